Background: an optimization exercise with open tools, aiming at small area and a short achievable clock period. Do not read the settings as production practice. The RTL was checked by simulation tests, not by an equivalence proof against the original design. Order is by start time. A run may have started before the one above it ended, and the first run may already hold edits. Some runs may be left out. An edit can pass the tests and still lose a function that they never use. Power figures rest on the tool's default switching activity, not on a simulated workload.

File: flow/constraint.sdc
create_clock -name core_clock -period 14.0 [get_ports {clk}]
set_input_delay 2.8000 -clock core_clock [delete_from_list [all_inputs] [get_ports {clk}]]
set_output_delay 2.8000 -clock core_clock [all_outputs]
set_load 0.01 [all_outputs]
File: flow/config.mk
export PLATFORM = sky130hd
export DESIGN_NAME = conv_calc_5ks
export DESIGN_NICKNAME = conv_calc_5ks
export VERILOG_FILES = /design/flow/design.v
export SDC_FILE = /design/flow/constraint.sdc
export NUM_CORES = 4
export LEC_CHECK = 0
export CAP_MARGIN = 20
export CORE_MARGIN = 2
export CORE_UTILIZATION = 40
export SLEW_MARGIN = 20
File: flow/run.sh
#!/bin/bash
# synth_recipe.tcl (not shown) runs the flow's synth.tcl, then flattens the netlist and writes it again
# the make line also repeats each setting of config.mk as NAME=value (left out here)
make -C /OpenROAD-flow-scripts/flow DESIGN_CONFIG=/design/flow/config.mk WORK_HOME=/design/flow/orfs CLKGATE_MAP_FILE= SYNTH_SCRIPT=/design/flow/synth_recipe.tcl finish
File: flow/design.v
`timescale 1ns / 1ps
module bit_shifter_1(
	input         clk,
	input         rst,
	input         i_skip,
	input  [3:0]  i_weight,
	input  [7:0]  i_activation,
	output [14:0] o_bit_shifted 
);
reg [13:0] r_bit_shifted;
reg        r_sign;
always @(posedge clk or posedge rst) begin
	if(rst) begin
		r_bit_shifted <= 14'd0;
		r_sign        <=  1'd0;
	end else begin
		if(i_skip) begin
			r_sign        <= 1'd0;
			r_bit_shifted <= 14'd0;
		end else begin
			case (i_weight [2:0])  
				3'd1    : r_bit_shifted <= {6'd0, i_activation      };
				3'd2    : r_bit_shifted <= {5'd0, i_activation, 1'd0};
				3'd3    : r_bit_shifted <= {4'd0, i_activation, 2'd0};
				3'd4    : r_bit_shifted <= {3'd0, i_activation, 3'd0};
				3'd5    : r_bit_shifted <= {2'd0, i_activation, 4'd0};
				3'd6    : r_bit_shifted <= {1'd0, i_activation, 5'd0};
				3'd7    : r_bit_shifted <= {      i_activation, 6'd0};
				default : r_bit_shifted <= 14'd0;
			endcase
			r_sign <= (i_weight[3]) ? 1'd1 : 1'd0;
		end
	end
end
assign o_bit_shifted = (r_sign) ? {r_sign, ~(r_bit_shifted)} + 1'd1 : {r_sign, r_bit_shifted};
endmodule
`timescale 1ns / 1ps
module pe_1(
    input clk,
    input rst,
    input  [3:0]  i_weight,
    input  [7:0]  i_activation,
    output [14:0] o_calculated
);
wire   w_skip;
assign w_skip    = ((!(i_activation[0]|
                       i_activation[1]|
                       i_activation[2]|
                       i_activation[3]|
                       i_activation[4]|
                       i_activation[5]|
                       i_activation[6]|
                       i_activation[7])) |
                   (!(i_weight[0]|
                      i_weight[1]|
                      i_weight[2]|
                      i_weight[3])));
bit_shifter_1 u_bit_shifter_1(
    .clk           (clk),
    .rst           (rst),
    .i_skip        (w_skip), 
	.i_weight      (i_weight),
	.i_activation  (i_activation),
	.o_bit_shifted (o_calculated)
);
endmodule
module conv_calc_5ks(
	valid_in, clk, rst,
	out_data_0, out_data_1, out_data_2, out_data_3, out_data_4,
	out_data_5, out_data_6, out_data_7, out_data_8, out_data_9,
	out_data_10, out_data_11, out_data_12, out_data_13, out_data_14,
	out_data_15, out_data_16, out_data_17, out_data_18, out_data_19,
	out_data_20, out_data_21, out_data_22, out_data_23, out_data_24,
    out_weight_0, out_weight_1,out_weight_2,out_weight_3,out_weight_4,out_weight_5,out_weight_6,
    out_weight_7,out_weight_8,out_weight_9,out_weight_10,out_weight_11,out_weight_12,out_weight_13,
    out_weight_14,out_weight_15,out_weight_16,out_weight_17,out_weight_18,out_weight_19,out_weight_20,
    out_weight_21,out_weight_22,out_weight_23,out_weight_24,out_weight_25,out_weight_26,out_weight_27,
    out_weight_28,out_weight_29,out_weight_30,out_weight_31,out_weight_32,out_weight_33,out_weight_34,
    out_weight_35,out_weight_36,out_weight_37,out_weight_38,out_weight_39,out_weight_40,out_weight_41,
    out_weight_42,out_weight_43,out_weight_44,out_weight_45,out_weight_46,out_weight_47,out_weight_48,
    out_weight_49,out_weight_50,out_weight_51,out_weight_52,out_weight_53,out_weight_54,out_weight_55,
    out_weight_56,out_weight_57,out_weight_58,out_weight_59,out_weight_60,out_weight_61,out_weight_62,
    out_weight_63,out_weight_64,out_weight_65,out_weight_66,out_weight_67,out_weight_68,out_weight_69,
    out_weight_70,out_weight_71,out_weight_72,out_weight_73,out_weight_74,
    bias_0, bias_1, bias_2,
	conv_out_1, conv_out_2, conv_out_3,
	valid_out
);
input valid_in, clk, rst;
input [7:0] out_data_0, out_data_1, out_data_2, out_data_3, out_data_4,
			out_data_5, out_data_6, out_data_7, out_data_8, out_data_9,
			out_data_10, out_data_11, out_data_12, out_data_13, out_data_14,
			out_data_15, out_data_16, out_data_17, out_data_18, out_data_19,
			out_data_20, out_data_21, out_data_22, out_data_23, out_data_24;
input [3:0] out_weight_0, out_weight_1,out_weight_2,out_weight_3,out_weight_4,out_weight_5,out_weight_6,
           out_weight_7,out_weight_8,out_weight_9,out_weight_10,out_weight_11,out_weight_12,out_weight_13,
           out_weight_14,out_weight_15,out_weight_16,out_weight_17,out_weight_18,out_weight_19,out_weight_20,
           out_weight_21,out_weight_22,out_weight_23,out_weight_24,out_weight_25,out_weight_26,out_weight_27,
           out_weight_28,out_weight_29,out_weight_30,out_weight_31,out_weight_32,out_weight_33,out_weight_34,
           out_weight_35,out_weight_36,out_weight_37,out_weight_38,out_weight_39,out_weight_40,out_weight_41,
           out_weight_42,out_weight_43,out_weight_44,out_weight_45,out_weight_46,out_weight_47,out_weight_48,
           out_weight_49,out_weight_50,out_weight_51,out_weight_52,out_weight_53,out_weight_54,out_weight_55,
           out_weight_56,out_weight_57,out_weight_58,out_weight_59,out_weight_60,out_weight_61,out_weight_62,
           out_weight_63,out_weight_64,out_weight_65,out_weight_66,out_weight_67,out_weight_68,out_weight_69,
           out_weight_70,out_weight_71,out_weight_72,out_weight_73,out_weight_74;
input [7:0] bias_0, bias_1, bias_2;			
output signed [11:0] conv_out_1;
output signed [11:0] conv_out_2;
output signed [11:0] conv_out_3;
output reg valid_out;
reg [7:0] r_bias_0, r_bias_1, r_bias_2;
always @(posedge clk or posedge rst) begin
	if (rst) begin
		r_bias_0  <= 8'd0;
		r_bias_1  <= 8'd0;
		r_bias_2  <= 8'd0;
		valid_out <= 1'b0;
	end else begin
		r_bias_0  <= bias_0;
		r_bias_1  <= bias_1;
		r_bias_2  <= bias_2;
		valid_out <= valid_in;
	end
end
wire signed [19:0] calc_out_1;  
wire signed [19:0] calc_out_2;  
wire signed [19:0] calc_out_3;  
wire signed [11:0] exp_bias [0:2];
reg [3:0] weight_1 [0:24];
reg [3:0] weight_2 [0:24];
reg [3:0] weight_3 [0:24];
wire signed [14:0] mul_out_1 [0:24];  
wire signed [14:0] mul_out_2 [0:24];  
wire signed [14:0] mul_out_3 [0:24];  
wire [7:0] exp_data [0:24];
assign exp_data[0] = out_data_0;
assign exp_data[1] = out_data_1;
assign exp_data[2] = out_data_2;
assign exp_data[3] = out_data_3;
assign exp_data[4] = out_data_4;
assign exp_data[5] = out_data_5;
assign exp_data[6] = out_data_6;
assign exp_data[7] = out_data_7;
assign exp_data[8] = out_data_8;
assign exp_data[9] = out_data_9;
assign exp_data[10] = out_data_10;
assign exp_data[11] = out_data_11;
assign exp_data[12] = out_data_12;
assign exp_data[13] = out_data_13;
assign exp_data[14] = out_data_14;
assign exp_data[15] = out_data_15;
assign exp_data[16] = out_data_16;
assign exp_data[17] = out_data_17;
assign exp_data[18] = out_data_18;
assign exp_data[19] = out_data_19;
assign exp_data[20] = out_data_20;
assign exp_data[21] = out_data_21;
assign exp_data[22] = out_data_22;
assign exp_data[23] = out_data_23;
assign exp_data[24] = out_data_24;
assign exp_bias[0] = (r_bias_0[7] == 1) ? {4'b1111, r_bias_0} : {4'd0, r_bias_0};
assign exp_bias[1] = (r_bias_1[7] == 1) ? {4'b1111, r_bias_1} : {4'd0, r_bias_1};
assign exp_bias[2] = (r_bias_2[7] == 1) ? {4'b1111, r_bias_2} : {4'd0, r_bias_2};
pe_1 pe_1_0(clk, rst, out_weight_0, exp_data[0],  mul_out_1[0]);
pe_1 pe_1_1(clk, rst, out_weight_1, exp_data[1],  mul_out_1[1]);
pe_1 pe_1_2(clk, rst, out_weight_2, exp_data[2],  mul_out_1[2]);
pe_1 pe_1_3(clk, rst, out_weight_3, exp_data[3],  mul_out_1[3]);
pe_1 pe_1_4(clk, rst, out_weight_4, exp_data[4],  mul_out_1[4]);
pe_1 pe_1_5(clk, rst, out_weight_5, exp_data[5],  mul_out_1[5]);
pe_1 pe_1_6(clk, rst, out_weight_6, exp_data[6],  mul_out_1[6]);
pe_1 pe_1_7(clk, rst, out_weight_7, exp_data[7],  mul_out_1[7]);
pe_1 pe_1_8(clk, rst, out_weight_8, exp_data[8],  mul_out_1[8]);
pe_1 pe_1_9(clk, rst, out_weight_9, exp_data[9],  mul_out_1[9]);
pe_1 pe_1_10(clk, rst, out_weight_10, exp_data[10],  mul_out_1[10]);
pe_1 pe_1_11(clk, rst, out_weight_11, exp_data[11],  mul_out_1[11]);
pe_1 pe_1_12(clk, rst, out_weight_12, exp_data[12],  mul_out_1[12]);
pe_1 pe_1_13(clk, rst, out_weight_13, exp_data[13],  mul_out_1[13]);
pe_1 pe_1_14(clk, rst, out_weight_14, exp_data[14],  mul_out_1[14]);
pe_1 pe_1_15(clk, rst, out_weight_15, exp_data[15],  mul_out_1[15]);
pe_1 pe_1_16(clk, rst, out_weight_16, exp_data[16],  mul_out_1[16]);
pe_1 pe_1_17(clk, rst, out_weight_17, exp_data[17],  mul_out_1[17]);
pe_1 pe_1_18(clk, rst, out_weight_18, exp_data[18],  mul_out_1[18]);
pe_1 pe_1_19(clk, rst, out_weight_19, exp_data[19],  mul_out_1[19]);
pe_1 pe_1_20(clk, rst, out_weight_20, exp_data[20],  mul_out_1[20]);
pe_1 pe_1_21(clk, rst, out_weight_21, exp_data[21],  mul_out_1[21]);
pe_1 pe_1_22(clk, rst, out_weight_22, exp_data[22],  mul_out_1[22]);
pe_1 pe_1_23(clk, rst, out_weight_23, exp_data[23],  mul_out_1[23]);
pe_1 pe_1_24(clk, rst, out_weight_24, exp_data[24],  mul_out_1[24]);
pe_1 pe_2_0(clk, rst, out_weight_25, exp_data[0],  mul_out_2[0]);
pe_1 pe_2_1(clk, rst, out_weight_26, exp_data[1],  mul_out_2[1]);
pe_1 pe_2_2(clk, rst, out_weight_27, exp_data[2],  mul_out_2[2]);
pe_1 pe_2_3(clk, rst, out_weight_28, exp_data[3],  mul_out_2[3]);
pe_1 pe_2_4(clk, rst, out_weight_29, exp_data[4],  mul_out_2[4]);
pe_1 pe_2_5(clk, rst, out_weight_30, exp_data[5],  mul_out_2[5]);
pe_1 pe_2_6(clk, rst, out_weight_31, exp_data[6],  mul_out_2[6]);
pe_1 pe_2_7(clk, rst, out_weight_32, exp_data[7],  mul_out_2[7]);
pe_1 pe_2_8(clk, rst, out_weight_33, exp_data[8],  mul_out_2[8]);
pe_1 pe_2_9(clk, rst, out_weight_34, exp_data[9],  mul_out_2[9]);
pe_1 pe_2_10(clk, rst, out_weight_35, exp_data[10],  mul_out_2[10]);
pe_1 pe_2_11(clk, rst, out_weight_36, exp_data[11],  mul_out_2[11]);
pe_1 pe_2_12(clk, rst, out_weight_37, exp_data[12],  mul_out_2[12]);
pe_1 pe_2_13(clk, rst, out_weight_38, exp_data[13],  mul_out_2[13]);
pe_1 pe_2_14(clk, rst, out_weight_39, exp_data[14],  mul_out_2[14]);
pe_1 pe_2_15(clk, rst, out_weight_40, exp_data[15],  mul_out_2[15]);
pe_1 pe_2_16(clk, rst, out_weight_41, exp_data[16],  mul_out_2[16]);
pe_1 pe_2_17(clk, rst, out_weight_42, exp_data[17],  mul_out_2[17]);
pe_1 pe_2_18(clk, rst, out_weight_43, exp_data[18],  mul_out_2[18]);
pe_1 pe_2_19(clk, rst, out_weight_44, exp_data[19],  mul_out_2[19]);
pe_1 pe_2_20(clk, rst, out_weight_45, exp_data[20],  mul_out_2[20]);
pe_1 pe_2_21(clk, rst, out_weight_46, exp_data[21],  mul_out_2[21]);
pe_1 pe_2_22(clk, rst, out_weight_47, exp_data[22],  mul_out_2[22]);
pe_1 pe_2_23(clk, rst, out_weight_48, exp_data[23],  mul_out_2[23]);
pe_1 pe_2_24(clk, rst, out_weight_49, exp_data[24],  mul_out_2[24]);
pe_1 pe_3_0(clk, rst, out_weight_50, exp_data[0],  mul_out_3[0]);
pe_1 pe_3_1(clk, rst, out_weight_51, exp_data[1],  mul_out_3[1]);
pe_1 pe_3_2(clk, rst, out_weight_52, exp_data[2],  mul_out_3[2]);
pe_1 pe_3_3(clk, rst, out_weight_53, exp_data[3],  mul_out_3[3]);
pe_1 pe_3_4(clk, rst, out_weight_54, exp_data[4],  mul_out_3[4]);
pe_1 pe_3_5(clk, rst, out_weight_55, exp_data[5],  mul_out_3[5]);
pe_1 pe_3_6(clk, rst, out_weight_56, exp_data[6],  mul_out_3[6]);
pe_1 pe_3_7(clk, rst, out_weight_57, exp_data[7],  mul_out_3[7]);
pe_1 pe_3_8(clk, rst, out_weight_58, exp_data[8],  mul_out_3[8]);
pe_1 pe_3_9(clk, rst, out_weight_59, exp_data[9],  mul_out_3[9]);
pe_1 pe_3_10(clk, rst, out_weight_60, exp_data[10],  mul_out_3[10]);
pe_1 pe_3_11(clk, rst, out_weight_61, exp_data[11],  mul_out_3[11]);
pe_1 pe_3_12(clk, rst, out_weight_62, exp_data[12],  mul_out_3[12]);
pe_1 pe_3_13(clk, rst, out_weight_63, exp_data[13],  mul_out_3[13]);
pe_1 pe_3_14(clk, rst, out_weight_64, exp_data[14],  mul_out_3[14]);
pe_1 pe_3_15(clk, rst, out_weight_65, exp_data[15],  mul_out_3[15]);
pe_1 pe_3_16(clk, rst, out_weight_66, exp_data[16],  mul_out_3[16]);
pe_1 pe_3_17(clk, rst, out_weight_67, exp_data[17],  mul_out_3[17]);
pe_1 pe_3_18(clk, rst, out_weight_68, exp_data[18],  mul_out_3[18]);
pe_1 pe_3_19(clk, rst, out_weight_69, exp_data[19],  mul_out_3[19]);
pe_1 pe_3_20(clk, rst, out_weight_70, exp_data[20],  mul_out_3[20]);
pe_1 pe_3_21(clk, rst, out_weight_71, exp_data[21],  mul_out_3[21]);
pe_1 pe_3_22(clk, rst, out_weight_72, exp_data[22],  mul_out_3[22]);
pe_1 pe_3_23(clk, rst, out_weight_73, exp_data[23],  mul_out_3[23]);
pe_1 pe_3_24(clk, rst, out_weight_74, exp_data[24],  mul_out_3[24]);
assign calc_out_1 =   mul_out_1[0] + mul_out_1[1] + mul_out_1[2] + mul_out_1[3] + mul_out_1[4] 
                    + mul_out_1[5] + mul_out_1[6] + mul_out_1[7] + mul_out_1[8] + mul_out_1[9]
                    + mul_out_1[10] + mul_out_1[11] + mul_out_1[12] + mul_out_1[13] + mul_out_1[14]
                    + mul_out_1[15] + mul_out_1[16] + mul_out_1[17] + mul_out_1[18] + mul_out_1[19] 
                    + mul_out_1[20] + mul_out_1[21] + mul_out_1[22] + mul_out_1[23] + mul_out_1[24];
assign calc_out_2 =   mul_out_2[0] + mul_out_2[1] + mul_out_2[2] + mul_out_2[3] + mul_out_2[4] 
                    + mul_out_2[5] + mul_out_2[6] + mul_out_2[7] + mul_out_2[8] + mul_out_2[9] 
                    + mul_out_2[10] + mul_out_2[11] + mul_out_2[12] + mul_out_2[13] + mul_out_2[14] 
                    + mul_out_2[15] + mul_out_2[16] + mul_out_2[17] + mul_out_2[18] + mul_out_2[19] 
                    + mul_out_2[20] + mul_out_2[21] + mul_out_2[22] + mul_out_2[23] + mul_out_2[24];
assign calc_out_3 =   mul_out_3[0] + mul_out_3[1] + mul_out_3[2] + mul_out_3[3] + mul_out_3[4] 
                    + mul_out_3[5] + mul_out_3[6] + mul_out_3[7] + mul_out_3[8] + mul_out_3[9] 
                    + mul_out_3[10] + mul_out_3[11] + mul_out_3[12] + mul_out_3[13] + mul_out_3[14] 
                    + mul_out_3[15] + mul_out_3[16] + mul_out_3[17] + mul_out_3[18] + mul_out_3[19] 
                    + mul_out_3[20] + mul_out_3[21] + mul_out_3[22] + mul_out_3[23] + mul_out_3[24];	
assign conv_out_1 = calc_out_1[19:8] + exp_bias[0];  
assign conv_out_2 = calc_out_2[19:8] + exp_bias[1];
assign conv_out_3 = calc_out_3[19:8] + exp_bias[2];
endmodule
==> results by group, run 1 <==
Floorplanning
  – Die W: about 520 um
  – Die height: 524 um
  – # rows: 190
  – Initial cell density of the core: 40.3%
  – Ports: about 560
  – Core ar.: between 200000 and 300000 um^2
  – Full die area: around 270000 um^2

Yosys
  – Most used DFF post-synth: dfrtp_1
  – Mux cell area share after synthesis: ~7.7%
  – Post-synth ARST share: 100%
  – Synth unique cells: between 70 and 80
  – Cell area after synthesis: between 100000 and 150000 um^2
  – Simple-gate area share of the yosys netlist: roughly 15%
  – Complex-gate fraction of the synthesized area: roughly 14%
  – Cell count after synthesis: 11895
  – Yosys Warn Count: 2
  – Largest family of logic cells by synthesized area: adder cells
  – Syn nets: between 10000 and 15000
  – Adder-cell share of the synthesized area: 22.3%
  – Sequential share of the synthesized area: a little over a quarter
  – Mean post-synth cell area: around 9 um^2
  – Post-synth EDFFs: 0
  – Yosys reg bits: around 1200
  – Post-Synth XOR/XNOR Area: between 7 and 8%

Cells and area
  – Number of fill cells: 25636
  – Layout cells sized above 1: roughly 5%
  – Commonest non-fill, non-tap cells in the layout: 1508 x nand2_1, 1296 x inv_1, 1150 x dfrtp_1
  – Area Overhead vs Synth: 11.8%
  – Fin util: between 40 and 50%
  – Final #Nets: between 10000 and 15000
  – Commonest non-fill, non-tap cell in the layout: nand2_1
  – Final instance count without filler cells: between 15000 and 20000

Clock tree
  – Number of setup buffers added after CTS: 0
  – Clk slew on worst S/H paths: 60 ps
  – H-tree depth: 4
  – CTS max path bufs: 3
  – Number of sinks on the clock net: ~1200
  – CTS tree: done
  – Cts bufs inserted: about 140
  – Root Driver: clkbuf_16

Global route
  – Grt total ovfl: 0
  – Largest net degree at the start of global routing: between 150 and 200
  – Global-route wire length before repair: ~620000 um
  – Vias in the first global route: 86632
  – All-Layer GR Usage: a little under a third
  – Initial antenna violation count: 57

Route
  – Routed wire length: between 400000 and 500000 um
  – Post-route ant nets: 0
  – Via count: about 90000
  – Initial DRC count: 9081
  – Via-to-Cell Ratio: 5.64
  – Routed WL per cell: approximately 28 um
  – DR pass1 iterations: 7
  – Final routed DRC violation total: 0

Critical path
  – Setup crit end kind: primary output
  – Max incr delay on CP: slightly above 800 ps
  – Type of origin of the critical path: register
  – CP arrival: 10760 ps
  – Most common cell on crit path: fa_1
  – CP max-delay cell: fa_1
  – Worst Path Max Fanout: 5
  – Crit path kind: register to primary output
  – CP Data Required Time: 11200 ps

Place
  – Final Wtd Congestion: roughly 1.0
  – Placed cell count: ~15000
  – Port buffer count: between 500 and 600
  – HPWL Detailed: approximately 360000 um

Run
  – Max cap viols: 0

STA
  – Max transition margin: between 20% and 30%
  – Period Utilization, post-route: 96.9%
  – Fin. max-slew vios: 0
  – # setup viols final: 0
  – Final period demand of the worst path: between 10000 and 15000 ps
  – Final Hold Viols: 0
  – Fmax: ~74 MHz
  – Least-Margin Pin Slew: between 1000 and 1500 ps

Outcome
  – Outcome: complete, no violations

Worst hold path
  – Hold Path Class: primary input to async pin
synthesized netlist by cell type (45+ instances only):
cell	number	share of area, %
nand2_1	1508	5.2
inv_1	1297	4.5
dfrtp_1	1150	27
fa_1	1080	20
o21ai_0	892	4.1
clkbuf_1	632	2.2
xnor2_1	579	4.7
nor2_1	555	1.9
mux2i_1	496	4.6
xor2_1	398	3.2
a21oi_1	384	1.8
nand2b_1	247	1.4
mux2_2	235	2.5
nor2b_1	221	1.3
o31ai_1	196	1.4
ha_1	192	2.2
nand3_1	154	0.71
a22oi_1	153	1.1
or3_1	146	0.85
and2_1	124	0.72
nor4_1	104	0.60
o41ai_1	101	0.82
buf_1	80	0.28
a21o_1	77	0.54
o22ai_1	77	0.45
o211ai_1	74	0.51
a211oi_1	63	0.44
or4_1	63	0.44
nor3_1	59	0.27
and3_1	45	0.26
worst max-delay path, delay by kind of cell, from the launching register on:
| kind | cells | cell delay, ps |
|---|---|---|
| flops | 1 | 410 |
| compound gates | 11 | 2540 |
| xor+xnor | 4 | 920 |
| buf+inv | 4 | 830 |
| simple gates | 3 | 720 |
| fa+ha+maj | 9 | 4550 |
final timing paths:
| kind | start | to | slack, ps | cells after the start |
|---|---|---|---|---|
| max in group asynchronous | rst | pe_1_12.u_bit_shifter_1.r_bit_shifted[0] | 8880 | 5 |
| worst min-delay path | rst | r_bias_2[6] | 2390 | 2 |
| min in group core_clock | bias_0[1] | r_bias_0[1] | 2420 | 1 |
| worst max-delay path | pe_3_13.u_bit_shifter_1.r_bit_shifted[2] | conv_out_3[11] | 440 | 31 |
cells by family (layout without fill, tap and decap cells):
| logic type | after synthesis | after routing |
|---|---|---|
| AO/OA/AOI/OAI | 2367 | 2367 |
| XOR/XNOR | 977 | 977 |
| adder cells (fa/ha/maj) | 1272 | 1272 |
| buffers and inverters | 2018 | 2153 |
| flip-flops | 1150 | 1150 |
| multiplexers | 761 | 761 |
| other | 0 | 27 |
| AND/OR/NAND/NOR | 3350 | 3350 |
layer usage:
metal | vias to the layer above | wire length [um] | global-route usage [%]
met3 | 677 | 30500 | 5.59
met2 | 3626 | 191000 | 47.5
met1 | 44111 | 185000 | 42.5
li1 | 39613 | - | -
met5 | - | 156 | 0
met4 | 24 | 25500 | 16.1
per-stage QoR:
step / setup WS [ps] / cell area, um^2 / hold slack [ps] / TNS [ps]
after global routing: -9.39 / 121000 / 2380 / -9.39
after floorplan: -4680 / 108000 / 2830 / -5377820
after detailed placement: 937 / 116000 / 3250 / 0
after CTS: 43.6 / 121000 / 2360 / 0
after global placement: 919 / 116000 / 3250 / 0
final: 441 / 121000 / 2390 / 0
timing repair:
item / 4_1_cts / 5_1_grt
hold buffers: 0 / 0
setup endpoints to repair: 0 / 2
gates resized for setup: 0 / 16
cell type report:
type                       count  area (um^2)  share of cell area, %
antenna                       27         67.6                 0.0560
timing repair buffer         588         5900                   4.89
clock buffer                 189         4050                   3.35
tap                         3552         4440                   3.68
clock inverter                70          862                  0.714
sequential                  1150        28800                   23.8
inverter                    1306         4910                   4.06
multi-input combinational   8727        71700                   59.4
Power of run 1 is left out: the tool's default activity adds up to more than one toggle a clock period on the data nets, which glitch-free logic cannot reach.
## Run 2: large edit since run 1, in outline
flow/design.v: 257 -> 4874 lines; modules unchanged: 0
  bit_shifter_1: edited, 35 -> 18 lines
  pe_1: edited, 29 -> 17 lines
  conv_calc_5ks: edited, 191 -> 4839 lines, shown in part
  code outside the modules changed too, not shown
==> module bit_shifter_1 as of run 2 <==
module bit_shifter_1(
    input  [2:0]  i_weight,
    input  [7:0]  i_activation,
    output reg [13:0] o_bit_shifted
);
always @(*) begin
    case (i_weight)
        3'd1    : o_bit_shifted = {6'd0, i_activation      };
        3'd2    : o_bit_shifted = {5'd0, i_activation, 1'd0};
        3'd3    : o_bit_shifted = {4'd0, i_activation, 2'd0};
        3'd4    : o_bit_shifted = {3'd0, i_activation, 3'd0};
        3'd5    : o_bit_shifted = {2'd0, i_activation, 4'd0};
        3'd6    : o_bit_shifted = {1'd0, i_activation, 5'd0};
        3'd7    : o_bit_shifted = {      i_activation, 6'd0};
        default : o_bit_shifted = 14'd0;
    endcase
end
endmodule
==> module pe_1 as of run 2 <==
module pe_1(
    input  [3:0]  i_weight,
    input  [7:0]  i_activation,
    output [15:0] o_pp
);
wire [13:0] t;
wire        s = i_weight[3];
bit_shifter_1 u_bit_shifter_1(
    .i_weight     (i_weight[2:0]),
    .i_activation (i_activation),
    .o_bit_shifted(t)
);
assign o_pp[0]    = t[0];
assign o_pp[13:1] = t[13:1] ^ {13{s}};
assign o_pp[14]   = s & ~t[0];
assign o_pp[15]   = ~s;
endmodule
==> module conv_calc_5ks as of run 2, first 9 of 4839 lines <==
module conv_calc_5ks(
    valid_in, clk, rst,
    out_data_0, out_data_1, out_data_2, out_data_3, out_data_4, out_data_5, out_data_6, out_data_7, out_data_8, out_data_9, out_data_10, out_data_11, out_data_12, out_data_13, out_data_14, out_data_15, out_data_16, out_data_17, out_data_18, out_data_19, out_data_20, out_data_21, out_data_22, out_data_23, out_data_24,
    out_weight_0, out_weight_1, out_weight_2, out_weight_3, out_weight_4, out_weight_5, out_weight_6, out_weight_7, out_weight_8, out_weight_9, out_weight_10, out_weight_11, out_weight_12, out_weight_13, out_weight_14, out_weight_15, out_weight_16, out_weight_17, out_weight_18, out_weight_19, out_weight_20, out_weight_21, out_weight_22, out_weight_23, out_weight_24, out_weight_25, out_weight_26, out_weight_27, out_weight_28, out_weight_29, out_weight_30, out_weight_31, out_weight_32, out_weight_33, out_weight_34, out_weight_35, out_weight_36, out_weight_37, out_weight_38, out_weight_39, out_weight_40, out_weight_41, out_weight_42, out_weight_43, out_weight_44, out_weight_45, out_weight_46, out_weight_47, out_weight_48, out_weight_49, out_weight_50, out_weight_51, out_weight_52, out_weight_53, out_weight_54, out_weight_55, out_weight_56, out_weight_57, out_weight_58, out_weight_59, out_weight_60, out_weight_61, out_weight_62, out_weight_63, out_weight_64, out_weight_65, out_weight_66, out_weight_67, out_weight_68, out_weight_69, out_weight_70, out_weight_71, out_weight_72, out_weight_73, out_weight_74,
    bias_0, bias_1, bias_2,
    conv_out_1, conv_out_2, conv_out_3,
    valid_out
);
input valid_in, clk, rst;
==> run 2 against run 1 <==
Against the previous run:
- sequential share of layout area down 23 points
- critical path depth shrank 10
- worst hold slack improved by 180 ps
- synthesized cell count is 29% lower
- area after synthesis down 37%
- global-route usage up 7.2 points
- via count is 29% lower
- routed wire length shrank 22%
- cell count fell by 33%
==> results by group, run 2 <==
Critical path
  – Worst Path Max Fanout: 23 (+18)
  – Setup crit end kind: register
  – Type of origin of the critical path: primary input
  – Crit path kind: primary input to register
  – CP arrival: 12190 ps (+1430 ps)
  – Crit path launch: out_weight_11[0]
  – CP Data Required Time: 14250 ps (+3050 ps)

STA
  – Max transition margin: 27.1% (+0.91 points)
  – Least-Margin Pin Slew: 1090 ps (-13.6 ps)
  – Fmax: 83.7 MHz (+14%)
  – Setup_tns: 0 ps (unchanged)
  – Period Utilization, post-route: 85.3% (-12 points)
  – RSZ-0062 raised after global routing: no
  – Fin. max-slew vios: 0 (unchanged)
  – # setup viols final: 0 (unchanged)
  – Final Hold Viols: 0 (unchanged)
  – Final period demand of the worst path: 11940 ps (-1620 ps)

Clock tree
  – Cts bufs inserted: 5 (-97%)
  – Resize count post-CTS: 0 (unchanged)
  – Root Driver: clkbuf_16
  – Hold_buf cts: 0 (unchanged)
  – H-tree depth: 2 (-2)
  – CTS max path bufs: 2 (-1)
  – Number of sinks on the clock net: 37 (-97%)
  – Clk slew on worst S/H paths: 90 ps (+30 ps)
  – Number of setup buffers added after CTS: 0 (unchanged)
  – CTS tree: done

Floorplanning
  – Die W: 415 um (-21%)
  – Full die area: 172000 um^2 (-37%)
  – Core ar.: 167000 um^2 (-38%)
  – Ports: 564 (unchanged)
  – Die height: 415 um (-21%)
  – Initial cell density of the core: 40.3% (+0.075 points)
  – # rows: 150 (-21%)

Route
  – Via count: 62622 (-29%)
  – Routed wire length: 338000 um (-22%)
  – Final routed DRC violation total: 0 (unchanged)
  – DR pass1 iterations: 8 (+1)
  – Post-route ant nets: 0 (unchanged)
  – Via-to-Cell Ratio: 5.94 (+5.4%)
  – Initial DRC count: 7887 (-13%)
  – Routed WL per cell: 32.1 um (+16%)

Cells and area
  – Layout cells sized above 1: 4.60% (-0.40 points)
  – Final instance count without filler cells: 10534 (-33%)
  – Sequential cell area: 746 um^2 (-97%)
  – Final instance area: 73400 um^2 (-39%)
  – Multi-input combinational cell area: 59400 um^2 (-17%)
  – Commonest non-fill, non-tap cells in the layout: 1139 x inv_1, 1123 x fa_1, 757 x nand2_1
  – Commonest non-fill, non-tap cell in the layout: inv_1
  – Area Overhead vs Synth: 8.71%
  – Number of fill cells: 17194 (-33%)
  – Largest regs: r_out_1 (12), r_out_2 (12), r_out_3 (12)
  – Final #Nets: 10019 (-27%)

Yosys
  – Most frequent cells after synthesis: 1139 x inv_1, 1123 x fa_1, 757 x nand2_1
  – Cell count after synthesis: 8491 (-29%)
  – Synth unique cells: 80 (+9.6%)
  – Largest cells by area after synthesis: fa_1 33%, xnor2_1 8.3%, inv_1 6.3%
  – Syn nets: 10185 (-26%)
  – Post-Synth XOR/XNOR Area: 13.1% (+5.2 points)
  – Post-synth top area share: 33.3% (+6.6 points)
  – Mean post-synth cell area: 7.95 um^2 (-12%)
  – Yosys reg bits: 37 (-97%)
  – Adder-cell share of the synthesized area: 34.1% (+12 points)
  – Area leader, netlist: fa_1
  – Cell area after synthesis: 67500 um^2 (-37%)
  – Most used DFF post-synth: dfxtp_1
  – Complex-gate fraction of the synthesized area: 15.6% (+1.8 points)
  – Top-count cell post-synth: inv_1
  – Sequential share of the synthesized area: 1.10% (-26 points)
  – Post-synth ARST share: 2.70% (-97 points)
  – Mux cell area share after synthesis: 11.2% (+3.6 points)
  – Simple-gate area share of the yosys netlist: 13.8% (-0.77 points)
  – Largest family of logic cells by synthesized area: adder cells
  – Yosys Warn Count: 2 (unchanged)
  – Post-synth EDFFs: 0 (unchanged)

Global route
  – Largest net degree at the start of global routing: 27 (-84%)
  – Initial antenna violation count: 15 (-74%)
  – All-Layer GR Usage: 38.4% (+7.2 points)
  – Vias in the first global route: 60092 (-31%)
  – Grt total ovfl: 0 (unchanged)
  – Global-route wire length before repair: 467000 um (-24%)

Run
  – Max cap viols: 0 (unchanged)

Place
  – Port buffer count: 563 (unchanged)
  – Post-DP Area: 73300 um^2 (-37%)
  – Final Wtd Congestion: 1.09 (+5.6%)
  – Placed cell count: 10522 (-31%)
  – HPWL Detailed: 292000 um (-18%)

Outcome
  – Outcome: complete, no violations

Worst hold path
  – Hold Path Class: primary input to async pin
-- run 2: cell types whose count changed after synthesis, moves of 102 or more --
cell,change
nor4_1,-102
nand2_1,-751
and2_1,-103
o31ai_1,-190
inv_1,-158
ha_1,-148
o21ai_0,-377
nand2b_1,-175
nor2_1,-136
or3_1,-143
dfrtp_1,-1149
-- run 2: final timing paths --
kind	endpoint	cells after the start
setup / recovery	r_out_1[9]	21
hold / removal	valid_out	2
max in group asynchronous	valid_out	2
min in group core_clock	valid_out	1
-- run 2: worst max-delay path, cell delays in order --
cell,delay [ps]
clkdlybuf4s50_1,1040
nor2b_1,470
nor3b_1,880
nor2b_1,160
fa_1,490
fa_1,520
fa_1,510
fa_1,450
fa_1,500
fa_1,530
fa_1,470
fa_1,490
fa_1,450
inv_1,90
fa_1,380
nand3b_1,220
a211oi_1,800
a31oi_1,340
o21ai_0,350
nand2_1,120
xnor2_1,130
-- run 2: cells by family (layout without fill, tap and decap cells) --
group | Yosys count | in the layout
simple gates | 1959 | 1959
buf+inv | 1950 | 1785
compound gates | 1665 | 1665
fa+ha+maj | 1167 | 1167
xor+xnor | 1009 | 1009
mux | 704 | 704
flops | 37 | 37
other cells | 0 | 4
-- run 2: through the flow --
stage               utilization (%)  hold slack, ps  setup WS, ps
global route                   43.8            2570          1790
detailed placement             43.8            2960          1820
finish                         43.8            2570          2060
CTS                            43.8            2550          2190
global placement               43.8            2940          1860
floorplan                         -            2530          4200
-- run 2: final cells by class --
cell class	instances	share of cell area (%)
inverter	1163	5.95
timing repair buffer	614	8.20
sequential	37	1.02
clock inverter	2	0.0136
multi-input combinational	6504	80.9
antenna	4	0.0136
tap	2204	3.76
clock buffer	6	0.176
-- run 2: routing by layer --
| metal | GRT usage (%) | up-vias | part of all wire, % |
|---|---|---|---|
| met2 | 58.1 | 3255 | 44 |
| li1 | - | 27231 | - |
| met4 | 22.2 | 16 | 7.0 |
| met5 | 0 | - | 0.028 |
| met1 | 50.6 | 31561 | 40 |
| met3 | 7.89 | 559 | 9.1 |
Power of run 2 is left out for the same reason.
--- run 3: outline of the changes from run 2 ---
flow/design.v: 4874 -> 4207 lines; modules unchanged: 0
  bit_shifter_1: edited, 18 -> 15 lines
  pe_1: edited, 17 -> 15 lines
  conv_calc_5ks: edited, 4839 -> 4177 lines, shown in part
==> module bit_shifter_1 as of run 3 <==
module bit_shifter_1(
    input  [3:0]  i_weight,
    input  [7:0]  i_activation,
    input  [8:0]  i_neg,
    output [14:0] o_bit_shifted
);
wire [2:0]  m  = i_weight[2:0];
wire        s  = i_weight[3];
wire [8:0]  v  = s ? i_neg : {1'b0, i_activation};
wire        g  = ~m[0] & (m[1] | m[2]);
wire [9:0]  y1 = ({v, 1'b0} & {10{m[0]}}) | ({v[8], v} & {10{g}});
wire [11:0] y2 = m[1] ? {y1, 2'b00} : {{2{y1[9]}}, y1};
wire [15:0] y3 = m[2] ? {y2, 4'b0000} : {{4{y2[11]}}, y2};
assign o_bit_shifted = y3[15:1];
endmodule
==> module pe_1 as of run 3 <==
module pe_1(
    input  [3:0]  i_weight,
    input  [7:0]  i_activation,
    input  [8:0]  i_neg,         
    output [14:0] o_pp
);
wire [14:0] p;
bit_shifter_1 u_bit_shifter_1(
    .i_weight     (i_weight),
    .i_activation (i_activation),
    .i_neg        (i_neg),
    .o_bit_shifted(p)
);
assign o_pp = {~p[14], p[13:0]};
endmodule
==> module conv_calc_5ks, changes in run 3, first 47 of 8780 lines <==
@@ -39,4 +39,30 @@
 assign a[23] = out_data_23;
 assign a[24] = out_data_24;
+wire [8:0] na [0:24];
+assign na[0] = 9'd0 - {1'b0, a[0]};
+assign na[1] = 9'd0 - {1'b0, a[1]};
+assign na[2] = 9'd0 - {1'b0, a[2]};
+assign na[3] = 9'd0 - {1'b0, a[3]};
+assign na[4] = 9'd0 - {1'b0, a[4]};
+assign na[5] = 9'd0 - {1'b0, a[5]};
+assign na[6] = 9'd0 - {1'b0, a[6]};
+assign na[7] = 9'd0 - {1'b0, a[7]};
+assign na[8] = 9'd0 - {1'b0, a[8]};
+assign na[9] = 9'd0 - {1'b0, a[9]};
+assign na[10] = 9'd0 - {1'b0, a[10]};
+assign na[11] = 9'd0 - {1'b0, a[11]};
+assign na[12] = 9'd0 - {1'b0, a[12]};
+assign na[13] = 9'd0 - {1'b0, a[13]};
+assign na[14] = 9'd0 - {1'b0, a[14]};
+assign na[15] = 9'd0 - {1'b0, a[15]};
+assign na[16] = 9'd0 - {1'b0, a[16]};
+assign na[17] = 9'd0 - {1'b0, a[17]};
+assign na[18] = 9'd0 - {1'b0, a[18]};
+assign na[19] = 9'd0 - {1'b0, a[19]};
+assign na[20] = 9'd0 - {1'b0, a[20]};
+assign na[21] = 9'd0 - {1'b0, a[21]};
+assign na[22] = 9'd0 - {1'b0, a[22]};
+assign na[23] = 9'd0 - {1'b0, a[23]};
+assign na[24] = 9'd0 - {1'b0, a[24]};
 wire [3:0] w [0:74];
 assign w[0] = out_weight_0;
@@ -115,4725 +141,4037 @@
 assign w[73] = out_weight_73;
 assign w[74] = out_weight_74;
-wire [15:0] pp0_0;
-pe_1 u_pe_0_0 (.i_weight(w[0]), .i_activation(a[0]), .o_pp(pp0_0));
-wire [15:0] pp0_1;
-pe_1 u_pe_0_1 (.i_weight(w[1]), .i_activation(a[1]), .o_pp(pp0_1));
-wire [15:0] pp0_2;
-pe_1 u_pe_0_2 (.i_weight(w[2]), .i_activation(a[2]), .o_pp(pp0_2));
-wire [15:0] pp0_3;
-pe_1 u_pe_0_3 (.i_weight(w[3]), .i_activation(a[3]), .o_pp(pp0_3));
-wire [15:0] pp0_4;
-pe_1 u_pe_0_4 (.i_weight(w[4]), .i_activation(a[4]), .o_pp(pp0_4));
-wire [15:0] pp0_5;
-pe_1 u_pe_0_5 (.i_weight(w[5]), .i_activation(a[5]), .o_pp(pp0_5));
-wire [15:0] pp0_6;
==> run 3 against run 2 <==
Against the previous run:
- design area rose by 8.9%
- cell count rose by 11%
- critical path depth fell by 5
- non-clock buffer count rose by 1
- highest routed layer unchanged
- first-iteration DRC count rose by 27%
- sequential share of layout area rose by 6.8 points
- critical endpoint is now conv_out_2[11]
- area after synthesis rose by 6.4%
==> results by group, run 3 <==
Yosys
  – Syn nets: 10926 (+7.3%)
  – Post-synth EDFFs: 0 (unchanged)
  – Sequential share of the synthesized area: 8.73% (+7.6 points)
  – Most used DFF post-synth: dfxtp_1
  – Largest cells by area after synthesis: fa_1 29%, dfxtp_1 8.7%, inv_1 6.9%
  – Cell area after synthesis: 71900 um^2 (+6.4%)
  – Yosys Warn Count: 1 (-1)
  – Post-synth ARST share: 0.319% (-2.4 points)
  – Mean post-synth cell area: 7.78 um^2 (-2.2%)
  – Cell count after synthesis: 9243 (+8.9%)
  – Area leader, netlist: fa_1
  – Yosys reg bits: 313 (+750%)
  – Post-synth top area share: 28.7% (-4.6 points)
  – Most frequent cells after synthesis: 1329 x inv_1, 1032 x fa_1, 863 x nand2_1, 863 x o21ai_0, 720 x nor2_1
  – Top-count cell post-synth: inv_1
  – Synth unique cells: 85 (+6.3%)

Floorplanning
  – Core ar.: 178000 um^2 (+6.6%)
  – Die W: 428 um (+3.1%)
  – Initial cell density of the core: 40.3% (-0.049 points)
  – Die height: 428 um (+3.1%)
  – Full die area: 183000 um^2 (+6.4%)
  – Ports: 564 (unchanged)
  – # rows: 155 (+3.3%)

Route
  – WL met1: 147000 um (+8.4%)
  – Routed WL per cell: 33.0 um (+2.9%)
  – Post-route ant nets: 0 (unchanged)
  – Routed wire length: 385000 um (+14%)
  – Met2 wire length: 169000 um (+14%)
  – Via count: 70367 (+12%)
  – Final routed DRC violation total: 0 (unchanged)
  – Uppermost routed layer: met5
  – Via-to-Cell Ratio: 6.03 (+1.4%)
  – Initial DRC count: 10012 (+27%)
  – DR pass1 iterations: 7 (-1)
  – WL met3: 35400 um (+15%)

Critical path
  – Crit path kind: register to primary output
  – Worst Path Buf+Inv: 5 (+3)
  – CP Cell Sequence: inv_1, fa_1, inv_1, fa_1, inv_1, fa_1, inv_1, ha_1, a21oi_1, o221ai_1, o21a_1, a2111oi_0, o31a_1, o21bai_1, a21oi_1, clkdlybuf4s50_1
  – CP Data Required Time: 11200 ps (-3050 ps)
  – Setup crit end kind: primary output
  – Type of origin of the critical path: register
  – CP arrival: 5850 ps (-6340 ps)
  – CP max-delay cell: a2111oi_0
  – Worst Path Max Fanout: 5 (-78%)
  – Max incr delay on CP: 800 ps (-240 ps)
  – Delay-heaviest family, CP: compound AO/OA/AOI/OAI gates
  – Most common cell on crit path: inv_1

STA
  – Max transition margin: 10.7% (-16 points)
  – Least-Margin Pin Slew: 1330 ps (+243 ps)
  – Fin. max-slew vios: 0 (unchanged)
  – Hold_ws: 2320 ps (-246 ps)
  – RSZ-0062 raised after global routing: no
  – Final period demand of the worst path: 8650 ps (-3290 ps)
  – # setup viols final: 0 (unchanged)
  – Period Utilization, post-route: 61.8% (-24 points)
  – Setup_tns: 0 ps (unchanged)
  – Fmax: 116 MHz (+38%)
  – Final Hold Viols: 0 (unchanged)

Pwr
  – Pwr Total: between 20 and 25 mW
  – P_int: around 11 mW
  – Power share of the sequential group: under 10%
  – Switch share: roughly 53%
  – Comb pwr share: between 80 and 90%
  – Worst VDD drop: roughly 0.0013 V
  – Leakage: about 35 nW
  – Power Density: 299 nW/um^2
  – Sw Pwr: roughly 13 mW
  – Clock power frac: under 10%

Clock tree
  – Cts bufs inserted: 43 (+38)
  – Hold_buf cts: 0 (unchanged)
  – CTS tree: done
  – Number of sinks on the clock net: 313 (+750%)
  – Resize count post-CTS: 0 (unchanged)
  – Clk slew on worst S/H paths: 60 ps (-30 ps)
  – H-tree depth: 2 (unchanged)
  – Number of setup buffers added after CTS: 0 (unchanged)
  – CTS max path bufs: 3 (+1)
  – Root Driver: clkbuf_16

Place
  – Port buffer count: 563 (unchanged)
  – HPWL Detailed: 342000 um (+17%)
  – Final Wtd Congestion: 1.15 (+5.4%)

Outcome
  – Outcome: complete, no violations

Global route
  – Initial antenna violation count: 65 (+50)
  – Vias in the first global route: 65866 (+9.6%)
  – All-Layer GR Usage: 40.9% (+2.5 points)
  – Largest net degree at the start of global routing: 29 (+7.4%)
  – Global-route wire length before repair: 523000 um (+12%)
  – Grt total ovfl: 0 (unchanged)

Run
  – Max cap viols: 0 (unchanged)

Cells and area
  – Area Overhead vs Synth: 11.2%
  – Final #Nets: 10921 (+9.0%)
  – Layout cells sized above 1: 4.24% (-0.36 points)
  – Commonest non-fill, non-tap cells in the layout: 1329 x inv_1, 1032 x fa_1, 863 x nand2_1, 863 x o21ai_0, 720 x nor2_1
  – Commonest non-fill, non-tap cell in the layout: inv_1
  – Number of fill cells: 18048 (+5.0%)

Worst hold path
  – Hold Path Class: primary input to async pin
[run 3: cell types whose count changed in the layout (fill, tap and decap cells not counted), moves of 171 or more]
cell     delta
o21ai_0   +348
xnor2_1   -335
nor2_1    +301
dfxtp_1   +276
a21oi_1   +206
inv_1     +190
xor2_1    -171
[run 3: logic make-up after synthesis]
family | synth area share [%]
buffers and inverters | 10.7
AO/OA/AOI/OAI | 22.0
adder cells (fa/ha/maj) | 30.9
AND/OR/NAND/NOR | 13.5
multiplexers | 7.97
flip-flops | 8.73
XOR/XNOR | 6.14
[run 3: power groups by stage]
stage                     registers, mW  logic, mW  clock network [mW]
after detailed placement           1.62       20.8                   0
after global routing               1.64       22.8                1.22
after CTS                          1.61       20.9                1.19
after global placement             1.63       20.5                   0
final                              1.61       21.1                1.19
after floorplan                    1.53       11.5                   0
[run 3: through the flow]
stage / utilization (%) / instances / instance area, um^2 / setup slack (ps)
after floorplan: - / 9243 / 71900 / 6600
after global placement: 43.9 / 11548 / 78300 / 5100
after detailed placement: 43.9 / 11548 / 78300 / 5070
after CTS: 44.7 / 11628 / 79800 / 5280
after global routing: 44.8 / 11658 / 79900 / 5120
final: 44.8 / 11669 / 79900 / 5350
[run 3: how the worst max path moves through the flow]
stage	to	slack, ps	startpoint	cells after the start
3_5_place_dp	r1_9_1	5070	out_data_0[0]	15
5_1_grt	conv_out_2[10]	5120	r1_6_1	16
6_report	conv_out_2[11]	5350	r1_6_1	16
2_1_floorplan	r1_7_1	6600	out_data_1[0]	16
4_1_cts	conv_out_2[11]	5280	r1_6_1	16
3_3_place_gp	r2_9_1	5100	out_data_12[0]	14
[run 3: routing by layer]
layer | vias to the layer above | global-route usage, %
li1 | 30820 | -
met1 | 34655 | 51.4
met2 | 4076 | 62.5
met3 | 788 | 8.06
met4 | 28 | 30.1
met5 | - | 0
[run 3: area by class of cell]
class,instances,area (um^2),area share [%]
inverter,1378,5170,6.47
tap,2355,2950,3.69
clock buffer,57,1170,1.46
multi-input combinational,6887,57900,72.5
sequential,313,6270,7.85
antenna,41,103,0.128
timing repair buffer,615,6020,7.53
clock inverter,23,310,0.388
==> run 4, diff against run 3 <==
--- a/flow/design.v
+++ b/flow/design.v
@@ -1404,316 +1404,4 @@
 wire t2_s1079, t2_c1079;
 wire [19:0] sa2, sb2, sum2;
-reg r0_0_0;
-reg r0_0_1;
-reg r0_0_2;
-reg r0_0_3;
-reg r0_0_4;
-reg r0_0_5;
-reg r0_1_0;
-reg r0_1_1;
-reg r0_1_2;
-reg r0_1_3;
-reg r0_1_4;
-reg r0_1_5;
-reg r0_2_0;
-reg r0_2_1;
-reg r0_2_2;
-reg r0_2_3;
-reg r0_2_4;
-reg r0_2_5;
-reg r0_3_0;
-reg r0_3_1;
-reg r0_3_2;
-reg r0_3_3;
-reg r0_3_4;
-reg r0_3_5;
-reg r0_4_0;
-reg r0_4_1;
-reg r0_4_2;
-reg r0_4_3;
-reg r0_4_4;
-reg r0_4_5;
-reg r0_5_0;
-reg r0_5_1;
-reg r0_5_2;
-reg r0_5_3;
-reg r0_5_4;
-reg r0_5_5;
-reg r0_6_0;
-reg r0_6_1;
-reg r0_6_2;
-reg r0_6_3;
-reg r0_6_4;
-reg r0_6_5;
-reg r0_7_0;
-reg r0_7_1;
-reg r0_7_2;
-reg r0_7_3;
-reg r0_7_4;
-reg r0_7_5;
-reg r0_8_0;
-reg r0_8_1;
-reg r0_8_2;
-reg r0_8_3;
-reg r0_8_4;
-reg r0_8_5;
-reg r0_9_0;
-reg r0_9_1;
-reg r0_9_2;
-reg r0_9_3;
-reg r0_9_4;
-reg r0_9_5;
-reg r0_10_0;
-reg r0_10_1;
-reg r0_10_2;
-reg r0_10_3;
-reg r0_10_4;
-reg r0_10_5;
-reg r0_11_0;
-reg r0_11_1;
-reg r0_11_2;
-reg r0_11_3;
-reg r0_11_4;
-reg r0_11_5;
-reg r0_12_0;
-reg r0_12_1;
-reg r0_12_2;
-reg r0_12_3;
-reg r0_12_4;
-reg r0_12_5;
-reg r0_13_0;
-reg r0_13_1;
-reg r0_13_2;
-reg r0_13_3;
-reg r0_13_4;
-reg r0_13_5;
-reg r0_14_0;
-reg r0_14_1;
-reg r0_14_2;
-reg r0_14_3;
-reg r0_14_4;
-reg r0_14_5;
-reg r0_15_0;
-reg r0_15_1;
-reg r0_15_2;
-reg r0_15_3;
-reg r0_15_4;
-reg r0_15_5;
-reg r0_16_0;
-reg r0_16_1;
-reg r0_16_2;
-reg r0_16_3;
-reg r0_16_4;
-reg r0_16_5;
-reg r0_17_0;
-reg r0_17_1;
-reg r1_0_0;
-reg r1_0_1;
-reg r1_0_2;
-reg r1_0_3;
-reg r1_0_4;
-reg r1_0_5;
-reg r1_1_0;
-reg r1_1_1;
-reg r1_1_2;
-reg r1_1_3;
-reg r1_1_4;
-reg r1_1_5;
-reg r1_2_0;
-reg r1_2_1;
-reg r1_2_2;
-reg r1_2_3;
-reg r1_2_4;
-reg r1_2_5;
-reg r1_3_0;
-reg r1_3_1;
-reg r1_3_2;
-reg r1_3_3;
-reg r1_3_4;
-reg r1_3_5;
-reg r1_4_0;
-reg r1_4_1;
-reg r1_4_2;
-reg r1_4_3;
-reg r1_4_4;
-reg r1_4_5;
-reg r1_5_0;
-reg r1_5_1;
-reg r1_5_2;
-reg r1_5_3;
-reg r1_5_4;
-reg r1_5_5;
-reg r1_6_0;
-reg r1_6_1;
-reg r1_6_2;
-reg r1_6_3;
-reg r1_6_4;
-reg r1_6_5;
-reg r1_7_0;
-reg r1_7_1;
-reg r1_7_2;
-reg r1_7_3;
-reg r1_7_4;
-reg r1_7_5;
-reg r1_8_0;
-reg r1_8_1;
-reg r1_8_2;
-reg r1_8_3;
-reg r1_8_4;
-reg r1_8_5;
-reg r1_9_0;
-reg r1_9_1;
-reg r1_9_2;
-reg r1_9_3;
-reg r1_9_4;
-reg r1_9_5;
-reg r1_10_0;
-reg r1_10_1;
-reg r1_10_2;
-reg r1_10_3;
-reg r1_10_4;
-reg r1_10_5;
-reg r1_11_0;
-reg r1_11_1;
-reg r1_11_2;
-reg r1_11_3;
-reg r1_11_4;
-reg r1_11_5;
-reg r1_12_0;
-reg r1_12_1;
-reg r1_12_2;
-reg r1_12_3;
-reg r1_12_4;
-reg r1_12_5;
-reg r1_13_0;
-reg r1_13_1;
-reg r1_13_2;
-reg r1_13_3;
-reg r1_13_4;
-reg r1_13_5;
-reg r1_14_0;
-reg r1_14_1;
-reg r1_14_2;
-reg r1_14_3;
-reg r1_14_4;
-reg r1_14_5;
-reg r1_15_0;
-reg r1_15_1;
-reg r1_15_2;
-reg r1_15_3;
-reg r1_15_4;
-reg r1_15_5;
-reg r1_16_0;
-reg r1_16_1;
-reg r1_16_2;
-reg r1_16_3;
-reg r1_16_4;
-reg r1_16_5;
-reg r1_17_0;
-reg r1_17_1;
-reg r2_0_0;
-reg r2_0_1;
-reg r2_0_2;
-reg r2_0_3;
-reg r2_0_4;
-reg r2_0_5;
-reg r2_1_0;
-reg r2_1_1;
-reg r2_1_2;
-reg r2_1_3;
-reg r2_1_4;
-reg r2_1_5;
-reg r2_2_0;
-reg r2_2_1;
-reg r2_2_2;
-reg r2_2_3;
-reg r2_2_4;
-reg r2_2_5;
-reg r2_3_0;
-reg r2_3_1;
-reg r2_3_2;
-reg r2_3_3;
-reg r2_3_4;
-reg r2_3_5;
-reg r2_4_0;
-reg r2_4_1;
-reg r2_4_2;
-reg r2_4_3;
-reg r2_4_4;
-reg r2_4_5;
-reg r2_5_0;
-reg r2_5_1;
-reg r2_5_2;
-reg r2_5_3;
-reg r2_5_4;
-reg r2_5_5;
-reg r2_6_0;
-reg r2_6_1;
-reg r2_6_2;
-reg r2_6_3;
-reg r2_6_4;
-reg r2_6_5;
-reg r2_7_0;
-reg r2_7_1;
-reg r2_7_2;
-reg r2_7_3;
-reg r2_7_4;
-reg r2_7_5;
-reg r2_8_0;
-reg r2_8_1;
-reg r2_8_2;
-reg r2_8_3;
-reg r2_8_4;
-reg r2_8_5;
-reg r2_9_0;
-reg r2_9_1;
-reg r2_9_2;
-reg r2_9_3;
-reg r2_9_4;
-reg r2_9_5;
-reg r2_10_0;
-reg r2_10_1;
-reg r2_10_2;
-reg r2_10_3;
-reg r2_10_4;
-reg r2_10_5;
-reg r2_11_0;
-reg r2_11_1;
-reg r2_11_2;
-reg r2_11_3;
-reg r2_11_4;
-reg r2_11_5;
-reg r2_12_0;
-reg r2_12_1;
-reg r2_12_2;
-reg r2_12_3;
-reg r2_12_4;
-reg r2_12_5;
-reg r2_13_0;
-reg r2_13_1;
-reg r2_13_2;
-reg r2_13_3;
-reg r2_13_4;
-reg r2_13_5;
-reg r2_14_0;
-reg r2_14_1;
-reg r2_14_2;
-reg r2_14_3;
-reg r2_14_4;
-reg r2_14_5;
-reg r2_15_0;
-reg r2_15_1;
-reg r2_15_2;
-reg r2_15_3;
-reg r2_15_4;
-reg r2_15_5;
-reg r2_16_0;
-reg r2_16_1;
-reg r2_16_2;
-reg r2_16_3;
-reg r2_16_4;
-reg r2_16_5;
-reg r2_17_0;
-reg r2_17_1;
 assign t0_s0 = pp0_0[0] ^ pp0_1[0] ^ pp0_2[0];
 assign t0_c0 = (pp0_0[0] & pp0_1[0]) | (pp0_0[0] & pp0_2[0]) | (pp0_1[0] & pp0_2[0]);
@@ -2298,82 +1986,82 @@
 assign t0_s290 = t0_c239 ^ t0_c240;
 assign t0_c290 = t0_c239 & t0_c240;
-assign t0_s291 = r0_0_0 ^ r0_0_1 ^ r0_0_2;
-assign t0_c291 = (r0_0_0 & r0_0_1) | (r0_0_0 & r0_0_2) | (r0_0_1 & r0_0_2);
-assign t0_s292 = r0_1_0 ^ r0_1_1 ^ r0_1_2;
-assign t0_c292 = (r0_1_0 & r0_1_1) | (r0_1_0 & r0_1_2) | (r0_1_1 & r0_1_2);
-assign t0_s293 = r0_1_3 ^ r0_1_4;
-assign t0_c293 = r0_1_3 & r0_1_4;
-assign t0_s294 = r0_2_0 ^ r0_2_1 ^ r0_2_2;
-assign t0_c294 = (r0_2_0 & r0_2_1) | (r0_2_0 & r0_2_2) | (r0_2_1 & r0_2_2);
-assign t0_s295 = r0_2_3 ^ r0_2_4 ^ r0_2_5;
-assign t0_c295 = (r0_2_3 & r0_2_4) | (r0_2_3 & r0_2_5) | (r0_2_4 & r0_2_5);
-assign t0_s296 = r0_3_0 ^ r0_3_1 ^ r0_3_2;
-assign t0_c296 = (r0_3_0 & r0_3_1) | (r0_3_0 & r0_3_2) | (r0_3_1 & r0_3_2);
-assign t0_s297 = r0_3_3 ^ r0_3_4 ^ r0_3_5;
-assign t0_c297 = (r0_3_3 & r0_3_4) | (r0_3_3 & r0_3_5) | (r0_3_4 & r0_3_5);
-assign t0_s298 = r0_4_0 ^ r0_4_1 ^ r0_4_2;
-assign t0_c298 = (r0_4_0 & r0_4_1) | (r0_4_0 & r0_4_2) | (r0_4_1 & r0_4_2);
-assign t0_s299 = r0_4_3 ^ r0_4_4 ^ r0_4_5;
-assign t0_c299 = (r0_4_3 & r0_4_4) | (r0_4_3 & r0_4_5) | (r0_4_4 & r0_4_5);
-assign t0_s300 = r0_5_0 ^ r0_5_1 ^ r0_5_2;
-assign t0_c300 = (r0_5_0 & r0_5_1) | (r0_5_0 & r0_5_2) | (r0_5_1 & r0_5_2);
-assign t0_s301 = r0_5_3 ^ r0_5_4 ^ r0_5_5;
-assign t0_c301 = (r0_5_3 & r0_5_4) | (r0_5_3 & r0_5_5) | (r0_5_4 & r0_5_5);
-assign t0_s302 = r0_6_0 ^ r0_6_1 ^ r0_6_2;
-assign t0_c302 = (r0_6_0 & r0_6_1) | (r0_6_0 & r0_6_2) | (r0_6_1 & r0_6_2);
-assign t0_s303 = r0_6_3 ^ r0_6_4 ^ r0_6_5;
-assign t0_c303 = (r0_6_3 & r0_6_4) | (r0_6_3 & r0_6_5) | (r0_6_4 & r0_6_5);
-assign t0_s304 = r0_7_0 ^ r0_7_1 ^ r0_7_2;
-assign t0_c304 = (r0_7_0 & r0_7_1) | (r0_7_0 & r0_7_2) | (r0_7_1 & r0_7_2);
-assign t0_s305 = r0_7_3 ^ r0_7_4 ^ r0_7_5;
-assign t0_c305 = (r0_7_3 & r0_7_4) | (r0_7_3 & r0_7_5) | (r0_7_4 & r0_7_5);
-assign t0_s306 = r0_8_0 ^ r0_8_1 ^ r0_8_2;
-assign t0_c306 = (r0_8_0 & r0_8_1) | (r0_8_0 & r0_8_2) | (r0_8_1 & r0_8_2);
-assign t0_s307 = r0_8_3 ^ r0_8_4 ^ r0_8_5;
-assign t0_c307 = (r0_8_3 & r0_8_4) | (r0_8_3 & r0_8_5) | (r0_8_4 & r0_8_5);
-assign t0_s308 = r0_9_0 ^ r0_9_1 ^ r0_9_2;
-assign t0_c308 = (r0_9_0 & r0_9_1) | (r0_9_0 & r0_9_2) | (r0_9_1 & r0_9_2);
-assign t0_s309 = r0_9_3 ^ r0_9_4 ^ r0_9_5;
-assign t0_c309 = (r0_9_3 & r0_9_4) | (r0_9_3 & r0_9_5) | (r0_9_4 & r0_9_5);
-assign t0_s310 = r0_10_0 ^ r0_10_1 ^ r0_10_2;
-assign t0_c310 = (r0_10_0 & r0_10_1) | (r0_10_0 & r0_10_2) | (r0_10_1 & r0_10_2);
-assign t0_s311 = r0_10_3 ^ r0_10_4 ^ r0_10_5;
-assign t0_c311 = (r0_10_3 & r0_10_4) | (r0_10_3 & r0_10_5) | (r0_10_4 & r0_10_5);
-assign t0_s312 = r0_11_0 ^ r0_11_1 ^ r0_11_2;
-assign t0_c312 = (r0_11_0 & r0_11_1) | (r0_11_0 & r0_11_2) | (r0_11_1 & r0_11_2);
-assign t0_s313 = r0_11_3 ^ r0_11_4 ^ r0_11_5;
-assign t0_c313 = (r0_11_3 & r0_11_4) | (r0_11_3 & r0_11_5) | (r0_11_4 & r0_11_5);
-assign t0_s314 = r0_12_0 ^ r0_12_1 ^ r0_12_2;
-assign t0_c314 = (r0_12_0 & r0_12_1) | (r0_12_0 & r0_12_2) | (r0_12_1 & r0_12_2);
-assign t0_s315 = r0_12_3 ^ r0_12_4 ^ r0_12_5;
-assign t0_c315 = (r0_12_3 & r0_12_4) | (r0_12_3 & r0_12_5) | (r0_12_4 & r0_12_5);
-assign t0_s316 = r0_13_0 ^ r0_13_1 ^ r0_13_2;
-assign t0_c316 = (r0_13_0 & r0_13_1) | (r0_13_0 & r0_13_2) | (r0_13_1 & r0_13_2);
-assign t0_s317 = r0_13_3 ^ r0_13_4 ^ r0_13_5;
-assign t0_c317 = (r0_13_3 & r0_13_4) | (r0_13_3 & r0_13_5) | (r0_13_4 & r0_13_5);
-assign t0_s318 = r0_14_0 ^ r0_14_1 ^ r0_14_2;
-assign t0_c318 = (r0_14_0 & r0_14_1) | (r0_14_0 & r0_14_2) | (r0_14_1 & r0_14_2);
-assign t0_s319 = r0_14_3 ^ r0_14_4 ^ r0_14_5;
-assign t0_c319 = (r0_14_3 & r0_14_4) | (r0_14_3 & r0_14_5) | (r0_14_4 & r0_14_5);
-assign t0_s320 = r0_15_0 ^ r0_15_1 ^ r0_15_2;
-assign t0_c320 = (r0_15_0 & r0_15_1) | (r0_15_0 & r0_15_2) | (r0_15_1 & r0_15_2);
-assign t0_s321 = r0_15_3 ^ r0_15_4 ^ r0_15_5;
-assign t0_c321 = (r0_15_3 & r0_15_4) | (r0_15_3 & r0_15_5) | (r0_15_4 & r0_15_5);
-assign t0_s322 = r0_16_0 ^ r0_16_1 ^ r0_16_2;
-assign t0_c322 = (r0_16_0 & r0_16_1) | (r0_16_0 & r0_16_2) | (r0_16_1 & r0_16_2);
-assign t0_s323 = r0_16_3 ^ r0_16_4 ^ r0_16_5;
-assign t0_c323 = (r0_16_3 & r0_16_4) | (r0_16_3 & r0_16_5) | (r0_16_4 & r0_16_5);
-assign t0_s324 = r0_0_3 ^ r0_0_4;
-assign t0_c324 = r0_0_3 & r0_0_4;
-assign t0_s325 = r0_1_5 ^ t0_s293 ^ t0_s292;
-assign t0_c325 = (r0_1_5 & t0_s293) | (r0_1_5 & t0_s292) | (t0_s293 & t0_s292);
-assign t0_s326 = t0_c293 ^ t0_s294 ^ t0_s295;
-assign t0_c326 = (t0_c293 & t0_s294) | (t0_c293 & t0_s295) | (t0_s294 & t0_s295);
-assign t0_s327 = t0_s296 ^ t0_s297 ^ t0_c294;
-assign t0_c327 = (t0_s296 & t0_s297) | (t0_s296 & t0_c294) | (t0_s297 & t0_c294);
-assign t0_s328 = t0_s298 ^ t0_s299 ^ t0_c296;
-assign t0_c328 = (t0_s298 & t0_s299) | (t0_s298 & t0_c296) | (t0_s299 & t0_c296);
-assign t0_s329 = t0_s300 ^ t0_s301 ^ t0_c298;
-assign t0_c329 = (t0_s300 & t0_s301) | (t0_s300 & t0_c298) | (t0_s301 & t0_c298);
+assign t0_s291 = t0_s95 ^ t0_s96 ^ t0_s181;
+assign t0_c291 = (t0_s95 & t0_s96) | (t0_s95 & t0_s181) | (t0_s96 & t0_s181);
+assign t0_s292 = t0_c243 ^ t0_s185 ^ t0_s244;
+assign t0_c292 = (t0_c243 & t0_s185) | (t0_c243 & t0_s244) | (t0_s185 & t0_s244);
+assign t0_s293 = t0_c242 ^ t0_s245;
+assign t0_c293 = t0_c242 & t0_s245;
+assign t0_s294 = t0_c244 ^ t0_c245 ^ t0_c246;
+assign t0_c294 = (t0_c244 & t0_c245) | (t0_c244 & t0_c246) | (t0_c245 & t0_c246);
+assign t0_s295 = t0_s247 ^ t0_s248 ^ t0_s249;
+assign t0_c295 = (t0_s247 & t0_s248) | (t0_s247 & t0_s249) | (t0_s248 & t0_s249);
+assign t0_s296 = t0_s250 ^ t0_c247 ^ t0_c248;
+assign t0_c296 = (t0_s250 & t0_c247) | (t0_s250 & t0_c248) | (t0_c247 & t0_c248);
+assign t0_s297 = t0_s251 ^ t0_c249 ^ t0_s252;
+assign t0_c297 = (t0_s251 & t0_c249) | (t0_s251 & t0_s252) | (t0_c249 & t0_s252);
+assign t0_s298 = t0_s253 ^ t0_c250 ^ t0_c251;
+assign t0_c298 = (t0_s253 & t0_c250) | (t0_s253 & t0_c251) | (t0_c250 & t0_c251);
+assign t0_s299 = t0_s254 ^ t0_s255 ^ t0_c252;
+assign t0_c299 = (t0_s254 & t0_s255) | (t0_s254 & t0_c252) | (t0_s255 & t0_c252);
+assign t0_s300 = t0_s256 ^ t0_c253 ^ t0_s257;
+assign t0_c300 = (t0_s256 & t0_c253) | (t0_s256 & t0_s257) | (t0_c253 & t0_s257);
+assign t0_s301 = t0_s258 ^ t0_c254 ^ t0_c255;
+assign t0_c301 = (t0_s258 & t0_c254) | (t0_s258 & t0_c255) | (t0_c254 & t0_c255);
+assign t0_s302 = t0_s259 ^ t0_c256 ^ t0_s260;
+assign t0_c302 = (t0_s259 & t0_c256) | (t0_s259 & t0_s260) | (t0_c256 & t0_s260);
+assign t0_s303 = t0_s261 ^ t0_c257 ^ t0_c258;
+assign t0_c303 = (t0_s261 & t0_c257) | (t0_s261 & t0_c258) | (t0_c257 & t0_c258);
+assign t0_s304 = t0_s262 ^ t0_c259 ^ t0_s263;
+assign t0_c304 = (t0_s262 & t0_c259) | (t0_s262 & t0_s263) | (t0_c259 & t0_s263);
+assign t0_s305 = t0_s264 ^ t0_c260 ^ t0_c261;
+assign t0_c305 = (t0_s264 & t0_c260) | (t0_s264 & t0_c261) | (t0_c260 & t0_c261);
+assign t0_s306 = t0_s265 ^ t0_c262 ^ t0_s266;
+assign t0_c306 = (t0_s265 & t0_c262) | (t0_s265 & t0_s266) | (t0_c262 & t0_s266);
+assign t0_s307 = t0_s267 ^ t0_c263 ^ t0_c264;
+assign t0_c307 = (t0_s267 & t0_c263) | (t0_s267 & t0_c264) | (t0_c263 & t0_c264);
+assign t0_s308 = t0_s268 ^ t0_c265 ^ t0_s269;
+assign t0_c308 = (t0_s268 & t0_c265) | (t0_s268 & t0_s269) | (t0_c265 & t0_s269);
+assign t0_s309 = t0_s270 ^ t0_c266 ^ t0_c267;
+assign t0_c309 = (t0_s270 & t0_c266) | (t0_s270 & t0_c267) | (t0_c266 & t0_c267);
+assign t0_s310 = t0_s271 ^ t0_c268 ^ t0_s272;
+assign t0_c310 = (t0_s271 & t0_c268) | (t0_s271 & t0_s272) | (t0_c268 & t0_s272);
+assign t0_s311 = t0_s273 ^ t0_c269 ^ t0_c270;
+assign t0_c311 = (t0_s273 & t0_c269) | (t0_s273 & t0_c270) | (t0_c269 & t0_c270);
+assign t0_s312 = t0_s274 ^ t0_c271 ^ t0_s275;
+assign t0_c312 = (t0_s274 & t0_c271) | (t0_s274 & t0_s275) | (t0_c271 & t0_s275);
+assign t0_s313 = t0_s276 ^ t0_c272 ^ t0_c273;
+assign t0_c313 = (t0_s276 & t0_c272) | (t0_s276 & t0_c273) | (t0_c272 & t0_c273);
+assign t0_s314 = t0_s277 ^ t0_c274 ^ t0_s278;
+assign t0_c314 = (t0_s277 & t0_c274) | (t0_s277 & t0_s278) | (t0_c274 & t0_s278);
+assign t0_s315 = t0_s279 ^ t0_c275 ^ t0_c276;
+assign t0_c315 = (t0_s279 & t0_c275) | (t0_s279 & t0_c276) | (t0_c275 & t0_c276);
+assign t0_s316 = t0_s280 ^ t0_c277 ^ t0_s281;
+assign t0_c316 = (t0_s280 & t0_c277) | (t0_s280 & t0_s281) | (t0_c277 & t0_s281);
+assign t0_s317 = t0_s282 ^ t0_c278 ^ t0_c279;
+assign t0_c317 = (t0_s282 & t0_c278) | (t0_s282 & t0_c279) | (t0_c278 & t0_c279);
+assign t0_s318 = t0_s283 ^ t0_c280 ^ t0_s284;
+assign t0_c318 = (t0_s283 & t0_c280) | (t0_s283 & t0_s284) | (t0_c280 & t0_s284);
+assign t0_s319 = t0_s285 ^ t0_c281 ^ t0_c282;
+assign t0_c319 = (t0_s285 & t0_c281) | (t0_s285 & t0_c282) | (t0_c281 & t0_c282);
+assign t0_s320 = t0_s286 ^ t0_c283 ^ t0_s287;
+assign t0_c320 = (t0_s286 & t0_c283) | (t0_s286 & t0_s287) | (t0_c283 & t0_s287);
+assign t0_s321 = t0_s288 ^ t0_c284 ^ t0_c285;
+assign t0_c321 = (t0_s288 & t0_c284) | (t0_s288 & t0_c285) | (t0_c284 & t0_c285);
+assign t0_s322 = t0_c241 ^ t0_s289 ^ t0_c286;
+assign t0_c322 = (t0_c241 & t0_s289) | (t0_c241 & t0_c286) | (t0_s289 & t0_c286);
+assign t0_s323 = t0_s290 ^ t0_c287 ^ t0_c288;
+assign t0_c323 = (t0_s290 & t0_c287) | (t0_s290 & t0_c288) | (t0_c287 & t0_c288);
+assign t0_s324 = t0_s182 ^ t0_s243;
+assign t0_c324 = t0_s182 & t0_s243;
+assign t0_s325 = t0_c291 ^ t0_s246 ^ t0_s292;
+assign t0_c325 = (t0_c291 & t0_s246) | (t0_c291 & t0_s292) | (t0_s246 & t0_s292);
+assign t0_s326 = t0_c292 ^ t0_c293 ^ t0_s294;
+assign t0_c326 = (t0_c292 & t0_c293) | (t0_c292 & t0_s294) | (t0_c293 & t0_s294);
+assign t0_s327 = t0_c294 ^ t0_s296 ^ t0_c295;
+assign t0_c327 = (t0_c294 & t0_s296) | (t0_c294 & t0_c295) | (t0_s296 & t0_c295);
+assign t0_s328 = t0_c296 ^ t0_s298 ^ t0_s299;
+assign t0_c328 = (t0_c296 & t0_s298) | (t0_c296 & t0_s299) | (t0_s298 & t0_s299);
+assign t0_s329 = t0_c298 ^ t0_s300 ^ t0_s301;
+assign t0_c329 = (t0_c298 & t0_s300) | (t0_c298 & t0_s301) | (t0_s300 & t0_s301);
 assign t0_s330 = t0_s302 ^ t0_s303 ^ t0_c300;
 assign t0_c330 = (t0_s302 & t0_s303) | (t0_s302 & t0_c300) | (t0_s303 & t0_c300);
@@ -2398,16 +2086,16 @@
 assign t0_s340 = t0_s322 ^ t0_s323 ^ t0_c320;
 assign t0_c340 = (t0_s322 & t0_s323) | (t0_s322 & t0_c320) | (t0_s323 & t0_c320);
-assign t0_s341 = r0_17_0 ^ r0_17_1 ^ t0_c322;
-assign t0_c341 = (r0_17_0 & r0_17_1) | (r0_17_0 & t0_c322) | (r0_17_1 & t0_c322);
-assign t0_s342 = r0_0_5 ^ t0_s324;
-assign t0_c342 = r0_0_5 & t0_s324;
-assign t0_s343 = t0_c324 ^ t0_c291 ^ t0_s325;
-assign t0_c343 = (t0_c324 & t0_c291) | (t0_c324 & t0_s325) | (t0_c291 & t0_s325);
-assign t0_s344 = t0_c292 ^ t0_s326 ^ t0_c325;
-assign t0_c344 = (t0_c292 & t0_s326) | (t0_c292 & t0_c325) | (t0_s326 & t0_c325);
-assign t0_s345 = t0_c295 ^ t0_s327 ^ t0_c326;
-assign t0_c345 = (t0_c295 & t0_s327) | (t0_c295 & t0_c326) | (t0_s327 & t0_c326);
-assign t0_s346 = t0_c297 ^ t0_s328 ^ t0_c327;
-assign t0_c346 = (t0_c297 & t0_s328) | (t0_c297 & t0_c327) | (t0_s328 & t0_c327);
+assign t0_s341 = t0_c289 ^ t0_c290 ^ t0_c322;
+assign t0_c341 = (t0_c289 & t0_c290) | (t0_c289 & t0_c322) | (t0_c290 & t0_c322);
+assign t0_s342 = t0_s242 ^ t0_s291;
+assign t0_c342 = t0_s242 & t0_s291;
+assign t0_s343 = t0_c324 ^ t0_s293 ^ t0_s325;
+assign t0_c343 = (t0_c324 & t0_s293) | (t0_c324 & t0_s325) | (t0_s293 & t0_s325);
+assign t0_s344 = t0_c325 ^ t0_s295 ^ t0_s326;
+assign t0_c344 = (t0_c325 & t0_s295) | (t0_c325 & t0_s326) | (t0_s295 & t0_s326);
+assign t0_s345 = t0_c326 ^ t0_s297 ^ t0_s327;
+assign t0_c345 = (t0_c326 & t0_s297) | (t0_c326 & t0_s327) | (t0_s297 & t0_s327);
+assign t0_s346 = t0_c297 ^ t0_c327 ^ t0_s328;
+assign t0_c346 = (t0_c297 & t0_c327) | (t0_c297 & t0_s328) | (t0_c327 & t0_s328);
 assign t0_s347 = t0_c299 ^ t0_s329 ^ t0_c328;
 assign t0_c347 = (t0_c299 & t0_s329) | (t0_c299 & t0_c328) | (t0_s329 & t0_c328);
@@ -2436,5 +2124,5 @@
 assign t0_s359 = t0_c323 ^ t0_s341 ^ t0_c340;
 assign t0_c359 = (t0_c323 & t0_s341) | (t0_c323 & t0_c340) | (t0_s341 & t0_c340);
-assign sa0 = {1'b1, t0_c341, t0_s359, t0_s358, t0_s357, t0_s356, t0_s355, t0_s354, t0_s353, t0_s352, t0_s351, t0_s350, t0_s349, t0_s348, t0_s347, t0_s346, t0_s345, t0_s344, t0_s343, t0_s291};
+assign sa0 = {1'b1, t0_c341, t0_s359, t0_s358, t0_s357, t0_s356, t0_s355, t0_s354, t0_s353, t0_s352, t0_s351, t0_s350, t0_s349, t0_s348, t0_s347, t0_s346, t0_s345, t0_s344, t0_s343, t0_s324};
 assign sb0 = {1'b0, t0_c359, t0_c358, t0_c357, t0_c356, t0_c355, t0_c354, t0_c353, t0_c352, t0_c351, t0_c350, t0_c349, t0_c348, t0_c347, t0_c346, t0_c345, t0_c344, t0_c343, t0_c342, t0_s342};
 assign sum0 = sa0 + sb0;
@@ -3021,82 +2709,82 @@
 assign t1_s650 = t1_c599 ^ t1_c600;
 assign t1_c650 = t1_c599 & t1_c600;
-assign t1_s651 = r1_0_0 ^ r1_0_1 ^ r1_0_2;
-assign t1_c651 = (r1_0_0 & r1_0_1) | (r1_0_0 & r1_0_2) | (r1_0_1 & r1_0_2);
-assign t1_s652 = r1_1_0 ^ r1_1_1 ^ r1_1_2;
-assign t1_c652 = (r1_1_0 & r1_1_1) | (r1_1_0 & r1_1_2) | (r1_1_1 & r1_1_2);
-assign t1_s653 = r1_1_3 ^ r1_1_4;
-assign t1_c653 = r1_1_3 & r1_1_4;
-assign t1_s654 = r1_2_0 ^ r1_2_1 ^ r1_2_2;
-assign t1_c654 = (r1_2_0 & r1_2_1) | (r1_2_0 & r1_2_2) | (r1_2_1 & r1_2_2);
-assign t1_s655 = r1_2_3 ^ r1_2_4 ^ r1_2_5;
-assign t1_c655 = (r1_2_3 & r1_2_4) | (r1_2_3 & r1_2_5) | (r1_2_4 & r1_2_5);
-assign t1_s656 = r1_3_0 ^ r1_3_1 ^ r1_3_2;
-assign t1_c656 = (r1_3_0 & r1_3_1) | (r1_3_0 & r1_3_2) | (r1_3_1 & r1_3_2);
-assign t1_s657 = r1_3_3 ^ r1_3_4 ^ r1_3_5;
-assign t1_c657 = (r1_3_3 & r1_3_4) | (r1_3_3 & r1_3_5) | (r1_3_4 & r1_3_5);
-assign t1_s658 = r1_4_0 ^ r1_4_1 ^ r1_4_2;
-assign t1_c658 = (r1_4_0 & r1_4_1) | (r1_4_0 & r1_4_2) | (r1_4_1 & r1_4_2);
-assign t1_s659 = r1_4_3 ^ r1_4_4 ^ r1_4_5;
-assign t1_c659 = (r1_4_3 & r1_4_4) | (r1_4_3 & r1_4_5) | (r1_4_4 & r1_4_5);
-assign t1_s660 = r1_5_0 ^ r1_5_1 ^ r1_5_2;
-assign t1_c660 = (r1_5_0 & r1_5_1) | (r1_5_0 & r1_5_2) | (r1_5_1 & r1_5_2);
-assign t1_s661 = r1_5_3 ^ r1_5_4 ^ r1_5_5;
-assign t1_c661 = (r1_5_3 & r1_5_4) | (r1_5_3 & r1_5_5) | (r1_5_4 & r1_5_5);
-assign t1_s662 = r1_6_0 ^ r1_6_1 ^ r1_6_2;
-assign t1_c662 = (r1_6_0 & r1_6_1) | (r1_6_0 & r1_6_2) | (r1_6_1 & r1_6_2);
-assign t1_s663 = r1_6_3 ^ r1_6_4 ^ r1_6_5;
-assign t1_c663 = (r1_6_3 & r1_6_4) | (r1_6_3 & r1_6_5) | (r1_6_4 & r1_6_5);
-assign t1_s664 = r1_7_0 ^ r1_7_1 ^ r1_7_2;
-assign t1_c664 = (r1_7_0 & r1_7_1) | (r1_7_0 & r1_7_2) | (r1_7_1 & r1_7_2);
-assign t1_s665 = r1_7_3 ^ r1_7_4 ^ r1_7_5;
-assign t1_c665 = (r1_7_3 & r1_7_4) | (r1_7_3 & r1_7_5) | (r1_7_4 & r1_7_5);
-assign t1_s666 = r1_8_0 ^ r1_8_1 ^ r1_8_2;
-assign t1_c666 = (r1_8_0 & r1_8_1) | (r1_8_0 & r1_8_2) | (r1_8_1 & r1_8_2);
-assign t1_s667 = r1_8_3 ^ r1_8_4 ^ r1_8_5;
-assign t1_c667 = (r1_8_3 & r1_8_4) | (r1_8_3 & r1_8_5) | (r1_8_4 & r1_8_5);
-assign t1_s668 = r1_9_0 ^ r1_9_1 ^ r1_9_2;
-assign t1_c668 = (r1_9_0 & r1_9_1) | (r1_9_0 & r1_9_2) | (r1_9_1 & r1_9_2);
-assign t1_s669 = r1_9_3 ^ r1_9_4 ^ r1_9_5;
-assign t1_c669 = (r1_9_3 & r1_9_4) | (r1_9_3 & r1_9_5) | (r1_9_4 & r1_9_5);
-assign t1_s670 = r1_10_0 ^ r1_10_1 ^ r1_10_2;
-assign t1_c670 = (r1_10_0 & r1_10_1) | (r1_10_0 & r1_10_2) | (r1_10_1 & r1_10_2);
-assign t1_s671 = r1_10_3 ^ r1_10_4 ^ r1_10_5;
-assign t1_c671 = (r1_10_3 & r1_10_4) | (r1_10_3 & r1_10_5) | (r1_10_4 & r1_10_5);
-assign t1_s672 = r1_11_0 ^ r1_11_1 ^ r1_11_2;
-assign t1_c672 = (r1_11_0 & r1_11_1) | (r1_11_0 & r1_11_2) | (r1_11_1 & r1_11_2);
-assign t1_s673 = r1_11_3 ^ r1_11_4 ^ r1_11_5;
-assign t1_c673 = (r1_11_3 & r1_11_4) | (r1_11_3 & r1_11_5) | (r1_11_4 & r1_11_5);
-assign t1_s674 = r1_12_0 ^ r1_12_1 ^ r1_12_2;
-assign t1_c674 = (r1_12_0 & r1_12_1) | (r1_12_0 & r1_12_2) | (r1_12_1 & r1_12_2);
-assign t1_s675 = r1_12_3 ^ r1_12_4 ^ r1_12_5;
-assign t1_c675 = (r1_12_3 & r1_12_4) | (r1_12_3 & r1_12_5) | (r1_12_4 & r1_12_5);
-assign t1_s676 = r1_13_0 ^ r1_13_1 ^ r1_13_2;
-assign t1_c676 = (r1_13_0 & r1_13_1) | (r1_13_0 & r1_13_2) | (r1_13_1 & r1_13_2);
-assign t1_s677 = r1_13_3 ^ r1_13_4 ^ r1_13_5;
-assign t1_c677 = (r1_13_3 & r1_13_4) | (r1_13_3 & r1_13_5) | (r1_13_4 & r1_13_5);
-assign t1_s678 = r1_14_0 ^ r1_14_1 ^ r1_14_2;
-assign t1_c678 = (r1_14_0 & r1_14_1) | (r1_14_0 & r1_14_2) | (r1_14_1 & r1_14_2);
-assign t1_s679 = r1_14_3 ^ r1_14_4 ^ r1_14_5;
-assign t1_c679 = (r1_14_3 & r1_14_4) | (r1_14_3 & r1_14_5) | (r1_14_4 & r1_14_5);
-assign t1_s680 = r1_15_0 ^ r1_15_1 ^ r1_15_2;
-assign t1_c680 = (r1_15_0 & r1_15_1) | (r1_15_0 & r1_15_2) | (r1_15_1 & r1_15_2);
-assign t1_s681 = r1_15_3 ^ r1_15_4 ^ r1_15_5;
-assign t1_c681 = (r1_15_3 & r1_15_4) | (r1_15_3 & r1_15_5) | (r1_15_4 & r1_15_5);
-assign t1_s682 = r1_16_0 ^ r1_16_1 ^ r1_16_2;
-assign t1_c682 = (r1_16_0 & r1_16_1) | (r1_16_0 & r1_16_2) | (r1_16_1 & r1_16_2);
-assign t1_s683 = r1_16_3 ^ r1_16_4 ^ r1_16_5;
-assign t1_c683 = (r1_16_3 & r1_16_4) | (r1_16_3 & r1_16_5) | (r1_16_4 & r1_16_5);
-assign t1_s684 = r1_0_3 ^ r1_0_4;
-assign t1_c684 = r1_0_3 & r1_0_4;
-assign t1_s685 = r1_1_5 ^ t1_s653 ^ t1_s652;
-assign t1_c685 = (r1_1_5 & t1_s653) | (r1_1_5 & t1_s652) | (t1_s653 & t1_s652);
-assign t1_s686 = t1_c653 ^ t1_s654 ^ t1_s655;
-assign t1_c686 = (t1_c653 & t1_s654) | (t1_c653 & t1_s655) | (t1_s654 & t1_s655);
-assign t1_s687 = t1_s656 ^ t1_s657 ^ t1_c654;
-assign t1_c687 = (t1_s656 & t1_s657) | (t1_s656 & t1_c654) | (t1_s657 & t1_c654);
-assign t1_s688 = t1_s658 ^ t1_s659 ^ t1_c656;
-assign t1_c688 = (t1_s658 & t1_s659) | (t1_s658 & t1_c656) | (t1_s659 & t1_c656);
-assign t1_s689 = t1_s660 ^ t1_s661 ^ t1_c658;
-assign t1_c689 = (t1_s660 & t1_s661) | (t1_s660 & t1_c658) | (t1_s661 & t1_c658);
+assign t1_s651 = t1_s455 ^ t1_s456 ^ t1_s541;
+assign t1_c651 = (t1_s455 & t1_s456) | (t1_s455 & t1_s541) | (t1_s456 & t1_s541);
+assign t1_s652 = t1_c603 ^ t1_s545 ^ t1_s604;
+assign t1_c652 = (t1_c603 & t1_s545) | (t1_c603 & t1_s604) | (t1_s545 & t1_s604);
+assign t1_s653 = t1_c602 ^ t1_s605;
+assign t1_c653 = t1_c602 & t1_s605;
+assign t1_s654 = t1_c604 ^ t1_c605 ^ t1_c606;
+assign t1_c654 = (t1_c604 & t1_c605) | (t1_c604 & t1_c606) | (t1_c605 & t1_c606);
+assign t1_s655 = t1_s607 ^ t1_s608 ^ t1_s609;
+assign t1_c655 = (t1_s607 & t1_s608) | (t1_s607 & t1_s609) | (t1_s608 & t1_s609);
+assign t1_s656 = t1_s610 ^ t1_c607 ^ t1_c608;
+assign t1_c656 = (t1_s610 & t1_c607) | (t1_s610 & t1_c608) | (t1_c607 & t1_c608);
+assign t1_s657 = t1_s611 ^ t1_c609 ^ t1_s612;
+assign t1_c657 = (t1_s611 & t1_c609) | (t1_s611 & t1_s612) | (t1_c609 & t1_s612);
+assign t1_s658 = t1_s613 ^ t1_c610 ^ t1_c611;
+assign t1_c658 = (t1_s613 & t1_c610) | (t1_s613 & t1_c611) | (t1_c610 & t1_c611);
+assign t1_s659 = t1_s614 ^ t1_s615 ^ t1_c612;
+assign t1_c659 = (t1_s614 & t1_s615) | (t1_s614 & t1_c612) | (t1_s615 & t1_c612);
+assign t1_s660 = t1_s616 ^ t1_c613 ^ t1_s617;
+assign t1_c660 = (t1_s616 & t1_c613) | (t1_s616 & t1_s617) | (t1_c613 & t1_s617);
+assign t1_s661 = t1_s618 ^ t1_c614 ^ t1_c615;
+assign t1_c661 = (t1_s618 & t1_c614) | (t1_s618 & t1_c615) | (t1_c614 & t1_c615);
+assign t1_s662 = t1_s619 ^ t1_c616 ^ t1_s620;
+assign t1_c662 = (t1_s619 & t1_c616) | (t1_s619 & t1_s620) | (t1_c616 & t1_s620);
+assign t1_s663 = t1_s621 ^ t1_c617 ^ t1_c618;
+assign t1_c663 = (t1_s621 & t1_c617) | (t1_s621 & t1_c618) | (t1_c617 & t1_c618);
+assign t1_s664 = t1_s622 ^ t1_c619 ^ t1_s623;
+assign t1_c664 = (t1_s622 & t1_c619) | (t1_s622 & t1_s623) | (t1_c619 & t1_s623);
+assign t1_s665 = t1_s624 ^ t1_c620 ^ t1_c621;
+assign t1_c665 = (t1_s624 & t1_c620) | (t1_s624 & t1_c621) | (t1_c620 & t1_c621);
+assign t1_s666 = t1_s625 ^ t1_c622 ^ t1_s626;
+assign t1_c666 = (t1_s625 & t1_c622) | (t1_s625 & t1_s626) | (t1_c622 & t1_s626);
+assign t1_s667 = t1_s627 ^ t1_c623 ^ t1_c624;
+assign t1_c667 = (t1_s627 & t1_c623) | (t1_s627 & t1_c624) | (t1_c623 & t1_c624);
+assign t1_s668 = t1_s628 ^ t1_c625 ^ t1_s629;
+assign t1_c668 = (t1_s628 & t1_c625) | (t1_s628 & t1_s629) | (t1_c625 & t1_s629);
+assign t1_s669 = t1_s630 ^ t1_c626 ^ t1_c627;
+assign t1_c669 = (t1_s630 & t1_c626) | (t1_s630 & t1_c627) | (t1_c626 & t1_c627);
+assign t1_s670 = t1_s631 ^ t1_c628 ^ t1_s632;
+assign t1_c670 = (t1_s631 & t1_c628) | (t1_s631 & t1_s632) | (t1_c628 & t1_s632);
+assign t1_s671 = t1_s633 ^ t1_c629 ^ t1_c630;
+assign t1_c671 = (t1_s633 & t1_c629) | (t1_s633 & t1_c630) | (t1_c629 & t1_c630);
+assign t1_s672 = t1_s634 ^ t1_c631 ^ t1_s635;
+assign t1_c672 = (t1_s634 & t1_c631) | (t1_s634 & t1_s635) | (t1_c631 & t1_s635);
+assign t1_s673 = t1_s636 ^ t1_c632 ^ t1_c633;
+assign t1_c673 = (t1_s636 & t1_c632) | (t1_s636 & t1_c633) | (t1_c632 & t1_c633);
+assign t1_s674 = t1_s637 ^ t1_c634 ^ t1_s638;
+assign t1_c674 = (t1_s637 & t1_c634) | (t1_s637 & t1_s638) | (t1_c634 & t1_s638);
+assign t1_s675 = t1_s639 ^ t1_c635 ^ t1_c636;
+assign t1_c675 = (t1_s639 & t1_c635) | (t1_s639 & t1_c636) | (t1_c635 & t1_c636);
+assign t1_s676 = t1_s640 ^ t1_c637 ^ t1_s641;
+assign t1_c676 = (t1_s640 & t1_c637) | (t1_s640 & t1_s641) | (t1_c637 & t1_s641);
+assign t1_s677 = t1_s642 ^ t1_c638 ^ t1_c639;
+assign t1_c677 = (t1_s642 & t1_c638) | (t1_s642 & t1_c639) | (t1_c638 & t1_c639);
+assign t1_s678 = t1_s643 ^ t1_c640 ^ t1_s644;
+assign t1_c678 = (t1_s643 & t1_c640) | (t1_s643 & t1_s644) | (t1_c640 & t1_s644);
+assign t1_s679 = t1_s645 ^ t1_c641 ^ t1_c642;
+assign t1_c679 = (t1_s645 & t1_c641) | (t1_s645 & t1_c642) | (t1_c641 & t1_c642);
+assign t1_s680 = t1_s646 ^ t1_c643 ^ t1_s647;
+assign t1_c680 = (t1_s646 & t1_c643) | (t1_s646 & t1_s647) | (t1_c643 & t1_s647);
+assign t1_s681 = t1_s648 ^ t1_c644 ^ t1_c645;
+assign t1_c681 = (t1_s648 & t1_c644) | (t1_s648 & t1_c645) | (t1_c644 & t1_c645);
+assign t1_s682 = t1_c601 ^ t1_s649 ^ t1_c646;
+assign t1_c682 = (t1_c601 & t1_s649) | (t1_c601 & t1_c646) | (t1_s649 & t1_c646);
+assign t1_s683 = t1_s650 ^ t1_c647 ^ t1_c648;
+assign t1_c683 = (t1_s650 & t1_c647) | (t1_s650 & t1_c648) | (t1_c647 & t1_c648);
+assign t1_s684 = t1_s542 ^ t1_s603;
+assign t1_c684 = t1_s542 & t1_s603;
+assign t1_s685 = t1_c651 ^ t1_s606 ^ t1_s652;
+assign t1_c685 = (t1_c651 & t1_s606) | (t1_c651 & t1_s652) | (t1_s606 & t1_s652);
+assign t1_s686 = t1_c652 ^ t1_c653 ^ t1_s654;
+assign t1_c686 = (t1_c652 & t1_c653) | (t1_c652 & t1_s654) | (t1_c653 & t1_s654);
+assign t1_s687 = t1_c654 ^ t1_s656 ^ t1_c655;
+assign t1_c687 = (t1_c654 & t1_s656) | (t1_c654 & t1_c655) | (t1_s656 & t1_c655);
+assign t1_s688 = t1_c656 ^ t1_s658 ^ t1_s659;
+assign t1_c688 = (t1_c656 & t1_s658) | (t1_c656 & t1_s659) | (t1_s658 & t1_s659);
+assign t1_s689 = t1_c658 ^ t1_s660 ^ t1_s661;
+assign t1_c689 = (t1_c658 & t1_s660) | (t1_c658 & t1_s661) | (t1_s660 & t1_s661);
 assign t1_s690 = t1_s662 ^ t1_s663 ^ t1_c660;
 assign t1_c690 = (t1_s662 & t1_s663) | (t1_s662 & t1_c660) | (t1_s663 & t1_c660);
@@ -3121,16 +2809,16 @@
 assign t1_s700 = t1_s682 ^ t1_s683 ^ t1_c680;
 assign t1_c700 = (t1_s682 & t1_s683) | (t1_s682 & t1_c680) | (t1_s683 & t1_c680);
-assign t1_s701 = r1_17_0 ^ r1_17_1 ^ t1_c682;
-assign t1_c701 = (r1_17_0 & r1_17_1) | (r1_17_0 & t1_c682) | (r1_17_1 & t1_c682);
-assign t1_s702 = r1_0_5 ^ t1_s684;
-assign t1_c702 = r1_0_5 & t1_s684;
-assign t1_s703 = t1_c684 ^ t1_c651 ^ t1_s685;
-assign t1_c703 = (t1_c684 & t1_c651) | (t1_c684 & t1_s685) | (t1_c651 & t1_s685);
-assign t1_s704 = t1_c652 ^ t1_s686 ^ t1_c685;
-assign t1_c704 = (t1_c652 & t1_s686) | (t1_c652 & t1_c685) | (t1_s686 & t1_c685);
-assign t1_s705 = t1_c655 ^ t1_s687 ^ t1_c686;
-assign t1_c705 = (t1_c655 & t1_s687) | (t1_c655 & t1_c686) | (t1_s687 & t1_c686);
-assign t1_s706 = t1_c657 ^ t1_s688 ^ t1_c687;
-assign t1_c706 = (t1_c657 & t1_s688) | (t1_c657 & t1_c687) | (t1_s688 & t1_c687);
+assign t1_s701 = t1_c649 ^ t1_c650 ^ t1_c682;
+assign t1_c701 = (t1_c649 & t1_c650) | (t1_c649 & t1_c682) | (t1_c650 & t1_c682);
+assign t1_s702 = t1_s602 ^ t1_s651;
+assign t1_c702 = t1_s602 & t1_s651;
+assign t1_s703 = t1_c684 ^ t1_s653 ^ t1_s685;
+assign t1_c703 = (t1_c684 & t1_s653) | (t1_c684 & t1_s685) | (t1_s653 & t1_s685);
+assign t1_s704 = t1_c685 ^ t1_s655 ^ t1_s686;
+assign t1_c704 = (t1_c685 & t1_s655) | (t1_c685 & t1_s686) | (t1_s655 & t1_s686);
+assign t1_s705 = t1_c686 ^ t1_s657 ^ t1_s687;
+assign t1_c705 = (t1_c686 & t1_s657) | (t1_c686 & t1_s687) | (t1_s657 & t1_s687);
+assign t1_s706 = t1_c657 ^ t1_c687 ^ t1_s688;
+assign t1_c706 = (t1_c657 & t1_c687) | (t1_c657 & t1_s688) | (t1_c687 & t1_s688);
 assign t1_s707 = t1_c659 ^ t1_s689 ^ t1_c688;
 assign t1_c707 = (t1_c659 & t1_s689) | (t1_c659 & t1_c688) | (t1_s689 & t1_c688);
@@ -3159,5 +2847,5 @@
 assign t1_s719 = t1_c683 ^ t1_s701 ^ t1_c700;
 assign t1_c719 = (t1_c683 & t1_s701) | (t1_c683 & t1_c700) | (t1_s701 & t1_c700);
-assign sa1 = {1'b1, t1_c701, t1_s719, t1_s718, t1_s717, t1_s716, t1_s715, t1_s714, t1_s713, t1_s712, t1_s711, t1_s710, t1_s709, t1_s708, t1_s707, t1_s706, t1_s705, t1_s704, t1_s703, t1_s651};
+assign sa1 = {1'b1, t1_c701, t1_s719, t1_s718, t1_s717, t1_s716, t1_s715, t1_s714, t1_s713, t1_s712, t1_s711, t1_s710, t1_s709, t1_s708, t1_s707, t1_s706, t1_s705, t1_s704, t1_s703, t1_s684};
 assign sb1 = {1'b0, t1_c719, t1_c718, t1_c717, t1_c716, t1_c715, t1_c714, t1_c713, t1_c712, t1_c711, t1_c710, t1_c709, t1_c708, t1_c707, t1_c706, t1_c705, t1_c704, t1_c703, t1_c702, t1_s702};
 assign sum1 = sa1 + sb1;
@@ -3744,82 +3432,82 @@
 assign t2_s1010 = t2_c959 ^ t2_c960;
 assign t2_c1010 = t2_c959 & t2_c960;
-assign t2_s1011 = r2_0_0 ^ r2_0_1 ^ r2_0_2;
-assign t2_c1011 = (r2_0_0 & r2_0_1) | (r2_0_0 & r2_0_2) | (r2_0_1 & r2_0_2);
-assign t2_s1012 = r2_1_0 ^ r2_1_1 ^ r2_1_2;
-assign t2_c1012 = (r2_1_0 & r2_1_1) | (r2_1_0 & r2_1_2) | (r2_1_1 & r2_1_2);
-assign t2_s1013 = r2_1_3 ^ r2_1_4;
-assign t2_c1013 = r2_1_3 & r2_1_4;
-assign t2_s1014 = r2_2_0 ^ r2_2_1 ^ r2_2_2;
-assign t2_c1014 = (r2_2_0 & r2_2_1) | (r2_2_0 & r2_2_2) | (r2_2_1 & r2_2_2);
-assign t2_s1015 = r2_2_3 ^ r2_2_4 ^ r2_2_5;
-assign t2_c1015 = (r2_2_3 & r2_2_4) | (r2_2_3 & r2_2_5) | (r2_2_4 & r2_2_5);
-assign t2_s1016 = r2_3_0 ^ r2_3_1 ^ r2_3_2;
-assign t2_c1016 = (r2_3_0 & r2_3_1) | (r2_3_0 & r2_3_2) | (r2_3_1 & r2_3_2);
-assign t2_s1017 = r2_3_3 ^ r2_3_4 ^ r2_3_5;
-assign t2_c1017 = (r2_3_3 & r2_3_4) | (r2_3_3 & r2_3_5) | (r2_3_4 & r2_3_5);
-assign t2_s1018 = r2_4_0 ^ r2_4_1 ^ r2_4_2;
-assign t2_c1018 = (r2_4_0 & r2_4_1) | (r2_4_0 & r2_4_2) | (r2_4_1 & r2_4_2);
-assign t2_s1019 = r2_4_3 ^ r2_4_4 ^ r2_4_5;
-assign t2_c1019 = (r2_4_3 & r2_4_4) | (r2_4_3 & r2_4_5) | (r2_4_4 & r2_4_5);
-assign t2_s1020 = r2_5_0 ^ r2_5_1 ^ r2_5_2;
-assign t2_c1020 = (r2_5_0 & r2_5_1) | (r2_5_0 & r2_5_2) | (r2_5_1 & r2_5_2);
-assign t2_s1021 = r2_5_3 ^ r2_5_4 ^ r2_5_5;
-assign t2_c1021 = (r2_5_3 & r2_5_4) | (r2_5_3 & r2_5_5) | (r2_5_4 & r2_5_5);
-assign t2_s1022 = r2_6_0 ^ r2_6_1 ^ r2_6_2;
-assign t2_c1022 = (r2_6_0 & r2_6_1) | (r2_6_0 & r2_6_2) | (r2_6_1 & r2_6_2);
-assign t2_s1023 = r2_6_3 ^ r2_6_4 ^ r2_6_5;
-assign t2_c1023 = (r2_6_3 & r2_6_4) | (r2_6_3 & r2_6_5) | (r2_6_4 & r2_6_5);
-assign t2_s1024 = r2_7_0 ^ r2_7_1 ^ r2_7_2;
-assign t2_c1024 = (r2_7_0 & r2_7_1) | (r2_7_0 & r2_7_2) | (r2_7_1 & r2_7_2);
-assign t2_s1025 = r2_7_3 ^ r2_7_4 ^ r2_7_5;
-assign t2_c1025 = (r2_7_3 & r2_7_4) | (r2_7_3 & r2_7_5) | (r2_7_4 & r2_7_5);
-assign t2_s1026 = r2_8_0 ^ r2_8_1 ^ r2_8_2;
-assign t2_c1026 = (r2_8_0 & r2_8_1) | (r2_8_0 & r2_8_2) | (r2_8_1 & r2_8_2);
-assign t2_s1027 = r2_8_3 ^ r2_8_4 ^ r2_8_5;
-assign t2_c1027 = (r2_8_3 & r2_8_4) | (r2_8_3 & r2_8_5) | (r2_8_4 & r2_8_5);
-assign t2_s1028 = r2_9_0 ^ r2_9_1 ^ r2_9_2;
-assign t2_c1028 = (r2_9_0 & r2_9_1) | (r2_9_0 & r2_9_2) | (r2_9_1 & r2_9_2);
-assign t2_s1029 = r2_9_3 ^ r2_9_4 ^ r2_9_5;
-assign t2_c1029 = (r2_9_3 & r2_9_4) | (r2_9_3 & r2_9_5) | (r2_9_4 & r2_9_5);
-assign t2_s1030 = r2_10_0 ^ r2_10_1 ^ r2_10_2;
-assign t2_c1030 = (r2_10_0 & r2_10_1) | (r2_10_0 & r2_10_2) | (r2_10_1 & r2_10_2);
-assign t2_s1031 = r2_10_3 ^ r2_10_4 ^ r2_10_5;
-assign t2_c1031 = (r2_10_3 & r2_10_4) | (r2_10_3 & r2_10_5) | (r2_10_4 & r2_10_5);
-assign t2_s1032 = r2_11_0 ^ r2_11_1 ^ r2_11_2;
-assign t2_c1032 = (r2_11_0 & r2_11_1) | (r2_11_0 & r2_11_2) | (r2_11_1 & r2_11_2);
-assign t2_s1033 = r2_11_3 ^ r2_11_4 ^ r2_11_5;
-assign t2_c1033 = (r2_11_3 & r2_11_4) | (r2_11_3 & r2_11_5) | (r2_11_4 & r2_11_5);
-assign t2_s1034 = r2_12_0 ^ r2_12_1 ^ r2_12_2;
-assign t2_c1034 = (r2_12_0 & r2_12_1) | (r2_12_0 & r2_12_2) | (r2_12_1 & r2_12_2);
-assign t2_s1035 = r2_12_3 ^ r2_12_4 ^ r2_12_5;
-assign t2_c1035 = (r2_12_3 & r2_12_4) | (r2_12_3 & r2_12_5) | (r2_12_4 & r2_12_5);
-assign t2_s1036 = r2_13_0 ^ r2_13_1 ^ r2_13_2;
-assign t2_c1036 = (r2_13_0 & r2_13_1) | (r2_13_0 & r2_13_2) | (r2_13_1 & r2_13_2);
-assign t2_s1037 = r2_13_3 ^ r2_13_4 ^ r2_13_5;
-assign t2_c1037 = (r2_13_3 & r2_13_4) | (r2_13_3 & r2_13_5) | (r2_13_4 & r2_13_5);
-assign t2_s1038 = r2_14_0 ^ r2_14_1 ^ r2_14_2;
-assign t2_c1038 = (r2_14_0 & r2_14_1) | (r2_14_0 & r2_14_2) | (r2_14_1 & r2_14_2);
-assign t2_s1039 = r2_14_3 ^ r2_14_4 ^ r2_14_5;
-assign t2_c1039 = (r2_14_3 & r2_14_4) | (r2_14_3 & r2_14_5) | (r2_14_4 & r2_14_5);
-assign t2_s1040 = r2_15_0 ^ r2_15_1 ^ r2_15_2;
-assign t2_c1040 = (r2_15_0 & r2_15_1) | (r2_15_0 & r2_15_2) | (r2_15_1 & r2_15_2);
-assign t2_s1041 = r2_15_3 ^ r2_15_4 ^ r2_15_5;
-assign t2_c1041 = (r2_15_3 & r2_15_4) | (r2_15_3 & r2_15_5) | (r2_15_4 & r2_15_5);
-assign t2_s1042 = r2_16_0 ^ r2_16_1 ^ r2_16_2;
-assign t2_c1042 = (r2_16_0 & r2_16_1) | (r2_16_0 & r2_16_2) | (r2_16_1 & r2_16_2);
-assign t2_s1043 = r2_16_3 ^ r2_16_4 ^ r2_16_5;
-assign t2_c1043 = (r2_16_3 & r2_16_4) | (r2_16_3 & r2_16_5) | (r2_16_4 & r2_16_5);
-assign t2_s1044 = r2_0_3 ^ r2_0_4;
-assign t2_c1044 = r2_0_3 & r2_0_4;
-assign t2_s1045 = r2_1_5 ^ t2_s1013 ^ t2_s1012;
-assign t2_c1045 = (r2_1_5 & t2_s1013) | (r2_1_5 & t2_s1012) | (t2_s1013 & t2_s1012);
-assign t2_s1046 = t2_c1013 ^ t2_s1014 ^ t2_s1015;
-assign t2_c1046 = (t2_c1013 & t2_s1014) | (t2_c1013 & t2_s1015) | (t2_s1014 & t2_s1015);
-assign t2_s1047 = t2_s1016 ^ t2_s1017 ^ t2_c1014;
-assign t2_c1047 = (t2_s1016 & t2_s1017) | (t2_s1016 & t2_c1014) | (t2_s1017 & t2_c1014);
-assign t2_s1048 = t2_s1018 ^ t2_s1019 ^ t2_c1016;
-assign t2_c1048 = (t2_s1018 & t2_s1019) | (t2_s1018 & t2_c1016) | (t2_s1019 & t2_c1016);
-assign t2_s1049 = t2_s1020 ^ t2_s1021 ^ t2_c1018;
-assign t2_c1049 = (t2_s1020 & t2_s1021) | (t2_s1020 & t2_c1018) | (t2_s1021 & t2_c1018);
+assign t2_s1011 = t2_s815 ^ t2_s816 ^ t2_s901;
+assign t2_c1011 = (t2_s815 & t2_s816) | (t2_s815 & t2_s901) | (t2_s816 & t2_s901);
+assign t2_s1012 = t2_c963 ^ t2_s905 ^ t2_s964;
+assign t2_c1012 = (t2_c963 & t2_s905) | (t2_c963 & t2_s964) | (t2_s905 & t2_s964);
+assign t2_s1013 = t2_c962 ^ t2_s965;
+assign t2_c1013 = t2_c962 & t2_s965;
+assign t2_s1014 = t2_c964 ^ t2_c965 ^ t2_c966;
+assign t2_c1014 = (t2_c964 & t2_c965) | (t2_c964 & t2_c966) | (t2_c965 & t2_c966);
+assign t2_s1015 = t2_s967 ^ t2_s968 ^ t2_s969;
+assign t2_c1015 = (t2_s967 & t2_s968) | (t2_s967 & t2_s969) | (t2_s968 & t2_s969);
+assign t2_s1016 = t2_s970 ^ t2_c967 ^ t2_c968;
+assign t2_c1016 = (t2_s970 & t2_c967) | (t2_s970 & t2_c968) | (t2_c967 & t2_c968);
+assign t2_s1017 = t2_s971 ^ t2_c969 ^ t2_s972;
+assign t2_c1017 = (t2_s971 & t2_c969) | (t2_s971 & t2_s972) | (t2_c969 & t2_s972);
+assign t2_s1018 = t2_s973 ^ t2_c970 ^ t2_c971;
+assign t2_c1018 = (t2_s973 & t2_c970) | (t2_s973 & t2_c971) | (t2_c970 & t2_c971);
+assign t2_s1019 = t2_s974 ^ t2_s975 ^ t2_c972;
+assign t2_c1019 = (t2_s974 & t2_s975) | (t2_s974 & t2_c972) | (t2_s975 & t2_c972);
+assign t2_s1020 = t2_s976 ^ t2_c973 ^ t2_s977;
+assign t2_c1020 = (t2_s976 & t2_c973) | (t2_s976 & t2_s977) | (t2_c973 & t2_s977);
+assign t2_s1021 = t2_s978 ^ t2_c974 ^ t2_c975;
+assign t2_c1021 = (t2_s978 & t2_c974) | (t2_s978 & t2_c975) | (t2_c974 & t2_c975);
+assign t2_s1022 = t2_s979 ^ t2_c976 ^ t2_s980;
+assign t2_c1022 = (t2_s979 & t2_c976) | (t2_s979 & t2_s980) | (t2_c976 & t2_s980);
+assign t2_s1023 = t2_s981 ^ t2_c977 ^ t2_c978;
+assign t2_c1023 = (t2_s981 & t2_c977) | (t2_s981 & t2_c978) | (t2_c977 & t2_c978);
+assign t2_s1024 = t2_s982 ^ t2_c979 ^ t2_s983;
+assign t2_c1024 = (t2_s982 & t2_c979) | (t2_s982 & t2_s983) | (t2_c979 & t2_s983);
+assign t2_s1025 = t2_s984 ^ t2_c980 ^ t2_c981;
+assign t2_c1025 = (t2_s984 & t2_c980) | (t2_s984 & t2_c981) | (t2_c980 & t2_c981);
+assign t2_s1026 = t2_s985 ^ t2_c982 ^ t2_s986;
+assign t2_c1026 = (t2_s985 & t2_c982) | (t2_s985 & t2_s986) | (t2_c982 & t2_s986);
+assign t2_s1027 = t2_s987 ^ t2_c983 ^ t2_c984;
+assign t2_c1027 = (t2_s987 & t2_c983) | (t2_s987 & t2_c984) | (t2_c983 & t2_c984);
+assign t2_s1028 = t2_s988 ^ t2_c985 ^ t2_s989;
+assign t2_c1028 = (t2_s988 & t2_c985) | (t2_s988 & t2_s989) | (t2_c985 & t2_s989);
+assign t2_s1029 = t2_s990 ^ t2_c986 ^ t2_c987;
+assign t2_c1029 = (t2_s990 & t2_c986) | (t2_s990 & t2_c987) | (t2_c986 & t2_c987);
+assign t2_s1030 = t2_s991 ^ t2_c988 ^ t2_s992;
+assign t2_c1030 = (t2_s991 & t2_c988) | (t2_s991 & t2_s992) | (t2_c988 & t2_s992);
+assign t2_s1031 = t2_s993 ^ t2_c989 ^ t2_c990;
+assign t2_c1031 = (t2_s993 & t2_c989) | (t2_s993 & t2_c990) | (t2_c989 & t2_c990);
+assign t2_s1032 = t2_s994 ^ t2_c991 ^ t2_s995;
+assign t2_c1032 = (t2_s994 & t2_c991) | (t2_s994 & t2_s995) | (t2_c991 & t2_s995);
+assign t2_s1033 = t2_s996 ^ t2_c992 ^ t2_c993;
+assign t2_c1033 = (t2_s996 & t2_c992) | (t2_s996 & t2_c993) | (t2_c992 & t2_c993);
+assign t2_s1034 = t2_s997 ^ t2_c994 ^ t2_s998;
+assign t2_c1034 = (t2_s997 & t2_c994) | (t2_s997 & t2_s998) | (t2_c994 & t2_s998);
+assign t2_s1035 = t2_s999 ^ t2_c995 ^ t2_c996;
+assign t2_c1035 = (t2_s999 & t2_c995) | (t2_s999 & t2_c996) | (t2_c995 & t2_c996);
+assign t2_s1036 = t2_s1000 ^ t2_c997 ^ t2_s1001;
+assign t2_c1036 = (t2_s1000 & t2_c997) | (t2_s1000 & t2_s1001) | (t2_c997 & t2_s1001);
+assign t2_s1037 = t2_s1002 ^ t2_c998 ^ t2_c999;
+assign t2_c1037 = (t2_s1002 & t2_c998) | (t2_s1002 & t2_c999) | (t2_c998 & t2_c999);
+assign t2_s1038 = t2_s1003 ^ t2_c1000 ^ t2_s1004;
+assign t2_c1038 = (t2_s1003 & t2_c1000) | (t2_s1003 & t2_s1004) | (t2_c1000 & t2_s1004);
+assign t2_s1039 = t2_s1005 ^ t2_c1001 ^ t2_c1002;
+assign t2_c1039 = (t2_s1005 & t2_c1001) | (t2_s1005 & t2_c1002) | (t2_c1001 & t2_c1002);
+assign t2_s1040 = t2_s1006 ^ t2_c1003 ^ t2_s1007;
+assign t2_c1040 = (t2_s1006 & t2_c1003) | (t2_s1006 & t2_s1007) | (t2_c1003 & t2_s1007);
+assign t2_s1041 = t2_s1008 ^ t2_c1004 ^ t2_c1005;
+assign t2_c1041 = (t2_s1008 & t2_c1004) | (t2_s1008 & t2_c1005) | (t2_c1004 & t2_c1005);
+assign t2_s1042 = t2_c961 ^ t2_s1009 ^ t2_c1006;
+assign t2_c1042 = (t2_c961 & t2_s1009) | (t2_c961 & t2_c1006) | (t2_s1009 & t2_c1006);
+assign t2_s1043 = t2_s1010 ^ t2_c1007 ^ t2_c1008;
+assign t2_c1043 = (t2_s1010 & t2_c1007) | (t2_s1010 & t2_c1008) | (t2_c1007 & t2_c1008);
+assign t2_s1044 = t2_s902 ^ t2_s963;
+assign t2_c1044 = t2_s902 & t2_s963;
+assign t2_s1045 = t2_c1011 ^ t2_s966 ^ t2_s1012;
+assign t2_c1045 = (t2_c1011 & t2_s966) | (t2_c1011 & t2_s1012) | (t2_s966 & t2_s1012);
+assign t2_s1046 = t2_c1012 ^ t2_c1013 ^ t2_s1014;
+assign t2_c1046 = (t2_c1012 & t2_c1013) | (t2_c1012 & t2_s1014) | (t2_c1013 & t2_s1014);
+assign t2_s1047 = t2_c1014 ^ t2_s1016 ^ t2_c1015;
+assign t2_c1047 = (t2_c1014 & t2_s1016) | (t2_c1014 & t2_c1015) | (t2_s1016 & t2_c1015);
+assign t2_s1048 = t2_c1016 ^ t2_s1018 ^ t2_s1019;
+assign t2_c1048 = (t2_c1016 & t2_s1018) | (t2_c1016 & t2_s1019) | (t2_s1018 & t2_s1019);
+assign t2_s1049 = t2_c1018 ^ t2_s1020 ^ t2_s1021;
+assign t2_c1049 = (t2_c1018 & t2_s1020) | (t2_c1018 & t2_s1021) | (t2_s1020 & t2_s1021);
 assign t2_s1050 = t2_s1022 ^ t2_s1023 ^ t2_c1020;
 assign t2_c1050 = (t2_s1022 & t2_s1023) | (t2_s1022 & t2_c1020) | (t2_s1023 & t2_c1020);
@@ -3844,16 +3532,16 @@
 assign t2_s1060 = t2_s1042 ^ t2_s1043 ^ t2_c1040;
 assign t2_c1060 = (t2_s1042 & t2_s1043) | (t2_s1042 & t2_c1040) | (t2_s1043 & t2_c1040);
-assign t2_s1061 = r2_17_0 ^ r2_17_1 ^ t2_c1042;
-assign t2_c1061 = (r2_17_0 & r2_17_1) | (r2_17_0 & t2_c1042) | (r2_17_1 & t2_c1042);
-assign t2_s1062 = r2_0_5 ^ t2_s1044;
-assign t2_c1062 = r2_0_5 & t2_s1044;
-assign t2_s1063 = t2_c1044 ^ t2_c1011 ^ t2_s1045;
-assign t2_c1063 = (t2_c1044 & t2_c1011) | (t2_c1044 & t2_s1045) | (t2_c1011 & t2_s1045);
-assign t2_s1064 = t2_c1012 ^ t2_s1046 ^ t2_c1045;
-assign t2_c1064 = (t2_c1012 & t2_s1046) | (t2_c1012 & t2_c1045) | (t2_s1046 & t2_c1045);
-assign t2_s1065 = t2_c1015 ^ t2_s1047 ^ t2_c1046;
-assign t2_c1065 = (t2_c1015 & t2_s1047) | (t2_c1015 & t2_c1046) | (t2_s1047 & t2_c1046);
-assign t2_s1066 = t2_c1017 ^ t2_s1048 ^ t2_c1047;
-assign t2_c1066 = (t2_c1017 & t2_s1048) | (t2_c1017 & t2_c1047) | (t2_s1048 & t2_c1047);
+assign t2_s1061 = t2_c1009 ^ t2_c1010 ^ t2_c1042;
+assign t2_c1061 = (t2_c1009 & t2_c1010) | (t2_c1009 & t2_c1042) | (t2_c1010 & t2_c1042);
+assign t2_s1062 = t2_s962 ^ t2_s1011;
+assign t2_c1062 = t2_s962 & t2_s1011;
+assign t2_s1063 = t2_c1044 ^ t2_s1013 ^ t2_s1045;
+assign t2_c1063 = (t2_c1044 & t2_s1013) | (t2_c1044 & t2_s1045) | (t2_s1013 & t2_s1045);
+assign t2_s1064 = t2_c1045 ^ t2_s1015 ^ t2_s1046;
+assign t2_c1064 = (t2_c1045 & t2_s1015) | (t2_c1045 & t2_s1046) | (t2_s1015 & t2_s1046);
+assign t2_s1065 = t2_c1046 ^ t2_s1017 ^ t2_s1047;
+assign t2_c1065 = (t2_c1046 & t2_s1017) | (t2_c1046 & t2_s1047) | (t2_s1017 & t2_s1047);
+assign t2_s1066 = t2_c1017 ^ t2_c1047 ^ t2_s1048;
+assign t2_c1066 = (t2_c1017 & t2_c1047) | (t2_c1017 & t2_s1048) | (t2_c1047 & t2_s1048);
 assign t2_s1067 = t2_c1019 ^ t2_s1049 ^ t2_c1048;
 assign t2_c1067 = (t2_c1019 & t2_s1049) | (t2_c1019 & t2_c1048) | (t2_s1049 & t2_c1048);
@@ -3882,5 +3570,5 @@
 assign t2_s1079 = t2_c1043 ^ t2_s1061 ^ t2_c1060;
 assign t2_c1079 = (t2_c1043 & t2_s1061) | (t2_c1043 & t2_c1060) | (t2_s1061 & t2_c1060);
-assign sa2 = {1'b1, t2_c1061, t2_s1079, t2_s1078, t2_s1077, t2_s1076, t2_s1075, t2_s1074, t2_s1073, t2_s1072, t2_s1071, t2_s1070, t2_s1069, t2_s1068, t2_s1067, t2_s1066, t2_s1065, t2_s1064, t2_s1063, t2_s1011};
+assign sa2 = {1'b1, t2_c1061, t2_s1079, t2_s1078, t2_s1077, t2_s1076, t2_s1075, t2_s1074, t2_s1073, t2_s1072, t2_s1071, t2_s1070, t2_s1069, t2_s1068, t2_s1067, t2_s1066, t2_s1065, t2_s1064, t2_s1063, t2_s1044};
 assign sb2 = {1'b0, t2_c1079, t2_c1078, t2_c1077, t2_c1076, t2_c1075, t2_c1074, t2_c1073, t2_c1072, t2_c1071, t2_c1070, t2_c1069, t2_c1068, t2_c1067, t2_c1066, t2_c1065, t2_c1064, t2_c1063, t2_c1062, t2_s1062};
 assign sum2 = sa2 + sb2;
@@ -3888,320 +3576,12 @@
     if (rst) valid_out <= 1'b0;
     else valid_out <= valid_in;
+reg [11:0] r_out_1, r_out_2, r_out_3;
 always @(posedge clk) begin
-    r0_0_0 <= t0_s95;
-    r0_0_1 <= t0_s96;
-    r0_0_2 <= t0_s181;
-    r0_0_3 <= t0_s182;
-    r0_0_4 <= t0_s242;
-    r0_0_5 <= t0_s243;
-    r0_1_0 <= t0_s185;
-    r0_1_1 <= t0_s244;
-    r0_1_2 <= t0_s245;
-    r0_1_3 <= t0_s246;
-    r0_1_4 <= t0_c242;
-    r0_1_5 <= t0_c243;
-    r0_2_0 <= t0_s247;
-    r0_2_1 <= t0_s248;
-    r0_2_2 <= t0_s249;
-    r0_2_3 <= t0_c244;
-    r0_2_4 <= t0_c245;
-    r0_2_5 <= t0_c246;
-    r0_3_0 <= t0_s250;
-    r0_3_1 <= t0_s251;
-    r0_3_2 <= t0_s252;
-    r0_3_3 <= t0_c247;
-    r0_3_4 <= t0_c248;
-    r0_3_5 <= t0_c249;
-    r0_4_0 <= t0_s253;
-    r0_4_1 <= t0_s254;
-    r0_4_2 <= t0_s255;
-    r0_4_3 <= t0_c250;
-    r0_4_4 <= t0_c251;
-    r0_4_5 <= t0_c252;
-    r0_5_0 <= t0_s256;
-    r0_5_1 <= t0_s257;
-    r0_5_2 <= t0_s258;
-    r0_5_3 <= t0_c253;
-    r0_5_4 <= t0_c254;
-    r0_5_5 <= t0_c255;
-    r0_6_0 <= t0_s259;
-    r0_6_1 <= t0_s260;
-    r0_6_2 <= t0_s261;
-    r0_6_3 <= t0_c256;
-    r0_6_4 <= t0_c257;
-    r0_6_5 <= t0_c258;
-    r0_7_0 <= t0_s262;
-    r0_7_1 <= t0_s263;
-    r0_7_2 <= t0_s264;
-    r0_7_3 <= t0_c259;
-    r0_7_4 <= t0_c260;
-    r0_7_5 <= t0_c261;
-    r0_8_0 <= t0_s265;
-    r0_8_1 <= t0_s266;
-    r0_8_2 <= t0_s267;
-    r0_8_3 <= t0_c262;
-    r0_8_4 <= t0_c263;
-    r0_8_5 <= t0_c264;
-    r0_9_0 <= t0_s268;
-    r0_9_1 <= t0_s269;
-    r0_9_2 <= t0_s270;
-    r0_9_3 <= t0_c265;
-    r0_9_4 <= t0_c266;
-    r0_9_5 <= t0_c267;
-    r0_10_0 <= t0_s271;
-    r0_10_1 <= t0_s272;
-    r0_10_2 <= t0_s273;
-    r0_10_3 <= t0_c268;
-    r0_10_4 <= t0_c269;
-    r0_10_5 <= t0_c270;
-    r0_11_0 <= t0_s274;
-    r0_11_1 <= t0_s275;
-    r0_11_2 <= t0_s276;
-    r0_11_3 <= t0_c271;
-    r0_11_4 <= t0_c272;
-    r0_11_5 <= t0_c273;
-    r0_12_0 <= t0_s277;
-    r0_12_1 <= t0_s278;
-    r0_12_2 <= t0_s279;
-    r0_12_3 <= t0_c274;
-    r0_12_4 <= t0_c275;
-    r0_12_5 <= t0_c276;
-    r0_13_0 <= t0_s280;
-    r0_13_1 <= t0_s281;
-    r0_13_2 <= t0_s282;
-    r0_13_3 <= t0_c277;
-    r0_13_4 <= t0_c278;
-    r0_13_5 <= t0_c279;
-    r0_14_0 <= t0_s283;
-    r0_14_1 <= t0_s284;
-    r0_14_2 <= t0_s285;
-    r0_14_3 <= t0_c280;
-    r0_14_4 <= t0_c281;
-    r0_14_5 <= t0_c282;
-    r0_15_0 <= t0_s286;
-    r0_15_1 <= t0_s287;
-    r0_15_2 <= t0_s288;
-    r0_15_3 <= t0_c283;
-    r0_15_4 <= t0_c284;
-    r0_15_5 <= t0_c285;
-    r0_16_0 <= t0_c241;
-    r0_16_1 <= t0_s289;
-    r0_16_2 <= t0_s290;
-    r0_16_3 <= t0_c286;
-    r0_16_4 <= t0_c287;
-    r0_16_5 <= t0_c288;
-    r0_17_0 <= t0_c289;
-    r0_17_1 <= t0_c290;
-    r1_0_0 <= t1_s455;
-    r1_0_1 <= t1_s456;
-    r1_0_2 <= t1_s541;
-    r1_0_3 <= t1_s542;
-    r1_0_4 <= t1_s602;
-    r1_0_5 <= t1_s603;
-    r1_1_0 <= t1_s545;
-    r1_1_1 <= t1_s604;
-    r1_1_2 <= t1_s605;
-    r1_1_3 <= t1_s606;
-    r1_1_4 <= t1_c602;
-    r1_1_5 <= t1_c603;
-    r1_2_0 <= t1_s607;
-    r1_2_1 <= t1_s608;
-    r1_2_2 <= t1_s609;
-    r1_2_3 <= t1_c604;
-    r1_2_4 <= t1_c605;
-    r1_2_5 <= t1_c606;
-    r1_3_0 <= t1_s610;
-    r1_3_1 <= t1_s611;
-    r1_3_2 <= t1_s612;
-    r1_3_3 <= t1_c607;
-    r1_3_4 <= t1_c608;
-    r1_3_5 <= t1_c609;
-    r1_4_0 <= t1_s613;
-    r1_4_1 <= t1_s614;
-    r1_4_2 <= t1_s615;
-    r1_4_3 <= t1_c610;
-    r1_4_4 <= t1_c611;
-    r1_4_5 <= t1_c612;
-    r1_5_0 <= t1_s616;
-    r1_5_1 <= t1_s617;
-    r1_5_2 <= t1_s618;
-    r1_5_3 <= t1_c613;
-    r1_5_4 <= t1_c614;
-    r1_5_5 <= t1_c615;
-    r1_6_0 <= t1_s619;
-    r1_6_1 <= t1_s620;
-    r1_6_2 <= t1_s621;
-    r1_6_3 <= t1_c616;
-    r1_6_4 <= t1_c617;
-    r1_6_5 <= t1_c618;
-    r1_7_0 <= t1_s622;
-    r1_7_1 <= t1_s623;
-    r1_7_2 <= t1_s624;
-    r1_7_3 <= t1_c619;
-    r1_7_4 <= t1_c620;
-    r1_7_5 <= t1_c621;
-    r1_8_0 <= t1_s625;
-    r1_8_1 <= t1_s626;
-    r1_8_2 <= t1_s627;
-    r1_8_3 <= t1_c622;
-    r1_8_4 <= t1_c623;
-    r1_8_5 <= t1_c624;
-    r1_9_0 <= t1_s628;
-    r1_9_1 <= t1_s629;
-    r1_9_2 <= t1_s630;
-    r1_9_3 <= t1_c625;
-    r1_9_4 <= t1_c626;
-    r1_9_5 <= t1_c627;
-    r1_10_0 <= t1_s631;
-    r1_10_1 <= t1_s632;
-    r1_10_2 <= t1_s633;
-    r1_10_3 <= t1_c628;
-    r1_10_4 <= t1_c629;
-    r1_10_5 <= t1_c630;
-    r1_11_0 <= t1_s634;
-    r1_11_1 <= t1_s635;
-    r1_11_2 <= t1_s636;
-    r1_11_3 <= t1_c631;
-    r1_11_4 <= t1_c632;
-    r1_11_5 <= t1_c633;
-    r1_12_0 <= t1_s637;
-    r1_12_1 <= t1_s638;
-    r1_12_2 <= t1_s639;
-    r1_12_3 <= t1_c634;
-    r1_12_4 <= t1_c635;
-    r1_12_5 <= t1_c636;
-    r1_13_0 <= t1_s640;
-    r1_13_1 <= t1_s641;
-    r1_13_2 <= t1_s642;
-    r1_13_3 <= t1_c637;
-    r1_13_4 <= t1_c638;
-    r1_13_5 <= t1_c639;
-    r1_14_0 <= t1_s643;
-    r1_14_1 <= t1_s644;
-    r1_14_2 <= t1_s645;
-    r1_14_3 <= t1_c640;
-    r1_14_4 <= t1_c641;
-    r1_14_5 <= t1_c642;
-    r1_15_0 <= t1_s646;
-    r1_15_1 <= t1_s647;
-    r1_15_2 <= t1_s648;
-    r1_15_3 <= t1_c643;
-    r1_15_4 <= t1_c644;
-    r1_15_5 <= t1_c645;
-    r1_16_0 <= t1_c601;
-    r1_16_1 <= t1_s649;
-    r1_16_2 <= t1_s650;
-    r1_16_3 <= t1_c646;
-    r1_16_4 <= t1_c647;
-    r1_16_5 <= t1_c648;
-    r1_17_0 <= t1_c649;
-    r1_17_1 <= t1_c650;
-    r2_0_0 <= t2_s815;
-    r2_0_1 <= t2_s816;
-    r2_0_2 <= t2_s901;
-    r2_0_3 <= t2_s902;
-    r2_0_4 <= t2_s962;
-    r2_0_5 <= t2_s963;
-    r2_1_0 <= t2_s905;
-    r2_1_1 <= t2_s964;
-    r2_1_2 <= t2_s965;
-    r2_1_3 <= t2_s966;
-    r2_1_4 <= t2_c962;
-    r2_1_5 <= t2_c963;
-    r2_2_0 <= t2_s967;
-    r2_2_1 <= t2_s968;
-    r2_2_2 <= t2_s969;
-    r2_2_3 <= t2_c964;
-    r2_2_4 <= t2_c965;
-    r2_2_5 <= t2_c966;
-    r2_3_0 <= t2_s970;
-    r2_3_1 <= t2_s971;
-    r2_3_2 <= t2_s972;
-    r2_3_3 <= t2_c967;
-    r2_3_4 <= t2_c968;
-    r2_3_5 <= t2_c969;
-    r2_4_0 <= t2_s973;
-    r2_4_1 <= t2_s974;
-    r2_4_2 <= t2_s975;
-    r2_4_3 <= t2_c970;
-    r2_4_4 <= t2_c971;
-    r2_4_5 <= t2_c972;
-    r2_5_0 <= t2_s976;
-    r2_5_1 <= t2_s977;
-    r2_5_2 <= t2_s978;
-    r2_5_3 <= t2_c973;
-    r2_5_4 <= t2_c974;
-    r2_5_5 <= t2_c975;
-    r2_6_0 <= t2_s979;
-    r2_6_1 <= t2_s980;
-    r2_6_2 <= t2_s981;
-    r2_6_3 <= t2_c976;
-    r2_6_4 <= t2_c977;
-    r2_6_5 <= t2_c978;
-    r2_7_0 <= t2_s982;
-    r2_7_1 <= t2_s983;
-    r2_7_2 <= t2_s984;
-    r2_7_3 <= t2_c979;
-    r2_7_4 <= t2_c980;
-    r2_7_5 <= t2_c981;
-    r2_8_0 <= t2_s985;
-    r2_8_1 <= t2_s986;
-    r2_8_2 <= t2_s987;
-    r2_8_3 <= t2_c982;
-    r2_8_4 <= t2_c983;
-    r2_8_5 <= t2_c984;
-    r2_9_0 <= t2_s988;
-    r2_9_1 <= t2_s989;
-    r2_9_2 <= t2_s990;
-    r2_9_3 <= t2_c985;
-    r2_9_4 <= t2_c986;
-    r2_9_5 <= t2_c987;
-    r2_10_0 <= t2_s991;
-    r2_10_1 <= t2_s992;
-    r2_10_2 <= t2_s993;
-    r2_10_3 <= t2_c988;
-    r2_10_4 <= t2_c989;
-    r2_10_5 <= t2_c990;
-    r2_11_0 <= t2_s994;
-    r2_11_1 <= t2_s995;
-    r2_11_2 <= t2_s996;
-    r2_11_3 <= t2_c991;
-    r2_11_4 <= t2_c992;
-    r2_11_5 <= t2_c993;
-    r2_12_0 <= t2_s997;
-    r2_12_1 <= t2_s998;
-    r2_12_2 <= t2_s999;
-    r2_12_3 <= t2_c994;
-    r2_12_4 <= t2_c995;
-    r2_12_5 <= t2_c996;
-    r2_13_0 <= t2_s1000;
-    r2_13_1 <= t2_s1001;
-    r2_13_2 <= t2_s1002;
-    r2_13_3 <= t2_c997;
-    r2_13_4 <= t2_c998;
-    r2_13_5 <= t2_c999;
-    r2_14_0 <= t2_s1003;
-    r2_14_1 <= t2_s1004;
-    r2_14_2 <= t2_s1005;
-    r2_14_3 <= t2_c1000;
-    r2_14_4 <= t2_c1001;
-    r2_14_5 <= t2_c1002;
-    r2_15_0 <= t2_s1006;
-    r2_15_1 <= t2_s1007;
-    r2_15_2 <= t2_s1008;
-    r2_15_3 <= t2_c1003;
-    r2_15_4 <= t2_c1004;
-    r2_15_5 <= t2_c1005;
-    r2_16_0 <= t2_c961;
-    r2_16_1 <= t2_s1009;
-    r2_16_2 <= t2_s1010;
-    r2_16_3 <= t2_c1006;
-    r2_16_4 <= t2_c1007;
-    r2_16_5 <= t2_c1008;
-    r2_17_0 <= t2_c1009;
-    r2_17_1 <= t2_c1010;
+    r_out_1 <= sum0[19:8];
+    r_out_2 <= sum1[19:8];
+    r_out_3 <= sum2[19:8];
 end
-assign conv_out_1 = sum0[19:8];
-assign conv_out_2 = sum1[19:8];
-assign conv_out_3 = sum2[19:8];
+assign conv_out_1 = r_out_1;
+assign conv_out_2 = r_out_2;
+assign conv_out_3 = r_out_3;
 endmodule
--- a/flow/config.mk
+++ b/flow/config.mk
@@ -9,3 +9,4 @@
 export CORE_MARGIN = 2
 export CORE_UTILIZATION = 40
+export SETUP_SLACK_MARGIN = 5
 export SLEW_MARGIN = 20
==> run 4 against run 3 <==
Against the previous run:
- still clean
- flip-flop and latch count down 276
- worst hold slack better by 270 ps
- global-route usage is 1.9 points higher
- via count shrank 0.12%
- design area grew 1.7%
==> results by group, run 4 <==
Global route
  – Global-route wire length before repair: 518000 um (-0.92%)
  – Grt total ovfl: 0 (unchanged)
  – Vias in the first global route: 65920 (+0.082%)
  – Largest net degree at the start of global routing: 28 (-3.4%)
  – Initial antenna violation count: 30 (-54%)
  – All-Layer GR Usage: 42.8% (+1.9 points)

STA
  – # setup viols final: 0 (unchanged)
  – Final period demand of the worst path: 10100 ps (+1450 ps)
  – RSZ-0062 raised after global routing: yes
  – Max transition margin: 31.0% (+20 points)
  – Fin. max-slew vios: 0 (unchanged)
  – Period Utilization, post-route: 72.1% (+10 points)
  – Setup_tns: 0 ps (unchanged)
  – Fmax: 99.0 MHz (-14%)
  – Least-Margin Pin Slew: 1030 ps (-304 ps)
  – Final Hold Viols: 0 (unchanged)

Cells and area
  – Commonest non-fill, non-tap cell in the layout: inv_1
  – Layout cells sized above 1: 20.2% (+16 points)
  – Final #Nets: 10726 (-1.8%)
  – Commonest non-fill, non-tap cells in the layout: 1251 x inv_1, 869 x fa_1, 690 x nand2_1
  – Largest regs: r_out_1 (12), r_out_2 (12), r_out_3 (12)
  – Area Overhead vs Synth: 20.7%

Critical path
  – WP depth: 23 (+7)
  – Type of origin of the critical path: primary input
  – Worst Path Buf+Inv: 4 (-1)
  – Worst Path Max Fanout: 10 (+5)
  – CP max-delay cell: clkdlybuf4s50_1
  – Max incr delay on CP: 690 ps (-110 ps)
  – Crit path kind: primary input to register
  – CP Data Required Time: 14290 ps (+3090 ps)
  – CP Cell Sequence: clkdlybuf4s50_1, o21ai_0, xor2_1, o22ai_1, mux2i_2, o22ai_4, fa_1, inv_1, fa_1, fa_1, fa_1, fa_1, inv_1, fa_1, fa_1, ha_1, a21oi_1, o211ai_1, buf_4, o2111ai_4, a21boi_2, o41ai_2, xnor2_1
  – Crit path launch: out_weight_0[3]
  – Delay-heaviest family, CP: adder cells
  – Setup crit end kind: register
  – Most common cell on crit path: fa_1
  – CP arrival: 10390 ps (+4540 ps)

Yosys
  – Most used DFF post-synth: dfxtp_1
  – Yosys Warn Count: 1 (unchanged)
  – Syn nets: 10465 (-4.2%)
  – Synth unique cells: 82 (-3.5%)
  – Post-synth top area share: 30.8% (+2.0 points)
  – Cell area after synthesis: 67300 um^2 (-6.3%)
  – Post-synth EDFFs: 0 (unchanged)
  – Largest cells by area after synthesis: fa_1 31%, inv_1 7.7%, mux2i_1 5.5%
  – Post-synth ARST share: 2.70% (+2.4 points)
  – Area leader, netlist: fa_1
  – Sequential share of the synthesized area: 1.11% (-7.6 points)
  – Top-count cell post-synth: inv_1
  – Most frequent cells after synthesis: 1381 x inv_1, 1035 x fa_1, 722 x o21ai_0
  – Cell count after synthesis: 8779 (-5.0%)
  – Mean post-synth cell area: 7.67 um^2 (-1.4%)
  – Yosys reg bits: 37 (-88%)

Route
  – Via-to-Cell Ratio: 6.24 (+3.5%)
  – Final routed DRC violation total: 0 (unchanged)
  – DR pass1 iterations: 7 (unchanged)
  – Post-route ant nets: 0 (unchanged)
  – Via count: 70283 (-0.12%)
  – Routed wire length: 379000 um (-1.7%)
  – Initial DRC count: 9148 (-8.6%)
  – Routed WL per cell: 33.6 um (+1.8%)

Clock tree
  – CTS tree: done
  – Clk slew on worst S/H paths: 90 ps (+30 ps)
  – Root Driver: clkbuf_16
  – Hold_buf cts: 0 (unchanged)
  – Cts bufs inserted: 5 (-88%)
  – Number of sinks on the clock net: 37 (-88%)
  – CTS max path bufs: 2 (-1)
  – H-tree depth: 2 (unchanged)

Floorplanning
  – Full die area: 172000 um^2 (-6.2%)
  – Initial cell density of the core: 40.3% (about the same)
  – # rows: 150 (-3.2%)
  – Die height: 414 um (-3.2%)
  – Core ar.: 167000 um^2 (-6.3%)
  – Ports: 564 (unchanged)
  – Die W: 414 um (-3.2%)

Place
  – Port buffer count: 563 (unchanged)
  – HPWL Detailed: 332000 um (-3.0%)
  – Final Wtd Congestion: 1.10 (-4.6%)

Outcome
  – Outcome: complete, no violations

Worst hold path
  – Hold Path Class: primary input to async pin

Run
  – Max cap viols: 0 (unchanged)
run 4: cell types whose count changed after synthesis, moves of 92 or more:
cell,before,now
o21ai_0,863,722
a21oi_1,582,347
mux2_2,97,189
nor2_1,720,555
nand2_1,863,699
dfxtp_1,312,36
run 4: final cells by class:
type / instances / area (um^2)
clock buffer: 5 / 125
multi-input combinational: 6685 / 63800
inverter: 1417 / 5560
fill: 16697 / 85900
clock inverter: 3 / 43.8
sequential: 37 / 746
timing repair buffer: 894 / 8190
antenna: 15 / 37.5
tap: 2204 / 2760
run 4: repair_timing:
action,in CTS,in global routing
buffers inserted,245,49
endpoints found under the setup margin,36,36
pin swaps,344,139
resized for setup,1690,410
run 4: final timing paths:
kind	to	slack [ps]
min in group core_clock	valid_out	2880
hold / removal	valid_out	2590
max in group asynchronous	valid_out	11330
setup / recovery	r_out_1[6]	3900
run 4: kinds of logic (layout without fill, tap and decap cells):
| family | after synthesis | after routing | synth area share [%] |
|---|---|---|---|
| xor gates and xnor gates | 477 | 477 | 6.20 |
| and+or+nand+nor | 1969 | 1969 | 13.4 |
| DFF | 37 | 37 | 1.11 |
| muxes | 612 | 612 | 10.4 |
| AOI/OAI and AO/OA | 2468 | 2468 | 24.2 |
| adders and majority gates | 1159 | 1159 | 33.1 |
| buffers and inverters | 2057 | 2319 | 11.6 |
| other | 0 | 15 | 0 |
run 4: stage by stage:
step | worst slack (ps) | std cells | util [%] | instance area [um^2] | hold WS [ps]
after CTS | 3930 | 11196 | 47.8 | 79900 | 2580
after global routing | 3770 | 11248 | 48.6 | 81300 | 2600
after floorplan | 4030 | 8779 | - | 68600 | 2530
after detailed placement | 2050 | 10943 | 44.6 | 74600 | 2950
after global placement | 1930 | 10939 | 44.5 | 74500 | 2940
final | 3900 | 11260 | 48.6 | 81300 | 2590
run 4: routing by layer:
metal  global-route usage, %  routed length, um  vias up
met5                       0                126        -
met4                    23.9              26800       20
met3                    8.37              35000      651
met2                    63.1             160000     3885
met1                    58.5             157000    35403
li1                        -                  -    30324
Power of run 4 is not shown: default switching activity piles up to over one toggle a cycle in this logic, so the estimate is an artifact.
--- run 5: outline of the changes from run 4 ---
flow/design.v: 3587 -> 3801 lines; modules unchanged: 0
  bit_shifter_1: edited, 15 -> 12 lines
  pe_1: edited, 15 -> 13 lines
  conv_calc_5ks: edited, 3557 -> 3776 lines, shown in part
==> module bit_shifter_1 as of run 5 <==
module bit_shifter_1(
    input  [2:0]  i_weight,
    input  [7:0]  i_activation,
    output [13:0] o_bit_shifted
);
wire [2:0]  m  = i_weight;
wire        g  = ~m[0] & (m[1] | m[2]);
wire [8:0]  y1 = ({i_activation, 1'b0} & {9{m[0]}}) | ({1'b0, i_activation} & {9{g}});
wire [10:0] y2 = m[1] ? {y1, 2'b00} : {2'b00, y1};
wire [14:0] y3 = m[2] ? {y2, 4'b0000} : {4'b0000, y2};
assign o_bit_shifted = y3[14:1];
endmodule
==> module pe_1 as of run 5 <==
module pe_1(
    input  [3:0]  i_weight,
    input  [7:0]  i_activation,
    output [13:0] o_pp
);
wire [13:0] t;
bit_shifter_1 u_bit_shifter_1(
    .i_weight     (i_weight[2:0]),
    .i_activation (i_activation),
    .o_bit_shifted(t)
);
assign o_pp = t ^ {14{i_weight[3]}};
endmodule
==> module conv_calc_5ks as of run 5, first 9 of 3776 lines <==
module conv_calc_5ks(
    valid_in, clk, rst,
    out_data_0, out_data_1, out_data_2, out_data_3, out_data_4, out_data_5, out_data_6, out_data_7, out_data_8, out_data_9, out_data_10, out_data_11, out_data_12, out_data_13, out_data_14, out_data_15, out_data_16, out_data_17, out_data_18, out_data_19, out_data_20, out_data_21, out_data_22, out_data_23, out_data_24,
    out_weight_0, out_weight_1, out_weight_2, out_weight_3, out_weight_4, out_weight_5, out_weight_6, out_weight_7, out_weight_8, out_weight_9, out_weight_10, out_weight_11, out_weight_12, out_weight_13, out_weight_14, out_weight_15, out_weight_16, out_weight_17, out_weight_18, out_weight_19, out_weight_20, out_weight_21, out_weight_22, out_weight_23, out_weight_24, out_weight_25, out_weight_26, out_weight_27, out_weight_28, out_weight_29, out_weight_30, out_weight_31, out_weight_32, out_weight_33, out_weight_34, out_weight_35, out_weight_36, out_weight_37, out_weight_38, out_weight_39, out_weight_40, out_weight_41, out_weight_42, out_weight_43, out_weight_44, out_weight_45, out_weight_46, out_weight_47, out_weight_48, out_weight_49, out_weight_50, out_weight_51, out_weight_52, out_weight_53, out_weight_54, out_weight_55, out_weight_56, out_weight_57, out_weight_58, out_weight_59, out_weight_60, out_weight_61, out_weight_62, out_weight_63, out_weight_64, out_weight_65, out_weight_66, out_weight_67, out_weight_68, out_weight_69, out_weight_70, out_weight_71, out_weight_72, out_weight_73, out_weight_74,
    bias_0, bias_1, bias_2,
    conv_out_1, conv_out_2, conv_out_3,
    valid_out
);
input valid_in, clk, rst;
--- a/flow/config.mk
+++ b/flow/config.mk
@@ -9,4 +9,3 @@
 export CORE_MARGIN = 2
 export CORE_UTILIZATION = 40
-export SETUP_SLACK_MARGIN = 5
 export SLEW_MARGIN = 20
==> run 5 against run 4 <==
Against the previous run:
- still clean on timing, DRC and antenna
- routed wire length decreased by 18%
- worst hold slack got worse by 190 ps
- design area decreased by 12%
- worst setup slack improved by 460 ps
- clock-buffer cell count increased by 13
- cell count decreased by 11%
- first-iteration DRC count decreased by 12%
- fmax increased by 4.8%
- synthesized cell count decreased by 9.9%
- critical path depth decreased by 7
- highest routed layer unchanged
==> results by group, run 5 <==
Clock tree
  – H-tree depth: 4 (+2)
  – Cts bufs inserted: 17 (+12)
  – Hold_buf cts: 0 (unchanged)
  – Clk slew on worst S/H paths: 90 ps (about the same)
  – CTS tree: done
  – CTS max path bufs: 2 (unchanged)
  – Number of setup buffers added after CTS: 0 (-100%)
  – Root Driver: clkbuf_16
  – Number of sinks on the clock net: 169 (+360%)
  – Resize count post-CTS: 0 (-100%)

Critical path
  – Most common cell on crit path: fa_1
  – Crit path kind: primary input to register
  – Max incr delay on CP: 1080 ps (+390 ps)
  – CP arrival: 10030 ps (-360 ps)
  – Setup crit end kind: register
  – CP Data Required Time: 14390 ps (+100 ps)
  – Worst Path Max Fanout: 15 (+5)
  – CP Cell Sequence: clkdlybuf4s50_1, fa_1, fa_1, fa_1, fa_1, inv_1, fa_1, fa_1, fa_1, xnor2_1, inv_1, fa_1, inv_1, fa_1, fa_1, fa_1
  – CP max-delay cell: clkdlybuf4s50_1
  – Type of origin of the critical path: primary input

Place
  – Port buffer count: 563 (unchanged)
  – HPWL Detailed: 271000 um (-18%)
  – Final Wtd Congestion: 1.06 (-3.6%)

Route
  – Met2 wire length: 132000 um (-18%)
  – WL met3: 36500 um (+4.4%)
  – WL met1: 126000 um (-20%)
  – Initial DRC count: 8050 (-12%)
  – Post-route ant nets: 0 (unchanged)
  – Final routed DRC violation total: 0 (unchanged)
  – Uppermost routed layer: met5
  – DR pass1 iterations: 6 (-1)
  – Routed WL per cell: 30.7 um (-8.7%)
  – Via-to-Cell Ratio: 5.83 (-6.7%)
  – Routed wire length: 309000 um (-18%)
  – Via count: 58585 (-17%)

STA
  – Least-Margin Pin Slew: 1130 ps (+105 ps)
  – Period Utilization, post-route: 68.8% (-3.3 points)
  – Final period demand of the worst path: 9640 ps (-462 ps)
  – Setup_tns: 0 ps (unchanged)
  – # setup viols final: 0 (unchanged)
  – RSZ-0062 raised after global routing: no
  – Final Hold Viols: 0 (unchanged)
  – Fin. max-slew vios: 0 (unchanged)
  – Fmax: 104 MHz (+4.8%)
  – Max transition margin: 24.2% (-6.8 points)

Yosys
  – Yosys Warn Count: 1 (unchanged)
  – Cell area after synthesis: 64800 um^2 (-3.7%)
  – Post-synth EDFFs: 0 (unchanged)
  – Most frequent cells after synthesis: 1041 x fa_1, 1000 x inv_1, 729 x xnor2_1
  – Sequential share of the synthesized area: 5.23% (+4.1 points)
  – Top-count cell post-synth: fa_1
  – Largest cells by area after synthesis: fa_1 32%, xnor2_1 9.9%, mux2i_1 6.3%
  – Syn nets: 9612 (-8.2%)
  – Most used DFF post-synth: dfxtp_1
  – Area leader, netlist: fa_1
  – Post-synth top area share: 32.2% (+1.4 points)
  – Mean post-synth cell area: 8.19 um^2 (+6.8%)
  – Synth unique cells: 69 (-16%)
  – Post-synth ARST share: 0.592% (-2.1 points)
  – Yosys reg bits: 169 (+360%)
  – Cell count after synthesis: 7912 (-9.9%)

Worst hold path
  – Hold Path Class: primary input to async pin

Cells and area
  – Area Overhead vs Synth: 10.3%
  – Commonest non-fill, non-tap cell in the layout: fa_1
  – Commonest non-fill, non-tap cells in the layout: 1041 x fa_1, 1000 x inv_1, 729 x xnor2_1
  – Layout cells sized above 1: 2.14% (-18 points)
  – Number of fill cells: 16237 (-2.8%)
  – Final #Nets: 9538 (-11%)

Floorplanning
  – Ports: 564 (unchanged)
  – Die W: 407 um (-1.9%)
  – Initial cell density of the core: 40.3% (+0.053 points)
  – Die height: 407 um (-1.9%)
  – # rows: 147 (-2.0%)
  – Core ar.: 161000 um^2 (-3.9%)
  – Full die area: 165000 um^2 (-3.7%)

Global route
  – Grt total ovfl: 0 (unchanged)
  – Global-route wire length before repair: 425000 um (-18%)
  – Initial antenna violation count: 86 (+190%)
  – Vias in the first global route: 55372 (-16%)
  – All-Layer GR Usage: 36.9% (-5.9 points)
  – Largest net degree at the start of global routing: 25 (-11%)

Outcome
  – Outcome: complete, no violations

Run
  – Max cap viols: 0 (unchanged)
## run 5: cell types whose count changed after synthesis, moves of 81 or more
cell,before,now
inv_1,1381,1000
xnor2_1,348,729
o21ai_0,722,375
a21oi_1,347,656
nand2_1,699,439
xor2_1,129,354
o22ai_1,151,8
mux2_2,189,52
dfxtp_1,36,168
a221oi_1,57,178
a32oi_1,21,111
o211ai_1,93,3
or2_2,88,1
o21a_1,94,13
## run 5: per-stage QoR
stage | hold WS, ps | std cells | utilization [%] | worst slack [ps] | area, um^2
global placement | 2940 | 9979 | 44.0 | 3960 | 70800
finish | 2400 | 10057 | 44.5 | 4360 | 71500
detailed placement | 2940 | 9979 | 44.0 | 3940 | 70800
floorplan | 2530 | 7912 | - | 4850 | 64800
CTS | 2360 | 10011 | 44.4 | 4490 | 71400
global route | 2390 | 10031 | 44.4 | 4130 | 71400
## run 5: cells by family after synthesis
family                     share of synthesized area (%)
AOI/OAI and AO/OA                                   16.2
xor gates and xnor gates                            14.6
adders and majority gates                           34.7
buffers and inverters                               10.2
DFF                                                 5.23
muxes                                               7.20
and+or+nand+nor                                     11.8
## run 5: layout make-up
cell class                      count  area [um^2]  share of cell area, %
Sequential cell                   169         3390                   4.74
Timing Repair Buffer              596         5880                   8.23
Antenna cell                       46          115                  0.161
Clock buffer                       18          429                  0.600
Clock inverter                     14          206                  0.289
Multi-Input combinational cell   5991        54800                   76.6
Inverter                         1063         3990                   5.58
Tap cell                         2160         2700                   3.78
## run 5: layer usage
layer	vias to the layer above	global-route usage [%]
met3	557	11.1
met2	3196	54.5
met5	-	0
met4	106	14.6
li1	25818	-
met1	28908	50.1
## run 5: path summary, 6_finish.rpt
| kind | cells after the start | to | startpoint |
|---|---|---|---|
| max | 16 | r2_3_1 | out_weight_57[3] |
| min | 2 | valid_out | rst |
| max in group asynchronous | 2 | valid_out | rst |
| min in group core_clock | 1 | valid_out | valid_in |
## run 5: critical path, delay by kind of cell
| family | cells | cell delay, ps |
|---|---|---|
| fa+ha+maj | 11 | 5550 |
| xor+xnor | 1 | 380 |
| buf+inv | 4 | 1290 |
Power of run 5 is not shown: the default activity estimate is doubtful for this run.
==> run 6, diff against run 5 <==
--- a/flow/design.v
+++ b/flow/design.v
@@ -1349,169 +1349,217 @@
 reg r0_0_1;
 reg r0_0_2;
+reg r0_0_3;
 reg r0_1_0;
 reg r0_1_1;
 reg r0_1_2;
+reg r0_1_3;
 reg r0_2_0;
 reg r0_2_1;
 reg r0_2_2;
+reg r0_2_3;
 reg r0_3_0;
 reg r0_3_1;
 reg r0_3_2;
+reg r0_3_3;
 reg r0_4_0;
 reg r0_4_1;
 reg r0_4_2;
+reg r0_4_3;
 reg r0_5_0;
 reg r0_5_1;
 reg r0_5_2;
+reg r0_5_3;
 reg r0_6_0;
 reg r0_6_1;
 reg r0_6_2;
+reg r0_6_3;
 reg r0_7_0;
 reg r0_7_1;
 reg r0_7_2;
+reg r0_7_3;
 reg r0_8_0;
 reg r0_8_1;
 reg r0_8_2;
+reg r0_8_3;
 reg r0_9_0;
 reg r0_9_1;
 reg r0_9_2;
+reg r0_9_3;
 reg r0_10_0;
 reg r0_10_1;
 reg r0_10_2;
+reg r0_10_3;
 reg r0_11_0;
 reg r0_11_1;
 reg r0_11_2;
+reg r0_11_3;
 reg r0_12_0;
 reg r0_12_1;
 reg r0_12_2;
+reg r0_12_3;
 reg r0_13_0;
 reg r0_13_1;
 reg r0_13_2;
+reg r0_13_3;
 reg r0_14_0;
 reg r0_14_1;
 reg r0_14_2;
+reg r0_14_3;
 reg r0_15_0;
 reg r0_15_1;
 reg r0_15_2;
+reg r0_15_3;
 reg r0_16_0;
 reg r0_16_1;
 reg r0_16_2;
-reg r0_17_0;
+reg r0_16_3;
 reg r0_17_1;
 reg r0_17_2;
+reg r0_17_3;
 reg r0_18_1;
-reg r0_18_2;
 reg r1_0_0;
 reg r1_0_1;
 reg r1_0_2;
+reg r1_0_3;
 reg r1_1_0;
 reg r1_1_1;
 reg r1_1_2;
+reg r1_1_3;
 reg r1_2_0;
 reg r1_2_1;
 reg r1_2_2;
+reg r1_2_3;
 reg r1_3_0;
 reg r1_3_1;
 reg r1_3_2;
+reg r1_3_3;
 reg r1_4_0;
 reg r1_4_1;
 reg r1_4_2;
+reg r1_4_3;
 reg r1_5_0;
 reg r1_5_1;
 reg r1_5_2;
+reg r1_5_3;
 reg r1_6_0;
 reg r1_6_1;
 reg r1_6_2;
+reg r1_6_3;
 reg r1_7_0;
 reg r1_7_1;
 reg r1_7_2;
+reg r1_7_3;
 reg r1_8_0;
 reg r1_8_1;
 reg r1_8_2;
+reg r1_8_3;
 reg r1_9_0;
 reg r1_9_1;
 reg r1_9_2;
+reg r1_9_3;
 reg r1_10_0;
 reg r1_10_1;
 reg r1_10_2;
+reg r1_10_3;
 reg r1_11_0;
 reg r1_11_1;
 reg r1_11_2;
+reg r1_11_3;
 reg r1_12_0;
 reg r1_12_1;
 reg r1_12_2;
+reg r1_12_3;
 reg r1_13_0;
 reg r1_13_1;
 reg r1_13_2;
+reg r1_13_3;
 reg r1_14_0;
 reg r1_14_1;
 reg r1_14_2;
+reg r1_14_3;
 reg r1_15_0;
 reg r1_15_1;
 reg r1_15_2;
+reg r1_15_3;
 reg r1_16_0;
 reg r1_16_1;
 reg r1_16_2;
-reg r1_17_0;
+reg r1_16_3;
 reg r1_17_1;
 reg r1_17_2;
+reg r1_17_3;
 reg r1_18_1;
-reg r1_18_2;
 reg r2_0_0;
 reg r2_0_1;
 reg r2_0_2;
+reg r2_0_3;
 reg r2_1_0;
 reg r2_1_1;
 reg r2_1_2;
+reg r2_1_3;
 reg r2_2_0;
 reg r2_2_1;
 reg r2_2_2;
+reg r2_2_3;
 reg r2_3_0;
 reg r2_3_1;
 reg r2_3_2;
+reg r2_3_3;
 reg r2_4_0;
 reg r2_4_1;
 reg r2_4_2;
+reg r2_4_3;
 reg r2_5_0;
 reg r2_5_1;
 reg r2_5_2;
+reg r2_5_3;
 reg r2_6_0;
 reg r2_6_1;
 reg r2_6_2;
+reg r2_6_3;
 reg r2_7_0;
 reg r2_7_1;
 reg r2_7_2;
+reg r2_7_3;
 reg r2_8_0;
 reg r2_8_1;
 reg r2_8_2;
+reg r2_8_3;
 reg r2_9_0;
 reg r2_9_1;
 reg r2_9_2;
+reg r2_9_3;
 reg r2_10_0;
 reg r2_10_1;
 reg r2_10_2;
+reg r2_10_3;
 reg r2_11_0;
 reg r2_11_1;
 reg r2_11_2;
+reg r2_11_3;
 reg r2_12_0;
 reg r2_12_1;
 reg r2_12_2;
+reg r2_12_3;
 reg r2_13_0;
 reg r2_13_1;
 reg r2_13_2;
+reg r2_13_3;
 reg r2_14_0;
 reg r2_14_1;
 reg r2_14_2;
+reg r2_14_3;
 reg r2_15_0;
 reg r2_15_1;
 reg r2_15_2;
+reg r2_15_3;
 reg r2_16_0;
 reg r2_16_1;
 reg r2_16_2;
-reg r2_17_0;
+reg r2_16_3;
 reg r2_17_1;
 reg r2_17_2;
+reg r2_17_3;
 reg r2_18_1;
-reg r2_18_2;
 assign t0_s0 = pp0_0[0] ^ pp0_1[0] ^ pp0_2[0];
 assign t0_c0 = (pp0_0[0] & pp0_1[0]) | (pp0_0[0] & pp0_2[0]) | (pp0_1[0] & pp0_2[0]);
@@ -2140,79 +2188,79 @@
 assign t0_s312 = t0_c278 ^ t0_c279;
 assign t0_c312 = t0_c278 & t0_c279;
-assign t0_s313 = t0_s177 ^ t0_s234;
-assign t0_c313 = t0_s177 & t0_s234;
-assign t0_s314 = t0_c280 ^ t0_s236 ^ t0_s281;
-assign t0_c314 = (t0_c280 & t0_s236) | (t0_c280 & t0_s281) | (t0_s236 & t0_s281);
-assign t0_s315 = t0_c281 ^ t0_c282 ^ t0_s283;
-assign t0_c315 = (t0_c281 & t0_c282) | (t0_c281 & t0_s283) | (t0_c282 & t0_s283);
-assign t0_s316 = t0_c283 ^ t0_s285 ^ t0_c284;
-assign t0_c316 = (t0_c283 & t0_s285) | (t0_c283 & t0_c284) | (t0_s285 & t0_c284);
-assign t0_s317 = t0_c285 ^ t0_s287 ^ t0_s288;
-assign t0_c317 = (t0_c285 & t0_s287) | (t0_c285 & t0_s288) | (t0_s287 & t0_s288);
-assign t0_s318 = t0_c287 ^ t0_s289 ^ t0_s290;
-assign t0_c318 = (t0_c287 & t0_s289) | (t0_c287 & t0_s290) | (t0_s289 & t0_s290);
-assign t0_s319 = t0_s291 ^ t0_s292 ^ t0_c289;
-assign t0_c319 = (t0_s291 & t0_s292) | (t0_s291 & t0_c289) | (t0_s292 & t0_c289);
-assign t0_s320 = t0_s293 ^ t0_s294 ^ t0_c291;
-assign t0_c320 = (t0_s293 & t0_s294) | (t0_s293 & t0_c291) | (t0_s294 & t0_c291);
-assign t0_s321 = t0_s295 ^ t0_s296 ^ t0_c293;
-assign t0_c321 = (t0_s295 & t0_s296) | (t0_s295 & t0_c293) | (t0_s296 & t0_c293);
-assign t0_s322 = t0_s297 ^ t0_s298 ^ t0_c295;
-assign t0_c322 = (t0_s297 & t0_s298) | (t0_s297 & t0_c295) | (t0_s298 & t0_c295);
-assign t0_s323 = t0_s299 ^ t0_s300 ^ t0_c297;
-assign t0_c323 = (t0_s299 & t0_s300) | (t0_s299 & t0_c297) | (t0_s300 & t0_c297);
-assign t0_s324 = t0_s301 ^ t0_s302 ^ t0_c299;
-assign t0_c324 = (t0_s301 & t0_s302) | (t0_s301 & t0_c299) | (t0_s302 & t0_c299);
-assign t0_s325 = t0_s303 ^ t0_s304 ^ t0_c301;
-assign t0_c325 = (t0_s303 & t0_s304) | (t0_s303 & t0_c301) | (t0_s304 & t0_c301);
-assign t0_s326 = t0_s305 ^ t0_s306 ^ t0_c303;
-assign t0_c326 = (t0_s305 & t0_s306) | (t0_s305 & t0_c303) | (t0_s306 & t0_c303);
-assign t0_s327 = t0_s307 ^ t0_s308 ^ t0_c305;
-assign t0_c327 = (t0_s307 & t0_s308) | (t0_s307 & t0_c305) | (t0_s308 & t0_c305);
-assign t0_s328 = t0_s309 ^ t0_s310 ^ t0_c307;
-assign t0_c328 = (t0_s309 & t0_s310) | (t0_s309 & t0_c307) | (t0_s310 & t0_c307);
-assign t0_s329 = t0_s311 ^ t0_c309 ^ t0_s312;
-assign t0_c329 = (t0_s311 & t0_c309) | (t0_s311 & t0_s312) | (t0_c309 & t0_s312);
-assign t0_s330 = 1'b1 ^ ~pc0[3] ^ t0_c311;
-assign t0_c330 = (1'b1 & ~pc0[3]) | (1'b1 & t0_c311) | (~pc0[3] & t0_c311);
-assign t0_s331 = r0_0_0 ^ r0_0_1;
-assign t0_c331 = r0_0_0 & r0_0_1;
-assign t0_s332 = r0_1_0 ^ r0_1_1 ^ r0_1_2;
-assign t0_c332 = (r0_1_0 & r0_1_1) | (r0_1_0 & r0_1_2) | (r0_1_1 & r0_1_2);
-assign t0_s333 = r0_2_0 ^ r0_2_1 ^ r0_2_2;
-assign t0_c333 = (r0_2_0 & r0_2_1) | (r0_2_0 & r0_2_2) | (r0_2_1 & r0_2_2);
-assign t0_s334 = r0_3_0 ^ r0_3_1 ^ r0_3_2;
-assign t0_c334 = (r0_3_0 & r0_3_1) | (r0_3_0 & r0_3_2) | (r0_3_1 & r0_3_2);
-assign t0_s335 = r0_4_0 ^ r0_4_1 ^ r0_4_2;
-assign t0_c335 = (r0_4_0 & r0_4_1) | (r0_4_0 & r0_4_2) | (r0_4_1 & r0_4_2);
-assign t0_s336 = r0_5_0 ^ r0_5_1 ^ r0_5_2;
-assign t0_c336 = (r0_5_0 & r0_5_1) | (r0_5_0 & r0_5_2) | (r0_5_1 & r0_5_2);
-assign t0_s337 = r0_6_0 ^ r0_6_1 ^ r0_6_2;
-assign t0_c337 = (r0_6_0 & r0_6_1) | (r0_6_0 & r0_6_2) | (r0_6_1 & r0_6_2);
-assign t0_s338 = r0_7_0 ^ r0_7_1 ^ r0_7_2;
-assign t0_c338 = (r0_7_0 & r0_7_1) | (r0_7_0 & r0_7_2) | (r0_7_1 & r0_7_2);
-assign t0_s339 = r0_8_0 ^ r0_8_1 ^ r0_8_2;
-assign t0_c339 = (r0_8_0 & r0_8_1) | (r0_8_0 & r0_8_2) | (r0_8_1 & r0_8_2);
-assign t0_s340 = r0_9_0 ^ r0_9_1 ^ r0_9_2;
-assign t0_c340 = (r0_9_0 & r0_9_1) | (r0_9_0 & r0_9_2) | (r0_9_1 & r0_9_2);
-assign t0_s341 = r0_10_0 ^ r0_10_1 ^ r0_10_2;
-assign t0_c341 = (r0_10_0 & r0_10_1) | (r0_10_0 & r0_10_2) | (r0_10_1 & r0_10_2);
-assign t0_s342 = r0_11_0 ^ r0_11_1 ^ r0_11_2;
-assign t0_c342 = (r0_11_0 & r0_11_1) | (r0_11_0 & r0_11_2) | (r0_11_1 & r0_11_2);
-assign t0_s343 = r0_12_0 ^ r0_12_1 ^ r0_12_2;
-assign t0_c343 = (r0_12_0 & r0_12_1) | (r0_12_0 & r0_12_2) | (r0_12_1 & r0_12_2);
-assign t0_s344 = r0_13_0 ^ r0_13_1 ^ r0_13_2;
-assign t0_c344 = (r0_13_0 & r0_13_1) | (r0_13_0 & r0_13_2) | (r0_13_1 & r0_13_2);
-assign t0_s345 = r0_14_0 ^ r0_14_1 ^ r0_14_2;
-assign t0_c345 = (r0_14_0 & r0_14_1) | (r0_14_0 & r0_14_2) | (r0_14_1 & r0_14_2);
-assign t0_s346 = r0_15_0 ^ r0_15_1 ^ r0_15_2;
-assign t0_c346 = (r0_15_0 & r0_15_1) | (r0_15_0 & r0_15_2) | (r0_15_1 & r0_15_2);
-assign t0_s347 = r0_16_0 ^ r0_16_1 ^ r0_16_2;
-assign t0_c347 = (r0_16_0 & r0_16_1) | (r0_16_0 & r0_16_2) | (r0_16_1 & r0_16_2);
-assign t0_s348 = r0_17_0 ^ r0_17_1 ^ r0_17_2;
-assign t0_c348 = (r0_17_0 & r0_17_1) | (r0_17_0 & r0_17_2) | (r0_17_1 & r0_17_2);
-assign t0_s349 = 1'b1 ^ r0_18_1 ^ r0_18_2;
-assign t0_c349 = (1'b1 & r0_18_1) | (1'b1 & r0_18_2) | (r0_18_1 & r0_18_2);
-assign sa0 = {t0_c349, t0_s349, t0_s348, t0_s347, t0_s346, t0_s345, t0_s344, t0_s343, t0_s342, t0_s341, t0_s340, t0_s339, t0_s338, t0_s337, t0_s336, t0_s335, t0_s334, t0_s333, t0_s332, r0_0_2};
+assign t0_s313 = r0_0_0 ^ r0_0_1;
+assign t0_c313 = r0_0_0 & r0_0_1;
+assign t0_s314 = r0_1_0 ^ r0_1_1 ^ r0_1_2;
+assign t0_c314 = (r0_1_0 & r0_1_1) | (r0_1_0 & r0_1_2) | (r0_1_1 & r0_1_2);
+assign t0_s315 = r0_2_0 ^ r0_2_1 ^ r0_2_2;
+assign t0_c315 = (r0_2_0 & r0_2_1) | (r0_2_0 & r0_2_2) | (r0_2_1 & r0_2_2);
+assign t0_s316 = r0_3_0 ^ r0_3_1 ^ r0_3_2;
+assign t0_c316 = (r0_3_0 & r0_3_1) | (r0_3_0 & r0_3_2) | (r0_3_1 & r0_3_2);
+assign t0_s317 = r0_4_0 ^ r0_4_1 ^ r0_4_2;
+assign t0_c317 = (r0_4_0 & r0_4_1) | (r0_4_0 & r0_4_2) | (r0_4_1 & r0_4_2);
+assign t0_s318 = r0_5_0 ^ r0_5_1 ^ r0_5_2;
+assign t0_c318 = (r0_5_0 & r0_5_1) | (r0_5_0 & r0_5_2) | (r0_5_1 & r0_5_2);
+assign t0_s319 = r0_6_0 ^ r0_6_1 ^ r0_6_2;
+assign t0_c319 = (r0_6_0 & r0_6_1) | (r0_6_0 & r0_6_2) | (r0_6_1 & r0_6_2);
+assign t0_s320 = r0_7_0 ^ r0_7_1 ^ r0_7_2;
+assign t0_c320 = (r0_7_0 & r0_7_1) | (r0_7_0 & r0_7_2) | (r0_7_1 & r0_7_2);
+assign t0_s321 = r0_8_0 ^ r0_8_1 ^ r0_8_2;
+assign t0_c321 = (r0_8_0 & r0_8_1) | (r0_8_0 & r0_8_2) | (r0_8_1 & r0_8_2);
+assign t0_s322 = r0_9_0 ^ r0_9_1 ^ r0_9_2;
+assign t0_c322 = (r0_9_0 & r0_9_1) | (r0_9_0 & r0_9_2) | (r0_9_1 & r0_9_2);
+assign t0_s323 = r0_10_0 ^ r0_10_1 ^ r0_10_2;
+assign t0_c323 = (r0_10_0 & r0_10_1) | (r0_10_0 & r0_10_2) | (r0_10_1 & r0_10_2);
+assign t0_s324 = r0_11_0 ^ r0_11_1 ^ r0_11_2;
+assign t0_c324 = (r0_11_0 & r0_11_1) | (r0_11_0 & r0_11_2) | (r0_11_1 & r0_11_2);
+assign t0_s325 = r0_12_0 ^ r0_12_1 ^ r0_12_2;
+assign t0_c325 = (r0_12_0 & r0_12_1) | (r0_12_0 & r0_12_2) | (r0_12_1 & r0_12_2);
+assign t0_s326 = r0_13_0 ^ r0_13_1 ^ r0_13_2;
+assign t0_c326 = (r0_13_0 & r0_13_1) | (r0_13_0 & r0_13_2) | (r0_13_1 & r0_13_2);
+assign t0_s327 = r0_14_0 ^ r0_14_1 ^ r0_14_2;
+assign t0_c327 = (r0_14_0 & r0_14_1) | (r0_14_0 & r0_14_2) | (r0_14_1 & r0_14_2);
+assign t0_s328 = r0_15_0 ^ r0_15_1 ^ r0_15_2;
+assign t0_c328 = (r0_15_0 & r0_15_1) | (r0_15_0 & r0_15_2) | (r0_15_1 & r0_15_2);
+assign t0_s329 = r0_16_0 ^ r0_16_1 ^ r0_16_2;
+assign t0_c329 = (r0_16_0 & r0_16_1) | (r0_16_0 & r0_16_2) | (r0_16_1 & r0_16_2);
+assign t0_s330 = 1'b1 ^ r0_17_1 ^ r0_17_2;
+assign t0_c330 = (1'b1 & r0_17_1) | (1'b1 & r0_17_2) | (r0_17_1 & r0_17_2);
+assign t0_s331 = r0_0_2 ^ r0_0_3;
+assign t0_c331 = r0_0_2 & r0_0_3;
+assign t0_s332 = r0_1_3 ^ t0_c313 ^ t0_s314;
+assign t0_c332 = (r0_1_3 & t0_c313) | (r0_1_3 & t0_s314) | (t0_c313 & t0_s314);
+assign t0_s333 = r0_2_3 ^ t0_s315 ^ t0_c314;
+assign t0_c333 = (r0_2_3 & t0_s315) | (r0_2_3 & t0_c314) | (t0_s315 & t0_c314);
+assign t0_s334 = r0_3_3 ^ t0_s316 ^ t0_c315;
+assign t0_c334 = (r0_3_3 & t0_s316) | (r0_3_3 & t0_c315) | (t0_s316 & t0_c315);
+assign t0_s335 = r0_4_3 ^ t0_s317 ^ t0_c316;
+assign t0_c335 = (r0_4_3 & t0_s317) | (r0_4_3 & t0_c316) | (t0_s317 & t0_c316);
+assign t0_s336 = r0_5_3 ^ t0_s318 ^ t0_c317;
+assign t0_c336 = (r0_5_3 & t0_s318) | (r0_5_3 & t0_c317) | (t0_s318 & t0_c317);
+assign t0_s337 = r0_6_3 ^ t0_s319 ^ t0_c318;
+assign t0_c337 = (r0_6_3 & t0_s319) | (r0_6_3 & t0_c318) | (t0_s319 & t0_c318);
+assign t0_s338 = r0_7_3 ^ t0_s320 ^ t0_c319;
+assign t0_c338 = (r0_7_3 & t0_s320) | (r0_7_3 & t0_c319) | (t0_s320 & t0_c319);
+assign t0_s339 = r0_8_3 ^ t0_s321 ^ t0_c320;
+assign t0_c339 = (r0_8_3 & t0_s321) | (r0_8_3 & t0_c320) | (t0_s321 & t0_c320);
+assign t0_s340 = r0_9_3 ^ t0_s322 ^ t0_c321;
+assign t0_c340 = (r0_9_3 & t0_s322) | (r0_9_3 & t0_c321) | (t0_s322 & t0_c321);
+assign t0_s341 = r0_10_3 ^ t0_s323 ^ t0_c322;
+assign t0_c341 = (r0_10_3 & t0_s323) | (r0_10_3 & t0_c322) | (t0_s323 & t0_c322);
+assign t0_s342 = r0_11_3 ^ t0_s324 ^ t0_c323;
+assign t0_c342 = (r0_11_3 & t0_s324) | (r0_11_3 & t0_c323) | (t0_s324 & t0_c323);
+assign t0_s343 = r0_12_3 ^ t0_s325 ^ t0_c324;
+assign t0_c343 = (r0_12_3 & t0_s325) | (r0_12_3 & t0_c324) | (t0_s325 & t0_c324);
+assign t0_s344 = r0_13_3 ^ t0_s326 ^ t0_c325;
+assign t0_c344 = (r0_13_3 & t0_s326) | (r0_13_3 & t0_c325) | (t0_s326 & t0_c325);
+assign t0_s345 = r0_14_3 ^ t0_s327 ^ t0_c326;
+assign t0_c345 = (r0_14_3 & t0_s327) | (r0_14_3 & t0_c326) | (t0_s327 & t0_c326);
+assign t0_s346 = r0_15_3 ^ t0_s328 ^ t0_c327;
+assign t0_c346 = (r0_15_3 & t0_s328) | (r0_15_3 & t0_c327) | (t0_s328 & t0_c327);
+assign t0_s347 = r0_16_3 ^ t0_s329 ^ t0_c328;
+assign t0_c347 = (r0_16_3 & t0_s329) | (r0_16_3 & t0_c328) | (t0_s329 & t0_c328);
+assign t0_s348 = r0_17_3 ^ t0_s330 ^ t0_c329;
+assign t0_c348 = (r0_17_3 & t0_s330) | (r0_17_3 & t0_c329) | (t0_s330 & t0_c329);
+assign t0_s349 = 1'b1 ^ r0_18_1 ^ t0_c330;
+assign t0_c349 = (1'b1 & r0_18_1) | (1'b1 & t0_c330) | (r0_18_1 & t0_c330);
+assign sa0 = {t0_c349, t0_s349, t0_s348, t0_s347, t0_s346, t0_s345, t0_s344, t0_s343, t0_s342, t0_s341, t0_s340, t0_s339, t0_s338, t0_s337, t0_s336, t0_s335, t0_s334, t0_s333, t0_s332, t0_s313};
 assign sb0 = {1'b0, t0_c348, t0_c347, t0_c346, t0_c345, t0_c344, t0_c343, t0_c342, t0_c341, t0_c340, t0_c339, t0_c338, t0_c337, t0_c336, t0_c335, t0_c334, t0_c333, t0_c332, t0_c331, t0_s331};
 assign sum0 = sa0 + sb0;
@@ -2843,79 +2891,79 @@
 assign t1_s662 = t1_c628 ^ t1_c629;
 assign t1_c662 = t1_c628 & t1_c629;
-assign t1_s663 = t1_s527 ^ t1_s584;
-assign t1_c663 = t1_s527 & t1_s584;
-assign t1_s664 = t1_c630 ^ t1_s586 ^ t1_s631;
-assign t1_c664 = (t1_c630 & t1_s586) | (t1_c630 & t1_s631) | (t1_s586 & t1_s631);
-assign t1_s665 = t1_c631 ^ t1_c632 ^ t1_s633;
-assign t1_c665 = (t1_c631 & t1_c632) | (t1_c631 & t1_s633) | (t1_c632 & t1_s633);
-assign t1_s666 = t1_c633 ^ t1_s635 ^ t1_c634;
-assign t1_c666 = (t1_c633 & t1_s635) | (t1_c633 & t1_c634) | (t1_s635 & t1_c634);
-assign t1_s667 = t1_c635 ^ t1_s637 ^ t1_s638;
-assign t1_c667 = (t1_c635 & t1_s637) | (t1_c635 & t1_s638) | (t1_s637 & t1_s638);
-assign t1_s668 = t1_c637 ^ t1_s639 ^ t1_s640;
-assign t1_c668 = (t1_c637 & t1_s639) | (t1_c637 & t1_s640) | (t1_s639 & t1_s640);
-assign t1_s669 = t1_s641 ^ t1_s642 ^ t1_c639;
-assign t1_c669 = (t1_s641 & t1_s642) | (t1_s641 & t1_c639) | (t1_s642 & t1_c639);
-assign t1_s670 = t1_s643 ^ t1_s644 ^ t1_c641;
-assign t1_c670 = (t1_s643 & t1_s644) | (t1_s643 & t1_c641) | (t1_s644 & t1_c641);
-assign t1_s671 = t1_s645 ^ t1_s646 ^ t1_c643;
-assign t1_c671 = (t1_s645 & t1_s646) | (t1_s645 & t1_c643) | (t1_s646 & t1_c643);
-assign t1_s672 = t1_s647 ^ t1_s648 ^ t1_c645;
-assign t1_c672 = (t1_s647 & t1_s648) | (t1_s647 & t1_c645) | (t1_s648 & t1_c645);
-assign t1_s673 = t1_s649 ^ t1_s650 ^ t1_c647;
-assign t1_c673 = (t1_s649 & t1_s650) | (t1_s649 & t1_c647) | (t1_s650 & t1_c647);
-assign t1_s674 = t1_s651 ^ t1_s652 ^ t1_c649;
-assign t1_c674 = (t1_s651 & t1_s652) | (t1_s651 & t1_c649) | (t1_s652 & t1_c649);
-assign t1_s675 = t1_s653 ^ t1_s654 ^ t1_c651;
-assign t1_c675 = (t1_s653 & t1_s654) | (t1_s653 & t1_c651) | (t1_s654 & t1_c651);
-assign t1_s676 = t1_s655 ^ t1_s656 ^ t1_c653;
-assign t1_c676 = (t1_s655 & t1_s656) | (t1_s655 & t1_c653) | (t1_s656 & t1_c653);
-assign t1_s677 = t1_s657 ^ t1_s658 ^ t1_c655;
-assign t1_c677 = (t1_s657 & t1_s658) | (t1_s657 & t1_c655) | (t1_s658 & t1_c655);
-assign t1_s678 = t1_s659 ^ t1_s660 ^ t1_c657;
-assign t1_c678 = (t1_s659 & t1_s660) | (t1_s659 & t1_c657) | (t1_s660 & t1_c657);
-assign t1_s679 = t1_s661 ^ t1_c659 ^ t1_s662;
-assign t1_c679 = (t1_s661 & t1_c659) | (t1_s661 & t1_s662) | (t1_c659 & t1_s662);
-assign t1_s680 = 1'b1 ^ ~pc1[3] ^ t1_c661;
-assign t1_c680 = (1'b1 & ~pc1[3]) | (1'b1 & t1_c661) | (~pc1[3] & t1_c661);
-assign t1_s681 = r1_0_0 ^ r1_0_1;
-assign t1_c681 = r1_0_0 & r1_0_1;
-assign t1_s682 = r1_1_0 ^ r1_1_1 ^ r1_1_2;
-assign t1_c682 = (r1_1_0 & r1_1_1) | (r1_1_0 & r1_1_2) | (r1_1_1 & r1_1_2);
-assign t1_s683 = r1_2_0 ^ r1_2_1 ^ r1_2_2;
-assign t1_c683 = (r1_2_0 & r1_2_1) | (r1_2_0 & r1_2_2) | (r1_2_1 & r1_2_2);
-assign t1_s684 = r1_3_0 ^ r1_3_1 ^ r1_3_2;
-assign t1_c684 = (r1_3_0 & r1_3_1) | (r1_3_0 & r1_3_2) | (r1_3_1 & r1_3_2);
-assign t1_s685 = r1_4_0 ^ r1_4_1 ^ r1_4_2;
-assign t1_c685 = (r1_4_0 & r1_4_1) | (r1_4_0 & r1_4_2) | (r1_4_1 & r1_4_2);
-assign t1_s686 = r1_5_0 ^ r1_5_1 ^ r1_5_2;
-assign t1_c686 = (r1_5_0 & r1_5_1) | (r1_5_0 & r1_5_2) | (r1_5_1 & r1_5_2);
-assign t1_s687 = r1_6_0 ^ r1_6_1 ^ r1_6_2;
-assign t1_c687 = (r1_6_0 & r1_6_1) | (r1_6_0 & r1_6_2) | (r1_6_1 & r1_6_2);
-assign t1_s688 = r1_7_0 ^ r1_7_1 ^ r1_7_2;
-assign t1_c688 = (r1_7_0 & r1_7_1) | (r1_7_0 & r1_7_2) | (r1_7_1 & r1_7_2);
-assign t1_s689 = r1_8_0 ^ r1_8_1 ^ r1_8_2;
-assign t1_c689 = (r1_8_0 & r1_8_1) | (r1_8_0 & r1_8_2) | (r1_8_1 & r1_8_2);
-assign t1_s690 = r1_9_0 ^ r1_9_1 ^ r1_9_2;
-assign t1_c690 = (r1_9_0 & r1_9_1) | (r1_9_0 & r1_9_2) | (r1_9_1 & r1_9_2);
-assign t1_s691 = r1_10_0 ^ r1_10_1 ^ r1_10_2;
-assign t1_c691 = (r1_10_0 & r1_10_1) | (r1_10_0 & r1_10_2) | (r1_10_1 & r1_10_2);
-assign t1_s692 = r1_11_0 ^ r1_11_1 ^ r1_11_2;
-assign t1_c692 = (r1_11_0 & r1_11_1) | (r1_11_0 & r1_11_2) | (r1_11_1 & r1_11_2);
-assign t1_s693 = r1_12_0 ^ r1_12_1 ^ r1_12_2;
-assign t1_c693 = (r1_12_0 & r1_12_1) | (r1_12_0 & r1_12_2) | (r1_12_1 & r1_12_2);
-assign t1_s694 = r1_13_0 ^ r1_13_1 ^ r1_13_2;
-assign t1_c694 = (r1_13_0 & r1_13_1) | (r1_13_0 & r1_13_2) | (r1_13_1 & r1_13_2);
-assign t1_s695 = r1_14_0 ^ r1_14_1 ^ r1_14_2;
-assign t1_c695 = (r1_14_0 & r1_14_1) | (r1_14_0 & r1_14_2) | (r1_14_1 & r1_14_2);
-assign t1_s696 = r1_15_0 ^ r1_15_1 ^ r1_15_2;
-assign t1_c696 = (r1_15_0 & r1_15_1) | (r1_15_0 & r1_15_2) | (r1_15_1 & r1_15_2);
-assign t1_s697 = r1_16_0 ^ r1_16_1 ^ r1_16_2;
-assign t1_c697 = (r1_16_0 & r1_16_1) | (r1_16_0 & r1_16_2) | (r1_16_1 & r1_16_2);
-assign t1_s698 = r1_17_0 ^ r1_17_1 ^ r1_17_2;
-assign t1_c698 = (r1_17_0 & r1_17_1) | (r1_17_0 & r1_17_2) | (r1_17_1 & r1_17_2);
-assign t1_s699 = 1'b1 ^ r1_18_1 ^ r1_18_2;
-assign t1_c699 = (1'b1 & r1_18_1) | (1'b1 & r1_18_2) | (r1_18_1 & r1_18_2);
-assign sa1 = {t1_c699, t1_s699, t1_s698, t1_s697, t1_s696, t1_s695, t1_s694, t1_s693, t1_s692, t1_s691, t1_s690, t1_s689, t1_s688, t1_s687, t1_s686, t1_s685, t1_s684, t1_s683, t1_s682, r1_0_2};
+assign t1_s663 = r1_0_0 ^ r1_0_1;
+assign t1_c663 = r1_0_0 & r1_0_1;
+assign t1_s664 = r1_1_0 ^ r1_1_1 ^ r1_1_2;
+assign t1_c664 = (r1_1_0 & r1_1_1) | (r1_1_0 & r1_1_2) | (r1_1_1 & r1_1_2);
+assign t1_s665 = r1_2_0 ^ r1_2_1 ^ r1_2_2;
+assign t1_c665 = (r1_2_0 & r1_2_1) | (r1_2_0 & r1_2_2) | (r1_2_1 & r1_2_2);
+assign t1_s666 = r1_3_0 ^ r1_3_1 ^ r1_3_2;
+assign t1_c666 = (r1_3_0 & r1_3_1) | (r1_3_0 & r1_3_2) | (r1_3_1 & r1_3_2);
+assign t1_s667 = r1_4_0 ^ r1_4_1 ^ r1_4_2;
+assign t1_c667 = (r1_4_0 & r1_4_1) | (r1_4_0 & r1_4_2) | (r1_4_1 & r1_4_2);
+assign t1_s668 = r1_5_0 ^ r1_5_1 ^ r1_5_2;
+assign t1_c668 = (r1_5_0 & r1_5_1) | (r1_5_0 & r1_5_2) | (r1_5_1 & r1_5_2);
+assign t1_s669 = r1_6_0 ^ r1_6_1 ^ r1_6_2;
+assign t1_c669 = (r1_6_0 & r1_6_1) | (r1_6_0 & r1_6_2) | (r1_6_1 & r1_6_2);
+assign t1_s670 = r1_7_0 ^ r1_7_1 ^ r1_7_2;
+assign t1_c670 = (r1_7_0 & r1_7_1) | (r1_7_0 & r1_7_2) | (r1_7_1 & r1_7_2);
+assign t1_s671 = r1_8_0 ^ r1_8_1 ^ r1_8_2;
+assign t1_c671 = (r1_8_0 & r1_8_1) | (r1_8_0 & r1_8_2) | (r1_8_1 & r1_8_2);
+assign t1_s672 = r1_9_0 ^ r1_9_1 ^ r1_9_2;
+assign t1_c672 = (r1_9_0 & r1_9_1) | (r1_9_0 & r1_9_2) | (r1_9_1 & r1_9_2);
+assign t1_s673 = r1_10_0 ^ r1_10_1 ^ r1_10_2;
+assign t1_c673 = (r1_10_0 & r1_10_1) | (r1_10_0 & r1_10_2) | (r1_10_1 & r1_10_2);
+assign t1_s674 = r1_11_0 ^ r1_11_1 ^ r1_11_2;
+assign t1_c674 = (r1_11_0 & r1_11_1) | (r1_11_0 & r1_11_2) | (r1_11_1 & r1_11_2);
+assign t1_s675 = r1_12_0 ^ r1_12_1 ^ r1_12_2;
+assign t1_c675 = (r1_12_0 & r1_12_1) | (r1_12_0 & r1_12_2) | (r1_12_1 & r1_12_2);
+assign t1_s676 = r1_13_0 ^ r1_13_1 ^ r1_13_2;
+assign t1_c676 = (r1_13_0 & r1_13_1) | (r1_13_0 & r1_13_2) | (r1_13_1 & r1_13_2);
+assign t1_s677 = r1_14_0 ^ r1_14_1 ^ r1_14_2;
+assign t1_c677 = (r1_14_0 & r1_14_1) | (r1_14_0 & r1_14_2) | (r1_14_1 & r1_14_2);
+assign t1_s678 = r1_15_0 ^ r1_15_1 ^ r1_15_2;
+assign t1_c678 = (r1_15_0 & r1_15_1) | (r1_15_0 & r1_15_2) | (r1_15_1 & r1_15_2);
+assign t1_s679 = r1_16_0 ^ r1_16_1 ^ r1_16_2;
+assign t1_c679 = (r1_16_0 & r1_16_1) | (r1_16_0 & r1_16_2) | (r1_16_1 & r1_16_2);
+assign t1_s680 = 1'b1 ^ r1_17_1 ^ r1_17_2;
+assign t1_c680 = (1'b1 & r1_17_1) | (1'b1 & r1_17_2) | (r1_17_1 & r1_17_2);
+assign t1_s681 = r1_0_2 ^ r1_0_3;
+assign t1_c681 = r1_0_2 & r1_0_3;
+assign t1_s682 = r1_1_3 ^ t1_c663 ^ t1_s664;
+assign t1_c682 = (r1_1_3 & t1_c663) | (r1_1_3 & t1_s664) | (t1_c663 & t1_s664);
+assign t1_s683 = r1_2_3 ^ t1_s665 ^ t1_c664;
+assign t1_c683 = (r1_2_3 & t1_s665) | (r1_2_3 & t1_c664) | (t1_s665 & t1_c664);
+assign t1_s684 = r1_3_3 ^ t1_s666 ^ t1_c665;
+assign t1_c684 = (r1_3_3 & t1_s666) | (r1_3_3 & t1_c665) | (t1_s666 & t1_c665);
+assign t1_s685 = r1_4_3 ^ t1_s667 ^ t1_c666;
+assign t1_c685 = (r1_4_3 & t1_s667) | (r1_4_3 & t1_c666) | (t1_s667 & t1_c666);
+assign t1_s686 = r1_5_3 ^ t1_s668 ^ t1_c667;
+assign t1_c686 = (r1_5_3 & t1_s668) | (r1_5_3 & t1_c667) | (t1_s668 & t1_c667);
+assign t1_s687 = r1_6_3 ^ t1_s669 ^ t1_c668;
+assign t1_c687 = (r1_6_3 & t1_s669) | (r1_6_3 & t1_c668) | (t1_s669 & t1_c668);
+assign t1_s688 = r1_7_3 ^ t1_s670 ^ t1_c669;
+assign t1_c688 = (r1_7_3 & t1_s670) | (r1_7_3 & t1_c669) | (t1_s670 & t1_c669);
+assign t1_s689 = r1_8_3 ^ t1_s671 ^ t1_c670;
+assign t1_c689 = (r1_8_3 & t1_s671) | (r1_8_3 & t1_c670) | (t1_s671 & t1_c670);
+assign t1_s690 = r1_9_3 ^ t1_s672 ^ t1_c671;
+assign t1_c690 = (r1_9_3 & t1_s672) | (r1_9_3 & t1_c671) | (t1_s672 & t1_c671);
+assign t1_s691 = r1_10_3 ^ t1_s673 ^ t1_c672;
+assign t1_c691 = (r1_10_3 & t1_s673) | (r1_10_3 & t1_c672) | (t1_s673 & t1_c672);
+assign t1_s692 = r1_11_3 ^ t1_s674 ^ t1_c673;
+assign t1_c692 = (r1_11_3 & t1_s674) | (r1_11_3 & t1_c673) | (t1_s674 & t1_c673);
+assign t1_s693 = r1_12_3 ^ t1_s675 ^ t1_c674;
+assign t1_c693 = (r1_12_3 & t1_s675) | (r1_12_3 & t1_c674) | (t1_s675 & t1_c674);
+assign t1_s694 = r1_13_3 ^ t1_s676 ^ t1_c675;
+assign t1_c694 = (r1_13_3 & t1_s676) | (r1_13_3 & t1_c675) | (t1_s676 & t1_c675);
+assign t1_s695 = r1_14_3 ^ t1_s677 ^ t1_c676;
+assign t1_c695 = (r1_14_3 & t1_s677) | (r1_14_3 & t1_c676) | (t1_s677 & t1_c676);
+assign t1_s696 = r1_15_3 ^ t1_s678 ^ t1_c677;
+assign t1_c696 = (r1_15_3 & t1_s678) | (r1_15_3 & t1_c677) | (t1_s678 & t1_c677);
+assign t1_s697 = r1_16_3 ^ t1_s679 ^ t1_c678;
+assign t1_c697 = (r1_16_3 & t1_s679) | (r1_16_3 & t1_c678) | (t1_s679 & t1_c678);
+assign t1_s698 = r1_17_3 ^ t1_s680 ^ t1_c679;
+assign t1_c698 = (r1_17_3 & t1_s680) | (r1_17_3 & t1_c679) | (t1_s680 & t1_c679);
+assign t1_s699 = 1'b1 ^ r1_18_1 ^ t1_c680;
+assign t1_c699 = (1'b1 & r1_18_1) | (1'b1 & t1_c680) | (r1_18_1 & t1_c680);
+assign sa1 = {t1_c699, t1_s699, t1_s698, t1_s697, t1_s696, t1_s695, t1_s694, t1_s693, t1_s692, t1_s691, t1_s690, t1_s689, t1_s688, t1_s687, t1_s686, t1_s685, t1_s684, t1_s683, t1_s682, t1_s663};
 assign sb1 = {1'b0, t1_c698, t1_c697, t1_c696, t1_c695, t1_c694, t1_c693, t1_c692, t1_c691, t1_c690, t1_c689, t1_c688, t1_c687, t1_c686, t1_c685, t1_c684, t1_c683, t1_c682, t1_c681, t1_s681};
 assign sum1 = sa1 + sb1;
@@ -3546,79 +3594,79 @@
 assign t2_s1012 = t2_c978 ^ t2_c979;
 assign t2_c1012 = t2_c978 & t2_c979;
-assign t2_s1013 = t2_s877 ^ t2_s934;
-assign t2_c1013 = t2_s877 & t2_s934;
-assign t2_s1014 = t2_c980 ^ t2_s936 ^ t2_s981;
-assign t2_c1014 = (t2_c980 & t2_s936) | (t2_c980 & t2_s981) | (t2_s936 & t2_s981);
-assign t2_s1015 = t2_c981 ^ t2_c982 ^ t2_s983;
-assign t2_c1015 = (t2_c981 & t2_c982) | (t2_c981 & t2_s983) | (t2_c982 & t2_s983);
-assign t2_s1016 = t2_c983 ^ t2_s985 ^ t2_c984;
-assign t2_c1016 = (t2_c983 & t2_s985) | (t2_c983 & t2_c984) | (t2_s985 & t2_c984);
-assign t2_s1017 = t2_c985 ^ t2_s987 ^ t2_s988;
-assign t2_c1017 = (t2_c985 & t2_s987) | (t2_c985 & t2_s988) | (t2_s987 & t2_s988);
-assign t2_s1018 = t2_c987 ^ t2_s989 ^ t2_s990;
-assign t2_c1018 = (t2_c987 & t2_s989) | (t2_c987 & t2_s990) | (t2_s989 & t2_s990);
-assign t2_s1019 = t2_s991 ^ t2_s992 ^ t2_c989;
-assign t2_c1019 = (t2_s991 & t2_s992) | (t2_s991 & t2_c989) | (t2_s992 & t2_c989);
-assign t2_s1020 = t2_s993 ^ t2_s994 ^ t2_c991;
-assign t2_c1020 = (t2_s993 & t2_s994) | (t2_s993 & t2_c991) | (t2_s994 & t2_c991);
-assign t2_s1021 = t2_s995 ^ t2_s996 ^ t2_c993;
-assign t2_c1021 = (t2_s995 & t2_s996) | (t2_s995 & t2_c993) | (t2_s996 & t2_c993);
-assign t2_s1022 = t2_s997 ^ t2_s998 ^ t2_c995;
-assign t2_c1022 = (t2_s997 & t2_s998) | (t2_s997 & t2_c995) | (t2_s998 & t2_c995);
-assign t2_s1023 = t2_s999 ^ t2_s1000 ^ t2_c997;
-assign t2_c1023 = (t2_s999 & t2_s1000) | (t2_s999 & t2_c997) | (t2_s1000 & t2_c997);
-assign t2_s1024 = t2_s1001 ^ t2_s1002 ^ t2_c999;
-assign t2_c1024 = (t2_s1001 & t2_s1002) | (t2_s1001 & t2_c999) | (t2_s1002 & t2_c999);
-assign t2_s1025 = t2_s1003 ^ t2_s1004 ^ t2_c1001;
-assign t2_c1025 = (t2_s1003 & t2_s1004) | (t2_s1003 & t2_c1001) | (t2_s1004 & t2_c1001);
-assign t2_s1026 = t2_s1005 ^ t2_s1006 ^ t2_c1003;
-assign t2_c1026 = (t2_s1005 & t2_s1006) | (t2_s1005 & t2_c1003) | (t2_s1006 & t2_c1003);
-assign t2_s1027 = t2_s1007 ^ t2_s1008 ^ t2_c1005;
-assign t2_c1027 = (t2_s1007 & t2_s1008) | (t2_s1007 & t2_c1005) | (t2_s1008 & t2_c1005);
-assign t2_s1028 = t2_s1009 ^ t2_s1010 ^ t2_c1007;
-assign t2_c1028 = (t2_s1009 & t2_s1010) | (t2_s1009 & t2_c1007) | (t2_s1010 & t2_c1007);
-assign t2_s1029 = t2_s1011 ^ t2_c1009 ^ t2_s1012;
-assign t2_c1029 = (t2_s1011 & t2_c1009) | (t2_s1011 & t2_s1012) | (t2_c1009 & t2_s1012);
-assign t2_s1030 = 1'b1 ^ ~pc2[3] ^ t2_c1011;
-assign t2_c1030 = (1'b1 & ~pc2[3]) | (1'b1 & t2_c1011) | (~pc2[3] & t2_c1011);
-assign t2_s1031 = r2_0_0 ^ r2_0_1;
-assign t2_c1031 = r2_0_0 & r2_0_1;
-assign t2_s1032 = r2_1_0 ^ r2_1_1 ^ r2_1_2;
-assign t2_c1032 = (r2_1_0 & r2_1_1) | (r2_1_0 & r2_1_2) | (r2_1_1 & r2_1_2);
-assign t2_s1033 = r2_2_0 ^ r2_2_1 ^ r2_2_2;
-assign t2_c1033 = (r2_2_0 & r2_2_1) | (r2_2_0 & r2_2_2) | (r2_2_1 & r2_2_2);
-assign t2_s1034 = r2_3_0 ^ r2_3_1 ^ r2_3_2;
-assign t2_c1034 = (r2_3_0 & r2_3_1) | (r2_3_0 & r2_3_2) | (r2_3_1 & r2_3_2);
-assign t2_s1035 = r2_4_0 ^ r2_4_1 ^ r2_4_2;
-assign t2_c1035 = (r2_4_0 & r2_4_1) | (r2_4_0 & r2_4_2) | (r2_4_1 & r2_4_2);
-assign t2_s1036 = r2_5_0 ^ r2_5_1 ^ r2_5_2;
-assign t2_c1036 = (r2_5_0 & r2_5_1) | (r2_5_0 & r2_5_2) | (r2_5_1 & r2_5_2);
-assign t2_s1037 = r2_6_0 ^ r2_6_1 ^ r2_6_2;
-assign t2_c1037 = (r2_6_0 & r2_6_1) | (r2_6_0 & r2_6_2) | (r2_6_1 & r2_6_2);
-assign t2_s1038 = r2_7_0 ^ r2_7_1 ^ r2_7_2;
-assign t2_c1038 = (r2_7_0 & r2_7_1) | (r2_7_0 & r2_7_2) | (r2_7_1 & r2_7_2);
-assign t2_s1039 = r2_8_0 ^ r2_8_1 ^ r2_8_2;
-assign t2_c1039 = (r2_8_0 & r2_8_1) | (r2_8_0 & r2_8_2) | (r2_8_1 & r2_8_2);
-assign t2_s1040 = r2_9_0 ^ r2_9_1 ^ r2_9_2;
-assign t2_c1040 = (r2_9_0 & r2_9_1) | (r2_9_0 & r2_9_2) | (r2_9_1 & r2_9_2);
-assign t2_s1041 = r2_10_0 ^ r2_10_1 ^ r2_10_2;
-assign t2_c1041 = (r2_10_0 & r2_10_1) | (r2_10_0 & r2_10_2) | (r2_10_1 & r2_10_2);
-assign t2_s1042 = r2_11_0 ^ r2_11_1 ^ r2_11_2;
-assign t2_c1042 = (r2_11_0 & r2_11_1) | (r2_11_0 & r2_11_2) | (r2_11_1 & r2_11_2);
-assign t2_s1043 = r2_12_0 ^ r2_12_1 ^ r2_12_2;
-assign t2_c1043 = (r2_12_0 & r2_12_1) | (r2_12_0 & r2_12_2) | (r2_12_1 & r2_12_2);
-assign t2_s1044 = r2_13_0 ^ r2_13_1 ^ r2_13_2;
-assign t2_c1044 = (r2_13_0 & r2_13_1) | (r2_13_0 & r2_13_2) | (r2_13_1 & r2_13_2);
-assign t2_s1045 = r2_14_0 ^ r2_14_1 ^ r2_14_2;
-assign t2_c1045 = (r2_14_0 & r2_14_1) | (r2_14_0 & r2_14_2) | (r2_14_1 & r2_14_2);
-assign t2_s1046 = r2_15_0 ^ r2_15_1 ^ r2_15_2;
-assign t2_c1046 = (r2_15_0 & r2_15_1) | (r2_15_0 & r2_15_2) | (r2_15_1 & r2_15_2);
-assign t2_s1047 = r2_16_0 ^ r2_16_1 ^ r2_16_2;
-assign t2_c1047 = (r2_16_0 & r2_16_1) | (r2_16_0 & r2_16_2) | (r2_16_1 & r2_16_2);
-assign t2_s1048 = r2_17_0 ^ r2_17_1 ^ r2_17_2;
-assign t2_c1048 = (r2_17_0 & r2_17_1) | (r2_17_0 & r2_17_2) | (r2_17_1 & r2_17_2);
-assign t2_s1049 = 1'b1 ^ r2_18_1 ^ r2_18_2;
-assign t2_c1049 = (1'b1 & r2_18_1) | (1'b1 & r2_18_2) | (r2_18_1 & r2_18_2);
-assign sa2 = {t2_c1049, t2_s1049, t2_s1048, t2_s1047, t2_s1046, t2_s1045, t2_s1044, t2_s1043, t2_s1042, t2_s1041, t2_s1040, t2_s1039, t2_s1038, t2_s1037, t2_s1036, t2_s1035, t2_s1034, t2_s1033, t2_s1032, r2_0_2};
+assign t2_s1013 = r2_0_0 ^ r2_0_1;
+assign t2_c1013 = r2_0_0 & r2_0_1;
+assign t2_s1014 = r2_1_0 ^ r2_1_1 ^ r2_1_2;
+assign t2_c1014 = (r2_1_0 & r2_1_1) | (r2_1_0 & r2_1_2) | (r2_1_1 & r2_1_2);
+assign t2_s1015 = r2_2_0 ^ r2_2_1 ^ r2_2_2;
+assign t2_c1015 = (r2_2_0 & r2_2_1) | (r2_2_0 & r2_2_2) | (r2_2_1 & r2_2_2);
+assign t2_s1016 = r2_3_0 ^ r2_3_1 ^ r2_3_2;
+assign t2_c1016 = (r2_3_0 & r2_3_1) | (r2_3_0 & r2_3_2) | (r2_3_1 & r2_3_2);
+assign t2_s1017 = r2_4_0 ^ r2_4_1 ^ r2_4_2;
+assign t2_c1017 = (r2_4_0 & r2_4_1) | (r2_4_0 & r2_4_2) | (r2_4_1 & r2_4_2);
+assign t2_s1018 = r2_5_0 ^ r2_5_1 ^ r2_5_2;
+assign t2_c1018 = (r2_5_0 & r2_5_1) | (r2_5_0 & r2_5_2) | (r2_5_1 & r2_5_2);
+assign t2_s1019 = r2_6_0 ^ r2_6_1 ^ r2_6_2;
+assign t2_c1019 = (r2_6_0 & r2_6_1) | (r2_6_0 & r2_6_2) | (r2_6_1 & r2_6_2);
+assign t2_s1020 = r2_7_0 ^ r2_7_1 ^ r2_7_2;
+assign t2_c1020 = (r2_7_0 & r2_7_1) | (r2_7_0 & r2_7_2) | (r2_7_1 & r2_7_2);
+assign t2_s1021 = r2_8_0 ^ r2_8_1 ^ r2_8_2;
+assign t2_c1021 = (r2_8_0 & r2_8_1) | (r2_8_0 & r2_8_2) | (r2_8_1 & r2_8_2);
+assign t2_s1022 = r2_9_0 ^ r2_9_1 ^ r2_9_2;
+assign t2_c1022 = (r2_9_0 & r2_9_1) | (r2_9_0 & r2_9_2) | (r2_9_1 & r2_9_2);
+assign t2_s1023 = r2_10_0 ^ r2_10_1 ^ r2_10_2;
+assign t2_c1023 = (r2_10_0 & r2_10_1) | (r2_10_0 & r2_10_2) | (r2_10_1 & r2_10_2);
+assign t2_s1024 = r2_11_0 ^ r2_11_1 ^ r2_11_2;
+assign t2_c1024 = (r2_11_0 & r2_11_1) | (r2_11_0 & r2_11_2) | (r2_11_1 & r2_11_2);
+assign t2_s1025 = r2_12_0 ^ r2_12_1 ^ r2_12_2;
+assign t2_c1025 = (r2_12_0 & r2_12_1) | (r2_12_0 & r2_12_2) | (r2_12_1 & r2_12_2);
+assign t2_s1026 = r2_13_0 ^ r2_13_1 ^ r2_13_2;
+assign t2_c1026 = (r2_13_0 & r2_13_1) | (r2_13_0 & r2_13_2) | (r2_13_1 & r2_13_2);
+assign t2_s1027 = r2_14_0 ^ r2_14_1 ^ r2_14_2;
+assign t2_c1027 = (r2_14_0 & r2_14_1) | (r2_14_0 & r2_14_2) | (r2_14_1 & r2_14_2);
+assign t2_s1028 = r2_15_0 ^ r2_15_1 ^ r2_15_2;
+assign t2_c1028 = (r2_15_0 & r2_15_1) | (r2_15_0 & r2_15_2) | (r2_15_1 & r2_15_2);
+assign t2_s1029 = r2_16_0 ^ r2_16_1 ^ r2_16_2;
+assign t2_c1029 = (r2_16_0 & r2_16_1) | (r2_16_0 & r2_16_2) | (r2_16_1 & r2_16_2);
+assign t2_s1030 = 1'b1 ^ r2_17_1 ^ r2_17_2;
+assign t2_c1030 = (1'b1 & r2_17_1) | (1'b1 & r2_17_2) | (r2_17_1 & r2_17_2);
+assign t2_s1031 = r2_0_2 ^ r2_0_3;
+assign t2_c1031 = r2_0_2 & r2_0_3;
+assign t2_s1032 = r2_1_3 ^ t2_c1013 ^ t2_s1014;
+assign t2_c1032 = (r2_1_3 & t2_c1013) | (r2_1_3 & t2_s1014) | (t2_c1013 & t2_s1014);
+assign t2_s1033 = r2_2_3 ^ t2_s1015 ^ t2_c1014;
+assign t2_c1033 = (r2_2_3 & t2_s1015) | (r2_2_3 & t2_c1014) | (t2_s1015 & t2_c1014);
+assign t2_s1034 = r2_3_3 ^ t2_s1016 ^ t2_c1015;
+assign t2_c1034 = (r2_3_3 & t2_s1016) | (r2_3_3 & t2_c1015) | (t2_s1016 & t2_c1015);
+assign t2_s1035 = r2_4_3 ^ t2_s1017 ^ t2_c1016;
+assign t2_c1035 = (r2_4_3 & t2_s1017) | (r2_4_3 & t2_c1016) | (t2_s1017 & t2_c1016);
+assign t2_s1036 = r2_5_3 ^ t2_s1018 ^ t2_c1017;
+assign t2_c1036 = (r2_5_3 & t2_s1018) | (r2_5_3 & t2_c1017) | (t2_s1018 & t2_c1017);
+assign t2_s1037 = r2_6_3 ^ t2_s1019 ^ t2_c1018;
+assign t2_c1037 = (r2_6_3 & t2_s1019) | (r2_6_3 & t2_c1018) | (t2_s1019 & t2_c1018);
+assign t2_s1038 = r2_7_3 ^ t2_s1020 ^ t2_c1019;
+assign t2_c1038 = (r2_7_3 & t2_s1020) | (r2_7_3 & t2_c1019) | (t2_s1020 & t2_c1019);
+assign t2_s1039 = r2_8_3 ^ t2_s1021 ^ t2_c1020;
+assign t2_c1039 = (r2_8_3 & t2_s1021) | (r2_8_3 & t2_c1020) | (t2_s1021 & t2_c1020);
+assign t2_s1040 = r2_9_3 ^ t2_s1022 ^ t2_c1021;
+assign t2_c1040 = (r2_9_3 & t2_s1022) | (r2_9_3 & t2_c1021) | (t2_s1022 & t2_c1021);
+assign t2_s1041 = r2_10_3 ^ t2_s1023 ^ t2_c1022;
+assign t2_c1041 = (r2_10_3 & t2_s1023) | (r2_10_3 & t2_c1022) | (t2_s1023 & t2_c1022);
+assign t2_s1042 = r2_11_3 ^ t2_s1024 ^ t2_c1023;
+assign t2_c1042 = (r2_11_3 & t2_s1024) | (r2_11_3 & t2_c1023) | (t2_s1024 & t2_c1023);
+assign t2_s1043 = r2_12_3 ^ t2_s1025 ^ t2_c1024;
+assign t2_c1043 = (r2_12_3 & t2_s1025) | (r2_12_3 & t2_c1024) | (t2_s1025 & t2_c1024);
+assign t2_s1044 = r2_13_3 ^ t2_s1026 ^ t2_c1025;
+assign t2_c1044 = (r2_13_3 & t2_s1026) | (r2_13_3 & t2_c1025) | (t2_s1026 & t2_c1025);
+assign t2_s1045 = r2_14_3 ^ t2_s1027 ^ t2_c1026;
+assign t2_c1045 = (r2_14_3 & t2_s1027) | (r2_14_3 & t2_c1026) | (t2_s1027 & t2_c1026);
+assign t2_s1046 = r2_15_3 ^ t2_s1028 ^ t2_c1027;
+assign t2_c1046 = (r2_15_3 & t2_s1028) | (r2_15_3 & t2_c1027) | (t2_s1028 & t2_c1027);
+assign t2_s1047 = r2_16_3 ^ t2_s1029 ^ t2_c1028;
+assign t2_c1047 = (r2_16_3 & t2_s1029) | (r2_16_3 & t2_c1028) | (t2_s1029 & t2_c1028);
+assign t2_s1048 = r2_17_3 ^ t2_s1030 ^ t2_c1029;
+assign t2_c1048 = (r2_17_3 & t2_s1030) | (r2_17_3 & t2_c1029) | (t2_s1030 & t2_c1029);
+assign t2_s1049 = 1'b1 ^ r2_18_1 ^ t2_c1030;
+assign t2_c1049 = (1'b1 & r2_18_1) | (1'b1 & t2_c1030) | (r2_18_1 & t2_c1030);
+assign sa2 = {t2_c1049, t2_s1049, t2_s1048, t2_s1047, t2_s1046, t2_s1045, t2_s1044, t2_s1043, t2_s1042, t2_s1041, t2_s1040, t2_s1039, t2_s1038, t2_s1037, t2_s1036, t2_s1035, t2_s1034, t2_s1033, t2_s1032, t2_s1013};
 assign sb2 = {1'b0, t2_c1048, t2_c1047, t2_c1046, t2_c1045, t2_c1044, t2_c1043, t2_c1042, t2_c1041, t2_c1040, t2_c1039, t2_c1038, t2_c1037, t2_c1036, t2_c1035, t2_c1034, t2_c1033, t2_c1032, t2_c1031, t2_s1031};
 assign sum2 = sa2 + sb2;
@@ -3627,172 +3675,220 @@
     else valid_out <= valid_in;
 always @(posedge clk) begin
-    r0_0_0 <= t0_s233;
-    r0_0_1 <= t0_s280;
-    r0_0_2 <= t0_s313;
-    r0_1_0 <= t0_s282;
-    r0_1_1 <= t0_s314;
-    r0_1_2 <= t0_c313;
-    r0_2_0 <= t0_s284;
-    r0_2_1 <= t0_s315;
-    r0_2_2 <= t0_c314;
-    r0_3_0 <= t0_s286;
-    r0_3_1 <= t0_s316;
-    r0_3_2 <= t0_c315;
-    r0_4_0 <= t0_c286;
-    r0_4_1 <= t0_s317;
-    r0_4_2 <= t0_c316;
-    r0_5_0 <= t0_c288;
-    r0_5_1 <= t0_s318;
-    r0_5_2 <= t0_c317;
-    r0_6_0 <= t0_c290;
-    r0_6_1 <= t0_s319;
-    r0_6_2 <= t0_c318;
-    r0_7_0 <= t0_c292;
-    r0_7_1 <= t0_s320;
-    r0_7_2 <= t0_c319;
-    r0_8_0 <= t0_c294;
-    r0_8_1 <= t0_s321;
-    r0_8_2 <= t0_c320;
-    r0_9_0 <= t0_c296;
-    r0_9_1 <= t0_s322;
-    r0_9_2 <= t0_c321;
-    r0_10_0 <= t0_c298;
-    r0_10_1 <= t0_s323;
-    r0_10_2 <= t0_c322;
-    r0_11_0 <= t0_c300;
-    r0_11_1 <= t0_s324;
-    r0_11_2 <= t0_c323;
-    r0_12_0 <= t0_c302;
-    r0_12_1 <= t0_s325;
-    r0_12_2 <= t0_c324;
-    r0_13_0 <= t0_c304;
-    r0_13_1 <= t0_s326;
-    r0_13_2 <= t0_c325;
-    r0_14_0 <= t0_c306;
-    r0_14_1 <= t0_s327;
-    r0_14_2 <= t0_c326;
-    r0_15_0 <= t0_c308;
-    r0_15_1 <= t0_s328;
-    r0_15_2 <= t0_c327;
-    r0_16_0 <= t0_c310;
-    r0_16_1 <= t0_s329;
-    r0_16_2 <= t0_c328;
-    r0_17_0 <= t0_c312;
-    r0_17_1 <= t0_s330;
-    r0_17_2 <= t0_c329;
+    r0_0_0 <= t0_s177;
+    r0_0_1 <= t0_s234;
+    r0_0_2 <= t0_s233;
+    r0_0_3 <= t0_s280;
+    r0_1_0 <= t0_s236;
+    r0_1_1 <= t0_s281;
+    r0_1_2 <= t0_s282;
+    r0_1_3 <= t0_c280;
+    r0_2_0 <= t0_s283;
+    r0_2_1 <= t0_s284;
+    r0_2_2 <= t0_c281;
+    r0_2_3 <= t0_c282;
+    r0_3_0 <= t0_s285;
+    r0_3_1 <= t0_s286;
+    r0_3_2 <= t0_c283;
+    r0_3_3 <= t0_c284;
+    r0_4_0 <= t0_s287;
+    r0_4_1 <= t0_s288;
+    r0_4_2 <= t0_c285;
+    r0_4_3 <= t0_c286;
+    r0_5_0 <= t0_s289;
+    r0_5_1 <= t0_s290;
+    r0_5_2 <= t0_c287;
+    r0_5_3 <= t0_c288;
+    r0_6_0 <= t0_s291;
+    r0_6_1 <= t0_s292;
+    r0_6_2 <= t0_c289;
+    r0_6_3 <= t0_c290;
+    r0_7_0 <= t0_s293;
+    r0_7_1 <= t0_s294;
+    r0_7_2 <= t0_c291;
+    r0_7_3 <= t0_c292;
+    r0_8_0 <= t0_s295;
+    r0_8_1 <= t0_s296;
+    r0_8_2 <= t0_c293;
+    r0_8_3 <= t0_c294;
+    r0_9_0 <= t0_s297;
+    r0_9_1 <= t0_s298;
+    r0_9_2 <= t0_c295;
+    r0_9_3 <= t0_c296;
+    r0_10_0 <= t0_s299;
+    r0_10_1 <= t0_s300;
+    r0_10_2 <= t0_c297;
+    r0_10_3 <= t0_c298;
+    r0_11_0 <= t0_s301;
+    r0_11_1 <= t0_s302;
+    r0_11_2 <= t0_c299;
+    r0_11_3 <= t0_c300;
+    r0_12_0 <= t0_s303;
+    r0_12_1 <= t0_s304;
+    r0_12_2 <= t0_c301;
+    r0_12_3 <= t0_c302;
+    r0_13_0 <= t0_s305;
+    r0_13_1 <= t0_s306;
+    r0_13_2 <= t0_c303;
+    r0_13_3 <= t0_c304;
+    r0_14_0 <= t0_s307;
+    r0_14_1 <= t0_s308;
+    r0_14_2 <= t0_c305;
+    r0_14_3 <= t0_c306;
+    r0_15_0 <= t0_s309;
+    r0_15_1 <= t0_s310;
+    r0_15_2 <= t0_c307;
+    r0_15_3 <= t0_c308;
+    r0_16_0 <= t0_s311;
+    r0_16_1 <= t0_s312;
+    r0_16_2 <= t0_c309;
+    r0_16_3 <= t0_c310;
+    r0_17_1 <= ~pc0[3];
+    r0_17_2 <= t0_c311;
+    r0_17_3 <= t0_c312;
     r0_18_1 <= ~pc0[4];
-    r0_18_2 <= t0_c330;
-    r1_0_0 <= t1_s583;
-    r1_0_1 <= t1_s630;
-    r1_0_2 <= t1_s663;
-    r1_1_0 <= t1_s632;
-    r1_1_1 <= t1_s664;
-    r1_1_2 <= t1_c663;
-    r1_2_0 <= t1_s634;
-    r1_2_1 <= t1_s665;
-    r1_2_2 <= t1_c664;
-    r1_3_0 <= t1_s636;
-    r1_3_1 <= t1_s666;
-    r1_3_2 <= t1_c665;
-    r1_4_0 <= t1_c636;
-    r1_4_1 <= t1_s667;
-    r1_4_2 <= t1_c666;
-    r1_5_0 <= t1_c638;
-    r1_5_1 <= t1_s668;
-    r1_5_2 <= t1_c667;
-    r1_6_0 <= t1_c640;
-    r1_6_1 <= t1_s669;
-    r1_6_2 <= t1_c668;
-    r1_7_0 <= t1_c642;
-    r1_7_1 <= t1_s670;
-    r1_7_2 <= t1_c669;
-    r1_8_0 <= t1_c644;
-    r1_8_1 <= t1_s671;
-    r1_8_2 <= t1_c670;
-    r1_9_0 <= t1_c646;
-    r1_9_1 <= t1_s672;
-    r1_9_2 <= t1_c671;
-    r1_10_0 <= t1_c648;
-    r1_10_1 <= t1_s673;
-    r1_10_2 <= t1_c672;
-    r1_11_0 <= t1_c650;
-    r1_11_1 <= t1_s674;
-    r1_11_2 <= t1_c673;
-    r1_12_0 <= t1_c652;
-    r1_12_1 <= t1_s675;
-    r1_12_2 <= t1_c674;
-    r1_13_0 <= t1_c654;
-    r1_13_1 <= t1_s676;
-    r1_13_2 <= t1_c675;
-    r1_14_0 <= t1_c656;
-    r1_14_1 <= t1_s677;
-    r1_14_2 <= t1_c676;
-    r1_15_0 <= t1_c658;
-    r1_15_1 <= t1_s678;
-    r1_15_2 <= t1_c677;
-    r1_16_0 <= t1_c660;
-    r1_16_1 <= t1_s679;
-    r1_16_2 <= t1_c678;
-    r1_17_0 <= t1_c662;
-    r1_17_1 <= t1_s680;
-    r1_17_2 <= t1_c679;
+    r1_0_0 <= t1_s527;
+    r1_0_1 <= t1_s584;
+    r1_0_2 <= t1_s583;
+    r1_0_3 <= t1_s630;
+    r1_1_0 <= t1_s586;
+    r1_1_1 <= t1_s631;
+    r1_1_2 <= t1_s632;
+    r1_1_3 <= t1_c630;
+    r1_2_0 <= t1_s633;
+    r1_2_1 <= t1_s634;
+    r1_2_2 <= t1_c631;
+    r1_2_3 <= t1_c632;
+    r1_3_0 <= t1_s635;
+    r1_3_1 <= t1_s636;
+    r1_3_2 <= t1_c633;
+    r1_3_3 <= t1_c634;
+    r1_4_0 <= t1_s637;
+    r1_4_1 <= t1_s638;
+    r1_4_2 <= t1_c635;
+    r1_4_3 <= t1_c636;
+    r1_5_0 <= t1_s639;
+    r1_5_1 <= t1_s640;
+    r1_5_2 <= t1_c637;
+    r1_5_3 <= t1_c638;
+    r1_6_0 <= t1_s641;
+    r1_6_1 <= t1_s642;
+    r1_6_2 <= t1_c639;
+    r1_6_3 <= t1_c640;
+    r1_7_0 <= t1_s643;
+    r1_7_1 <= t1_s644;
+    r1_7_2 <= t1_c641;
+    r1_7_3 <= t1_c642;
+    r1_8_0 <= t1_s645;
+    r1_8_1 <= t1_s646;
+    r1_8_2 <= t1_c643;
+    r1_8_3 <= t1_c644;
+    r1_9_0 <= t1_s647;
+    r1_9_1 <= t1_s648;
+    r1_9_2 <= t1_c645;
+    r1_9_3 <= t1_c646;
+    r1_10_0 <= t1_s649;
+    r1_10_1 <= t1_s650;
+    r1_10_2 <= t1_c647;
+    r1_10_3 <= t1_c648;
+    r1_11_0 <= t1_s651;
+    r1_11_1 <= t1_s652;
+    r1_11_2 <= t1_c649;
+    r1_11_3 <= t1_c650;
+    r1_12_0 <= t1_s653;
+    r1_12_1 <= t1_s654;
+    r1_12_2 <= t1_c651;
+    r1_12_3 <= t1_c652;
+    r1_13_0 <= t1_s655;
+    r1_13_1 <= t1_s656;
+    r1_13_2 <= t1_c653;
+    r1_13_3 <= t1_c654;
+    r1_14_0 <= t1_s657;
+    r1_14_1 <= t1_s658;
+    r1_14_2 <= t1_c655;
+    r1_14_3 <= t1_c656;
+    r1_15_0 <= t1_s659;
+    r1_15_1 <= t1_s660;
+    r1_15_2 <= t1_c657;
+    r1_15_3 <= t1_c658;
+    r1_16_0 <= t1_s661;
+    r1_16_1 <= t1_s662;
+    r1_16_2 <= t1_c659;
+    r1_16_3 <= t1_c660;
+    r1_17_1 <= ~pc1[3];
+    r1_17_2 <= t1_c661;
+    r1_17_3 <= t1_c662;
     r1_18_1 <= ~pc1[4];
-    r1_18_2 <= t1_c680;
-    r2_0_0 <= t2_s933;
-    r2_0_1 <= t2_s980;
-    r2_0_2 <= t2_s1013;
-    r2_1_0 <= t2_s982;
-    r2_1_1 <= t2_s1014;
-    r2_1_2 <= t2_c1013;
-    r2_2_0 <= t2_s984;
-    r2_2_1 <= t2_s1015;
-    r2_2_2 <= t2_c1014;
-    r2_3_0 <= t2_s986;
-    r2_3_1 <= t2_s1016;
-    r2_3_2 <= t2_c1015;
-    r2_4_0 <= t2_c986;
-    r2_4_1 <= t2_s1017;
-    r2_4_2 <= t2_c1016;
-    r2_5_0 <= t2_c988;
-    r2_5_1 <= t2_s1018;
-    r2_5_2 <= t2_c1017;
-    r2_6_0 <= t2_c990;
-    r2_6_1 <= t2_s1019;
-    r2_6_2 <= t2_c1018;
-    r2_7_0 <= t2_c992;
-    r2_7_1 <= t2_s1020;
-    r2_7_2 <= t2_c1019;
-    r2_8_0 <= t2_c994;
-    r2_8_1 <= t2_s1021;
-    r2_8_2 <= t2_c1020;
-    r2_9_0 <= t2_c996;
-    r2_9_1 <= t2_s1022;
-    r2_9_2 <= t2_c1021;
-    r2_10_0 <= t2_c998;
-    r2_10_1 <= t2_s1023;
-    r2_10_2 <= t2_c1022;
-    r2_11_0 <= t2_c1000;
-    r2_11_1 <= t2_s1024;
-    r2_11_2 <= t2_c1023;
-    r2_12_0 <= t2_c1002;
-    r2_12_1 <= t2_s1025;
-    r2_12_2 <= t2_c1024;
-    r2_13_0 <= t2_c1004;
-    r2_13_1 <= t2_s1026;
-    r2_13_2 <= t2_c1025;
-    r2_14_0 <= t2_c1006;
-    r2_14_1 <= t2_s1027;
-    r2_14_2 <= t2_c1026;
-    r2_15_0 <= t2_c1008;
-    r2_15_1 <= t2_s1028;
-    r2_15_2 <= t2_c1027;
-    r2_16_0 <= t2_c1010;
-    r2_16_1 <= t2_s1029;
-    r2_16_2 <= t2_c1028;
-    r2_17_0 <= t2_c1012;
-    r2_17_1 <= t2_s1030;
-    r2_17_2 <= t2_c1029;
+    r2_0_0 <= t2_s877;
+    r2_0_1 <= t2_s934;
+    r2_0_2 <= t2_s933;
+    r2_0_3 <= t2_s980;
+    r2_1_0 <= t2_s936;
+    r2_1_1 <= t2_s981;
+    r2_1_2 <= t2_s982;
+    r2_1_3 <= t2_c980;
+    r2_2_0 <= t2_s983;
+    r2_2_1 <= t2_s984;
+    r2_2_2 <= t2_c981;
+    r2_2_3 <= t2_c982;
+    r2_3_0 <= t2_s985;
+    r2_3_1 <= t2_s986;
+    r2_3_2 <= t2_c983;
+    r2_3_3 <= t2_c984;
+    r2_4_0 <= t2_s987;
+    r2_4_1 <= t2_s988;
+    r2_4_2 <= t2_c985;
+    r2_4_3 <= t2_c986;
+    r2_5_0 <= t2_s989;
+    r2_5_1 <= t2_s990;
+    r2_5_2 <= t2_c987;
+    r2_5_3 <= t2_c988;
+    r2_6_0 <= t2_s991;
+    r2_6_1 <= t2_s992;
+    r2_6_2 <= t2_c989;
+    r2_6_3 <= t2_c990;
+    r2_7_0 <= t2_s993;
+    r2_7_1 <= t2_s994;
+    r2_7_2 <= t2_c991;
+    r2_7_3 <= t2_c992;
+    r2_8_0 <= t2_s995;
+    r2_8_1 <= t2_s996;
+    r2_8_2 <= t2_c993;
+    r2_8_3 <= t2_c994;
+    r2_9_0 <= t2_s997;
+    r2_9_1 <= t2_s998;
+    r2_9_2 <= t2_c995;
+    r2_9_3 <= t2_c996;
+    r2_10_0 <= t2_s999;
+    r2_10_1 <= t2_s1000;
+    r2_10_2 <= t2_c997;
+    r2_10_3 <= t2_c998;
+    r2_11_0 <= t2_s1001;
+    r2_11_1 <= t2_s1002;
+    r2_11_2 <= t2_c999;
+    r2_11_3 <= t2_c1000;
+    r2_12_0 <= t2_s1003;
+    r2_12_1 <= t2_s1004;
+    r2_12_2 <= t2_c1001;
+    r2_12_3 <= t2_c1002;
+    r2_13_0 <= t2_s1005;
+    r2_13_1 <= t2_s1006;
+    r2_13_2 <= t2_c1003;
+    r2_13_3 <= t2_c1004;
+    r2_14_0 <= t2_s1007;
+    r2_14_1 <= t2_s1008;
+    r2_14_2 <= t2_c1005;
+    r2_14_3 <= t2_c1006;
+    r2_15_0 <= t2_s1009;
+    r2_15_1 <= t2_s1010;
+    r2_15_2 <= t2_c1007;
+    r2_15_3 <= t2_c1008;
+    r2_16_0 <= t2_s1011;
+    r2_16_1 <= t2_s1012;
+    r2_16_2 <= t2_c1009;
+    r2_16_3 <= t2_c1010;
+    r2_17_1 <= ~pc2[3];
+    r2_17_2 <= t2_c1011;
+    r2_17_3 <= t2_c1012;
     r2_18_1 <= ~pc2[4];
-    r2_18_2 <= t2_c1030;
 end
 assign conv_out_1 = sum0[19:8];
==> run 6 against run 5 <==
Against the previous run:
- utilization fell by 0.22 points
- routed wire length up 3.8%
- area after synthesis rose by 2.1%
- worst setup slack better by 380 ps
- via count grew 2.4%
- still clean on timing, DRC and antenna
- critical endpoint is now r2_2_1
==> results by group, run 6 <==
Cells and area
  – Final #Nets: 9599 (+0.64%)
  – Layout cells sized above 1: 2.61% (+0.47 points)
  – Commonest non-fill, non-tap cell in the layout: fa_1
  – Area Overhead vs Synth: 10.1%
  – Commonest non-fill, non-tap cells in the layout: 1041 x fa_1, 963 x inv_1, 697 x xnor2_1

Yosys
  – Most used DFF post-synth: dfxtp_1
  – Yosys Warn Count: 1 (unchanged)
  – Area leader, netlist: fa_1
  – Simple-gate area share of the yosys netlist: 11.1% (-0.74 points)
  – Post-synth ARST share: 0.461% (-0.13 points)
  – Syn nets: 9673 (+0.63%)
  – Post-synth top area share: 31.5% (-0.66 points)
  – Cell count after synthesis: 7973 (+0.77%)
  – Synth unique cells: 75 (+8.7%)
  – Post-synth EDFFs: 0 (unchanged)
  – Complex-gate fraction of the synthesized area: 17.0% (+0.79 points)
  – Mean post-synth cell area: 8.30 um^2 (+1.3%)
  – Top-count cell post-synth: fa_1
  – Largest family of logic cells by synthesized area: adder cells
  – Sequential share of the synthesized area: 6.57% (+1.3 points)
  – Adder-cell share of the synthesized area: 34.0% (-0.71 points)
  – Largest cells by area after synthesis: fa_1 31%, xnor2_1 9.2%, dfxtp_1 6.5%
  – Cell area after synthesis: 66200 um^2 (+2.1%)
  – Mux cell area share after synthesis: 6.72% (-0.49 points)
  – Most frequent cells after synthesis: 1041 x fa_1, 963 x inv_1, 697 x xnor2_1
  – Post-Synth XOR/XNOR Area: 14.4% (-0.25 points)
  – Yosys reg bits: 217 (+28%)

Critical path
  – Crit path kind: primary input to register
  – CP max-delay cell: clkdlybuf4s50_1
  – Most common cell on crit path: fa_1
  – Max incr delay on CP: 980 ps (-100 ps)
  – Worst Path Buf+Inv: 4 (unchanged)
  – Type of origin of the critical path: primary input
  – CP Data Required Time: 14540 ps (+150 ps)
  – Setup crit end kind: register
  – WP depth: 15 (-1)
  – Crit path capture: r2_2_1
  – CP Cell Sequence: clkdlybuf4s50_1, fa_1, inv_1, fa_1, fa_1, fa_1, fa_1, fa_1, fa_1, xnor2_1, fa_1, inv_1, fa_1, inv_1, fa_1
  – Crit path launch: out_weight_51[3]
  – Delay-heaviest family, CP: adder cells
  – CP arrival: 9800 ps (-230 ps)
  – Worst Path Max Fanout: 15 (unchanged)

Clock tree
  – Hold_buf cts: 0 (unchanged)
  – Root Driver: clkbuf_16
  – CTS tree: done
  – H-tree depth: 1 (-3)
  – Cts bufs inserted: 28 (+11)
  – CTS max path bufs: 3 (+1)
  – Number of setup buffers added after CTS: 0 (unchanged)
  – Resize count post-CTS: 0 (unchanged)
  – Number of sinks on the clock net: 217 (+28%)
  – Clk slew on worst S/H paths: 80 ps (about the same)

Global route
  – Grt total ovfl: 0 (unchanged)
  – Global-route wire length before repair: 437000 um (+2.9%)
  – Vias in the first global route: 55886 (+0.93%)
  – Initial antenna violation count: 72 (-16%)
  – Largest net degree at the start of global routing: 24 (-4.0%)
  – All-Layer GR Usage: 37.0% (+0.14 points)

Route
  – Via count: 59989 (+2.4%)
  – Via-to-Cell Ratio: 5.91 (+1.4%)
  – DR pass1 iterations: 6 (unchanged)
  – Final routed DRC violation total: 0 (unchanged)
  – Initial DRC count: 8394 (+4.3%)
  – Routed wire length: 321000 um (+3.8%)
  – Routed WL per cell: 31.6 um (+2.9%)
  – Post-route ant nets: 0 (unchanged)

STA
  – Max transition margin: 20.6% (-3.5 points)
  – Period Utilization, post-route: 66.1% (-2.7 points)
  – # setup viols final: 0 (unchanged)
  – Fmax: 108 MHz (+4.1%)
  – Setup_tns: 0 ps (unchanged)
  – RSZ-0062 raised after global routing: no
  – Final Hold Viols: 0 (unchanged)
  – Least-Margin Pin Slew: 1190 ps (+53.0 ps)
  – Fin. max-slew vios: 0 (unchanged)
  – Final period demand of the worst path: 9260 ps (-381 ps)

Floorplanning
  – Full die area: 169000 um^2 (+2.1%)
  – Initial cell density of the core: 40.2% (-0.13 points)
  – Core ar.: 165000 um^2 (+2.4%)
  – Die height: 411 um (+1.0%)
  – Die W: 411 um (+1.0%)
  – # rows: 149 (+1.4%)
  – Ports: 564 (unchanged)

Place
  – Port buffer count: 563 (unchanged)
  – HPWL Detailed: 280000 um (+3.4%)
  – Final Wtd Congestion: 1.06 (+0.31%)

Outcome
  – Outcome: complete, no violations

Worst hold path
  – Hold Path Class: primary input to async pin

Run
  – Max cap viols: 0 (unchanged)
run 6: layout make-up:
cell class	count	area, um^2
Clock buffer	39	812
Multi-Input combinational cell	6021	55000
Fill cell	16382	91800
Inverter	1047	3930
Antenna cell	44	110
Clock inverter	10	120
Tap cell	2189	2740
Timing Repair Buffer	584	5790
Sequential cell	217	4350
run 6: metal layers:
metal / routed length (um) / GRT usage, % / up-vias
met5: 391 / 0 / -
met4: 13500 / 13.4 / 64
met3: 36200 / 9.47 / 423
met2: 139000 / 55.4 / 3476
met1: 132000 / 51.3 / 29807
li1: - / - / 26219
run 6: worst min path at each step:
stage	end	slack, ps	cells after the start
finish	valid_out	2300	2
global route	valid_out	2310	2
CTS	valid_out	2300	2
detailed placement	valid_out	2950	2
global placement	valid_out	2940	2
floorplan	valid_out	2530	1
run 6: kinds of logic after synthesis:
| logic type | Yosys count |
|---|---|
| AOI/OAI and AO/OA | 1792 |
| buffers and inverters | 1735 |
| and+or+nand+nor | 1541 |
| adders and majority gates | 1173 |
| xor gates and xnor gates | 1087 |
| muxes | 428 |
| DFF | 217 |
run 6: per-stage QoR:
step	cell area, um^2	instances	utilization [%]	setup slack [ps]	hold WS [ps]
after global routing	72800	10124	44.2	4660	2310
after global placement	71800	10058	43.6	4220	2940
after CTS	72800	10107	44.2	4910	2300
final	72900	10151	44.3	4740	2300
after detailed placement	71800	10058	43.6	4250	2950
after floorplan	66200	7973	-	5960	2530
Power of run 6 is not shown: the default activity estimate is doubtful for this run.
--- run 7: outline of the changes from run 6 ---
flow/design.v: 3897 -> 4254 lines; modules unchanged: 2
  conv_calc_5ks: edited, 3872 -> 4229 lines, shown in part
==> module conv_calc_5ks as of run 7, first 9 of 4229 lines <==
module conv_calc_5ks(
    valid_in, clk, rst,
    out_data_0, out_data_1, out_data_2, out_data_3, out_data_4, out_data_5, out_data_6, out_data_7, out_data_8, out_data_9, out_data_10, out_data_11, out_data_12, out_data_13, out_data_14, out_data_15, out_data_16, out_data_17, out_data_18, out_data_19, out_data_20, out_data_21, out_data_22, out_data_23, out_data_24,
    out_weight_0, out_weight_1, out_weight_2, out_weight_3, out_weight_4, out_weight_5, out_weight_6, out_weight_7, out_weight_8, out_weight_9, out_weight_10, out_weight_11, out_weight_12, out_weight_13, out_weight_14, out_weight_15, out_weight_16, out_weight_17, out_weight_18, out_weight_19, out_weight_20, out_weight_21, out_weight_22, out_weight_23, out_weight_24, out_weight_25, out_weight_26, out_weight_27, out_weight_28, out_weight_29, out_weight_30, out_weight_31, out_weight_32, out_weight_33, out_weight_34, out_weight_35, out_weight_36, out_weight_37, out_weight_38, out_weight_39, out_weight_40, out_weight_41, out_weight_42, out_weight_43, out_weight_44, out_weight_45, out_weight_46, out_weight_47, out_weight_48, out_weight_49, out_weight_50, out_weight_51, out_weight_52, out_weight_53, out_weight_54, out_weight_55, out_weight_56, out_weight_57, out_weight_58, out_weight_59, out_weight_60, out_weight_61, out_weight_62, out_weight_63, out_weight_64, out_weight_65, out_weight_66, out_weight_67, out_weight_68, out_weight_69, out_weight_70, out_weight_71, out_weight_72, out_weight_73, out_weight_74,
    bias_0, bias_1, bias_2,
    conv_out_1, conv_out_2, conv_out_3,
    valid_out
);
input valid_in, clk, rst;
==> run 7 against run 6 <==
Against the previous run:
- still clean on timing, DRC and antenna
- utilization up 0.30 points
- design area increased by 1.0%
- flip-flop and latch count did not move
- clock-buffer cell count down 9
- sequential share of layout area fell by 0.060 points
- synthesized cell count grew 0.43%
- largest cell class unchanged
==> results by group, run 7 <==
Route
  – Routed wire length: 311000 um (-3.0%)
  – Via-to-Cell Ratio: 5.83 (-1.3%)
  – DR pass1 iterations: 7 (+1)
  – Via count: 59487 (-0.84%)
  – Post-route ant nets: 0 (unchanged)
  – Final routed DRC violation total: 0 (unchanged)
  – Routed WL per cell: 30.5 um (-3.4%)
  – Initial DRC count: 8408 (+0.17%)

Global route
  – Vias in the first global route: 56308 (+0.76%)
  – Global-route wire length before repair: 430000 um (-1.7%)
  – Largest net degree at the start of global routing: 26 (+8.3%)
  – All-Layer GR Usage: 35.9% (-1.1 points)
  – Initial antenna violation count: 67 (-6.9%)
  – Grt total ovfl: 0 (unchanged)

Worst hold path
  – Hold Path Class: primary input to async pin

STA
  – # setup viols final: 0 (unchanged)
  – Setup_tns: 0 ps (unchanged)
  – RSZ-0062 raised after global routing: no
  – Final Hold Viols: 0 (unchanged)
  – Max transition margin: 20.7% (+0.046 points)
  – Fmax: 129 MHz (+20%)
  – Period Utilization, post-route: 55.2% (-11 points)
  – Final period demand of the worst path: 7730 ps (-1530 ps)
  – Least-Margin Pin Slew: 1190 ps (-0.691 ps)
  – Fin. max-slew vios: 0 (unchanged)

Yosys
  – Yosys reg bits: 217 (unchanged)
  – Area leader, netlist: fa_1
  – Post-Synth XOR/XNOR Area: 14.1% (-0.30 points)
  – Most frequent cells after synthesis: 1107 x fa_1, 939 x inv_1, 681 x xnor2_1
  – Top-count cell post-synth: fa_1
  – Largest cells by area after synthesis: fa_1 33%, xnor2_1 9.0%, dfxtp_1 6.5%
  – Complex-gate fraction of the synthesized area: 15.6% (-1.4 points)
  – Synth unique cells: 68 (-9.3%)
  – Simple-gate area share of the yosys netlist: 11.9% (+0.79 points)
  – Mean post-synth cell area: 8.32 um^2 (+0.22%)
  – Sequential share of the synthesized area: 6.53% (-0.042 points)
  – Mux cell area share after synthesis: 6.94% (+0.22 points)
  – Largest family of logic cells by synthesized area: adder cells
  – Cell area after synthesis: 66600 um^2 (+0.65%)
  – Adder-cell share of the synthesized area: 35.4% (+1.4 points)
  – Post-synth EDFFs: 0 (unchanged)
  – Syn nets: 9755 (+0.85%)
  – Post-synth top area share: 33.3% (+1.8 points)
  – Most used DFF post-synth: dfxtp_1
  – Post-synth ARST share: 0.461% (unchanged)
  – Cell count after synthesis: 8007 (+0.43%)
  – Yosys Warn Count: 1 (unchanged)

Critical path
  – Crit path kind: register to primary output
  – Setup crit end kind: primary output
  – Worst Path Max Fanout: 4 (-11)
  – CP Data Required Time: 11200 ps (-3340 ps)
  – CP arrival: 4930 ps (-4870 ps)
  – Type of origin of the critical path: register

Clock tree
  – Number of setup buffers added after CTS: 0 (unchanged)
  – CTS max path bufs: 3 (unchanged)
  – Cts bufs inserted: 25 (-11%)
  – Number of sinks on the clock net: 217 (unchanged)
  – Root Driver: clkbuf_16
  – Hold_buf cts: 0 (unchanged)
  – Clk slew on worst S/H paths: 60 ps (-20 ps)
  – H-tree depth: 1 (unchanged)
  – Resize count post-CTS: 0 (unchanged)
  – CTS tree: done

Cells and area
  – Commonest non-fill, non-tap cell in the layout: fa_1
  – Area Overhead vs Synth: 10.5%
  – Final #Nets: 9696 (+1.0%)
  – Fin util: 44.6% (+0.30 points)
  – Layout cells sized above 1: 2.66% (+0.047 points)
  – Commonest non-fill, non-tap cells in the layout: 1107 x fa_1, 939 x inv_1, 681 x xnor2_1
  – Number of fill cells: 16551 (+1.0%)

Floorplanning
  – Die W: 412 um (+0.32%)
  – Full die area: 170000 um^2 (+0.65%)
  – Die height: 412 um (+0.32%)
  – Initial cell density of the core: 40.3% (+0.12 points)
  – # rows: 149 (unchanged)
  – Ports: 564 (unchanged)
  – Core ar.: 165000 um^2 (+0.34%)

Pwr
  – Power Density: between 200 and 300 nW/um^2
  – Worst VDD drop: 0.000525 V
  – Leakage: around 30 nW

Run
  – Max cap viols: 0 (unchanged)

Place
  – Port buffer count: 563 (unchanged)
  – Final Wtd Congestion: 1.09 (+2.9%)
  – HPWL Detailed: 272000 um (-3.0%)

Outcome
  – Outcome: complete, no violations
run 7: layout make-up:
| class | count | area [um^2] | share of cell area (%) |
|---|---|---|---|
| Antenna cell | 41 | 103 | 0.139 |
| Clock inverter | 15 | 181 | 0.247 |
| Tap cell | 2189 | 2740 | 3.72 |
| Multi-Input combinational cell | 6103 | 55900 | 75.9 |
| Timing Repair Buffer | 603 | 5930 | 8.06 |
| Clock buffer | 30 | 674 | 0.916 |
| Sequential cell | 217 | 4350 | 5.91 |
| Inverter | 998 | 3750 | 5.09 |
run 7: per-layer routing:
layer  wire length (um)  up-vias  track usage (%)
met5                494        -                0
met4              13400       70             12.7
met3              38800      503             11.0
met2             131000     3367             52.5
met1             127000    29418             49.9
li1                   -    26129                -
run 7: kinds of logic after synthesis:
logic type | Yosys count
xor gates and xnor gates | 1071
adders and majority gates | 1221
DFF | 217
muxes | 452
AOI/OAI and AO/OA | 1696
buffers and inverters | 1687
and+or+nand+nor | 1663
run 7: where the power goes:
part	switching, mW	internal, mW	leakage [nW]
sequential	0.199	1.23	1.83
combinational	9.96	7.39	27.8
clock	0.306	0.403	0.416
run 7: how the worst max path moves through the flow:
| stage | slack (ps) | from | end | cells after the start |
|---|---|---|---|---|
| after CTS | 6270 | r0_1_0 | conv_out_1[7] | 13 |
| after detailed placement | 5800 | out_weight_8[3] | r0_3_1 | 15 |
| after global routing | 6090 | out_weight_41[2] | r1_4_0 | 16 |
| after global placement | 5780 | out_weight_33[3] | r1_3_1 | 15 |
| final | 6270 | r0_1_0 | conv_out_1[7] | 13 |
| after floorplan | 6930 | out_weight_56[3] | r2_3_1 | 15 |
run 7: per-stage QoR:
stage | instances | power (mW) | instance area [um^2] | setup slack (ps) | hold slack, ps
2_1_floorplan | 8007 | 11.5 | 66600 | 6930 | 2530
3_3_place_gp | 10110 | 18.3 | 72600 | 5780 | 2940
3_5_place_dp | 10110 | 18.5 | 72600 | 5800 | 2950
4_1_cts | 10155 | 19.3 | 73500 | 6270 | 2350
5_1_grt | 10172 | 21.4 | 73500 | 6090 | 2360
6_report | 10196 | 19.5 | 73600 | 6270 | 2370
run 7: worst max-delay path: stages, from the launching register on:
cell,delay (ps)
dfxtp_1,340
fa_1,540
inv_1,50
fa_1,500
inv_1,40
ha_1,260
a31o_2,140
a21oi_1,70
o22ai_1,540
a221oi_1,260
o21ai_0,350
a21oi_1,150
o21ai_0,460
clkdlybuf4s50_1,640
==> run 8, diff against run 7 <==
==> flow/flow/run.sh (new file) <==
#!/bin/bash
set -euo pipefail
MARGIN=${MARGIN:-7.0}
bash standard.sh SETUP_SLACK_MARGIN=$MARGIN finish > standard.log 2>&1
==> flow/standard.sh (new file) <==
#!/bin/bash
# synth_recipe.tcl (not shown) runs the flow's synth.tcl, then flattens the netlist and writes it again
# the make line also repeats each setting of config.mk as NAME=value (left out here)
make -C /OpenROAD-flow-scripts/flow DESIGN_CONFIG=/design/flow/config.mk WORK_HOME=/design/flow/orfs CLKGATE_MAP_FILE= SYNTH_SCRIPT=/design/flow/synth_recipe.tcl "${@:-finish}"
removed: flow/run.sh
==> run 8 against run 7 <==
Against the previous run:
- still clean
- synthesized cell count did not move
- worst hold slack got worse by 45 ps
- cell count is 0.25% higher
- routed wire length increased by 0.68%
- clock-buffer cell count rose by 3
- worst setup slack gained 730 ps
- sequential share of layout area about the same
- clock power is 3.8% higher
- highest routed layer unchanged
==> results by group, run 8 <==
Outcome
  – Outcome: complete, no violations

Place
  – Pre-CTS setup slack: 5770 ps (-32.3 ps)
  – Post-DP Area: 72700 um^2 (about the same)
  – Port buffer count: 563 (unchanged)
  – HPWL Detailed: 273000 um (+0.27%)
  – Final Wtd Congestion: 1.07 (-1.9%)

Yosys
  – Yosys reg bits: 217 (unchanged)
  – Sequential share of the synthesized area: 6.53% (unchanged)
  – Synth unique cells: 68 (unchanged)
  – Post-synth EDFFs: 0 (unchanged)
  – Cell count after synthesis: 8007 (unchanged)
  – Largest cells by area after synthesis: fa_1 33%, xnor2_1 9.0%, dfxtp_1 6.5%
  – Mean post-synth cell area: 8.32 um^2 (unchanged)
  – Area leader, netlist: fa_1
  – Post-synth top area share: 33.3% (unchanged)
  – Yosys Warn Count: 1 (unchanged)
  – Top-count cell post-synth: fa_1
  – Syn nets: 9755 (unchanged)
  – Most frequent cells after synthesis: 1107 x fa_1, 939 x inv_1, 681 x xnor2_1
  – Post-synth ARST share: 0.461% (unchanged)
  – Most used DFF post-synth: dfxtp_1
  – Cell area after synthesis: 66600 um^2 (unchanged)

Global route
  – Global-route wire length before repair: 431000 um (+0.28%)
  – Grt total ovfl: 0 (unchanged)
  – All-Layer GR Usage: 36.1% (+0.14 points)
  – Largest net degree at the start of global routing: 26 (unchanged)
  – Initial antenna violation count: 108 (+61%)
  – Vias in the first global route: 56208 (-0.18%)

Pwr
  – Worst VDD drop: 0.000548 V (+4.4%)
  – Sw Pwr: 10.6 mW (+1.2%)
  – Power share of the sequential group: 7.3% (about the same)
  – Switch share: 54.0% (+0.28 points)
  – Clock power frac: 3.8% (+0.2 points)
  – P_int: 9.03 mW (+0.12%)
  – Power Density: 268 nW/um^2 (+1.1%)
  – Comb pwr share: 89.0% (about the same)
  – Leakage: 31.2 nW (+3.9%)

STA
  – Fmax: 143 MHz (+10%)
  – Worst Slack Setup Final: 7000 ps (+729 ps)
  – RSZ-0062 raised after global routing: yes
  – Period Utilization, post-route: 50.0% (-5.2 points)
  – Fin. max-slew vios: 0 (unchanged)
  – Final Hold Viols: 0 (unchanged)
  – Setup_tns: 0 ps (unchanged)
  – Final period demand of the worst path: 7000 ps (-729 ps)
  – # setup viols final: 0 (unchanged)
  – Max transition margin: 24.3% (+3.6 points)
  – Hold_ws: 2320 ps (-44.7 ps)
  – Least-Margin Pin Slew: 1130 ps (-52.6 ps)

Floorplanning
  – Initial cell density of the core: 40.3% (unchanged)
  – Full die area: 170000 um^2 (unchanged)
  – Die height: 412 um (unchanged)
  – Core ar.: 165000 um^2 (unchanged)
  – Die W: 412 um (unchanged)
  – Ports: 564 (unchanged)
  – # rows: 149 (unchanged)

Critical path
  – Type of origin of the critical path: primary input
  – Setup crit end kind: register
  – CP Data Required Time: 14480 ps (+3280 ps)
  – Crit path kind: primary input to register
  – CP arrival: 7480 ps (+2550 ps)
  – Worst Path Max Fanout: 12 (+8)

Cells and area
  – Final instance area: 73300 um^2 (-0.40%)
  – Fin util: 44.4% (-0.18 points)
  – Area Overhead vs Synth: 10.1%
  – Commonest non-fill, non-tap cell in the layout: fa_1
  – Commonest non-fill, non-tap cells in the layout: 1103 x fa_1, 937 x inv_1, 679 x xnor2_1
  – Final #Nets: 9714 (+0.19%)
  – Layout cells sized above 1: 6.01% (+3.4 points)

Route
  – Via-to-Cell Ratio: 5.88 (+0.81%)
  – Via count: 60114 (+1.1%)
  – DR pass1 iterations: 6 (-1)
  – Initial DRC count: 8660 (+3.0%)
  – Post-route ant nets: 0 (unchanged)
  – Final routed DRC violation total: 0 (unchanged)
  – Routed WL per cell: 30.6 um (+0.43%)
  – Routed wire length: 313000 um (+0.68%)

Clock tree
  – CTS tree: done
  – Root Driver: clkbuf_16
  – Clk slew on worst S/H paths: 60 ps (about the same)
  – Number of sinks on the clock net: 217 (unchanged)
  – Cts bufs inserted: 25 (unchanged)
  – CTS max path bufs: 3 (unchanged)
  – H-tree depth: 1 (unchanged)

Run
  – Max cap viols: 0 (unchanged)

Worst hold path
  – Hold Path Class: primary input to async pin
## run 8: power groups by stage
stage	logic (mW)	registers (mW)	clock network, mW
2_1_floorplan	10.1	1.38	0
3_3_place_gp	16.6	1.43	0
3_5_place_dp	17.0	1.44	0
4_1_cts	17.2	1.43	0.743
5_1_grt	19.2	1.46	0.761
6_report	17.5	1.43	0.736
## run 8: stage by stage
| step | std cells | total power, mW |
|---|---|---|
| 2_1_floorplan | 8007 | 11.5 |
| 3_3_place_gp | 10114 | 18.1 |
| 3_5_place_dp | 10114 | 18.4 |
| 4_1_cts | 10163 | 19.4 |
| 5_1_grt | 10191 | 21.4 |
| 6_report | 10221 | 19.6 |
## run 8: final timing paths
kind | endpoint | startpoint | slack, ps
min in group core_clock | valid_out | valid_in | 2630
max in group asynchronous | valid_out | rst | 11590
hold / removal | valid_out | rst | 2320
setup / recovery | r1_6_0 | out_data_0[0] | 7000
## run 8: area by class of cell
cell class                      count  area [um^2]
Fill cell                       16725        91900
Multi-Input combinational cell   6103        56100
Timing Repair Buffer              621         5350
Sequential cell                   217         4350
Inverter                          998         3790
Tap cell                         2189         2740
Clock buffer                       33          686
Clock inverter                     12          171
Antenna cell                       48          120
## run 8: metal layers
| layer | up-vias | track usage [%] | share of wire [%] |
|---|---|---|---|
| met3 | 596 | 11.1 | 12 |
| li1 | 26213 | - | - |
| met5 | - | 0 | 0.21 |
| met2 | 3445 | 53.0 | 42 |
| met1 | 29756 | 50.1 | 41 |
| met4 | 104 | 12.3 | 4.4 |
## run 8: cells by family after synthesis
family,synth area share (%)
and+or+nand+nor,11.9
buffers and inverters,9.58
xor gates and xnor gates,14.1
AOI/OAI and AO/OA,15.6
DFF,6.53
adders and majority gates,35.4
muxes,6.94
## run 8: timing repair
action                     CTS  global route
hold buffers                 0             0
gates resized for setup    399           497
pin swaps                   10             9
buffers inserted             4            10
setup endpoints to repair  157           136
## run 8: worst max-delay path: stages
cell,delay [ps]
clkdlybuf4s50_1,1050
a21oi_1,190
a21oi_1,280
mux2i_1,160
xnor2_1,190
fa_1,580
inv_1,100
fa_1,510
inv_1,50
fa_1,480
fa_1,530
inv_1,70
fa_1,480
## Run 9: large edit since run 8, in outline
flow/design.v: 4254 -> 3084 lines; modules unchanged: 2
  conv_calc_5ks: edited, 4229 -> 3059 lines, shown in part
==> module conv_calc_5ks as of run 9, first 9 of 3059 lines <==
module conv_calc_5ks(
    valid_in, clk, rst,
    out_data_0, out_data_1, out_data_2, out_data_3, out_data_4, out_data_5, out_data_6, out_data_7, out_data_8, out_data_9, out_data_10, out_data_11, out_data_12, out_data_13, out_data_14, out_data_15, out_data_16, out_data_17, out_data_18, out_data_19, out_data_20, out_data_21, out_data_22, out_data_23, out_data_24,
    out_weight_0, out_weight_1, out_weight_2, out_weight_3, out_weight_4, out_weight_5, out_weight_6, out_weight_7, out_weight_8, out_weight_9, out_weight_10, out_weight_11, out_weight_12, out_weight_13, out_weight_14, out_weight_15, out_weight_16, out_weight_17, out_weight_18, out_weight_19, out_weight_20, out_weight_21, out_weight_22, out_weight_23, out_weight_24, out_weight_25, out_weight_26, out_weight_27, out_weight_28, out_weight_29, out_weight_30, out_weight_31, out_weight_32, out_weight_33, out_weight_34, out_weight_35, out_weight_36, out_weight_37, out_weight_38, out_weight_39, out_weight_40, out_weight_41, out_weight_42, out_weight_43, out_weight_44, out_weight_45, out_weight_46, out_weight_47, out_weight_48, out_weight_49, out_weight_50, out_weight_51, out_weight_52, out_weight_53, out_weight_54, out_weight_55, out_weight_56, out_weight_57, out_weight_58, out_weight_59, out_weight_60, out_weight_61, out_weight_62, out_weight_63, out_weight_64, out_weight_65, out_weight_66, out_weight_67, out_weight_68, out_weight_69, out_weight_70, out_weight_71, out_weight_72, out_weight_73, out_weight_74,
    bias_0, bias_1, bias_2,
    conv_out_1, conv_out_2, conv_out_3,
    valid_out
);
input valid_in, clk, rst;
removed: flow/flow/run.sh
removed: flow/standard.sh
==> flow/run.sh (new file) <==
#!/bin/bash
# synth_recipe.tcl (not shown) runs the flow's synth.tcl, then flattens the netlist and writes it again
# the make line also repeats each setting of config.mk as NAME=value (left out here)
make -C /OpenROAD-flow-scripts/flow DESIGN_CONFIG=/design/flow/config.mk WORK_HOME=/design/flow/orfs CLKGATE_MAP_FILE= SYNTH_SCRIPT=/design/flow/synth_recipe.tcl finish
==> run 9 against run 8 <==
Against the previous run:
- sequential power is essentially flat
- utilization is 0.29 points higher
- cell count is 3.5% lower
- non-clock buffer count is 30 lower
- fmax down 11%
- via count decreased by 2.3%
- design area decreased by 0.81%
- still clean on timing, DRC and antenna
- critical path type unchanged
- worst setup slack worse by 860 ps
==> results by group, run 9 <==
Yosys
  – Cell count after synthesis: 7673 (-4.2%)
  – Mean post-synth cell area: 8.55 um^2 (+2.8%)
  – Synth unique cells: 65 (-4.4%)
  – Most frequent cells after synthesis: 1109 x fa_1, 1050 x xnor2_1, 723 x inv_1
  – Post-synth EDFFs: 0 (unchanged)
  – Area leader, netlist: fa_1
  – Syn nets: 9423 (-3.4%)
  – Most used DFF post-synth: dfxtp_1
  – Largest cells by area after synthesis: fa_1 34%, xnor2_1 14%, dfxtp_1 6.6%
  – Sequential share of the synthesized area: 6.63% (+0.097 points)
  – Post-synth top area share: 33.8% (+0.55 points)
  – Yosys Warn Count: 1 (unchanged)
  – Post-synth ARST share: 0.461% (unchanged)
  – Top-count cell post-synth: fa_1
  – Yosys reg bits: 217 (unchanged)
  – Cell area after synthesis: 65600 um^2 (-1.5%)

Cells and area
  – Final instance count without filler cells: 9866 (-3.5%)
  – Commonest non-fill, non-tap cell in the layout: fa_1
  – Final #Nets: 9361 (-3.6%)
  – Fin util: 44.7% (+0.29 points)
  – Area Overhead vs Synth: 10.8%
  – Final instance area: 72700 um^2 (-0.81%)
  – Layout cells sized above 1: 2.35% (-3.7 points)
  – Commonest non-fill, non-tap cells in the layout: 1109 x fa_1, 1050 x xnor2_1, 723 x inv_1

Clock tree
  – Clk slew on worst S/H paths: 60 ps (about the same)
  – CTS tree: done
  – Number of sinks on the clock net: 217 (unchanged)
  – CTS max path bufs: 3 (unchanged)
  – Root Driver: clkbuf_16
  – Cts bufs inserted: 29 (+16%)
  – Resize count post-CTS: 0 (-100%)
  – Number of setup buffers added after CTS: 0 (-4)
  – Hold_buf cts: 0 (unchanged)
  – H-tree depth: 1 (unchanged)

Pwr
  – Pwr Total: 19.8 mW (+0.98%)
  – Worst VDD drop: 0.00107 V (+96%)
  – Sw Pwr: 10.4 mW (-1.4%)
  – P_int: 9.38 mW (+3.8%)
  – Leakage: 28.2 nW (-9.6%)
  – Power Density: 273 nW/um^2 (+1.8%)
  – Clock power frac: 3.9% (about the same)
  – Comb pwr share: 88.9% (about the same)
  – Switch share: 52.7% (-1.3 points)
  – Power share of the sequential group: 7.2% (about the same)

Place
  – Final Wtd Congestion: 1.12 (+4.2%)
  – Post-DP Area: 71600 um^2 (-1.4%)
  – Port buffer count: 563 (unchanged)
  – HPWL Detailed: 278000 um (+1.8%)
  – Placed cell count: 9755 (-3.5%)
  – Pre-CTS setup slack: 5620 ps (-149 ps)

Floorplanning
  – Full die area: 167000 um^2 (-1.4%)
  – Core ar.: 163000 um^2 (-1.5%)
  – Ports: 564 (unchanged)
  – Initial cell density of the core: 40.3% (about the same)
  – Die W: 409 um (-0.73%)
  – Die height: 409 um (-0.73%)
  – # rows: 148 (-0.67%)

STA
  – Setup_tns: 0 ps (unchanged)
  – Hold_ws: 2280 ps (-39.4 ps)
  – Max transition margin: 17.7% (-6.6 points)
  – Final Hold Viols: 0 (unchanged)
  – Fmax: 127 MHz (-11%)
  – Least-Margin Pin Slew: 1230 ps (+97.1 ps)
  – Worst Slack Setup Final: 6140 ps (-863 ps)
  – Final period demand of the worst path: 7860 ps (+863 ps)
  – RSZ-0062 raised after global routing: no
  – Period Utilization, post-route: 56.1% (+6.2 points)
  – Fin. max-slew vios: 0 (unchanged)
  – # setup viols final: 0 (unchanged)

Global route
  – Grt total ovfl: 0 (unchanged)
  – Vias in the first global route: 56243 (+0.062%)
  – Global-route wire length before repair: 440000 um (+2.1%)
  – All-Layer GR Usage: 37.6% (+1.5 points)
  – Largest net degree at the start of global routing: 26 (unchanged)
  – Initial antenna violation count: 95 (-12%)

Critical path
  – Type of origin of the critical path: primary input
  – Setup crit end kind: register
  – Crit path kind: primary input to register
  – Worst Path Max Fanout: 14 (+2)
  – CP Data Required Time: 14530 ps (+50 ps)
  – CP arrival: 8390 ps (+910 ps)

Route
  – Final routed DRC violation total: 0 (unchanged)
  – Initial DRC count: 8054 (-7.0%)
  – Via-to-Cell Ratio: 5.95 (+1.2%)
  – Routed wire length: 321000 um (+2.6%)
  – DR pass1 iterations: 7 (+1)
  – Routed WL per cell: 32.6 um (+6.3%)
  – Via count: 58751 (-2.3%)
  – Post-route ant nets: 0 (unchanged)

Outcome
  – Outcome: complete, no violations

Run
  – Max cap viols: 0 (unchanged)

Worst hold path
  – Hold Path Class: primary input to async pin
[run 9: critical path, stage by stage]
cell             delay [ps]
clkdlybuf4s50_1         650
clkinv_1                660
fa_1                    700
inv_1                   380
ha_1                    240
inv_1                    60
fa_1                    480
fa_1                    440
fa_1                    430
fa_1                    510
fa_1                    520
inv_1                    60
fa_1                    440
[run 9: final timing paths]
path,startpoint,endpoint,slack (ps)
worst max-delay path,out_weight_57[3],r2_3_1,6140
worst min-delay path,rst,valid_out,2280
max in group asynchronous,rst,valid_out,11630
min in group core_clock,valid_in,valid_out,2660
[run 9: power by group through the flow]
stage                     clock network (mW)  registers (mW)  logic (mW)
final                                  0.777            1.43        17.6
after global placement                     0            1.44        17.1
after global routing                   0.806            1.46        19.3
after floorplan                            0            1.39        10.3
after detailed placement                   0            1.44        17.3
after CTS                              0.787            1.43        17.5
[run 9: routing by layer]
metal | track usage (%) | wire, um
met1 | 49.3 | 125000
met2 | 55.8 | 138000
met3 | 9.51 | 34600
met4 | 22.5 | 23300
met5 | 0 | 451
[run 9: cells by family after synthesis]
kind of cell	share of synthesized area [%]
AO/OA/AOI/OAI	15.5
AND/OR/NAND/NOR	11.4
buffers and inverters	8.35
adder cells (fa/ha/maj)	36.0
XOR/XNOR	14.3
multiplexers	7.77
flip-flops	6.63
[run 9: cell type report]
type / instances / area (um^2)
timing repair buffer: 591 / 5850
fill: 16040 / 90100
clock buffer: 35 / 748
clock inverter: 17 / 189
antenna: 59 / 148
tap: 2175 / 2720
sequential: 217 / 4350
multi-input combinational: 5998 / 55800
inverter: 774 / 2910
==> run 10, diff against run 9 <==
==> flow/flow/run.sh (new file) <==
#!/bin/bash
set -euo pipefail
MARGIN=${MARGIN:-7.5}
bash standard.sh SETUP_SLACK_MARGIN=$MARGIN finish > standard.log 2>&1
==> flow/standard.sh (new file) <==
#!/bin/bash
# synth_recipe.tcl (not shown) runs the flow's synth.tcl, then flattens the netlist and writes it again
# the make line also repeats each setting of config.mk as NAME=value (left out here)
make -C /OpenROAD-flow-scripts/flow DESIGN_CONFIG=/design/flow/config.mk WORK_HOME=/design/flow/orfs CLKGATE_MAP_FILE= SYNTH_SCRIPT=/design/flow/synth_recipe.tcl "${@:-finish}"
removed: flow/run.sh
==> run 10 against run 9 <==
Against the previous run:
- critical endpoint is now conv_out_1[2]
- combinational power rose by 6%
- critical path depth increased by 2
- power grew 5.7%
- global-route usage fell by 0.24 points
==> results by group, run 10 <==
Route
  – Via-to-Cell Ratio: 5.98 (+0.37%)
  – Routed WL per cell: 32.1 um (-1.4%)
  – Final routed DRC violation total: 0 (unchanged)
  – WL met3: 35000 um (+1.0%)
  – Uppermost routed layer: met5
  – Post-route ant nets: 0 (unchanged)
  – Met2 wire length: 136000 um (-1.1%)
  – DR pass1 iterations: 9 (+2)
  – Initial DRC count: 7737 (-3.9%)
  – WL met1: 124000 um (-0.69%)
  – Via count: 59959 (+2.1%)
  – Routed wire length: 322000 um (+0.23%)

Yosys
  – Syn nets: 9423 (unchanged)
  – Mean post-synth cell area: 8.55 um^2 (unchanged)
  – Largest family of logic cells by synthesized area: adder cells
  – Complex-gate fraction of the synthesized area: 15.5% (unchanged)
  – Post-synth ARST share: 0.461% (unchanged)
  – Mux cell area share after synthesis: 7.77% (unchanged)
  – Adder-cell share of the synthesized area: 36.0% (unchanged)
  – Largest cells by area after synthesis: fa_1 34%, xnor2_1 14%, dfxtp_1 6.6%
  – Synth unique cells: 65 (unchanged)
  – Cell count after synthesis: 7673 (unchanged)
  – Most used DFF post-synth: dfxtp_1
  – Post-synth top area share: 33.8% (unchanged)
  – Most frequent cells after synthesis: 1109 x fa_1, 1050 x xnor2_1, 723 x inv_1
  – Sequential share of the synthesized area: 6.63% (unchanged)
  – Top-count cell post-synth: fa_1
  – Yosys Warn Count: 1 (unchanged)
  – Yosys reg bits: 217 (unchanged)
  – Simple-gate area share of the yosys netlist: 11.4% (unchanged)
  – Post-Synth XOR/XNOR Area: 14.3% (unchanged)
  – Cell area after synthesis: 65600 um^2 (unchanged)
  – Post-synth EDFFs: 0 (unchanged)
  – Area leader, netlist: fa_1

Floorplanning
  – Ports: 564 (unchanged)
  – Die W: 409 um (unchanged)
  – Full die area: 167000 um^2 (unchanged)
  – Die height: 409 um (unchanged)
  – Core ar.: 163000 um^2 (unchanged)
  – # rows: 148 (unchanged)
  – Initial cell density of the core: 40.3% (unchanged)

Pwr
  – Leakage: 30.1 nW (+6.7%)
  – Worst VDD drop: 0.000841 V (-22%)
  – Power Density: 278 nW/um^2 (+2.1%)

STA
  – Fmax: 148 MHz (+16%)
  – # setup viols final: 0 (unchanged)
  – Worst Slack Setup Final: 7240 ps (+1100 ps)
  – Final period demand of the worst path: 6760 ps (-1100 ps)
  – Final Hold Viols: 0 (unchanged)
  – RSZ-0062 raised after global routing: yes
  – Fin. max-slew vios: 0 (unchanged)
  – Setup_tns: 0 ps (unchanged)
  – Max transition margin: 25.9% (+8.2 points)
  – Period Utilization, post-route: 48.3% (-7.8 points)
  – Least-Margin Pin Slew: 1110 ps (-119 ps)

Run
  – Max cap viols: 0 (unchanged)

Clock tree
  – H-tree depth: 1 (unchanged)
  – Cts bufs inserted: 31 (+6.9%)
  – CTS tree: done
  – Clk slew on worst S/H paths: 70 ps (about the same)
  – Root Driver: clkbuf_16
  – Number of sinks on the clock net: 217 (unchanged)
  – CTS max path bufs: 3 (unchanged)
  – Hold_buf cts: 0 (unchanged)

Global route
  – Initial antenna violation count: 131 (+38%)
  – Largest net degree at the start of global routing: 26 (unchanged)
  – All-Layer GR Usage: 37.4% (-0.24 points)
  – Vias in the first global route: 56279 (+0.064%)
  – Global-route wire length before repair: 438000 um (-0.46%)
  – Grt total ovfl: 0 (unchanged)

Cells and area
  – Commonest non-fill, non-tap cells in the layout: 1009 x fa_1, 962 x xnor2_1, 663 x inv_1
  – Area Overhead vs Synth: 14.7%
  – Number of fill cells: 16046 (+0.037%)
  – Layout cells sized above 1: 16.1% (+14 points)
  – Final #Nets: 9512 (+1.6%)
  – Commonest non-fill, non-tap cell in the layout: fa_1

Place
  – HPWL Detailed: 277000 um (-0.11%)
  – Final Wtd Congestion: 1.13 (+0.88%)
  – Pre-CTS setup slack: 5800 ps (+185 ps)
  – Port buffer count: 563 (unchanged)

Critical path
  – CP Data Required Time: 11200 ps (-3330 ps)
  – CP arrival: 3960 ps (-4430 ps)
  – Type of origin of the critical path: register
  – Worst Path Max Fanout: 3 (-11)
  – Setup crit end kind: primary output
  – Crit path kind: register to primary output

Worst hold path
  – Hold Path Class: primary input to async pin

Outcome
  – Outcome: complete, no violations
run 10: cell count changes in the layout (fill, tap and decap cells not counted), sizes merged:
cell	before	now
inv	754	720
buf	28	347
clkdlybuf4s50	563	63
clkbuf	35	214
dlygate4sd2	0	32
clkdlybuf4s18	0	15
clkdlybuf4s15	0	62
dlymetal6s2s	0	44
clkinvlp	3	44
diode	59	73
clkinv	32	26
run 10: routing by layer:
metal / global-route usage, % / up-vias
li1: - / 25761
met1: 49.2 / 29825
met2: 54.4 / 3532
met3: 8.85 / 773
met4: 24.8 / 68
met5: 0 / -
run 10: logic make-up (layout without fill, tap and decap cells):
group,after synthesis,in the layout
mux,501,501
compound gates,1646,1646
fa+ha+maj,1223,1223
buf+inv,1458,1569
flops,217,217
xor+xnor,1074,1074
other cells,0,73
simple gates,1554,1554
run 10: worst max-delay path: stages (launching register included):
cell and delay (ps):
dfxtp_2 320, fa_1 550, inv_2 40, fa_2 530
inv_2 40, ha_4 140, a211oi_2 170, nand2_1 90
a221o_2 420, buf_4 170, buf_6 110, o21a_1 190
o21a_1 190, nor2_2 90, xnor2_1 120, buf_2 160
run 10: cell type report:
| class | instances | area (um^2) | share of cell area (%) |
|---|---|---|---|
| inverters | 774 | 3160 | 4.20 |
| well taps | 2175 | 2720 | 3.61 |
| flip-flops and latches | 217 | 4360 | 5.79 |
| clock buffers | 37 | 838 | 1.11 |
| repair buffers | 740 | 5780 | 7.68 |
| diodes | 73 | 183 | 0.243 |
| multi-input cells | 5998 | 58100 | 77.1 |
| clock inverters | 18 | 173 | 0.229 |
run 10: worst max-delay path by stage:
stage	slack (ps)	end	cells after the start	start
floorplan	7440	r0_3_1	14	out_weight_7[3]
global placement	5720	r1_5_0	14	out_weight_41[1]
detailed placement	5800	r1_5_0	14	out_weight_41[1]
CTS	7210	conv_out_1[10]	14	r0_1_0
global route	7130	conv_out_1[10]	14	r0_1_0
finish	7240	conv_out_1[2]	15	r0_1_0
run 10: through the flow:
stage | instances | total power, mW | instance area [um^2] | utilization [%] | hold slack [ps]
2_1_floorplan | 7673 | 11.7 | 66100 | - | 2530
3_3_place_gp | 9746 | 18.3 | 71600 | 44.0 | 2950
3_5_place_dp | 9746 | 18.6 | 71600 | 44.0 | 2950
4_1_cts | 9882 | 20.1 | 74500 | 45.7 | 2280
5_1_grt | 10001 | 22.8 | 75200 | 46.2 | 2300
6_report | 10032 | 21.0 | 75300 | 46.3 | 2290
run 10: report_power, final:
group          total (mW)  internal, mW  leakage [nW]  switching, mW
Sequential           1.44          1.23          1.83          0.207
Combinational        18.7          8.09          27.8           10.6
Clock               0.829         0.463         0.493          0.366
run 10: what timing repair did:
action | 4_1_cts | 5_1_grt
gates resized for setup | 1564 | 1043
buffers inserted | 81 | 75
hold endpoints to repair | 0 | 0
setup endpoints to repair | 212 | 175
cloned | 0 | 2
pin swaps | 128 | 115
==> run 11, diff against run 10 <==
==> flow/design.v: back to that of run 7 <==
==> flow/flow/run.sh (replaced) <==
#!/bin/bash
set -euo pipefail
MARGIN=${MARGIN:-7.0}
bash standard.sh SETUP_SLACK_MARGIN=$MARGIN finish > standard.log 2>&1
--- a/flow/config.mk
+++ b/flow/config.mk
@@ -8,4 +8,5 @@
 export CAP_MARGIN = 20
 export CORE_MARGIN = 2
-export CORE_UTILIZATION = 40
+export CORE_UTILIZATION = 55
+export PLACE_DENSITY = 0.75
 export SLEW_MARGIN = 20
==> run 11 against run 10 <==
Against the previous run:
- critical path depth is 1 lower
- cell count shrank 3.7%
- sequential share of layout area up 0.19 points
- power fell by 6.4%
- global-route usage grew 9.7 points
- clock power is 8.0% lower
- worst hold slack gained 49 ps
- routed wire length fell by 7.9%
- largest cell class unchanged
==> results by group, run 11 <==
Outcome
  – Outcome: complete, no violations

Route
  – Via count: 60527 (+0.95%)
  – Initial DRC count: 8709 (+13%)
  – DR pass1 iterations: 8 (-1)
  – Post-route ant nets: 0 (unchanged)
  – Final routed DRC violation total: 0 (unchanged)
  – Routed wire length: 296000 um (-7.9%)
  – Routed WL per cell: 30.7 um (-4.4%)
  – Via-to-Cell Ratio: 6.27 (+4.9%)

Critical path
  – CP arrival: 7470 ps (+3510 ps)
  – CP Cell Sequence: dlygate4sd2_1, mux2_2, nand2_1, o21ai_0, mux2i_1, xnor2_1, fa_1, inv_1, fa_1, inv_1, fa_1, fa_1, inv_1, fa_1
  – Delay-heaviest family, CP: adder cells
  – Worst Path Max Fanout: 11 (+8)
  – Type of origin of the critical path: primary input
  – CP max-delay cell: dlygate4sd2_1
  – Max incr delay on CP: 710 ps (+160 ps)
  – Most common cell on crit path: fa_1
  – Setup crit end kind: register
  – Worst Path Buf+Inv: 4 (-1)
  – CP Data Required Time: 14470 ps (+3270 ps)
  – Crit path kind: primary input to register

Yosys
  – Syn nets: 9755 (+3.5%)
  – Cell area after synthesis: 66600 um^2 (+1.5%)
  – Most used DFF post-synth: dfxtp_1
  – Synth unique cells: 68 (+4.6%)
  – Top-count cell post-synth: fa_1
  – Adder-cell share of the synthesized area: 35.4% (-0.59 points)
  – Area leader, netlist: fa_1
  – Yosys Warn Count: 1 (unchanged)
  – Post-synth ARST share: 0.461% (unchanged)
  – Most frequent cells after synthesis: 1107 x fa_1, 939 x inv_1, 681 x xnor2_1
  – Sequential share of the synthesized area: 6.53% (-0.097 points)
  – Complex-gate fraction of the synthesized area: 15.6% (+0.11 points)
  – Post-Synth XOR/XNOR Area: 14.1% (-0.25 points)
  – Mux cell area share after synthesis: 6.94% (-0.83 points)
  – Post-synth EDFFs: 0 (unchanged)
  – Largest cells by area after synthesis: fa_1 33%, xnor2_1 9.0%, dfxtp_1 6.5%
  – Simple-gate area share of the yosys netlist: 11.9% (+0.43 points)
  – Post-synth top area share: 33.3% (-0.55 points)
  – Largest family of logic cells by synthesized area: adder cells
  – Mean post-synth cell area: 8.32 um^2 (-2.8%)
  – Yosys reg bits: 217 (unchanged)
  – Cell count after synthesis: 8007 (+4.4%)

Clock tree
  – H-tree depth: 1 (unchanged)
  – Root Driver: clkbuf_16
  – CTS max path bufs: 3 (unchanged)
  – Clk slew on worst S/H paths: 70 ps (about the same)
  – CTS tree: done
  – Number of sinks on the clock net: 217 (unchanged)
  – Cts bufs inserted: 27 (-13%)

Global route
  – All-Layer GR Usage: 47.1% (+9.7 points)
  – Met1 Use GR: 62.7% (+13 points)
  – Met2 usage: 66.3% (+12 points)
  – Grt total ovfl: 0 (unchanged)
  – Initial antenna violation count: 80 (-39%)
  – Most used routing layer in global routing: met2
  – Vias in the first global route: 56819 (+0.96%)
  – Largest net degree at the start of global routing: 26 (unchanged)
  – Global Route met3 Usage: 18.0% (+9.1 points)
  – Global-route wire length before repair: 416000 um (-5.0%)

STA
  – Fmax: 143 MHz (-3.4%)
  – RSZ-0062 raised after global routing: yes
  – Worst Slack Setup Final: 7000 ps (-235 ps)
  – Period Utilization, post-route: 50.0% (+1.7 points)
  – Setup_tns: 0 ps (unchanged)
  – Final period demand of the worst path: 7000 ps (+235 ps)
  – Fin. max-slew vios: 0 (unchanged)
  – Least-Margin Pin Slew: 1140 ps (+26.4 ps)
  – Final Hold Viols: 0 (unchanged)
  – # setup viols final: 0 (unchanged)
  – Max transition margin: 24.1% (-1.8 points)

Floorplanning
  – Initial cell density of the core: 55.5% (+15 points)
  – Core ar.: 120000 um^2 (-26%)
  – Die height: 352 um (-14%)
  – Full die area: 124000 um^2 (-26%)
  – # rows: 127 (-14%)
  – Ports: 564 (unchanged)
  – Die W: 352 um (-14%)

Pwr
  – Worst VDD drop: 0.000430 V (-49%)
  – Leakage: 31.4 nW (+4.4%)
  – Power Density: 270 nW/um^2 (-3.1%)

Cells and area
  – Final #Nets: 9725 (+2.2%)
  – Number of fill cells: 10796 (-33%)
  – Area Overhead vs Synth: 9.25%
  – Layout cells sized above 1: 6.38% (-9.7 points)
  – Multi-input combinational cell area: 56100 um^2 (-3.3%)
  – Final instance count without filler cells: 9656 (-3.7%)
  – Sequential cell area: 4350 um^2 (-0.17%)
  – Commonest non-fill, non-tap cell in the layout: fa_1
  – Commonest non-fill, non-tap cells in the layout: 1104 x fa_1, 937 x inv_1, 673 x xnor2_1

Place
  – HPWL Detailed: 256000 um (-7.8%)
  – Placed cell count: 9540 (-2.1%)
  – Final Wtd Congestion: 1.13 (+0.46%)
  – Port buffer count: 563 (unchanged)
  – Pre-CTS setup slack: 5860 ps (+59.0 ps)

Worst hold path
  – Hold Path Class: primary input to async pin

Run
  – Max cap viols: 0 (unchanged)
run 11: cell types whose count changed after synthesis, moves of 37 or more:
cell	before	now
xnor2_1	1050	681
xor2_1	24	390
inv_1	723	939
nand2_1	430	489
mux2i_1	431	373
nor2_1	472	509
run 11: cell type report:
class | count | area share, %
multi-input cells | 6103 | 77.2
flip-flops and latches | 217 | 5.98
clock inverters | 17 | 0.297
diodes | 47 | 0.162
clock buffers | 32 | 0.982
repair buffers | 630 | 7.44
inverters | 998 | 5.21
well taps | 1612 | 2.77
run 11: metrics by stage:
| step | utilization [%] | total power [mW] | instance area (um^2) | hold WS [ps] |
|---|---|---|---|---|
| floorplan | - | 11.5 | 66600 | 2530 |
| global placement | 60.0 | 17.7 | 72000 | 2940 |
| detailed placement | 60.0 | 18.2 | 72000 | 2950 |
| CTS | 60.6 | 19.0 | 72700 | 2330 |
| global route | 60.6 | 21.3 | 72700 | 2360 |
| finish | 60.7 | 19.6 | 72800 | 2340 |
run 11: power by group:
part / total, mW / internal [mW] / switching [mW]
clock: 0.763 / 0.441 / 0.322
combinational: 17.4 / 7.24 / 10.2
sequential: 1.43 / 1.23 / 0.204
total: 19.6 / 8.91 / 10.7
run 11: layer usage:
layer	wire length (um)	up-vias
met3	43600	802
met5	399	-
met2	120000	4225
li1	-	26235
met4	20200	62
met1	112000	29203
run 11: worst paths after layout:
kind                               start         to  slack [ps]  cells after the start
setup / recovery           out_data_3[5]     r0_7_0        7000                     14
hold / removal                       rst  valid_out        2340                      2
min in group core_clock         valid_in  valid_out        2650                      1
max in group asynchronous            rst  valid_out       11580                      2
run 11: logic make-up (layout without fill, tap and decap cells):
kind of cell             count (synthesis)  after routing
multiplexers                           452            452
AND/OR/NAND/NOR                       1663           1663
buffers and inverters                 1687           1677
other                                    0             47
XOR/XNOR                              1071           1071
flip-flops                             217            217
adder cells (fa/ha/maj)               1221           1221
AO/OA/AOI/OAI                         1696           1696
run 11: what timing repair did:
action,in CTS,in global routing
setup buffers,2,18
gates resized for setup,376,576
pin swaps,8,13
hold buffers,0,0
setup endpoints to repair,159,143
==> run 12, diff against run 11 <==
==> flow/design.v: back to that of run 9 <==
==> flow/flow/run.sh (replaced) <==
#!/bin/bash
set -euo pipefail
MARGIN=${MARGIN:-8.0}
bash standard.sh SETUP_SLACK_MARGIN=$MARGIN finish > standard.log 2>&1
--- a/flow/config.mk
+++ b/flow/config.mk
@@ -8,5 +8,4 @@
 export CAP_MARGIN = 20
 export CORE_MARGIN = 2
-export CORE_UTILIZATION = 55
-export PLACE_DENSITY = 0.75
+export CORE_UTILIZATION = 40
 export SLEW_MARGIN = 20
==> run 12 against run 11 <==
Against the previous run:
- via count increased by 0.24%
- power increased by 18%
- cell count increased by 6.4%
- global-route usage decreased by 9.8 points
- combinational power increased by 21%
- clock-buffer cell count increased by 2
- sequential power about the same
- critical endpoint is now conv_out_2[10]
- largest cell class unchanged
==> results by group, run 12 <==
Outcome
  – Outcome: complete, no violations

Clock tree
  – CTS max path bufs: 3 (unchanged)
  – Clk slew on worst S/H paths: 60 ps (about the same)
  – CTS tree: done
  – H-tree depth: 1 (unchanged)
  – Number of sinks on the clock net: 217 (unchanged)
  – Cts bufs inserted: 27 (unchanged)
  – Root Driver: clkbuf_16

Yosys
  – Synth unique cells: 65 (-4.4%)
  – Most frequent cells after synthesis: 1109 x fa_1, 1050 x xnor2_1, 723 x inv_1
  – Syn nets: 9423 (-3.4%)
  – Post-synth ARST share: 0.461% (unchanged)
  – Sequential share of the synthesized area: 6.63% (+0.097 points)
  – Post-synth EDFFs: 0 (unchanged)
  – Top-count cell post-synth: fa_1
  – Post-synth top area share: 33.8% (+0.55 points)
  – Yosys reg bits: 217 (unchanged)
  – Most used DFF post-synth: dfxtp_1
  – Cell area after synthesis: 65600 um^2 (-1.5%)
  – Largest cells by area after synthesis: fa_1 34%, xnor2_1 14%, dfxtp_1 6.6%
  – Mean post-synth cell area: 8.55 um^2 (+2.8%)
  – Cell count after synthesis: 7673 (-4.2%)
  – Area leader, netlist: fa_1
  – Yosys Warn Count: 1 (unchanged)

Pwr
  – Power share of the sequential group: 6.2% (-1.1 points)
  – Switch share: 51.8% (-2.8 points)
  – Worst VDD drop: 0.000770 V (+79%)
  – Power Density: 264 nW/um^2 (-2.2%)
  – P_int: 11.2 mW (+25%)
  – Leakage: 34.6 nW (+10%)
  – Sw Pwr: 12.0 mW (+12%)
  – Clock power frac: 3.2% (-0.7 points)
  – Comb pwr share: 90.6% (+1.8 points)
  – Pwr Total: 23.2 mW (+18%)

STA
  – # setup viols final: 0 (unchanged)
  – Max transition margin: 47.4% (+23 points)
  – RSZ-0062 raised after global routing: yes
  – Worst Slack Setup Final: 7060 ps (+57.8 ps)
  – Fmax: 144 MHz (+0.83%)
  – Least-Margin Pin Slew: 778 ps (-361 ps)
  – Final period demand of the worst path: 6940 ps (-57.8 ps)
  – Period Utilization, post-route: 49.6% (-0.41 points)
  – Fin. max-slew vios: 0 (unchanged)
  – Final Hold Viols: 0 (unchanged)
  – Setup_tns: 0 ps (unchanged)

Cells and area
  – Final #Nets: 9805 (+0.82%)
  – Area Overhead vs Synth: 33.9%
  – Number of fill cells: 14543 (+35%)
  – Commonest non-fill, non-tap cell in the layout: xnor2_1
  – Final instance count without filler cells: 10275 (+6.4%)
  – Layout cells sized above 1: 38.8% (+32 points)
  – Commonest non-fill, non-tap cells in the layout: 721 x xnor2_1, 702 x fa_1, 556 x inv_1

Route
  – Via-to-Cell Ratio: 5.90 (-5.8%)
  – Post-route ant nets: 0 (unchanged)
  – DR pass1 iterations: 8 (unchanged)
  – Routed WL per cell: 31.6 um (+2.9%)
  – Initial DRC count: 6894 (-21%)
  – Final routed DRC violation total: 0 (unchanged)
  – Via count: 60670 (+0.24%)
  – Routed wire length: 324000 um (+9.5%)

Global route
  – Grt total ovfl: 0 (unchanged)
  – Initial antenna violation count: 40 (-50%)
  – Global-route wire length before repair: 439000 um (+5.4%)
  – Largest net degree at the start of global routing: 25 (-3.8%)
  – Global Route met3 Usage: 6.26% (-12 points)
  – Most used routing layer in global routing: met2
  – All-Layer GR Usage: 37.2% (-9.8 points)
  – Met2 usage: 57.0% (-9.3 points)
  – Met1 Use GR: 48.2% (-14 points)
  – Vias in the first global route: 58276 (+2.6%)

Critical path
  – Max incr delay on CP: 580 ps (-130 ps)
  – Worst Path Buf+Inv: 4 (unchanged)
  – Crit path kind: register to primary output
  – CP arrival: 4140 ps (-3330 ps)
  – Setup crit end kind: primary output
  – CP Cell Sequence: fa_1, fa_1, ha_4, nand4_1, a21oi_4, o2111ai_4, buf_6, a211oi_4, buf_4, o41ai_4, buf_4, o311ai_2, buf_2
  – Delay-heaviest family, CP: adder cells
  – Type of origin of the critical path: register
  – CP Data Required Time: 11200 ps (-3270 ps)
  – CP max-delay cell: fa_1
  – Worst Path Max Fanout: 3 (-8)

Floorplanning
  – # rows: 148 (+17%)
  – Core ar.: 163000 um^2 (+36%)
  – Die W: 409 um (+16%)
  – Full die area: 167000 um^2 (+35%)
  – Die height: 409 um (+16%)
  – Initial cell density of the core: 40.3% (-15 points)
  – Ports: 564 (unchanged)

Place
  – HPWL Detailed: 271000 um (+6.1%)
  – Placed cell count: 9754 (+2.2%)
  – Pre-CTS setup slack: 6030 ps (+163 ps)
  – Port buffer count: 563 (unchanged)
  – Final Wtd Congestion: 1.07 (-5.4%)

Run
  – Max cap viols: 0 (unchanged)

Worst hold path
  – Hold Path Class: primary input to async pin
## run 12: cell count changes in the layout (fill, tap and decap cells not counted), sizes merged, moves of 129 or more
cell           before   now
clkdlybuf4s50     164    35
xor2              390    24
inv               977   715
clkbuf            219    87
xnor2             681  1050
buf                70   889
## run 12: what timing repair did
action	4_1_cts	5_1_grt
setup buffers	283	145
pin swaps	640	702
hold buffers	0	0
endpoints found under the hold margin	0	0
setup endpoints to repair	225	175
gates cloned	8	11
resized for setup	4096	1258
## run 12: power groups by stage
stage / clock [mW] / combinational [mW] / sequential [mW]
2_1_floorplan: 0 / 10.8 / 1.39
3_3_place_gp: 0 / 17.5 / 1.44
3_5_place_dp: 0 / 17.7 / 1.44
4_1_cts: 0.755 / 19.3 / 1.43
5_1_grt: 0.775 / 22.7 / 1.46
6_report: 0.746 / 21.0 / 1.43
## run 12: cell families after synthesis
| group | after synthesis | synth area share, % |
|---|---|---|
| XOR/XNOR | 1074 | 14.3 |
| buffers and inverters | 1458 | 8.35 |
| AO/OA/AOI/OAI | 1646 | 15.5 |
| adder cells (fa/ha/maj) | 1223 | 36.0 |
| AND/OR/NAND/NOR | 1554 | 11.4 |
| multiplexers | 501 | 7.77 |
| flip-flops | 217 | 6.63 |
## run 12: metrics by stage
| step | util [%] | cell area [um^2] | hold WS [ps] |
|---|---|---|---|
| after floorplan | - | 71000 | 2530 |
| after CTS | 50.2 | 81600 | 2310 |
| after global routing | 54.0 | 87800 | 2350 |
| final | 54.0 | 87900 | 2330 |
| after detailed placement | 45.1 | 73400 | 2940 |
| after global placement | 45.1 | 73400 | 2940 |
## run 12: cell type report
class	count	area, um^2	area share (%)
diodes	25	62.6	0.0712
clock buffers	34	732	0.833
clock inverters	15	185	0.211
inverters	774	3380	3.85
multi-input cells	5998	65500	74.6
flip-flops and latches	217	4360	4.96
well taps	2175	2720	3.10
repair buffers	1037	10900	12.4
## run 12: worst paths after layout
check | end | from | cells past startpoint | slack, ps
max in group asynchronous | valid_out | rst | 2 | 11580
min in group core_clock | valid_out | valid_in | 1 | 2640
setup / recovery | conv_out_2[10] | r1_6_1 | 13 | 7060
hold / removal | valid_out | rst | 2 | 2330
## run 12: metal layers
layer | part of all wire, % | wire length [um] | vias to the layer above
met5 | 0.017 | 54 | -
met4 | 8.5 | 27700 | 8
met3 | 8.5 | 27600 | 693
met2 | 44 | 144000 | 3036
met1 | 39 | 125000 | 30532
li1 | - | - | 26401
==> run 13, diff against run 12 <==
--- a/flow/design.v
+++ b/flow/design.v
@@ -1808,7 +1808,7 @@
 assign {t0_c127, t0_s127} = {pp0_18[1]} + {pp0_19[1]} + {pp0_20[1]};
 assign {t0_c128, t0_s128} = {pp0_21[1]} + {pp0_22[1]} + {pp0_23[1]};
-assign {t0_c129, t0_s129} = {pp0_24[1]} + {p0_c18} + {t0_s25};
-assign {t0_c130, t0_s130} = {t0_s26} + {t0_s27} + {t0_s28};
-assign {t0_c131, t0_s131} = {t0_s29} + {t0_s30};
+assign {t0_c129, t0_s129} = {pp0_24[1]} + {t0_s25} + {t0_s26};
+assign {t0_c130, t0_s130} = {t0_s27} + {t0_s28} + {t0_s29};
+assign {t0_c131, t0_s131} = {t0_s30} + {t0_c21};
 assign {t0_c132, t0_s132} = {pp0_21[2]} + {pp0_22[2]} + {pp0_23[2]};
 assign {t0_c133, t0_s133} = {pp0_24[2]} + {t0_s31} + {t0_s32};
@@ -1891,8 +1891,8 @@
 assign {t0_c210, t0_s210} = {~bias_0[7]} + {t0_c123} + {t0_c116};
 assign {t0_c211, t0_s211} = {pp0_21[0]} + {pp0_22[0]} + {pp0_23[0]};
-assign {t0_c212, t0_s212} = {pp0_24[0]} + {p0_s15} + {p0_s18};
-assign {t0_c213, t0_s213} = {t0_c21} + {t0_c22} + {t0_c23};
-assign {t0_c214, t0_s214} = {t0_c24} + {t0_s127} + {t0_s128};
-assign {t0_c215, t0_s215} = {t0_c124} + {t0_c125} + {t0_c126};
+assign {t0_c212, t0_s212} = {pp0_24[0]} + {t0_s21} + {t0_s22};
+assign {t0_c213, t0_s213} = {t0_c22} + {t0_c23} + {t0_c24};
+assign {t0_c214, t0_s214} = {t0_s127} + {t0_s128} + {t0_c124};
+assign {t0_c215, t0_s215} = {t0_c125} + {t0_c126} + {t0_s131};
 assign {t0_c216, t0_s216} = {t0_s132} + {t0_c127} + {t0_c128};
 assign {t0_c217, t0_s217} = {t0_s137} + {t0_c131} + {t0_s133};
@@ -1943,6 +1943,6 @@
 assign {t0_c262, t0_s262} = {t0_s202} + {t0_s203} + {t0_c193};
 assign {t0_c263, t0_s263} = {t0_c194} + {t0_c195} + {t0_c196};
-assign {t0_c264, t0_s264} = {t0_s204} + {t0_s205} + {t0_s206};
-assign {t0_c265, t0_s265} = {t0_s207} + {t0_c115} + {t0_c198};
+assign {t0_c264, t0_s264} = {t0_s204} + {t0_c115} + {t0_c198};
+assign {t0_c265, t0_s265} = {t0_s205} + {t0_s206} + {t0_s207};
 assign {t0_c266, t0_s266} = {t0_s208} + {t0_s209} + {t0_c199};
 assign {t0_c267, t0_s267} = {t0_c200} + {t0_c201} + {t0_c202};
@@ -1951,18 +1951,18 @@
 assign {t0_c270, t0_s270} = {t0_c204} + {t0_s210} + {t0_c205};
 assign {t0_c271, t0_s271} = {t0_c206} + {t0_c207} + {t0_c208};
-assign {t0_c272, t0_s272} = {t0_s21} + {t0_s22} + {t0_s23};
-assign {t0_c273, t0_s273} = {t0_s24} + {t0_s124};
-assign {t0_c274, t0_s274} = {t0_c211} + {t0_s131} + {t0_c212};
-assign {t0_c275, t0_s275} = {t0_s129} + {t0_s130} + {t0_s213};
-assign {t0_c276, t0_s276} = {t0_s214} + {t0_s215};
+assign {t0_c272, t0_s272} = {t0_s23} + {t0_s24} + {t0_s124};
+assign {t0_c273, t0_s273} = {t0_s125} + {t0_s126};
+assign {t0_c274, t0_s274} = {t0_c211} + {t0_s129} + {t0_s130};
+assign {t0_c275, t0_s275} = {t0_s213} + {t0_s214} + {t0_c212};
+assign {t0_c276, t0_s276} = {p0_c18} + {t0_s215};
 assign {t0_c277, t0_s277} = {t0_s216} + {t0_c213} + {t0_c214};
-assign {t0_c278, t0_s278} = {t0_c215} + {p0_s20} + {p0_c19};
-assign {t0_c279, t0_s279} = {t0_s219} + {t0_s217} + {t0_s218};
-assign {t0_c280, t0_s280} = {t0_c216} + {t0_s143} + {t0_s220};
-assign {t0_c281, t0_s281} = {t0_c219} + {t0_s221} + {t0_s222};
-assign {t0_c282, t0_s282} = {t0_c217} + {t0_c218} + {t0_s223};
-assign {t0_c283, t0_s283} = {t0_c143} + {t0_s224} + {t0_c220};
-assign {t0_c284, t0_s284} = {t0_s225} + {t0_s226} + {t0_s227};
-assign {t0_c285, t0_s285} = {t0_c221} + {t0_c222} + {t0_c223};
+assign {t0_c278, t0_s278} = {t0_c215} + {t0_s219} + {t0_s217};
+assign {t0_c279, t0_s279} = {t0_s218} + {p0_s20} + {p0_c19};
+assign {t0_c280, t0_s280} = {t0_c216} + {t0_s220} + {t0_c219};
+assign {t0_c281, t0_s281} = {t0_s221} + {t0_s222} + {t0_c217};
+assign {t0_c282, t0_s282} = {t0_c218} + {t0_s143} + {t0_s223};
+assign {t0_c283, t0_s283} = {t0_s224} + {t0_c220} + {t0_s225};
+assign {t0_c284, t0_s284} = {t0_s226} + {t0_s227} + {t0_c221};
+assign {t0_c285, t0_s285} = {t0_c222} + {t0_c143} + {t0_c223};
 assign {t0_c286, t0_s286} = {t0_c149} + {t0_s228} + {t0_c224};
 assign {t0_c287, t0_s287} = {t0_s229} + {t0_s230} + {t0_s231};
@@ -1992,23 +1992,23 @@
 assign {t0_c311, t0_s311} = {t0_s261} + {t0_s262} + {t0_s263};
 assign {t0_c312, t0_s312} = {t0_c257} + {t0_c258} + {t0_c259};
-assign {t0_c313, t0_s313} = {t0_s264} + {t0_c203} + {t0_s265};
-assign {t0_c314, t0_s314} = {t0_c260} + {t0_s266} + {t0_s267};
+assign {t0_c313, t0_s313} = {t0_c203} + {t0_s264} + {t0_c260};
+assign {t0_c314, t0_s314} = {t0_s265} + {t0_s266} + {t0_s267};
 assign {t0_c315, t0_s315} = {t0_c261} + {t0_c262} + {t0_c263};
-assign {t0_c316, t0_s316} = {t0_s268} + {t0_s269} + {t0_s270};
-assign {t0_c317, t0_s317} = {t0_c264} + {t0_c209} + {t0_c265};
+assign {t0_c316, t0_s316} = {t0_s268} + {t0_s269} + {t0_c209};
+assign {t0_c317, t0_s317} = {t0_c264} + {t0_s270} + {t0_c265};
 assign {t0_c318, t0_s318} = {t0_s271} + {t0_c266} + {t0_c267};
 assign {t0_c319, t0_s319} = {1'b1} + {t0_c210} + {t0_c268};
 assign {t0_c320, t0_s320} = {t0_c269} + {t0_c270};
-assign {t0_c321, t0_s321} = {t0_s125} + {t0_s126} + {t0_s211};
-assign {t0_c322, t0_s322} = {t0_c273} + {t0_c272} + {p0_s19};
-assign {t0_c323, t0_s323} = {t0_s274} + {t0_s276};
-assign {t0_c324, t0_s324} = {t0_c274} + {t0_c276} + {t0_s277};
-assign {t0_c325, t0_s325} = {t0_c275} + {t0_s278} + {t0_s279};
-assign {t0_c326, t0_s326} = {t0_c277} + {t0_s280} + {t0_c278};
-assign {t0_c327, t0_s327} = {t0_s281} + {t0_c279} + {t0_s282};
-assign {t0_c328, t0_s328} = {t0_s283} + {t0_c280} + {t0_s284};
+assign {t0_c321, t0_s321} = {t0_s211} + {t0_s273} + {p0_s15};
+assign {t0_c322, t0_s322} = {t0_c273} + {t0_c272} + {t0_s274};
+assign {t0_c323, t0_s323} = {t0_s275} + {t0_s276};
+assign {t0_c324, t0_s324} = {t0_s277} + {t0_c274} + {t0_c275};
+assign {t0_c325, t0_s325} = {t0_c276} + {t0_s278} + {t0_s279};
+assign {t0_c326, t0_s326} = {t0_c277} + {t0_s280} + {t0_s281};
+assign {t0_c327, t0_s327} = {t0_c278} + {t0_c279} + {t0_s282};
+assign {t0_c328, t0_s328} = {t0_c280} + {t0_s283} + {t0_s284};
 assign {t0_c329, t0_s329} = {t0_c281} + {t0_s285} + {t0_c282};
-assign {t0_c330, t0_s330} = {t0_s286} + {t0_c283} + {t0_s287};
-assign {t0_c331, t0_s331} = {t0_s288} + {t0_c284} + {t0_c285};
+assign {t0_c330, t0_s330} = {t0_s286} + {t0_s287} + {t0_s288};
+assign {t0_c331, t0_s331} = {t0_c283} + {t0_c284} + {t0_c285};
 assign {t0_c332, t0_s332} = {t0_s289} + {t0_c286} + {t0_s290};
 assign {t0_c333, t0_s333} = {t0_s291} + {t0_c287} + {t0_c288};
@@ -2029,8 +2029,8 @@
 assign {t0_c348, t0_s348} = {t0_s313} + {t0_c310} + {t0_s314};
 assign {t0_c349, t0_s349} = {t0_s315} + {t0_c311} + {t0_c312};
-assign {t0_c350, t0_s350} = {t0_s316} + {t0_s317} + {t0_c313};
+assign {t0_c350, t0_s350} = {t0_s316} + {t0_c313} + {t0_s317};
 assign {t0_c351, t0_s351} = {t0_s318} + {t0_c314} + {t0_c315};
-assign {t0_c352, t0_s352} = {t0_s319} + {t0_s320} + {t0_c316};
-assign {t0_c353, t0_s353} = {t0_c271} + {t0_c317} + {t0_c318};
+assign {t0_c352, t0_s352} = {t0_s319} + {t0_c271} + {t0_c316};
+assign {t0_c353, t0_s353} = {t0_s320} + {t0_c317} + {t0_c318};
 assign {t0_c354, t0_s354} = {r0_0_0} + {r0_0_1};
 assign {t0_c355, t0_s355} = {r0_1_0} + {r0_1_1} + {r0_1_2};
@@ -2201,7 +2201,7 @@
 assign {t1_c517, t1_s517} = {pp1_18[1]} + {pp1_19[1]} + {pp1_20[1]};
 assign {t1_c518, t1_s518} = {pp1_21[1]} + {pp1_22[1]} + {pp1_23[1]};
-assign {t1_c519, t1_s519} = {pp1_24[1]} + {p1_c408} + {t1_s415};
-assign {t1_c520, t1_s520} = {t1_s416} + {t1_s417} + {t1_s418};
-assign {t1_c521, t1_s521} = {t1_s419} + {t1_s420};
+assign {t1_c519, t1_s519} = {pp1_24[1]} + {t1_s415} + {t1_s416};
+assign {t1_c520, t1_s520} = {t1_s417} + {t1_s418} + {t1_s419};
+assign {t1_c521, t1_s521} = {t1_s420} + {t1_c411};
 assign {t1_c522, t1_s522} = {pp1_21[2]} + {pp1_22[2]} + {pp1_23[2]};
 assign {t1_c523, t1_s523} = {pp1_24[2]} + {t1_s421} + {t1_s422};
@@ -2284,8 +2284,8 @@
 assign {t1_c600, t1_s600} = {~bias_1[7]} + {t1_c513} + {t1_c506};
 assign {t1_c601, t1_s601} = {pp1_21[0]} + {pp1_22[0]} + {pp1_23[0]};
-assign {t1_c602, t1_s602} = {pp1_24[0]} + {p1_s405} + {p1_s408};
-assign {t1_c603, t1_s603} = {t1_c411} + {t1_c412} + {t1_c413};
-assign {t1_c604, t1_s604} = {t1_c414} + {t1_s517} + {t1_s518};
-assign {t1_c605, t1_s605} = {t1_c514} + {t1_c515} + {t1_c516};
+assign {t1_c602, t1_s602} = {pp1_24[0]} + {t1_s411} + {t1_s412};
+assign {t1_c603, t1_s603} = {t1_c412} + {t1_c413} + {t1_c414};
+assign {t1_c604, t1_s604} = {t1_s517} + {t1_s518} + {t1_c514};
+assign {t1_c605, t1_s605} = {t1_c515} + {t1_c516} + {t1_s521};
 assign {t1_c606, t1_s606} = {t1_s522} + {t1_c517} + {t1_c518};
 assign {t1_c607, t1_s607} = {t1_s527} + {t1_c521} + {t1_s523};
@@ -2336,6 +2336,6 @@
 assign {t1_c652, t1_s652} = {t1_s592} + {t1_s593} + {t1_c583};
 assign {t1_c653, t1_s653} = {t1_c584} + {t1_c585} + {t1_c586};
-assign {t1_c654, t1_s654} = {t1_s594} + {t1_s595} + {t1_s596};
-assign {t1_c655, t1_s655} = {t1_s597} + {t1_c505} + {t1_c588};
+assign {t1_c654, t1_s654} = {t1_s594} + {t1_c505} + {t1_c588};
+assign {t1_c655, t1_s655} = {t1_s595} + {t1_s596} + {t1_s597};
 assign {t1_c656, t1_s656} = {t1_s598} + {t1_s599} + {t1_c589};
 assign {t1_c657, t1_s657} = {t1_c590} + {t1_c591} + {t1_c592};
@@ -2344,18 +2344,18 @@
 assign {t1_c660, t1_s660} = {t1_c594} + {t1_s600} + {t1_c595};
 assign {t1_c661, t1_s661} = {t1_c596} + {t1_c597} + {t1_c598};
-assign {t1_c662, t1_s662} = {t1_s411} + {t1_s412} + {t1_s413};
-assign {t1_c663, t1_s663} = {t1_s414} + {t1_s514};
-assign {t1_c664, t1_s664} = {t1_c601} + {t1_s521} + {t1_c602};
-assign {t1_c665, t1_s665} = {t1_s519} + {t1_s520} + {t1_s603};
-assign {t1_c666, t1_s666} = {t1_s604} + {t1_s605};
+assign {t1_c662, t1_s662} = {t1_s413} + {t1_s414} + {t1_s514};
+assign {t1_c663, t1_s663} = {t1_s515} + {t1_s516};
+assign {t1_c664, t1_s664} = {t1_c601} + {t1_s519} + {t1_s520};
+assign {t1_c665, t1_s665} = {t1_s603} + {t1_s604} + {t1_c602};
+assign {t1_c666, t1_s666} = {p1_c408} + {t1_s605};
 assign {t1_c667, t1_s667} = {t1_s606} + {t1_c603} + {t1_c604};
-assign {t1_c668, t1_s668} = {t1_c605} + {p1_s410} + {p1_c409};
-assign {t1_c669, t1_s669} = {t1_s609} + {t1_s607} + {t1_s608};
-assign {t1_c670, t1_s670} = {t1_c606} + {t1_s533} + {t1_s610};
-assign {t1_c671, t1_s671} = {t1_c609} + {t1_s611} + {t1_s612};
-assign {t1_c672, t1_s672} = {t1_c607} + {t1_c608} + {t1_s613};
-assign {t1_c673, t1_s673} = {t1_c533} + {t1_s614} + {t1_c610};
-assign {t1_c674, t1_s674} = {t1_s615} + {t1_s616} + {t1_s617};
-assign {t1_c675, t1_s675} = {t1_c611} + {t1_c612} + {t1_c613};
+assign {t1_c668, t1_s668} = {t1_c605} + {t1_s609} + {t1_s607};
+assign {t1_c669, t1_s669} = {t1_s608} + {p1_s410} + {p1_c409};
+assign {t1_c670, t1_s670} = {t1_c606} + {t1_s610} + {t1_c609};
+assign {t1_c671, t1_s671} = {t1_s611} + {t1_s612} + {t1_c607};
+assign {t1_c672, t1_s672} = {t1_c608} + {t1_s533} + {t1_s613};
+assign {t1_c673, t1_s673} = {t1_s614} + {t1_c610} + {t1_s615};
+assign {t1_c674, t1_s674} = {t1_s616} + {t1_s617} + {t1_c611};
+assign {t1_c675, t1_s675} = {t1_c612} + {t1_c533} + {t1_c613};
 assign {t1_c676, t1_s676} = {t1_c539} + {t1_s618} + {t1_c614};
 assign {t1_c677, t1_s677} = {t1_s619} + {t1_s620} + {t1_s621};
@@ -2385,23 +2385,23 @@
 assign {t1_c701, t1_s701} = {t1_s651} + {t1_s652} + {t1_s653};
 assign {t1_c702, t1_s702} = {t1_c647} + {t1_c648} + {t1_c649};
-assign {t1_c703, t1_s703} = {t1_s654} + {t1_c593} + {t1_s655};
-assign {t1_c704, t1_s704} = {t1_c650} + {t1_s656} + {t1_s657};
+assign {t1_c703, t1_s703} = {t1_c593} + {t1_s654} + {t1_c650};
+assign {t1_c704, t1_s704} = {t1_s655} + {t1_s656} + {t1_s657};
 assign {t1_c705, t1_s705} = {t1_c651} + {t1_c652} + {t1_c653};
-assign {t1_c706, t1_s706} = {t1_s658} + {t1_s659} + {t1_s660};
-assign {t1_c707, t1_s707} = {t1_c654} + {t1_c599} + {t1_c655};
+assign {t1_c706, t1_s706} = {t1_s658} + {t1_s659} + {t1_c599};
+assign {t1_c707, t1_s707} = {t1_c654} + {t1_s660} + {t1_c655};
 assign {t1_c708, t1_s708} = {t1_s661} + {t1_c656} + {t1_c657};
 assign {t1_c709, t1_s709} = {1'b1} + {t1_c600} + {t1_c658};
 assign {t1_c710, t1_s710} = {t1_c659} + {t1_c660};
-assign {t1_c711, t1_s711} = {t1_s515} + {t1_s516} + {t1_s601};
-assign {t1_c712, t1_s712} = {t1_c663} + {t1_c662} + {p1_s409};
-assign {t1_c713, t1_s713} = {t1_s664} + {t1_s666};
-assign {t1_c714, t1_s714} = {t1_c664} + {t1_c666} + {t1_s667};
-assign {t1_c715, t1_s715} = {t1_c665} + {t1_s668} + {t1_s669};
-assign {t1_c716, t1_s716} = {t1_c667} + {t1_s670} + {t1_c668};
-assign {t1_c717, t1_s717} = {t1_s671} + {t1_c669} + {t1_s672};
-assign {t1_c718, t1_s718} = {t1_s673} + {t1_c670} + {t1_s674};
+assign {t1_c711, t1_s711} = {t1_s601} + {t1_s663} + {p1_s405};
+assign {t1_c712, t1_s712} = {t1_c663} + {t1_c662} + {t1_s664};
+assign {t1_c713, t1_s713} = {t1_s665} + {t1_s666};
+assign {t1_c714, t1_s714} = {t1_s667} + {t1_c664} + {t1_c665};
+assign {t1_c715, t1_s715} = {t1_c666} + {t1_s668} + {t1_s669};
+assign {t1_c716, t1_s716} = {t1_c667} + {t1_s670} + {t1_s671};
+assign {t1_c717, t1_s717} = {t1_c668} + {t1_c669} + {t1_s672};
+assign {t1_c718, t1_s718} = {t1_c670} + {t1_s673} + {t1_s674};
 assign {t1_c719, t1_s719} = {t1_c671} + {t1_s675} + {t1_c672};
-assign {t1_c720, t1_s720} = {t1_s676} + {t1_c673} + {t1_s677};
-assign {t1_c721, t1_s721} = {t1_s678} + {t1_c674} + {t1_c675};
+assign {t1_c720, t1_s720} = {t1_s676} + {t1_s677} + {t1_s678};
+assign {t1_c721, t1_s721} = {t1_c673} + {t1_c674} + {t1_c675};
 assign {t1_c722, t1_s722} = {t1_s679} + {t1_c676} + {t1_s680};
 assign {t1_c723, t1_s723} = {t1_s681} + {t1_c677} + {t1_c678};
@@ -2422,8 +2422,8 @@
 assign {t1_c738, t1_s738} = {t1_s703} + {t1_c700} + {t1_s704};
 assign {t1_c739, t1_s739} = {t1_s705} + {t1_c701} + {t1_c702};
-assign {t1_c740, t1_s740} = {t1_s706} + {t1_s707} + {t1_c703};
+assign {t1_c740, t1_s740} = {t1_s706} + {t1_c703} + {t1_s707};
 assign {t1_c741, t1_s741} = {t1_s708} + {t1_c704} + {t1_c705};
-assign {t1_c742, t1_s742} = {t1_s709} + {t1_s710} + {t1_c706};
-assign {t1_c743, t1_s743} = {t1_c661} + {t1_c707} + {t1_c708};
+assign {t1_c742, t1_s742} = {t1_s709} + {t1_c661} + {t1_c706};
+assign {t1_c743, t1_s743} = {t1_s710} + {t1_c707} + {t1_c708};
 assign {t1_c744, t1_s744} = {r1_0_0} + {r1_0_1};
 assign {t1_c745, t1_s745} = {r1_1_0} + {r1_1_1} + {r1_1_2};
@@ -2594,7 +2594,7 @@
 assign {t2_c907, t2_s907} = {pp2_18[1]} + {pp2_19[1]} + {pp2_20[1]};
 assign {t2_c908, t2_s908} = {pp2_21[1]} + {pp2_22[1]} + {pp2_23[1]};
-assign {t2_c909, t2_s909} = {pp2_24[1]} + {p2_c798} + {t2_s805};
-assign {t2_c910, t2_s910} = {t2_s806} + {t2_s807} + {t2_s808};
-assign {t2_c911, t2_s911} = {t2_s809} + {t2_s810};
+assign {t2_c909, t2_s909} = {pp2_24[1]} + {t2_s805} + {t2_s806};
+assign {t2_c910, t2_s910} = {t2_s807} + {t2_s808} + {t2_s809};
+assign {t2_c911, t2_s911} = {t2_s810} + {t2_c801};
 assign {t2_c912, t2_s912} = {pp2_21[2]} + {pp2_22[2]} + {pp2_23[2]};
 assign {t2_c913, t2_s913} = {pp2_24[2]} + {t2_s811} + {t2_s812};
@@ -2677,8 +2677,8 @@
 assign {t2_c990, t2_s990} = {~bias_2[7]} + {t2_c903} + {t2_c896};
 assign {t2_c991, t2_s991} = {pp2_21[0]} + {pp2_22[0]} + {pp2_23[0]};
-assign {t2_c992, t2_s992} = {pp2_24[0]} + {p2_s795} + {p2_s798};
-assign {t2_c993, t2_s993} = {t2_c801} + {t2_c802} + {t2_c803};
-assign {t2_c994, t2_s994} = {t2_c804} + {t2_s907} + {t2_s908};
-assign {t2_c995, t2_s995} = {t2_c904} + {t2_c905} + {t2_c906};
+assign {t2_c992, t2_s992} = {pp2_24[0]} + {t2_s801} + {t2_s802};
+assign {t2_c993, t2_s993} = {t2_c802} + {t2_c803} + {t2_c804};
+assign {t2_c994, t2_s994} = {t2_s907} + {t2_s908} + {t2_c904};
+assign {t2_c995, t2_s995} = {t2_c905} + {t2_c906} + {t2_s911};
 assign {t2_c996, t2_s996} = {t2_s912} + {t2_c907} + {t2_c908};
 assign {t2_c997, t2_s997} = {t2_s917} + {t2_c911} + {t2_s913};
@@ -2729,6 +2729,6 @@
 assign {t2_c1042, t2_s1042} = {t2_s982} + {t2_s983} + {t2_c973};
 assign {t2_c1043, t2_s1043} = {t2_c974} + {t2_c975} + {t2_c976};
-assign {t2_c1044, t2_s1044} = {t2_s984} + {t2_s985} + {t2_s986};
-assign {t2_c1045, t2_s1045} = {t2_s987} + {t2_c895} + {t2_c978};
+assign {t2_c1044, t2_s1044} = {t2_s984} + {t2_c895} + {t2_c978};
+assign {t2_c1045, t2_s1045} = {t2_s985} + {t2_s986} + {t2_s987};
 assign {t2_c1046, t2_s1046} = {t2_s988} + {t2_s989} + {t2_c979};
 assign {t2_c1047, t2_s1047} = {t2_c980} + {t2_c981} + {t2_c982};
@@ -2737,18 +2737,18 @@
 assign {t2_c1050, t2_s1050} = {t2_c984} + {t2_s990} + {t2_c985};
 assign {t2_c1051, t2_s1051} = {t2_c986} + {t2_c987} + {t2_c988};
-assign {t2_c1052, t2_s1052} = {t2_s801} + {t2_s802} + {t2_s803};
-assign {t2_c1053, t2_s1053} = {t2_s804} + {t2_s904};
-assign {t2_c1054, t2_s1054} = {t2_c991} + {t2_s911} + {t2_c992};
-assign {t2_c1055, t2_s1055} = {t2_s909} + {t2_s910} + {t2_s993};
-assign {t2_c1056, t2_s1056} = {t2_s994} + {t2_s995};
+assign {t2_c1052, t2_s1052} = {t2_s803} + {t2_s804} + {t2_s904};
+assign {t2_c1053, t2_s1053} = {t2_s905} + {t2_s906};
+assign {t2_c1054, t2_s1054} = {t2_c991} + {t2_s909} + {t2_s910};
+assign {t2_c1055, t2_s1055} = {t2_s993} + {t2_s994} + {t2_c992};
+assign {t2_c1056, t2_s1056} = {p2_c798} + {t2_s995};
 assign {t2_c1057, t2_s1057} = {t2_s996} + {t2_c993} + {t2_c994};
-assign {t2_c1058, t2_s1058} = {t2_c995} + {p2_s800} + {p2_c799};
-assign {t2_c1059, t2_s1059} = {t2_s999} + {t2_s997} + {t2_s998};
-assign {t2_c1060, t2_s1060} = {t2_c996} + {t2_s923} + {t2_s1000};
-assign {t2_c1061, t2_s1061} = {t2_c999} + {t2_s1001} + {t2_s1002};
-assign {t2_c1062, t2_s1062} = {t2_c997} + {t2_c998} + {t2_s1003};
-assign {t2_c1063, t2_s1063} = {t2_c923} + {t2_s1004} + {t2_c1000};
-assign {t2_c1064, t2_s1064} = {t2_s1005} + {t2_s1006} + {t2_s1007};
-assign {t2_c1065, t2_s1065} = {t2_c1001} + {t2_c1002} + {t2_c1003};
+assign {t2_c1058, t2_s1058} = {t2_c995} + {t2_s999} + {t2_s997};
+assign {t2_c1059, t2_s1059} = {t2_s998} + {p2_s800} + {p2_c799};
+assign {t2_c1060, t2_s1060} = {t2_c996} + {t2_s1000} + {t2_c999};
+assign {t2_c1061, t2_s1061} = {t2_s1001} + {t2_s1002} + {t2_c997};
+assign {t2_c1062, t2_s1062} = {t2_c998} + {t2_s923} + {t2_s1003};
+assign {t2_c1063, t2_s1063} = {t2_s1004} + {t2_c1000} + {t2_s1005};
+assign {t2_c1064, t2_s1064} = {t2_s1006} + {t2_s1007} + {t2_c1001};
+assign {t2_c1065, t2_s1065} = {t2_c1002} + {t2_c923} + {t2_c1003};
 assign {t2_c1066, t2_s1066} = {t2_c929} + {t2_s1008} + {t2_c1004};
 assign {t2_c1067, t2_s1067} = {t2_s1009} + {t2_s1010} + {t2_s1011};
@@ -2778,23 +2778,23 @@
 assign {t2_c1091, t2_s1091} = {t2_s1041} + {t2_s1042} + {t2_s1043};
 assign {t2_c1092, t2_s1092} = {t2_c1037} + {t2_c1038} + {t2_c1039};
-assign {t2_c1093, t2_s1093} = {t2_s1044} + {t2_c983} + {t2_s1045};
-assign {t2_c1094, t2_s1094} = {t2_c1040} + {t2_s1046} + {t2_s1047};
+assign {t2_c1093, t2_s1093} = {t2_c983} + {t2_s1044} + {t2_c1040};
+assign {t2_c1094, t2_s1094} = {t2_s1045} + {t2_s1046} + {t2_s1047};
 assign {t2_c1095, t2_s1095} = {t2_c1041} + {t2_c1042} + {t2_c1043};
-assign {t2_c1096, t2_s1096} = {t2_s1048} + {t2_s1049} + {t2_s1050};
-assign {t2_c1097, t2_s1097} = {t2_c1044} + {t2_c989} + {t2_c1045};
+assign {t2_c1096, t2_s1096} = {t2_s1048} + {t2_s1049} + {t2_c989};
+assign {t2_c1097, t2_s1097} = {t2_c1044} + {t2_s1050} + {t2_c1045};
 assign {t2_c1098, t2_s1098} = {t2_s1051} + {t2_c1046} + {t2_c1047};
 assign {t2_c1099, t2_s1099} = {1'b1} + {t2_c990} + {t2_c1048};
 assign {t2_c1100, t2_s1100} = {t2_c1049} + {t2_c1050};
-assign {t2_c1101, t2_s1101} = {t2_s905} + {t2_s906} + {t2_s991};
-assign {t2_c1102, t2_s1102} = {t2_c1053} + {t2_c1052} + {p2_s799};
-assign {t2_c1103, t2_s1103} = {t2_s1054} + {t2_s1056};
-assign {t2_c1104, t2_s1104} = {t2_c1054} + {t2_c1056} + {t2_s1057};
-assign {t2_c1105, t2_s1105} = {t2_c1055} + {t2_s1058} + {t2_s1059};
-assign {t2_c1106, t2_s1106} = {t2_c1057} + {t2_s1060} + {t2_c1058};
-assign {t2_c1107, t2_s1107} = {t2_s1061} + {t2_c1059} + {t2_s1062};
-assign {t2_c1108, t2_s1108} = {t2_s1063} + {t2_c1060} + {t2_s1064};
+assign {t2_c1101, t2_s1101} = {t2_s991} + {t2_s1053} + {p2_s795};
+assign {t2_c1102, t2_s1102} = {t2_c1053} + {t2_c1052} + {t2_s1054};
+assign {t2_c1103, t2_s1103} = {t2_s1055} + {t2_s1056};
+assign {t2_c1104, t2_s1104} = {t2_s1057} + {t2_c1054} + {t2_c1055};
+assign {t2_c1105, t2_s1105} = {t2_c1056} + {t2_s1058} + {t2_s1059};
+assign {t2_c1106, t2_s1106} = {t2_c1057} + {t2_s1060} + {t2_s1061};
+assign {t2_c1107, t2_s1107} = {t2_c1058} + {t2_c1059} + {t2_s1062};
+assign {t2_c1108, t2_s1108} = {t2_c1060} + {t2_s1063} + {t2_s1064};
 assign {t2_c1109, t2_s1109} = {t2_c1061} + {t2_s1065} + {t2_c1062};
-assign {t2_c1110, t2_s1110} = {t2_s1066} + {t2_c1063} + {t2_s1067};
-assign {t2_c1111, t2_s1111} = {t2_s1068} + {t2_c1064} + {t2_c1065};
+assign {t2_c1110, t2_s1110} = {t2_s1066} + {t2_s1067} + {t2_s1068};
+assign {t2_c1111, t2_s1111} = {t2_c1063} + {t2_c1064} + {t2_c1065};
 assign {t2_c1112, t2_s1112} = {t2_s1069} + {t2_c1066} + {t2_s1070};
 assign {t2_c1113, t2_s1113} = {t2_s1071} + {t2_c1067} + {t2_c1068};
@@ -2815,8 +2815,8 @@
 assign {t2_c1128, t2_s1128} = {t2_s1093} + {t2_c1090} + {t2_s1094};
 assign {t2_c1129, t2_s1129} = {t2_s1095} + {t2_c1091} + {t2_c1092};
-assign {t2_c1130, t2_s1130} = {t2_s1096} + {t2_s1097} + {t2_c1093};
+assign {t2_c1130, t2_s1130} = {t2_s1096} + {t2_c1093} + {t2_s1097};
 assign {t2_c1131, t2_s1131} = {t2_s1098} + {t2_c1094} + {t2_c1095};
-assign {t2_c1132, t2_s1132} = {t2_s1099} + {t2_s1100} + {t2_c1096};
-assign {t2_c1133, t2_s1133} = {t2_c1051} + {t2_c1097} + {t2_c1098};
+assign {t2_c1132, t2_s1132} = {t2_s1099} + {t2_c1051} + {t2_c1096};
+assign {t2_c1133, t2_s1133} = {t2_s1100} + {t2_c1097} + {t2_c1098};
 assign {t2_c1134, t2_s1134} = {r2_0_0} + {r2_0_1};
 assign {t2_c1135, t2_s1135} = {r2_1_0} + {r2_1_1} + {r2_1_2};
@@ -2863,8 +2863,8 @@
 always @(posedge clk) begin
     r0_0_0 <= t0_s212;
-    r0_0_1 <= t0_s273;
-    r0_0_2 <= t0_s272;
+    r0_0_1 <= t0_s272;
+    r0_0_2 <= p0_s18;
     r0_0_3 <= t0_s321;
-    r0_1_0 <= t0_s275;
+    r0_1_0 <= p0_s19;
     r0_1_1 <= t0_s322;
     r0_1_2 <= t0_s323;
@@ -2935,8 +2935,8 @@
     r0_17_3 <= t0_c353;
     r1_0_0 <= t1_s602;
-    r1_0_1 <= t1_s663;
-    r1_0_2 <= t1_s662;
+    r1_0_1 <= t1_s662;
+    r1_0_2 <= p1_s408;
     r1_0_3 <= t1_s711;
-    r1_1_0 <= t1_s665;
+    r1_1_0 <= p1_s409;
     r1_1_1 <= t1_s712;
     r1_1_2 <= t1_s713;
@@ -3007,8 +3007,8 @@
     r1_17_3 <= t1_c743;
     r2_0_0 <= t2_s992;
-    r2_0_1 <= t2_s1053;
-    r2_0_2 <= t2_s1052;
+    r2_0_1 <= t2_s1052;
+    r2_0_2 <= p2_s798;
     r2_0_3 <= t2_s1101;
-    r2_1_0 <= t2_s1055;
+    r2_1_0 <= p2_s799;
     r2_1_1 <= t2_s1102;
     r2_1_2 <= t2_s1103;
==> flow/flow/run.sh (replaced) <==
#!/bin/bash
set -euo pipefail
MARGIN=${MARGIN:-7.5}
bash standard.sh SETUP_SLACK_MARGIN=$MARGIN finish > standard.log 2>&1
==> run 13 against run 12 <==
Against the previous run:
- highest routed layer unchanged
- first-iteration DRC count is 18% higher
- utilization shrank 7.8 points
- routed wire length up 2.6%
- critical path type unchanged
- fmax is 3.4% higher
- worst setup slack improved by 220 ps
- critical path depth did not move
- synthesized cell count up 0.78%
- still clean
- clock-buffer cell count grew 2
- global-route usage rose by 1.3 points
- via count is 0.80% lower
==> results by group, run 13 <==
Floorplanning
  – Core ar.: 164000 um^2 (+1.0%)
  – Die W: 410 um (+0.31%)
  – Initial cell density of the core: 40.2% (-0.16 points)
  – Ports: 564 (unchanged)
  – # rows: 149 (+0.68%)
  – Die height: 410 um (+0.31%)
  – Full die area: 168000 um^2 (+0.61%)

Cells and area
  – Commonest non-fill, non-tap cells in the layout: 977 x fa_1, 930 x xnor2_1, 656 x inv_1
  – Commonest non-fill, non-tap cell in the layout: fa_1
  – Final #Nets: 9567 (-2.4%)
  – Fin util: 46.2% (-7.8 points)
  – Area Overhead vs Synth: 15.0%
  – Final instance count without filler cells: 10070 (-2.0%)
  – Layout cells sized above 1: 17.0% (-22 points)

Critical path
  – CP max-delay cell: fa_1
  – CP arrival: 3910 ps (-230 ps)
  – Max incr delay on CP: 530 ps (-50 ps)
  – Worst Path Max Fanout: 3 (unchanged)
  – CP Cell Sequence: fa_1, inv_1, fa_1, inv_1, ha_1, nand4_1, nand3b_1, a2111oi_4, nor3_4, buf_6, a221o_1, xor2_1, buf_2
  – Crit path launch: r1_1_2
  – Setup crit end kind: primary output
  – Delay-heaviest family, CP: adder cells
  – Crit path kind: register to primary output
  – Worst Path Buf+Inv: 4 (unchanged)
  – CP Data Required Time: 11200 ps (about the same)
  – Type of origin of the critical path: register

Yosys
  – Yosys Warn Count: 1 (unchanged)
  – Top-count cell post-synth: fa_1
  – Syn nets: 9484 (+0.65%)
  – Yosys reg bits: 217 (unchanged)
  – Synth unique cells: 70 (+7.7%)
  – Most frequent cells after synthesis: 1110 x fa_1, 1051 x xnor2_1, 696 x inv_1
  – Cell count after synthesis: 7733 (+0.78%)
  – Most used DFF post-synth: dfxtp_1
  – Area leader, netlist: fa_1
  – Sequential share of the synthesized area: 6.59% (-0.041 points)
  – Post-synth EDFFs: 0 (unchanged)
  – Post-synth top area share: 33.7% (-0.18 points)
  – Largest cells by area after synthesis: fa_1 34%, xnor2_1 14%, dfxtp_1 6.5%
  – Mean post-synth cell area: 8.54 um^2 (-0.16%)
  – Cell area after synthesis: 66000 um^2 (+0.62%)
  – Post-synth ARST share: 0.461% (unchanged)

Worst hold path
  – Hold Path Class: primary input to async pin

Place
  – Placed cell count: 9823 (+0.71%)
  – HPWL Detailed: 288000 um (+6.2%)
  – Final Wtd Congestion: 1.11 (+3.4%)
  – Port buffer count: 563 (unchanged)

Global route
  – Initial antenna violation count: 77 (+93%)
  – Global-route wire length before repair: 450000 um (+2.7%)
  – Grt total ovfl: 0 (unchanged)
  – Vias in the first global route: 56636 (-2.8%)
  – All-Layer GR Usage: 38.5% (+1.3 points)
  – Largest net degree at the start of global routing: 25 (unchanged)

Clock tree
  – Hold_buf cts: 0 (unchanged)
  – Cts bufs inserted: 27 (unchanged)
  – Number of sinks on the clock net: 217 (unchanged)
  – Clk slew on worst S/H paths: 70 ps (about the same)
  – CTS tree: done
  – H-tree depth: 1 (unchanged)
  – CTS max path bufs: 3 (unchanged)
  – Root Driver: clkbuf_16

Outcome
  – Outcome: complete, no violations

Route
  – Via count: 60187 (-0.80%)
  – Routed WL per cell: 33.1 um (+4.7%)
  – Initial DRC count: 8140 (+18%)
  – Post-route ant nets: 0 (unchanged)
  – DR pass1 iterations: 6 (-2)
  – Final routed DRC violation total: 0 (unchanged)
  – Routed wire length: 333000 um (+2.6%)
  – Via-to-Cell Ratio: 5.98 (+1.2%)

STA
  – Final period demand of the worst path: 6710 ps (-225 ps)
  – RSZ-0062 raised after global routing: yes
  – Least-Margin Pin Slew: 933 ps (+155 ps)
  – Setup_tns: 0 ps (unchanged)
  – Period Utilization, post-route: 48.0% (-1.6 points)
  – Fin. max-slew vios: 0 (unchanged)
  – Max transition margin: 37.8% (-9.6 points)
  – Final Hold Viols: 0 (unchanged)
  – Fmax: 149 MHz (+3.4%)
  – # setup viols final: 0 (unchanged)

Run
  – Max cap viols: 0 (unchanged)
## run 13: through the flow
step,area (um^2),setup slack (ps),hold slack (ps)
floorplan,66300,7490,2530
global placement,72000,5810,2940
detailed placement,72000,5940,2940
CTS,75000,7330,2280
global route,75900,7190,2320
finish,76000,7290,2300
## run 13: cells by family (layout without fill, tap and decap cells)
group / after synthesis / in the layout / synth area share [%]
AND/OR/NAND/NOR: 1616 / 1616 / 11.9
multiplexers: 477 / 477 / 7.34
flip-flops: 217 / 217 / 6.59
XOR/XNOR: 1074 / 1074 / 14.2
AO/OA/AOI/OAI: 1688 / 1688 / 15.9
adder cells (fa/ha/maj): 1224 / 1224 / 35.8
other: 0 / 45 / 0
buffers and inverters: 1437 / 1540 / 8.25
## run 13: worst paths after layout
kind,to,slack [ps],depth (start not counted)
worst max-delay path,conv_out_2[6],7290,13
worst min-delay path,valid_out,2300,2
max in group asynchronous,valid_out,11610,2
min in group core_clock,valid_out,2610,1
## run 13: layout make-up
type | count | area (um^2)
Fill cell | 16376 | 88500
Multi-Input combinational cell | 6079 | 59100
Timing Repair Buffer | 729 | 5560
Sequential cell | 217 | 4370
Inverter | 762 | 3130
Tap cell | 2189 | 2740
Clock buffer | 36 | 719
Clock inverter | 13 | 265
Antenna cell | 45 | 113
## run 13: layer usage
| layer | vias to the layer above | GRT usage, % | part of all wire, % |
|---|---|---|---|
| met4 | 62 | 18.1 | 6.4 |
| met1 | 30053 | 52.1 | 40 |
| met3 | 638 | 10.0 | 11 |
| li1 | 25985 | - | - |
| met5 | - | 0 | 0.11 |
| met2 | 3449 | 57.3 | 42 |
## run 13: what timing repair did
item / 4_1_cts / 5_1_grt
endpoints found under the setup margin: 214 / 171
setup buffers: 97 / 55
gates cloned: 0 / 1
endpoints found under the hold margin: 0 / 0
gates resized for setup: 1634 / 1124
pin swaps: 91 / 134
Power of run 13 is not shown: the default activity estimate is doubtful for this run.
==> run 14, diff against run 13 <==
==> flow/design.v: back to that of run 9 <==
==> flow/flow/run.sh (replaced) <==
#!/bin/bash
set -euo pipefail
MARGIN=${MARGIN:-8.0}
bash standard.sh SETUP_SLACK_MARGIN=$MARGIN finish > standard.log 2>&1
--- a/flow/config.mk
+++ b/flow/config.mk
@@ -10,2 +10,3 @@
 export CORE_UTILIZATION = 40
 export SLEW_MARGIN = 20
+export TNS_END_PERCENT = 0
==> run 14 against run 13 <==
Against the previous run:
- still clean on timing, DRC and antenna
- worst hold slack worse by 23 ps
- non-clock buffer count is 116 lower
- first-iteration DRC count is 3.2% lower
- cell count is 2.0% lower
- routed wire length is 2.4% lower
- design area is 3.7% lower
- worst setup slack worse by 310 ps
- area after synthesis is 0.62% lower
- largest cell class unchanged
==> results by group, run 14 <==
Global route
  – Largest net degree at the start of global routing: 26 (+4.0%)
  – All-Layer GR Usage: 38.1% (-0.43 points)
  – Grt total ovfl: 0 (unchanged)
  – Global-route wire length before repair: 444000 um (-1.3%)
  – Vias in the first global route: 55724 (-1.6%)
  – Initial antenna violation count: 71 (-7.8%)

STA
  – Period Utilization, post-route: 50.1% (+2.2 points)
  – Setup_tns: 0 ps (unchanged)
  – Max transition margin: 15.9% (-22 points)
  – Fmax: 142 MHz (-4.4%)
  – Fin. max-slew vios: 0 (unchanged)
  – Least-Margin Pin Slew: 1240 ps (+311 ps)
  – # setup viols final: 0 (unchanged)
  – RSZ-0062 raised after global routing: yes
  – Final period demand of the worst path: 7020 ps (+306 ps)
  – Worst Slack Setup Final: 6980 ps (-306 ps)
  – Final Hold Viols: 0 (unchanged)

Critical path
  – Worst Path Max Fanout: 13 (+10)
  – Type of origin of the critical path: primary input
  – Most common cell on crit path: fa_1
  – Delay-heaviest family, CP: adder cells
  – Worst Path Buf+Inv: 3 (-1)
  – CP max-delay cell: xnor2_1
  – CP Data Required Time: 14550 ps (+3350 ps)
  – CP Cell Sequence: clkdlybuf4s50_1, clkinv_1, xnor2_1, fa_1, fa_1, fa_1, fa_1, inv_1
  – Crit path kind: primary input to register
  – Setup crit end kind: register
  – CP arrival: 7570 ps (+3660 ps)
  – Max incr delay on CP: 1000 ps (+470 ps)

Yosys
  – Cell area after synthesis: 65600 um^2 (-0.62%)
  – Syn nets: 9423 (-0.64%)
  – Yosys reg bits: 217 (unchanged)
  – Cell count after synthesis: 7673 (-0.78%)
  – Sequential share of the synthesized area: 6.63% (+0.041 points)
  – Synth unique cells: 65 (-7.1%)
  – Post-synth top area share: 33.8% (+0.18 points)
  – Post-synth ARST share: 0.461% (unchanged)
  – Area leader, netlist: fa_1
  – Mean post-synth cell area: 8.55 um^2 (+0.16%)
  – Top-count cell post-synth: fa_1
  – Most used DFF post-synth: dfxtp_1
  – Post-synth EDFFs: 0 (unchanged)
  – Most frequent cells after synthesis: 1109 x fa_1, 1050 x xnor2_1, 723 x inv_1
  – Yosys Warn Count: 1 (unchanged)
  – Largest cells by area after synthesis: fa_1 34%, xnor2_1 14%, dfxtp_1 6.6%

Floorplanning
  – # rows: 148 (-0.67%)
  – Initial cell density of the core: 40.3% (+0.16 points)
  – Core ar.: 163000 um^2 (-1.0%)
  – Die W: 409 um (-0.30%)
  – Die height: 409 um (-0.30%)
  – Full die area: 167000 um^2 (-0.61%)
  – Ports: 564 (unchanged)

Cells and area
  – Commonest non-fill, non-tap cells in the layout: 1089 x fa_1, 1025 x xnor2_1, 712 x inv_1
  – Area Overhead vs Synth: 11.4%
  – Commonest non-fill, non-tap cell in the layout: fa_1
  – Fin util: 44.9% (-1.3 points)
  – Final instance count without filler cells: 9870 (-2.0%)
  – Final instance area: 73100 um^2 (-3.7%)
  – Final #Nets: 9384 (-1.9%)
  – Layout cells sized above 1: 5.75% (-11 points)

Route
  – Via count: 58489 (-2.8%)
  – Via-to-Cell Ratio: 5.93 (-0.85%)
  – Final routed DRC violation total: 0 (unchanged)
  – Routed wire length: 325000 um (-2.4%)
  – DR pass1 iterations: 8 (+2)
  – Routed WL per cell: 32.9 um (-0.45%)
  – Initial DRC count: 7881 (-3.2%)
  – Post-route ant nets: 0 (unchanged)

Pwr
  – Clock power frac: roughly 4%
  – Power share of the sequential group: slightly above 7%
  – P_int: approximately 9.3 mW
  – Switch share: about 53%
  – Comb pwr share: 88.7%
  – Sw Pwr: 10.6 mW
  – Worst VDD drop: ~0.00086 V
  – Leakage: a little under 30 nW
  – Power Density: ~270 nW/um^2

Place
  – HPWL Detailed: 284000 um (-1.4%)
  – Pre-CTS setup slack: 5870 ps (-66.7 ps)
  – Post-DP Area: 71700 um^2 (-0.36%)
  – Placed cell count: 9757 (-0.67%)
  – Port buffer count: 563 (unchanged)
  – Final Wtd Congestion: 1.13 (+2.1%)

Worst hold path
  – Hold Path Class: primary input to async pin

Clock tree
  – Clk slew on worst S/H paths: 70 ps (about the same)
  – H-tree depth: 1 (unchanged)
  – Root Driver: clkbuf_16
  – CTS max path bufs: 3 (unchanged)
  – Number of sinks on the clock net: 217 (unchanged)
  – CTS tree: done
  – Cts bufs inserted: 30 (+11%)

Outcome
  – Outcome: complete, no violations

Run
  – Max cap viols: 0 (unchanged)
==> run 14: repair_timing <==
item | in CTS | in global routing
hold buffers | 0 | 0
pin swaps | 17 | 5
endpoints found under the setup margin | 228 | 227
buffers inserted | 19 | 1
hold endpoints to repair | 0 | 0
gates resized for setup | 475 | 248
==> run 14: power by group through the flow <==
stage          registers, mW  clock network (mW)  logic [mW]
2_1_floorplan           1.39                   0        10.3
5_1_grt                 1.47               0.844        19.4
6_report                1.43               0.810        17.7
3_5_place_dp            1.45                   0        17.2
4_1_cts                 1.44               0.822        17.5
3_3_place_gp            1.44                   0        17.0
==> run 14: final cells by class <==
type	instances	area (um^2)
diodes	41	103
clock buffers	35	800
clock inverters	17	190
fillers	16158	89600
inverters	774	2960
multi-input cells	5998	56400
flip-flops and latches	217	4350
well taps	2175	2720
repair buffers	613	5610
==> run 14: worst paths after layout <==
path	startpoint	to	slack, ps	cells past startpoint
worst min-delay path	rst	valid_out	2270	2
min in group core_clock	valid_in	valid_out	2590	1
worst max-delay path	out_weight_73[3]	r2_7_0	6980	8
max in group asynchronous	rst	valid_out	11640	2
==> run 14: stage by stage <==
step,hold slack (ps),power [mW]
global route,2290,21.7
global placement,2940,18.4
floorplan,2530,11.7
finish,2270,19.9
detailed placement,2950,18.6
CTS,2240,19.8
==> run 14: per-layer routing <==
metal  vias to the layer above  wire length, um  share of wire (%)  global-route usage, %
li1                      25438                -                  -                      -
met1                     29098           131000                 40                   51.6
met2                      3344           139000                 43                   57.0
met3                       573            31300                9.6                   7.23
met4                        36            23000                7.1                   21.2
met5                         -              237              0.073                      0
==> run 14: logic make-up after synthesis <==
logic type               share of synthesized area, %
AO/OA/AOI/OAI                                    15.5
AND/OR/NAND/NOR                                  11.4
buffers and inverters                            8.35
adder cells (fa/ha/maj)                          36.0
XOR/XNOR                                         14.3
multiplexers                                     7.77
flip-flops                                       6.63
--- run 15: outline of the changes from run 14 ---
flow/design.v: 3084 -> 2970 lines; modules unchanged: 2
  conv_calc_5ks: edited, 3059 -> 2945 lines, shown in part
==> module conv_calc_5ks, changes in run 15, first 74 of 2777 lines <==
@@ -636,45 +636,45 @@
 wire t0_s369, t0_c369;
 wire t0_s370, t0_c370;
-wire t0_s371, t0_c371;
-wire t0_s372, t0_c372;
-wire t0_s373, t0_c373;
-wire t0_s374, t0_c374;
-wire t0_s375, t0_c375;
-wire t0_s376, t0_c376;
-wire t0_s377, t0_c377;
-wire t0_s378, t0_c378;
-wire t0_s379, t0_c379;
-wire t0_s380, t0_c380;
-wire t0_s381, t0_c381;
-wire t0_s382, t0_c382;
-wire t0_s383, t0_c383;
-wire t0_s384, t0_c384;
-wire t0_s385, t0_c385;
-wire t0_s386, t0_c386;
-wire t0_s387, t0_c387;
-wire t0_s388, t0_c388;
-wire t0_s389, t0_c389;
 wire [19:0] sa0, sb0, sum0;
+wire p1_s371, p1_c371;
+wire p1_s372, p1_c372;
+wire p1_s373, p1_c373;
+wire p1_s374, p1_c374;
+wire p1_s375, p1_c375;
+wire p1_s376, p1_c376;
+wire p1_s377, p1_c377;
+wire p1_s378, p1_c378;
+wire p1_s379, p1_c379;
+wire p1_s380, p1_c380;
+wire p1_s381, p1_c381;
+wire p1_s382, p1_c382;
+wire p1_s383, p1_c383;
+wire p1_s384, p1_c384;
+wire p1_s385, p1_c385;
+wire p1_s386, p1_c386;
+wire p1_s387, p1_c387;
+wire p1_s388, p1_c388;
+wire p1_s389, p1_c389;
 wire p1_s390, p1_c390;
 wire p1_s391, p1_c391;
-wire p1_s392, p1_c392;
-wire p1_s393, p1_c393;
-wire p1_s394, p1_c394;
-wire p1_s395, p1_c395;
-wire p1_s396, p1_c396;
-wire p1_s397, p1_c397;
-wire p1_s398, p1_c398;
-wire p1_s399, p1_c399;
-wire p1_s400, p1_c400;
-wire p1_s401, p1_c401;
-wire p1_s402, p1_c402;
-wire p1_s403, p1_c403;
-wire p1_s404, p1_c404;
-wire p1_s405, p1_c405;
-wire p1_s406, p1_c406;
-wire p1_s407, p1_c407;
-wire p1_s408, p1_c408;
-wire p1_s409, p1_c409;
-wire p1_s410, p1_c410;
+wire t1_s392, t1_c392;
+wire t1_s393, t1_c393;
+wire t1_s394, t1_c394;
+wire t1_s395, t1_c395;
+wire t1_s396, t1_c396;
+wire t1_s397, t1_c397;
+wire t1_s398, t1_c398;
+wire t1_s399, t1_c399;
+wire t1_s400, t1_c400;
+wire t1_s401, t1_c401;
+wire t1_s402, t1_c402;
==> run 15 against run 14 <==
Against the previous run:
- routed wire length fell by 3.2%
- combinational power is 4% higher
- fmax increased by 2.6%
- area after synthesis is 2.0% lower
- flip-flop and latch count unchanged
- global-route usage fell by 0.48 points
- sequential share of layout area up 0.087 points
- cell count is 1.5% lower
- die area down 2.0%
- largest cell class unchanged
- highest routed layer unchanged
==> results by group, run 15 <==
STA
  – Period Utilization, post-route: 48.9% (-1.3 points)
  – Worst Slack Setup Final: 7160 ps (+179 ps)
  – RSZ-0062 raised after global routing: yes
  – Least-Margin Pin Slew: 1090 ps (-154 ps)
  – Max transition margin: 27.3% (+11 points)
  – # setup viols final: 0 (unchanged)
  – Final Hold Viols: 0 (unchanged)
  – Fmax: 146 MHz (+2.6%)
  – Final period demand of the worst path: 6840 ps (-179 ps)
  – Setup_tns: 0 ps (unchanged)
  – Fin. max-slew vios: 0 (unchanged)

Yosys
  – Top-count cell post-synth: fa_1
  – Syn nets: 9249 (-1.8%)
  – Yosys reg bits: 217 (unchanged)
  – Post-Synth XOR/XNOR Area: 14.7% (+0.32 points)
  – Cell count after synthesis: 7555 (-1.5%)
  – Yosys Warn Count: 1 (unchanged)
  – Complex-gate fraction of the synthesized area: 17.1% (+1.6 points)
  – Post-synth EDFFs: 0 (unchanged)
  – Post-synth ARST share: 0.461% (unchanged)
  – Mux cell area share after synthesis: 6.94% (-0.83 points)
  – Most frequent cells after synthesis: 1059 x fa_1, 704 x inv_1, 643 x xor2_1
  – Post-synth top area share: 33.0% (-0.86 points)
  – Area leader, netlist: fa_1
  – Most used DFF post-synth: dfxtp_1
  – Adder-cell share of the synthesized area: 35.1% (-0.94 points)
  – Simple-gate area share of the yosys netlist: 11.0% (-0.40 points)
  – Sequential share of the synthesized area: 6.76% (+0.14 points)
  – Synth unique cells: 66 (+1.5%)
  – Largest cells by area after synthesis: fa_1 33%, xor2_1 8.8%, dfxtp_1 6.7%
  – Cell area after synthesis: 64300 um^2 (-2.0%)
  – Mean post-synth cell area: 8.51 um^2 (-0.48%)
  – Largest family of logic cells by synthesized area: adder cells

Critical path
  – Type of origin of the critical path: primary input
  – CP arrival: 7350 ps (-220 ps)
  – CP Data Required Time: 14500 ps (-50 ps)
  – Worst Path Max Fanout: 12 (-1)
  – Setup crit end kind: register
  – Crit path kind: primary input to register

Cells and area
  – Layout cells sized above 1: 8.19% (+2.4 points)
  – Commonest non-fill, non-tap cell in the layout: fa_1
  – Area Overhead vs Synth: 12.1%
  – Final #Nets: 9182 (-2.2%)
  – Sequential cell area: 4350 um^2 (unchanged)
  – Number of fill cells: 16031 (-0.79%)
  – Commonest non-fill, non-tap cells in the layout: 1001 x fa_1, 694 x inv_1, 611 x xor2_1
  – Multi-input combinational cell area: 55700 um^2 (-1.3%)
  – Final instance count without filler cells: 9724 (-1.5%)

Floorplanning
  – Die height: 405 um (-1.0%)
  – Ports: 564 (unchanged)
  – Die W: 405 um (-1.0%)
  – Core ar.: 160000 um^2 (-1.6%)
  – # rows: 147 (-0.68%)
  – Full die area: 164000 um^2 (-2.0%)
  – Initial cell density of the core: 40.1% (-0.18 points)

Place
  – Pre-CTS setup slack: 6010 ps (+137 ps)
  – Placed cell count: 9600 (-1.6%)
  – Port buffer count: 563 (unchanged)
  – HPWL Detailed: 274000 um (-3.4%)
  – Final Wtd Congestion: 1.06 (-6.2%)

Route
  – Routed WL per cell: 32.3 um (-1.7%)
  – DR pass1 iterations: 8 (unchanged)
  – Via count: 58259 (-0.39%)
  – Final routed DRC violation total: 0 (unchanged)
  – Post-route ant nets: 0 (unchanged)
  – Via-to-Cell Ratio: 5.99 (+1.1%)
  – Initial DRC count: 7585 (-3.8%)
  – Routed wire length: 314000 um (-3.2%)

Worst hold path
  – Hold Path Class: primary input to async pin

Global route
  – Initial antenna violation count: 102 (+44%)
  – Global-route wire length before repair: 431000 um (-3.1%)
  – Grt total ovfl: 0 (unchanged)
  – Largest net degree at the start of global routing: 24 (-7.7%)
  – All-Layer GR Usage: 37.6% (-0.48 points)
  – Vias in the first global route: 54976 (-1.3%)

Clock tree
  – Number of sinks on the clock net: 217 (unchanged)
  – CTS tree: done
  – CTS max path bufs: 3 (unchanged)
  – Root Driver: clkbuf_16
  – H-tree depth: 1 (unchanged)
  – Hold_buf cts: 0 (unchanged)
  – Cts bufs inserted: 24 (-20%)
  – Clk slew on worst S/H paths: 80 ps (about the same)

Pwr
  – Pwr Total: 20.5 mW (+3.1%)
  – Leakage: 29.3 nW (+0.20%)
  – Worst VDD drop: 0.000406 V (-53%)
  – Power Density: 285 nW/um^2 (+4.6%)

Run
  – Max cap viols: 0 (unchanged)

Outcome
  – Outcome: complete, no violations
[run 15: changes by cell type in the layout (fill, tap and decap cells not counted), sizes merged, moves of 42 or more]
| cell | previous run | this run |
|---|---|---|
| nor2 | 472 | 413 |
| nand3 | 118 | 169 |
| xor2 | 24 | 643 |
| clkdlybuf4s15 | 57 | 142 |
| clkdlybuf4s50 | 221 | 118 |
| xnor2 | 1050 | 433 |
| a211o | 1 | 43 |
| mux2 | 70 | 16 |
| fa | 1109 | 1059 |
| a211oi | 48 | 90 |
[run 15: logic make-up (layout without fill, tap and decap cells)]
kind of cell               count (synthesis)  in the layout
and+or+nand+nor                         1469           1469
adders and majority gates               1167           1167
AOI/OAI and AO/OA                       1732           1732
muxes                                    444            444
buffers and inverters                   1450           1401
other                                      0             58
xor gates and xnor gates                1076           1076
DFF                                      217            217
[run 15: final cells by class]
class                   count  share of cell area, %
multi-input cells        5888                   77.2
repair buffers            614                   7.65
flip-flops and latches    217                   6.03
inverters                 743                   3.96
well taps                2160                   3.75
clock buffers              30                  0.934
clock inverters            14                  0.257
diodes                     58                  0.201
[run 15: layer usage]
| metal | vias up | wire length, um | track usage (%) |
|---|---|---|---|
| li1 | 25226 | - | - |
| met5 | - | 486 | 0 |
| met2 | 3284 | 134000 | 55.8 |
| met1 | 29151 | 128000 | 51.4 |
| met4 | 78 | 14900 | 14.4 |
| met3 | 520 | 37600 | 11.0 |
[run 15: per-stage QoR]
| step | instance area, um^2 | utilization (%) | hold slack, ps |
|---|---|---|---|
| after floorplan | 65100 | - | 2530 |
| after global placement | 70400 | 43.9 | 2940 |
| after detailed placement | 70400 | 43.9 | 2950 |
| after CTS | 71800 | 44.8 | 2290 |
| after global routing | 72000 | 44.9 | 2320 |
| final | 72100 | 45.0 | 2310 |
[run 15: final timing paths]
path / from / depth (start not counted) / slack [ps] / to
max: out_data_17[5] / 11 / 7160 / r0_11_0
min: rst / 2 / 2310 / valid_out
max in group asynchronous: rst / 2 / 11600 / valid_out
min in group core_clock: valid_in / 1 / 2620 / valid_out
[run 15: report_power, final]
part           internal, mW  leakage (nW)  switching (mW)
Clock                 0.401         0.413           0.323
Sequential             1.24          1.83           0.204
Combinational          7.85          27.0            10.5
[run 15: timing repair]
action / CTS / global route
pin swaps: 26 / 18
setup buffers: 12 / 10
resized for setup: 891 / 341
endpoints found under the setup margin: 231 / 229
[run 15: worst max-delay path, cell delays in order]
cell and delay, ps:
clkdlybuf4s15_1 650, mux2i_1 150, o21ai_0 290, nand2_1 120, xor2_1 210, fa_1 880, fa_1 580, fa_1 530
fa_1 560, fa_1 520, inv_1 40
==> run 16, diff against run 15 <==
==> flow/flow/run.sh (replaced) <==
#!/bin/bash
set -euo pipefail
MARGIN=${MARGIN:-7.5}
bash standard.sh SETUP_SLACK_MARGIN=$MARGIN finish > standard.log 2>&1
--- a/flow/config.mk
+++ b/flow/config.mk
@@ -10,3 +10,2 @@
 export CORE_UTILIZATION = 40
 export SLEW_MARGIN = 20
-export TNS_END_PERCENT = 0
==> run 16 against run 15 <==
Against the previous run:
- global-route usage up 0.28 points
- synthesized cell count unchanged
- utilization up 2.1 points
- flip-flop and latch count unchanged
- sequential share of layout area down 0.25 points
- cell count up 2.1%
- critical path depth down 1
- routed wire length up 1.2%
- first-iteration DRC count up 0.29%
- worst setup slack better by 76 ps
- critical path type is now register to primary output
- largest cell class unchanged
==> results by group, run 16 <==
Outcome
  – Outcome: complete, no violations

Global route
  – All-Layer GR Usage: 37.9% (+0.28 points)
  – Largest net degree at the start of global routing: 24 (unchanged)
  – Grt total ovfl: 0 (unchanged)
  – Global-route wire length before repair: 433000 um (+0.60%)
  – Vias in the first global route: 55235 (+0.47%)
  – Initial antenna violation count: 110 (+7.8%)

Yosys
  – Most frequent cells after synthesis: 1059 x fa_1, 704 x inv_1, 643 x xor2_1
  – Post-synth top area share: 33.0% (unchanged)
  – Post-synth EDFFs: 0 (unchanged)
  – Cell area after synthesis: 64300 um^2 (unchanged)
  – Syn nets: 9249 (unchanged)
  – Cell count after synthesis: 7555 (unchanged)
  – Largest cells by area after synthesis: fa_1 33%, xor2_1 8.8%, dfxtp_1 6.7%
  – Yosys Warn Count: 1 (unchanged)
  – Yosys reg bits: 217 (unchanged)
  – Area leader, netlist: fa_1
  – Synth unique cells: 66 (unchanged)
  – Sequential share of the synthesized area: 6.76% (unchanged)
  – Mean post-synth cell area: 8.51 um^2 (unchanged)
  – Top-count cell post-synth: fa_1
  – Post-synth ARST share: 0.461% (unchanged)
  – Most used DFF post-synth: dfxtp_1

Critical path
  – Worst Path Max Fanout: 2 (-10)
  – CP Data Required Time: 11200 ps (-3300 ps)
  – Crit path kind: register to primary output
  – Setup crit end kind: primary output
  – CP arrival: 3960 ps (-3390 ps)
  – Type of origin of the critical path: register

Floorplanning
  – Die height: 405 um (unchanged)
  – Ports: 564 (unchanged)
  – Initial cell density of the core: 40.1% (unchanged)
  – Full die area: 164000 um^2 (unchanged)
  – Core ar.: 160000 um^2 (unchanged)
  – Die W: 405 um (unchanged)
  – # rows: 147 (unchanged)

Cells and area
  – Sequential cell area: 4370 um^2 (+0.40%)
  – Number of fill cells: 15696 (-2.1%)
  – Commonest non-fill, non-tap cell in the layout: fa_1
  – Layout cells sized above 1: 18.4% (+10 points)
  – Multi-input combinational cell area: 57900 um^2 (+4.1%)
  – Area Overhead vs Synth: 17.3%
  – Fin util: 47.1% (+2.1 points)
  – Commonest non-fill, non-tap cells in the layout: 912 x fa_1, 681 x inv_1, 592 x xor2_1
  – Final #Nets: 9369 (+2.0%)

Clock tree
  – CTS tree: done
  – H-tree depth: 1 (unchanged)
  – CTS max path bufs: 3 (unchanged)
  – Number of sinks on the clock net: 217 (unchanged)
  – Root Driver: clkbuf_16
  – Cts bufs inserted: 27 (+13%)
  – Clk slew on worst S/H paths: 70 ps (about the same)
  – Hold_buf cts: 0 (unchanged)

Place
  – Final Wtd Congestion: 1.06 (-0.20%)
  – Port buffer count: 563 (unchanged)
  – HPWL Detailed: 271000 um (-1.3%)

STA
  – RSZ-0062 raised after global routing: yes
  – Period Utilization, post-route: 48.3% (-0.55 points)
  – Final Hold Viols: 0 (unchanged)
  – Least-Margin Pin Slew: 1100 ps (+11.8 ps)
  – Fin. max-slew vios: 0 (unchanged)
  – Setup_tns: 0 ps (unchanged)
  – Fmax: 148 MHz (+1.1%)
  – # setup viols final: 0 (unchanged)
  – Final period demand of the worst path: 6760 ps (-76.5 ps)
  – Max transition margin: 26.6% (-0.79 points)

Route
  – Final routed DRC violation total: 0 (unchanged)
  – Initial DRC count: 7607 (+0.29%)
  – Via count: 58736 (+0.82%)
  – Routed WL per cell: 32.1 um (-0.87%)
  – Post-route ant nets: 0 (unchanged)
  – Routed wire length: 318000 um (+1.2%)
  – DR pass1 iterations: 6 (-2)
  – Via-to-Cell Ratio: 5.92 (-1.2%)

Run
  – Max cap viols: 0 (unchanged)

Worst hold path
  – Hold Path Class: primary input to async pin
==> run 16: changes by cell type in the layout (fill, tap and decap cells not counted), moves of 82 or more <==
cell	delta
buf_2	+163
fa_2	+89
dlygate4sd2_1	-113
buf_4	+153
fa_1	-89
clkbuf_4	+93
a21oi_1	-86
a21oi_2	+82
==> run 16: path summary, 6_finish.rpt <==
check                      startpoint              to  slack, ps  cells after the start
max                            r2_7_0  conv_out_3[10]       7240                     10
min                               rst       valid_out       2350                      2
max in group asynchronous         rst       valid_out      11560                      2
min in group core_clock      valid_in       valid_out       2640                      1
==> run 16: routing by layer <==
metal	up-vias	track usage, %	wire, um
li1	25598	-	-
met3	587	10.8	38000
met4	48	14.4	17400
met5	-	0	294
met2	3244	55.9	133000
met1	29259	52.3	129000
==> run 16: cell type report <==
type	count	area share, %
Multi-Input combinational cell	5888	76.8
Inverter	743	3.80
Timing Repair Buffer	798	8.61
Tap cell	2160	3.58
Clock inverter	11	0.186
Clock buffer	37	1.01
Antenna cell	72	0.239
Sequential cell	217	5.79
==> run 16: what timing repair did <==
item	in CTS	in global routing
pin swaps	174	246
resized for setup	1864	1230
endpoints found under the setup margin	212	163
cloned	3	1
setup buffers	108	76
==> run 16: worst max-delay path: stages, from the launching register on <==
cell      delay [ps]
dfxtp_2          320
fa_1             500
fa_1             560
ha_4             220
a21o_1           220
a211oi_4         250
or3b_4           410
a211o_1          350
a31o_1           240
xor2_1           150
buf_2            150
==> run 16: cell families after synthesis <==
group	share of synthesized area, %
multiplexers	6.94
AO/OA/AOI/OAI	17.1
adder cells (fa/ha/maj)	35.1
flip-flops	6.76
AND/OR/NAND/NOR	11.0
XOR/XNOR	14.7
buffers and inverters	8.48
==> run 16: per-stage QoR <==
stage | setup slack, ps | hold WS [ps] | instance area, um^2 | cells
floorplan | 7450 | 2530 | 64700 | 7555
global placement | 6040 | 2940 | 70400 | 9618
detailed placement | 6020 | 2960 | 70400 | 9618
CTS | 7240 | 2330 | 73800 | 9777
global route | 7170 | 2340 | 75300 | 9877
finish | 7240 | 2350 | 75400 | 9926
Power of run 16 is not shown: the default activity estimate is doubtful for this run.
==> run 17, diff against run 16 <==
==> flow/flow/run.sh (replaced) <==
#!/bin/bash
set -euo pipefail
MARGIN=${MARGIN:-8.0}
bash standard.sh SETUP_SLACK_MARGIN=$MARGIN \
  "BUFFER_PORTS_ARGS=-buffer_cell sky130_fd_sc_hd__buf_2" \
  finish > standard.log 2>&1
--- a/flow/config.mk
+++ b/flow/config.mk
@@ -10,2 +10,3 @@
 export CORE_UTILIZATION = 40
 export SLEW_MARGIN = 20
+export TNS_END_PERCENT = 0
==> run 17 against run 16 <==
Against the previous run:
- critical path depth did not move
- area after synthesis did not move
- non-clock buffer count fell by 227
- cell count fell by 2.4%
- synthesized cell count did not move
- global-route usage fell by 0.53 points
- via count fell by 1.5%
- worst hold slack got worse by 310 ps
- flip-flop and latch count did not move
- routed wire length fell by 1.9%
- first-iteration DRC count rose by 1.0%
- fmax fell by 0.31%
- critical endpoint unchanged
- largest cell class unchanged
==> results by group, run 17 <==
Yosys
  – Yosys reg bits: 217 (unchanged)
  – Synth unique cells: 66 (unchanged)
  – Mean post-synth cell area: 8.51 um^2 (unchanged)
  – Post-synth EDFFs: 0 (unchanged)
  – Sequential share of the synthesized area: 6.76% (unchanged)
  – Post-synth top area share: 33.0% (unchanged)
  – Cell count after synthesis: 7555 (unchanged)
  – Area leader, netlist: fa_1
  – Largest cells by area after synthesis: fa_1 33%, xor2_1 8.8%, dfxtp_1 6.7%
  – Post-synth ARST share: 0.461% (unchanged)
  – Cell area after synthesis: 64300 um^2 (unchanged)
  – Yosys Warn Count: 1 (unchanged)
  – Top-count cell post-synth: fa_1
  – Syn nets: 9249 (unchanged)
  – Most used DFF post-synth: dfxtp_1
  – Most frequent cells after synthesis: 1059 x fa_1, 704 x inv_1, 643 x xor2_1

STA
  – Fin. max-slew vios: 0 (unchanged)
  – Final Hold Viols: 0 (unchanged)
  – Max transition margin: 48.6% (+22 points)
  – Setup_tns: 0 ps (unchanged)
  – Worst Slack Setup Final: 7210 ps (-20.8 ps)
  – Period Utilization, post-route: 48.5% (+0.15 points)
  – # setup viols final: 0 (unchanged)
  – Fmax: 147 MHz (-0.31%)
  – RSZ-0062 raised after global routing: yes
  – Least-Margin Pin Slew: 765 ps (-337 ps)
  – Final period demand of the worst path: 6790 ps (+20.8 ps)

Global route
  – Global-route wire length before repair: 428000 um (-1.2%)
  – Largest net degree at the start of global routing: 24 (unchanged)
  – All-Layer GR Usage: 37.4% (-0.53 points)
  – Grt total ovfl: 0 (unchanged)
  – Vias in the first global route: 54464 (-1.4%)
  – Initial antenna violation count: 145 (+32%)

Run
  – Max cap viols: 0 (unchanged)

Pwr
  – Power Density: between 200 and 300 nW/um^2
  – Worst VDD drop: between 0.0004 and 0.0005 V
  – Pwr Total: between 15 and 20 mW
  – Leakage: 28.2 nW

Route
  – Initial DRC count: 7684 (+1.0%)
  – Via count: 57838 (-1.5%)
  – Final routed DRC violation total: 0 (unchanged)
  – Routed wire length: 312000 um (-1.9%)
  – DR pass1 iterations: 6 (unchanged)
  – Routed WL per cell: 32.2 um (+0.50%)
  – Via-to-Cell Ratio: 5.97 (+0.88%)
  – Post-route ant nets: 0 (unchanged)

Place
  – Pre-CTS setup slack: 6650 ps (+638 ps)
  – Port buffer count: 563 (unchanged)
  – HPWL Detailed: 273000 um (+0.99%)
  – Final Wtd Congestion: 1.09 (+3.2%)

Critical path
  – CP arrival: 3990 ps (+30 ps)
  – CP Data Required Time: 11200 ps (about the same)
  – CP max-delay cell: fa_2
  – Type of origin of the critical path: register
  – CP Cell Sequence: fa_1, fa_2, ha_4, and2_4, a211oi_4, or3b_4, a211o_1, a31o_4, xor2_1, buf_2
  – Max incr delay on CP: 600 ps (+40 ps)
  – Worst Path Max Fanout: 4 (+2)
  – Crit path kind: register to primary output
  – Setup crit end kind: primary output

Clock tree
  – Clk slew on worst S/H paths: 80 ps (about the same)
  – Number of sinks on the clock net: 217 (unchanged)
  – Hold_buf cts: 0 (unchanged)
  – CTS max path bufs: 3 (unchanged)
  – CTS tree: done
  – H-tree depth: 1 (unchanged)
  – Cts bufs inserted: 24 (-11%)
  – Root Driver: clkbuf_16

Cells and area
  – Commonest non-fill, non-tap cells in the layout: 1051 x fa_1, 697 x inv_1, 642 x xor2_1
  – Final #Nets: 9139 (-2.5%)
  – Layout cells sized above 1: 9.49% (-8.9 points)
  – Area Overhead vs Synth: 6.45%
  – Number of fill cells: 16261 (+3.6%)
  – Commonest non-fill, non-tap cell in the layout: fa_1

Floorplanning
  – Core ar.: 160000 um^2 (unchanged)
  – Full die area: 164000 um^2 (unchanged)
  – # rows: 147 (unchanged)
  – Ports: 564 (unchanged)
  – Die height: 405 um (unchanged)
  – Initial cell density of the core: 40.1% (unchanged)
  – Die W: 405 um (unchanged)

Outcome
  – Outcome: complete, no violations

Worst hold path
  – Hold Path Class: primary input to async pin
run 17: cell counts after synthesis:
No cell type changed its count.
run 17: where the power goes:
| group | switching, mW | total (mW) | internal, mW |
|---|---|---|---|
| Sequential | 0.213 | 1.45 | 1.24 |
| Combinational | 10.3 | 17.3 | 7.06 |
| Clock | 0.321 | 0.653 | 0.332 |
| Total | 10.8 | 19.4 | 8.63 |
run 17: cell families (layout without fill, tap and decap cells):
| kind of cell | count (synthesis) | count (layout) | share of synthesized area [%] |
|---|---|---|---|
| and+or+nand+nor | 1469 | 1469 | 11.0 |
| muxes | 444 | 444 | 6.94 |
| adders and majority gates | 1167 | 1167 | 35.1 |
| DFF | 217 | 217 | 6.76 |
| other | 0 | 71 | 0 |
| AOI/OAI and AO/OA | 1732 | 1732 | 17.1 |
| buffers and inverters | 1450 | 1353 | 8.48 |
| xor gates and xnor gates | 1076 | 1076 | 14.7 |
run 17: worst max-delay path: cells and delay by family (launching register included):
family	cells	cell delay [ps]
AO/OA/AOI/OAI	3	840
XOR/XNOR	1	130
adder cells (fa/ha/maj)	3	1320
buffers and inverters	1	150
flip-flops	1	340
AND/OR/NAND/NOR	2	600
run 17: worst max-delay path by stage:
stage                     startpoint  cells after the start              to
finish                        r2_9_0                     10  conv_out_3[10]
global route                  r2_7_0                     10  conv_out_3[10]
CTS                           r2_9_2                     10  conv_out_3[10]
detailed placement  out_weight_31[3]                     13          r1_3_1
global placement    out_weight_31[3]                     13          r1_3_1
floorplan            out_weight_7[3]                     14          r0_3_1
run 17: repair_timing:
action                     4_1_cts  5_1_grt
gates resized for setup         10       14
buffers inserted                 2        5
setup endpoints to repair      200      205
gates cloned                     0        0
pin swaps                        6       10
run 17: layout make-up:
class	count	area, um^2	area share [%]
Timing Repair Buffer	571	2880	4.20
Clock buffer	32	661	0.965
Sequential cell	217	4350	6.36
Multi-Input combinational cell	5888	54800	80.1
Clock inverter	7	61.3	0.0896
Tap cell	2160	2700	3.95
Inverter	743	2820	4.11
Antenna cell	71	178	0.260
run 17: metrics by stage:
| step | instances | util (%) | hold WS (ps) | instance area, um^2 |
|---|---|---|---|---|
| 5_1_grt | 9643 | 42.7 | 2040 | 68300 |
| 2_1_floorplan | 7555 | - | 2530 | 65100 |
| 4_1_cts | 9613 | 42.6 | 2020 | 68200 |
| 3_5_place_dp | 9572 | 42.1 | 2630 | 67400 |
| 3_3_place_gp | 9572 | 42.1 | 2630 | 67400 |
| 6_report | 9689 | 42.7 | 2040 | 68500 |
run 17: routing by layer:
metal  vias up  track usage (%)  share of wire (%)
li1      25158                -                  -
met1     28985             50.3                 41
met2      3062             55.6                 43
met3       511             12.1                 12
met4       122             14.0                4.4
met5         -                0               0.25
==> run 18, diff against run 17 <==
==> flow/flow/run.sh (replaced) <==
#!/bin/bash
set -euo pipefail
MARGIN=${MARGIN:-8.0}
bash standard.sh SETUP_SLACK_MARGIN=$MARGIN \
  "BUFFER_PORTS_ARGS=-buffer_cell sky130_fd_sc_hd__buf_1" \
  finish > standard.log 2>&1
==> run 18 against run 17 <==
Against the previous run:
- sequential share of layout area fell by 0.063 points
- first-iteration DRC count rose by 0.20%
- largest power group unchanged
- still clean
- synthesized cell count did not move
- worst hold slack got worse by 81 ps
==> results by group, run 18 <==
Outcome
  – Outcome: complete, no violations

Route
  – Via count: 57796 (-0.073%)
  – Final routed DRC violation total: 0 (unchanged)
  – Routed wire length: 311000 um (-0.22%)
  – Routed WL per cell: 31.9 um (-1.0%)
  – Post-route ant nets: 0 (unchanged)
  – DR pass1 iterations: 8 (+2)
  – Via-to-Cell Ratio: 5.92 (-0.86%)
  – Initial DRC count: 7699 (+0.20%)

Global route
  – Initial antenna violation count: 96 (-34%)
  – Vias in the first global route: 54692 (+0.42%)
  – Most used routing layer in global routing: met2
  – Grt total ovfl: 0 (unchanged)
  – Global-route wire length before repair: 428000 um (-0.11%)
  – Largest net degree at the start of global routing: 24 (unchanged)
  – All-Layer GR Usage: 37.3% (-0.079 points)
  – Met2 usage: 55.3% (-0.39 points)
  – Met1 Use GR: 50.8% (+0.46 points)
  – Global Route met3 Usage: 11.6% (-0.40 points)

Yosys
  – Simple-gate area share of the yosys netlist: 11.0% (unchanged)
  – Syn nets: 9249 (unchanged)
  – Adder-cell share of the synthesized area: 35.1% (unchanged)
  – Post-synth top area share: 33.0% (unchanged)
  – Cell area after synthesis: 64300 um^2 (unchanged)
  – Synth unique cells: 66 (unchanged)
  – Most frequent cells after synthesis: 1059 x fa_1, 704 x inv_1, 643 x xor2_1
  – Mux cell area share after synthesis: 6.94% (unchanged)
  – Cell count after synthesis: 7555 (unchanged)
  – Mean post-synth cell area: 8.51 um^2 (unchanged)
  – Area leader, netlist: fa_1
  – Yosys reg bits: 217 (unchanged)
  – Most used DFF post-synth: dfxtp_1
  – Yosys Warn Count: 1 (unchanged)
  – Top-count cell post-synth: fa_1
  – Post-Synth XOR/XNOR Area: 14.7% (unchanged)
  – Sequential share of the synthesized area: 6.76% (unchanged)
  – Post-synth ARST share: 0.461% (unchanged)
  – Largest family of logic cells by synthesized area: adder cells
  – Post-synth EDFFs: 0 (unchanged)
  – Complex-gate fraction of the synthesized area: 17.1% (unchanged)
  – Largest cells by area after synthesis: fa_1 33%, xor2_1 8.8%, dfxtp_1 6.7%

Critical path
  – CP Cell Sequence: buf_1, mux2i_1, o21ai_0, nand2_1, xor2_1, fa_1, fa_1, fa_1, fa_1, fa_1, inv_1
  – Type of origin of the critical path: primary input
  – Setup crit end kind: register
  – CP Data Required Time: 14520 ps (+3320 ps)
  – Worst Path Max Fanout: 9 (+5)
  – Max incr delay on CP: 690 ps (+90 ps)
  – Crit path kind: primary input to register
  – CP arrival: 7340 ps (+3350 ps)
  – CP max-delay cell: buf_1
  – Most common cell on crit path: fa_1

Place
  – HPWL Detailed: 272000 um (-0.44%)
  – Final Wtd Congestion: 1.12 (+2.3%)
  – Port buffer count: 563 (unchanged)
  – Placed cell count: 9649 (+0.80%)

Run
  – Max cap viols: 0 (unchanged)

Cells and area
  – Commonest non-fill, non-tap cells in the layout: 1047 x fa_1, 694 x inv_1, 640 x xor2_1
  – Final #Nets: 9221 (+0.90%)
  – Area Overhead vs Synth: 7.52%
  – Commonest non-fill, non-tap cell in the layout: fa_1
  – Layout cells sized above 1: 6.21% (-3.3 points)
  – Number of fill cells: 16200 (-0.38%)
  – Final instance count without filler cells: 9766 (+0.79%)

STA
  – Period Utilization, post-route: 48.7% (+0.22 points)
  – Least-Margin Pin Slew: 1220 ps (+458 ps)
  – Setup_tns: 0 ps (unchanged)
  – Final period demand of the worst path: 6820 ps (+30.8 ps)
  – RSZ-0062 raised after global routing: yes
  – Fin. max-slew vios: 0 (unchanged)
  – Max transition margin: 18.5% (-30 points)
  – # setup viols final: 0 (unchanged)
  – Final Hold Viols: 0 (unchanged)
  – Fmax: 147 MHz (-0.45%)

Floorplanning
  – Core ar.: 160000 um^2 (unchanged)
  – Full die area: 164000 um^2 (unchanged)
  – Die W: 405 um (unchanged)
  – # rows: 147 (unchanged)
  – Initial cell density of the core: 40.1% (unchanged)
  – Ports: 564 (unchanged)
  – Die height: 405 um (unchanged)

Pwr
  – Worst VDD drop: 0.000335 V (-18%)
  – Leakage: 27.9 nW (-1.3%)
  – Power Density: 283 nW/um^2 (-0.29%)

Clock tree
  – H-tree depth: 1 (unchanged)
  – Number of sinks on the clock net: 217 (unchanged)
  – Root Driver: clkbuf_16
  – CTS tree: done
  – CTS max path bufs: 3 (unchanged)
  – Clk slew on worst S/H paths: 80 ps (about the same)
  – Cts bufs inserted: 27 (+13%)
  – Hold_buf cts: 0 (unchanged)

Worst hold path
  – Hold Path Class: primary input to async pin
## run 18: metal layers
metal | share of wire, % | vias up
li1 | - | 25338
met1 | 41 | 28818
met2 | 43 | 3093
met3 | 12 | 469
met4 | 4.3 | 78
met5 | 0.16 | -
## run 18: cell families after synthesis
| logic type | count (synthesis) |
|---|---|
| AOI/OAI and AO/OA | 1732 |
| xor gates and xnor gates | 1076 |
| adders and majority gates | 1167 |
| buffers and inverters | 1450 |
| DFF | 217 |
| muxes | 444 |
| and+or+nand+nor | 1469 |
## run 18: area by class of cell
class	instances	area (um^2)	area share, %
clock inverters	17	298	0.431
repair buffers	650	3160	4.57
multi-input cells	5888	54900	79.4
flip-flops and latches	217	4350	6.30
well taps	2160	2700	3.91
inverters	743	2820	4.08
diodes	58	145	0.210
clock buffers	33	738	1.07
## run 18: through the flow
| stage | setup slack [ps] | hold WS (ps) | area [um^2] | power [mW] | util, % |
|---|---|---|---|---|---|
| floorplan | 7550 | 2530 | 65100 | 11.9 | - |
| global placement | 6210 | 2610 | 67200 | 17.6 | 42.0 |
| detailed placement | 6180 | 2610 | 67300 | 17.8 | 42.0 |
| CTS | 7210 | 1930 | 68600 | 19.1 | 42.9 |
| global route | 7130 | 1970 | 69100 | 21.4 | 43.1 |
| finish | 7180 | 1960 | 69100 | 19.6 | 43.2 |
## run 18: worst max-delay path, delay by kind of cell
family                     cells  cell delay, ps
adders and majority gates      5            2760
buffers and inverters          2             730
AOI/OAI and AO/OA              1             420
xor gates and xnor gates       1             240
muxes                          1             180
and+or+nand+nor                1             180
## run 18: how the worst max path moves through the flow
stage | start | slack [ps] | cells after the start | to
after global placement | out_weight_14[0] | 6210 | 12 | r0_9_0
after detailed placement | out_weight_5[0] | 6180 | 12 | r0_8_0
final | out_data_13[6] | 7180 | 11 | r0_11_0
after CTS | r2_1_0 | 7210 | 12 | conv_out_3[10]
after floorplan | out_weight_7[3] | 7550 | 14 | r0_3_1
after global routing | r2_7_2 | 7130 | 10 | conv_out_3[10]
## run 18: what timing repair did
action,4_1_cts,5_1_grt
gates cloned,0,0
buffers inserted,4,4
pin swaps,5,14
setup endpoints to repair,211,224
gates resized for setup,107,232
## run 18: power by group
part | internal (mW) | total, mW | leakage [nW] | switching, mW
registers | 1.24 | 1.44 | 1.83 | 0.208
logic | 6.93 | 17.3 | 25.6 | 10.3
clock network | 0.508 | 0.863 | 0.492 | 0.355
==> run 19, diff against run 18 <==
==> flow/flow/run.sh (replaced) <==
#!/bin/bash
set -euo pipefail
MARGIN=${MARGIN:-9.0}
bash standard.sh SETUP_SLACK_MARGIN=$MARGIN \
  "BUFFER_PORTS_ARGS=-buffer_cell sky130_fd_sc_hd__buf_2" \
  finish > standard.log 2>&1
==> run 19 against run 18 <==
Against the previous run:
- die area stayed put
- cell count decreased by 0.79%
- flip-flop and latch count unchanged
- largest cell class unchanged
- highest routed layer unchanged
==> results by group, run 19 <==
Critical path
  – CP Data Required Time: 11200 ps (-3320 ps)
  – Worst Path Max Fanout: 4 (-5)
  – CP arrival: 3990 ps (-3350 ps)
  – Setup crit end kind: primary output
  – Crit path capture: conv_out_3[10]
  – Crit path launch: r2_9_0
  – Type of origin of the critical path: register
  – Crit path kind: register to primary output

Pwr
  – Leakage: 28.2 nW (+1.3%)
  – Power Density: 284 nW/um^2 (+0.30%)
  – Worst VDD drop: 0.000408 V (+22%)

Yosys
  – Mean post-synth cell area: 8.51 um^2 (unchanged)
  – Top-count cell post-synth: fa_1
  – Post-synth top area share: 33.0% (unchanged)
  – Yosys Warn Count: 1 (unchanged)
  – Synth unique cells: 66 (unchanged)
  – Post-synth ARST share: 0.461% (unchanged)
  – Cell count after synthesis: 7555 (unchanged)
  – Cell area after synthesis: 64300 um^2 (unchanged)
  – Sequential share of the synthesized area: 6.76% (unchanged)
  – Syn nets: 9249 (unchanged)
  – Post-synth EDFFs: 0 (unchanged)
  – Most frequent cells after synthesis: 1059 x fa_1, 704 x inv_1, 643 x xor2_1
  – Area leader, netlist: fa_1
  – Most used DFF post-synth: dfxtp_1
  – Yosys reg bits: 217 (unchanged)
  – Largest cells by area after synthesis: fa_1 33%, xor2_1 8.8%, dfxtp_1 6.7%

STA
  – Hold_ws: 2040 ps (+81.5 ps)
  – # setup viols final: 0 (unchanged)
  – Period Utilization, post-route: 48.5% (-0.22 points)
  – Fmax: 147 MHz (+0.45%)
  – Final period demand of the worst path: 6790 ps (-30.8 ps)
  – Final Hold Viols: 0 (unchanged)
  – RSZ-0062 raised after global routing: yes
  – Max transition margin: 48.6% (+30 points)
  – Setup_tns: 0 ps (unchanged)
  – Fin. max-slew vios: 0 (unchanged)
  – Least-Margin Pin Slew: 765 ps (-458 ps)

Clock tree
  – H-tree depth: 1 (unchanged)
  – Number of sinks on the clock net: 217 (unchanged)
  – Clk slew on worst S/H paths: 80 ps (about the same)
  – Cts bufs inserted: 24 (-11%)
  – CTS tree: done
  – CTS max path bufs: 3 (unchanged)
  – Root Driver: clkbuf_16

Floorplanning
  – Core ar.: 160000 um^2 (unchanged)
  – # rows: 147 (unchanged)
  – Initial cell density of the core: 40.1% (unchanged)
  – Full die area: 164000 um^2 (unchanged)
  – Die height: 405 um (unchanged)
  – Ports: 564 (unchanged)
  – Die W: 405 um (unchanged)

Route
  – Routed WL per cell: 32.2 um (+1.0%)
  – Via-to-Cell Ratio: 5.97 (+0.87%)
  – Final routed DRC violation total: 0 (unchanged)
  – Post-route ant nets: 0 (unchanged)
  – Via count: 57838 (+0.073%)
  – Initial DRC count: 7684 (-0.19%)
  – DR pass1 iterations: 6 (-2)
  – Routed wire length: 312000 um (+0.22%)

Global route
  – Vias in the first global route: 54464 (-0.42%)
  – Largest net degree at the start of global routing: 24 (unchanged)
  – Grt total ovfl: 0 (unchanged)
  – All-Layer GR Usage: 37.4% (+0.079 points)
  – Global-route wire length before repair: 428000 um (+0.11%)
  – Initial antenna violation count: 145 (+51%)

Cells and area
  – Final instance area: 68500 um^2 (-1.0%)
  – Fin util: 42.7% (-0.43 points)
  – Number of fill cells: 16261 (+0.38%)
  – Area Overhead vs Synth: 6.45%
  – Final #Nets: 9139 (-0.89%)
  – Commonest non-fill, non-tap cell in the layout: fa_1
  – Commonest non-fill, non-tap cells in the layout: 1051 x fa_1, 697 x inv_1, 642 x xor2_1
  – Layout cells sized above 1: 9.49% (+3.3 points)

Worst hold path
  – Hold Path Class: primary input to async pin

Place
  – Post-DP Area: 67400 um^2 (+0.18%)
  – Port buffer count: 563 (unchanged)
  – Final Wtd Congestion: 1.09 (-2.2%)
  – HPWL Detailed: 273000 um (+0.45%)

Run
  – Max cap viols: 0 (unchanged)

Outcome
  – Outcome: complete, no violations
==> run 19: cell counts after synthesis <==
Identical to the previous run, type by type.
==> run 19: through the flow <==
stage / power [mW] / cells / setup WS, ps
5_1_grt: 21.3 / 9643 / 7130
3_5_place_dp: 18.1 / 9572 / 6650
3_3_place_gp: 17.9 / 9572 / 6750
2_1_floorplan: 11.9 / 7555 / 7550
4_1_cts: 19.1 / 9613 / 7200
6_report: 19.4 / 9689 / 7210
==> run 19: cell families after synthesis <==
group	count (synthesis)	share of synthesized area [%]
compound gates	1732	17.1
simple gates	1469	11.0
buf+inv	1450	8.48
fa+ha+maj	1167	35.1
xor+xnor	1076	14.7
mux	444	6.94
flops	217	6.76
==> run 19: critical path: stages (launching register included) <==
cell	delay [ps]
dfxtp_2	340
fa_1	500
fa_2	600
ha_4	220
and2_4	180
a211oi_4	220
or3b_4	420
a211o_1	350
a31o_4	270
xor2_1	130
buf_2	150
==> run 19: final cells by class <==
cell class	instances	area, um^2	area share (%)
diodes	71	178	0.260
clock buffers	32	661	0.965
clock inverters	7	61.3	0.0896
inverters	743	2820	4.11
multi-input cells	5888	54800	80.1
flip-flops and latches	217	4350	6.36
well taps	2160	2700	3.95
repair buffers	571	2880	4.20
==> run 19: how the worst min path moves through the flow <==
stage	slack (ps)	to	start
global route	2040	valid_out	rst
global placement	2630	valid_out	rst
finish	2040	valid_out	rst
CTS	2020	valid_out	rst
detailed placement	2630	valid_out	rst
floorplan	2530	valid_out	rst
==> run 19: repair_timing <==
item,4_1_cts,5_1_grt
gates resized for setup,10,14
pin swaps,6,10
hold buffers,0,0
buffers inserted,2,5
setup endpoints to repair,234,236
==> run 19: routing by layer <==
layer	vias to the layer above	track usage (%)	routed length, um
li1	25158	-	-
met2	3062	55.6	134000
met1	28985	50.3	127000
met3	511	12.1	36800
met4	122	14.0	13900
met5	-	0	790
==> run 19: power by group <==
group          total, mW  switching [mW]  internal, mW
Clock              0.653           0.321         0.332
Sequential          1.45           0.213          1.24
Combinational       17.3            10.3          7.06
Total               19.4            10.8          8.63
==> run 20, diff against run 19 <==
==> flow/flow/run.sh (replaced) <==
#!/bin/bash
set -euo pipefail
MARGIN=${MARGIN:-8.0}
bash standard.sh SETUP_SLACK_MARGIN=$MARGIN \
  "BUFFER_PORTS_ARGS=-buffer_cell sky130_fd_sc_hd__buf_2" \
  finish > standard.log 2>&1
--- a/flow/config.mk
+++ b/flow/config.mk
@@ -10,3 +10,3 @@
 export CORE_UTILIZATION = 40
 export SLEW_MARGIN = 20
-export TNS_END_PERCENT = 0
+export TNS_END_PERCENT = 5
==> run 20 against run 19 <==
Against the previous run:
- critical path type unchanged
- combinational power up 6%
- routed wire length about the same
- die area unchanged
- area after synthesis unchanged
- critical path depth unchanged
- critical endpoint unchanged
==> results by group, run 20 <==
Outcome
  – Outcome: complete, no violations

Yosys
  – Cell area after synthesis: 64300 um^2 (unchanged)
  – Post-synth top area share: 33.0% (unchanged)
  – Complex-gate fraction of the synthesized area: 17.1% (unchanged)
  – Largest family of logic cells by synthesized area: adder cells
  – Top-count cell post-synth: fa_1
  – Syn nets: 9249 (unchanged)
  – Largest cells by area after synthesis: fa_1 33%, xor2_1 8.8%, dfxtp_1 6.7%
  – Mux cell area share after synthesis: 6.94% (unchanged)
  – Mean post-synth cell area: 8.51 um^2 (unchanged)
  – Yosys reg bits: 217 (unchanged)
  – Yosys Warn Count: 1 (unchanged)
  – Most used DFF post-synth: dfxtp_1
  – Post-Synth XOR/XNOR Area: 14.7% (unchanged)
  – Synth unique cells: 66 (unchanged)
  – Area leader, netlist: fa_1
  – Adder-cell share of the synthesized area: 35.1% (unchanged)
  – Sequential share of the synthesized area: 6.76% (unchanged)
  – Simple-gate area share of the yosys netlist: 11.0% (unchanged)
  – Post-synth EDFFs: 0 (unchanged)
  – Most frequent cells after synthesis: 1059 x fa_1, 704 x inv_1, 643 x xor2_1
  – Post-synth ARST share: 0.461% (unchanged)
  – Cell count after synthesis: 7555 (unchanged)

Pwr
  – Worst VDD drop: 0.000376 V (-7.8%)
  – Leakage: 29.6 nW (+4.6%)
  – Power Density: 282 nW/um^2 (-0.65%)

Global route
  – Global-route wire length before repair: 425000 um (-0.67%)
  – Grt total ovfl: 0 (unchanged)
  – All-Layer GR Usage: 37.0% (-0.34 points)
  – Vias in the first global route: 54733 (+0.49%)
  – Largest net degree at the start of global routing: 24 (unchanged)
  – Initial antenna violation count: 108 (-26%)

Cells and area
  – Number of fill cells: 15956 (-1.9%)
  – Commonest non-fill, non-tap cells in the layout: 979 x fa_1, 677 x inv_1, 613 x xor2_1
  – Layout cells sized above 1: 17.2% (+7.7 points)
  – Final #Nets: 9220 (+0.89%)
  – Final instance area: 72800 um^2 (+6.4%)
  – Fin util: 45.5% (+2.7 points)
  – Commonest non-fill, non-tap cell in the layout: fa_1
  – Area Overhead vs Synth: 13.2%

STA
  – Setup_tns: 0 ps (unchanged)
  – Fin. max-slew vios: 0 (unchanged)
  – Max transition margin: 46.5% (-2.1 points)
  – Final period demand of the worst path: 6790 ps (+6.90 ps)
  – Fmax: 147 MHz (-0.10%)
  – Least-Margin Pin Slew: 796 ps (+31.7 ps)
  – Final Hold Viols: 0 (unchanged)
  – RSZ-0062 raised after global routing: yes
  – Period Utilization, post-route: 48.5% (+0.049 points)
  – # setup viols final: 0 (unchanged)

Floorplanning
  – Core ar.: 160000 um^2 (unchanged)
  – Initial cell density of the core: 40.1% (unchanged)
  – Die W: 405 um (unchanged)
  – Ports: 564 (unchanged)
  – Full die area: 164000 um^2 (unchanged)
  – # rows: 147 (unchanged)
  – Die height: 405 um (unchanged)

Clock tree
  – Hold_buf cts: 0 (unchanged)
  – Cts bufs inserted: 25 (+4.2%)
  – H-tree depth: 1 (unchanged)
  – Number of sinks on the clock net: 217 (unchanged)
  – CTS tree: done
  – Clk slew on worst S/H paths: 80 ps (about the same)
  – CTS max path bufs: 3 (unchanged)
  – Root Driver: clkbuf_16

Place
  – HPWL Detailed: 271000 um (-0.97%)
  – Final Wtd Congestion: 1.07 (-1.5%)
  – Post-DP Area: 67400 um^2 (about the same)
  – Port buffer count: 563 (unchanged)

Route
  – DR pass1 iterations: 9 (+3)
  – Routed WL per cell: 32.0 um (-0.76%)
  – Routed wire length: 312000 um (about the same)
  – Final routed DRC violation total: 0 (unchanged)
  – Via count: 58479 (+1.1%)
  – Post-route ant nets: 0 (unchanged)
  – Via-to-Cell Ratio: 5.99 (+0.30%)
  – Initial DRC count: 8282 (+7.8%)

Run
  – Max cap viols: 0 (unchanged)

Critical path
  – CP arrival: 3990 ps (about the same)
  – Crit path kind: register to primary output
  – Max incr delay on CP: 590 ps (about the same)
  – Worst Path Max Fanout: 2 (-2)
  – Type of origin of the critical path: register
  – CP Cell Sequence: fa_1, fa_2, ha_4, a21o_1, a211oi_4, or3b_4, a211o_1, a31o_1, xor2_1, buf_2
  – Setup crit end kind: primary output
  – CP Data Required Time: 11200 ps (about the same)
  – CP max-delay cell: fa_2

Worst hold path
  – Hold Path Class: primary input to async pin
## run 20: critical path: cells and delay by family, from the launching register on
family / cells / cell delay, ps
compound gates: 4 / 1020
xor+xnor: 1 / 170
simple gates: 1 / 410
buf+inv: 1 / 160
flops: 1 / 330
fa+ha+maj: 3 / 1320
## run 20: cell families (layout without fill, tap and decap cells)
group,after synthesis,after routing
flip-flops,217,217
other,0,63
XOR/XNOR,1076,1076
adder cells (fa/ha/maj),1167,1167
buffers and inverters,1450,1439
multiplexers,444,444
AO/OA/AOI/OAI,1732,1732
AND/OR/NAND/NOR,1469,1469
## run 20: worst max path at each step
stage	depth (start not counted)	slack [ps]	endpoint	from
2_1_floorplan	14	7550	r0_3_1	out_weight_7[3]
3_3_place_gp	11	6800	r0_12_0	out_data_6[7]
3_5_place_dp	13	6810	r0_5_0	out_weight_7[2]
4_1_cts	10	7140	conv_out_3[10]	r2_7_0
5_1_grt	10	7160	conv_out_3[10]	r2_7_0
6_report	10	7210	conv_out_3[10]	r2_7_0
## run 20: per-stage QoR
stage	cells	power (mW)	hold slack, ps	setup WS, ps
CTS	9631	20.0	1980	7140
floorplan	7555	11.9	2530	7550
finish	9767	20.5	2000	7210
global placement	9571	18.1	2630	6800
global route	9721	22.4	2000	7160
detailed placement	9571	18.3	2630	6810
## run 20: area by class of cell
type | count | area (um^2) | area share (%)
antenna | 63 | 158 | 0.217
timing repair inverter | 1 | 5.00 | 0.00687
clock inverter | 10 | 156 | 0.215
multi-input combinational | 5888 | 57400 | 78.8
timing repair buffer | 650 | 4410 | 6.06
clock buffer | 35 | 723 | 0.993
inverter | 743 | 2940 | 4.03
tap | 2160 | 2700 | 3.71
sequential | 217 | 4360 | 5.99
## run 20: repair_timing
action / in CTS / in global routing
gates cloned: 0 / 1
pin swaps: 41 / 216
setup buffers: 15 / 72
resized for setup: 56 / 1072
setup endpoints to repair: 195 / 202
## run 20: layer usage
layer | global-route usage [%] | vias to the layer above | part of all wire, %
li1 | - | 25320 | -
met1 | 49.4 | 29145 | 39
met2 | 55.5 | 3338 | 43
met3 | 12.0 | 596 | 13
met4 | 14.0 | 80 | 5.3
met5 | 0 | - | 0.17
## run 20: report_power, final
group / switching (mW) / internal [mW]
sequential: 0.194 / 1.24
combinational: 10.6 / 7.76
clock: 0.322 / 0.419
total: 11.1 / 9.42
==> run 21, diff against run 20 <==
==> flow/run.sh (new file) <==
#!/bin/bash
# synth_recipe.tcl (not shown) runs the flow's synth.tcl, then flattens the netlist and writes it again
# the make line also repeats each setting of config.mk as NAME=value (left out here)
make -C /OpenROAD-flow-scripts/flow DESIGN_CONFIG=/design/flow/config.mk WORK_HOME=/design/flow/orfs CLKGATE_MAP_FILE= SYNTH_SCRIPT=/design/flow/synth_recipe.tcl finish
--- a/flow/config.mk
+++ b/flow/config.mk
@@ -10,3 +10,2 @@
 export CORE_UTILIZATION = 40
 export SLEW_MARGIN = 20
-export TNS_END_PERCENT = 5
removed: flow/flow/run.sh
removed: flow/standard.sh
==> run 21 against run 20 <==
Against the previous run:
- utilization is 0.97 points lower
- critical path depth grew 3
- routed wire length shrank 1.0%
- worst hold slack improved by 300 ps
- non-clock buffer count is 54 lower
- sequential share of layout area up 0.12 points
- global-route usage is essentially flat
- combinational power barely moved
- first-iteration DRC count decreased by 1.8%
- largest power group unchanged
- sequential power about the same
- power shrank 0.89%
- flip-flop and latch count unchanged
- largest cell class unchanged
==> results by group, run 21 <==
STA
  – Hold_ws: 2300 ps (+297 ps)
  – Final Hold Viols: 0 (unchanged)
  – Fin. max-slew vios: 0 (unchanged)
  – Final period demand of the worst path: 7470 ps (+677 ps)
  – Least-Margin Pin Slew: 1130 ps (+335 ps)
  – Max transition margin: 24.3% (-22 points)
  – Period Utilization, post-route: 53.4% (+4.8 points)
  – # setup viols final: 0 (unchanged)
  – Setup_tns: 0 ps (unchanged)
  – Fmax: 134 MHz (-9.1%)
  – RSZ-0062 raised after global routing: no

Clock tree
  – Cts bufs inserted: 27 (+8.0%)
  – Hold_buf cts: 0 (unchanged)
  – CTS tree: done
  – Number of sinks on the clock net: 217 (unchanged)
  – Clk slew on worst S/H paths: 70 ps (about the same)
  – Number of setup buffers added after CTS: 0 (-15)
  – CTS max path bufs: 3 (unchanged)
  – H-tree depth: 1 (unchanged)
  – Resize count post-CTS: 0 (-100%)
  – Root Driver: clkbuf_16

Yosys
  – Post-Synth XOR/XNOR Area: 14.7% (unchanged)
  – Yosys reg bits: 217 (unchanged)
  – Cell area after synthesis: 64300 um^2 (unchanged)
  – Mean post-synth cell area: 8.51 um^2 (unchanged)
  – Most frequent cells after synthesis: 1059 x fa_1, 704 x inv_1, 643 x xor2_1
  – Synth unique cells: 66 (unchanged)
  – Most used DFF post-synth: dfxtp_1
  – Adder-cell share of the synthesized area: 35.1% (unchanged)
  – Post-synth EDFFs: 0 (unchanged)
  – Largest cells by area after synthesis: fa_1 33%, xor2_1 8.8%, dfxtp_1 6.7%
  – Largest family of logic cells by synthesized area: adder cells
  – Top-count cell post-synth: fa_1
  – Cell count after synthesis: 7555 (unchanged)
  – Post-synth top area share: 33.0% (unchanged)
  – Post-synth ARST share: 0.461% (unchanged)
  – Mux cell area share after synthesis: 6.94% (unchanged)
  – Sequential share of the synthesized area: 6.76% (unchanged)
  – Syn nets: 9249 (unchanged)
  – Complex-gate fraction of the synthesized area: 17.1% (unchanged)
  – Yosys Warn Count: 1 (unchanged)
  – Area leader, netlist: fa_1
  – Simple-gate area share of the yosys netlist: 11.0% (unchanged)

Route
  – Post-route ant nets: 0 (unchanged)
  – Routed WL per cell: 31.8 um (-0.46%)
  – Via count: 57748 (-1.3%)
  – Routed wire length: 309000 um (-1.0%)
  – DR pass1 iterations: 7 (-2)
  – Final routed DRC violation total: 0 (unchanged)
  – Via-to-Cell Ratio: 5.95 (-0.70%)
  – Initial DRC count: 8130 (-1.8%)

Critical path
  – WP depth: 13 (+3)
  – Most common cell on crit path: fa_1
  – CP Data Required Time: 14500 ps (+3300 ps)
  – Delay-heaviest family, CP: adder cells
  – Worst Path Buf+Inv: 2 (+1)
  – CP Cell Sequence: clkdlybuf4s50_1, nor2b_1, a21oi_1, nor2_1, a31oi_1, o21ai_0, xnor2_1, fa_1, fa_1, fa_1, fa_1, inv_1, fa_1
  – Crit path kind: primary input to register
  – CP max-delay cell: clkdlybuf4s50_1
  – CP arrival: 7970 ps (+3980 ps)
  – Crit path launch: out_weight_11[0]
  – Setup crit end kind: register
  – Max incr delay on CP: 760 ps (+170 ps)
  – Worst Path Max Fanout: 19 (+17)
  – Type of origin of the critical path: primary input

Place
  – HPWL Detailed: 270000 um (-0.32%)
  – Final Wtd Congestion: 1.08 (+0.34%)
  – Port buffer count: 563 (unchanged)

Run
  – Max cap viols: 0 (unchanged)

Cells and area
  – Layout cells sized above 1: 1.57% (-16 points)
  – Commonest non-fill, non-tap cell in the layout: fa_1
  – Commonest non-fill, non-tap cells in the layout: 1059 x fa_1, 704 x inv_1, 643 x xor2_1
  – Area Overhead vs Synth: 10.8%
  – Final #Nets: 9167 (-0.57%)
  – Number of fill cells: 15799 (-0.98%)

Floorplanning
  – Initial cell density of the core: 40.1% (unchanged)
  – Ports: 564 (unchanged)
  – Die W: 405 um (unchanged)
  – Core ar.: 160000 um^2 (unchanged)
  – Die height: 405 um (unchanged)
  – Full die area: 164000 um^2 (unchanged)
  – # rows: 147 (unchanged)

Global route
  – Grt total ovfl: 0 (unchanged)
  – Vias in the first global route: 53947 (-1.4%)
  – Initial antenna violation count: 82 (-24%)
  – Global-route wire length before repair: 423000 um (-0.40%)
  – Largest net degree at the start of global routing: 24 (unchanged)
  – All-Layer GR Usage: 37.0% (about the same)

Pwr
  – Leakage: 28.4 nW (-4.0%)
  – Power Density: 286 nW/um^2 (+1.3%)
  – Pwr Total: 20.3 mW (-0.89%)
  – Worst VDD drop: 0.000500 V (+33%)

Worst hold path
  – Hold Path Class: primary input to async pin

Outcome
  – Outcome: complete, no violations
## run 21: power by group
| part | switching, mW | internal, mW | total (mW) |
|---|---|---|---|
| Combinational | 10.3 | 7.84 | 18.2 |
| Sequential | 0.204 | 1.24 | 1.44 |
| Clock | 0.348 | 0.395 | 0.742 |
| Total | 10.9 | 9.47 | 20.3 |
## run 21: layout make-up
| class | instances | area (um^2) | share of cell area (%) |
|---|---|---|---|
| multi-input combinational | 5888 | 54500 | 76.5 |
| clock inverter | 18 | 163 | 0.228 |
| clock buffer | 32 | 724 | 1.02 |
| antenna | 59 | 148 | 0.207 |
| sequential | 217 | 4350 | 6.10 |
| inverter | 743 | 2790 | 3.91 |
| tap | 2160 | 2700 | 3.79 |
| timing repair buffer | 596 | 5880 | 8.25 |
## run 21: kinds of logic after synthesis
logic type,after synthesis
AO/OA/AOI/OAI,1732
XOR/XNOR,1076
adder cells (fa/ha/maj),1167
buffers and inverters,1450
flip-flops,217
multiplexers,444
AND/OR/NAND/NOR,1469
## run 21: final timing paths
kind | to
worst max-delay path | r0_5_0
max in group asynchronous | valid_out
worst min-delay path | valid_out
min in group core_clock | valid_out
## run 21: routing by layer
metal / track usage, % / up-vias / routed length [um]
met5: 0 / - / 301
li1: - / 25220 / -
met3: 11.3 / 509 / 36700
met1: 50.0 / 28629 / 125000
met4: 13.7 / 48 / 13500
met2: 55.4 / 3342 / 133000
## run 21: stage by stage
step	std cells	utilization (%)	cell area, um^2	setup slack, ps
global route	9680	44.4	71200	6300
finish	9713	44.5	71300	6530
floorplan	7555	-	64300	6820
CTS	9654	44.4	71100	6530
global placement	9604	43.8	70200	6000
detailed placement	9604	43.8	70200	6030

what the ideal ports hide:
In the flow no input, the clock included, has a driving cell. The finished layouts below were timed again as built, in two steps.
Step 1 assumes that a clkbuf_16 drives the clock port and a buf_2 every other input.
Step 2 also shifts input and output timing later by t, the mid clock arrival at the registers, as if the neighbouring blocks saw the same clock.
Three values: ideal ports, drivers, drivers and shift; two values: the first two.
| run | t (ns) | slack for setup (ns) | hold slack, ns | latest minus earliest clock arrival (ns) | worst slew at a driven data input, ns |
|---|---|---|---|---|---|
| run 1 | 0.911 | 0.441 / 0.331 / 1.242 | 2.390 / 2.302 / 3.212 | 0.047 / 0.047 | 0.21 |
| run 2 | 0.439 | 2.056 / 2.099 / 1.661 | 2.565 / 2.511 / 2.950 | 0.015 / 0.015 | 0.14 |
| run 3 | 0.723 | 5.348 / 5.254 / 4.838 | 2.319 / 2.255 / 2.978 | 0.038 / 0.038 | 0.29 |
| run 4 | 0.420 | 3.900 / 3.883 / 3.462 | 2.586 / 2.540 / 2.961 | 0.013 / 0.013 | 0.17 |
| run 5 | 0.570 | 4.362 / 4.337 / 3.767 | 2.398 / 2.360 / 2.930 | 0.024 / 0.024 | 0.27 |
| run 6 | 0.719 | 4.743 / 4.788 / 4.069 | 2.298 / 2.243 / 2.962 | 0.074 / 0.074 | 0.28 |
| run 7 | 0.649 | 6.275 / 6.200 / 5.650 | 2.366 / 2.313 / 2.962 | 0.033 / 0.033 | 0.25 |
| run 8 | 0.659 | 7.003 / 6.959 / 6.300 | 2.321 / 2.274 / 2.934 | 0.033 / 0.033 | 0.23 |
| run 9 | 0.749 | 6.140 / 6.208 / 5.459 | 2.282 / 2.212 / 2.961 | 0.015 / 0.014 | 0.40 |
| run 10 | 0.720 | 7.239 / 7.157 / 6.758 | 2.287 / 2.228 / 2.948 | 0.034 / 0.034 | 0.23 |
| run 11 | 0.659 | 7.003 / 6.983 / 6.324 | 2.337 / 2.287 / 2.946 | 0.019 / 0.019 | 0.22 |
| run 12 | 0.693 | 7.061 / 6.975 / 7.068 | 2.327 / 2.266 / 2.958 | 0.019 / 0.019 | 0.29 |
| run 13 | 0.706 | 7.286 / 7.191 / 6.757 | 2.298 / 2.225 / 2.931 | 0.036 / 0.037 | 0.24 |
| run 14 | 0.738 | 6.980 / 7.005 / 6.267 | 2.275 / 2.208 / 2.946 | 0.040 / 0.040 | 0.25 |
| run 15 | 0.659 | 7.159 / 7.106 / 6.447 | 2.311 / 2.271 / 2.929 | 0.031 / 0.031 | 0.24 |
| run 16 | 0.658 | 7.236 / 7.173 / 6.762 | 2.348 / 2.314 / 2.972 | 0.019 / 0.020 | 0.34 |
| run 17 | 0.665 | 7.215 / 7.151 / 6.595 | 2.037 / 1.994 / 2.658 | 0.039 / 0.039 | 0.26 |
| run 18 | 0.699 | 7.184 / 7.118 / 6.457 | 1.956 / 1.909 / 2.607 | 0.041 / 0.041 | 0.25 |
| run 19 | 0.665 | 7.215 / 7.151 / 6.595 | 2.037 / 1.994 / 2.658 | 0.039 / 0.039 | 0.26 |
| run 20 | 0.665 | 7.208 / 7.141 / 6.578 | 2.001 / 1.955 / 2.620 | 0.031 / 0.031 | 0.29 |
| run 21 | 0.689 | 6.531 / 6.467 / 5.779 | 2.298 / 2.250 / 2.939 | 0.045 / 0.045 | 0.28 |
After both steps setup and hold are still met in every run listed. The setup slack of run 21, which loses most, moves by -0.064 ns with the drivers and by -0.752 ns with both steps.
